This design comes from an exercise in tuning for small area on the open sky130 flow, not from production work. Where RTL was checked, it was by simulation tests only, not by an equivalence proof against the original. Runs are listed by start time; runs that overlapped did not see each other's results, and the first one shown may already differ from the original design. Some runs may be left out. An edit can pass the tests and still lose a function that they never use. No functional check of the RTL was part of runs 2, 4, 6 to 9, 11 to 14, 16 to 20, 24, 26 to 31 and 35. The clock port is modelled as an ideal driver, which makes a skipped or thinned clock tree look cheaper than it is; a real chip needs a root buffer or a tree. Power and IR drop assume default switching activity.

$ cat flow/design.v
module mul_int4_int8_to_int12 (
    input  wire signed [3:0]  a,    
    input  wire signed [7:0]  b,    
    output wire signed [11:0] y     
);
    assign y = a * b;
endmodule
module add_int12_int20_to_int20 (
    input  wire signed [11:0] in12,  
    input  wire signed [19:0] in20,   
    output wire signed [19:0] out20   
);
    wire signed [19:0] in12_ext;
    assign in12_ext = {{8{in12[11]}}, in12};
    assign out20 = in20 + in12_ext;
endmodule
module cmp_gt_int20 (
    input  wire signed [19:0] a,
    input  wire signed [19:0] b,
    output wire               gt
);
    assign gt = (a > b);
endmodule
module reg_int20_clr_load (
    input  wire               clk,
    input  wire               rst_n,    
    input  wire               clr,      
    input  wire               load,     
    input  wire signed [19:0] d,
    output reg  signed [19:0] q
);
    always @(posedge clk or negedge rst_n) begin
        if (!rst_n)
            q <= '0;
        else if (clr)
            q <= '0;
        else if (load)
            q <= d;
    end
endmodule
module reg_intN_clr_load #(
    parameter N = 3
)(
    input  wire           clk,
    input  wire           rst_n,
    input  wire           clr,
    input  wire           load,
    input  wire [N-1:0]   d,
    output reg  [N-1:0]   q
);
    always @(posedge clk or negedge rst_n) begin
        if (!rst_n) q <= '0;
        else if (clr) q <= '0;
        else if (load) q <= d;
    end
endmodule
`timescale 1ns/1ps
module classifier_mac_argmax_modular #(
    parameter int CLASS_BITS = 3
)(
    input  wire               clk,
    input  wire               rst_n,
    input  wire signed [3:0]  x_int4,
    input  wire signed [7:0]  w_int8,
    input  wire               new_feat,    
    input  wire               new_class,   
    input  wire [CLASS_BITS-1:0] class_id,
    output wire signed [19:0] acc20,
    output wire signed [19:0] max_score,
    output wire [CLASS_BITS-1:0] max_class
);
    wire signed [11:0] prod12;
    wire signed [19:0] acc_fb;
    wire signed [19:0] sum20;
    wire signed [19:0] max_score_q;
    wire               gt;
    wire               update_max;
    mul_int4_int8_to_int12 u_mul (
        .a (x_int4),
        .b (w_int8),
        .y (prod12)
    );
    add_int12_int20_to_int20 u_add (
        .in12 (prod12),
        .in20 (acc_fb),
        .out20(sum20)
    );
    reg_int20_clr_load u_acc (
        .clk  (clk),
        .rst_n(rst_n),
        .clr  (new_class),   
        .load (new_feat & ~new_class),
        .d    (sum20),
        .q    (acc_fb)
    );
    assign acc20 = acc_fb;
    cmp_gt_int20 u_cmp (
        .a  (acc_fb),
        .b  (max_score_q),
        .gt (gt)
    );
    assign update_max = new_class & gt;
    reg_int20_clr_load u_max_score (
        .clk  (clk),
        .rst_n(rst_n),
        .clr  (1'b0),         
        .load (update_max),
        .d    (acc_fb),
        .q    (max_score_q)
    );
    assign max_score = max_score_q;
    reg_intN_clr_load #(
        .N(CLASS_BITS)
    ) u_max_class (
        .clk  (clk),
        .rst_n(rst_n),
        .clr  (1'b0),          
        .load (update_max),
        .d    (class_id),
        .q    (max_class)
    );
endmodule
`timescale 1ns/1ps
module classifier_top (
  input  wire clk,
  input  wire rst_n,
  input  wire signed [3:0]  x_int4,
  input  wire signed [7:0]  w_int8,
  input  wire new_feat,
  input  wire new_class,
  input  wire [2:0] class_id,
  output wire signed [19:0] acc20,
  output wire signed [19:0] max_score,
  output wire [2:0] max_class
);
  classifier_mac_argmax_modular #(.CLASS_BITS(3)) u (
    .clk      (clk),
    .rst_n    (rst_n),
    .x_int4   (x_int4),
    .w_int8   (w_int8),
    .new_feat (new_feat),
    .new_class(new_class),
    .class_id (class_id),
    .acc20    (acc20),
    .max_score(max_score),
    .max_class(max_class)
  );
endmodule
$ cat flow/run.sh
#!/bin/bash
# synth_recipe.tcl (not shown) runs the flow's synth.tcl, then flattens the netlist and writes it again
# the make line also repeats each setting of config.mk as NAME=value (left out here)
make -C /OpenROAD-flow-scripts/flow DESIGN_CONFIG=/design/flow/config.mk WORK_HOME=/design/flow/orfs CLKGATE_MAP_FILE= SYNTH_SCRIPT=/design/flow/synth_recipe.tcl finish
$ cat flow/config.mk
export PLATFORM = sky130hd
export DESIGN_NAME = classifier_top
export DESIGN_NICKNAME = classifier_top
export VERILOG_FILES = /design/flow/design.v
export SDC_FILE = /design/flow/constraint.sdc
export NUM_CORES = 4
export LEC_CHECK = 0
export CAP_MARGIN = 20
export CORE_MARGIN = 2
export CORE_UTILIZATION = 40
export SLEW_MARGIN = 20
$ cat flow/constraint.sdc
create_clock -name core_clock -period 6.5 [get_ports {clk}]
set_input_delay 1.3000 -clock core_clock [delete_from_list [all_inputs] [get_ports {clk}]]
set_output_delay 1.3000 -clock core_clock [all_outputs]
set_load 0.01 [all_outputs]
==> results.yml, run 1 <==
outcome:
  status: "complete, no violations"
timing:
  slew_headroom: 0.2905
  fin_setup_tns_ns: 0
  clock_skew_ns: 0.003056
  period_minus_slack_ns: 5.675
  final_hold_viol_count: 0
  rsz0062_at_grt: "no"
  post-route-period-util: 0.8730
  final-setup-viol-count: 0
  timing.final.max_slew_violations: 0
  worst_pin_slew_ns: 1.064
  max_clock_freq_mhz: 176.2
cells_and_area:
  nFillCells: 1329
  drive_gt1_frac: 0.03482
  areaGrowthSynthToFinish_pct: 15.56
  diodes: 0
  final_cells: 898
  fin_util: 0.4719
  layout.nets: 839
  seq_area_mm2: 0.001076
  multi_input_area_mm2: 0.003998
worst_setup_path:
  crit_chain: "clkdlybuf4s50_1 > mux2_2 > ha_1 > buf_4 > inv_1 > fa_1 > fa_1 > inv_1 > ha_1 > nand2_1 > nor4b_1 > a21boi_1 > o21ba_2 > mux2i_1 > mux2_1"
  r2r.worst_path.cells: 12
  crit_slowest_cell: "clkdlybuf4s50_1"
  criticalPathCategory: "in2reg"
  required_ns: 6.67
  max_stage_delay_ns: 0.56
  reg2reg_to: "u.u_acc.q[16]$_DFFE_PN0P_"
  reg2reg_setup_slack_ns: 2.09
  end_kind: "register"
  cp_top_family: "adder cells"
  start_kind: "input port"
  crit_buf_inv: 4
  crit_arrival_ns: 5.84
  critPathMaxFanout: 9
  critical_path.reg2reg.startpoint: "u.u_acc.q[3]$_DFFE_PN0P_"
global_route:
  antenna_found_initial: 0
  grt_overflow: 0
  grt_max_degree: 70
  grt_usage: 0.2020
  grt_pass1_wl_um: 24540
  grt_pass1_vias: 4908
route:
  wl_per_cell_um: 16.41
  vias: 5015
  vias_per_cell: 5.585
  drt_pass1_iterations: 5
  wirelength_um: 14740
  drtIter0Drc: 522
  final_antenna_net_count: 0
  drc: 0
yosys:
  syn-num-nets: 800
  syn_area_mm2: 0.005647
  yosys.area.top_type: "dfrtp_1"
  yosys_warnings: 2
  ys_ff_latch: 43
  seq_area_frac_synth: 0.1906
  async_flop_share: 1.000
  yosysUniqueCellTypes: 58
  synth-edff-count: 0
  netlist_top_cells_area: "dfrtp_1 (19%), fa_1 (15%), ha_1 (14%)"
  yosysTopAreaCellShare: 0.1906
  synthCells: 678
  synth_area_per_cell_um2: 8.328
  synth_ff_type: "dfrtp_1"
cts:
  cts.sinks: 43
  clk_pin_slew_ns: 0.06
  htree_num_levels: 2
  cts_root_buffer: "clkbuf_16"
  hold_buffers: 0
  cts_resized: 0
  cts_setup_buffers: 0
  cts_buffers: 5
  cts_buffer_depth: 2
  clk_latency_ns: 0.29
  cts_tree: "done"
placed_design:
  place.gp.congestion: 0.8196
  io_buffers: 61
  placedCellCount: 889
  dp_hpwl_um: 10900
die:
  die_x_um: 122.8
  start_util: 0.4084
  io_pins: 62
  num_rows: 43
  dieArea_mm2: 0.01508
  die_y_um: 122.8
  core-area_mm2: 0.01383
hold_path:
  hold_path.class: "reg2reg"
  hold_path_depth: 2
  min_from: "u.u_max_class.q[0]$_DFFE_PN0P_"
  worstHoldEndpoint: "u.u_max_class.q[0]$_DFFE_PN0P_"
flow_run:
  drv_cap: 0
pwr:
  peakVddDrop_v: 0.0002247
  p_per_area_mw_per_mm2: 493.0
  p_leak_uw: 0.003075
routing by layer:
metal | global-route usage | vias to the layer above | routed length (um)
li1 | - | 2438 | -
met1 | 0.2760 | 2424 | 6982
met2 | 0.3494 | 145 | 7083
met3 | 0.01766 | 8 | 582
met4 | 0.03951 | 0 | 93
met5 | 0 | - | 0
worst min-delay path: cells and delay by family, from the launching register on:
family / cells / cell delay, ns
compound gates: 1 / 0.10
flops: 1 / 0.38
simple gates: 1 / 0.05
sequential cells by signal, summed over array words and instances, names as in the netlist:
register         flops
u.u_max_class.q      3
u.u_acc.q           20
u.u_max_score.q     20
layout by cell type (no fill, tap or decap), drive strengths merged, types with 4 or more instances in the layout:
| cell | netlist | final |
|---|---|---|
| inv | 108 | 108 |
| nand2 | 86 | 86 |
| ha | 61 | 61 |
| clkdlybuf4s50 | 0 | 60 |
| dfrtp | 43 | 43 |
| fa | 42 | 42 |
| nor2 | 40 | 40 |
| a311oi | 26 | 26 |
| a31oi | 26 | 26 |
| and2 | 26 | 26 |
| nor4 | 26 | 26 |
| a21oi | 22 | 22 |
| a221oi | 20 | 20 |
| mux2i | 12 | 12 |
| a21o | 10 | 10 |
| xnor2 | 10 | 10 |
| o21ai | 10 | 10 |
| nor2b | 9 | 9 |
| buf | 14 | 9 |
| a211oi | 7 | 7 |
| clkbuf | 23 | 6 |
| nand4 | 5 | 5 |
| nand3 | 4 | 4 |
| nand2b | 4 | 4 |
| o21a | 4 | 4 |
final cells by class:
type                    count  share of cell area
multi-input cells         489              0.6127
clock inverters             2            0.001918
inverters                 109             0.06270
clock buffers               6             0.01975
flip-flops and latches     43              0.1649
repair buffers             69              0.1035
well taps                 180             0.03452
stage by stage:
step | area (um^2) | setup slack, ns | total power, uW | hold WS (ns)
finish | 6525 | 0.8254 | 3217 | 0.5577
global route | 6525 | 0.5538 | 3558 | 0.5940
CTS | 6507 | 0.8279 | 3204 | 0.5612
detailed placement | 6366 | 0.5317 | 2940 | 0.5457
global placement | 6366 | 0.5599 | 2887 | 0.5306
floorplan | 5647 | 1.144 | 2243 | 0.5775
synth_stat cells, types with 5 or more instances:
cell type / number
nor4_1: 25
nand2_1: 86
buf_2: 8
inv_1: 108
xnor2_1: 10
ha_1: 61
a21oi_1: 22
nand4_1: 5
nor2b_1: 9
nor2_1: 40
dfrtp_1: 43
o21ai_0: 8
and2_1: 26
a221oi_1: 19
a21o_1: 10
mux2i_1: 12
a211oi_1: 6
fa_1: 42
a311oi_1: 26
clkbuf_1: 23
a31oi_1: 26
logic make-up after synthesis:
logic type,after synthesis,share of synthesized area
buf+inv,146,0.1035
compound gates,145,0.1937
fa+ha+maj,103,0.2841
simple gates,214,0.1828
xor+xnor,13,0.02016
flops,43,0.1906
mux,14,0.02526
how the worst max path moves through the flow:
stage,from,endpoint,slack (ns),depth (start not counted)
after global routing,x_int4[3],u.u_acc.q[19]$_DFFE_PN0P_,0.55,15
after CTS,x_int4[3],u.u_acc.q[16]$_DFFE_PN0P_,0.83,13
after detailed placement,x_int4[3],u.u_acc.q[16]$_DFFE_PN0P_,0.53,13
final,x_int4[3],u.u_acc.q[19]$_DFFE_PN0P_,0.83,15
after global placement,x_int4[3],u.u_acc.q[16]$_DFFE_PN0P_,0.56,13
after floorplan,w_int8[7],u.u_acc.q[19]$_DFFE_PN0P_,1.14,13
report_power, final:
group,internal [uW],switching (uW),leakage [uW]
combinational,1010,1400,0.00246
sequential,384,180,0.000547
clock,142,105,0.0000669
==> run 2: changes to the inputs <==
==> flow/design.v (replaced) <==
module classifier_top (
  input  wire clk,
  input  wire rst_n,
  input  wire signed [3:0]  x_int4,
  input  wire signed [7:0]  w_int8,
  input  wire new_feat,
  input  wire new_class,
  input  wire [2:0] class_id,
  output reg  signed [19:0] acc20,
  output reg  signed [19:0] max_score,
  output reg  [2:0] max_class
);
  wire en = new_feat & ~new_class;
  wire [3:0] xg = x_int4 & {4{en}};
  wire [19:0] ag = acc20 & {20{~new_class}};
  wire [19:0] sum;
  wire pp1 = (xg[0] & w_int8[0]);
  wire pp2 = (xg[0] & w_int8[1]);
  wire pp3 = (xg[0] & w_int8[2]);
  wire pp4 = (xg[0] & w_int8[3]);
  wire pp5 = (xg[0] & w_int8[4]);
  wire pp6 = (xg[0] & w_int8[5]);
  wire pp7 = (xg[0] & w_int8[6]);
  wire pp8 = ~(xg[0] & w_int8[7]);
  wire pp9 = (xg[1] & w_int8[0]);
  wire pp10 = (xg[1] & w_int8[1]);
  wire pp11 = (xg[1] & w_int8[2]);
  wire pp12 = (xg[1] & w_int8[3]);
  wire pp13 = (xg[1] & w_int8[4]);
  wire pp14 = (xg[1] & w_int8[5]);
  wire pp15 = (xg[1] & w_int8[6]);
  wire pp16 = ~(xg[1] & w_int8[7]);
  wire pp17 = (xg[2] & w_int8[0]);
  wire pp18 = (xg[2] & w_int8[1]);
  wire pp19 = (xg[2] & w_int8[2]);
  wire pp20 = (xg[2] & w_int8[3]);
  wire pp21 = (xg[2] & w_int8[4]);
  wire pp22 = (xg[2] & w_int8[5]);
  wire pp23 = (xg[2] & w_int8[6]);
  wire pp24 = ~(xg[2] & w_int8[7]);
  wire pp25 = ~(xg[3] & w_int8[0]);
  wire pp26 = ~(xg[3] & w_int8[1]);
  wire pp27 = ~(xg[3] & w_int8[2]);
  wire pp28 = ~(xg[3] & w_int8[3]);
  wire pp29 = ~(xg[3] & w_int8[4]);
  wire pp30 = ~(xg[3] & w_int8[5]);
  wire pp31 = ~(xg[3] & w_int8[6]);
  wire pp32 = (xg[3] & w_int8[7]);
  wire s33 = ag[0] ^ pp1;
  wire c34 = ag[0] & pp1;
  wire s35 = ag[1] ^ pp2 ^ pp9;
  wire c36 = (ag[1] & pp2) | (ag[1] & pp9) | (pp2 & pp9);
  wire s37 = c34 ^ s35;
  wire c38 = c34 & s35;
  wire s39 = ag[2] ^ pp3 ^ pp10;
  wire c40 = (ag[2] & pp3) | (ag[2] & pp10) | (pp3 & pp10);
  wire s41 = pp17 ^ c36 ^ s39;
  wire c42 = (pp17 & c36) | (pp17 & s39) | (c36 & s39);
  wire s43 = c38 ^ s41;
  wire c44 = c38 & s41;
  wire s45 = 1'b1 ^ ag[3] ^ pp4;
  wire c46 = (1'b1 & ag[3]) | (1'b1 & pp4) | (ag[3] & pp4);
  wire s47 = pp11 ^ pp18 ^ pp25;
  wire c48 = (pp11 & pp18) | (pp11 & pp25) | (pp18 & pp25);
  wire s49 = c40 ^ s45 ^ s47;
  wire c50 = (c40 & s45) | (c40 & s47) | (s45 & s47);
  wire s51 = c42 ^ s49 ^ c44;
  wire c52 = (c42 & s49) | (c42 & c44) | (s49 & c44);
  wire s53 = ag[4] ^ pp5 ^ pp12;
  wire c54 = (ag[4] & pp5) | (ag[4] & pp12) | (pp5 & pp12);
  wire s55 = pp19 ^ pp26 ^ c46;
  wire c56 = (pp19 & pp26) | (pp19 & c46) | (pp26 & c46);
  wire s57 = c48 ^ s53 ^ c50;
  wire c58 = (c48 & s53) | (c48 & c50) | (s53 & c50);
  wire s59 = s55 ^ s57 ^ c52;
  wire c60 = (s55 & s57) | (s55 & c52) | (s57 & c52);
  wire s61 = ag[5] ^ pp6 ^ pp13;
  wire c62 = (ag[5] & pp6) | (ag[5] & pp13) | (pp6 & pp13);
  wire s63 = pp20 ^ pp27 ^ c54;
  wire c64 = (pp20 & pp27) | (pp20 & c54) | (pp27 & c54);
  wire s65 = s61 ^ c56 ^ s63;
  wire c66 = (s61 & c56) | (s61 & s63) | (c56 & s63);
  wire s67 = c58 ^ s65 ^ c60;
  wire c68 = (c58 & s65) | (c58 & c60) | (s65 & c60);
  wire s69 = ag[6] ^ pp7 ^ pp14;
  wire c70 = (ag[6] & pp7) | (ag[6] & pp14) | (pp7 & pp14);
  wire s71 = pp21 ^ pp28 ^ c62;
  wire c72 = (pp21 & pp28) | (pp21 & c62) | (pp28 & c62);
  wire s73 = s69 ^ c64 ^ s71;
  wire c74 = (s69 & c64) | (s69 & s71) | (c64 & s71);
  wire s75 = c66 ^ s73 ^ c68;
  wire c76 = (c66 & s73) | (c66 & c68) | (s73 & c68);
  wire s77 = 1'b1 ^ ag[7] ^ pp8;
  wire c78 = (1'b1 & ag[7]) | (1'b1 & pp8) | (ag[7] & pp8);
  wire s79 = pp15 ^ pp22 ^ pp29;
  wire c80 = (pp15 & pp22) | (pp15 & pp29) | (pp22 & pp29);
  wire s81 = c70 ^ s77 ^ s79;
  wire c82 = (c70 & s77) | (c70 & s79) | (s77 & s79);
  wire s83 = c72 ^ s81 ^ c74;
  wire c84 = (c72 & s81) | (c72 & c74) | (s81 & c74);
  wire s85 = s83 ^ c76;
  wire c86 = s83 & c76;
  wire s87 = ag[8] ^ pp16 ^ pp23;
  wire c88 = (ag[8] & pp16) | (ag[8] & pp23) | (pp16 & pp23);
  wire s89 = pp30 ^ c78 ^ c80;
  wire c90 = (pp30 & c78) | (pp30 & c80) | (c78 & c80);
  wire s91 = s87 ^ c82 ^ s89;
  wire c92 = (s87 & c82) | (s87 & s89) | (c82 & s89);
  wire s93 = s91 ^ c84 ^ c86;
  wire c94 = (s91 & c84) | (s91 & c86) | (c84 & c86);
  wire s95 = ag[9] ^ pp24 ^ pp31;
  wire c96 = (ag[9] & pp24) | (ag[9] & pp31) | (pp24 & pp31);
  wire s97 = c88 ^ s95 ^ c90;
  wire c98 = (c88 & s95) | (c88 & c90) | (s95 & c90);
  wire s99 = c92 ^ s97 ^ c94;
  wire c100 = (c92 & s97) | (c92 & c94) | (s97 & c94);
  wire s101 = ag[10] ^ pp32 ^ c96;
  wire c102 = (ag[10] & pp32) | (ag[10] & c96) | (pp32 & c96);
  wire s103 = s101 ^ c98 ^ c100;
  wire c104 = (s101 & c98) | (s101 & c100) | (c98 & c100);
  wire inc105 = c102 & c104;
  wire dec106 = ~(c102 | c104);
  wire n107 = ag[11] ^ (inc105 | dec106);
  wire n108 = ag[12] ^ ((inc105 & ag[11]) | (dec106 & ~ag[11]));
  wire all1109 = ag[11] & ag[12];
  wire all0110 = ~ag[11] & ~ag[12];
  wire n111 = ag[13] ^ ((inc105 & all1109) | (dec106 & all0110));
  wire all1112 = all1109 & ag[13];
  wire all0113 = all0110 & ~ag[13];
  wire n114 = ag[14] ^ ((inc105 & all1112) | (dec106 & all0113));
  wire all1115 = all1112 & ag[14];
  wire all0116 = all0113 & ~ag[14];
  wire n117 = ag[15] ^ ((inc105 & all1115) | (dec106 & all0116));
  wire all1118 = all1115 & ag[15];
  wire all0119 = all0116 & ~ag[15];
  wire n120 = ag[16] ^ ((inc105 & all1118) | (dec106 & all0119));
  wire all1121 = all1118 & ag[16];
  wire all0122 = all0119 & ~ag[16];
  wire n123 = ag[17] ^ ((inc105 & all1121) | (dec106 & all0122));
  wire all1124 = all1121 & ag[17];
  wire all0125 = all0122 & ~ag[17];
  wire n126 = ag[18] ^ ((inc105 & all1124) | (dec106 & all0125));
  wire all1127 = all1124 & ag[18];
  wire all0128 = all0125 & ~ag[18];
  wire n129 = ag[19] ^ ((inc105 & all1127) | (dec106 & all0128));
  wire all1130 = all1127 & ag[19];
  wire all0131 = all0128 & ~ag[19];
  assign sum[0] = s33;
  assign sum[1] = s37;
  assign sum[2] = s43;
  assign sum[3] = s51;
  assign sum[4] = s59;
  assign sum[5] = s67;
  assign sum[6] = s75;
  assign sum[7] = s85;
  assign sum[8] = s93;
  assign sum[9] = s99;
  assign sum[10] = s103;
  assign sum[11] = n107;
  assign sum[12] = n108;
  assign sum[13] = n111;
  assign sum[14] = n114;
  assign sum[15] = n117;
  assign sum[16] = n120;
  assign sum[17] = n123;
  assign sum[18] = n126;
  assign sum[19] = n129;
  wire [20:0] g;
  assign g[0] = 1'b0;
  genvar k;
  generate
    for (k = 0; k < 19; k = k + 1) begin : cmp
      assign g[k+1] = (acc20[k] & ~max_score[k]) | ((acc20[k] | ~max_score[k]) & g[k]);
    end
  endgenerate
  assign g[20] = (~acc20[19] & max_score[19]) | ((~acc20[19] | max_score[19]) & g[19]);
  wire upd = new_class & g[20];
  always @(posedge clk or negedge rst_n) begin
    if (!rst_n) begin
      acc20     <= 20'd0;
      max_score <= 20'd0;
      max_class <= 3'd0;
    end else begin
      acc20 <= sum;
      if (upd) begin
        max_score <= acc20;
        max_class <= class_id;
      end
    end
  end
endmodule
--- a/flow/config.mk
+++ b/flow/config.mk
@@ -7,2 +7,3 @@
 export LEC_CHECK = 0
+export ABC_AREA = 1
 export CAP_MARGIN = 20
==> run 2 against run 1 <==
Against the previous run:
- clock power decreased by 33%
- largest power group unchanged
- flip-flop and latch count unchanged
- largest cell class unchanged
- die area decreased by 45%
- highest routed layer unchanged
- via count down 48%
- power decreased by 50%
- core utilization up 8.8 points
- sequential share of layout area increased by 9.7 points
==> results.yml, run 2 <==
worst_setup_path:
  crit_path_frequent_cell: "fa_2"
  end_kind: "register"
  required_ns: 6.72
  critPathMaxFanout: 5
  max_stage_delay_ns: 0.52
  crit_arrival_ns: 6.55
  criticalPathCategory: "in2reg"
  start_kind: "input port"
  crit_slowest_cell: "fa_1"
cts:
  htree_num_levels: 2
  cts_buffers: 5
  cts_tree: "done"
  hold_buffers: 0
  cts_root_buffer: "clkbuf_8"
  cts_buffer_depth: 2
  clk_pin_slew_ns: 0.08
  clk_latency_ns: 0.29
  cts.sinks: 43
placed_design:
  io_buffers: 61
  post-place-ws_ns: -0.6807
  dp_hpwl_um: 5456
  place.gp.congestion: 0.8142
  place_area_mm2: 0.003938
global_route:
  antenna_found_initial: 0
  grt_pass1_wl_um: 11360
  grt_overflow: 0
  grt_pass1_vias: 2411
  grt_usage: 0.1705
  grt_max_degree: 44
cells_and_area:
  final_area_mm2: 0.004101
  seq_area_mm2: 0.001076
  drive_gt1_frac: 0.1598
  multi_input_area_mm2: 0.001724
  layout_common_cells: "nand2_1 (105), inv_1 (66), clkdlybuf4s50_1 (51), dfrtp_1 (43), nor2_1 (35)"
  layout.nets: 519
  nFillCells: 692
  fin_util: 0.5595
  final_common_cell: "nand2_1"
  areaGrowthSynthToFinish_pct: 34.01
  diodes: 0
  largest_registers: "acc20: 20 flops, max_score: 20 flops, max_class: 3 flops"
flow_run:
  drv_cap: 0
outcome:
  status: "complete, no violations"
timing:
  clock_skew_ns: 0.01031
  final_hold_viol_count: 0
  period_minus_slack_ns: 6.333
  hold_ws_ns: 0.5026
  rsz0062_at_grt: "yes"
  timing.final.ws_setup_ns: 0.1675
  worst_pin_slew_ns: 0.9569
  final-setup-viol-count: 0
  timing.final.max_slew_violations: 0
  slew_headroom: 0.3621
  max_clock_freq_mhz: 157.9
  post-route-period-util: 0.9742
yosys:
  synth_common_cells: "nand2_1 (106), inv_1 (75), dfrtp_1 (43), nor2_1 (37), fa_1 (30)"
  netlist_top_cells_area: "dfrtp_1 (35%), fa_1 (20%), nand2_1 (13%)"
  yosysUniqueCellTypes: 24
  async_flop_share: 1.000
  synth_area_per_cell_um2: 8.054
  synth_ff_type: "dfrtp_1"
  yosysTopAreaCellShare: 0.3516
  syn-num-nets: 437
  ys_ff_latch: 43
  synth-edff-count: 0
  yosys.area.top_type: "dfrtp_1"
  yosys_warnings: 1
  seq_area_frac_synth: 0.3516
  syn_area_mm2: 0.003060
  synth_most_common_cell: "nand2_1"
  synthCells: 380
route:
  drc: 0
  drtIter0Drc: 91
  vias_per_cell: 4.628
  wirelength_um: 6959
  wl_per_cell_um: 12.38
  final_antenna_net_count: 0
  drt_pass1_iterations: 5
  vias: 2601
pwr:
  p_switching_uw: 697.8
  p_int_uw: 922.1
  p_per_area_mw_per_mm2: 395.0
  pwr-share-comb: 0.592
  seqPwrFrac: 0.306
  peakVddDrop_v: 0.0001298
  power_uw: 1620
  p_leak_uw: 0.002132
  power_frac_clock: 0.102
  netSwitchingFraction: 0.4308
die:
  die_x_um: 91.47
  num_rows: 31
  die_y_um: 91.47
  start_util: 0.4175
  io_pins: 62
  core-area_mm2: 0.007331
  dieArea_mm2: 0.008367
hold_path:
  hold_path.class: "reg2reg"
## run 2: changes by cell type after synthesis, moves of 26 or more
cell / delta
a311oi_1: -26
a31oi_1: -26
and2_1: -26
ha_1: -53
inv_1: -33
## run 2: power by group through the flow
| stage | combinational [uW] | sequential (uW) | clock (uW) |
|---|---|---|---|
| 4_1_cts | 959 | 497 | 171 |
| 6_report | 959 | 495 | 166 |
| 5_1_grt | 1090 | 515 | 184 |
| 3_3_place_gp | 925 | 499 | 0 |
| 3_5_place_dp | 948 | 502 | 0 |
| 2_1_floorplan | 560 | 526 | 0 |
## run 2: cells by family (layout without fill, tap and decap cells)
kind of cell               after synthesis  count (layout)  share of synthesized area
AOI/OAI and AO/OA                       22              22                    0.04007
xor gates and xnor gates                 9               9                    0.02576
adders and majority gates               38              38                     0.2289
buffers and inverters                   90             173                     0.1161
DFF                                     43              43                     0.3516
and+or+nand+nor                        178             178                     0.2375
## run 2: per-stage QoR
stage / cells / TNS, ns
after floorplan: 380 / -0.03994
after global placement: 548 / -2.674
after detailed placement: 548 / -3.197
after CTS: 558 / 0
after global routing: 562 / -0.08545
final: 562 / 0
## run 2: final timing paths
path / start / end / slack [ns] / depth (start not counted)
max: new_class / acc20[19]$_DFF_PN0_ / 0.17 / 32
min: acc20[0]$_DFF_PN0_ / max_score[0]$_DFFE_PN0P_ / 0.50 / 2
max reg2reg: acc20[2]$_DFF_PN0_ / acc20[19]$_DFF_PN0_ / 1.07 / 28
min reg2reg: acc20[0]$_DFF_PN0_ / max_score[0]$_DFFE_PN0P_ / 0.50 / 2
max in group asynchronous: rst_n / acc20[5]$_DFF_PN0_ / 4.74 / 1
min in group asynchronous: rst_n / acc20[11]$_DFF_PN0_ / 1.14 / 1
## run 2: final cells by class
class                   instances  share of cell area
multi-input cells             247              0.4204
flip-flops and latches         43              0.2624
repair buffers                 83              0.1882
inverters                      82             0.07810
well taps                      99             0.03020
clock buffers                   6             0.01769
clock inverters                 2            0.003051
## run 2: metal layers
| metal | share of wire | vias to the layer above | track usage |
|---|---|---|---|
| li1 | - | 1287 | - |
| met5 | 0 | - | 0 |
| met1 | 0.45 | 1246 | 0.2327 |
| met4 | 0.0092 | 0 | 0.04167 |
| met3 | 0.035 | 7 | 0.01992 |
| met2 | 0.51 | 61 | 0.2892 |
## run 2: worst max-delay path: cells and delay by family
kind,cells,cell delay [ns]
AO/OA/AOI/OAI,1,0.06
XOR/XNOR,1,0.14
adder cells (fa/ha/maj),12,3.65
buffers and inverters,9,0.54
AND/OR/NAND/NOR,9,0.85
## run 2: what timing repair did
item,CTS,global route
setup endpoints to repair,5,4
pin swaps,4,17
buffers inserted,2,4
resized for setup,8,26
==> run 3: changes to the inputs <==
==> flow/design.v (replaced) <==
module classifier_top (
  input  wire clk,
  input  wire rst_n,
  input  wire signed [3:0]  x_int4,
  input  wire signed [7:0]  w_int8,
  input  wire new_feat,
  input  wire new_class,
  input  wire [2:0] class_id,
  output reg  signed [19:0] acc20,
  output reg  signed [19:0] max_score,
  output reg  [2:0] max_class
);
  wire en = new_feat & ~new_class;
  wire [3:0] xg = x_int4 & {4{en}};
  wire [19:0] ag = acc20 & {20{~new_class}};
  wire [19:0] sum;
  wire one1 = xg[0] ^ 1'b0;
  wire two2 = (xg[1] & ~xg[0] & ~1'b0) | (~xg[1] & xg[0] & 1'b0);
  wire pp3 = ((one1 & w_int8[0]) | (two2 & 1'b0)) ^ xg[1];
  wire pp4 = ((one1 & w_int8[1]) | (two2 & w_int8[0])) ^ xg[1];
  wire pp5 = ((one1 & w_int8[2]) | (two2 & w_int8[1])) ^ xg[1];
  wire pp6 = ((one1 & w_int8[3]) | (two2 & w_int8[2])) ^ xg[1];
  wire pp7 = ((one1 & w_int8[4]) | (two2 & w_int8[3])) ^ xg[1];
  wire pp8 = ((one1 & w_int8[5]) | (two2 & w_int8[4])) ^ xg[1];
  wire pp9 = ((one1 & w_int8[6]) | (two2 & w_int8[5])) ^ xg[1];
  wire pp10 = ((one1 & w_int8[7]) | (two2 & w_int8[6])) ^ xg[1];
  wire pp11 = ((one1 & w_int8[7]) | (two2 & w_int8[7])) ^ xg[1];
  wire pp12 = ~pp11;
  wire one13 = xg[2] ^ xg[1];
  wire two14 = (xg[3] & ~xg[2] & ~xg[1]) | (~xg[3] & xg[2] & xg[1]);
  wire pp15 = ((one13 & w_int8[0]) | (two14 & 1'b0)) ^ xg[3];
  wire pp16 = ((one13 & w_int8[1]) | (two14 & w_int8[0])) ^ xg[3];
  wire pp17 = ((one13 & w_int8[2]) | (two14 & w_int8[1])) ^ xg[3];
  wire pp18 = ((one13 & w_int8[3]) | (two14 & w_int8[2])) ^ xg[3];
  wire pp19 = ((one13 & w_int8[4]) | (two14 & w_int8[3])) ^ xg[3];
  wire pp20 = ((one13 & w_int8[5]) | (two14 & w_int8[4])) ^ xg[3];
  wire pp21 = ((one13 & w_int8[6]) | (two14 & w_int8[5])) ^ xg[3];
  wire pp22 = ((one13 & w_int8[7]) | (two14 & w_int8[6])) ^ xg[3];
  wire pp23 = ((one13 & w_int8[7]) | (two14 & w_int8[7])) ^ xg[3];
  wire pp24 = ~pp23;
  wire s25 = ag[0] ^ xg[1] ^ pp3;
  wire c26 = (ag[0] & xg[1]) | (ag[0] & pp3) | (xg[1] & pp3);
  wire s27 = ag[1] ^ pp4 ^ c26;
  wire c28 = (ag[1] & pp4) | (ag[1] & c26) | (pp4 & c26);
  wire s29 = ag[2] ^ xg[3] ^ pp5;
  wire c30 = (ag[2] & xg[3]) | (ag[2] & pp5) | (xg[3] & pp5);
  wire s31 = pp15 ^ s29 ^ c28;
  wire c32 = (pp15 & s29) | (pp15 & c28) | (s29 & c28);
  wire s33 = ag[3] ^ pp6 ^ pp16;
  wire c34 = (ag[3] & pp6) | (ag[3] & pp16) | (pp6 & pp16);
  wire s35 = c30 ^ s33 ^ c32;
  wire c36 = (c30 & s33) | (c30 & c32) | (s33 & c32);
  wire s37 = ag[4] ^ pp7 ^ pp17;
  wire c38 = (ag[4] & pp7) | (ag[4] & pp17) | (pp7 & pp17);
  wire s39 = c34 ^ s37 ^ c36;
  wire c40 = (c34 & s37) | (c34 & c36) | (s37 & c36);
  wire s41 = ag[5] ^ pp8 ^ pp18;
  wire c42 = (ag[5] & pp8) | (ag[5] & pp18) | (pp8 & pp18);
  wire s43 = c38 ^ s41 ^ c40;
  wire c44 = (c38 & s41) | (c38 & c40) | (s41 & c40);
  wire s45 = ag[6] ^ pp9 ^ pp19;
  wire c46 = (ag[6] & pp9) | (ag[6] & pp19) | (pp9 & pp19);
  wire s47 = c42 ^ s45 ^ c44;
  wire c48 = (c42 & s45) | (c42 & c44) | (s45 & c44);
  wire s49 = ag[7] ^ pp10 ^ pp20;
  wire c50 = (ag[7] & pp10) | (ag[7] & pp20) | (pp10 & pp20);
  wire s51 = c46 ^ s49 ^ c48;
  wire c52 = (c46 & s49) | (c46 & c48) | (s49 & c48);
  wire s53 = 1'b1 ^ ag[8] ^ pp12;
  wire c54 = (1'b1 & ag[8]) | (1'b1 & pp12) | (ag[8] & pp12);
  wire s55 = pp21 ^ c50 ^ s53;
  wire c56 = (pp21 & c50) | (pp21 & s53) | (c50 & s53);
  wire s57 = s55 ^ c52;
  wire c58 = s55 & c52;
  wire s59 = 1'b1 ^ ag[9] ^ pp22;
  wire c60 = (1'b1 & ag[9]) | (1'b1 & pp22) | (ag[9] & pp22);
  wire s61 = c54 ^ s59 ^ c56;
  wire c62 = (c54 & s59) | (c54 & c56) | (s59 & c56);
  wire s63 = s61 ^ c58;
  wire c64 = s61 & c58;
  wire s65 = ag[10] ^ pp24 ^ c60;
  wire c66 = (ag[10] & pp24) | (ag[10] & c60) | (pp24 & c60);
  wire s67 = s65 ^ c62 ^ c64;
  wire c68 = (s65 & c62) | (s65 & c64) | (c62 & c64);
  wire s69 = 1'b1 ^ ag[11] ^ c66;
  wire c70 = (1'b1 & ag[11]) | (1'b1 & c66) | (ag[11] & c66);
  wire s71 = s69 ^ c68;
  wire c72 = s69 & c68;
  wire inc73 = c70 & c72;
  wire dec74 = ~(c70 | c72);
  wire n75 = ag[12] ^ (inc73 | dec74);
  wire n76 = ag[13] ^ ((inc73 & ag[12]) | (dec74 & ~ag[12]));
  wire all177 = ag[12] & ag[13];
  wire all078 = ~ag[12] & ~ag[13];
  wire n79 = ag[14] ^ ((inc73 & all177) | (dec74 & all078));
  wire all180 = all177 & ag[14];
  wire all081 = all078 & ~ag[14];
  wire n82 = ag[15] ^ ((inc73 & all180) | (dec74 & all081));
  wire all183 = all180 & ag[15];
  wire all084 = all081 & ~ag[15];
  wire n85 = ag[16] ^ ((inc73 & all183) | (dec74 & all084));
  wire all186 = all183 & ag[16];
  wire all087 = all084 & ~ag[16];
  wire n88 = ag[17] ^ ((inc73 & all186) | (dec74 & all087));
  wire all189 = all186 & ag[17];
  wire all090 = all087 & ~ag[17];
  wire n91 = ag[18] ^ ((inc73 & all189) | (dec74 & all090));
  wire all192 = all189 & ag[18];
  wire all093 = all090 & ~ag[18];
  wire n94 = ag[19] ^ ((inc73 & all192) | (dec74 & all093));
  wire all195 = all192 & ag[19];
  wire all096 = all093 & ~ag[19];
  assign sum[0] = s25;
  assign sum[1] = s27;
  assign sum[2] = s31;
  assign sum[3] = s35;
  assign sum[4] = s39;
  assign sum[5] = s43;
  assign sum[6] = s47;
  assign sum[7] = s51;
  assign sum[8] = s57;
  assign sum[9] = s63;
  assign sum[10] = s67;
  assign sum[11] = s71;
  assign sum[12] = n75;
  assign sum[13] = n76;
  assign sum[14] = n79;
  assign sum[15] = n82;
  assign sum[16] = n85;
  assign sum[17] = n88;
  assign sum[18] = n91;
  assign sum[19] = n94;
  wire [20:0] g;
  assign g[0] = 1'b0;
  genvar k;
  generate
    for (k = 0; k < 19; k = k + 1) begin : cmp
      assign g[k+1] = (acc20[k] & ~max_score[k]) | ((acc20[k] | ~max_score[k]) & g[k]);
    end
  endgenerate
  assign g[20] = (~acc20[19] & max_score[19]) | ((~acc20[19] | max_score[19]) & g[19]);
  wire upd = new_class & g[20];
  always @(posedge clk or negedge rst_n) begin
    if (!rst_n) begin
      acc20     <= 20'd0;
      max_score <= 20'd0;
      max_class <= 3'd0;
    end else begin
      acc20 <= sum;
      if (upd) begin
        max_score <= acc20;
        max_class <= class_id;
      end
    end
  end
endmodule
==> run 3 against run 2 <==
Against the previous run:
- final area decreased by 0.88%
- synthesized cell count shrank 3.7%
- die area down 3.5%
- clock-buffer cell count grew 2
- hold slack improved by 0.00082 ns
- routed wire length is 0.75% lower
- clock skew down 0.0067 ns
- final cell count decreased by 1.4%
- critical path depth down 6
- via count fell by 2.1%
- non-clock buffer count grew 8
- power barely moved
==> results.yml, run 3 <==
outcome:
  status: "complete, no violations"
yosys:
  async_flop_share: 1.000
  synth_area_per_cell_um2: 8.058
  syn-num-nets: 410
  synth_common_cells: "nand2_1 (97), inv_1 (67), dfrtp_1 (43), nand3_1 (24), nor2_1 (22)"
  syn_area_mm2: 0.002949
  synth_most_common_cell: "nand2_1"
  netlist_top_cells_area: "dfrtp_1 (36%), nand2_1 (12%), fa_1 (12%)"
  ys_ff_latch: 43
  yosysTopAreaCellShare: 0.3649
  yosysUniqueCellTypes: 31
  seq_area_frac_synth: 0.3649
  yosys_warnings: 1
  synthCells: 366
  synth_ff_type: "dfrtp_1"
  synth-edff-count: 0
  yosys.area.top_type: "dfrtp_1"
timing:
  worst_pin_slew_ns: 0.5579
  clock_skew_ns: 0.003652
  slew_headroom: 0.6281
  timing.final.max_slew_violations: 0
  post-route-period-util: 0.9755
  final-setup-viol-count: 0
  final_hold_viol_count: 0
  max_clock_freq_mhz: 157.7
  period_minus_slack_ns: 6.341
worst_setup_path:
  crit_slowest_cell: "clkdlybuf4s50_1"
  cp_top_family: "adder cells"
  critPathMaxFanout: 2
  required_ns: 6.68
  crit_path_frequent_cell: "fa_2"
  start_kind: "input port"
  max_stage_delay_ns: 0.49
  criticalPathCategory: "in2reg"
  crit_arrival_ns: 6.52
  reg2reg_setup_slack_ns: 1.46
  crit_buf_inv: 4
  end_kind: "register"
cells_and_area:
  layout.nets: 498
  areaGrowthSynthToFinish_pct: 37.84
  fin_util: 0.5635
  layout_common_cells: "nand2_1 (94), inv_1 (63), clkdlybuf4s50_1 (56), dfrtp_1 (43), buf_4 (30)"
  largest_registers: "acc20: 20 flops, max_score: 20 flops, max_class: 3 flops"
  final_common_cell: "nand2_1"
  seq_area_mm2: 0.001076
  diodes: 0
  nFillCells: 684
  drive_gt1_frac: 0.1560
  multi_input_area_mm2: 0.001657
die:
  dieArea_mm2: 0.008076
  start_util: 0.4088
  io_pins: 62
  core-area_mm2: 0.007214
  die_y_um: 89.87
  die_x_um: 89.87
  num_rows: 31
pwr:
  p_switching_uw: 677.9
  netSwitchingFraction: 0.4183
  power_frac_clock: 0.115
  seqPwrFrac: 0.312
  pwr-share-comb: 0.573
  peakVddDrop_v: 0.0001480
  p_leak_uw: 0.002077
  p_int_uw: 942.8
  power_uw: 1621
  p_per_area_mw_per_mm2: 398.7
cts:
  hold_buffers: 0
  htree_num_levels: 2
  cts_tree: "done"
  clk_pin_slew_ns: 0.08
  cts_buffer_depth: 2
  cts.sinks: 43
  cts_buffers: 5
  cts_root_buffer: "clkbuf_8"
  clk_latency_ns: 0.29
route:
  vias: 2547
  drc: 0
  vias_per_cell: 4.597
  wirelength_um: 6907
  drtIter0Drc: 117
  drt_pass1_iterations: 4
  final_antenna_net_count: 0
  wl_per_cell_um: 12.47
hold_path:
  hold_path.class: "reg2reg"
global_route:
  antenna_found_initial: 0
  grt_usage: 0.1811
  grt_pass1_wl_um: 12000
  grt_overflow: 0
  grt_pass1_vias: 2541
  grt_max_degree: 44
placed_design:
  place.gp.congestion: 0.8506
  io_buffers: 61
  dp_hpwl_um: 5269
flow_run:
  drv_cap: 0
run 3: cell type report:
class | count | area share
Sequential cell | 43 | 0.2647
Tap cell | 99 | 0.03047
Timing Repair Buffer | 91 | 0.2059
Clock buffer | 8 | 0.02462
Inverter | 69 | 0.06679
Multi-Input combinational cell | 244 | 0.4075
run 3: power by group through the flow:
| stage | combinational [uW] | sequential [uW] | clock [uW] |
|---|---|---|---|
| 3_3_place_gp | 921 | 510 | 0 |
| 2_1_floorplan | 519 | 539 | 0 |
| 3_5_place_dp | 939 | 514 | 0 |
| 4_1_cts | 944 | 509 | 192 |
| 5_1_grt | 1060 | 526 | 203 |
| 6_report | 929 | 506 | 186 |
run 3: layer usage:
layer	routed length, um	GRT usage	vias to the layer above
met2	3238	0.2986	34
li1	-	-	1311
met5	0	0	-
met4	66	0.04103	0
met3	199	0.02850	5
met1	3402	0.2540	1197
run 3: path summary, 6_finish.rpt:
path                                           from                   endpoint  cells after the start
worst min-delay path            acc20[18]$_DFF_PN0_  max_score[18]$_DFFE_PN0P_                      2
worst max register to register   acc20[0]$_DFF_PN0_        acc20[19]$_DFF_PN0_                     23
worst min register to register  acc20[18]$_DFF_PN0_  max_score[18]$_DFFE_PN0P_                      2
worst max-delay path                      x_int4[2]        acc20[19]$_DFF_PN0_                     26
max in group asynchronous                     rst_n  max_score[13]$_DFFE_PN0P_                      1
min in group asynchronous                     rst_n         acc20[0]$_DFF_PN0_                      1
run 3: through the flow:
step / std cells / instance area [um^2] / setup slack, ns / hold WS (ns) / TNS, ns
final: 554 / 4065 / 0.1594 / 0.5035 / 0
after CTS: 552 / 4024 / 0.006273 / 0.5069 / 0
after global routing: 554 / 4065 / -0.06126 / 0.5372 / -0.2356
after floorplan: 366 / 3055 / 0.005255 / 0.5227 / 0
after detailed placement: 543 / 3916 / -0.6412 / 0.4910 / -4.498
after global placement: 543 / 3916 / -0.5503 / 0.4865 / -3.804
run 3: timing repair:
action,CTS,global route
buffers inserted,1,2
pin swaps,4,15
setup endpoints to repair,7,7
gates resized for setup,5,11
run 3: tightest hold or removal path: stages, from the launching register on:
cell and delay, ns:
dfrtp_1 0.37, nand2_1 0.06, nand2_1 0.04
run 3: kinds of logic (layout without fill, tap and decap cells):
logic type                 count (synthesis)  in the layout  synth area share
and+or+nand+nor                          153            153            0.2164
buffers and inverters                     79            168            0.1078
DFF                                       43             43            0.3649
AOI/OAI and AO/OA                         40             40           0.08401
adders and majority gates                 25             25            0.1493
xor gates and xnor gates                  25             25           0.07425
muxes                                      1              1          0.003394
==> run 4: changes to the inputs <==
==> flow/design.v (replaced) <==
module classifier_top (
  input  wire clk,
  input  wire rst_n,
  input  wire signed [3:0]  x_int4,
  input  wire signed [7:0]  w_int8,
  input  wire new_feat,
  input  wire new_class,
  input  wire [2:0] class_id,
  output reg  signed [19:0] acc20,
  output reg  signed [19:0] max_score,
  output reg  [2:0] max_class
);
  wire en = new_feat & ~new_class;
  wire [3:0] xg = x_int4 & {4{en}};
  wire [19:0] ag = acc20 & {20{~new_class}};
  wire [19:0] sum;
  wire pp1 = (xg[0] & w_int8[0]);
  wire pp2 = (xg[0] & w_int8[1]);
  wire pp3 = (xg[0] & w_int8[2]);
  wire pp4 = (xg[0] & w_int8[3]);
  wire pp5 = (xg[0] & w_int8[4]);
  wire pp6 = (xg[0] & w_int8[5]);
  wire pp7 = (xg[0] & w_int8[6]);
  wire pp8 = ~(xg[0] & w_int8[7]);
  wire pp9 = (xg[1] & w_int8[0]);
  wire pp10 = (xg[1] & w_int8[1]);
  wire pp11 = (xg[1] & w_int8[2]);
  wire pp12 = (xg[1] & w_int8[3]);
  wire pp13 = (xg[1] & w_int8[4]);
  wire pp14 = (xg[1] & w_int8[5]);
  wire pp15 = (xg[1] & w_int8[6]);
  wire pp16 = ~(xg[1] & w_int8[7]);
  wire pp17 = (xg[2] & w_int8[0]);
  wire pp18 = (xg[2] & w_int8[1]);
  wire pp19 = (xg[2] & w_int8[2]);
  wire pp20 = (xg[2] & w_int8[3]);
  wire pp21 = (xg[2] & w_int8[4]);
  wire pp22 = (xg[2] & w_int8[5]);
  wire pp23 = (xg[2] & w_int8[6]);
  wire pp24 = ~(xg[2] & w_int8[7]);
  wire pp25 = ~(xg[3] & w_int8[0]);
  wire pp26 = ~(xg[3] & w_int8[1]);
  wire pp27 = ~(xg[3] & w_int8[2]);
  wire pp28 = ~(xg[3] & w_int8[3]);
  wire pp29 = ~(xg[3] & w_int8[4]);
  wire pp30 = ~(xg[3] & w_int8[5]);
  wire pp31 = ~(xg[3] & w_int8[6]);
  wire pp32 = (xg[3] & w_int8[7]);
  wire s33 = ag[1] ^ pp2 ^ pp9;
  wire c34 = (ag[1] & pp2) | (ag[1] & pp9) | (pp2 & pp9);
  wire s35 = ag[2] ^ pp3 ^ pp10;
  wire c36 = (ag[2] & pp3) | (ag[2] & pp10) | (pp3 & pp10);
  wire s37 = 1'b1 ^ ag[3] ^ pp4;
  wire c38 = (1'b1 & ag[3]) | (1'b1 & pp4) | (ag[3] & pp4);
  wire s39 = pp11 ^ pp18 ^ pp25;
  wire c40 = (pp11 & pp18) | (pp11 & pp25) | (pp18 & pp25);
  wire s41 = ag[4] ^ pp5 ^ pp12;
  wire c42 = (ag[4] & pp5) | (ag[4] & pp12) | (pp5 & pp12);
  wire s43 = ag[5] ^ pp6 ^ pp13;
  wire c44 = (ag[5] & pp6) | (ag[5] & pp13) | (pp6 & pp13);
  wire s45 = ag[6] ^ pp7 ^ pp14;
  wire c46 = (ag[6] & pp7) | (ag[6] & pp14) | (pp7 & pp14);
  wire s47 = 1'b1 ^ ag[7] ^ pp8;
  wire c48 = (1'b1 & ag[7]) | (1'b1 & pp8) | (ag[7] & pp8);
  wire s49 = pp15 ^ pp22 ^ pp29;
  wire c50 = (pp15 & pp22) | (pp15 & pp29) | (pp22 & pp29);
  wire s51 = ag[8] ^ pp16 ^ pp23;
  wire c52 = (ag[8] & pp16) | (ag[8] & pp23) | (pp16 & pp23);
  wire s53 = ag[9] ^ pp24 ^ pp31;
  wire c54 = (ag[9] & pp24) | (ag[9] & pp31) | (pp24 & pp31);
  wire s55 = pp17 ^ c34 ^ s35;
  wire c56 = (pp17 & c34) | (pp17 & s35) | (c34 & s35);
  wire s57 = c36 ^ s37 ^ s39;
  wire c58 = (c36 & s37) | (c36 & s39) | (s37 & s39);
  wire s59 = pp19 ^ pp26 ^ c38;
  wire c60 = (pp19 & pp26) | (pp19 & c38) | (pp26 & c38);
  wire s61 = pp20 ^ pp27 ^ c42;
  wire c62 = (pp20 & pp27) | (pp20 & c42) | (pp27 & c42);
  wire s63 = pp21 ^ pp28 ^ c44;
  wire c64 = (pp21 & pp28) | (pp21 & c44) | (pp28 & c44);
  wire s65 = c46 ^ s47 ^ s49;
  wire c66 = (c46 & s47) | (c46 & s49) | (s47 & s49);
  wire s67 = pp30 ^ c48 ^ c50;
  wire c68 = (pp30 & c48) | (pp30 & c50) | (c48 & c50);
  wire s69 = ag[10] ^ pp32 ^ c54;
  wire c70 = (ag[10] & pp32) | (ag[10] & c54) | (pp32 & c54);
  wire s71 = c40 ^ s41 ^ c58;
  wire c72 = (c40 & s41) | (c40 & c58) | (s41 & c58);
  wire s73 = s43 ^ c60 ^ s61;
  wire c74 = (s43 & c60) | (s43 & s61) | (c60 & s61);
  wire s75 = s45 ^ c62 ^ s63;
  wire c76 = (s45 & c62) | (s45 & s63) | (c62 & s63);
  wire s77 = s51 ^ c66 ^ s67;
  wire c78 = (s51 & c66) | (s51 & s67) | (c66 & s67);
  wire s79 = c52 ^ s53 ^ c68;
  wire c80 = (c52 & s53) | (c52 & c68) | (s53 & c68);
  wire s81 = c64 ^ s65 ^ c76;
  wire c82 = (c64 & s65) | (c64 & c76) | (s65 & c76);
  wire s83 = ag[0] ^ pp1;
  wire c84 = ag[0] & pp1;
  wire s85 = c84 ^ s33;
  wire c86 = c84 & s33;
  wire s87 = c86 ^ s55;
  wire c88 = c86 & s55;
  wire s89 = c56 ^ s57 ^ c88;
  wire c90 = (c56 & s57) | (c56 & c88) | (s57 & c88);
  wire p91 = s59 ^ s71;
  wire g92 = s59 & s71;
  wire s93 = p91 ^ c90;
  wire cy94 = g92 | (p91 & c90);
  wire p95 = c72 ^ s73;
  wire g96 = c72 & s73;
  wire s97 = p95 ^ cy94;
  wire cy98 = g96 | (p95 & cy94);
  wire p99 = c74 ^ s75;
  wire g100 = c74 & s75;
  wire s101 = p99 ^ cy98;
  wire cy102 = g100 | (p99 & cy98);
  wire s103 = s81 ^ cy102;
  wire cy104 = s81 & cy102;
  wire p105 = s77 ^ c82;
  wire g106 = s77 & c82;
  wire s107 = p105 ^ cy104;
  wire cy108 = g106 | (p105 & cy104);
  wire p109 = c78 ^ s79;
  wire g110 = c78 & s79;
  wire s111 = p109 ^ cy108;
  wire cy112 = g110 | (p109 & cy108);
  wire p113 = s69 ^ c80;
  wire g114 = s69 & c80;
  wire s115 = p113 ^ cy112;
  wire cy116 = g114 | (p113 & cy112);
  wire inc117 = c70 & cy116;
  wire dec118 = ~(c70 | cy116);
  wire n119 = ag[11] ^ (inc117 | dec118);
  wire n120 = ag[12] ^ ((inc117 & ag[11]) | (dec118 & ~ag[11]));
  wire all1121 = ag[11] & ag[12];
  wire all0122 = ~ag[11] & ~ag[12];
  wire n123 = ag[13] ^ ((inc117 & all1121) | (dec118 & all0122));
  wire all1124 = all1121 & ag[13];
  wire all0125 = all0122 & ~ag[13];
  wire n126 = ag[14] ^ ((inc117 & all1124) | (dec118 & all0125));
  wire all1127 = all1124 & ag[14];
  wire all0128 = all0125 & ~ag[14];
  wire n129 = ag[15] ^ ((inc117 & all1127) | (dec118 & all0128));
  wire all1130 = all1127 & ag[15];
  wire all0131 = all0128 & ~ag[15];
  wire n132 = ag[16] ^ ((inc117 & all1130) | (dec118 & all0131));
  wire all1133 = all1130 & ag[16];
  wire all0134 = all0131 & ~ag[16];
  wire n135 = ag[17] ^ ((inc117 & all1133) | (dec118 & all0134));
  wire all1136 = all1133 & ag[17];
  wire all0137 = all0134 & ~ag[17];
  wire n138 = ag[18] ^ ((inc117 & all1136) | (dec118 & all0137));
  wire all1139 = all1136 & ag[18];
  wire all0140 = all0137 & ~ag[18];
  wire n141 = ag[19] ^ ((inc117 & all1139) | (dec118 & all0140));
  wire all1142 = all1139 & ag[19];
  wire all0143 = all0140 & ~ag[19];
  assign sum[0] = s83;
  assign sum[1] = s85;
  assign sum[2] = s87;
  assign sum[3] = s89;
  assign sum[4] = s93;
  assign sum[5] = s97;
  assign sum[6] = s101;
  assign sum[7] = s103;
  assign sum[8] = s107;
  assign sum[9] = s111;
  assign sum[10] = s115;
  assign sum[11] = n119;
  assign sum[12] = n120;
  assign sum[13] = n123;
  assign sum[14] = n126;
  assign sum[15] = n129;
  assign sum[16] = n132;
  assign sum[17] = n135;
  assign sum[18] = n138;
  assign sum[19] = n141;
  wire [20:0] g;
  assign g[0] = 1'b0;
  genvar k;
  generate
    for (k = 0; k < 19; k = k + 1) begin : cmp
      assign g[k+1] = (acc20[k] & ~max_score[k]) | ((acc20[k] | ~max_score[k]) & g[k]);
    end
  endgenerate
  assign g[20] = (~acc20[19] & max_score[19]) | ((~acc20[19] | max_score[19]) & g[19]);
  wire upd = new_class & g[20];
  always @(posedge clk or negedge rst_n) begin
    if (!rst_n) begin
      acc20     <= 20'd0;
      max_score <= 20'd0;
      max_class <= 3'd0;
    end else begin
      acc20 <= sum;
      if (upd) begin
        max_score <= acc20;
        max_class <= class_id;
      end
    end
  end
endmodule
==> flow/flow/run.sh (new file) <==
#!/bin/bash
# Standard ORFS layout (standard.sh, unchanged synthesis), with the port buffers
# that buffer_ports inserts made sky130_fd_sc_hd__buf_1 instead of the default choice.
set -euo pipefail
export BUFFER_PORTS_ARGS="-buffer_cell sky130_fd_sc_hd__buf_1"
bash standard.sh finish > standard_flow.log 2>&1
==> flow/standard.sh (new file) <==
#!/bin/bash
# synth_recipe.tcl (not shown) runs the flow's synth.tcl, then flattens the netlist and writes it again
# the make line also repeats each setting of config.mk as NAME=value (left out here)
make -C /OpenROAD-flow-scripts/flow DESIGN_CONFIG=/design/flow/config.mk WORK_HOME=/design/flow/orfs CLKGATE_MAP_FILE= SYNTH_SCRIPT=/design/flow/synth_recipe.tcl "${@:-finish}"
--- a/flow/config.mk
+++ b/flow/config.mk
@@ -11,2 +11,3 @@
 export CORE_UTILIZATION = 40
+export GPL_TIMING_DRIVEN = 0
 export SLEW_MARGIN = 20
removed: flow/run.sh
==> run 4 against run 3 <==
Against the previous run:
- routed wire length grew 1.8%
- critical endpoint unchanged
- hold slack worse by 0.030 ns
- clock skew up 0.0069 ns
- clock power decreased by 11%
- area after synthesis grew 5.6%
- maximum frequency is 1.1% lower
- combinational power grew 2%
- sequential power is 1% lower
- worst setup slack worse by 0.072 ns
- clock-buffer cell count fell by 2
==> results.yml, run 4 <==
route:
  drc: 0
  drtIter0Drc: 83
  drt_pass1_iterations: 4
  vias: 2565
  final_antenna_net_count: 0
  vias_per_cell: 4.532
  wl_per_cell_um: 12.42
  wirelength_um: 7031
die:
  die_y_um: 92.24
  dieArea_mm2: 0.008507
  io_pins: 62
  num_rows: 32
  core-area_mm2: 0.007647
  start_util: 0.4072
  die_x_um: 92.24
worst_setup_path:
  crit_buf_inv: 10
  crit_end: "acc20[19]$_DFF_PN0_"
  cp_top_family: "adder cells"
  start_kind: "input port"
  r2r.worst_path.cells: 29
  crit_slowest_cell: "fa_1"
  cp-startpoint: "new_class"
  reg2reg_setup_slack_ns: 1.02
  max_stage_delay_ns: 0.55
  path_depth: 31
  crit_arrival_ns: 6.60
  required_ns: 6.68
  critPathMaxFanout: 4
  crit_path_frequent_cell: "fa_2"
  critical_path.reg2reg.startpoint: "acc20[2]$_DFF_PN0_"
  reg2reg_to: "acc20[19]$_DFF_PN0_"
  criticalPathCategory: "in2reg"
  end_kind: "register"
timing:
  final-setup-viol-count: 0
  period_minus_slack_ns: 6.413
  max_clock_freq_mhz: 155.9
  hold_ws_ns: 0.4739
  timing.final.max_slew_violations: 0
  final_hold_viol_count: 0
  slew_headroom: 0.6394
  post-route-period-util: 0.9865
  rsz0062_at_grt: "yes"
  fin_setup_tns_ns: 0
  worst_pin_slew_ns: 0.5408
  clock_skew_ns: 0.01058
outcome:
  status: "complete, no violations"
global_route:
  grt_usage: 0.1765
  grt_pass1_wl_um: 11900
  antenna_found_initial: 0
  grt_max_degree: 24
  grt_overflow: 0
  grt_pass1_vias: 2483
yosys:
  synthCells: 387
  synth_most_common_cell: "nand2_1"
  synth_area_per_cell_um2: 8.047
  synth_ff_type: "dfrtp_1"
  ys_ff_latch: 43
  yosys.area.top_type: "dfrtp_1"
  synth_common_cells: "nand2_1 (100), inv_1 (70), dfrtp_1 (43), nor2_1 (39), fa_1 (30)"
  netlist_top_cells_area: "dfrtp_1 (35%), fa_1 (19%), nand2_1 (12%)"
  syn-num-nets: 444
  seq_area_frac_synth: 0.3455
  yosys_warnings: 1
  syn_area_mm2: 0.003114
  async_flop_share: 1.000
  synth-edff-count: 0
  yosysUniqueCellTypes: 25
  yosysTopAreaCellShare: 0.3455
placed_design:
  io_buffers: 61
  place_area_mm2: 0.003552
  place.gp.congestion: 0.8370
  dp_hpwl_um: 5569
cells_and_area:
  areaGrowthSynthToFinish_pct: 22.54
  drive_gt1_frac: 0.1810
  final_common_cell: "nand2_1"
  diodes: 0
  final_area_mm2: 0.003816
  largest_registers: "acc20: 20 flops, max_score: 20 flops, max_class: 3 flops"
  seq_area_mm2: 0.001076
  multi_input_area_mm2: 0.001774
  nFillCells: 744
  layout_common_cells: "nand2_1 (99), inv_1 (62), buf_1 (58), dfrtp_1 (43), nor2_1 (34)"
  fin_util: 0.4990
  layout.nets: 520
cts:
  cts_root_buffer: "clkbuf_8"
  clk_pin_slew_ns: 0.08
  cts_buffer_depth: 2
  cts.sinks: 43
  htree_num_levels: 2
  cts_tree: "done"
  clk_latency_ns: 0.29
  hold_buffers: 0
  cts_buffers: 5
pwr:
  p_leak_uw: 0.001948
  p_per_area_mw_per_mm2: 422.1
  peakVddDrop_v: 0.0001195
hold_path:
  hold_path.class: "reg2reg"
flow_run:
  drv_cap: 0
==> run 4: layer usage <==
metal	vias up	part of all wire	GRT usage
met1	1219	0.47	0.2513
met2	45	0.48	0.2849
li1	1293	-	-
met3	8	0.033	0.02547
met4	0	0.011	0.04478
met5	-	0	0
==> run 4: what timing repair did <==
item / CTS / global route
hold endpoints to repair: 0 / 0
setup buffers: 6 / 1
gates resized for setup: 13 / 24
setup endpoints to repair: 5 / 4
pin swaps: 6 / 1
==> run 4: where the power goes <==
part           switching [uW]  internal [uW]  leakage [uW]
logic                     572            373       0.00136
clock network            90.4           75.1     0.0000412
registers                 113            387      0.000542
==> run 4: logic make-up after synthesis <==
kind of cell             synth area share
AO/OA/AOI/OAI                     0.03214
XOR/XNOR                          0.02531
adder cells (fa/ha/maj)            0.2250
buffers and inverters              0.1229
flip-flops                         0.3455
AND/OR/NAND/NOR                    0.2491
==> run 4: layout make-up <==
class | count | area share
Buffer | 8 | 0.02066
Clock buffer | 6 | 0.01902
Clock inverter | 2 | 0.003279
Inverter | 87 | 0.08885
Multi-Input combinational cell | 249 | 0.4649
Sequential cell | 43 | 0.2820
Tap cell | 102 | 0.03344
Timing Repair Buffer | 69 | 0.08787
==> run 4: worst min-delay path, stage by stage, from the launching register on <==
cell,delay [ns]
dfrtp_1,0.35
nand2_1,0.05
nand2_1,0.05
==> run 4: how the worst min path moves through the flow <==
| stage | startpoint | end | slack, ns | depth (start not counted) |
|---|---|---|---|---|
| 6_report | max_class[1]$_DFFE_PN0P_ | max_class[1]$_DFFE_PN0P_ | 0.47 | 2 |
| 5_1_grt | max_class[1]$_DFFE_PN0P_ | max_class[1]$_DFFE_PN0P_ | 0.50 | 2 |
| 4_1_cts | max_class[1]$_DFFE_PN0P_ | max_class[1]$_DFFE_PN0P_ | 0.48 | 2 |
| 3_5_place_dp | max_class[1]$_DFFE_PN0P_ | max_class[1]$_DFFE_PN0P_ | 0.46 | 2 |
| 3_3_place_gp | max_class[0]$_DFFE_PN0P_ | max_class[0]$_DFFE_PN0P_ | 0.45 | 2 |
| 2_1_floorplan | max_class[2]$_DFFE_PN0P_ | max_class[2]$_DFFE_PN0P_ | 0.51 | 2 |
==> run 4: stage by stage <==
stage	instances	worst slack, ns	total power (uW)
finish	566	0.08746	1611
global route	566	-0.1714	1794
CTS	565	0.002537	1591
global placement	550	-0.6658	1370
detailed placement	551	-0.7171	1400
floorplan	387	0.005515	1140
==> run 5: changes to the inputs <==
==> flow/design.v: back to that of run 3 <==
==> run 5 against run 4 <==
Against the previous run:
- still clean on timing, DRC and antenna
- synthesized cell count down 5.4%
- clock-buffer cell count unchanged
- final area down 5.6%
- clock power up 29%
- core utilization about the same
- power down 7.0%
- first-iteration DRC count up 13%
- largest cell class unchanged
- highest routed layer unchanged
==> results.yml, run 5 <==
yosys:
  yosys.area.top_type: "dfrtp_1"
  syn_area_mm2: 0.002949
  seq_area_frac_synth: 0.3649
  synth_area_per_cell_um2: 8.058
  async_flop_share: 1.000
  netlist_top_cells_area: "dfrtp_1 (36%), nand2_1 (12%), fa_1 (12%)"
  yosysUniqueCellTypes: 31
  synth_common_cells: "nand2_1 (97), inv_1 (67), dfrtp_1 (43), nand3_1 (24), nor2_1 (22)"
  synthCells: 366
  yosysTopAreaCellShare: 0.3649
  synth_most_common_cell: "nand2_1"
  ys_ff_latch: 43
  synth_ff_type: "dfrtp_1"
  yosys_warnings: 1
  synth-edff-count: 0
  syn-num-nets: 410
route:
  drc: 0
  vias: 2513
  drtIter0Drc: 94
  wirelength_um: 6685
  final_antenna_net_count: 0
  wl_per_cell_um: 12.40
  vias_per_cell: 4.662
  drt_pass1_iterations: 4
timing:
  post-route-period-util: 0.9660
  worst_pin_slew_ns: 0.5448
  fin_setup_tns_ns: 0
  final_hold_viol_count: 0
  max_clock_freq_mhz: 159.3
  slew_headroom: 0.6368
  clock_skew_ns: 0.003924
  rsz0062_at_grt: "no"
  period_minus_slack_ns: 6.279
  timing.final.max_slew_violations: 0
  final-setup-viol-count: 0
die:
  core-area_mm2: 0.007214
  dieArea_mm2: 0.008076
  start_util: 0.4088
  die_x_um: 89.87
  die_y_um: 89.87
  io_pins: 62
  num_rows: 31
pwr:
  p_per_area_mw_per_mm2: 415.7
  netSwitchingFraction: 0.4512
  p_switching_uw: 675.7
  peakVddDrop_v: 0.0001364
  power_frac_clock: 0.143
  seqPwrFrac: 0.336
  p_leak_uw: 0.001843
  pwr-share-comb: 0.520
  power_uw: 1498
  p_int_uw: 822.0
cells_and_area:
  diodes: 0
  layout_common_cells: "nand2_1 (94), inv_1 (64), buf_1 (58), dfrtp_1 (43), nand3_1 (24)"
  layout.nets: 483
  areaGrowthSynthToFinish_pct: 22.19
  fin_util: 0.4995
  final_cells: 539
  largest_registers: "acc20: 20 flops, max_score: 20 flops, max_class: 3 flops"
  nFillCells: 739
  drive_gt1_frac: 0.1205
  final_common_cell: "nand2_1"
worst_setup_path:
  criticalPathCategory: "in2reg"
  start_kind: "input port"
  crit_path_frequent_cell: "fa_2"
  max_stage_delay_ns: 0.54
  crit_slowest_cell: "fa_1"
  crit_arrival_ns: 6.46
  critPathMaxFanout: 7
  end_kind: "register"
  required_ns: 6.68
flow_run:
  drv_cap: 0
cts:
  cts.sinks: 43
  cts_root_buffer: "clkbuf_8"
  cts_buffer_depth: 2
  clk_latency_ns: 0.30
  clk_pin_slew_ns: 0.08
  cts_tree: "done"
  htree_num_levels: 2
  hold_buffers: 0
  cts_buffers: 5
outcome:
  status: "complete, no violations"
placed_design:
  place.gp.congestion: 0.8203
  placedCellCount: 526
  dp_hpwl_um: 5105
  io_buffers: 60
hold_path:
  hold_path.class: "reg2reg"
global_route:
  grt_overflow: 0
  antenna_found_initial: 0
  grt_max_degree: 32
  grt_pass1_wl_um: 11690
  grt_usage: 0.1781
  grt_pass1_vias: 2487
[run 5: area by class of cell]
type                            instances  area (um^2)  share of cell area
Timing Repair Buffer                   66        285.3             0.07917
Clock buffer                            6        82.58             0.02292
Clock inverter                          2        35.03            0.009722
Multi-Input combinational cell        244         1654              0.4590
Buffer                                 10        75.07             0.02083
Sequential cell                        43         1076              0.2986
Tap cell                               99        123.9             0.03438
Inverter                               69        271.5             0.07535
[run 5: kinds of logic after synthesis]
| family | after synthesis | share of synthesized area |
|---|---|---|
| DFF | 43 | 0.3649 |
| xor gates and xnor gates | 25 | 0.07425 |
| muxes | 1 | 0.003394 |
| adders and majority gates | 25 | 0.1493 |
| and+or+nand+nor | 153 | 0.2164 |
| AOI/OAI and AO/OA | 40 | 0.08401 |
| buffers and inverters | 79 | 0.1078 |
[run 5: per-stage QoR]
| step | cell area (um^2) | setup WS, ns | hold WS, ns |
|---|---|---|---|
| after global placement | 3405 | -0.2636 | 0.4850 |
| final | 3603 | 0.2209 | 0.4964 |
| after floorplan | 3055 | 0.005255 | 0.5227 |
| after CTS | 3543 | 0.02263 | 0.5024 |
| after global routing | 3603 | 0.008427 | 0.5361 |
| after detailed placement | 3426 | -0.2909 | 0.4832 |
[run 5: what timing repair did]
action	in CTS	in global routing
setup endpoints to repair	0	8
setup buffers	0	5
gates resized for setup	0	8
[run 5: path summary, 6_finish.rpt]
kind / startpoint / endpoint / slack, ns / cells after the start
worst max-delay path: new_class / acc20[19]$_DFF_PN0_ / 0.22 / 29
worst min-delay path: acc20[17]$_DFF_PN0_ / max_score[17]$_DFFE_PN0P_ / 0.50 / 2
worst max register to register: acc20[0]$_DFF_PN0_ / acc20[19]$_DFF_PN0_ / 1.45 / 23
worst min register to register: acc20[17]$_DFF_PN0_ / max_score[17]$_DFFE_PN0P_ / 0.50 / 2
max in group asynchronous: rst_n / acc20[19]$_DFF_PN0_ / 5.14 / 2
min in group asynchronous: rst_n / acc20[0]$_DFF_PN0_ / 0.89 / 1
[run 5: layer usage]
layer | part of all wire | global-route usage | vias to the layer above | wire, um
li1 | - | - | 1282 | -
met1 | 0.48 | 0.2418 | 1173 | 3239
met2 | 0.47 | 0.2967 | 49 | 3140
met3 | 0.032 | 0.02850 | 9 | 217
met4 | 0.013 | 0.05128 | 0 | 87
met5 | 0 | 0 | - | 0
[run 5: critical path: cells and delay by family]
kind	cells	cell delay [ns]
AOI/OAI and AO/OA	2	0.21
xor gates and xnor gates	2	0.25
adders and majority gates	12	3.56
buffers and inverters	7	0.54
and+or+nand+nor	6	0.58
[run 5: power groups by stage]
stage | registers (uW) | clock network [uW] | logic (uW)
after floorplan | 539 | 0 | 519
after global placement | 507 | 0 | 762
after detailed placement | 509 | 0 | 785
after CTS | 504 | 223 | 786
after global routing | 522 | 234 | 913
final | 504 | 214 | 779
==> run 6: changes to the inputs <==
==> flow/design.v (replaced) <==
module classifier_top (
  input  wire clk,
  input  wire rst_n,
  input  wire signed [3:0]  x_int4,
  input  wire signed [7:0]  w_int8,
  input  wire new_feat,
  input  wire new_class,
  input  wire [2:0] class_id,
  output reg  signed [19:0] acc20,
  output reg  signed [19:0] max_score,
  output reg  [2:0] max_class
);
  wire en = new_feat & ~new_class;
  wire [3:0] xg = x_int4 & {4{en}};
  wire [19:0] ag = acc20 & {20{~new_class}};
  wire [19:0] sum;
  wire pp1 = (xg[0] & w_int8[0]);
  wire pp2 = (xg[0] & w_int8[1]);
  wire pp3 = (xg[0] & w_int8[2]);
  wire pp4 = (xg[0] & w_int8[3]);
  wire pp5 = (xg[0] & w_int8[4]);
  wire pp6 = (xg[0] & w_int8[5]);
  wire pp7 = (xg[0] & w_int8[6]);
  wire pp8 = ~(xg[0] & w_int8[7]);
  wire pp9 = (xg[1] & w_int8[0]);
  wire pp10 = (xg[1] & w_int8[1]);
  wire pp11 = (xg[1] & w_int8[2]);
  wire pp12 = (xg[1] & w_int8[3]);
  wire pp13 = (xg[1] & w_int8[4]);
  wire pp14 = (xg[1] & w_int8[5]);
  wire pp15 = (xg[1] & w_int8[6]);
  wire pp16 = ~(xg[1] & w_int8[7]);
  wire pp17 = (xg[2] & w_int8[0]);
  wire pp18 = (xg[2] & w_int8[1]);
  wire pp19 = (xg[2] & w_int8[2]);
  wire pp20 = (xg[2] & w_int8[3]);
  wire pp21 = (xg[2] & w_int8[4]);
  wire pp22 = (xg[2] & w_int8[5]);
  wire pp23 = (xg[2] & w_int8[6]);
  wire pp24 = ~(xg[2] & w_int8[7]);
  wire pp25 = ~(xg[3] & w_int8[0]);
  wire pp26 = ~(xg[3] & w_int8[1]);
  wire pp27 = ~(xg[3] & w_int8[2]);
  wire pp28 = ~(xg[3] & w_int8[3]);
  wire pp29 = ~(xg[3] & w_int8[4]);
  wire pp30 = ~(xg[3] & w_int8[5]);
  wire pp31 = ~(xg[3] & w_int8[6]);
  wire pp32 = (xg[3] & w_int8[7]);
  wire s33 = ag[1] ^ pp2 ^ pp9;
  wire c34 = (ag[1] & pp2) | (ag[1] & pp9) | (pp2 & pp9);
  wire s35 = ag[2] ^ pp3 ^ pp10;
  wire c36 = (ag[2] & pp3) | (ag[2] & pp10) | (pp3 & pp10);
  wire s37 = 1'b1 ^ ag[3] ^ pp4;
  wire c38 = (1'b1 & ag[3]) | (1'b1 & pp4) | (ag[3] & pp4);
  wire s39 = pp11 ^ pp18 ^ pp25;
  wire c40 = (pp11 & pp18) | (pp11 & pp25) | (pp18 & pp25);
  wire s41 = ag[4] ^ pp5 ^ pp12;
  wire c42 = (ag[4] & pp5) | (ag[4] & pp12) | (pp5 & pp12);
  wire s43 = ag[5] ^ pp6 ^ pp13;
  wire c44 = (ag[5] & pp6) | (ag[5] & pp13) | (pp6 & pp13);
  wire s45 = ag[6] ^ pp7 ^ pp14;
  wire c46 = (ag[6] & pp7) | (ag[6] & pp14) | (pp7 & pp14);
  wire s47 = 1'b1 ^ ag[7] ^ pp8;
  wire c48 = (1'b1 & ag[7]) | (1'b1 & pp8) | (ag[7] & pp8);
  wire s49 = pp15 ^ pp22 ^ pp29;
  wire c50 = (pp15 & pp22) | (pp15 & pp29) | (pp22 & pp29);
  wire s51 = ag[8] ^ pp16 ^ pp23;
  wire c52 = (ag[8] & pp16) | (ag[8] & pp23) | (pp16 & pp23);
  wire s53 = ag[9] ^ pp24 ^ pp31;
  wire c54 = (ag[9] & pp24) | (ag[9] & pp31) | (pp24 & pp31);
  wire s55 = pp17 ^ c34 ^ s35;
  wire c56 = (pp17 & c34) | (pp17 & s35) | (c34 & s35);
  wire s57 = c36 ^ s37 ^ s39;
  wire c58 = (c36 & s37) | (c36 & s39) | (s37 & s39);
  wire s59 = pp19 ^ pp26 ^ c38;
  wire c60 = (pp19 & pp26) | (pp19 & c38) | (pp26 & c38);
  wire s61 = pp20 ^ pp27 ^ c42;
  wire c62 = (pp20 & pp27) | (pp20 & c42) | (pp27 & c42);
  wire s63 = pp21 ^ pp28 ^ c44;
  wire c64 = (pp21 & pp28) | (pp21 & c44) | (pp28 & c44);
  wire s65 = c46 ^ s47 ^ s49;
  wire c66 = (c46 & s47) | (c46 & s49) | (s47 & s49);
  wire s67 = pp30 ^ c48 ^ c50;
  wire c68 = (pp30 & c48) | (pp30 & c50) | (c48 & c50);
  wire s69 = ag[10] ^ pp32 ^ c54;
  wire c70 = (ag[10] & pp32) | (ag[10] & c54) | (pp32 & c54);
  wire s71 = c40 ^ s41 ^ c58;
  wire c72 = (c40 & s41) | (c40 & c58) | (s41 & c58);
  wire s73 = s43 ^ c60 ^ s61;
  wire c74 = (s43 & c60) | (s43 & s61) | (c60 & s61);
  wire s75 = s45 ^ c62 ^ s63;
  wire c76 = (s45 & c62) | (s45 & s63) | (c62 & s63);
  wire s77 = s51 ^ c66 ^ s67;
  wire c78 = (s51 & c66) | (s51 & s67) | (c66 & s67);
  wire s79 = c52 ^ s53 ^ c68;
  wire c80 = (c52 & s53) | (c52 & c68) | (s53 & c68);
  wire s81 = c64 ^ s65 ^ c76;
  wire c82 = (c64 & s65) | (c64 & c76) | (s65 & c76);
  wire s83 = ag[0] ^ pp1;
  wire c84 = ag[0] & pp1;
  wire s85 = c84 ^ s33;
  wire c86 = c84 & s33;
  wire s87 = c86 ^ s55;
  wire c88 = c86 & s55;
  wire s89 = c56 ^ s57 ^ c88;
  wire c90 = (c56 & s57) | (c56 & c88) | (s57 & c88);
  wire p91, g92, cy93;
  mac_gp u_p91 (.a(s59), .b(s71), .p(p91), .g(g92));
  mac_cy u_cy93 (.g(g92), .p(p91), .c(c90), .co(cy93));
  wire s94 = p91 ^ c90;
  wire p95, g96, cy97;
  mac_gp u_p95 (.a(c72), .b(s73), .p(p95), .g(g96));
  mac_cy u_cy97 (.g(g96), .p(p95), .c(cy93), .co(cy97));
  wire s98 = p95 ^ cy93;
  wire p99, g100, cy101;
  mac_gp u_p99 (.a(c74), .b(s75), .p(p99), .g(g100));
  mac_cy u_cy101 (.g(g100), .p(p99), .c(cy97), .co(cy101));
  wire s102 = p99 ^ cy97;
  wire s103 = s81 ^ cy101;
  wire cy104 = s81 & cy101;
  wire p105, g106, cy107;
  mac_gp u_p105 (.a(s77), .b(c82), .p(p105), .g(g106));
  mac_cy u_cy107 (.g(g106), .p(p105), .c(cy104), .co(cy107));
  wire s108 = p105 ^ cy104;
  wire p109, g110, cy111;
  mac_gp u_p109 (.a(c78), .b(s79), .p(p109), .g(g110));
  mac_cy u_cy111 (.g(g110), .p(p109), .c(cy107), .co(cy111));
  wire s112 = p109 ^ cy107;
  wire p113, g114, cy115;
  mac_gp u_p113 (.a(s69), .b(c80), .p(p113), .g(g114));
  mac_cy u_cy115 (.g(g114), .p(p113), .c(cy111), .co(cy115));
  wire s116 = p113 ^ cy111;
  wire inc117 = c70 & cy115;
  wire dec118 = ~(c70 | cy115);
  wire n119 = ag[11] ^ (inc117 | dec118);
  wire n120 = ag[12] ^ ((inc117 & ag[11]) | (dec118 & ~ag[11]));
  wire all1121 = ag[11] & ag[12];
  wire all0122 = ~ag[11] & ~ag[12];
  wire n123 = ag[13] ^ ((inc117 & all1121) | (dec118 & all0122));
  wire all1124 = all1121 & ag[13];
  wire all0125 = all0122 & ~ag[13];
  wire n126 = ag[14] ^ ((inc117 & all1124) | (dec118 & all0125));
  wire all1127 = all1124 & ag[14];
  wire all0128 = all0125 & ~ag[14];
  wire n129 = ag[15] ^ ((inc117 & all1127) | (dec118 & all0128));
  wire all1130 = all1127 & ag[15];
  wire all0131 = all0128 & ~ag[15];
  wire n132 = ag[16] ^ ((inc117 & all1130) | (dec118 & all0131));
  wire all1133 = all1130 & ag[16];
  wire all0134 = all0131 & ~ag[16];
  wire n135 = ag[17] ^ ((inc117 & all1133) | (dec118 & all0134));
  wire all1136 = all1133 & ag[17];
  wire all0137 = all0134 & ~ag[17];
  wire n138 = ag[18] ^ ((inc117 & all1136) | (dec118 & all0137));
  wire all1139 = all1136 & ag[18];
  wire all0140 = all0137 & ~ag[18];
  wire n141 = ag[19] ^ ((inc117 & all1139) | (dec118 & all0140));
  wire all1142 = all1139 & ag[19];
  wire all0143 = all0140 & ~ag[19];
  assign sum[0] = s83;
  assign sum[1] = s85;
  assign sum[2] = s87;
  assign sum[3] = s89;
  assign sum[4] = s94;
  assign sum[5] = s98;
  assign sum[6] = s102;
  assign sum[7] = s103;
  assign sum[8] = s108;
  assign sum[9] = s112;
  assign sum[10] = s116;
  assign sum[11] = n119;
  assign sum[12] = n120;
  assign sum[13] = n123;
  assign sum[14] = n126;
  assign sum[15] = n129;
  assign sum[16] = n132;
  assign sum[17] = n135;
  assign sum[18] = n138;
  assign sum[19] = n141;
  wire [20:0] g;
  assign g[0] = 1'b0;
  genvar k;
  generate
    for (k = 0; k < 19; k = k + 1) begin : cmp
      assign g[k+1] = (acc20[k] & ~max_score[k]) | ((acc20[k] | ~max_score[k]) & g[k]);
    end
  endgenerate
  assign g[20] = (~acc20[19] & max_score[19]) | ((~acc20[19] | max_score[19]) & g[19]);
  wire upd = new_class & g[20];
  always @(posedge clk or negedge rst_n) begin
    if (!rst_n) begin
      acc20     <= 20'd0;
      max_score <= 20'd0;
      max_class <= 3'd0;
    end else begin
      acc20 <= sum;
      if (upd) begin
        max_score <= acc20;
        max_class <= class_id;
      end
    end
  end
endmodule
module mac_gp (input wire a, input wire b, output wire p, output wire g);
  assign p = a ^ b;
  assign g = a & b;
endmodule
module mac_cy (input wire g, input wire p, input wire c, output wire co);
  assign co = g | (p & c);
endmodule
--- a/flow/config.mk
+++ b/flow/config.mk
@@ -13 +13,3 @@
 export SLEW_MARGIN = 20
+export SYNTH_HIERARCHICAL = 1
+export SYNTH_MINIMUM_KEEP_SIZE = 0
==> run 6 against run 5 <==
Against the previous run:
- clock-buffer cell count did not move
- sequential share of layout area decreased by 0.85 points
- flip-flop and latch count unchanged
- area after synthesis up 7.8%
- first-iteration DRC count grew 69%
- via count increased by 7.3%
- power grew 5.6%
==> results.yml, run 6 <==
outcome:
  status: "complete, no violations"
cells_and_area:
  areaGrowthSynthToFinish_pct: 16.60
  largest_registers: "acc20: 20 flops, max_score: 20 flops, max_class: 3 flops"
  drive_gt1_frac: 0.1023
  layout_common_cells: "nand2_1 (96), inv_1 (78), buf_1 (60), dfrtp_1 (43), nor2_1 (40)"
  layout.nets: 525
  final_area_mm2: 0.003709
  diodes: 0
  final_common_cell: "nand2_1"
yosys:
  synthAdderAreaFrac: 0.2061
  synth_top_family_by_area: "simple AND/OR/NAND/NOR gates"
  synth_area_per_cell_um2: 8.032
  synth_compound_gate_area_share: 0.03659
  syn_area_mm2: 0.003181
  synth-xor-area-share: 0.04131
  async_flop_share: 1.000
  synthCells: 396
  ys_ff_latch: 43
  synth_most_common_cell: "nand2_1"
  yosysUniqueCellTypes: 28
  syn-num-nets: 453
  yosys.area.top_type: "dfrtp_1"
  synth_common_cells: "nand2_1 (96), inv_1 (79), dfrtp_1 (43), nor2_1 (40), nand3_1 (30)"
  seq_area_frac_synth: 0.3383
  yosys.area_share.simple: 0.2596
  yosys_warnings: 7
  synth_ff_type: "dfrtp_1"
  yosysTopAreaCellShare: 0.3383
  netlist_top_cells_area: "dfrtp_1 (34%), fa_1 (15%), nand2_1 (11%)"
  muxShareOfSynthArea: 0
  synth-edff-count: 0
worst_setup_path:
  crit_arrival_ns: 6.18
  crit_end: "acc20[18]$_DFF_PN0_"
  reg2reg_setup_slack_ns: 1.79
  max_stage_delay_ns: 0.53
  reg2reg_to: "acc20[18]$_DFF_PN0_"
  end_kind: "register"
  critPathMaxFanout: 10
  required_ns: 6.73
  critical_path.reg2reg.startpoint: "acc20[4]$_DFF_PN0_"
  crit_slowest_cell: "fa_1"
  crit_path_frequent_cell: "nand2_1"
  start_kind: "input port"
  cp-startpoint: "new_class"
  criticalPathCategory: "in2reg"
  r2r.worst_path.cells: 30
cts:
  clk_latency_ns: 0.30
  cts_root_buffer: "clkbuf_8"
  cts_tree: "done"
  htree_num_levels: 2
  hold_buffers: 0
  clk_pin_slew_ns: 0.09
  cts.sinks: 43
  cts_buffers: 5
  cts_buffer_depth: 2
timing:
  timing.final.max_slew_violations: 0
  slew_headroom: 0.6622
  timing.final.ws_setup_ns: 0.5490
  rsz0062_at_grt: "no"
  clock_skew_ns: 0.009203
  final-setup-viol-count: 0
  period_minus_slack_ns: 5.951
  final_hold_viol_count: 0
  post-route-period-util: 0.9155
  fin_setup_tns_ns: 0
  max_clock_freq_mhz: 168.0
  worst_pin_slew_ns: 0.5066
die:
  core-area_mm2: 0.007727
  die_x_um: 93.17
  start_util: 0.4116
  io_pins: 62
  die_y_um: 93.17
  num_rows: 32
  dieArea_mm2: 0.008681
global_route:
  grt_pass1_wl_um: 11620
  antenna_found_initial: 0
  grt_usage: 0.1694
  grt_max_degree: 24
  grt_overflow: 0
  grt_pass1_vias: 2486
pwr:
  peakVddDrop_v: 0.0002421
  p_per_area_mw_per_mm2: 426.4
  p_int_uw: 827.3
  pwr-share-comb: 0.567
  seqPwrFrac: 0.325
  p_leak_uw: 0.001954
  power_frac_clock: 0.108
  netSwitchingFraction: 0.4768
  p_switching_uw: 753.9
route:
  drt_pass1_iterations: 4
  drtIter0Drc: 159
  vias: 2697
  wirelength_um: 7065
  vias_per_cell: 4.723
  final_antenna_net_count: 0
  wl_per_cell_um: 12.37
  drc: 0
placed_design:
  io_buffers: 60
  place.gp.congestion: 0.7868
  place_area_mm2: 0.003555
  post-place-ws_ns: -0.1615
  dp_hpwl_um: 5556
flow_run:
  drv_cap: 0
hold_path:
  hold_path.class: "reg2reg"
## run 6: worst min-delay path by stage
stage,start,to,slack (ns),cells past startpoint
after floorplan,acc20[0]$_DFF_PN0_,max_score[0]$_DFFE_PN0P_,0.52,2
after global placement,acc20[14]$_DFF_PN0_,max_score[14]$_DFFE_PN0P_,0.48,2
after detailed placement,acc20[14]$_DFF_PN0_,max_score[14]$_DFFE_PN0P_,0.49,2
after CTS,acc20[14]$_DFF_PN0_,max_score[14]$_DFFE_PN0P_,0.50,2
after global routing,acc20[14]$_DFF_PN0_,max_score[14]$_DFFE_PN0P_,0.51,2
final,acc20[14]$_DFF_PN0_,max_score[14]$_DFFE_PN0P_,0.50,2
## run 6: per-stage QoR
stage | power (uW) | util | cells | hold WS, ns
CTS | 1598 | 0.4710 | 567 | 0.4970
finish | 1581 | 0.4799 | 571 | 0.4963
floorplan | 1165 | - | 396 | 0.5227
global placement | 1394 | 0.4573 | 558 | 0.4787
global route | 1754 | 0.4799 | 571 | 0.5129
detailed placement | 1418 | 0.4600 | 559 | 0.4866
## run 6: area by class of cell
cell class	instances	area, um^2
clock buffers	6	72.57
clock inverters	2	12.51
inverters	81	307.8
flip-flops and latches	43	1076
plain buffers	8	73.82
well taps	102	127.6
multi-input cells	264	1762
fillers	783	4019
repair buffers	65	276.5
## run 6: metal layers
| layer | up-vias | global-route usage | routed length, um |
|---|---|---|---|
| met3 | 7 | 0.03223 | 345 |
| met4 | 0 | 0.04779 | 66 |
| li1 | 1329 | - | - |
| met5 | - | 0 | 0 |
| met1 | 1291 | 0.2393 | 3300 |
| met2 | 70 | 0.2669 | 3353 |
## run 6: critical path: cells and delay by family
kind | cells | cell delay (ns)
AOI/OAI and AO/OA | 1 | 0.22
xor gates and xnor gates | 1 | 0.18
buffers and inverters | 9 | 0.87
and+or+nand+nor | 19 | 1.61
adders and majority gates | 6 | 1.97
## run 6: Yosys stat by module (local to each module, per instance)
module,area (um^2),cells inside,copies in the design,flops+latches
classifier_top,3038,372,1,43
mac_cy,11.26,3,6,0
mac_gp,12.51,1,6,0
## run 6: what timing repair did
action,4_1_cts,5_1_grt
endpoints found under the setup margin,0,4
buffers inserted,0,4
gates resized for setup,0,9
endpoints found under the hold margin,0,0
## run 6: cell families (layout without fill, tap and decap cells)
group	count (synthesis)	in the layout
flops	43	43
compound gates	20	20
fa+ha+maj	38	38
simple gates	191	191
buf+inv	89	162
xor+xnor	15	15
## run 6: power by group through the flow
stage	Combinational, uW	Clock, uW	Sequential, uW
floorplan	623	0	542
global placement	878	0	516
detailed placement	899	0	519
CTS	908	176	515
global route	1040	185	532
finish	897	170	514
==> run 7: changes to the inputs <==
--- a/flow/design.v
+++ b/flow/design.v
@@ -48,88 +48,94 @@
   wire pp32 = (xg[3] & w_int8[7]);
-  wire s33 = ag[1] ^ pp2 ^ pp9;
-  wire c34 = (ag[1] & pp2) | (ag[1] & pp9) | (pp2 & pp9);
+  wire s33 = ag[1] ^ pp2;
+  wire c34 = ag[1] & pp2;
   wire s35 = ag[2] ^ pp3 ^ pp10;
   wire c36 = (ag[2] & pp3) | (ag[2] & pp10) | (pp3 & pp10);
-  wire s37 = 1'b1 ^ ag[3] ^ pp4;
-  wire c38 = (1'b1 & ag[3]) | (1'b1 & pp4) | (ag[3] & pp4);
-  wire s39 = pp11 ^ pp18 ^ pp25;
-  wire c40 = (pp11 & pp18) | (pp11 & pp25) | (pp18 & pp25);
-  wire s41 = ag[4] ^ pp5 ^ pp12;
-  wire c42 = (ag[4] & pp5) | (ag[4] & pp12) | (pp5 & pp12);
-  wire s43 = ag[5] ^ pp6 ^ pp13;
-  wire c44 = (ag[5] & pp6) | (ag[5] & pp13) | (pp6 & pp13);
-  wire s45 = ag[6] ^ pp7 ^ pp14;
-  wire c46 = (ag[6] & pp7) | (ag[6] & pp14) | (pp7 & pp14);
-  wire s47 = 1'b1 ^ ag[7] ^ pp8;
-  wire c48 = (1'b1 & ag[7]) | (1'b1 & pp8) | (ag[7] & pp8);
-  wire s49 = pp15 ^ pp22 ^ pp29;
-  wire c50 = (pp15 & pp22) | (pp15 & pp29) | (pp22 & pp29);
-  wire s51 = ag[8] ^ pp16 ^ pp23;
-  wire c52 = (ag[8] & pp16) | (ag[8] & pp23) | (pp16 & pp23);
-  wire s53 = ag[9] ^ pp24 ^ pp31;
-  wire c54 = (ag[9] & pp24) | (ag[9] & pp31) | (pp24 & pp31);
-  wire s55 = pp17 ^ c34 ^ s35;
-  wire c56 = (pp17 & c34) | (pp17 & s35) | (c34 & s35);
-  wire s57 = c36 ^ s37 ^ s39;
-  wire c58 = (c36 & s37) | (c36 & s39) | (s37 & s39);
-  wire s59 = pp19 ^ pp26 ^ c38;
-  wire c60 = (pp19 & pp26) | (pp19 & c38) | (pp26 & c38);
-  wire s61 = pp20 ^ pp27 ^ c42;
-  wire c62 = (pp20 & pp27) | (pp20 & c42) | (pp27 & c42);
-  wire s63 = pp21 ^ pp28 ^ c44;
-  wire c64 = (pp21 & pp28) | (pp21 & c44) | (pp28 & c44);
-  wire s65 = c46 ^ s47 ^ s49;
-  wire c66 = (c46 & s47) | (c46 & s49) | (s47 & s49);
-  wire s67 = pp30 ^ c48 ^ c50;
-  wire c68 = (pp30 & c48) | (pp30 & c50) | (c48 & c50);
-  wire s69 = ag[10] ^ pp32 ^ c54;
-  wire c70 = (ag[10] & pp32) | (ag[10] & c54) | (pp32 & c54);
-  wire s71 = c40 ^ s41 ^ c58;
-  wire c72 = (c40 & s41) | (c40 & c58) | (s41 & c58);
-  wire s73 = s43 ^ c60 ^ s61;
-  wire c74 = (s43 & c60) | (s43 & s61) | (c60 & s61);
-  wire s75 = s45 ^ c62 ^ s63;
-  wire c76 = (s45 & c62) | (s45 & s63) | (c62 & s63);
-  wire s77 = s51 ^ c66 ^ s67;
-  wire c78 = (s51 & c66) | (s51 & s67) | (c66 & s67);
-  wire s79 = c52 ^ s53 ^ c68;
-  wire c80 = (c52 & s53) | (c52 & c68) | (s53 & c68);
-  wire s81 = c64 ^ s65 ^ c76;
-  wire c82 = (c64 & s65) | (c64 & c76) | (s65 & c76);
+  wire s37 = pp17 ^ c34;
+  wire c38 = pp17 & c34;
+  wire s39 = 1'b1 ^ ag[3] ^ pp4;
+  wire c40 = (1'b1 & ag[3]) | (1'b1 & pp4) | (ag[3] & pp4);
+  wire s41 = pp11 ^ pp18 ^ pp25;
+  wire c42 = (pp11 & pp18) | (pp11 & pp25) | (pp18 & pp25);
+  wire s43 = c36 ^ c38 ^ s39;
+  wire c44 = (c36 & c38) | (c36 & s39) | (c38 & s39);
+  wire s45 = ag[4] ^ pp5 ^ pp12;
+  wire c46 = (ag[4] & pp5) | (ag[4] & pp12) | (pp5 & pp12);
+  wire s47 = pp19 ^ pp26 ^ c40;
+  wire c48 = (pp19 & pp26) | (pp19 & c40) | (pp26 & c40);
+  wire s49 = c42 ^ s45 ^ c44;
+  wire c50 = (c42 & s45) | (c42 & c44) | (s45 & c44);
+  wire s51 = ag[5] ^ pp6 ^ pp13;
+  wire c52 = (ag[5] & pp6) | (ag[5] & pp13) | (pp6 & pp13);
+  wire s53 = pp20 ^ pp27 ^ c46;
+  wire c54 = (pp20 & pp27) | (pp20 & c46) | (pp27 & c46);
+  wire s55 = s51 ^ c48 ^ s53;
+  wire c56 = (s51 & c48) | (s51 & s53) | (c48 & s53);
+  wire s57 = ag[6] ^ pp7 ^ pp14;
+  wire c58 = (ag[6] & pp7) | (ag[6] & pp14) | (pp7 & pp14);
+  wire s59 = pp21 ^ pp28 ^ c52;
+  wire c60 = (pp21 & pp28) | (pp21 & c52) | (pp28 & c52);
+  wire s61 = s57 ^ c54 ^ s59;
+  wire c62 = (s57 & c54) | (s57 & s59) | (c54 & s59);
+  wire s63 = 1'b1 ^ ag[7] ^ pp8;
+  wire c64 = (1'b1 & ag[7]) | (1'b1 & pp8) | (ag[7] & pp8);
+  wire s65 = pp15 ^ pp22 ^ pp29;
+  wire c66 = (pp15 & pp22) | (pp15 & pp29) | (pp22 & pp29);
+  wire s67 = c58 ^ s63 ^ s65;
+  wire c68 = (c58 & s63) | (c58 & s65) | (s63 & s65);
+  wire s69 = c60 ^ s67 ^ c62;
+  wire c70 = (c60 & s67) | (c60 & c62) | (s67 & c62);
+  wire s71 = ag[8] ^ pp16 ^ pp23;
+  wire c72 = (ag[8] & pp16) | (ag[8] & pp23) | (pp16 & pp23);
+  wire s73 = pp30 ^ c64 ^ c66;
+  wire c74 = (pp30 & c64) | (pp30 & c66) | (c64 & c66);
+  wire s75 = s71 ^ c68 ^ s73;
+  wire c76 = (s71 & c68) | (s71 & s73) | (c68 & s73);
+  wire s77 = ag[9] ^ pp24 ^ pp31;
+  wire c78 = (ag[9] & pp24) | (ag[9] & pp31) | (pp24 & pp31);
+  wire s79 = c72 ^ s77 ^ c74;
+  wire c80 = (c72 & s77) | (c72 & c74) | (s77 & c74);
+  wire s81 = ag[10] ^ pp32 ^ c78;
+  wire c82 = (ag[10] & pp32) | (ag[10] & c78) | (pp32 & c78);
   wire s83 = ag[0] ^ pp1;
   wire c84 = ag[0] & pp1;
-  wire s85 = c84 ^ s33;
-  wire c86 = c84 & s33;
-  wire s87 = c86 ^ s55;
-  wire c88 = c86 & s55;
-  wire s89 = c56 ^ s57 ^ c88;
-  wire c90 = (c56 & s57) | (c56 & c88) | (s57 & c88);
-  wire p91, g92, cy93;
-  mac_gp u_p91 (.a(s59), .b(s71), .p(p91), .g(g92));
+  wire s85 = pp9 ^ s33 ^ c84;
+  wire c86 = (pp9 & s33) | (pp9 & c84) | (s33 & c84);
+  wire s87 = s35 ^ s37 ^ c86;
+  wire c88 = (s35 & s37) | (s35 & c86) | (s37 & c86);
+  wire s89 = s41 ^ s43 ^ c88;
+  wire c90 = (s41 & s43) | (s41 & c88) | (s43 & c88);
+  wire p91 = s47 ^ s49;
+  wire g92 = s47 & s49;
+  wire cy93;
   mac_cy u_cy93 (.g(g92), .p(p91), .c(c90), .co(cy93));
   wire s94 = p91 ^ c90;
-  wire p95, g96, cy97;
-  mac_gp u_p95 (.a(c72), .b(s73), .p(p95), .g(g96));
+  wire p95 = c50 ^ s55;
+  wire g96 = c50 & s55;
+  wire cy97;
   mac_cy u_cy97 (.g(g96), .p(p95), .c(cy93), .co(cy97));
   wire s98 = p95 ^ cy93;
-  wire p99, g100, cy101;
-  mac_gp u_p99 (.a(c74), .b(s75), .p(p99), .g(g100));
+  wire p99 = c56 ^ s61;
+  wire g100 = c56 & s61;
+  wire cy101;
   mac_cy u_cy101 (.g(g100), .p(p99), .c(cy97), .co(cy101));
   wire s102 = p99 ^ cy97;
-  wire s103 = s81 ^ cy101;
-  wire cy104 = s81 & cy101;
-  wire p105, g106, cy107;
-  mac_gp u_p105 (.a(s77), .b(c82), .p(p105), .g(g106));
-  mac_cy u_cy107 (.g(g106), .p(p105), .c(cy104), .co(cy107));
-  wire s108 = p105 ^ cy104;
-  wire p109, g110, cy111;
-  mac_gp u_p109 (.a(c78), .b(s79), .p(p109), .g(g110));
+  wire s103 = s69 ^ cy101;
+  wire c104 = s69 & cy101;
+  wire p105 = s75 ^ c70;
+  wire g106 = s75 & c70;
+  wire cy107;
+  mac_cy u_cy107 (.g(g106), .p(p105), .c(c104), .co(cy107));
+  wire s108 = p105 ^ c104;
+  wire p109 = c76 ^ s79;
+  wire g110 = c76 & s79;
+  wire cy111;
   mac_cy u_cy111 (.g(g110), .p(p109), .c(cy107), .co(cy111));
   wire s112 = p109 ^ cy107;
-  wire p113, g114, cy115;
-  mac_gp u_p113 (.a(s69), .b(c80), .p(p113), .g(g114));
+  wire p113 = s81 ^ c80;
+  wire g114 = s81 & c80;
+  wire cy115;
   mac_cy u_cy115 (.g(g114), .p(p113), .c(cy111), .co(cy115));
   wire s116 = p113 ^ cy111;
-  wire inc117 = c70 & cy115;
-  wire dec118 = ~(c70 | cy115);
+  wire inc117 = c82 & cy115;
+  wire dec118 = ~(c82 | cy115);
   wire n119 = ag[11] ^ (inc117 | dec118);
@@ -203,7 +209,8 @@
 endmodule
-module mac_gp (input wire a, input wire b, output wire p, output wire g);
-  assign p = a ^ b;
-  assign g = a & b;
-endmodule
-module mac_cy (input wire g, input wire p, input wire c, output wire co);
+module mac_cy (
+  input  wire g,
+  input  wire p,
+  input  wire c,
+  output wire co
+);
   assign co = g | (p & c);
==> run 7 against run 6 <==
Against the previous run:
- clock-buffer cell count is the same
- maximum frequency grew 0.25%
- global-route usage shrank 0.11 points
- clock skew shrank 0.0060 ns
- routed wire length shrank 3.2%
- critical path type unchanged
- largest power group unchanged
==> results.yml, run 7 <==
outcome:
  status: "complete, no violations"
cells_and_area:
  fin_util: 0.4707
  diodes: 0
  drive_gt1_frac: 0.03758
  largest_registers: "acc20: 20 flops, max_score: 20 flops, max_class: 3 flops"
  areaGrowthSynthToFinish_pct: 14.90
  nFillCells: 798
  layout.nets: 537
  layout_common_cells: "nand2_1 (128), inv_1 (90), buf_1 (59), dfrtp_1 (43), nor2_1 (37)"
  final_common_cell: "nand2_1"
die:
  io_pins: 62
  dieArea_mm2: 0.008599
  core-area_mm2: 0.007687
  num_rows: 32
  die_x_um: 92.73
  start_util: 0.4097
  die_y_um: 92.73
yosys:
  seq_area_frac_synth: 0.3417
  synth_area_per_cell_um2: 7.644
  syn-num-nets: 469
  yosys.area.top_type: "dfrtp_1"
  syn_area_mm2: 0.003149
  yosysTopAreaCellShare: 0.3417
  synth_most_common_cell: "nand2_1"
  synth-edff-count: 0
  async_flop_share: 1.000
  synth_common_cells: "nand2_1 (128), inv_1 (91), dfrtp_1 (43), nor2_1 (37), nand3_1 (29)"
  yosys_warnings: 7
  netlist_top_cells_area: "dfrtp_1 (34%), fa_1 (15%), nand2_1 (15%)"
  yosysUniqueCellTypes: 17
  synth_ff_type: "dfrtp_1"
  ys_ff_latch: 43
  synthCells: 412
global_route:
  grt_pass1_wl_um: 11600
  grt_max_degree: 24
  grt_usage: 0.1683
  grt_overflow: 0
  grt_pass1_vias: 2593
  antenna_found_initial: 0
timing:
  fin_setup_tns_ns: 0
  worst_pin_slew_ns: 0.5839
  max_clock_freq_mhz: 168.5
  slew_headroom: 0.6107
  final-setup-viol-count: 0
  rsz0062_at_grt: "no"
  period_minus_slack_ns: 5.936
  final_hold_viol_count: 0
  post-route-period-util: 0.9133
  clock_skew_ns: 0.003170
  timing.final.max_slew_violations: 0
route:
  vias: 2619
  vias_per_cell: 4.508
  drt_pass1_iterations: 4
  wl_per_cell_um: 11.77
  final_antenna_net_count: 0
  wirelength_um: 6841
  drc: 0
  drtIter0Drc: 85
placed_design:
  dp_hpwl_um: 5618
  io_buffers: 60
  place.gp.congestion: 0.8467
worst_setup_path:
  criticalPathCategory: "in2reg"
  end_kind: "register"
  required_ns: 6.72
  crit_arrival_ns: 6.15
  start_kind: "input port"
  cp_top_family: "adder cells"
  max_stage_delay_ns: 0.49
  critPathMaxFanout: 8
  crit_slowest_cell: "fa_1"
  crit_path_frequent_cell: "nand2_1"
  crit_buf_inv: 7
cts:
  cts.sinks: 43
  clk_pin_slew_ns: 0.08
  cts_root_buffer: "clkbuf_8"
  cts_tree: "done"
  htree_num_levels: 2
  hold_buffers: 0
  cts_buffers: 5
  cts_buffer_depth: 2
  clk_latency_ns: 0.29
flow_run:
  drv_cap: 0
hold_path:
  hold_path.class: "reg2reg"
pwr:
  peakVddDrop_v: 0.0001203
  p_per_area_mw_per_mm2: 406.1
  p_leak_uw: 0.002002
## run 7: changes by cell type in the layout (fill, tap and decap cells not counted), moves of 3 or more
cell / delta
nor2_1: -3
buf_12: -3
nand2_2: -19
nand2_1: +32
buf_4: -5
inv_1: +12
## run 7: modules after synthesis (local to each module, per instance)
module,cell area (um^2),flip-flops and latches,copies in the design
classifier_top,3082,43,1
mac_cy,11.26,0,6
## run 7: logic make-up after synthesis
logic type / Yosys count / share of synthesized area
and+or+nand+nor: 197 / 0.2515
buffers and inverters: 100 / 0.1248
DFF: 43 / 0.3417
adders and majority gates: 38 / 0.2082
AOI/OAI and AO/OA: 19 / 0.03218
xor gates and xnor gates: 15 / 0.04172
## run 7: worst register-to-register path, delay by kind of cell, from the launching register on
kind	cells	cell delay [ns]
xor+xnor	1	0.18
fa+ha+maj	6	2.10
buf+inv	6	0.41
simple gates	18	1.44
compound gates	1	0.09
flops	1	0.41
## run 7: final timing paths
path,start,slack [ns],cells after the start,end
worst min-delay path,acc20[13]$_DFF_PN0_,0.50,2,max_score[13]$_DFFE_PN0P_
worst max-delay path,new_class,0.56,36,acc20[19]$_DFF_PN0_
worst min register to register,acc20[13]$_DFF_PN0_,0.50,2,max_score[13]$_DFFE_PN0P_
min in group asynchronous,rst_n,1.00,1,max_class[1]$_DFFE_PN0P_
max in group asynchronous,rst_n,4.99,2,acc20[12]$_DFF_PN0_
worst max register to register,acc20[4]$_DFF_PN0_,1.80,32,acc20[19]$_DFF_PN0_
## run 7: repair_timing
action                     CTS  global route
setup endpoints to repair    2             4
gates resized for setup      0             6
cloned                       0             0
setup buffers                0             1
## run 7: layer usage
metal | routed length [um] | GRT usage | part of all wire | vias to the layer above
li1 | - | - | - | 1354
met1 | 3168 | 0.2116 | 0.46 | 1200
met2 | 3320 | 0.3005 | 0.49 | 54
met3 | 250 | 0.02604 | 0.037 | 11
met4 | 100 | 0.04657 | 0.015 | 0
met5 | 0 | 0 | 0 | -
## run 7: cell type report
class                   count  area (um^2)  share of cell area
inverters                  91        345.3             0.09544
clock buffers               6        72.57             0.02006
well taps                 102        127.6             0.03527
repair buffers             62        261.5             0.07227
flip-flops and latches     43         1076              0.2974
plain buffers               8        50.05             0.01383
multi-input cells         269         1685              0.4658
## run 7: per-stage QoR
| step | total power [uW] | instance area, um^2 | hold slack (ns) | setup slack [ns] | std cells |
|---|---|---|---|---|---|
| finish | 1470 | 3618 | 0.4973 | 0.5636 | 581 |
| global route | 1646 | 3618 | 0.5468 | 0.02065 | 581 |
| CTS | 1491 | 3600 | 0.5067 | 0.1518 | 580 |
| detailed placement | 1329 | 3531 | 0.4876 | -0.3940 | 575 |
| global placement | 1298 | 3502 | 0.4831 | -0.2686 | 574 |
| floorplan | 1090 | 3149 | 0.5223 | 0.5907 | 412 |
## run 7: power by group
| part | leakage (uW) | internal (uW) | switching, uW |
|---|---|---|---|
| registers | 0.000540 | 387 | 112 |
| logic | 0.00142 | 319 | 493 |
| clock network | 0.0000371 | 71.7 | 86.1 |
==> run 8: changes to the inputs <==
==> flow/design.v (replaced) <==
module classifier_top (
  input  wire clk,
  input  wire rst_n,
  input  wire signed [3:0]  x_int4,
  input  wire signed [7:0]  w_int8,
  input  wire new_feat,
  input  wire new_class,
  input  wire [2:0] class_id,
  output reg  signed [19:0] acc20,
  output reg  signed [19:0] max_score,
  output reg  [2:0] max_class
);
  wire en = new_feat & ~new_class;
  wire [3:0] xg = x_int4 & {4{en}};
  wire [19:0] ag = acc20 & {20{~new_class}};
  wire [19:0] sum;
  wire two1 = xg[1] & ~xg[0];
  wire pp2 = ((xg[0] & w_int8[0]) | (two1 & 1'b0)) ^ xg[1];
  wire pp3 = ((xg[0] & w_int8[1]) | (two1 & w_int8[0])) ^ xg[1];
  wire pp4 = ((xg[0] & w_int8[2]) | (two1 & w_int8[1])) ^ xg[1];
  wire pp5 = ((xg[0] & w_int8[3]) | (two1 & w_int8[2])) ^ xg[1];
  wire pp6 = ((xg[0] & w_int8[4]) | (two1 & w_int8[3])) ^ xg[1];
  wire pp7 = ((xg[0] & w_int8[5]) | (two1 & w_int8[4])) ^ xg[1];
  wire pp8 = ((xg[0] & w_int8[6]) | (two1 & w_int8[5])) ^ xg[1];
  wire pp9 = ((xg[0] & w_int8[7]) | (two1 & w_int8[6])) ^ xg[1];
  wire pp10 = ~(((xg[0] & w_int8[7]) | (two1 & w_int8[7])) ^ xg[1]);
  wire one11 = xg[2] ^ xg[1];
  wire two12 = (xg[3] & ~xg[2] & ~xg[1]) | (~xg[3] & xg[2] & xg[1]);
  wire pp13 = ((one11 & w_int8[0]) | (two12 & 1'b0)) ^ xg[3];
  wire pp14 = ((one11 & w_int8[1]) | (two12 & w_int8[0])) ^ xg[3];
  wire pp15 = ((one11 & w_int8[2]) | (two12 & w_int8[1])) ^ xg[3];
  wire pp16 = ((one11 & w_int8[3]) | (two12 & w_int8[2])) ^ xg[3];
  wire pp17 = ((one11 & w_int8[4]) | (two12 & w_int8[3])) ^ xg[3];
  wire pp18 = ((one11 & w_int8[5]) | (two12 & w_int8[4])) ^ xg[3];
  wire pp19 = ((one11 & w_int8[6]) | (two12 & w_int8[5])) ^ xg[3];
  wire pp20 = ((one11 & w_int8[7]) | (two12 & w_int8[6])) ^ xg[3];
  wire pp21 = ~(((one11 & w_int8[7]) | (two12 & w_int8[7])) ^ xg[3]);
  wire s22 = ag[0] ^ xg[1] ^ pp2;
  wire c23 = (ag[0] & xg[1]) | (ag[0] & pp2) | (xg[1] & pp2);
  wire s24 = ag[1] ^ pp3 ^ c23;
  wire c25 = (ag[1] & pp3) | (ag[1] & c23) | (pp3 & c23);
  wire s26 = ag[2] ^ xg[3] ^ pp4;
  wire c27 = (ag[2] & xg[3]) | (ag[2] & pp4) | (xg[3] & pp4);
  wire s28 = pp13 ^ s26;
  wire c29 = pp13 & s26;
  wire s30 = ag[3] ^ pp5 ^ pp14;
  wire c31 = (ag[3] & pp5) | (ag[3] & pp14) | (pp5 & pp14);
  wire s32 = c27 ^ s30;
  wire c33 = c27 & s30;
  wire s34 = ag[4] ^ pp6 ^ pp15;
  wire c35 = (ag[4] & pp6) | (ag[4] & pp15) | (pp6 & pp15);
  wire s36 = c31 ^ s34;
  wire c37 = c31 & s34;
  wire s38 = ag[5] ^ pp7 ^ pp16;
  wire c39 = (ag[5] & pp7) | (ag[5] & pp16) | (pp7 & pp16);
  wire s40 = c35 ^ s38;
  wire c41 = c35 & s38;
  wire s42 = ag[6] ^ pp8 ^ pp17;
  wire c43 = (ag[6] & pp8) | (ag[6] & pp17) | (pp8 & pp17);
  wire s44 = c39 ^ s42 ^ c41;
  wire c45 = (c39 & s42) | (c39 & c41) | (s42 & c41);
  wire s46 = ag[7] ^ pp9 ^ pp18;
  wire c47 = (ag[7] & pp9) | (ag[7] & pp18) | (pp9 & pp18);
  wire s48 = c43 ^ s46 ^ c45;
  wire c49 = (c43 & s46) | (c43 & c45) | (s46 & c45);
  wire s50 = 1'b1 ^ ag[8] ^ pp10;
  wire c51 = (1'b1 & ag[8]) | (1'b1 & pp10) | (ag[8] & pp10);
  wire s52 = pp19 ^ c47 ^ s50;
  wire c53 = (pp19 & c47) | (pp19 & s50) | (c47 & s50);
  wire s54 = 1'b1 ^ ag[9] ^ pp20;
  wire c55 = (1'b1 & ag[9]) | (1'b1 & pp20) | (ag[9] & pp20);
  wire s56 = c51 ^ s54 ^ c53;
  wire c57 = (c51 & s54) | (c51 & c53) | (s54 & c53);
  wire s58 = ag[10] ^ pp21 ^ c55;
  wire c59 = (ag[10] & pp21) | (ag[10] & c55) | (pp21 & c55);
  wire s60 = s28 ^ c25;
  wire c61 = s28 & c25;
  wire p62 = c29 ^ s32;
  wire g63 = c29 & s32;
  wire cy64;
  mac_cy u_cy64 (.g(g63), .p(p62), .c(c61), .co(cy64));
  wire s65 = p62 ^ c61;
  wire p66 = c33 ^ s36;
  wire g67 = c33 & s36;
  wire cy68;
  mac_cy u_cy68 (.g(g67), .p(p66), .c(cy64), .co(cy68));
  wire s69 = p66 ^ cy64;
  wire p70 = c37 ^ s40;
  wire g71 = c37 & s40;
  wire cy72;
  mac_cy u_cy72 (.g(g71), .p(p70), .c(cy68), .co(cy72));
  wire s73 = p70 ^ cy68;
  wire s74 = s44 ^ cy72;
  wire c75 = s44 & cy72;
  wire s76 = s48 ^ c75;
  wire c77 = s48 & c75;
  wire p78 = s52 ^ c49;
  wire g79 = s52 & c49;
  wire cy80;
  mac_cy u_cy80 (.g(g79), .p(p78), .c(c77), .co(cy80));
  wire s81 = p78 ^ c77;
  wire s82 = s56 ^ cy80;
  wire c83 = s56 & cy80;
  wire p84 = s58 ^ c57;
  wire g85 = s58 & c57;
  wire cy86;
  mac_cy u_cy86 (.g(g85), .p(p84), .c(c83), .co(cy86));
  wire s87 = p84 ^ c83;
  wire inc88 = c59 & cy86;
  wire dec89 = ~(c59 | cy86);
  wire n90 = ag[11] ^ (inc88 | dec89);
  wire n91 = ag[12] ^ ((inc88 & ag[11]) | (dec89 & ~ag[11]));
  wire all192 = ag[11] & ag[12];
  wire all093 = ~ag[11] & ~ag[12];
  wire n94 = ag[13] ^ ((inc88 & all192) | (dec89 & all093));
  wire all195 = all192 & ag[13];
  wire all096 = all093 & ~ag[13];
  wire n97 = ag[14] ^ ((inc88 & all195) | (dec89 & all096));
  wire all198 = all195 & ag[14];
  wire all099 = all096 & ~ag[14];
  wire n100 = ag[15] ^ ((inc88 & all198) | (dec89 & all099));
  wire all1101 = all198 & ag[15];
  wire all0102 = all099 & ~ag[15];
  wire n103 = ag[16] ^ ((inc88 & all1101) | (dec89 & all0102));
  wire all1104 = all1101 & ag[16];
  wire all0105 = all0102 & ~ag[16];
  wire n106 = ag[17] ^ ((inc88 & all1104) | (dec89 & all0105));
  wire all1107 = all1104 & ag[17];
  wire all0108 = all0105 & ~ag[17];
  wire n109 = ag[18] ^ ((inc88 & all1107) | (dec89 & all0108));
  wire all1110 = all1107 & ag[18];
  wire all0111 = all0108 & ~ag[18];
  wire n112 = ag[19] ^ ((inc88 & all1110) | (dec89 & all0111));
  wire all1113 = all1110 & ag[19];
  wire all0114 = all0111 & ~ag[19];
  assign sum[0] = s22;
  assign sum[1] = s24;
  assign sum[2] = s60;
  assign sum[3] = s65;
  assign sum[4] = s69;
  assign sum[5] = s73;
  assign sum[6] = s74;
  assign sum[7] = s76;
  assign sum[8] = s81;
  assign sum[9] = s82;
  assign sum[10] = s87;
  assign sum[11] = n90;
  assign sum[12] = n91;
  assign sum[13] = n94;
  assign sum[14] = n97;
  assign sum[15] = n100;
  assign sum[16] = n103;
  assign sum[17] = n106;
  assign sum[18] = n109;
  assign sum[19] = n112;
  wire [20:0] g;
  assign g[0] = 1'b0;
  genvar k;
  generate
    for (k = 0; k < 19; k = k + 1) begin : cmp
      assign g[k+1] = (acc20[k] & ~max_score[k]) | ((acc20[k] | ~max_score[k]) & g[k]);
    end
  endgenerate
  assign g[20] = (~acc20[19] & max_score[19]) | ((~acc20[19] | max_score[19]) & g[19]);
  wire upd = new_class & g[20];
  always @(posedge clk or negedge rst_n) begin
    if (!rst_n) begin
      acc20     <= 20'd0;
      max_score <= 20'd0;
      max_class <= 3'd0;
    end else begin
      acc20 <= sum;
      if (upd) begin
        max_score <= acc20;
        max_class <= class_id;
      end
    end
  end
endmodule
module mac_cy (
  input  wire g,
  input  wire p,
  input  wire c,
  output wire co
);
  assign co = g | (p & c);
endmodule
==> run 8 against run 7 <==
Against the previous run:
- still clean
- combinational power shrank 1%
- core utilization grew 1.2 points
- global-route usage grew 1.1 points
- power grew 3.9%
- die area shrank 1.9%
- worst setup slack lost 0.072 ns
- clock power grew 39%
==> results.yml, run 8 <==
yosys:
  yosysTopAreaCellShare: 0.3486
  ys_ff_latch: 43
  yosys.area.top_type: "dfrtp_1"
  synth-edff-count: 0
  synth_ff_type: "dfrtp_1"
  synth_common_cells: "nand2_1 (102), inv_1 (68), dfrtp_1 (43), xor2_1 (27), nand3_1 (25)"
  synthCells: 396
  synth_most_common_cell: "nand2_1"
  yosys_warnings: 7
  async_flop_share: 1.000
  yosysUniqueCellTypes: 26
  syn_area_mm2: 0.003087
  syn-num-nets: 444
  netlist_top_cells_area: "dfrtp_1 (35%), nand2_1 (12%), inv_1 (8.3%)"
  seq_area_frac_synth: 0.3486
  synth_area_per_cell_um2: 7.795
die:
  die_x_um: 91.85
  io_pins: 62
  start_util: 0.4058
  num_rows: 32
  core-area_mm2: 0.007607
  die_y_um: 91.85
  dieArea_mm2: 0.008436
cells_and_area:
  drive_gt1_frac: 0.1109
  multi_input_area_mm2: 0.001717
  largest_registers: "acc20: 20 flops, max_score: 20 flops, max_class: 3 flops"
  layout.nets: 516
  seq_area_mm2: 0.001076
  final_common_cell: "nand2_1"
  diodes: 0
  nFillCells: 783
  layout_common_cells: "nand2_1 (98), inv_1 (68), buf_1 (59), dfrtp_1 (43), xor2_1 (27)"
  areaGrowthSynthToFinish_pct: 18.89
placed_design:
  place.gp.congestion: 0.8341
  post-place-ws_ns: -0.4770
  dp_hpwl_um: 5553
  io_buffers: 60
cts:
  hold_buffers: 0
  htree_num_levels: 2
  cts_tree: "done"
  clk_pin_slew_ns: 0.09
  cts_buffer_depth: 2
  cts_buffers: 5
  clk_latency_ns: 0.30
  cts_root_buffer: "clkbuf_8"
  cts.sinks: 43
timing:
  post-route-period-util: 0.9243
  clock_skew_ns: 0.01113
  max_clock_freq_mhz: 166.4
  timing.final.ws_setup_ns: 0.4918
  final_hold_viol_count: 0
  worst_pin_slew_ns: 0.5946
  period_minus_slack_ns: 6.008
  slew_headroom: 0.6036
  fin_setup_tns_ns: 0
  timing.final.max_slew_violations: 0
  final-setup-viol-count: 0
worst_setup_path:
  criticalPathCategory: "in2reg"
  start_kind: "input port"
  critical_path.reg2reg.startpoint: "acc20[3]$_DFF_PN0_"
  cp-startpoint: "new_class"
  crit_slowest_cell: "fa_1"
  max_stage_delay_ns: 0.49
  critPathMaxFanout: 9
  crit_arrival_ns: 6.25
  required_ns: 6.74
  crit_path_frequent_cell: "nand2_1"
  reg2reg_setup_slack_ns: 2.08
  end_kind: "register"
flow_run:
  drv_cap: 0
route:
  drt_pass1_iterations: 5
  wl_per_cell_um: 12.38
  drc: 0
  drtIter0Drc: 117
  vias: 2732
  final_antenna_net_count: 0
  wirelength_um: 7068
  vias_per_cell: 4.785
outcome:
  status: "complete, no violations"
hold_path:
  hold_path.class: "reg2reg"
  min_from: "acc20[7]$_DFF_PN0_"
global_route:
  grt_pass1_wl_um: 12120
  grt_usage: 0.1791
  grt_max_degree: 24
  antenna_found_initial: 0
  grt_overflow: 0
  grt_pass1_vias: 2654
pwr:
  power_uw: 1528
  p_leak_uw: 0.001964
  peakVddDrop_v: 0.0001220
  p_per_area_mw_per_mm2: 416.2
## run 8: cell types whose count changed in the layout (fill, tap and decap cells not counted), moves of 12 or more
cell     delta
xor2_1     +14
nand2_1    -30
nand2_2    +14
fa_1       -12
o22ai_1    +13
inv_1      -22
nor2_1     -20
## run 8: metrics by stage
step | instance area (um^2) | hold slack, ns | instances | utilization
4_1_cts | 3595 | 0.5085 | 567 | 0.4725
6_report | 3670 | 0.5014 | 571 | 0.4824
3_5_place_dp | 3468 | 0.4888 | 559 | 0.4559
2_1_floorplan | 3087 | 0.5227 | 396 | -
5_1_grt | 3670 | 0.5194 | 571 | 0.4824
3_3_place_gp | 3440 | 0.4862 | 558 | 0.4521
## run 8: power breakdown
part	switching, uW	internal (uW)	leakage, uW
Sequential	118	387	0.000540
Combinational	492	311	0.00136
Clock	95.3	124	0.0000612
Total	706	822	0.00196
## run 8: routing by layer
layer | part of all wire | vias to the layer above | global-route usage
met2 | 0.51 | 54 | 0.3180
met5 | 0 | - | 0
met1 | 0.44 | 1299 | 0.2234
met4 | 0.015 | 0 | 0.06219
li1 | - | 1371 | -
met3 | 0.036 | 8 | 0.02383
## run 8: logic make-up (layout without fill, tap and decap cells)
group           after synthesis  after routing  share of synthesized area
xor+xnor                     30             30                    0.08513
fa+ha+maj                    29             29                     0.1467
simple gates                163            163                     0.2238
flops                        43             43                     0.3486
compound gates               45             45                    0.08391
buf+inv                      86            159                     0.1119
## run 8: area by class of cell
cell class | instances | share of cell area
Clock buffer | 6 | 0.02250
Inverter | 78 | 0.08046
Multi-Input combinational cell | 267 | 0.4678
Clock inverter | 2 | 0.009547
Buffer | 8 | 0.01432
Tap cell | 102 | 0.03478
Timing Repair Buffer | 65 | 0.07740
Sequential cell | 43 | 0.2932
## run 8: worst paths after layout
path | to | cells after the start
setup / recovery | acc20[19]$_DFF_PN0_ | 36
hold / removal | max_score[7]$_DFFE_PN0P_ | 2
setup reg to reg | acc20[19]$_DFF_PN0_ | 28
hold reg to reg | max_score[7]$_DFFE_PN0P_ | 2
max in group asynchronous | acc20[10]$_DFF_PN0_ | 2
min in group asynchronous | max_class[2]$_DFFE_PN0P_ | 1
## run 8: critical path: cells and delay by family
kind            cells  cell delay (ns)
fa+ha+maj           7             1.84
buf+inv             5             0.48
simple gates       18             1.72
xor+xnor            2             0.32
compound gates      4             0.61
## run 8: timing repair
action / CTS / global route
buffers inserted: 0 / 4
endpoints found under the setup margin: 2 / 4
endpoints found under the hold margin: 0 / 0
resized for setup: 2 / 12
pin swaps: 0 / 1
## run 8: modules after synthesis, one instance, submodules excluded
module	area, um^2	cells	times used
classifier_top	3030	381	1
mac_cy	11.26	3	5
==> run 9: changes to the inputs <==
==> flow/design.v: back to that of run 7 <==
==> flow/flow/run.sh (replaced) <==
#!/bin/bash
# Standard ORFS layout (standard.sh, unchanged synthesis), with the port buffers
# that buffer_ports inserts made sky130_fd_sc_hd__buf_1 instead of the default choice, and
# ORFS's power recovery (downsizing gates off the critical paths) after global routing.
set -euo pipefail
export BUFFER_PORTS_ARGS="-buffer_cell sky130_fd_sc_hd__buf_1"
export RECOVER_POWER=100
bash standard.sh finish > standard_flow.log 2>&1
==> run 9 against run 8 <==
Against the previous run:
- area after synthesis is 2.0% higher
- global-route usage is 1.1 points lower
- routed wire length is 3.4% lower
- maximum frequency is 1.1% higher
- still clean on timing, DRC and antenna
- die area is 1.9% higher
- clock-buffer cell count stayed put
- non-clock buffer count is 3 lower
- largest cell class unchanged
- critical path depth stayed put
==> results.yml, run 9 <==
placed_design:
  placedCellCount: 575
  io_buffers: 60
  dp_hpwl_um: 5618
  place.gp.congestion: 0.8467
  place_area_mm2: 0.003531
  post-place-ws_ns: -0.3940
timing:
  period_minus_slack_ns: 5.941
  post-route-period-util: 0.9140
  max_clock_freq_mhz: 168.3
  final_hold_viol_count: 0
  worst_pin_slew_ns: 1.242
  timing.final.max_slew_violations: 0
  slew_headroom: 0.1719
  timing.final.ws_setup_ns: 0.5593
  clock_skew_ns: 0.002831
  final-setup-viol-count: 0
  rsz0062_at_grt: "no"
  fin_setup_tns_ns: 0
cells_and_area:
  diodes: 0
  final_cells: 581
  areaGrowthSynthToFinish_pct: 13.15
  drive_gt1_frac: 0.02505
  layout_common_cells: "nand2_1 (130), inv_1 (90), buf_1 (59), dfrtp_1 (43), nor2_1 (37)"
  fin_util: 0.4635
  layout.nets: 537
  final_area_mm2: 0.003563
  final_common_cell: "nand2_1"
  largest_registers: "acc20: 20 flops, max_score: 20 flops, max_class: 3 flops"
  nFillCells: 805
worst_setup_path:
  r2r.worst_path.cells: 32
  crit_end: "acc20[19]$_DFF_PN0_"
  path_depth: 36
  crit_path_frequent_cell: "nand2_1"
  reg2reg_to: "acc20[19]$_DFF_PN0_"
  criticalPathCategory: "in2reg"
  crit_slowest_cell: "fa_1"
  cp-startpoint: "new_class"
  reg2reg_setup_slack_ns: 1.80
  critical_path.reg2reg.startpoint: "acc20[4]$_DFF_PN0_"
  crit_buf_inv: 7
  max_stage_delay_ns: 0.49
  crit_arrival_ns: 6.15
  start_kind: "input port"
  required_ns: 6.71
  critPathMaxFanout: 8
  cp_top_family: "adder cells"
  end_kind: "register"
cts:
  htree_num_levels: 2
  cts_buffers: 5
  hold_buffers: 0
  clk_latency_ns: 0.29
  cts_tree: "done"
  clk_pin_slew_ns: 0.07
  cts_root_buffer: "clkbuf_8"
  cts.sinks: 43
  cts_buffer_depth: 2
yosys:
  synth_top_family_by_area: "simple AND/OR/NAND/NOR gates"
  synth_common_cells: "nand2_1 (128), inv_1 (91), dfrtp_1 (43), nor2_1 (37), nand3_1 (29)"
  yosys.area_share.simple: 0.2515
  syn-num-nets: 469
  synth_ff_type: "dfrtp_1"
  netlist_top_cells_area: "dfrtp_1 (34%), fa_1 (15%), nand2_1 (15%)"
  synth-edff-count: 0
  yosysTopAreaCellShare: 0.3417
  yosysUniqueCellTypes: 17
  async_flop_share: 1.000
  synthCells: 412
  ys_ff_latch: 43
  yosys.area.top_type: "dfrtp_1"
  synthAdderAreaFrac: 0.2082
  synth_most_common_cell: "nand2_1"
  synth-xor-area-share: 0.04172
  synth_compound_gate_area_share: 0.03218
  synth_area_per_cell_um2: 7.644
  muxShareOfSynthArea: 0
  yosys_warnings: 7
  seq_area_frac_synth: 0.3417
  syn_area_mm2: 0.003149
die:
  die_y_um: 92.73
  num_rows: 32
  dieArea_mm2: 0.008599
  die_x_um: 92.73
  start_util: 0.4097
  io_pins: 62
  core-area_mm2: 0.007687
pwr:
  p_int_uw: 762.3
  power_frac_clock: 0.108
  netSwitchingFraction: 0.4728
  p_leak_uw: 0.001972
  p_switching_uw: 683.5
  pwr-share-comb: 0.546
  peakVddDrop_v: 0.0001203
  seqPwrFrac: 0.346
  p_per_area_mw_per_mm2: 405.7
global_route:
  antenna_found_initial: 0
  grt_usage: 0.1683
  grt_pass1_wl_um: 11600
  grt_pass1_vias: 2593
  grt_max_degree: 24
  grt_overflow: 0
route:
  final_antenna_net_count: 0
  wl_per_cell_um: 11.75
  vias_per_cell: 4.525
  wirelength_um: 6827
  vias: 2629
  drt_pass1_iterations: 4
  drtIter0Drc: 96
  drc: 0
outcome:
  status: "complete, no violations"
hold_path:
  hold_path.class: "reg2reg"
  hold_path_depth: 2
flow_run:
  drv_cap: 0
[run 9: modules after synthesis, one instance, submodules excluded]
module	cells inside	cell area (um^2)	times used	flip-flops and latches
classifier_top	394	3082	1	43
mac_cy	3	11.26	6	0
[run 9: kinds of logic (layout without fill, tap and decap cells)]
group / count (synthesis) / in the layout
xor+xnor: 15 / 15
buf+inv: 100 / 167
simple gates: 197 / 197
fa+ha+maj: 38 / 38
compound gates: 19 / 19
flops: 43 / 43
[run 9: metrics by stage]
| stage | hold WS [ns] | total power, uW |
|---|---|---|
| global placement | 0.4831 | 1298 |
| detailed placement | 0.4876 | 1329 |
| global route | 0.5468 | 1622 |
| finish | 0.4986 | 1446 |
| CTS | 0.5067 | 1491 |
| floorplan | 0.5223 | 1090 |
[run 9: cell type report]
type | instances | area, um^2 | area share
Multi-Input combinational cell | 269 | 1670 | 0.4687
Sequential cell | 43 | 1076 | 0.3020
Inverter | 91 | 345.3 | 0.09691
Buffer | 8 | 35.03 | 0.009831
Timing Repair Buffer | 62 | 236.5 | 0.06636
Tap cell | 102 | 127.6 | 0.03581
Clock buffer | 6 | 72.57 | 0.02037
[run 9: power groups by stage]
stage / combinational [uW] / sequential [uW] / clock [uW]
final: 789 / 500 / 157
after global routing: 934 / 517 / 171
after CTS: 828 / 500 / 163
after detailed placement: 823 / 506 / 0
after global placement: 796 / 502 / 0
after floorplan: 559 / 530 / 0
[run 9: worst min-delay path: stages (launching register included)]
cell and delay [ns]:
dfrtp_1 0.37, nand2_1 0.06, nand2_1 0.05
[run 9: worst min-delay path by stage]
| stage | slack (ns) | from | end |
|---|---|---|---|
| floorplan | 0.52 | acc20[2]$_DFF_PN0_ | max_score[2]$_DFFE_PN0P_ |
| global placement | 0.48 | acc20[13]$_DFF_PN0_ | max_score[13]$_DFFE_PN0P_ |
| detailed placement | 0.49 | acc20[13]$_DFF_PN0_ | max_score[13]$_DFFE_PN0P_ |
| CTS | 0.51 | acc20[13]$_DFF_PN0_ | max_score[13]$_DFFE_PN0P_ |
| global route | 0.55 | acc20[4]$_DFF_PN0_ | max_score[4]$_DFFE_PN0P_ |
| finish | 0.50 | acc20[13]$_DFF_PN0_ | max_score[13]$_DFFE_PN0P_ |
[run 9: timing repair]
action	CTS	global route
buffers inserted	0	1
resized for setup	0	6
setup endpoints to repair	2	4
[run 9: routing by layer]
metal | GRT usage | vias up | wire length [um]
met5 | 0 | - | 0
li1 | - | 1350 | -
met3 | 0.02604 | 9 | 280
met1 | 0.2116 | 1208 | 3148
met4 | 0.04657 | 0 | 93
met2 | 0.3005 | 62 | 3304
==> run 10: changes to the inputs <==
==> flow/design.v: back to that of run 3 <==
--- a/flow/config.mk
+++ b/flow/config.mk
@@ -13,3 +13 @@
 export SLEW_MARGIN = 20
-export SYNTH_HIERARCHICAL = 1
-export SYNTH_MINIMUM_KEEP_SIZE = 0
==> run 10 against run 9 <==
Against the previous run:
- the layout now fails its checks (capacitance limit, slew limit)
- first-iteration DRC count fell by 6.3%
- area after synthesis fell by 6.4%
- maximum frequency fell by 5.1%
- clock power rose by 37%
- die area fell by 6.1%
- sequential share of layout area rose by 0.053 points
- worst setup slack got worse by 0.32 ns
- critical path type unchanged
- largest cell class unchanged
- highest routed layer unchanged
==> results.yml, run 10 <==
yosys:
  synth_common_cells: "nand2_1 (97), inv_1 (67), dfrtp_1 (43), nand3_1 (24), nor2_1 (22)"
  yosys.area.top_type: "dfrtp_1"
  netlist_top_cells_area: "dfrtp_1 (36%), nand2_1 (12%), fa_1 (12%)"
  syn_area_mm2: 0.002949
  synth-edff-count: 0
  yosysTopAreaCellShare: 0.3649
  yosys_warnings: 1
  ys_ff_latch: 43
  seq_area_frac_synth: 0.3649
  synthCells: 366
  async_flop_share: 1.000
  syn-num-nets: 410
  synth_area_per_cell_um2: 8.058
  synth_most_common_cell: "nand2_1"
  yosysUniqueCellTypes: 31
  synth_ff_type: "dfrtp_1"
timing:
  timing.final.ws_setup_ns: 0.2419
  fin_setup_tns_ns: 0
  rsz0062_at_grt: "no"
  post-route-period-util: 0.9628
  period_minus_slack_ns: 6.258
  timing.final.max_slew_violations: 32
  max_clock_freq_mhz: 159.8
  worst_pin_slew_ns: 1.674
  slew_headroom: -0.1158
  clock_skew_ns: 0.002633
  final_hold_viol_count: 0
  final-setup-viol-count: 0
route:
  drtIter0Drc: 90
  drc: 0
  final_antenna_net_count: 0
  vias_per_cell: 4.620
  vias: 2490
  wl_per_cell_um: 12.36
  drt_pass1_iterations: 4
  wirelength_um: 6664
hold_path:
  hold_path.class: "reg2reg"
  hold_path_depth: 2
cells_and_area:
  layout.nets: 483
  areaGrowthSynthToFinish_pct: 20.62
  fin_util: 0.4931
  seq_area_mm2: 0.001076
  drive_gt1_frac: 0.1023
  layout_common_cells: "nand2_1 (96), inv_1 (64), buf_1 (58), dfrtp_1 (43), nand3_1 (24)"
  largest_registers: "acc20: 20 flops, max_score: 20 flops, max_class: 3 flops"
  final_area_mm2: 0.003557
  nFillCells: 747
  multi_input_area_mm2: 0.001634
  diodes: 0
  final_common_cell: "nand2_1"
cts:
  cts_buffer_depth: 2
  cts_tree: "done"
  cts_buffers: 5
  htree_num_levels: 2
  cts.sinks: 43
  clk_latency_ns: 0.30
  clk_pin_slew_ns: 0.08
  cts_root_buffer: "clkbuf_8"
placed_design:
  post-place-ws_ns: -0.2909
  dp_hpwl_um: 5105
  io_buffers: 60
  place.gp.congestion: 0.8203
  place_area_mm2: 0.003426
worst_setup_path:
  r2r.worst_path.cells: 22
  start_kind: "input port"
  criticalPathCategory: "in2reg"
  end_kind: "register"
  required_ns: 6.68
  critPathMaxFanout: 7
  reg2reg_setup_slack_ns: 1.47
  crit_arrival_ns: 6.44
die:
  die_y_um: 89.87
  start_util: 0.4088
  dieArea_mm2: 0.008076
  io_pins: 62
  die_x_um: 89.87
  core-area_mm2: 0.007214
  num_rows: 31
global_route:
  grt_max_degree: 32
  antenna_found_initial: 0
  grt_pass1_vias: 2487
  grt_pass1_wl_um: 11690
  grt_overflow: 0
  grt_usage: 0.1781
pwr:
  p_leak_uw: 0.001821
  p_per_area_mw_per_mm2: 415.2
  peakVddDrop_v: 0.0001374
  power_uw: 1477
outcome:
  status: "finished with violations"
  violations: "capacitance limit, slew limit"
flow_run:
  drv_cap: 1
-- run 10: metrics by stage --
stage,hold slack (ns),std cells
detailed placement,0.4832,526
global placement,0.4850,525
floorplan,0.5227,366
global route,0.5361,539
CTS,0.5024,534
finish,0.4964,539
-- run 10: where the power goes --
group | total, uW | internal (uW) | switching, uW
clock | 215 | 124 | 91.0
sequential | 504 | 390 | 114
combinational | 758 | 295 | 463
-- run 10: per-layer routing --
metal,part of all wire,global-route usage
met5,0,0
met3,0.031,0.02850
met4,0.013,0.05128
met2,0.47,0.2967
met1,0.49,0.2418
-- run 10: final cells by class --
class | instances | area share
Tap cell | 99 | 0.03482
Multi-Input combinational cell | 244 | 0.4594
Inverter | 69 | 0.07633
Clock buffer | 6 | 0.02321
Timing Repair Buffer | 66 | 0.07527
Buffer | 10 | 0.01864
Sequential cell | 43 | 0.3025
Clock inverter | 2 | 0.009849
-- run 10: kinds of logic after synthesis --
group,after synthesis,share of synthesized area
xor gates and xnor gates,25,0.07425
and+or+nand+nor,153,0.2164
muxes,1,0.003394
DFF,43,0.3649
adders and majority gates,25,0.1493
buffers and inverters,79,0.1078
AOI/OAI and AO/OA,40,0.08401
-- run 10: timing repair --
item	4_1_cts	5_1_grt
hold buffers	0	0
setup buffers	0	5
resized for setup	0	8
setup endpoints to repair	0	8
-- run 10: worst max-delay path, stage by stage --
cell and delay [ns]:
buf_6 0.13, clkinv_8 0.06, nand2_4 0.05, nor2_4 0.14, buf_8 0.13, nand2_4 0.07, o22ai_2 0.13, xor2_1 0.11
fa_1 0.54, inv_1 0.05, fa_2 0.34, fa_2 0.39, fa_2 0.34, fa_2 0.35, fa_2 0.36, fa_2 0.36
ha_4 0.16, ha_2 0.18, inv_2 0.05, fa_1 0.16, inv_1 0.04, ha_2 0.18, ha_1 0.18, inv_1 0.07
nor3_1 0.07, nor3b_2 0.17, o21bai_1 0.16, xor2_1 0.14
-- run 10: final timing paths --
path,from,end
min reg2reg,acc20[17]$_DFF_PN0_,max_score[17]$_DFFE_PN0P_
max in group asynchronous,rst_n,acc20[13]$_DFF_PN0_
min in group asynchronous,rst_n,acc20[0]$_DFF_PN0_
min,acc20[17]$_DFF_PN0_,max_score[17]$_DFFE_PN0P_
max reg2reg,acc20[0]$_DFF_PN0_,acc20[17]$_DFF_PN0_
max,new_class,acc20[17]$_DFF_PN0_
==> run 11: changes to the inputs <==
==> flow/design.v (replaced) <==
module classifier_top (
  input  wire clk,
  input  wire rst_n,
  input  wire signed [3:0]  x_int4,
  input  wire signed [7:0]  w_int8,
  input  wire new_feat,
  input  wire new_class,
  input  wire [2:0] class_id,
  output reg  signed [19:0] acc20,
  output reg  signed [19:0] max_score,
  output reg  [2:0] max_class
);
  wire en1;
  c_nor2b u_en1 (new_class, new_feat, en1);
  wire nxg2;
  c_nand2 u_nxg2 (x_int4[0], en1, nxg2);
  wire nxg3;
  c_nand2 u_nxg3 (x_int4[1], en1, nxg3);
  wire nxg4;
  c_nand2 u_nxg4 (x_int4[2], en1, nxg4);
  wire nxg5;
  c_nand2 u_nxg5 (x_int4[3], en1, nxg5);
  wire xg6;
  c_inv u_xg6 (nxg5, xg6);
  wire nw7;
  c_inv u_nw7 (w_int8[0], nw7);
  wire nw8;
  c_inv u_nw8 (w_int8[1], nw8);
  wire nw9;
  c_inv u_nw9 (w_int8[2], nw9);
  wire nw10;
  c_inv u_nw10 (w_int8[3], nw10);
  wire nw11;
  c_inv u_nw11 (w_int8[4], nw11);
  wire nw12;
  c_inv u_nw12 (w_int8[5], nw12);
  wire nw13;
  c_inv u_nw13 (w_int8[6], nw13);
  wire pp14;
  c_nor2 u_pp14 (nxg2, nw7, pp14);
  wire pp15;
  c_nor2 u_pp15 (nxg2, nw8, pp15);
  wire pp16;
  c_nor2 u_pp16 (nxg2, nw9, pp16);
  wire pp17;
  c_nor2 u_pp17 (nxg2, nw10, pp17);
  wire pp18;
  c_nor2 u_pp18 (nxg2, nw11, pp18);
  wire pp19;
  c_nor2 u_pp19 (nxg2, nw12, pp19);
  wire pp20;
  c_nor2 u_pp20 (nxg2, nw13, pp20);
  wire pp21;
  c_nand2b u_pp21 (nxg2, w_int8[7], pp21);
  wire pp22;
  c_nor2 u_pp22 (nxg3, nw7, pp22);
  wire pp23;
  c_nor2 u_pp23 (nxg3, nw8, pp23);
  wire pp24;
  c_nor2 u_pp24 (nxg3, nw9, pp24);
  wire pp25;
  c_nor2 u_pp25 (nxg3, nw10, pp25);
  wire pp26;
  c_nor2 u_pp26 (nxg3, nw11, pp26);
  wire pp27;
  c_nor2 u_pp27 (nxg3, nw12, pp27);
  wire pp28;
  c_nor2 u_pp28 (nxg3, nw13, pp28);
  wire pp29;
  c_nand2b u_pp29 (nxg3, w_int8[7], pp29);
  wire pp30;
  c_nor2 u_pp30 (nxg4, nw7, pp30);
  wire pp31;
  c_nor2 u_pp31 (nxg4, nw8, pp31);
  wire pp32;
  c_nor2 u_pp32 (nxg4, nw9, pp32);
  wire pp33;
  c_nor2 u_pp33 (nxg4, nw10, pp33);
  wire pp34;
  c_nor2 u_pp34 (nxg4, nw11, pp34);
  wire pp35;
  c_nor2 u_pp35 (nxg4, nw12, pp35);
  wire pp36;
  c_nor2 u_pp36 (nxg4, nw13, pp36);
  wire pp37;
  c_nand2b u_pp37 (nxg4, w_int8[7], pp37);
  wire pp38;
  c_nand2 u_pp38 (xg6, w_int8[0], pp38);
  wire pp39;
  c_nand2 u_pp39 (xg6, w_int8[1], pp39);
  wire pp40;
  c_nand2 u_pp40 (xg6, w_int8[2], pp40);
  wire pp41;
  c_nand2 u_pp41 (xg6, w_int8[3], pp41);
  wire pp42;
  c_nand2 u_pp42 (xg6, w_int8[4], pp42);
  wire pp43;
  c_nand2 u_pp43 (xg6, w_int8[5], pp43);
  wire pp44;
  c_nand2 u_pp44 (xg6, w_int8[6], pp44);
  wire pp45;
  c_nor2b u_pp45 (nxg5, w_int8[7], pp45);
  wire ag46;
  c_nor2b u_ag46 (new_class, acc20[1], ag46);
  wire f47, f48;
  c_fa u_f47 (ag46, pp15, pp22, f47, f48);
  wire ag49;
  c_nor2b u_ag49 (new_class, acc20[2], ag49);
  wire f50, f51;
  c_fa u_f50 (ag49, pp16, pp23, f50, f51);
  wire f52, f53;
  c_fa u_f52 (pp30, f48, f50, f52, f53);
  wire ag54;
  c_nor2b u_ag54 (new_class, acc20[3], ag54);
  wire s55;
  c_xnor2 u_s55 (ag54, pp17, s55);
  wire co56;
  c_or2 u_co56 (ag54, pp17, co56);
  wire f57, f58;
  c_fa u_f57 (pp24, pp31, pp38, f57, f58);
  wire f59, f60;
  c_fa u_f59 (s55, f51, f57, f59, f60);
  wire ag61;
  c_nor2b u_ag61 (new_class, acc20[4], ag61);
  wire f62, f63;
  c_fa u_f62 (ag61, pp18, pp25, f62, f63);
  wire f64, f65;
  c_fa u_f64 (pp32, pp39, co56, f64, f65);
  wire f66, f67;
  c_fa u_f66 (f58, f62, f64, f66, f67);
  wire ag68;
  c_nor2b u_ag68 (new_class, acc20[5], ag68);
  wire f69, f70;
  c_fa u_f69 (ag68, pp19, pp26, f69, f70);
  wire f71, f72;
  c_fa u_f71 (pp33, pp40, f63, f71, f72);
  wire f73, f74;
  c_fa u_f73 (f69, f65, f71, f73, f74);
  wire ag75;
  c_nor2b u_ag75 (new_class, acc20[6], ag75);
  wire f76, f77;
  c_fa u_f76 (ag75, pp20, pp27, f76, f77);
  wire f78, f79;
  c_fa u_f78 (pp34, pp41, f70, f78, f79);
  wire f80, f81;
  c_fa u_f80 (f76, f72, f78, f80, f81);
  wire ag82;
  c_nor2b u_ag82 (new_class, acc20[7], ag82);
  wire s83;
  c_xnor2 u_s83 (ag82, pp21, s83);
  wire co84;
  c_or2 u_co84 (ag82, pp21, co84);
  wire f85, f86;
  c_fa u_f85 (pp28, pp35, pp42, f85, f86);
  wire f87, f88;
  c_fa u_f87 (s83, f77, f85, f87, f88);
  wire f89, f90;
  c_fa u_f89 (f79, f87, f81, f89, f90);
  wire ag91;
  c_nor2b u_ag91 (new_class, acc20[8], ag91);
  wire f92, f93;
  c_fa u_f92 (ag91, pp29, pp36, f92, f93);
  wire f94, f95;
  c_fa u_f94 (pp43, co84, f86, f94, f95);
  wire f96, f97;
  c_fa u_f96 (f92, f88, f94, f96, f97);
  wire ag98;
  c_nor2b u_ag98 (new_class, acc20[9], ag98);
  wire f99, f100;
  c_fa u_f99 (ag98, pp37, pp44, f99, f100);
  wire f101, f102;
  c_fa u_f101 (f93, f99, f95, f101, f102);
  wire ag103;
  c_nor2b u_ag103 (new_class, acc20[10], ag103);
  wire f104, f105;
  c_fa u_f104 (ag103, pp45, f100, f104, f105);
  wire ag106;
  c_nor2b u_ag106 (new_class, acc20[11], ag106);
  wire s107;
  c_xnor2 u_s107 (ag106, f105, s107);
  wire co108;
  c_or2 u_co108 (ag106, f105, co108);
  wire ag109;
  c_nor2b u_ag109 (new_class, acc20[12], ag109);
  wire s110;
  c_xnor2 u_s110 (ag109, co108, s110);
  wire co111;
  c_or2 u_co111 (ag109, co108, co111);
  wire ag112;
  c_nor2b u_ag112 (new_class, acc20[13], ag112);
  wire s113;
  c_xnor2 u_s113 (ag112, co111, s113);
  wire co114;
  c_or2 u_co114 (ag112, co111, co114);
  wire ag115;
  c_nor2b u_ag115 (new_class, acc20[14], ag115);
  wire s116;
  c_xnor2 u_s116 (ag115, co114, s116);
  wire co117;
  c_or2 u_co117 (ag115, co114, co117);
  wire ag118;
  c_nor2b u_ag118 (new_class, acc20[15], ag118);
  wire s119;
  c_xnor2 u_s119 (ag118, co117, s119);
  wire co120;
  c_or2 u_co120 (ag118, co117, co120);
  wire ag121;
  c_nor2b u_ag121 (new_class, acc20[16], ag121);
  wire s122;
  c_xnor2 u_s122 (ag121, co120, s122);
  wire co123;
  c_or2 u_co123 (ag121, co120, co123);
  wire ag124;
  c_nor2b u_ag124 (new_class, acc20[17], ag124);
  wire s125;
  c_xnor2 u_s125 (ag124, co123, s125);
  wire co126;
  c_or2 u_co126 (ag124, co123, co126);
  wire ag127;
  c_nor2b u_ag127 (new_class, acc20[18], ag127);
  wire s128;
  c_xnor2 u_s128 (ag127, co126, s128);
  wire co129;
  c_or2 u_co129 (ag127, co126, co129);
  wire ag130;
  c_nor2b u_ag130 (new_class, acc20[19], ag130);
  wire s131;
  c_xnor2 u_s131 (ag130, co129, s131);
  wire co132;
  c_or2 u_co132 (ag130, co129, co132);
  wire ag133;
  c_nor2b u_ag133 (new_class, acc20[0], ag133);
  wire h134, h135;
  c_ha u_h134 (ag133, pp14, h134, h135);
  wire s136;
  c_xor2 u_s136 (f47, h135, s136);
  wire cy137;
  c_nand2 u_cy137 (f47, h135, cy137);
  wire s138;
  c_xnor2 u_s138 (f52, cy137, s138);
  wire cy139;
  c_nand2b u_cy139 (cy137, f52, cy139);
  wire ci140;
  c_inv u_ci140 (cy139, ci140);
  wire f141, f142;
  c_fa u_f141 (f53, f59, ci140, f141, f142);
  wire gp143, gp144;
  c_ha u_gp143 (f60, f66, gp143, gp144);
  wire s145;
  c_xor2 u_s145 (gp143, f142, s145);
  wire cy146;
  c_a21oi u_cy146 (gp143, f142, gp144, cy146);
  wire pn147;
  c_xnor2 u_pn147 (f67, f73, pn147);
  wire gn148;
  c_nand2 u_gn148 (f67, f73, gn148);
  wire s149;
  c_xor2 u_s149 (pn147, cy146, s149);
  wire cy150;
  c_o21ai u_cy150 (pn147, cy146, gn148, cy150);
  wire gp151, gp152;
  c_ha u_gp151 (f74, f80, gp151, gp152);
  wire s153;
  c_xor2 u_s153 (gp151, cy150, s153);
  wire cy154;
  c_a21oi u_cy154 (gp151, cy150, gp152, cy154);
  wire s155;
  c_xnor2 u_s155 (f89, cy154, s155);
  wire cy156;
  c_nand2b u_cy156 (cy154, f89, cy156);
  wire pn157;
  c_xnor2 u_pn157 (f96, f90, pn157);
  wire gn158;
  c_nand2 u_gn158 (f96, f90, gn158);
  wire s159;
  c_xor2 u_s159 (pn157, cy156, s159);
  wire cy160;
  c_o21ai u_cy160 (pn157, cy156, gn158, cy160);
  wire gp161, gp162;
  c_ha u_gp161 (f97, f101, gp161, gp162);
  wire s163;
  c_xor2 u_s163 (gp161, cy160, s163);
  wire cy164;
  c_a21oi u_cy164 (gp161, cy160, gp162, cy164);
  wire pn165;
  c_xnor2 u_pn165 (f104, f102, pn165);
  wire gn166;
  c_nand2 u_gn166 (f104, f102, gn166);
  wire s167;
  c_xor2 u_s167 (pn165, cy164, s167);
  wire cy168;
  c_o21ai u_cy168 (pn165, cy164, gn166, cy168);
  wire s169;
  c_xor2 u_s169 (s107, cy168, s169);
  wire cy170;
  c_nand2 u_cy170 (s107, cy168, cy170);
  wire s171;
  c_xnor2 u_s171 (s110, cy170, s171);
  wire cy172;
  c_nand2b u_cy172 (cy170, s110, cy172);
  wire s173;
  c_xnor2 u_s173 (s113, cy172, s173);
  wire cy174;
  c_nand2b u_cy174 (cy172, s113, cy174);
  wire s175;
  c_xnor2 u_s175 (s116, cy174, s175);
  wire cy176;
  c_nand2b u_cy176 (cy174, s116, cy176);
  wire s177;
  c_xnor2 u_s177 (s119, cy176, s177);
  wire cy178;
  c_nand2b u_cy178 (cy176, s119, cy178);
  wire s179;
  c_xnor2 u_s179 (s122, cy178, s179);
  wire cy180;
  c_nand2b u_cy180 (cy178, s122, cy180);
  wire s181;
  c_xnor2 u_s181 (s125, cy180, s181);
  wire cy182;
  c_nand2b u_cy182 (cy180, s125, cy182);
  wire s183;
  c_xnor2 u_s183 (s128, cy182, s183);
  wire cy184;
  c_nand2b u_cy184 (cy182, s128, cy184);
  wire s185;
  c_xnor2 u_s185 (s131, cy184, s185);
  wire gt186;
  c_nor2b u_gt186 (max_score[0], acc20[0], gt186);
  wire cx187;
  c_nor2b u_cx187 (max_score[1], acc20[1], cx187);
  wire cy188;
  c_nand2b u_cy188 (acc20[1], max_score[1], cy188);
  wire gt189;
  c_a21oi u_gt189 (cy188, gt186, cx187, gt189);
  wire cx190;
  c_nand2b u_cx190 (max_score[2], acc20[2], cx190);
  wire cy191;
  c_nor2b u_cy191 (acc20[2], max_score[2], cy191);
  wire gt192;
  c_o21ai u_gt192 (cy191, gt189, cx190, gt192);
  wire cx193;
  c_nor2b u_cx193 (max_score[3], acc20[3], cx193);
  wire cy194;
  c_nand2b u_cy194 (acc20[3], max_score[3], cy194);
  wire gt195;
  c_a21oi u_gt195 (cy194, gt192, cx193, gt195);
  wire cx196;
  c_nand2b u_cx196 (max_score[4], acc20[4], cx196);
  wire cy197;
  c_nor2b u_cy197 (acc20[4], max_score[4], cy197);
  wire gt198;
  c_o21ai u_gt198 (cy197, gt195, cx196, gt198);
  wire cx199;
  c_nor2b u_cx199 (max_score[5], acc20[5], cx199);
  wire cy200;
  c_nand2b u_cy200 (acc20[5], max_score[5], cy200);
  wire gt201;
  c_a21oi u_gt201 (cy200, gt198, cx199, gt201);
  wire cx202;
  c_nand2b u_cx202 (max_score[6], acc20[6], cx202);
  wire cy203;
  c_nor2b u_cy203 (acc20[6], max_score[6], cy203);
  wire gt204;
  c_o21ai u_gt204 (cy203, gt201, cx202, gt204);
  wire cx205;
  c_nor2b u_cx205 (max_score[7], acc20[7], cx205);
  wire cy206;
  c_nand2b u_cy206 (acc20[7], max_score[7], cy206);
  wire gt207;
  c_a21oi u_gt207 (cy206, gt204, cx205, gt207);
  wire cx208;
  c_nand2b u_cx208 (max_score[8], acc20[8], cx208);
  wire cy209;
  c_nor2b u_cy209 (acc20[8], max_score[8], cy209);
  wire gt210;
  c_o21ai u_gt210 (cy209, gt207, cx208, gt210);
  wire cx211;
  c_nor2b u_cx211 (max_score[9], acc20[9], cx211);
  wire cy212;
  c_nand2b u_cy212 (acc20[9], max_score[9], cy212);
  wire gt213;
  c_a21oi u_gt213 (cy212, gt210, cx211, gt213);
  wire cx214;
  c_nand2b u_cx214 (max_score[10], acc20[10], cx214);
  wire cy215;
  c_nor2b u_cy215 (acc20[10], max_score[10], cy215);
  wire gt216;
  c_o21ai u_gt216 (cy215, gt213, cx214, gt216);
  wire cx217;
  c_nor2b u_cx217 (max_score[11], acc20[11], cx217);
  wire cy218;
  c_nand2b u_cy218 (acc20[11], max_score[11], cy218);
  wire gt219;
  c_a21oi u_gt219 (cy218, gt216, cx217, gt219);
  wire cx220;
  c_nand2b u_cx220 (max_score[12], acc20[12], cx220);
  wire cy221;
  c_nor2b u_cy221 (acc20[12], max_score[12], cy221);
  wire gt222;
  c_o21ai u_gt222 (cy221, gt219, cx220, gt222);
  wire cx223;
  c_nor2b u_cx223 (max_score[13], acc20[13], cx223);
  wire cy224;
  c_nand2b u_cy224 (acc20[13], max_score[13], cy224);
  wire gt225;
  c_a21oi u_gt225 (cy224, gt222, cx223, gt225);
  wire cx226;
  c_nand2b u_cx226 (max_score[14], acc20[14], cx226);
  wire cy227;
  c_nor2b u_cy227 (acc20[14], max_score[14], cy227);
  wire gt228;
  c_o21ai u_gt228 (cy227, gt225, cx226, gt228);
  wire cx229;
  c_nor2b u_cx229 (max_score[15], acc20[15], cx229);
  wire cy230;
  c_nand2b u_cy230 (acc20[15], max_score[15], cy230);
  wire gt231;
  c_a21oi u_gt231 (cy230, gt228, cx229, gt231);
  wire cx232;
  c_nand2b u_cx232 (max_score[16], acc20[16], cx232);
  wire cy233;
  c_nor2b u_cy233 (acc20[16], max_score[16], cy233);
  wire gt234;
  c_o21ai u_gt234 (cy233, gt231, cx232, gt234);
  wire cx235;
  c_nor2b u_cx235 (max_score[17], acc20[17], cx235);
  wire cy236;
  c_nand2b u_cy236 (acc20[17], max_score[17], cy236);
  wire gt237;
  c_a21oi u_gt237 (cy236, gt234, cx235, gt237);
  wire cx238;
  c_nand2b u_cx238 (max_score[18], acc20[18], cx238);
  wire cy239;
  c_nor2b u_cy239 (acc20[18], max_score[18], cy239);
  wire gt240;
  c_o21ai u_gt240 (cy239, gt237, cx238, gt240);
  wire cx241;
  c_nor2b u_cx241 (acc20[19], max_score[19], cx241);
  wire cy242;
  c_nand2b u_cy242 (max_score[19], acc20[19], cy242);
  wire gt243;
  c_a21oi u_gt243 (cy242, gt240, cx241, gt243);
  wire upd244;
  c_nor2b u_upd244 (gt243, new_class, upd244);
  wire updn245;
  c_nand2b u_updn245 (gt243, new_class, updn245);
  wire md246;
  c_a22o u_md246 (upd244, acc20[0], updn245, max_score[0], md246);
  wire md247;
  c_a22o u_md247 (upd244, acc20[1], updn245, max_score[1], md247);
  wire md248;
  c_a22o u_md248 (upd244, acc20[2], updn245, max_score[2], md248);
  wire md249;
  c_a22o u_md249 (upd244, acc20[3], updn245, max_score[3], md249);
  wire md250;
  c_a22o u_md250 (upd244, acc20[4], updn245, max_score[4], md250);
  wire md251;
  c_a22o u_md251 (upd244, acc20[5], updn245, max_score[5], md251);
  wire md252;
  c_a22o u_md252 (upd244, acc20[6], updn245, max_score[6], md252);
  wire md253;
  c_a22o u_md253 (upd244, acc20[7], updn245, max_score[7], md253);
  wire md254;
  c_a22o u_md254 (upd244, acc20[8], updn245, max_score[8], md254);
  wire md255;
  c_a22o u_md255 (upd244, acc20[9], updn245, max_score[9], md255);
  wire md256;
  c_a22o u_md256 (upd244, acc20[10], updn245, max_score[10], md256);
  wire md257;
  c_a22o u_md257 (upd244, acc20[11], updn245, max_score[11], md257);
  wire md258;
  c_a22o u_md258 (upd244, acc20[12], updn245, max_score[12], md258);
  wire md259;
  c_a22o u_md259 (upd244, acc20[13], updn245, max_score[13], md259);
  wire md260;
  c_a22o u_md260 (upd244, acc20[14], updn245, max_score[14], md260);
  wire md261;
  c_a22o u_md261 (upd244, acc20[15], updn245, max_score[15], md261);
  wire md262;
  c_a22o u_md262 (upd244, acc20[16], updn245, max_score[16], md262);
  wire md263;
  c_a22o u_md263 (upd244, acc20[17], updn245, max_score[17], md263);
  wire md264;
  c_a22o u_md264 (upd244, acc20[18], updn245, max_score[18], md264);
  wire md265;
  c_a22o u_md265 (upd244, acc20[19], updn245, max_score[19], md265);
  wire cd266;
  c_a22o u_cd266 (upd244, class_id[0], updn245, max_class[0], cd266);
  wire cd267;
  c_a22o u_cd267 (upd244, class_id[1], updn245, max_class[1], cd267);
  wire cd268;
  c_a22o u_cd268 (upd244, class_id[2], updn245, max_class[2], cd268);
  wire [19:0] acc_d = {s185, s183, s181, s179, s177, s175, s173, s171, s169, s167, s163, s159, s155, s153, s149, s145, f141, s138, s136, h134};
  wire [19:0] max_d = {md265, md264, md263, md262, md261, md260, md259, md258, md257, md256, md255, md254, md253, md252, md251, md250, md249, md248, md247, md246};
  wire [2:0] cls_d = {cd268, cd267, cd266};
  always @(posedge clk or negedge rst_n) begin
    if (!rst_n) begin
      acc20     <= 20'd0;
      max_score <= 20'd0;
      max_class <= 3'd0;
    end else begin
      acc20     <= acc_d;
      max_score <= max_d;
      max_class <= cls_d;
    end
  end
endmodule
module c_a21oi (input a1, input a2, input b1, output y);
  assign y = ~((a1 & a2) | b1);
endmodule
module c_a22o (input a1, input a2, input b1, input b2, output y);
  assign y = (a1 & a2) | (b1 & b2);
endmodule
module c_fa (input a, input b, input c, output s, output co);
  assign s = a ^ b ^ c;
  assign co = (a & b) | (a & c) | (b & c);
endmodule
module c_ha (input a, input b, output s, output co);
  assign s = a ^ b;
  assign co = a & b;
endmodule
module c_inv (input a, output y);
  assign y = ~a;
endmodule
module c_nand2 (input a, input b, output y);
  assign y = ~(a & b);
endmodule
module c_nand2b (input an, input b, output y);
  assign y = an | ~b;
endmodule
module c_nor2 (input a, input b, output y);
  assign y = ~(a | b);
endmodule
module c_nor2b (input a, input bn, output y);
  assign y = ~a & bn;
endmodule
module c_o21ai (input a1, input a2, input b1, output y);
  assign y = ~((a1 | a2) & b1);
endmodule
module c_or2 (input a, input b, output y);
  assign y = a | b;
endmodule
module c_xnor2 (input a, input b, output y);
  assign y = ~(a ^ b);
endmodule
module c_xor2 (input a, input b, output y);
  assign y = a ^ b;
endmodule
==> flow/flow/run.sh (replaced) <==
#!/bin/bash
# The standard layout (standard.sh) with two changes to how the layout is made:
#  - the port buffers that buffer_ports inserts are sky130_fd_sc_hd__buf_1;
#  - after the standard synthesis (run unchanged), combinational cells that synthesis
#    upsized are set back to their smallest drive strength (downsize.tcl); the floorplan's
#    timing repair and the later repair steps upsize again wherever timing needs it.
# Each tool's output goes to its own log file here.
set -euo pipefail
export BUFFER_PORTS_ARGS="-buffer_cell sky130_fd_sc_hd__buf_1"
bash standard.sh synth > synth.log 2>&1
export RESULTS=orfs/results/sky130hd/classifier_top/base
openroad -no_init -exit flow/downsize.tcl > downsize.log 2>&1
bash standard.sh finish > standard_flow.log 2>&1
==> flow/flow/downsize.tcl (new file) <==
# Set every combinational cell of the synthesized netlist to its smallest-area variant of
# the same function (e.g. nor2b_4 -> nor2b_1). Registers, buffers and tie cells are kept.
set results $::env(RESULTS)
read_db $results/1_synth.odb
read_liberty $::env(FLOW_HOME)/platforms/sky130hd/lib/sky130_fd_sc_hd__tt_025C_1v80.lib
set db [ord::get_db]
set block [[$db getChip] getBlock]
set n 0
foreach inst [$block getInsts] {
  set m [[$inst getMaster] getName]
  if {![regexp {^sky130_fd_sc_hd__([a-z0-9]+)_([0-9]+)$} $m -> base size]} { continue }
  if {[regexp {^(df|edf|sdf|dl|buf|clkbuf|clkdly|dlygate|dlymetal|conb|tap|fill|decap|diode|lpflow|probe)} $base]} { continue }
  set best $m
  set best_area [[$inst getMaster] getWidth]
  foreach s {0 1 2} {
    set cand "sky130_fd_sc_hd__${base}_$s"
    set cm [$db findMaster $cand]
    if {$cm == "NULL" || $cand == $m} { continue }
    if {[get_lib_cells -quiet $cand] == ""} { continue }
    if {[$cm getWidth] < $best_area} {
      set best $cand
      set best_area [$cm getWidth]
    }
  }
  if {$best != $m} {
    puts "[$inst getName]: $m -> $best"
    replace_cell [$inst getName] $best
    incr n
  }
}
puts "downsized $n cells"
write_db $results/1_synth.odb
--- a/flow/config.mk
+++ b/flow/config.mk
@@ -7,3 +7,2 @@
 export LEC_CHECK = 0
-export ABC_AREA = 1
 export CAP_MARGIN = 20
@@ -13 +12,3 @@
 export SLEW_MARGIN = 20
+export SYNTH_HIERARCHICAL = 1
+export SYNTH_MINIMUM_KEEP_SIZE = 0
==> run 11 against run 10 <==
Against the previous run:
- now clean on timing, DRC and antenna
- synthesized cell count is 23% lower
- hold slack better by 0.0060 ns
- worst setup slack better by 0.29 ns
- largest cell class unchanged
==> results.yml, run 11 <==
die:
  num_rows: 31
  core-area_mm2: 0.007176
  die_x_um: 89.41
  start_util: 0.4066
  die_y_um: 89.41
  io_pins: 62
  dieArea_mm2: 0.007993
pwr:
  power_uw: 1539
  peakVddDrop_v: 0.0002367
  power_frac_clock: 0.108
  p_switching_uw: 656.8
  p_per_area_mw_per_mm2: 451.4
  seqPwrFrac: 0.337
  netSwitchingFraction: 0.4267
  p_int_uw: 882.6
  p_leak_uw: 0.001433
  pwr-share-comb: 0.555
cts:
  cts_buffers: 5
  cts_buffer_depth: 2
  cts_root_buffer: "clkbuf_8"
  htree_num_levels: 2
  cts_tree: "done"
  hold_buffers: 0
  cts.sinks: 43
  clk_pin_slew_ns: 0.08
  clk_latency_ns: 0.29
  cts_setup_buffers: 0
placed_design:
  io_buffers: 61
  place.gp.congestion: 0.7366
  placedCellCount: 444
  dp_hpwl_um: 4463
  place_area_mm2: 0.003317
worst_setup_path:
  end_kind: "register"
  critPathMaxFanout: 23
  required_ns: 6.69
  crit_arrival_ns: 6.16
  reg2reg_setup_slack_ns: 1.65
  criticalPathCategory: "in2reg"
  start_kind: "input port"
route:
  vias: 2170
  drt_pass1_iterations: 4
  wirelength_um: 5762
  final_antenna_net_count: 0
  wl_per_cell_um: 12.75
  vias_per_cell: 4.801
  drtIter0Drc: 83
  drc: 0
outcome:
  status: "complete, no violations"
global_route:
  antenna_found_initial: 0
  grt_pass1_vias: 2133
  grt_overflow: 0
  grt_max_degree: 24
  grt_usage: 0.1597
  grt_pass1_wl_um: 9887
yosys:
  synthCells: 282
  syn-num-nets: 329
  synth_area_per_cell_um2: 10.35
  yosys_warnings: 7
  syn_area_mm2: 0.002918
cells_and_area:
  areaGrowthSynthToFinish_pct: 16.90
  final_area_mm2: 0.003411
  nFillCells: 718
  largest_registers: "acc20: 20 flops, max_score: 20 flops, max_class: 3 flops"
  final_cells: 452
  layout.nets: 399
  final_common_cell: "buf_1"
  drive_gt1_frac: 0.03966
  layout_common_cells: "buf_1 (59), dfrtp_1 (43), nor2b_1 (41), nand2b_1 (32)"
  diodes: 0
timing:
  final-setup-viol-count: 0
  period_minus_slack_ns: 5.972
  max_clock_freq_mhz: 167.4
  post-route-period-util: 0.9188
  slew_headroom: 0.3579
  hold_ws_ns: 0.5024
  worst_pin_slew_ns: 0.9631
  final_hold_viol_count: 0
  rsz0062_at_grt: "no"
  timing.final.max_slew_violations: 0
  clock_skew_ns: 0.005267
  fin_setup_tns_ns: 0
flow_run:
  drv_cap: 0
hold_path:
  hold_path.class: "reg2reg"
## run 11: per-stage QoR
step | util | setup slack, ns
3_3_place_gp | 0.4558 | -0.5511
5_1_grt | 0.4753 | 0.01528
6_report | 0.4753 | 0.5276
3_5_place_dp | 0.4622 | -0.5953
2_1_floorplan | - | 0.8515
4_1_cts | 0.4752 | 0.09808
## run 11: layout make-up
| type | instances | area, um^2 | share of cell area |
|---|---|---|---|
| clock inverter | 2 | 12.51 | 0.003668 |
| tap | 99 | 123.9 | 0.03632 |
| inverter | 9 | 33.78 | 0.009905 |
| sequential | 43 | 1076 | 0.3155 |
| clock buffer | 6 | 72.57 | 0.02128 |
| timing repair buffer | 63 | 276.5 | 0.08107 |
| multi-input combinational | 230 | 1815 | 0.5323 |
## run 11: worst paths after layout
path / endpoint / from / depth (start not counted)
max in group asynchronous: max_score[9]$_DFF_PN0_ / rst_n / 2
min in group asynchronous: max_score[1]$_DFF_PN0_ / rst_n / 1
worst min register to register: max_class[1]$_DFF_PN0_ / max_class[1]$_DFF_PN0_ / 1
worst max register to register: acc20[19]$_DFF_PN0_ / acc20[4]$_DFF_PN0_ / 20
worst max-delay path: acc20[19]$_DFF_PN0_ / new_class / 25
worst min-delay path: max_class[1]$_DFF_PN0_ / max_class[1]$_DFF_PN0_ / 1
## run 11: power by group through the flow
stage	sequential [uW]	clock, uW	combinational, uW
after detailed placement	525	0	864
after global placement	518	0	838
final	519	167	854
after CTS	521	176	871
after global routing	545	184	975
after floorplan	551	0	589
## run 11: timing repair
| item | 4_1_cts | 5_1_grt |
|---|---|---|
| cloned | 0 | 0 |
| setup endpoints to repair | 2 | 3 |
| resized for setup | 2 | 5 |
## run 11: critical path, stage by stage
cell and delay (ns):
clkbuf_4 0.24, nor2b_2 0.23, nand2_1 0.22, nor2_1 0.18, fa_1 0.44, fa_1 0.53, nand2b_1 0.06, inv_1 0.06
fa_1 0.20, a21oi_1 0.10, o21ai_1 0.21, a21oi_1 0.12, nand2b_1 0.19, o21ai_1 0.22, a21oi_1 0.13, o21ai_1 0.23
nand2_1 0.12, nand2b_1 0.18, nand2b_1 0.18, nand2b_1 0.17, nand2b_1 0.18, nand2b_1 0.17, nand2b_1 0.17, nand2b_1 0.16
xnor2_1 0.13
## run 11: layer usage
metal	track usage	part of all wire	vias up
li1	-	-	1059
met1	0.2303	0.48	1052
met2	0.2451	0.45	54
met3	0.03509	0.056	5
met4	0.04071	0.0073	0
met5	0	0	-
==> run 12: too many edits to list; what changed since run 11 <==
flow/design.v: 548 -> 565 lines; modules unchanged: 12
  classifier_top: edited, 507 -> 527 lines, not shown
  removed: c_or2
--- a/flow/flow/run.sh
+++ b/flow/flow/run.sh
@@ -9,2 +9,3 @@
 export BUFFER_PORTS_ARGS="-buffer_cell sky130_fd_sc_hd__buf_1"
+export CTS_ARGS="-sink_clustering_enable -repair_clock_nets -dont_use_dummy_load -buf_list sky130_fd_sc_hd__clkbuf_8 -root_buf sky130_fd_sc_hd__clkbuf_8 -sink_clustering_size 25"
 bash standard.sh synth > synth.log 2>&1
==> run 12 against run 11 <==
Against the previous run:
- first-iteration DRC count decreased by 22%
- final cell count rose by 1.3%
- still clean
- register-to-register slack gained 0.14 ns
- die area up 0.49%
- maximum frequency about the same
- critical path depth is the same
- non-clock buffer count shrank 1
- clock-buffer cell count shrank 1
- hold slack got worse by 0.0031 ns
- largest power group unchanged
- critical path type unchanged
- sequential share of layout area is 0.29 points higher
- sequential power grew 0.8%
- routed wire length rose by 10%
==> results.yml, run 12 <==
outcome:
  status: "complete, no violations"
route:
  vias: 2214
  drt_pass1_iterations: 6
  final_antenna_net_count: 0
  vias_per_cell: 4.834
  drtIter0Drc: 65
  wirelength_um: 6353
  wl_per_cell_um: 13.87
  drc: 0
cts:
  cts_buffers: 5
  cts_root_buffer: "clkbuf_8"
  cts_tree: "done"
  cts_buffer_depth: 2
  cts_setup_buffers: 0
  cts.sinks: 43
  clk_pin_slew_ns: 0.08
  htree_num_levels: 2
  clk_latency_ns: 0.29
placed_design:
  post-place-ws_ns: 0.1270
  io_buffers: 61
  place.gp.congestion: 0.7490
  dp_hpwl_um: 4851
  place_area_mm2: 0.003308
cells_and_area:
  layout_common_cells: "buf_1 (59), nor2b_1 (45), dfrtp_1 (43), nand2b_1 (31), nor2_1 (31)"
  areaGrowthSynthToFinish_pct: 15.23
  layout.nets: 408
  nFillCells: 694
  seq_area_mm2: 0.001076
  diodes: 0
  drive_gt1_frac: 0.02228
  multi_input_area_mm2: 0.001815
  final_area_mm2: 0.003379
  final_common_cell: "buf_1"
  largest_registers: "acc20: 20 flops, max_score: 20 flops, max_class: 3 flops"
timing:
  final-setup-viol-count: 0
  rsz0062_at_grt: "no"
  slew_headroom: 0.4488
  timing.final.ws_setup_ns: 0.5243
  period_minus_slack_ns: 5.976
  worst_pin_slew_ns: 0.8251
  clock_skew_ns: 0.003394
  timing.final.max_slew_violations: 0
  final_hold_viol_count: 0
  post-route-period-util: 0.9193
  max_clock_freq_mhz: 167.3
die:
  start_util: 0.4087
  die_y_um: 89.63
  core-area_mm2: 0.007176
  dieArea_mm2: 0.008033
  num_rows: 31
  die_x_um: 89.63
  io_pins: 62
pwr:
  peakVddDrop_v: 0.0001707
  power_uw: 1529
  p_per_area_mw_per_mm2: 452.5
  p_leak_uw: 0.001455
global_route:
  antenna_found_initial: 0
  grt_usage: 0.1738
  grt_pass1_wl_um: 10580
  grt_max_degree: 32
  grt_overflow: 0
  grt_pass1_vias: 2172
worst_setup_path:
  end_kind: "register"
  critPathMaxFanout: 31
  required_ns: 6.72
  crit_arrival_ns: 6.20
  criticalPathCategory: "in2reg"
  crit_slowest_cell: "fa_1"
  crit_path_frequent_cell: "nor2_1"
  max_stage_delay_ns: 0.45
  start_kind: "input port"
flow_run:
  drv_cap: 0
yosys:
  syn-num-nets: 339
  syn_area_mm2: 0.002933
  synthCells: 292
  yosys_warnings: 7
  synth_area_per_cell_um2: 10.04
hold_path:
  hold_path.class: "reg2reg"
[run 12: final timing paths]
kind / startpoint / to / slack (ns) / cells after the start
min reg2reg: max_class[2]$_DFF_PN0_ / max_class[2]$_DFF_PN0_ / 0.50 / 1
max in group asynchronous: rst_n / acc20[6]$_DFF_PN0_ / 5.12 / 2
min: max_class[2]$_DFF_PN0_ / max_class[2]$_DFF_PN0_ / 0.50 / 1
min in group asynchronous: rst_n / max_score[17]$_DFF_PN0_ / 0.90 / 1
max reg2reg: acc20[4]$_DFF_PN0_ / acc20[19]$_DFF_PN0_ / 1.79 / 20
max: new_class / acc20[19]$_DFF_PN0_ / 0.52 / 25
[run 12: what timing repair did]
action | in CTS | in global routing
resized for setup | 0 | 1
setup endpoints to repair | 0 | 1
hold buffers | 0 | 0
[run 12: power by group]
group / leakage (uW) / switching, uW / total [uW] / internal [uW]
Clock: 0.0000359 / 84.0 / 153 / 69.3
Combinational: 0.000884 / 462 / 853 / 390
Sequential: 0.000535 / 127 / 523 / 396
[run 12: layout make-up]
| class | instances | share of cell area |
|---|---|---|
| Timing Repair Buffer | 62 | 0.07516 |
| Multi-Input combinational cell | 238 | 0.5372 |
| Sequential cell | 43 | 0.3184 |
| Inverter | 11 | 0.01222 |
| Tap cell | 99 | 0.03665 |
| Clock buffer | 5 | 0.02036 |
[run 12: through the flow]
| stage | hold slack [ns] | utilization | std cells | TNS [ns] |
|---|---|---|---|---|
| final | 0.4992 | 0.4710 | 458 | 0 |
| after detailed placement | 0.4784 | 0.4610 | 453 | 0 |
| after floorplan | 0.5325 | - | 292 | 0 |
| after global routing | 0.5192 | 0.4710 | 458 | 0 |
| after global placement | 0.4774 | 0.4579 | 452 | -0.9784 |
| after CTS | 0.5029 | 0.4706 | 458 | 0 |
[run 12: worst max-delay path, delay by kind of cell]
family	cells	cell delay (ns)
compound gates	6	1.05
xor+xnor	1	0.14
fa+ha+maj	3	1.19
buf+inv	2	0.32
simple gates	13	2.16
[run 12: routing by layer]
metal | global-route usage | vias up | routed length, um
met5 | 0 | - | 0
met4 | 0.04478 | 0 | 78
met3 | 0.02651 | 7 | 189
met2 | 0.2921 | 37 | 3091
met1 | 0.2361 | 1089 | 2994
li1 | - | 1081 | -
==> run 13: changes to the inputs <==
--- a/flow/flow/run.sh
+++ b/flow/flow/run.sh
@@ -9,3 +9,3 @@
 export BUFFER_PORTS_ARGS="-buffer_cell sky130_fd_sc_hd__buf_1"
-export CTS_ARGS="-sink_clustering_enable -repair_clock_nets -dont_use_dummy_load -buf_list sky130_fd_sc_hd__clkbuf_8 -root_buf sky130_fd_sc_hd__clkbuf_8 -sink_clustering_size 25"
+export CTS_ARGS="-sink_clustering_enable -repair_clock_nets -dont_use_dummy_load -buf_list sky130_fd_sc_hd__clkbuf_16 -root_buf sky130_fd_sc_hd__clkbuf_16 -sink_clustering_size 50 -sink_clustering_max_diameter 500"
 bash standard.sh synth > synth.log 2>&1
==> run 13 against run 12 <==
Against the previous run:
- first-iteration DRC count up 32%
- area after synthesis unchanged
- combinational power hardly changed
- clock-buffer cell count unchanged
- flip-flop and latch count unchanged
- routed wire length hardly changed
- clock power rose by 48%
- sequential power about the same
- clock skew about the same
- critical endpoint unchanged
==> results.yml, run 13 <==
worst_setup_path:
  criticalPathCategory: "in2reg"
  path_depth: 25
  crit_buf_inv: 2
  critical_path.reg2reg.startpoint: "acc20[4]$_DFF_PN0_"
  r2r.worst_path.cells: 20
  critPathMaxFanout: 31
  crit_slowest_cell: "fa_1"
  required_ns: 6.71
  reg2reg_to: "acc20[19]$_DFF_PN0_"
  cp_top_family: "simple AND/OR/NAND/NOR gates"
  end_kind: "register"
  max_stage_delay_ns: 0.54
  start_kind: "input port"
  reg2reg_setup_slack_ns: 1.79
  crit_arrival_ns: 6.10
die:
  dieArea_mm2: 0.008033
  start_util: 0.4087
  die_y_um: 89.63
  die_x_um: 89.63
  io_pins: 62
  core-area_mm2: 0.007176
  num_rows: 31
timing:
  max_clock_freq_mhz: 169.5
  post-route-period-util: 0.9076
  slew_headroom: 0.4139
  fin_setup_tns_ns: 0
  period_minus_slack_ns: 5.899
  final_hold_viol_count: 0
  final-setup-viol-count: 0
  rsz0062_at_grt: "no"
  worst_pin_slew_ns: 0.8774
  timing.final.max_slew_violations: 0
  hold_ws_ns: 0.4943
  clock_skew_ns: 0.003237
global_route:
  grt_max_degree: 32
  antenna_found_initial: 0
  grt_usage: 0.1757
  grt_overflow: 0
  grt_pass1_wl_um: 10610
  grt_pass1_vias: 2174
cts:
  cts_root_buffer: "clkbuf_16"
  cts_buffers: 5
  cts_buffer_depth: 2
  clk_latency_ns: 0.28
  cts.sinks: 43
  cts_tree: "done"
  clk_pin_slew_ns: 0.05
  cts_setup_buffers: 0
  htree_num_levels: 2
  hold_buffers: 0
route:
  vias_per_cell: 4.810
  final_antenna_net_count: 0
  drtIter0Drc: 86
  drc: 0
  wirelength_um: 6347
  wl_per_cell_um: 13.86
  vias: 2203
  drt_pass1_iterations: 4
placed_design:
  place.gp.congestion: 0.7490
  io_buffers: 61
  placedCellCount: 453
  dp_hpwl_um: 4851
pwr:
  p_leak_uw: 0.001482
  p_per_area_mw_per_mm2: 466.1
  peakVddDrop_v: 0.0001591
yosys:
  syn-num-nets: 339
  syn_area_mm2: 0.002933
  synthCells: 292
  yosys_warnings: 7
  synth_area_per_cell_um2: 10.04
flow_run:
  drv_cap: 0
hold_path:
  worstHoldEndpoint: "max_class[2]$_DFF_PN0_"
  min_from: "max_class[2]$_DFF_PN0_"
  hold_path_depth: 1
  hold_path.class: "reg2reg"
cells_and_area:
  areaGrowthSynthToFinish_pct: 17.24
  largest_registers: "acc20: 20 flops, max_score: 20 flops, max_class: 3 flops"
  final_common_cell: "buf_1"
  layout_common_cells: "buf_1 (59), nor2b_1 (44), dfrtp_1 (43), nand2b_1 (31), nor2_1 (31)"
  diodes: 0
  final_cells: 458
  fin_util: 0.4792
  layout.nets: 408
  drive_gt1_frac: 0.02507
outcome:
  status: "complete, no violations"
-- run 13: metal layers --
metal | GRT usage | part of all wire | vias up
li1 | - | - | 1081
met1 | 0.2411 | 0.48 | 1077
met2 | 0.2868 | 0.48 | 38
met3 | 0.02925 | 0.029 | 7
met4 | 0.05292 | 0.013 | 0
met5 | 0 | 0 | -
-- run 13: cell type report --
cell class                      count  area, um^2
Fill cell                         694        3737
Multi-Input combinational cell    238        1818
Timing Repair Buffer               62       254.0
Clock buffer                        5       125.1
Tap cell                           99       123.9
Inverter                           11       41.29
Sequential cell                    43        1076
-- run 13: power breakdown --
group	switching [uW]	internal, uW	total, uW
Sequential	127	396	523
Clock	90.1	136	226
Combinational	463	391	854
-- run 13: what timing repair did --
| item | 4_1_cts | 5_1_grt |
|---|---|---|
| endpoints found under the hold margin | 0 | 0 |
| endpoints found under the setup margin | 0 | 1 |
| resized for setup | 0 | 2 |
-- run 13: how the worst max path moves through the flow --
stage | end | slack, ns | start
4_1_cts | acc20[19]$_DFF_PN0_ | 0.40 | new_class
2_1_floorplan | acc20[19]$_DFF_PN0_ | 1.15 | new_feat
5_1_grt | acc20[19]$_DFF_PN0_ | 0.08 | new_class
6_report | acc20[19]$_DFF_PN0_ | 0.60 | new_class
3_3_place_gp | acc20[19]$_DFF_PN0_ | -0.41 | new_class
3_5_place_dp | acc20[19]$_DFF_PN0_ | 0.13 | new_class
-- run 13: stage by stage --
step	setup slack (ns)	power, uW	instance area (um^2)
after floorplan	1.155	1139	2933
after global placement	-0.4112	1370	3286
after detailed placement	0.1270	1392	3308
after CTS	0.3968	1629	3433
after global routing	0.07966	1762	3438
final	0.6005	1603	3438
-- run 13: worst reg2reg max path, stage by stage, from the launching register on --
cell and delay [ns]:
dfrtp_1 0.43, nor2b_1 0.18, fa_1 0.45, fa_1 0.50, fa_1 0.44, xnor2_1 0.17
o21ai_1 0.21, a21oi_1 0.13, nand2b_1 0.20, o21ai_1 0.23, a21oi_1 0.13, o21ai_1 0.24
nand2_1 0.12, nor2_1 0.18, nand2_1 0.11, nor2_1 0.19, nand2_1 0.11, nor2_1 0.19
nand2_1 0.11, nor2_1 0.15, xor2_1 0.14
## Run 14: large edit since run 13, in outline
flow/design.v: 565 -> 539 lines; modules unchanged: 12
  classifier_top: edited, 527 -> 501 lines, not shown
--- a/flow/flow/run.sh
+++ b/flow/flow/run.sh
@@ -3,2 +3,3 @@
 #  - the port buffers that buffer_ports inserts are sky130_fd_sc_hd__buf_1;
+#  - clock tree synthesis inserts no dummy loads;
 #  - after the standard synthesis (run unchanged), combinational cells that synthesis
@@ -9,3 +10,3 @@
 export BUFFER_PORTS_ARGS="-buffer_cell sky130_fd_sc_hd__buf_1"
-export CTS_ARGS="-sink_clustering_enable -repair_clock_nets -dont_use_dummy_load -buf_list sky130_fd_sc_hd__clkbuf_16 -root_buf sky130_fd_sc_hd__clkbuf_16 -sink_clustering_size 50 -sink_clustering_max_diameter 500"
+export CTS_ARGS="-sink_clustering_enable -repair_clock_nets -dont_use_dummy_load"
 bash standard.sh synth > synth.log 2>&1
==> run 14 against run 13 <==
Against the previous run:
- final cell count shrank 3.1%
- area after synthesis shrank 3.4%
- power grew 1.9%
- first-iteration DRC count grew 35%
- via count shrank 1.7%
==> results.yml, run 14 <==
cts:
  cts_tree: "done"
  clk_latency_ns: 0.29
  cts_root_buffer: "clkbuf_8"
  htree_num_levels: 2
  cts.sinks: 43
  cts_buffer_depth: 2
  cts_buffers: 5
  clk_pin_slew_ns: 0.08
route:
  drc: 0
  wl_per_cell_um: 13.98
  drtIter0Drc: 116
  vias_per_cell: 4.876
  vias: 2165
  final_antenna_net_count: 0
  drt_pass1_iterations: 4
  wirelength_um: 6205
timing:
  rsz0062_at_grt: "no"
  final_hold_viol_count: 0
  worst_pin_slew_ns: 0.8062
  period_minus_slack_ns: 5.923
  clock_skew_ns: 0.009959
  max_clock_freq_mhz: 168.8
  timing.final.max_slew_violations: 0
  slew_headroom: 0.4614
  hold_ws_ns: 0.4985
  final-setup-viol-count: 0
  post-route-period-util: 0.9112
yosys:
  yosys_warnings: 7
  synth_area_per_cell_um2: 10.12
  syn-num-nets: 327
  synthCells: 280
  syn_area_mm2: 0.002833
cells_and_area:
  largest_registers: "acc20: 20 flops, max_score: 20 flops, max_class: 3 flops"
  final_cells: 444
  fin_util: 0.4844
  layout_common_cells: "buf_1 (59), nor2_1 (45), dfrtp_1 (43), nand2b_1 (27), nor2b_1 (26)"
  layout.nets: 397
  final_common_cell: "buf_1"
  diodes: 0
  areaGrowthSynthToFinish_pct: 16.83
  drive_gt1_frac: 0.04598
  nFillCells: 679
pwr:
  p_switching_uw: 742.5
  power_frac_clock: 0.094
  netSwitchingFraction: 0.4545
  p_leak_uw: 0.001447
  pwr-share-comb: 0.611
  peakVddDrop_v: 0.0002117
  power_uw: 1634
  p_int_uw: 891.3
  seqPwrFrac: 0.295
  p_per_area_mw_per_mm2: 493.7
worst_setup_path:
  crit_buf_inv: 2
  cp_top_family: "simple AND/OR/NAND/NOR gates"
  critPathMaxFanout: 27
  crit_slowest_cell: "fa_1"
  end_kind: "register"
  crit_path_frequent_cell: "nor2_1"
  crit_arrival_ns: 6.09
  start_kind: "input port"
  max_stage_delay_ns: 0.48
  required_ns: 6.67
  criticalPathCategory: "in2reg"
die:
  core-area_mm2: 0.006832
  die_y_um: 88.16
  die_x_um: 88.16
  io_pins: 62
  start_util: 0.4147
  dieArea_mm2: 0.007771
  num_rows: 30
global_route:
  grt_pass1_wl_um: 10290
  grt_overflow: 0
  use_met3: 0.03676
  busiest_layer: "met2"
  grtUsageMet1: 0.2428
  grt_max_degree: 28
  grt_pass1_vias: 2135
  antenna_found_initial: 0
  grt_usage: 0.1728
  grt_util_met2: 0.2782
placed_design:
  place.gp.congestion: 0.7352
  dp_hpwl_um: 4806
  io_buffers: 61
  placedCellCount: 438
flow_run:
  drv_cap: 0
outcome:
  status: "complete, no violations"
hold_path:
  hold_path.class: "reg2reg"
## run 14: what timing repair did
| action | in CTS | in global routing |
|---|---|---|
| gates resized for setup | 0 | 10 |
| hold buffers | 0 | 0 |
| buffers inserted | 0 | 1 |
| endpoints found under the setup margin | 0 | 5 |
## run 14: final timing paths
path,from,to,slack (ns),cells after the start
worst max-delay path,new_class,acc20[19]$_DFF_PN0_,0.58,27
worst min-delay path,max_class[2]$_DFF_PN0_,max_class[2]$_DFF_PN0_,0.50,1
worst max register to register,acc20[2]$_DFF_PN0_,acc20[19]$_DFF_PN0_,1.75,23
worst min register to register,max_class[2]$_DFF_PN0_,max_class[2]$_DFF_PN0_,0.50,1
max in group asynchronous,rst_n,max_score[6]$_DFF_PN0_,5.06,2
min in group asynchronous,rst_n,max_score[1]$_DFF_PN0_,0.95,1
## run 14: through the flow
step	setup TNS (ns)	worst slack (ns)	instance area, um^2
after CTS	0	0.006555	3273
after global routing	0	0.01822	3309
final	0	0.5773	3309
after detailed placement	-0.4735	-0.2846	3204
after floorplan	0	0.7667	2833
after global placement	-2.448	-0.7149	3182
## run 14: power groups by stage
| stage | logic (uW) | clock network [uW] | registers (uW) |
|---|---|---|---|
| 2_1_floorplan | 697 | 0 | 507 |
| 3_3_place_gp | 958 | 0 | 486 |
| 3_5_place_dp | 977 | 0 | 490 |
| 4_1_cts | 981 | 156 | 485 |
| 5_1_grt | 1140 | 166 | 504 |
| 6_report | 999 | 153 | 482 |
## run 14: layer usage
metal / part of all wire / vias up
li1: - / 1049
met5: 0 / -
met2: 0.49 / 40
met1: 0.46 / 1074
met3: 0.043 / 2
met4: 0.0045 / 0
## run 14: cell type report
class / count / area (um^2) / area share
clock buffers: 5 / 68.82 / 0.02079
inverters: 11 / 41.29 / 0.01248
multi-input cells: 226 / 1742 / 0.5263
flip-flops and latches: 43 / 1076 / 0.3251
well taps: 96 / 120.1 / 0.03629
repair buffers: 63 / 261.5 / 0.07902
--- run 15: outline of the changes from run 14 ---
flow/design.v: 539 -> 527 lines; modules unchanged: 12
  classifier_top: edited, 501 -> 483 lines, not shown
  c_a22oi: new, 3 lines
  c_and2: new, 3 lines
==> module c_a22oi as of run 15 <==
module c_a22oi (input a1, input a2, input b1, input b2, output y);
  assign y = ~((a1 & a2) | (b1 & b2));
endmodule
==> module c_and2 as of run 15 <==
module c_and2 (input a, input b, output y);
  assign y = a & b;
endmodule
==> run 15 against run 14 <==
Against the previous run:
- still clean on timing, DRC and antenna
- sequential share of layout area up 0.49 points
- global-route usage down 1.5 points
- clock power about the same
- final area is 1.5% lower
- power is 7.3% lower
- highest routed layer unchanged
==> results.yml, run 15 <==
placed_design:
  dp_hpwl_um: 4397
  place_area_mm2: 0.003142
  place.gp.congestion: 0.7636
  io_buffers: 61
timing:
  max_clock_freq_mhz: 164.2
  final-setup-viol-count: 0
  final_hold_viol_count: 0
  timing.final.max_slew_violations: 0
  slew_headroom: 0.4314
  fin_setup_tns_ns: 0
  clock_skew_ns: 0.01776
  post-route-period-util: 0.9370
  rsz0062_at_grt: "no"
  worst_pin_slew_ns: 0.8511
  period_minus_slack_ns: 6.091
worst_setup_path:
  max_stage_delay_ns: 0.51
  crit_path_frequent_cell: "nand2_1"
  crit_slowest_cell: "fa_1"
  start_kind: "input port"
  critPathMaxFanout: 27
  criticalPathCategory: "in2reg"
  end_kind: "register"
  crit_arrival_ns: 6.28
  required_ns: 6.69
cts:
  cts.sinks: 43
  clk_pin_slew_ns: 0.09
  hold_buffers: 0
  cts_tree: "done"
  cts_root_buffer: "clkbuf_8"
  clk_latency_ns: 0.30
  cts_buffer_depth: 2
  cts_buffers: 5
  htree_num_levels: 2
pwr:
  netSwitchingFraction: 0.4547
  peakVddDrop_v: 0.0001331
  p_switching_uw: 689.0
  p_leak_uw: 0.001379
  p_per_area_mw_per_mm2: 464.7
  power_frac_clock: 0.100
  pwr-share-comb: 0.595
  seqPwrFrac: 0.305
  p_int_uw: 826.2
route:
  wl_met2_um: 2794
  vias: 2157
  wirelength_um: 5702
  wl_per_cell_um: 13.61
  final_antenna_net_count: 0
  top_layer: "met4"
  wl_met1_um: 2654
  vias_per_cell: 5.148
  drt_pass1_iterations: 4
  drc: 0
  drtIter0Drc: 75
  wl_met3_um: 223
die:
  die_y_um: 87.54
  io_pins: 62
  start_util: 0.4131
  num_rows: 30
  core-area_mm2: 0.006756
  dieArea_mm2: 0.007662
  die_x_um: 87.54
cells_and_area:
  drive_gt1_frac: 0.05310
  largest_registers: "acc20: 20 flops, max_score: 20 flops, max_class: 3 flops"
  layout.nets: 379
  diodes: 0
  areaGrowthSynthToFinish_pct: 16.81
  nFillCells: 651
  final_area_mm2: 0.003261
  final_common_cell: "buf_1"
  layout_common_cells: "buf_1 (59), dfrtp_1 (43), xnor2_1 (36), nor2b_1 (27), a22o_1 (23)"
yosys:
  syn-num-nets: 309
  synth_area_per_cell_um2: 10.30
  yosys_warnings: 7
  synthCells: 271
  syn_area_mm2: 0.002791
global_route:
  grt_overflow: 0
  grt_pass1_wl_um: 9404
  grt_usage: 0.1576
  antenna_found_initial: 0
  grt_pass1_vias: 1977
  grt_max_degree: 31
outcome:
  status: "complete, no violations"
hold_path:
  hold_path.class: "reg2reg"
flow_run:
  drv_cap: 0
[run 15: final timing paths]
path	cells past startpoint	slack [ns]	endpoint	startpoint
max in group asynchronous	2	5.12	max_score[11]$_DFF_PN0_	rst_n
setup reg to reg	22	2.11	acc20[19]$_DFF_PN0_	acc20[0]$_DFF_PN0_
hold reg to reg	1	0.50	max_class[1]$_DFF_PN0_	max_class[1]$_DFF_PN0_
setup / recovery	28	0.41	acc20[19]$_DFF_PN0_	new_class
min in group asynchronous	1	0.89	max_class[1]$_DFF_PN0_	rst_n
hold / removal	1	0.50	max_class[1]$_DFF_PN0_	max_class[1]$_DFF_PN0_
[run 15: final cells by class]
| cell class | count | area [um^2] | area share |
|---|---|---|---|
| multi-input cells | 224 | 1739 | 0.5334 |
| flip-flops and latches | 43 | 1076 | 0.3300 |
| repair buffers | 63 | 261.5 | 0.08020 |
| well taps | 80 | 100.1 | 0.03070 |
| clock buffers | 5 | 68.82 | 0.02111 |
| inverters | 4 | 15.01 | 0.004605 |
[run 15: routing by layer]
metal | vias to the layer above | GRT usage
met4 | 0 | 0.04196
met3 | 3 | 0.02922
li1 | 1060 | -
met2 | 49 | 0.2679
met1 | 1045 | 0.2076
met5 | - | 0
[run 15: power by group through the flow]
stage	clock (uW)	sequential [uW]	combinational [uW]
3_5_place_dp	0	469	883
5_1_grt	164	482	1010
2_1_floorplan	0	489	612
3_3_place_gp	0	466	870
4_1_cts	159	464	889
6_report	151	462	902
[run 15: what timing repair did]
item,4_1_cts,5_1_grt
resized for setup,7,9
endpoints found under the setup margin,6,4
setup buffers,0,1
cloned,0,0
pin swaps,0,1
[run 15: worst max-delay path: cells and delay by family]
| family | cells | cell delay, ns |
|---|---|---|
| xor gates and xnor gates | 4 | 0.73 |
| adders and majority gates | 3 | 1.15 |
| and+or+nand+nor | 14 | 1.88 |
| buffers and inverters | 1 | 0.20 |
| AOI/OAI and AO/OA | 6 | 1.00 |
[run 15: metrics by stage]
step	hold WS, ns	total power, uW	worst slack, ns	std cells	util
after global routing	0.5247	1658	0.03398	419	0.4826
after CTS	0.5064	1512	0.02854	418	0.4772
after detailed placement	0.4853	1352	-1.068	413	0.4650
after global placement	0.4762	1336	-0.9026	412	0.4619
after floorplan	0.5325	1101	0.5322	271	-
final	0.4968	1515	0.4095	419	0.4826
==> run 16: changes to the inputs <==
--- a/flow/design.v
+++ b/flow/design.v
@@ -296,177 +296,163 @@
   c_nor2b u_gt161 (max_score[0], acc20[0], gt161);
-  wire cpx162;
-  c_nor2b u_cpx162 (max_score[1], acc20[1], cpx162);
-  wire cpy163;
-  c_nand2b u_cpy163 (acc20[1], max_score[1], cpy163);
-  wire gt164;
-  c_a21oi u_gt164 (cpy163, gt161, cpx162, gt164);
-  wire cpx165;
-  c_nand2b u_cpx165 (max_score[2], acc20[2], cpx165);
-  wire cpy166;
-  c_nor2b u_cpy166 (acc20[2], max_score[2], cpy166);
+  wire mn162;
+  c_inv u_mn162 (max_score[1], mn162);
+  wire gt163;
+  c_maj3 u_gt163 (acc20[1], mn162, gt161, gt163);
+  wire mn164;
+  c_inv u_mn164 (max_score[2], mn164);
+  wire gt165;
+  c_maj3 u_gt165 (acc20[2], mn164, gt163, gt165);
+  wire mn166;
+  c_inv u_mn166 (max_score[3], mn166);
   wire gt167;
-  c_o21ai u_gt167 (cpy166, gt164, cpx165, gt167);
-  wire cpx168;
-  c_nor2b u_cpx168 (max_score[3], acc20[3], cpx168);
-  wire cpy169;
-  c_nand2b u_cpy169 (acc20[3], max_score[3], cpy169);
-  wire gt170;
-  c_a21oi u_gt170 (cpy169, gt167, cpx168, gt170);
-  wire cpx171;
-  c_nand2b u_cpx171 (max_score[4], acc20[4], cpx171);
-  wire cpy172;
-  c_nor2b u_cpy172 (acc20[4], max_score[4], cpy172);
+  c_maj3 u_gt167 (acc20[3], mn166, gt165, gt167);
+  wire mn168;
+  c_inv u_mn168 (max_score[4], mn168);
+  wire gt169;
+  c_maj3 u_gt169 (acc20[4], mn168, gt167, gt169);
+  wire mn170;
+  c_inv u_mn170 (max_score[5], mn170);
+  wire gt171;
+  c_maj3 u_gt171 (acc20[5], mn170, gt169, gt171);
+  wire mn172;
+  c_inv u_mn172 (max_score[6], mn172);
   wire gt173;
-  c_o21ai u_gt173 (cpy172, gt170, cpx171, gt173);
-  wire cpx174;
-  c_nor2b u_cpx174 (max_score[5], acc20[5], cpx174);
-  wire cpy175;
-  c_nand2b u_cpy175 (acc20[5], max_score[5], cpy175);
-  wire gt176;
-  c_a21oi u_gt176 (cpy175, gt173, cpx174, gt176);
-  wire cpx177;
-  c_nand2b u_cpx177 (max_score[6], acc20[6], cpx177);
-  wire cpy178;
-  c_nor2b u_cpy178 (acc20[6], max_score[6], cpy178);
-  wire gt179;
-  c_o21ai u_gt179 (cpy178, gt176, cpx177, gt179);
-  wire cpx180;
-  c_nor2b u_cpx180 (max_score[7], acc20[7], cpx180);
-  wire cpy181;
-  c_nand2b u_cpy181 (acc20[7], max_score[7], cpy181);
-  wire gt182;
-  c_a21oi u_gt182 (cpy181, gt179, cpx180, gt182);
-  wire cpx183;
-  c_nand2b u_cpx183 (max_score[8], acc20[8], cpx183);
-  wire cpy184;
-  c_nor2b u_cpy184 (acc20[8], max_score[8], cpy184);
-  wire gt185;
-  c_o21ai u_gt185 (cpy184, gt182, cpx183, gt185);
-  wire cpx186;
-  c_nor2b u_cpx186 (max_score[9], acc20[9], cpx186);
-  wire cpy187;
-  c_nand2b u_cpy187 (acc20[9], max_score[9], cpy187);
-  wire gt188;
-  c_a21oi u_gt188 (cpy187, gt185, cpx186, gt188);
-  wire cpx189;
-  c_nand2b u_cpx189 (max_score[10], acc20[10], cpx189);
-  wire cpy190;
-  c_nor2b u_cpy190 (acc20[10], max_score[10], cpy190);
-  wire gt191;
-  c_o21ai u_gt191 (cpy190, gt188, cpx189, gt191);
-  wire cpx192;
-  c_nor2b u_cpx192 (max_score[11], acc20[11], cpx192);
-  wire cpy193;
-  c_nand2b u_cpy193 (acc20[11], max_score[11], cpy193);
-  wire gt194;
-  c_a21oi u_gt194 (cpy193, gt191, cpx192, gt194);
-  wire cpx195;
-  c_nand2b u_cpx195 (max_score[12], acc20[12], cpx195);
-  wire cpy196;
-  c_nor2b u_cpy196 (acc20[12], max_score[12], cpy196);
-  wire gt197;
-  c_o21ai u_gt197 (cpy196, gt194, cpx195, gt197);
-  wire cpx198;
-  c_nor2b u_cpx198 (max_score[13], acc20[13], cpx198);
-  wire cpy199;
-  c_nand2b u_cpy199 (acc20[13], max_score[13], cpy199);
-  wire gt200;
-  c_a21oi u_gt200 (cpy199, gt197, cpx198, gt200);
-  wire cpx201;
-  c_nand2b u_cpx201 (max_score[14], acc20[14], cpx201);
-  wire cpy202;
-  c_nor2b u_cpy202 (acc20[14], max_score[14], cpy202);
-  wire gt203;
-  c_o21ai u_gt203 (cpy202, gt200, cpx201, gt203);
-  wire cpx204;
-  c_nor2b u_cpx204 (max_score[15], acc20[15], cpx204);
-  wire cpy205;
-  c_nand2b u_cpy205 (acc20[15], max_score[15], cpy205);
-  wire gt206;
-  c_a21oi u_gt206 (cpy205, gt203, cpx204, gt206);
-  wire cpx207;
-  c_nand2b u_cpx207 (max_score[16], acc20[16], cpx207);
-  wire cpy208;
-  c_nor2b u_cpy208 (acc20[16], max_score[16], cpy208);
-  wire gt209;
-  c_o21ai u_gt209 (cpy208, gt206, cpx207, gt209);
-  wire cpx210;
-  c_nor2b u_cpx210 (max_score[17], acc20[17], cpx210);
-  wire cpy211;
-  c_nand2b u_cpy211 (acc20[17], max_score[17], cpy211);
-  wire gt212;
-  c_a21oi u_gt212 (cpy211, gt209, cpx210, gt212);
-  wire cpx213;
-  c_nand2b u_cpx213 (max_score[18], acc20[18], cpx213);
-  wire cpy214;
-  c_nor2b u_cpy214 (acc20[18], max_score[18], cpy214);
-  wire gt215;
-  c_o21ai u_gt215 (cpy214, gt212, cpx213, gt215);
-  wire cpx216;
-  c_nor2b u_cpx216 (acc20[19], max_score[19], cpx216);
-  wire cpy217;
-  c_nand2b u_cpy217 (max_score[19], acc20[19], cpy217);
-  wire gt218;
-  c_a21oi u_gt218 (cpy217, gt215, cpx216, gt218);
-  wire upd219;
-  c_nor2b u_upd219 (gt218, new_class, upd219);
-  wire updn220;
-  c_nand2b u_updn220 (gt218, new_class, updn220);
+  c_maj3 u_gt173 (acc20[6], mn172, gt171, gt173);
+  wire mn174;
+  c_inv u_mn174 (max_score[7], mn174);
+  wire gt175;
+  c_maj3 u_gt175 (acc20[7], mn174, gt173, gt175);
+  wire cpx176;
+  c_nor2b u_cpx176 (max_score[8], acc20[8], cpx176);
+  wire cpy177;
+  c_nand2b u_cpy177 (acc20[8], max_score[8], cpy177);
+  wire gt178;
+  c_a21oi u_gt178 (cpy177, gt175, cpx176, gt178);
+  wire cpx179;
+  c_nand2b u_cpx179 (max_score[9], acc20[9], cpx179);
+  wire cpy180;
+  c_nor2b u_cpy180 (acc20[9], max_score[9], cpy180);
+  wire gt181;
+  c_o21ai u_gt181 (cpy180, gt178, cpx179, gt181);
+  wire cpx182;
+  c_nor2b u_cpx182 (max_score[10], acc20[10], cpx182);
+  wire cpy183;
+  c_nand2b u_cpy183 (acc20[10], max_score[10], cpy183);
+  wire gt184;
+  c_a21oi u_gt184 (cpy183, gt181, cpx182, gt184);
+  wire cpx185;
+  c_nand2b u_cpx185 (max_score[11], acc20[11], cpx185);
+  wire cpy186;
+  c_nor2b u_cpy186 (acc20[11], max_score[11], cpy186);
+  wire gt187;
+  c_o21ai u_gt187 (cpy186, gt184, cpx185, gt187);
+  wire cpx188;
+  c_nor2b u_cpx188 (max_score[12], acc20[12], cpx188);
+  wire cpy189;
+  c_nand2b u_cpy189 (acc20[12], max_score[12], cpy189);
+  wire gt190;
+  c_a21oi u_gt190 (cpy189, gt187, cpx188, gt190);
+  wire cpx191;
+  c_nand2b u_cpx191 (max_score[13], acc20[13], cpx191);
+  wire cpy192;
+  c_nor2b u_cpy192 (acc20[13], max_score[13], cpy192);
+  wire gt193;
+  c_o21ai u_gt193 (cpy192, gt190, cpx191, gt193);
+  wire cpx194;
+  c_nor2b u_cpx194 (max_score[14], acc20[14], cpx194);
+  wire cpy195;
+  c_nand2b u_cpy195 (acc20[14], max_score[14], cpy195);
+  wire gt196;
+  c_a21oi u_gt196 (cpy195, gt193, cpx194, gt196);
+  wire cpx197;
+  c_nand2b u_cpx197 (max_score[15], acc20[15], cpx197);
+  wire cpy198;
+  c_nor2b u_cpy198 (acc20[15], max_score[15], cpy198);
+  wire gt199;
+  c_o21ai u_gt199 (cpy198, gt196, cpx197, gt199);
+  wire cpx200;
+  c_nor2b u_cpx200 (max_score[16], acc20[16], cpx200);
+  wire cpy201;
+  c_nand2b u_cpy201 (acc20[16], max_score[16], cpy201);
+  wire gt202;
+  c_a21oi u_gt202 (cpy201, gt199, cpx200, gt202);
+  wire cpx203;
+  c_nand2b u_cpx203 (max_score[17], acc20[17], cpx203);
+  wire cpy204;
+  c_nor2b u_cpy204 (acc20[17], max_score[17], cpy204);
+  wire gt205;
+  c_o21ai u_gt205 (cpy204, gt202, cpx203, gt205);
+  wire cpx206;
+  c_nor2b u_cpx206 (max_score[18], acc20[18], cpx206);
+  wire cpy207;
+  c_nand2b u_cpy207 (acc20[18], max_score[18], cpy207);
+  wire gt208;
+  c_a21oi u_gt208 (cpy207, gt205, cpx206, gt208);
+  wire cpx209;
+  c_nand2b u_cpx209 (acc20[19], max_score[19], cpx209);
+  wire cpy210;
+  c_nor2b u_cpy210 (max_score[19], acc20[19], cpy210);
+  wire gt211;
+  c_o21ai u_gt211 (cpy210, gt208, cpx209, gt211);
+  wire updn212;
+  c_nand2 u_updn212 (new_class, gt211, updn212);
+  wire upd213;
+  c_inv u_upd213 (updn212, upd213);
+  wire md214;
+  c_a22o u_md214 (upd213, acc20[0], updn212, max_score[0], md214);
+  wire md215;
+  c_a22o u_md215 (upd213, acc20[3], updn212, max_score[3], md215);
+  wire md216;
+  c_a22o u_md216 (upd213, acc20[6], updn212, max_score[6], md216);
+  wire md217;
+  c_a22o u_md217 (upd213, acc20[9], updn212, max_score[9], md217);
+  wire md218;
+  c_a22o u_md218 (upd213, acc20[12], updn212, max_score[12], md218);
+  wire md219;
+  c_a22o u_md219 (upd213, acc20[15], updn212, max_score[15], md219);
+  wire md220;
+  c_a22o u_md220 (upd213, acc20[18], updn212, max_score[18], md220);
   wire md221;
-  c_a22o u_md221 (upd219, acc20[0], updn220, max_score[0], md221);
-  wire md222;
-  c_a22o u_md222 (upd219, acc20[3], updn220, max_score[3], md222);
-  wire md223;
-  c_a22o u_md223 (upd219, acc20[6], updn220, max_score[6], md223);
+  c_a22o u_md221 (upd213, class_id[1], updn212, max_class[1], md221);
+  wire updn222;
+  c_nand2 u_updn222 (new_class, gt211, updn222);
+  wire upd223;
+  c_inv u_upd223 (updn222, upd223);
   wire md224;
-  c_a22o u_md224 (upd219, acc20[9], updn220, max_score[9], md224);
+  c_a22o u_md224 (upd223, acc20[1], updn222, max_score[1], md224);
   wire md225;
-  c_a22o u_md225 (upd219, acc20[12], updn220, max_score[12], md225);
+  c_a22o u_md225 (upd223, acc20[4], updn222, max_score[4], md225);
   wire md226;
-  c_a22o u_md226 (upd219, acc20[15], updn220, max_score[15], md226);
+  c_a22o u_md226 (upd223, acc20[7], updn222, max_score[7], md226);
   wire md227;
-  c_a22o u_md227 (upd219, acc20[18], updn220, max_score[18], md227);
+  c_a22o u_md227 (upd223, acc20[10], updn222, max_score[10], md227);
   wire md228;
-  c_a22o u_md228 (upd219, class_id[1], updn220, max_class[1], md228);
-  wire upd229;
-  c_nor2b u_upd229 (gt218, new_class, upd229);
-  wire updn230;
-  c_nand2b u_updn230 (gt218, new_class, updn230);
+  c_a22o u_md228 (upd223, acc20[13], updn222, max_score[13], md228);
+  wire md229;
+  c_a22o u_md229 (upd223, acc20[16], updn222, max_score[16], md229);
+  wire md230;
+  c_a22o u_md230 (upd223, acc20[19], updn222, max_score[19], md230);
   wire md231;
-  c_a22o u_md231 (upd229, acc20[1], updn230, max_score[1], md231);
-  wire md232;
-  c_a22o u_md232 (upd229, acc20[4], updn230, max_score[4], md232);
-  wire md233;
-  c_a22o u_md233 (upd229, acc20[7], updn230, max_score[7], md233);
+  c_a22o u_md231 (upd223, class_id[2], updn222, max_class[2], md231);
+  wire updn232;
+  c_nand2 u_updn232 (new_class, gt211, updn232);
+  wire upd233;
+  c_inv u_upd233 (updn232, upd233);
   wire md234;
-  c_a22o u_md234 (upd229, acc20[10], updn230, max_score[10], md234);
+  c_a22o u_md234 (upd233, acc20[2], updn232, max_score[2], md234);
   wire md235;
-  c_a22o u_md235 (upd229, acc20[13], updn230, max_score[13], md235);
+  c_a22o u_md235 (upd233, acc20[5], updn232, max_score[5], md235);
   wire md236;
-  c_a22o u_md236 (upd229, acc20[16], updn230, max_score[16], md236);
+  c_a22o u_md236 (upd233, acc20[8], updn232, max_score[8], md236);
   wire md237;
-  c_a22o u_md237 (upd229, acc20[19], updn230, max_score[19], md237);
+  c_a22o u_md237 (upd233, acc20[11], updn232, max_score[11], md237);
   wire md238;
-  c_a22o u_md238 (upd229, class_id[2], updn230, max_class[2], md238);
-  wire upd239;
-  c_nor2b u_upd239 (gt218, new_class, upd239);
-  wire updn240;
-  c_nand2b u_updn240 (gt218, new_class, updn240);
-  wire md241;
-  c_a22o u_md241 (upd239, acc20[2], updn240, max_score[2], md241);
-  wire md242;
-  c_a22o u_md242 (upd239, acc20[5], updn240, max_score[5], md242);
-  wire md243;
-  c_a22o u_md243 (upd239, acc20[8], updn240, max_score[8], md243);
-  wire md244;
-  c_a22o u_md244 (upd239, acc20[11], updn240, max_score[11], md244);
-  wire md245;
-  c_a22o u_md245 (upd239, acc20[14], updn240, max_score[14], md245);
-  wire md246;
-  c_a22o u_md246 (upd239, acc20[17], updn240, max_score[17], md246);
-  wire md247;
-  c_a22o u_md247 (upd239, class_id[0], updn240, max_class[0], md247);
+  c_a22o u_md238 (upd233, acc20[14], updn232, max_score[14], md238);
+  wire md239;
+  c_a22o u_md239 (upd233, acc20[17], updn232, max_score[17], md239);
+  wire md240;
+  c_a22o u_md240 (upd233, class_id[0], updn232, max_class[0], md240);
   wire [19:0] acc_d = {z160, z159, z158, z157, z156, z155, z154, z153, z152, z151, z150, z149, z148, z147, z146, z145, z144, z143, z142, z141};
-  wire [19:0] max_d = {md237, md227, md246, md236, md226, md245, md235, md225, md244, md234, md224, md243, md233, md223, md242, md232, md222, md241, md231, md221};
-  wire [2:0] cls_d = {md238, md228, md247};
+  wire [19:0] max_d = {md230, md220, md239, md229, md219, md238, md228, md218, md237, md227, md217, md236, md226, md216, md235, md225, md215, md234, md224, md214};
+  wire [2:0] cls_d = {md231, md221, md240};
   always @(posedge clk or negedge rst_n) begin
@@ -506,2 +492,5 @@
 endmodule
+module c_maj3 (input a, input b, input c, output y);
+  assign y = (a & b) | (a & c) | (b & c);
+endmodule
 module c_nand2 (input a, input b, output y);
==> run 16 against run 15 <==
Against the previous run:
- die area down 1.4%
- clock skew down 0.0022 ns
- non-clock buffer count unchanged
- largest cell class unchanged
- final cell count down 1.7%
- synthesized cell count down 2.6%
- highest routed layer unchanged
- core utilization up 0.12 points
- power down 0.85%
- sequential power about the same
- final area down 0.31%
==> results.yml, run 16 <==
timing:
  slew_headroom: 0.6361
  clock_skew_ns: 0.01560
  period_minus_slack_ns: 6.039
  post-route-period-util: 0.9291
  worst_pin_slew_ns: 0.5443
  final-setup-viol-count: 0
  fin_setup_tns_ns: 0
  max_clock_freq_mhz: 165.6
  final_hold_viol_count: 0
  timing.final.max_slew_violations: 0
global_route:
  use_met3: 0.03318
  busiest_layer: "met2"
  grt_util_met2: 0.2727
  antenna_found_initial: 0
  grt_usage: 0.1615
  grtUsageMet1: 0.2066
  grt_overflow: 0
  grt_max_degree: 25
  grt_pass1_wl_um: 9342
  grt_pass1_vias: 1948
worst_setup_path:
  crit_arrival_ns: 6.20
  max_stage_delay_ns: 0.51
  crit_path_frequent_cell: "nand2_1"
  crit_buf_inv: 1
  start_kind: "input port"
  required_ns: 6.66
  critPathMaxFanout: 24
  criticalPathCategory: "in2reg"
  cp_top_family: "simple AND/OR/NAND/NOR gates"
  end_kind: "register"
  crit_slowest_cell: "fa_1"
cts:
  clk_latency_ns: 0.29
  clk_pin_slew_ns: 0.07
  htree_num_levels: 2
  cts_buffer_depth: 2
  hold_buffers: 0
  cts.sinks: 43
  cts_tree: "done"
  cts_buffers: 5
  cts_root_buffer: "clkbuf_8"
cells_and_area:
  layout_common_cells: "buf_1 (59), dfrtp_1 (43), xnor2_1 (36), a22o_1 (23), nor2_1 (21)"
  largest_registers: "acc20: 20 flops, max_score: 20 flops, max_class: 3 flops"
  areaGrowthSynthToFinish_pct: 18.20
  final_common_cell: "buf_1"
  fin_util: 0.4838
  multi_input_area_mm2: 0.001684
  seq_area_mm2: 0.001076
  layout.nets: 372
  diodes: 0
  drive_gt1_frac: 0.06627
  nFillCells: 649
die:
  io_pins: 62
  die_y_um: 86.92
  dieArea_mm2: 0.007554
  num_rows: 30
  start_util: 0.4093
  core-area_mm2: 0.006719
  die_x_um: 86.92
route:
  vias_per_cell: 5.070
  wl_per_cell_um: 14.17
  vias: 2089
  drt_pass1_iterations: 4
  wirelength_um: 5838
  final_antenna_net_count: 0
  drc: 0
  drtIter0Drc: 82
outcome:
  status: "complete, no violations"
yosys:
  synthCells: 264
  syn_area_mm2: 0.002750
  yosys_warnings: 7
  syn-num-nets: 302
  synth_area_per_cell_um2: 10.42
hold_path:
  hold_path.class: "reg2reg"
pwr:
  peakVddDrop_v: 0.0001482
  p_per_area_mw_per_mm2: 462.2
  p_leak_uw: 0.001390
placed_design:
  place.gp.congestion: 0.7500
  io_buffers: 61
  dp_hpwl_um: 4475
flow_run:
  drv_cap: 0
==> run 16: repair_timing <==
item / CTS / global route
setup endpoints to repair: 6 / 4
buffers inserted: 0 / 1
pin swaps: 0 / 1
gates resized for setup: 7 / 13
==> run 16: path summary, 6_finish.rpt <==
check | start | endpoint | slack, ns | cells past startpoint
worst min-delay path | max_class[1]$_DFF_PN0_ | max_class[1]$_DFF_PN0_ | 0.50 | 1
worst max-delay path | new_class | acc20[19]$_DFF_PN0_ | 0.46 | 28
worst min register to register | max_class[1]$_DFF_PN0_ | max_class[1]$_DFF_PN0_ | 0.50 | 1
worst max register to register | acc20[0]$_DFF_PN0_ | max_score[9]$_DFF_PN0_ | 0.86 | 23
min in group asynchronous | rst_n | max_score[2]$_DFF_PN0_ | 0.98 | 1
max in group asynchronous | rst_n | acc20[19]$_DFF_PN0_ | 5.02 | 2
==> run 16: layout make-up <==
type / count / area share
well taps: 80 / 0.03079
repair buffers: 63 / 0.08276
clock buffers: 5 / 0.02117
inverters: 14 / 0.01617
multi-input cells: 207 / 0.5181
flip-flops and latches: 43 / 0.3310
==> run 16: where the power goes <==
part           internal (uW)  leakage, uW  switching [uW]
registers                358     0.000571             105
logic                    386     0.000783             502
clock network           69.3    0.0000359            80.6
total                    814      0.00139             688
==> run 16: worst register-to-register path: stages, from the launching register on <==
cell     delay (ns)
dfrtp_1        0.44
nor2b_1        0.16
maj3_1         0.35
maj3_1         0.36
maj3_1         0.38
maj3_1         0.37
maj3_1         0.37
maj3_1         0.38
maj3_1         0.37
a21oi_1        0.13
o21ai_1        0.08
a21oi_1        0.12
o21ai_1        0.09
a21oi_1        0.16
o21ai_1        0.12
a21oi_1        0.15
o21ai_1        0.08
a21oi_1        0.13
o21ai_1        0.09
a21oi_1        0.15
o21ai_1        0.13
nand2_1        0.33
inv_1          0.29
a22o_1         0.30
==> run 16: metal layers <==
layer | share of wire | wire length [um] | vias up
met2 | 0.50 | 2891 | 48
met3 | 0.042 | 244 | 7
met5 | 0 | 0 | -
met4 | 0.015 | 87 | 0
li1 | - | - | 1030
met1 | 0.45 | 2615 | 1004
==> run 16: stage by stage <==
step / cells / power, uW / hold slack [ns] / area, um^2 / setup slack [ns]
2_1_floorplan: 264 / 1080 / 0.5322 / 2750 / 0.5322
3_3_place_gp: 405 / 1314 / 0.4798 / 3079 / -0.8777
3_5_place_dp: 406 / 1333 / 0.4829 / 3108 / -1.002
4_1_cts: 411 / 1491 / 0.5070 / 3191 / 0.04416
5_1_grt: 412 / 1644 / 0.5426 / 3251 / -0.05399
6_report: 412 / 1502 / 0.5028 / 3251 / 0.4607
==> run 17: changes to the inputs <==
--- a/flow/design.v
+++ b/flow/design.v
@@ -324,18 +324,18 @@
   c_maj3 u_gt175 (acc20[7], mn174, gt173, gt175);
-  wire cpx176;
-  c_nor2b u_cpx176 (max_score[8], acc20[8], cpx176);
-  wire cpy177;
-  c_nand2b u_cpy177 (acc20[8], max_score[8], cpy177);
-  wire gt178;
-  c_a21oi u_gt178 (cpy177, gt175, cpx176, gt178);
-  wire cpx179;
-  c_nand2b u_cpx179 (max_score[9], acc20[9], cpx179);
-  wire cpy180;
-  c_nor2b u_cpy180 (acc20[9], max_score[9], cpy180);
+  wire mn176;
+  c_inv u_mn176 (max_score[8], mn176);
+  wire gt177;
+  c_maj3 u_gt177 (acc20[8], mn176, gt175, gt177);
+  wire mn178;
+  c_inv u_mn178 (max_score[9], mn178);
+  wire gt179;
+  c_maj3 u_gt179 (acc20[9], mn178, gt177, gt179);
+  wire mn180;
+  c_inv u_mn180 (max_score[10], mn180);
   wire gt181;
-  c_o21ai u_gt181 (cpy180, gt178, cpx179, gt181);
+  c_maj3 u_gt181 (acc20[10], mn180, gt179, gt181);
   wire cpx182;
-  c_nor2b u_cpx182 (max_score[10], acc20[10], cpx182);
+  c_nor2b u_cpx182 (max_score[11], acc20[11], cpx182);
   wire cpy183;
-  c_nand2b u_cpy183 (acc20[10], max_score[10], cpy183);
+  c_nand2b u_cpy183 (acc20[11], max_score[11], cpy183);
   wire gt184;
@@ -343,5 +343,5 @@
   wire cpx185;
-  c_nand2b u_cpx185 (max_score[11], acc20[11], cpx185);
+  c_nand2b u_cpx185 (max_score[12], acc20[12], cpx185);
   wire cpy186;
-  c_nor2b u_cpy186 (acc20[11], max_score[11], cpy186);
+  c_nor2b u_cpy186 (acc20[12], max_score[12], cpy186);
   wire gt187;
@@ -349,5 +349,5 @@
   wire cpx188;
-  c_nor2b u_cpx188 (max_score[12], acc20[12], cpx188);
+  c_nor2b u_cpx188 (max_score[13], acc20[13], cpx188);
   wire cpy189;
-  c_nand2b u_cpy189 (acc20[12], max_score[12], cpy189);
+  c_nand2b u_cpy189 (acc20[13], max_score[13], cpy189);
   wire gt190;
@@ -355,5 +355,5 @@
   wire cpx191;
-  c_nand2b u_cpx191 (max_score[13], acc20[13], cpx191);
+  c_nand2b u_cpx191 (max_score[14], acc20[14], cpx191);
   wire cpy192;
-  c_nor2b u_cpy192 (acc20[13], max_score[13], cpy192);
+  c_nor2b u_cpy192 (acc20[14], max_score[14], cpy192);
   wire gt193;
@@ -361,5 +361,5 @@
   wire cpx194;
-  c_nor2b u_cpx194 (max_score[14], acc20[14], cpx194);
+  c_nor2b u_cpx194 (max_score[15], acc20[15], cpx194);
   wire cpy195;
-  c_nand2b u_cpy195 (acc20[14], max_score[14], cpy195);
+  c_nand2b u_cpy195 (acc20[15], max_score[15], cpy195);
   wire gt196;
@@ -367,5 +367,5 @@
   wire cpx197;
-  c_nand2b u_cpx197 (max_score[15], acc20[15], cpx197);
+  c_nand2b u_cpx197 (max_score[16], acc20[16], cpx197);
   wire cpy198;
-  c_nor2b u_cpy198 (acc20[15], max_score[15], cpy198);
+  c_nor2b u_cpy198 (acc20[16], max_score[16], cpy198);
   wire gt199;
@@ -373,5 +373,5 @@
   wire cpx200;
-  c_nor2b u_cpx200 (max_score[16], acc20[16], cpx200);
+  c_nor2b u_cpx200 (max_score[17], acc20[17], cpx200);
   wire cpy201;
-  c_nand2b u_cpy201 (acc20[16], max_score[16], cpy201);
+  c_nand2b u_cpy201 (acc20[17], max_score[17], cpy201);
   wire gt202;
@@ -379,5 +379,5 @@
   wire cpx203;
-  c_nand2b u_cpx203 (max_score[17], acc20[17], cpx203);
+  c_nand2b u_cpx203 (max_score[18], acc20[18], cpx203);
   wire cpy204;
-  c_nor2b u_cpy204 (acc20[17], max_score[17], cpy204);
+  c_nor2b u_cpy204 (acc20[18], max_score[18], cpy204);
   wire gt205;
@@ -385,74 +385,68 @@
   wire cpx206;
-  c_nor2b u_cpx206 (max_score[18], acc20[18], cpx206);
+  c_nor2b u_cpx206 (acc20[19], max_score[19], cpx206);
   wire cpy207;
-  c_nand2b u_cpy207 (acc20[18], max_score[18], cpy207);
+  c_nand2b u_cpy207 (max_score[19], acc20[19], cpy207);
   wire gt208;
   c_a21oi u_gt208 (cpy207, gt205, cpx206, gt208);
-  wire cpx209;
-  c_nand2b u_cpx209 (acc20[19], max_score[19], cpx209);
-  wire cpy210;
-  c_nor2b u_cpy210 (max_score[19], acc20[19], cpy210);
-  wire gt211;
-  c_o21ai u_gt211 (cpy210, gt208, cpx209, gt211);
-  wire updn212;
-  c_nand2 u_updn212 (new_class, gt211, updn212);
-  wire upd213;
-  c_inv u_upd213 (updn212, upd213);
+  wire upd209;
+  c_nor2b u_upd209 (gt208, new_class, upd209);
+  wire updn210;
+  c_nand2b u_updn210 (gt208, new_class, updn210);
+  wire md211;
+  c_a22o u_md211 (upd209, acc20[0], updn210, max_score[0], md211);
+  wire md212;
+  c_a22o u_md212 (upd209, acc20[3], updn210, max_score[3], md212);
+  wire md213;
+  c_a22o u_md213 (upd209, acc20[6], updn210, max_score[6], md213);
   wire md214;
-  c_a22o u_md214 (upd213, acc20[0], updn212, max_score[0], md214);
+  c_a22o u_md214 (upd209, acc20[9], updn210, max_score[9], md214);
   wire md215;
-  c_a22o u_md215 (upd213, acc20[3], updn212, max_score[3], md215);
+  c_a22o u_md215 (upd209, acc20[12], updn210, max_score[12], md215);
   wire md216;
-  c_a22o u_md216 (upd213, acc20[6], updn212, max_score[6], md216);
+  c_a22o u_md216 (upd209, acc20[15], updn210, max_score[15], md216);
   wire md217;
-  c_a22o u_md217 (upd213, acc20[9], updn212, max_score[9], md217);
+  c_a22o u_md217 (upd209, acc20[18], updn210, max_score[18], md217);
   wire md218;
-  c_a22o u_md218 (upd213, acc20[12], updn212, max_score[12], md218);
-  wire md219;
-  c_a22o u_md219 (upd213, acc20[15], updn212, max_score[15], md219);
-  wire md220;
-  c_a22o u_md220 (upd213, acc20[18], updn212, max_score[18], md220);
+  c_a22o u_md218 (upd209, class_id[1], updn210, max_class[1], md218);
+  wire upd219;
+  c_nor2b u_upd219 (gt208, new_class, upd219);
+  wire updn220;
+  c_nand2b u_updn220 (gt208, new_class, updn220);
   wire md221;
-  c_a22o u_md221 (upd213, class_id[1], updn212, max_class[1], md221);
-  wire updn222;
-  c_nand2 u_updn222 (new_class, gt211, updn222);
-  wire upd223;
-  c_inv u_upd223 (updn222, upd223);
+  c_a22o u_md221 (upd219, acc20[1], updn220, max_score[1], md221);
+  wire md222;
+  c_a22o u_md222 (upd219, acc20[4], updn220, max_score[4], md222);
+  wire md223;
+  c_a22o u_md223 (upd219, acc20[7], updn220, max_score[7], md223);
   wire md224;
-  c_a22o u_md224 (upd223, acc20[1], updn222, max_score[1], md224);
+  c_a22o u_md224 (upd219, acc20[10], updn220, max_score[10], md224);
   wire md225;
-  c_a22o u_md225 (upd223, acc20[4], updn222, max_score[4], md225);
+  c_a22o u_md225 (upd219, acc20[13], updn220, max_score[13], md225);
   wire md226;
-  c_a22o u_md226 (upd223, acc20[7], updn222, max_score[7], md226);
+  c_a22o u_md226 (upd219, acc20[16], updn220, max_score[16], md226);
   wire md227;
-  c_a22o u_md227 (upd223, acc20[10], updn222, max_score[10], md227);
+  c_a22o u_md227 (upd219, acc20[19], updn220, max_score[19], md227);
   wire md228;
-  c_a22o u_md228 (upd223, acc20[13], updn222, max_score[13], md228);
-  wire md229;
-  c_a22o u_md229 (upd223, acc20[16], updn222, max_score[16], md229);
-  wire md230;
-  c_a22o u_md230 (upd223, acc20[19], updn222, max_score[19], md230);
+  c_a22o u_md228 (upd219, class_id[2], updn220, max_class[2], md228);
+  wire upd229;
+  c_nor2b u_upd229 (gt208, new_class, upd229);
+  wire updn230;
+  c_nand2b u_updn230 (gt208, new_class, updn230);
   wire md231;
-  c_a22o u_md231 (upd223, class_id[2], updn222, max_class[2], md231);
-  wire updn232;
-  c_nand2 u_updn232 (new_class, gt211, updn232);
-  wire upd233;
-  c_inv u_upd233 (updn232, upd233);
+  c_a22o u_md231 (upd229, acc20[2], updn230, max_score[2], md231);
+  wire md232;
+  c_a22o u_md232 (upd229, acc20[5], updn230, max_score[5], md232);
+  wire md233;
+  c_a22o u_md233 (upd229, acc20[8], updn230, max_score[8], md233);
   wire md234;
-  c_a22o u_md234 (upd233, acc20[2], updn232, max_score[2], md234);
+  c_a22o u_md234 (upd229, acc20[11], updn230, max_score[11], md234);
   wire md235;
-  c_a22o u_md235 (upd233, acc20[5], updn232, max_score[5], md235);
+  c_a22o u_md235 (upd229, acc20[14], updn230, max_score[14], md235);
   wire md236;
-  c_a22o u_md236 (upd233, acc20[8], updn232, max_score[8], md236);
+  c_a22o u_md236 (upd229, acc20[17], updn230, max_score[17], md236);
   wire md237;
-  c_a22o u_md237 (upd233, acc20[11], updn232, max_score[11], md237);
-  wire md238;
-  c_a22o u_md238 (upd233, acc20[14], updn232, max_score[14], md238);
-  wire md239;
-  c_a22o u_md239 (upd233, acc20[17], updn232, max_score[17], md239);
-  wire md240;
-  c_a22o u_md240 (upd233, class_id[0], updn232, max_class[0], md240);
+  c_a22o u_md237 (upd229, class_id[0], updn230, max_class[0], md237);
   wire [19:0] acc_d = {z160, z159, z158, z157, z156, z155, z154, z153, z152, z151, z150, z149, z148, z147, z146, z145, z144, z143, z142, z141};
-  wire [19:0] max_d = {md230, md220, md239, md229, md219, md238, md228, md218, md237, md227, md217, md236, md226, md216, md235, md225, md215, md234, md224, md214};
-  wire [2:0] cls_d = {md231, md221, md240};
+  wire [19:0] max_d = {md227, md217, md236, md226, md216, md235, md225, md215, md234, md224, md214, md233, md223, md213, md232, md222, md212, md231, md221, md211};
+  wire [2:0] cls_d = {md228, md218, md237};
   always @(posedge clk or negedge rst_n) begin
==> run 17 against run 16 <==
Against the previous run:
- register-to-register slack got worse by 0.51 ns
- critical path depth fell by 6
- critical endpoint is now max_score[17]$_DFF_PN0_
- area after synthesis rose by 0.14%
- combinational power rose by 5.3%
- clock skew rose by 0.0021 ns
- non-clock buffer count did not move
- final area rose by 0.19%
- largest power group unchanged
==> results.yml, run 17 <==
timing:
  rsz0062_at_grt: "yes"
  max_clock_freq_mhz: 162.5
  period_minus_slack_ns: 6.152
  final-setup-viol-count: 0
  final_hold_viol_count: 0
  worst_pin_slew_ns: 0.6650
  timing.final.max_slew_violations: 0
  post-route-period-util: 0.9465
  clock_skew_ns: 0.01770
  timing.final.ws_setup_ns: 0.3476
  slew_headroom: 0.5558
cts:
  clk_latency_ns: 0.29
  cts_buffer_depth: 2
  htree_num_levels: 2
  cts_buffers: 5
  cts.sinks: 43
  cts_tree: "done"
  cts_root_buffer: "clkbuf_8"
  clk_pin_slew_ns: 0.07
worst_setup_path:
  criticalPathCategory: "reg2reg"
  crit_slowest_cell: "dfrtp_1"
  crit_path_frequent_cell: "maj3_1"
  start_kind: "register"
  crit_arrival_ns: 6.32
  critPathMaxFanout: 7
  crit_chain: "nor2b_1 > maj3_1 > maj3_1 > maj3_1 > maj3_1 > maj3_1 > maj3_1 > maj3_1 > maj3_1 > maj3_1 > maj3_1 > a21oi_1 > o21ai_1 > a21oi_1 > o21ai_1 > a21oi_1 > o21ai_1 > a21oi_1 > o21ai_1 > a21oi_2 > nor2b_1 > a22o_1"
  end_kind: "register"
  crit_buf_inv: 0
  max_stage_delay_ns: 0.43
  required_ns: 6.67
  cp_top_family: "adder cells"
route:
  drtIter0Drc: 86
  drc: 0
  wirelength_um: 5935
  vias: 2057
  final_antenna_net_count: 0
  wl_per_cell_um: 14.51
  drt_pass1_iterations: 4
  vias_per_cell: 5.029
die:
  dieArea_mm2: 0.007565
  die_y_um: 86.98
  num_rows: 30
  io_pins: 62
  core-area_mm2: 0.006719
  die_x_um: 86.98
  start_util: 0.4099
global_route:
  grt_max_degree: 28
  grt_usage: 0.1702
  grt_overflow: 0
  antenna_found_initial: 0
  grt_pass1_wl_um: 10010
  grt_pass1_vias: 2061
yosys:
  syn-num-nets: 299
  syn_area_mm2: 0.002754
  synthCells: 261
  yosys_warnings: 7
  synth_area_per_cell_um2: 10.55
cells_and_area:
  largest_registers: "acc20: 20 flops, max_score: 20 flops, max_class: 3 flops"
  diodes: 0
  final_cells: 409
  final_common_cell: "buf_1"
  areaGrowthSynthToFinish_pct: 18.26
  layout_common_cells: "buf_1 (59), dfrtp_1 (43), xnor2_1 (36), a22o_1 (23), nor2_1 (21)"
  final_area_mm2: 0.003257
  layout.nets: 369
  nFillCells: 666
  drive_gt1_frac: 0.08207
pwr:
  p_leak_uw: 0.001371
  p_per_area_mw_per_mm2: 475.2
  power_uw: 1548
  peakVddDrop_v: 0.0001549
placed_design:
  dp_hpwl_um: 4408
  post-place-ws_ns: -1.072
  io_buffers: 61
  place.gp.congestion: 0.7704
  place_area_mm2: 0.003112
  placedCellCount: 403
outcome:
  status: "complete, no violations"
hold_path:
  hold_path.class: "reg2reg"
flow_run:
  drv_cap: 0
## run 17: what timing repair did
item	4_1_cts	5_1_grt
setup endpoints to repair	6	27
gates cloned	0	0
setup buffers	0	1
gates resized for setup	8	16
hold buffers	0	0
pin swaps	0	1
## run 17: path summary, 6_finish.rpt
path,start,endpoint,cells after the start,slack [ns]
max,acc20[0]$_DFF_PN0_,max_score[17]$_DFF_PN0_,22,0.35
max reg2reg,acc20[0]$_DFF_PN0_,max_score[17]$_DFF_PN0_,22,0.35
max in group asynchronous,rst_n,max_score[19]$_DFF_PN0_,2,5.00
min in group asynchronous,rst_n,max_score[12]$_DFF_PN0_,1,0.98
min,max_class[2]$_DFF_PN0_,max_class[2]$_DFF_PN0_,1,0.50
min reg2reg,max_class[2]$_DFF_PN0_,max_class[2]$_DFF_PN0_,1,0.50
## run 17: cell type report
| cell class | count | area [um^2] | share of cell area |
|---|---|---|---|
| timing repair buffer | 63 | 269.0 | 0.08260 |
| clock buffer | 5 | 68.82 | 0.02113 |
| tap | 80 | 100.1 | 0.03073 |
| inverter | 14 | 52.55 | 0.01614 |
| multi-input combinational | 204 | 1690 | 0.5190 |
| sequential | 43 | 1076 | 0.3304 |
## run 17: per-stage QoR
| step | TNS [ns] | util | hold slack (ns) |
|---|---|---|---|
| after detailed placement | -4.929 | 0.4631 | 0.4842 |
| final | 0 | 0.4847 | 0.4962 |
| after CTS | 0 | 0.4758 | 0.5045 |
| after floorplan | 0 | - | 0.5325 |
| after global routing | -0.2332 | 0.4847 | 0.5231 |
| after global placement | -4.293 | 0.4588 | 0.4791 |
## run 17: worst register-to-register path, stage by stage (launching register included)
cell,delay (ns)
dfrtp_1,0.43
nor2b_1,0.15
maj3_1,0.35
maj3_1,0.36
maj3_1,0.38
maj3_1,0.36
maj3_1,0.36
maj3_1,0.36
maj3_1,0.36
maj3_1,0.37
maj3_1,0.36
maj3_1,0.40
a21oi_1,0.21
o21ai_1,0.10
a21oi_1,0.15
o21ai_1,0.09
a21oi_1,0.14
o21ai_1,0.08
a21oi_1,0.13
o21ai_1,0.12
a21oi_2,0.26
nor2b_1,0.22
a22o_1,0.28
## run 17: routing by layer
| metal | wire, um | GRT usage | up-vias | part of all wire |
|---|---|---|---|---|
| met5 | 0 | 0 | - | 0 |
| met4 | 73 | 0.05256 | 0 | 0.012 |
| met3 | 240 | 0.03318 | 6 | 0.040 |
| met2 | 2859 | 0.2901 | 45 | 0.48 |
| met1 | 2762 | 0.2179 | 984 | 0.47 |
| li1 | - | - | 1022 | - |
## run 17: where the power goes
part,switching (uW),internal (uW)
Sequential,103,358
Combinational,519,418
Clock,81.2,69.3
Total,702,845
==> run 18: changes to the inputs <==
==> flow/design.v: back to that of run 16 <==
--- a/flow/flow/run.sh
+++ b/flow/flow/run.sh
@@ -1,5 +1,7 @@
 #!/bin/bash
-# The standard layout (standard.sh) with two changes to how the layout is made:
+# The standard layout (standard.sh) with these changes to how the layout is made:
 #  - the port buffers that buffer_ports inserts are sky130_fd_sc_hd__buf_1;
-#  - clock tree synthesis inserts no dummy loads;
+#  - clock tree synthesis inserts no dummy loads, and its tree (a root buffer and leaf
+#    buffers) is then reduced to 3 leaf buffers (collapse.tcl), each register still clocked
+#    through the root and one leaf;
 #  - after the standard synthesis (run unchanged), combinational cells that synthesis
@@ -11,2 +13,4 @@
 export CTS_ARGS="-sink_clustering_enable -repair_clock_nets -dont_use_dummy_load"
+export POST_CTS_TCL=$PWD/flow/collapse.tcl CLK_KEEP=3
+export CLK_LEAF_CELL=sky130_fd_sc_hd__clkbuf_8 CLK_ROOT_CELL=sky130_fd_sc_hd__clkbuf_2
 bash standard.sh synth > synth.log 2>&1
==> flow/flow/collapse.tcl (new file) <==
# Reduce the clock tree that clock_tree_synthesis built (a root buffer feeding leaf buffers)
# to $::env(CLK_KEEP) leaf buffers: the sinks of every other leaf move to the nearest kept
# leaf. Kept leaves become $::env(CLK_LEAF_CELL), the root $::env(CLK_ROOT_CELL). The clock
# still reaches every register through buffers, all at the same depth.
set block [ord::get_db_block]
set clk_net [$block findNet clk]
set roots {}
foreach it [$clk_net getITerms] {
  if {[$it isInputSignal]} { lappend roots [$it getInst] }
}
proc inst_xy {inst} {
  set b [$inst getBBox]
  return [list [expr {([$b xMin] + [$b xMax]) / 2}] [expr {([$b yMin] + [$b yMax]) / 2}]]
}
if {[llength $roots] != 1} {
  puts "collapse: clock port feeds [llength $roots] cells; left as is"
} else {
  set root [lindex $roots 0]
  set n0 [[$root findITerm X] getNet]
  set leaves {}
  foreach it [$n0 getITerms] {
    if {[$it isInputSignal] && [string match *clkbuf* [[[$it getInst] getMaster] getName]]} {
      lappend leaves [$it getInst]
    }
  }
  set keep [expr {min($::env(CLK_KEEP), [llength $leaves])}]
  # keep the leaves farthest apart: greedy, starting from the first
  set kept [list [lindex $leaves 0]]
  while {[llength $kept] < $keep} {
    set bestl ""; set bestd -1
    foreach l $leaves {
      if {[lsearch -exact $kept $l] >= 0} { continue }
      lassign [inst_xy $l] x y
      set dmin 1e30
      foreach k $kept { lassign [inst_xy $k] kx ky; set d [expr {abs($x-$kx)+abs($y-$ky)}]; if {$d < $dmin} { set dmin $d } }
      if {$dmin > $bestd} { set bestd $dmin; set bestl $l }
    }
    lappend kept $bestl
  }
  set moved 0
  foreach l $leaves {
    if {[lsearch -exact $kept $l] >= 0} { continue }
    set n1 [[$l findITerm X] getNet]
    foreach s [$n1 getITerms] {
      if {![$s isInputSignal]} { continue }
      lassign [inst_xy [$s getInst]] x y
      set best ""; set bd 1e30
      foreach k $kept { lassign [inst_xy $k] kx ky; set d [expr {abs($x-$kx)+abs($y-$ky)}]; if {$d < $bd} { set bd $d; set best $k } }
      $s disconnect
      $s connect [[$best findITerm X] getNet]
      incr moved
    }
    [$l findITerm A] disconnect
    [$l findITerm X] disconnect
    odb::dbInst_destroy $l
    odb::dbNet_destroy $n1
  }
  foreach k $kept { replace_cell [$k getName] $::env(CLK_LEAF_CELL) }
  replace_cell [$root getName] $::env(CLK_ROOT_CELL)
  puts "collapse: kept [llength $kept] of [llength $leaves] leaves, moved $moved sinks"
}
==> run 18 against run 17 <==
Against the previous run:
- die area fell by 0.14%
- clock power fell by 18%
- power fell by 5.5%
- clock-buffer cell count fell by 1
- register-to-register slack improved by 0.47 ns
- critical path depth rose by 6
- highest routed layer unchanged
==> results.yml, run 18 <==
timing:
  clock_skew_ns: 0.03923
  timing.final.max_slew_violations: 0
  worst_pin_slew_ns: 0.5473
  max_clock_freq_mhz: 167.1
  fin_setup_tns_ns: 0
  post-route-period-util: 0.9209
  final-setup-viol-count: 0
  slew_headroom: 0.6341
  final_hold_viol_count: 0
  period_minus_slack_ns: 5.986
worst_setup_path:
  reg2reg_setup_slack_ns: 0.82
  crit_slowest_cell: "fa_1"
  crit_arrival_ns: 6.21
  r2r.worst_path.cells: 23
  end_kind: "register"
  crit_path_frequent_cell: "nand2_1"
  critPathMaxFanout: 24
  critical_path.reg2reg.startpoint: "acc20[0]$_DFF_PN0_"
  max_stage_delay_ns: 0.51
  required_ns: 6.73
  reg2reg_to: "max_score[9]$_DFF_PN0_"
  start_kind: "input port"
  criticalPathCategory: "in2reg"
die:
  start_util: 0.4093
  dieArea_mm2: 0.007554
  num_rows: 30
  die_y_um: 86.92
  die_x_um: 86.92
  io_pins: 62
  core-area_mm2: 0.006719
cts:
  clk_pin_slew_ns: 0.12
  cts.sinks: 43
  clk_latency_ns: 0.37
route:
  vias_per_cell: 5.044
  wirelength_um: 5804
  wl_per_cell_um: 14.12
  drt_pass1_iterations: 4
  vias: 2073
  drtIter0Drc: 76
  drc: 0
  final_antenna_net_count: 0
pwr:
  p_per_area_mw_per_mm2: 454.4
  peakVddDrop_v: 0.0001531
  p_leak_uw: 0.001376
  power_uw: 1462
placed_design:
  dp_hpwl_um: 4475
  io_buffers: 61
  place.gp.congestion: 0.7500
  place_area_mm2: 0.003108
cells_and_area:
  final_area_mm2: 0.003218
  diodes: 0
  layout_common_cells: "buf_1 (59), dfrtp_1 (43), xnor2_1 (37), a22o_1 (23), nor2_1 (22)"
  drive_gt1_frac: 0.05740
  fin_util: 0.4790
  final_common_cell: "buf_1"
  areaGrowthSynthToFinish_pct: 17.02
  largest_registers: "acc20: 20 flops, max_score: 20 flops, max_class: 3 flops"
  layout.nets: 371
outcome:
  status: "complete, no violations"
yosys:
  syn-num-nets: 302
  synth_area_per_cell_um2: 10.42
  syn_area_mm2: 0.002750
  yosys_warnings: 7
  synthCells: 264
global_route:
  grt_pass1_wl_um: 9335
  grt_pass1_vias: 1949
  grt_usage: 0.1613
  grt_max_degree: 25
  grt_overflow: 0
  antenna_found_initial: 0
flow_run:
  drv_cap: 0
hold_path:
  hold_path.class: "reg2reg"
  hold_path_depth: 1
  worstHoldEndpoint: "max_class[1]$_DFF_PN0_"
  min_from: "max_class[1]$_DFF_PN0_"
## run 18: worst max-delay path, delay by kind of cell
kind | cells | cell delay (ns)
compound gates | 6 | 0.96
xor+xnor | 4 | 0.67
fa+ha+maj | 3 | 1.15
buf+inv | 1 | 0.24
simple gates | 14 | 1.87
## run 18: how the worst max path moves through the flow
stage	start	end	slack, ns
5_1_grt	new_class	acc20[19]$_DFF_PN0_	-0.02
3_3_place_gp	new_class	acc20[19]$_DFF_PN0_	-0.88
2_1_floorplan	new_feat	acc20[19]$_DFF_PN0_	0.53
3_5_place_dp	new_class	acc20[19]$_DFF_PN0_	-1.00
6_report	new_class	acc20[19]$_DFF_PN0_	0.51
## run 18: layout make-up
cell class	instances	area, um^2
Clock buffer	4	46.29
Fill cell	654	3501
Inverter	14	52.55
Multi-Input combinational cell	207	1674
Sequential cell	43	1076
Tap cell	80	100.1
Timing Repair Buffer	63	269.0
## run 18: stage by stage
stage	std cells	hold slack [ns]	setup slack (ns)
global placement	405	0.4798	-0.8777
detailed placement	406	0.4829	-1.002
floorplan	264	0.5322	0.5322
global route	411	0.5554	-0.02077
finish	411	0.5132	0.5145
## run 18: routing by layer
metal / global-route usage / routed length (um) / vias to the layer above
li1: - / - / 1026
met1: 0.2097 / 2624 / 985
met2: 0.2706 / 2836 / 51
met3: 0.03033 / 246 / 11
met4: 0.05398 / 96 / 0
met5: 0 / 0 / -
## run 18: report_power, final
| group | leakage [uW] | total (uW) | switching, uW | internal (uW) |
|---|---|---|---|---|
| clock | 0.0000257 | 123 | 77.1 | 45.7 |
| combinational | 0.000779 | 876 | 495 | 381 |
| sequential | 0.000571 | 463 | 106 | 358 |
| total | 0.00138 | 1460 | 677 | 785 |
==> run 19: changes to the inputs <==
--- a/flow/config.mk
+++ b/flow/config.mk
@@ -7,3 +7,3 @@
 export LEC_CHECK = 0
-export CAP_MARGIN = 20
+export CAP_MARGIN = 0
 export CORE_MARGIN = 2
@@ -11,3 +11,3 @@
 export GPL_TIMING_DRIVEN = 0
-export SLEW_MARGIN = 20
+export SLEW_MARGIN = 0
 export SYNTH_HIERARCHICAL = 1
==> run 19 against run 18 <==
Against the previous run:
- via count unchanged
- core utilization is the same
- synthesized cell count unchanged
- flip-flop and latch count unchanged
- sequential share of layout area did not move
- critical path type unchanged
- final area unchanged
- die area unchanged
- still clean on timing, DRC and antenna
==> results.yml, run 19 <==
outcome:
  status: "complete, no violations"
cts:
  cts.sinks: 43
  clk_pin_slew_ns: 0.12
  clk_latency_ns: 0.37
die:
  start_util: 0.4093
  num_rows: 30
  die_x_um: 86.92
  core-area_mm2: 0.006719
  dieArea_mm2: 0.007554
  die_y_um: 86.92
  io_pins: 62
timing:
  clock_skew_ns: 0.03923
  slew_headroom: 0.6341
  final_hold_viol_count: 0
  final-setup-viol-count: 0
  max_clock_freq_mhz: 167.1
  period_minus_slack_ns: 5.986
  worst_pin_slew_ns: 0.5473
  post-route-period-util: 0.9209
  timing.final.max_slew_violations: 0
placed_design:
  dp_hpwl_um: 4475
  io_buffers: 61
  placedCellCount: 406
  place_area_mm2: 0.003108
  place.gp.congestion: 0.7500
global_route:
  antenna_found_initial: 0
  grt_overflow: 0
  grt_max_degree: 25
  grt_pass1_wl_um: 9335
  grt_pass1_vias: 1949
  grt_usage: 0.1613
flow_run:
  drv_cap: 0
yosys:
  syn-num-nets: 302
  synthCells: 264
  syn_area_mm2: 0.002750
  synth_area_per_cell_um2: 10.42
  yosys_warnings: 7
cells_and_area:
  layout.nets: 371
  drive_gt1_frac: 0.05740
  final_cells: 411
  nFillCells: 654
  diodes: 0
  final_area_mm2: 0.003218
  final_common_cell: "buf_1"
  areaGrowthSynthToFinish_pct: 17.02
  largest_registers: "acc20: 20 flops, max_score: 20 flops, max_class: 3 flops"
  layout_common_cells: "buf_1 (59), dfrtp_1 (43), xnor2_1 (37), a22o_1 (23), nor2_1 (22)"
route:
  wl_per_cell_um: 14.12
  drtIter0Drc: 76
  drt_pass1_iterations: 4
  wirelength_um: 5804
  final_antenna_net_count: 0
  drc: 0
  vias: 2073
  vias_per_cell: 5.044
pwr:
  peakVddDrop_v: 0.0001531
  p_leak_uw: 0.001376
  p_per_area_mw_per_mm2: 454.4
worst_setup_path:
  required_ns: 6.73
  end_kind: "register"
  reg2reg_to: "max_score[9]$_DFF_PN0_"
  critPathMaxFanout: 24
  criticalPathCategory: "in2reg"
  r2r.worst_path.cells: 23
  reg2reg_setup_slack_ns: 0.82
  critical_path.reg2reg.startpoint: "acc20[0]$_DFF_PN0_"
  start_kind: "input port"
  crit_arrival_ns: 6.21
hold_path:
  hold_path.class: "reg2reg"
  worstHoldEndpoint: "max_class[1]$_DFF_PN0_"
  hold_path_depth: 1
  min_from: "max_class[1]$_DFF_PN0_"
## run 19: critical path: stages
cell      delay [ns]
clkbuf_4        0.24
nor2b_4         0.21
nand2_2         0.14
xor2_1          0.18
and2_2          0.22
a22oi_1         0.20
xnor2_1         0.16
fa_1            0.44
ha_1            0.20
fa_1            0.51
nand2_1         0.10
o21ai_2         0.19
nand2_1         0.11
o21ai_2         0.20
a21oi_2         0.10
o21ai_2         0.16
a21oi_1         0.11
xor2_1          0.20
nand2_1         0.10
nor2_1          0.17
nand2_1         0.12
nor2_1          0.16
nand2_1         0.12
nor2_2          0.13
nand2_1         0.10
nor2_1          0.13
xnor2_1         0.13
nor2_1          0.06
## run 19: routing by layer
metal,wire [um],up-vias,global-route usage
li1,-,1026,-
met2,2836,51,0.2706
met1,2624,985,0.2097
met4,96,0,0.05398
met5,0,-,0
met3,246,11,0.03033
## run 19: layout make-up
| cell class | instances | area [um^2] | share of cell area |
|---|---|---|---|
| multi-input cells | 207 | 1674 | 0.5202 |
| flip-flops and latches | 43 | 1076 | 0.3344 |
| repair buffers | 63 | 269.0 | 0.08359 |
| well taps | 80 | 100.1 | 0.03110 |
| inverters | 14 | 52.55 | 0.01633 |
| clock buffers | 4 | 46.29 | 0.01439 |
## run 19: worst max-delay path by stage
stage | startpoint | to | slack [ns] | cells after the start
2_1_floorplan | new_feat | acc20[19]$_DFF_PN0_ | 0.53 | 26
3_3_place_gp | new_class | acc20[19]$_DFF_PN0_ | -0.88 | 27
3_5_place_dp | new_class | acc20[19]$_DFF_PN0_ | -1.00 | 27
5_1_grt | new_class | acc20[19]$_DFF_PN0_ | -0.02 | 28
6_report | new_class | acc20[19]$_DFF_PN0_ | 0.51 | 28
## run 19: power breakdown
part / leakage [uW] / switching [uW] / internal (uW) / total, uW
Clock: 0.0000257 / 77.1 / 45.7 / 123
Sequential: 0.000571 / 106 / 358 / 463
Combinational: 0.000779 / 495 / 381 / 876
## run 19: through the flow
stage               TNS (ns)  worst slack (ns)  total power [uW]  hold WS, ns    util
floorplan                  0            0.5322              1080       0.5322       -
global placement      -3.455           -0.8777              1314       0.4798  0.4583
detailed placement    -4.323            -1.002              1333       0.4829  0.4626
global route        -0.02077          -0.02077              1607       0.5554  0.4790
finish                     0            0.5145              1462       0.5132  0.4790
## Run 20: large edit since run 19, in outline
flow/design.v: 516 -> 519 lines; modules unchanged: 15
  classifier_top: edited, 469 -> 463 lines, not shown
  c_and3: new, 3 lines
  c_and3b: new, 3 lines
  c_nand3: new, 3 lines
==> module c_and3 as of run 20 <==
module c_and3 (input a, input b, input c, output y);
  assign y = a & b & c;
endmodule
==> module c_and3b as of run 20 <==
module c_and3b (input an, input b, input c, output y);
  assign y = ~an & b & c;
endmodule
==> module c_nand3 as of run 20 <==
module c_nand3 (input a, input b, input c, output y);
  assign y = ~(a & b & c);
endmodule
--- a/flow/flow/run.sh
+++ b/flow/flow/run.sh
@@ -14,3 +14,3 @@
 export POST_CTS_TCL=$PWD/flow/collapse.tcl CLK_KEEP=3
-export CLK_LEAF_CELL=sky130_fd_sc_hd__clkbuf_8 CLK_ROOT_CELL=sky130_fd_sc_hd__clkbuf_2
+export CLK_LEAF_CELL=sky130_fd_sc_hd__clkbuf_8 CLK_ROOT_CELL=sky130_fd_sc_hd__clkbuf_4
 bash standard.sh synth > synth.log 2>&1
--- a/flow/config.mk
+++ b/flow/config.mk
@@ -7,3 +7,3 @@
 export LEC_CHECK = 0
-export CAP_MARGIN = 0
+export CAP_MARGIN = 20
 export CORE_MARGIN = 2
@@ -11,3 +11,3 @@
 export GPL_TIMING_DRIVEN = 0
-export SLEW_MARGIN = 0
+export SLEW_MARGIN = 20
 export SYNTH_HIERARCHICAL = 1
==> run 20 against run 19 <==
Against the previous run:
- sequential power up 4%
- final area fell by 0.97%
- flip-flop and latch count did not move
- global-route usage down 0.49 points
- combinational power rose by 4.7%
- non-clock buffer count shrank 1
- synthesized cell count shrank 1.1%
- power is 4.1% higher
- largest power group unchanged
==> results.yml, run 20 <==
pwr:
  power_uw: 1522
  p_leak_uw: 0.001331
  p_per_area_mw_per_mm2: 477.5
  peakVddDrop_v: 0.0001562
cells_and_area:
  final_common_cell: "buf_1"
  layout_common_cells: "buf_1 (59), dfrtp_1 (43), xnor2_1 (42), a22o_1 (23), nor2_1 (20)"
  fin_util: 0.4717
  areaGrowthSynthToFinish_pct: 14.83
  layout.nets: 366
  diodes: 0
  multi_input_area_mm2: 0.001658
  nFillCells: 655
  drive_gt1_frac: 0.02752
  largest_registers: "acc20: 20 flops, max_score: 20 flops, max_class: 3 flops"
  seq_area_mm2: 0.001076
worst_setup_path:
  criticalPathCategory: "in2reg"
  reg2reg_setup_slack_ns: 0.82
  required_ns: 6.71
  crit_arrival_ns: 6.15
  start_kind: "input port"
  critical_path.reg2reg.startpoint: "acc20[0]$_DFF_PN0_"
  cp-startpoint: "new_class"
  crit_end: "acc20[19]$_DFF_PN0_"
  r2r.worst_path.cells: 23
  critPathMaxFanout: 24
  end_kind: "register"
  reg2reg_to: "max_score[9]$_DFF_PN0_"
timing:
  post-route-period-util: 0.9145
  max_clock_freq_mhz: 168.2
  fin_setup_tns_ns: 0
  slew_headroom: 0.5740
  final-setup-viol-count: 0
  period_minus_slack_ns: 5.944
  timing.final.max_slew_violations: 0
  hold_ws_ns: 0.5020
  clock_skew_ns: 0.02811
  final_hold_viol_count: 0
  worst_pin_slew_ns: 0.6372
  rsz0062_at_grt: "no"
outcome:
  status: "complete, no violations"
route:
  vias: 2032
  drc: 0
  drt_pass1_iterations: 4
  final_antenna_net_count: 0
  wirelength_um: 5657
  vias_per_cell: 4.993
  drtIter0Drc: 68
  wl_per_cell_um: 13.90
die:
  start_util: 0.4107
  core-area_mm2: 0.006756
  die_x_um: 87.30
  num_rows: 30
  dieArea_mm2: 0.007620
  die_y_um: 87.30
  io_pins: 62
global_route:
  grt_max_degree: 25
  grt_usage: 0.1564
  grt_overflow: 0
  antenna_found_initial: 0
  grt_pass1_wl_um: 9315
  grt_pass1_vias: 1919
yosys:
  synth_area_per_cell_um2: 10.63
  synthCells: 261
  syn_area_mm2: 0.002775
  yosys_warnings: 7
  syn-num-nets: 298
cts:
  clk_latency_ns: 0.33
  clk_pin_slew_ns: 0.10
  cts.sinks: 43
placed_design:
  io_buffers: 61
  place.gp.congestion: 0.7198
  dp_hpwl_um: 4354
flow_run:
  drv_cap: 0
hold_path:
  hold_path.class: "reg2reg"
## run 20: cell count changes in the layout (fill, tap and decap cells not counted), moves of 3 or more
cell,before,now
and2_1,0,3
and3b_1,0,3
ha_1,6,3
nand2_1,16,13
o21ai_1,6,9
o21ai_2,3,0
xnor2_1,37,42
xor2_1,14,11
## run 20: cell type report
cell class | instances | share of cell area
multi-input combinational | 206 | 0.5202
sequential | 43 | 0.3377
timing repair buffer | 62 | 0.08127
tap | 80 | 0.03141
clock buffer | 4 | 0.01531
inverter | 12 | 0.01413
## run 20: how the worst min path moves through the flow
stage / start / end / slack (ns) / cells after the start
after floorplan: max_class[0]$_DFF_PN0_ / max_class[0]$_DFF_PN0_ / 0.53 / 1
final: max_class[0]$_DFF_PN0_ / max_class[0]$_DFF_PN0_ / 0.50 / 1
after detailed placement: max_class[0]$_DFF_PN0_ / max_class[0]$_DFF_PN0_ / 0.49 / 1
after global routing: max_class[1]$_DFF_PN0_ / max_class[1]$_DFF_PN0_ / 0.54 / 1
after global placement: max_class[0]$_DFF_PN0_ / max_class[0]$_DFF_PN0_ / 0.48 / 1
## run 20: worst max-delay path, stage by stage
cell      delay, ns
clkbuf_2       0.31
nor2b_2        0.27
and2_1         0.34
a22oi_1        0.16
xnor2_1        0.22
fa_1           0.45
ha_1           0.20
fa_1           0.51
nand2_1        0.09
o21ai_1        0.20
nand2_1        0.11
nand2b_1       0.18
o21ai_1        0.23
nand2_1        0.12
o21ai_1        0.18
xnor2_1        0.20
nand3_1        0.19
and3b_1        0.31
nand3_1        0.15
and3b_1        0.26
xnor2_1        0.12
nor2_1         0.06
## run 20: per-stage QoR
| step | area, um^2 | cells | setup slack [ns] |
|---|---|---|---|
| final | 3187 | 407 | 0.5560 |
| after global routing | 3187 | 407 | 0.08749 |
| after detailed placement | 3133 | 403 | -0.3000 |
| after global placement | 3104 | 402 | -0.2372 |
| after floorplan | 2775 | 261 | 0.9670 |
## run 20: routing by layer
layer / GRT usage / vias to the layer above / share of wire
li1: - / 1023 / -
met1: 0.2143 / 957 / 0.49
met2: 0.2603 / 48 / 0.46
met3: 0.02275 / 4 / 0.042
met4: 0.03916 / 0 / 0.0081
met5: 0 / - / 0
## run 20: where the power goes
part	switching [uW]	internal [uW]
Combinational	514	403
Clock	75.6	49.2
Sequential	116	364
==> run 21: too many edits to list; what changed since run 20 <==
flow/design.v: 519 -> 516 lines; modules unchanged: 17
  classifier_top: edited, 463 -> 463 lines, not shown
  removed: c_nand3
==> run 21 against run 20 <==
Against the previous run:
- critical endpoint unchanged
- global-route usage is 0.86 points higher
- still clean
- clock skew fell by 0.0030 ns
- first-iteration DRC count up 60%
- power rose by 0.63%
- via count grew 2.4%
==> results.yml, run 21 <==
flow_run:
  drv_cap: 0
cells_and_area:
  final_area_mm2: 0.003181
  layout_common_cells: "buf_1 (59), dfrtp_1 (43), xnor2_1 (37), nor2_1 (23), a22o_1 (23)"
  areaGrowthSynthToFinish_pct: 15.60
  drive_gt1_frac: 0.04587
  layout.nets: 367
  nFillCells: 651
  final_common_cell: "buf_1"
  largest_registers: "acc20: 20 flops, max_score: 20 flops, max_class: 3 flops"
  diodes: 0
worst_setup_path:
  required_ns: 6.73
  path_depth: 27
  crit_buf_inv: 1
  r2r.worst_path.cells: 23
  crit_slowest_cell: "fa_1"
  cp_top_family: "simple AND/OR/NAND/NOR gates"
  reg2reg_to: "max_score[4]$_DFF_PN0_"
  max_stage_delay_ns: 0.41
  crit_path_frequent_cell: "nand2_1"
  reg2reg_setup_slack_ns: 0.77
  criticalPathCategory: "in2reg"
  critical_path.reg2reg.startpoint: "acc20[0]$_DFF_PN0_"
  critPathMaxFanout: 24
  crit_end: "acc20[19]$_DFF_PN0_"
  start_kind: "input port"
  end_kind: "register"
  crit_arrival_ns: 6.11
  cp-startpoint: "new_class"
route:
  wirelength_um: 6008
  vias_per_cell: 5.113
  drt_pass1_iterations: 4
  vias: 2081
  drtIter0Drc: 109
  wl_per_cell_um: 14.76
  drc: 0
  final_antenna_net_count: 0
die:
  die_y_um: 86.94
  die_x_um: 86.94
  io_pins: 62
  num_rows: 30
  start_util: 0.4095
  core-area_mm2: 0.006719
  dieArea_mm2: 0.007558
timing:
  rsz0062_at_grt: "no"
  slew_headroom: 0.6211
  clock_skew_ns: 0.02510
  hold_ws_ns: 0.5028
  max_clock_freq_mhz: 170.0
  post-route-period-util: 0.9052
  timing.final.max_slew_violations: 0
  period_minus_slack_ns: 5.884
  worst_pin_slew_ns: 0.5683
  final-setup-viol-count: 0
  final_hold_viol_count: 0
pwr:
  p_per_area_mw_per_mm2: 481.4
  p_leak_uw: 0.001352
  peakVddDrop_v: 0.0001989
global_route:
  antenna_found_initial: 0
  grt_usage: 0.1650
  grtUsageMet1: 0.2163
  grt_pass1_vias: 1969
  grt_max_degree: 25
  grt_util_met2: 0.2790
  grt_pass1_wl_um: 9625
  busiest_layer: "met2"
  use_met3: 0.02559
  grt_overflow: 0
yosys:
  synth_area_per_cell_um2: 10.54
  yosys_warnings: 7
  synthCells: 261
  syn_area_mm2: 0.002751
  syn-num-nets: 299
placed_design:
  place.gp.congestion: 0.7275
  io_buffers: 61
  dp_hpwl_um: 4538
  place_area_mm2: 0.003109
cts:
  clk_pin_slew_ns: 0.11
  clk_latency_ns: 0.33
  cts.sinks: 43
hold_path:
  hold_path.class: "reg2reg"
outcome:
  status: "complete, no violations"
## run 21: cell count changes in the layout (fill, tap and decap cells not counted), moves of 3 or more
| cell | previous run | this run |
|---|---|---|
| xnor2_1 | 42 | 37 |
| xor2_1 | 11 | 15 |
| and2_1 | 3 | 0 |
| and2_2 | 1 | 4 |
| and3b_1 | 3 | 0 |
| ha_1 | 3 | 6 |
| nor2_1 | 20 | 23 |
## run 21: through the flow
step | worst slack (ns) | utilization | total power, uW | cells | setup TNS, ns
final | 0.6162 | 0.4734 | 1531 | 407 | 0
after global routing | 0.05739 | 0.4734 | 1676 | 407 | 0
after floorplan | 0.7931 | - | 1132 | 261 | 0
after detailed placement | -0.6236 | 0.4628 | 1410 | 403 | -1.848
after global placement | -0.5158 | 0.4585 | 1386 | 402 | -1.332
## run 21: cell type report
cell class	instances	area (um^2)	share of cell area
multi-input combinational	207	1653	0.5197
sequential	43	1076	0.3383
timing repair buffer	62	261.5	0.08222
tap	80	100.1	0.03147
clock buffer	4	48.80	0.01534
inverter	11	41.29	0.01298
## run 21: per-layer routing
metal | vias up | share of wire
li1 | 1028 | -
met1 | 1000 | 0.47
met2 | 51 | 0.49
met3 | 2 | 0.038
met4 | 0 | 0.0052
met5 | - | 0
## run 21: worst min path at each step
stage                                 startpoint                      to  slack [ns]  cells after the start
final                     max_class[1]$_DFF_PN0_  max_class[1]$_DFF_PN0_        0.50                      1
after global placement    max_class[2]$_DFF_PN0_  max_class[2]$_DFF_PN0_        0.48                      1
after detailed placement  max_class[2]$_DFF_PN0_  max_class[2]$_DFF_PN0_        0.49                      1
after global routing      max_class[1]$_DFF_PN0_  max_class[1]$_DFF_PN0_        0.53                      1
after floorplan           max_class[0]$_DFF_PN0_  max_class[0]$_DFF_PN0_        0.53                      1
## run 21: power breakdown
group | leakage (uW) | internal, uW | switching (uW)
registers | 0.000572 | 364 | 117
clock network | 0.0000262 | 49.3 | 80.6
logic | 0.000753 | 391 | 529
total | 0.00135 | 804 | 727
==> run 22: changes to the inputs <==
--- a/flow/flow/run.sh
+++ b/flow/flow/run.sh
@@ -6,2 +6,4 @@
 #    through the root and one leaf;
+#  - the reset port's buffer is made sky130_fd_sc_hd__buf_4 before repair_design (rst.tcl),
+#    since it drives every register's reset;
 #  - after the standard synthesis (run unchanged), combinational cells that synthesis
@@ -14,2 +16,3 @@
 export POST_CTS_TCL=$PWD/flow/collapse.tcl CLK_KEEP=3
+export PRE_RESIZE_TCL=$PWD/flow/rst.tcl RST_BUF_CELL=sky130_fd_sc_hd__buf_4
 export CLK_LEAF_CELL=sky130_fd_sc_hd__clkbuf_8 CLK_ROOT_CELL=sky130_fd_sc_hd__clkbuf_4
==> flow/flow/rst.tcl (new file) <==
# Size the reset input's port buffer for its load (all register resets) up front
set block [ord::get_db_block]
set bt [$block findBTerm rst_n]
set net [$bt getNet]
foreach it [$net getITerms] {
  if {[$it isInputSignal]} {
    set inst [$it getInst]
    puts "rst buffer [$inst getName] [[$inst getMaster] getName] -> $::env(RST_BUF_CELL)"
    replace_cell [$inst getName] $::env(RST_BUF_CELL)
  }
}
--- a/flow/config.mk
+++ b/flow/config.mk
@@ -11,2 +11,3 @@
 export GPL_TIMING_DRIVEN = 0
+export SETUP_SLACK_MARGIN = -0.45
 export SLEW_MARGIN = 20
==> run 22 against run 21 <==
Against the previous run:
- still clean
- sequential share of layout area up 0.44 points
- maximum frequency down 5.8%
- first-iteration DRC count down 59%
- hold slack better by 0.0050 ns
- clock power about the same
- final area down 1.3%
- global-route usage up 0.16 points
- largest power group unchanged
- highest routed layer unchanged
==> results.yml, run 22 <==
cells_and_area:
  largest_registers: "acc20: 20 flops, max_score: 20 flops, max_class: 3 flops"
  diodes: 0
  drive_gt1_frac: 0.02761
  final_area_mm2: 0.003139
  final_common_cell: "buf_1"
  areaGrowthSynthToFinish_pct: 14.10
  layout_common_cells: "buf_1 (59), dfrtp_1 (43), xnor2_1 (37), nor2_1 (23), a22o_1 (23)"
  layout.nets: 366
timing:
  timing.final.max_slew_violations: 0
  final_hold_viol_count: 0
  slew_headroom: 0.6292
  max_clock_freq_mhz: 160.1
  final-setup-viol-count: 0
  post-route-period-util: 0.9609
  fin_setup_tns_ns: 0
  clock_skew_ns: 0.02700
  worst_pin_slew_ns: 0.5562
  period_minus_slack_ns: 6.246
cts:
  cts.sinks: 43
  clk_pin_slew_ns: 0.11
  clk_latency_ns: 0.34
pwr:
  power_frac_clock: 0.085
  p_leak_uw: 0.001332
  peakVddDrop_v: 0.0001969
  p_switching_uw: 715.5
  pwr-share-comb: 0.598
  p_int_uw: 801.4
  seqPwrFrac: 0.317
  p_per_area_mw_per_mm2: 483.2
  netSwitchingFraction: 0.4717
route:
  wirelength_um: 5957
  final_antenna_net_count: 0
  drc: 0
  drt_pass1_iterations: 4
  vias: 2095
  wl_per_cell_um: 14.67
  vias_per_cell: 5.160
  drtIter0Drc: 45
global_route:
  grt_max_degree: 44
  grt_pass1_vias: 2000
  grt_usage: 0.1666
  grt_overflow: 0
  grt_pass1_wl_um: 9715
  antenna_found_initial: 0
die:
  num_rows: 30
  dieArea_mm2: 0.007558
  io_pins: 62
  die_x_um: 86.94
  start_util: 0.4095
  core-area_mm2: 0.006719
  die_y_um: 86.94
yosys:
  yosys_warnings: 7
  syn_area_mm2: 0.002751
  syn-num-nets: 299
  synth_area_per_cell_um2: 10.54
  synthCells: 261
worst_setup_path:
  reg2reg_setup_slack_ns: 0.81
  criticalPathCategory: "in2reg"
  end_kind: "register"
  r2r.worst_path.cells: 23
  reg2reg_to: "max_score[15]$_DFF_PN0_"
  required_ns: 6.72
  start_kind: "input port"
  critPathMaxFanout: 24
  critical_path.reg2reg.startpoint: "acc20[0]$_DFF_PN0_"
  crit_arrival_ns: 6.46
outcome:
  status: "complete, no violations"
hold_path:
  hold_path_depth: 1
  hold_path.class: "reg2reg"
  worstHoldEndpoint: "max_class[1]$_DFF_PN0_"
  min_from: "max_class[1]$_DFF_PN0_"
placed_design:
  dp_hpwl_um: 4477
  place_area_mm2: 0.003084
  place.gp.congestion: 0.7275
  io_buffers: 61
flow_run:
  drv_cap: 0
-- run 22: metal layers --
layer,wire (um),global-route usage,up-vias
li1,-,-,1025
met1,2788,0.2175,1014
met2,2891,0.2845,51
met5,0,0,-
met3,227,0.02654,5
met4,50,0.04972,0
-- run 22: power by group through the flow --
stage | logic, uW | registers, uW | clock network [uW]
after floorplan | 629 | 503 | 0
after global placement | 901 | 484 | 0
after detailed placement | 916 | 488 | 0
after global routing | 1030 | 500 | 144
final | 906 | 481 | 130
-- run 22: worst max-delay path, cell delays in order --
cell	delay (ns)
clkbuf_2	0.31
nor2b_2	0.29
and2_1	0.34
a22oi_1	0.16
xnor2_1	0.22
fa_1	0.46
ha_1	0.21
fa_1	0.51
nand2_1	0.09
o21ai_1	0.22
nand2_1	0.12
o21ai_1	0.21
a21oi_1	0.12
o21ai_1	0.23
a21oi_1	0.13
xor2_1	0.25
nand2_1	0.12
nor2_1	0.17
nand2_1	0.12
nor2_1	0.17
nand2_1	0.11
nor2_1	0.17
nand2_1	0.11
nor2_1	0.13
xnor2_1	0.13
nor2_1	0.06
-- run 22: how the worst max path moves through the flow --
stage,startpoint,end,slack [ns],cells past startpoint
final,new_class,acc20[19]$_DFF_PN0_,0.25,26
after global routing,new_class,acc20[19]$_DFF_PN0_,-0.44,26
after detailed placement,new_class,acc20[19]$_DFF_PN0_,-0.65,26
after global placement,new_class,acc20[19]$_DFF_PN0_,-0.52,26
after floorplan,new_feat,acc20[19]$_DFF_PN0_,0.79,25
-- run 22: stage by stage --
step	hold slack, ns	cells	total power, uW	util	worst slack (ns)
floorplan	0.5322	261	1132	-	0.7931
global placement	0.4800	402	1386	0.4585	-0.5158
detailed placement	0.4855	402	1404	0.4590	-0.6473
global route	0.5283	406	1674	0.4672	-0.4403
finish	0.5078	406	1517	0.4672	0.2539
-- run 22: layout make-up --
type / count / area (um^2)
Clock buffer: 4 / 48.80
Fill cell: 661 / 3580
Multi-Input combinational cell: 207 / 1639
Tap cell: 80 / 100.1
Timing Repair Buffer: 61 / 234.0
Inverter: 11 / 41.29
Sequential cell: 43 / 1076
==> run 23: changes to the inputs <==
--- a/flow/config.mk
+++ b/flow/config.mk
@@ -11,3 +11,3 @@
 export GPL_TIMING_DRIVEN = 0
-export SETUP_SLACK_MARGIN = -0.45
+export SETUP_SLACK_MARGIN = -0.3
 export SLEW_MARGIN = 20
==> run 23 against run 22 <==
Against the previous run:
- highest routed layer unchanged
- sequential power hardly changed
- maximum frequency is 2.1% higher
- area after synthesis stayed put
- synthesized cell count stayed put
==> results.yml, run 23 <==
outcome:
  status: "complete, no violations"
route:
  final_antenna_net_count: 0
  vias: 2089
  drt_pass1_iterations: 4
  vias_per_cell: 5.145
  wirelength_um: 5956
  drc: 0
  wl_per_cell_um: 14.67
  drtIter0Drc: 44
die:
  start_util: 0.4095
  dieArea_mm2: 0.007558
  core-area_mm2: 0.006719
  num_rows: 30
  die_x_um: 86.94
  die_y_um: 86.94
  io_pins: 62
placed_design:
  placedCellCount: 402
  io_buffers: 61
  place.gp.congestion: 0.7275
  dp_hpwl_um: 4477
worst_setup_path:
  cp-startpoint: "new_class"
  start_kind: "input port"
  critical_path.reg2reg.startpoint: "acc20[0]$_DFF_PN0_"
  critPathMaxFanout: 24
  criticalPathCategory: "in2reg"
  required_ns: 6.72
  end_kind: "register"
  crit_arrival_ns: 6.34
yosys:
  syn_area_mm2: 0.002751
  yosys_warnings: 7
  synth_area_per_cell_um2: 10.54
  synthCells: 261
  syn-num-nets: 299
timing:
  final_hold_viol_count: 0
  final-setup-viol-count: 0
  timing.final.max_slew_violations: 0
  post-route-period-util: 0.9414
  fin_setup_tns_ns: 0
  worst_pin_slew_ns: 0.5500
  period_minus_slack_ns: 6.119
  max_clock_freq_mhz: 163.4
  clock_skew_ns: 0.02645
  slew_headroom: 0.6334
cts:
  cts.sinks: 43
  clk_pin_slew_ns: 0.11
  clk_latency_ns: 0.34
cells_and_area:
  final_cells: 406
  final_common_cell: "buf_1"
  layout_common_cells: "buf_1 (59), dfrtp_1 (43), xnor2_1 (37), nor2_1 (23), a22o_1 (23)"
  largest_registers: "acc20: 20 flops, max_score: 20 flops, max_class: 3 flops"
  layout.nets: 366
  areaGrowthSynthToFinish_pct: 14.23
  diodes: 0
  drive_gt1_frac: 0.03681
hold_path:
  min_from: "max_class[1]$_DFF_PN0_"
  hold_path.class: "reg2reg"
global_route:
  grt_usage: 0.1666
  grt_pass1_wl_um: 9715
  grt_overflow: 0
  grt_max_degree: 44
  antenna_found_initial: 0
  grt_pass1_vias: 2000
flow_run:
  drv_cap: 0
pwr:
  p_per_area_mw_per_mm2: 482.5
  p_leak_uw: 0.001334
  peakVddDrop_v: 0.0001965
run 23: routing by layer:
layer	track usage	routed length [um]	share of wire
met1	0.2175	2789	0.47
met2	0.2845	2894	0.49
met3	0.02654	221	0.037
met4	0.04972	50	0.0084
met5	0	0	0
run 23: metrics by stage:
step	utilization	cell area, um^2	hold slack (ns)	setup slack, ns	total power [uW]
after detailed placement	0.4590	3084	0.4855	-0.6473	1404
final	0.4678	3143	0.5078	0.3811	1517
after floorplan	-	2751	0.5322	0.7931	1132
after global routing	0.4678	3143	0.5283	-0.2619	1675
after global placement	0.4585	3080	0.4800	-0.5158	1386
run 23: path summary, 6_finish.rpt:
path / end / slack [ns] / cells after the start
worst max-delay path: acc20[19]$_DFF_PN0_ / 0.38 / 26
worst max register to register: max_score[15]$_DFF_PN0_ / 0.81 / 23
min in group asynchronous: acc20[8]$_DFF_PN0_ / 0.95 / 1
max in group asynchronous: acc20[17]$_DFF_PN0_ / 5.15 / 1
worst min register to register: max_class[1]$_DFF_PN0_ / 0.51 / 1
worst min-delay path: max_class[1]$_DFF_PN0_ / 0.51 / 1
run 23: area by class of cell:
cell class                      instances  area [um^2]
Clock buffer                            4        48.80
Fill cell                             660         3576
Inverter                               11        41.29
Multi-Input combinational cell        207         1643
Sequential cell                        43         1076
Tap cell                               80        100.1
Timing Repair Buffer                   61        234.0
run 23: worst max-delay path, stage by stage:
cell and delay, ns:
buf_2 0.38, nor2b_2 0.13, and3b_2 0.30, a22oi_1 0.21
xnor2_1 0.18, fa_1 0.46, ha_1 0.21, fa_1 0.51
nand2_1 0.09, o21ai_1 0.22, nand2_1 0.12, o21ai_1 0.21
a21oi_1 0.12, o21ai_1 0.23, a21oi_1 0.13, xor2_1 0.25
nand2_1 0.12, nor2_1 0.17, nand2_1 0.12, nor2_1 0.17
nand2_1 0.11, nor2_1 0.17, nand2_1 0.11, nor2_1 0.13
xnor2_1 0.13, nor2_1 0.06
run 23: power breakdown:
part           internal [uW]  switching [uW]  total (uW)  leakage (uW)
logic                    388             518         907      0.000736
clock network           49.3            80.2         129     0.0000262
registers                364             117         481      0.000572
## Run 24: large edit since run 23, in outline
flow/design.v: 516 -> 500 lines; modules unchanged: 17
  classifier_top: edited, 463 -> 447 lines, shown in part
==> module classifier_top, changes in run 24, first 43 of 802 lines <==
@@ -9,153 +9,151 @@
   output reg  signed [19:0] acc20,
-  output reg  signed [19:0] max_score,
+  output wire signed [19:0] max_score,
   output reg  [2:0] max_class
 );
-  wire en1;
-  c_nor2b u_en1 (new_class, new_feat, en1);
-  wire one2;
-  c_and2 u_one2 (x_int4[0], en1, one2);
-  wire two3;
-  c_and3b u_two3 (x_int4[0], x_int4[1], en1, two3);
-  wire neg4;
-  c_and2 u_neg4 (x_int4[1], en1, neg4);
+  wire one1;
+  c_and2 u_one1 (x_int4[0], new_feat, one1);
+  wire two2;
+  c_and3b u_two2 (x_int4[0], x_int4[1], new_feat, two2);
+  wire neg3;
+  c_and2 u_neg3 (x_int4[1], new_feat, neg3);
+  wire one4;
+  c_xor2 u_one4 (x_int4[1], x_int4[2], one4);
   wire one5;
-  c_xor2 u_one5 (x_int4[1], x_int4[2], one5);
-  wire one6;
-  c_and2 u_one6 (one5, en1, one6);
+  c_and2 u_one5 (one4, new_feat, one5);
+  wire two6;
+  c_xnor2 u_two6 (x_int4[2], x_int4[1], two6);
   wire two7;
-  c_xnor2 u_two7 (x_int4[2], x_int4[1], two7);
+  c_xor2 u_two7 (x_int4[3], x_int4[2], two7);
   wire two8;
-  c_xor2 u_two8 (x_int4[3], x_int4[2], two8);
-  wire two9;
-  c_and3 u_two9 (two7, two8, en1, two9);
-  wire neg10;
-  c_and2 u_neg10 (x_int4[3], en1, neg10);
-  wire sel11;
-  c_nand2 u_sel11 (one2, w_int8[0], sel11);
-  wire pp12;
-  c_xnor2 u_pp12 (sel11, neg4, pp12);
-  wire sel13;
==> run 24 against run 23 <==
Against the previous run:
- still clean
- register-to-register slack got worse by 0.71 ns
- final area fell by 2.3%
- critical path type is now reg2reg
- highest routed layer unchanged
- power decreased by 2.5%
- global-route usage down 0.70 points
==> results.yml, run 24 <==
outcome:
  status: "complete, no violations"
global_route:
  grt_overflow: 0
  grt_usage: 0.1595
  antenna_found_initial: 0
  grt_max_degree: 43
  grt_pass1_wl_um: 9418
  grt_pass1_vias: 1912
die:
  die_y_um: 86.07
  num_rows: 29
  start_util: 0.4194
  io_pins: 62
  core-area_mm2: 0.006422
  die_x_um: 86.07
  dieArea_mm2: 0.007407
timing:
  period_minus_slack_ns: 6.397
  post-route-period-util: 0.9842
  final_hold_viol_count: 0
  fin_setup_tns_ns: 0
  worst_pin_slew_ns: 1.025
  slew_headroom: 0.3169
  timing.final.max_slew_violations: 0
  max_clock_freq_mhz: 156.3
  final-setup-viol-count: 0
  clock_skew_ns: 0.04187
yosys:
  syn-num-nets: 290
  yosys_warnings: 7
  synth_area_per_cell_um2: 10.65
  synthCells: 253
  syn_area_mm2: 0.002694
cts:
  clk_latency_ns: 0.34
  clk_pin_slew_ns: 0.12
  cts.sinks: 42
cells_and_area:
  drive_gt1_frac: 0.02208
  largest_register_ff_count: 20
  diodes: 0
  layout.nets: 356
  final_area_mm2: 0.003070
  layout_common_cells: "buf_1 (59), dfrtp_1 (42), xnor2_1 (38), nor2_1 (22), a22o_1 (22)"
  top_register: "acc20"
  final_common_cell: "buf_1"
  areaGrowthSynthToFinish_pct: 13.98
  largest_registers: "acc20: 20 flops, max_q: 19 flops, max_class: 3 flops"
pwr:
  p_leak_uw: 0.001279
  seqPwrFrac: 0.312
  netSwitchingFraction: 0.4562
  p_switching_uw: 674.5
  power_frac_clock: 0.086
  power_uw: 1479
  peakVddDrop_v: 0.0001296
  p_int_uw: 804.1
  pwr-share-comb: 0.602
  p_per_area_mw_per_mm2: 481.5
route:
  drc: 0
  final_antenna_net_count: 0
  wirelength_um: 5641
  vias_per_cell: 5.033
  drt_pass1_iterations: 4
  wl_per_cell_um: 14.32
  vias: 1983
  drtIter0Drc: 64
worst_setup_path:
  critPathMaxFanout: 8
  crit_arrival_ns: 6.59
  required_ns: 6.69
  criticalPathCategory: "reg2reg"
  start_kind: "register"
  end_kind: "register"
placed_design:
  dp_hpwl_um: 4268
  place_area_mm2: 0.003019
  place.gp.congestion: 0.8019
  io_buffers: 60
flow_run:
  drv_cap: 0
hold_path:
  hold_path.class: "reg2reg"
-- run 24: worst paths after layout --
check / startpoint / end / slack, ns / depth (start not counted)
max: acc20[0]$_DFF_PN0_ / max_q[8]$_DFF_PN0_ / 0.10 / 23
min: max_class[1]$_DFF_PN0_ / max_class[1]$_DFF_PN0_ / 0.51 / 1
max reg2reg: acc20[0]$_DFF_PN0_ / max_q[8]$_DFF_PN0_ / 0.10 / 23
min reg2reg: max_class[1]$_DFF_PN0_ / max_class[1]$_DFF_PN0_ / 0.51 / 1
max in group asynchronous: rst_n / max_q[9]$_DFF_PN0_ / 5.16 / 1
min in group asynchronous: rst_n / max_class[1]$_DFF_PN0_ / 0.91 / 1
-- run 24: final cells by class --
class	instances	area, um^2
buffer	1	7.507
clock buffer	4	48.80
fill	624	3352
inverter	15	56.30
multi-input combinational	195	1582
sequential	42	1051
tap	77	96.34
timing repair buffer	60	229.0
-- run 24: power by group through the flow --
stage          Combinational (uW)  Clock [uW]  Sequential (uW)
3_3_place_gp                  879           0              464
3_5_place_dp                  902           0              467
5_1_grt                      1020         139              479
6_report                      890         127              461
2_1_floorplan                 639           0              481
-- run 24: worst max-delay path, stage by stage (launching register included) --
cell     delay [ns]
dfrtp_1        0.45
nor2b_1        0.16
maj3_1         0.36
maj3_1         0.37
maj3_1         0.37
maj3_1         0.37
maj3_1         0.37
maj3_1         0.36
maj3_1         0.37
maj3_1         0.38
maj3_1         0.36
maj3_1         0.36
a21oi_1        0.15
o21ai_1        0.11
a21oi_1        0.15
o21ai_1        0.09
a21oi_1        0.15
o21ai_1        0.09
a21oi_1        0.15
o21ai_1        0.09
nor2b_1        0.16
nand2_1        0.27
inv_1          0.26
a22o_1         0.29
-- run 24: stage by stage --
step	utilization	setup WS [ns]	hold WS [ns]	cells
5_1_grt	0.4781	-0.2636	0.5468	394
3_5_place_dp	0.4701	0.01982	0.4854	390
3_3_place_gp	0.4695	0.07434	0.4760	390
2_1_floorplan	-	0.8346	0.5322	253
6_report	0.4781	0.1028	0.5078	394
-- run 24: layer usage --
layer / part of all wire / global-route usage / vias up / routed length [um]
met5: 0 / 0 / - / 0
met4: 0.0067 / 0.03030 / 0 / 38
met3: 0.041 / 0.02695 / 4 / 234
met2: 0.47 / 0.2692 / 48 / 2670
met1: 0.48 / 0.2176 / 943 / 2697
li1: - / - / 988 / -
## Run 25: large edit since run 24, in outline
flow/design.v: 500 -> 510 lines; modules unchanged: 17
  classifier_top: edited, 447 -> 457 lines, not shown
==> run 25 against run 24 <==
Against the previous run:
- synthesized cell count grew 2.0%
- clock power is essentially flat
- largest power group unchanged
- via count grew 1.2%
- critical endpoint is now acc20[19]$_DFF_PN0_
- hold slack lost 0.0077 ns
- power grew 1.4%
- first-iteration DRC count shrank 28%
- critical path type is now in2reg
- worst setup slack gained 0.47 ns
- still clean
==> results.yml, run 25 <==
timing:
  slew_headroom: 0.3335
  timing.final.ws_setup_ns: 0.5748
  rsz0062_at_grt: "no"
  fin_setup_tns_ns: 0
  timing.final.max_slew_violations: 0
  clock_skew_ns: 0.02956
  max_clock_freq_mhz: 168.8
  final_hold_viol_count: 0
  final-setup-viol-count: 0
  worst_pin_slew_ns: 0.9998
  post-route-period-util: 0.9116
  period_minus_slack_ns: 5.925
worst_setup_path:
  critPathMaxFanout: 9
  crit_path_frequent_cell: "nand2_1"
  reg2reg_setup_slack_ns: 0.96
  crit_slowest_cell: "fa_1"
  max_stage_delay_ns: 0.51
  end_kind: "register"
  required_ns: 6.66
  start_kind: "input port"
  reg2reg_to: "max_q[0]$_DFF_PN0_"
  r2r.worst_path.cells: 23
  cp_top_family: "simple AND/OR/NAND/NOR gates"
  crit_arrival_ns: 6.09
  criticalPathCategory: "in2reg"
  crit_buf_inv: 1
  critical_path.reg2reg.startpoint: "acc20[0]$_DFF_PN0_"
route:
  top_layer: "met4"
  wirelength_um: 5477
  drtIter0Drc: 46
  wl_met1_um: 2753
  final_antenna_net_count: 0
  vias: 2006
  wl_met2_um: 2499
  wl_met3_um: 194
  wl_per_cell_um: 13.73
  drc: 0
  vias_per_cell: 5.028
  drt_pass1_iterations: 6
die:
  io_pins: 62
  start_util: 0.4194
  die_x_um: 86.29
  die_y_um: 86.29
  dieArea_mm2: 0.007446
  core-area_mm2: 0.006459
  num_rows: 29
yosys:
  synth_area_per_cell_um2: 10.50
  synthCells: 258
  syn-num-nets: 296
  yosys_warnings: 7
  syn_area_mm2: 0.002709
global_route:
  grt_max_degree: 43
  grt_pass1_wl_um: 9066
  grt_pass1_vias: 1879
  grt_overflow: 0
  grt_usage: 0.1553
  antenna_found_initial: 0
pwr:
  p_leak_uw: 0.001300
  seqPwrFrac: 0.309
  peakVddDrop_v: 0.0001358
  p_int_uw: 809.0
  p_per_area_mw_per_mm2: 486.4
  power_uw: 1500
  netSwitchingFraction: 0.4605
  p_switching_uw: 690.6
  power_frac_clock: 0.084
  pwr-share-comb: 0.606
cts:
  clk_latency_ns: 0.34
  clk_pin_slew_ns: 0.08
  cts.sinks: 42
placed_design:
  post-place-ws_ns: 0.2500
  dp_hpwl_um: 4183
  place.gp.congestion: 0.7396
  placedCellCount: 395
  io_buffers: 60
hold_path:
  min_from: "max_class[1]$_DFF_PN0_"
  hold_path_depth: 1
  worstHoldEndpoint: "max_class[1]$_DFF_PN0_"
  hold_path.class: "reg2reg"
cells_and_area:
  areaGrowthSynthToFinish_pct: 13.81
  largest_register_ff_count: 20
  nFillCells: 624
  layout_common_cells: "buf_1 (59), dfrtp_1 (42), xnor2_1 (37), nor2_1 (24), a22o_1 (22)"
  largest_registers: "acc20: 20 flops, max_q: 19 flops, max_class: 3 flops"
  final_cells: 399
  drive_gt1_frac: 0.01863
  final_common_cell: "buf_1"
  diodes: 0
  fin_util: 0.4773
  top_register: "acc20"
  layout.nets: 362
outcome:
  status: "complete, no violations"
flow_run:
  drv_cap: 0
## run 25: final cells by class
class | instances | area, um^2 | area share
Buffer | 1 | 7.507 | 0.002435
Inverter | 11 | 41.29 | 0.01339
Timing Repair Buffer | 60 | 229.0 | 0.07427
Multi-Input combinational cell | 204 | 1609 | 0.5219
Tap cell | 77 | 96.34 | 0.03125
Clock buffer | 4 | 48.80 | 0.01583
Sequential cell | 42 | 1051 | 0.3409
## run 25: stage by stage
stage | cell area, um^2 | hold WS (ns)
floorplan | 2709 | 0.5322
global placement | 3030 | 0.4800
detailed placement | 3034 | 0.4829
global route | 3083 | 0.5190
finish | 3083 | 0.5001
## run 25: routing by layer
metal / up-vias / global-route usage
met5: - / 0
met4: 0 / 0.04261
met3: 4 / 0.02667
met2: 47 / 0.2530
met1: 948 / 0.2155
li1: 1007 / -
## run 25: power groups by stage
stage                     Combinational, uW  Clock, uW  Sequential (uW)
after floorplan                         653          0              488
after global placement                  904          0              468
after detailed placement                921          0              471
after global routing                   1030        140              482
final                                   909        127              464
## run 25: how the worst max path moves through the flow
stage	startpoint	end	slack (ns)	cells after the start
after detailed placement	x_int4[2]	acc20[19]$_DFF_PN0_	0.25	26
final	x_int4[2]	acc20[19]$_DFF_PN0_	0.57	26
after global routing	x_int4[1]	acc20[19]$_DFF_PN0_	0.06	26
after global placement	x_int4[1]	acc20[19]$_DFF_PN0_	0.36	25
after floorplan	x_int4[2]	acc20[19]$_DFF_PN0_	0.94	25
==> run 26: too many edits to list; what changed since run 25 <==
flow/design.v: 510 -> 506 lines; modules unchanged: 17
  classifier_top: edited, 457 -> 453 lines, not shown
==> run 26 against run 25 <==
Against the previous run:
- via count is 0.90% lower
- clock power hardly changed
- area after synthesis is 0.46% lower
- synthesized cell count is 0.78% lower
- register-to-register slack worse by 0.04 ns
- combinational power is 8.9% higher
- routed wire length is 1.3% lower
- core utilization is 0.11 points higher
- sequential power is 1% higher
- sequential share of layout area is 0.11 points higher
- flip-flop and latch count stayed put
- largest cell class unchanged
- still clean on timing, DRC and antenna
==> results.yml, run 26 <==
cells_and_area:
  areaGrowthSynthToFinish_pct: 13.97
  diodes: 0
  layout_common_cells: "buf_1 (57), dfrtp_1 (42), xnor2_1 (37), nor2_1 (24), a22o_1 (22)"
  largest_registers: "acc20: 20 flops, max_q: 19 flops, max_class: 3 flops"
  layout.nets: 360
  final_area_mm2: 0.003073
  nFillCells: 637
  fin_util: 0.4785
  final_cells: 397
  top_register: "acc20"
  final_common_cell: "buf_1"
  drive_gt1_frac: 0.02500
  largest_register_ff_count: 20
die:
  dieArea_mm2: 0.007413
  io_pins: 62
  start_util: 0.4198
  die_y_um: 86.10
  die_x_um: 86.10
  num_rows: 29
  core-area_mm2: 0.006422
cts:
  cts.sinks: 42
  clk_latency_ns: 0.34
  clk_pin_slew_ns: 0.11
timing:
  worst_pin_slew_ns: 1.029
  timing.final.max_slew_violations: 0
  max_clock_freq_mhz: 165.8
  post-route-period-util: 0.9278
  slew_headroom: 0.3137
  final-setup-viol-count: 0
  period_minus_slack_ns: 6.030
  clock_skew_ns: 0.02717
  hold_ws_ns: 0.5028
  final_hold_viol_count: 0
route:
  drc: 0
  drt_pass1_iterations: 4
  vias_per_cell: 5.008
  wl_per_cell_um: 13.62
  drtIter0Drc: 108
  final_antenna_net_count: 0
  vias: 1988
  wirelength_um: 5407
flow_run:
  drv_cap: 0
hold_path:
  hold_path_depth: 1
  hold_path.class: "reg2reg"
  worstHoldEndpoint: "max_class[2]$_DFF_PN0_"
  min_from: "max_class[2]$_DFF_PN0_"
placed_design:
  place_area_mm2: 0.003022
  placedCellCount: 393
  io_buffers: 60
  place.gp.congestion: 0.7100
  dp_hpwl_um: 4093
pwr:
  p_leak_uw: 0.001290
  p_per_area_mw_per_mm2: 515.6
  peakVddDrop_v: 0.0001526
  power_uw: 1584
worst_setup_path:
  crit_arrival_ns: 6.23
  r2r.worst_path.cells: 23
  end_kind: "register"
  reg2reg_to: "max_q[12]$_DFF_PN0_"
  reg2reg_setup_slack_ns: 0.92
  required_ns: 6.70
  start_kind: "input port"
  critical_path.reg2reg.startpoint: "acc20[0]$_DFF_PN0_"
  critPathMaxFanout: 13
  criticalPathCategory: "in2reg"
global_route:
  grt_usage: 0.1609
  grt_max_degree: 43
  grt_pass1_vias: 1935
  grt_overflow: 0
  antenna_found_initial: 0
  grt_pass1_wl_um: 9328
yosys:
  yosys_warnings: 7
  syn-num-nets: 294
  synthCells: 256
  syn_area_mm2: 0.002696
  synth_area_per_cell_um2: 10.53
outcome:
  status: "complete, no violations"
[run 26: layout make-up]
type / count / area, um^2 / share of cell area
Tap cell: 77 / 96.34 / 0.03135
Inverter: 11 / 41.29 / 0.01344
Timing Repair Buffer: 60 / 231.5 / 0.07533
Clock buffer: 4 / 48.80 / 0.01588
Multi-Input combinational cell: 202 / 1597 / 0.5195
Sequential cell: 42 / 1051 / 0.3420
Buffer: 1 / 7.507 / 0.002443
[run 26: how the worst max path moves through the flow]
stage,startpoint,endpoint,slack (ns),cells past startpoint
after detailed placement,x_int4[1],acc20[19]$_DFF_PN0_,-0.26,26
after floorplan,x_int4[2],acc20[19]$_DFF_PN0_,0.95,25
final,x_int4[1],acc20[19]$_DFF_PN0_,0.47,26
after global routing,x_int4[1],acc20[19]$_DFF_PN0_,-0.15,26
after global placement,x_int4[1],acc20[19]$_DFF_PN0_,-0.17,26
[run 26: critical path: stages]
cell and delay (ns):
clkbuf_2 0.32, xor2_1 0.17, and2_1 0.32, a22oi_1 0.16, xnor2_1 0.19, fa_1 0.44
ha_1 0.20, fa_1 0.51, nand2_1 0.09, o21ai_1 0.20, nand2_1 0.11, o21ai_1 0.23
a21oi_1 0.14, o21ai_1 0.21, a21oi_1 0.11, xor2_1 0.26, nand2_1 0.12, nor2_1 0.17
nand2_1 0.10, nor2_1 0.17, nand2_1 0.11, nor2_1 0.16, nand2_1 0.11, nor2_1 0.12
xnor2_1 0.14, nor2_1 0.06
[run 26: power by group]
| group | internal [uW] | switching, uW | total [uW] |
|---|---|---|---|
| combinational | 445 | 546 | 990 |
| sequential | 361 | 109 | 470 |
| clock | 49.1 | 75.5 | 125 |
| total | 854 | 730 | 1580 |
[run 26: metal layers]
layer  global-route usage  part of all wire
met1               0.2217              0.49
met5                    0                 0
met2               0.2622              0.45
met4              0.04762             0.012
met3              0.02502             0.039
[run 26: metrics by stage]
| stage | TNS (ns) | worst slack (ns) |
|---|---|---|
| after floorplan | 0 | 0.9455 |
| after detailed placement | -0.4459 | -0.2611 |
| after global placement | -0.2656 | -0.1745 |
| after global routing | -0.1778 | -0.1461 |
| final | 0 | 0.4696 |
--- run 27: outline of the changes from run 26 ---
flow/design.v: 506 -> 492 lines; modules unchanged: 17
  classifier_top: edited, 453 -> 439 lines, not shown
==> run 27 against run 26 <==
Against the previous run:
- critical endpoint is now max_q[16]$_DFF_PN0_
- sequential share of layout area is 0.30 points higher
- final cell count is 1.8% lower
- worst setup slack worse by 0.29 ns
- flip-flop and latch count stayed put
==> results.yml, run 27 <==
placed_design:
  placedCellCount: 386
  io_buffers: 60
  dp_hpwl_um: 4161
  place.gp.congestion: 0.7591
cts:
  clk_latency_ns: 0.32
  cts.sinks: 42
  clk_pin_slew_ns: 0.10
timing:
  final_hold_viol_count: 0
  final-setup-viol-count: 0
  worst_pin_slew_ns: 1.029
  timing.final.max_slew_violations: 0
  post-route-period-util: 0.9719
  fin_setup_tns_ns: 0
  hold_ws_ns: 0.5039
  clock_skew_ns: 0.01360
  period_minus_slack_ns: 6.317
  max_clock_freq_mhz: 158.3
  slew_headroom: 0.3142
worst_setup_path:
  crit_arrival_ns: 6.52
  reg2reg_setup_slack_ns: 0.18
  critPathMaxFanout: 8
  required_ns: 6.70
  criticalPathCategory: "reg2reg"
  reg2reg_to: "max_q[16]$_DFF_PN0_"
  r2r.worst_path.cells: 23
  end_kind: "register"
  start_kind: "register"
  critical_path.reg2reg.startpoint: "acc20[0]$_DFF_PN0_"
cells_and_area:
  largest_registers: "acc20: 20 flops, max_q: 19 flops, max_class: 3 flops"
  largest_register_ff_count: 20
  layout.nets: 352
  layout_common_cells: "buf_1 (58), dfrtp_1 (42), xnor2_1 (38), a22o_1 (22), nor2_1 (21)"
  final_cells: 390
  final_common_cell: "buf_1"
  top_register: "acc20"
  diodes: 0
  areaGrowthSynthToFinish_pct: 14.16
  drive_gt1_frac: 0.02556
hold_path:
  min_from: "max_class[1]$_DFF_PN0_"
  hold_path_depth: 1
  worstHoldEndpoint: "max_class[1]$_DFF_PN0_"
  hold_path.class: "reg2reg"
route:
  final_antenna_net_count: 0
  drc: 0
  drt_pass1_iterations: 6
  vias_per_cell: 4.946
  vias: 1929
  wirelength_um: 5361
  drtIter0Drc: 85
  wl_per_cell_um: 13.75
die:
  start_util: 0.4179
  die_y_um: 85.68
  die_x_um: 85.68
  io_pins: 62
  num_rows: 29
  dieArea_mm2: 0.007341
  core-area_mm2: 0.006386
pwr:
  p_leak_uw: 0.001263
  p_per_area_mw_per_mm2: 511.1
  peakVddDrop_v: 0.0003797
yosys:
  syn-num-nets: 286
  yosys_warnings: 7
  syn_area_mm2: 0.002669
  synthCells: 249
  synth_area_per_cell_um2: 10.72
global_route:
  grt_overflow: 0
  grt_pass1_wl_um: 9328
  antenna_found_initial: 0
  grt_max_degree: 43
  grt_usage: 0.1615
  grt_pass1_vias: 2031
outcome:
  status: "complete, no violations"
flow_run:
  drv_cap: 0
run 27: how the worst max path moves through the flow:
stage                                        end                from  slack, ns  depth (start not counted)
after detailed placement     acc20[19]$_DFF_PN0_           x_int4[1]      -0.10                         25
after global routing      max_class[0]$_DFF_PN0_  acc20[0]$_DFF_PN0_      -0.22                         23
after global placement       acc20[19]$_DFF_PN0_           x_int4[1]      -0.05                         25
final                        max_q[16]$_DFF_PN0_  acc20[0]$_DFF_PN0_       0.18                         23
after floorplan           max_class[2]$_DFF_PN0_  acc20[0]$_DFF_PN0_       0.83                         23
run 27: per-stage QoR:
step	util	setup slack, ns	cell area (um^2)	power [uW]
final	0.4771	0.1827	3047	1557
after detailed placement	0.4688	-0.1032	2994	1451
after floorplan	-	0.8346	2669	1193
after global routing	0.4771	-0.2172	3047	1742
after global placement	0.4683	-0.04730	2990	1434
run 27: final cells by class:
class / instances / area (um^2)
well taps: 77 / 96.34
repair buffers: 60 / 230.2
inverters: 15 / 56.30
flip-flops and latches: 42 / 1051
plain buffers: 1 / 7.507
clock buffers: 4 / 48.80
multi-input cells: 191 / 1556
fillers: 621 / 3339
run 27: power breakdown:
part           internal (uW)  switching (uW)  leakage, uW
registers                360             108     0.000555
clock network           49.1            72.7    0.0000262
logic                    438             529     0.000682
run 27: per-layer routing:
| metal | track usage | wire [um] |
|---|---|---|
| met1 | 0.2019 | 2450 |
| met4 | 0.04906 | 53 |
| met5 | 0 | 0 |
| met3 | 0.02887 | 267 |
| met2 | 0.2848 | 2589 |
run 27: worst max-delay path, stage by stage, from the launching register on:
cell and delay, ns:
dfrtp_1 0.44, nor2b_1 0.16, maj3_1 0.35, maj3_1 0.36, maj3_1 0.36, maj3_1 0.36, maj3_1 0.36, maj3_1 0.37
maj3_1 0.37, maj3_1 0.36, maj3_1 0.36, maj3_1 0.36, a21oi_1 0.15, o21ai_1 0.10, a21oi_1 0.18, o21ai_1 0.09
a21oi_1 0.14, o21ai_1 0.09, a21oi_1 0.15, o21ai_1 0.09, nor2b_1 0.16, nand2_1 0.29, inv_1 0.26, a22o_1 0.28
## Run 28: large edit since run 27, in outline
flow/design.v: 492 -> 502 lines; modules unchanged: 17
  classifier_top: edited, 439 -> 449 lines, shown in part
==> module classifier_top, changes in run 28, first 46 of 598 lines <==
@@ -108,20 +108,20 @@
   c_fa u_f52 (acc20[3], pp15, pp29, f52, f53);
-  wire f54, f55;
-  c_fa u_f54 (f49, f52, f51, f54, f55);
+  wire h54, h55;
+  c_ha u_h54 (f49, f52, h54, h55);
   wire f56, f57;
   c_fa u_f56 (acc20[4], pp17, pp31, f56, f57);
-  wire h58, h59;
-  c_ha u_h58 (f53, f56, h58, h59);
+  wire f58, f59;
+  c_fa u_f58 (f53, f56, h55, f58, f59);
   wire f60, f61;
   c_fa u_f60 (acc20[5], pp19, pp33, f60, f61);
-  wire f62, f63;
-  c_fa u_f62 (f57, f60, h59, f62, f63);
+  wire h62, h63;
+  c_ha u_h62 (f57, f60, h62, h63);
   wire f64, f65;
   c_fa u_f64 (acc20[6], pp21, pp35, f64, f65);
-  wire h66, h67;
-  c_ha u_h66 (f61, f64, h66, h67);
+  wire f66, f67;
+  c_fa u_f66 (f61, f64, h63, f66, f67);
   wire f68, f69;
   c_fa u_f68 (acc20[7], pp23, pp37, f68, f69);
-  wire f70, f71;
-  c_fa u_f70 (f65, f68, h67, f70, f71);
+  wire h70, h71;
+  c_ha u_h70 (f65, f68, h70, h71);
   wire co72;
@@ -134,293 +134,303 @@
   c_nor2 u_co76 (acc20[9], pp41, co76);
-  wire i77;
-  c_inv u_i77 (co72, i77);
+  wire s77;
+  c_xor2 u_s77 (acc20[9], pp41, s77);
   wire s78;
-  c_xnor2 u_s78 (acc20[9], pp41, s78);
-  wire f79, f80;
-  c_fa u_f79 (i77, s78, f75, f79, f80);
-  wire i81;
-  c_inv u_i81 (co76, i81);
-  wire f82, f83;
-  c_fa u_f82 (acc20[10], pp43, i81, f82, f83);
-  wire h84, h85;
==> run 28 against run 27 <==
Against the previous run:
- critical path type is now in2reg
- hold slack got worse by 0.0049 ns
- final area increased by 0.62%
- maximum frequency increased by 5.9%
- final cell count increased by 1.3%
- largest power group unchanged
- global-route usage decreased by 0.46 points
- core utilization about the same
- critical endpoint is now acc20[19]$_DFF_PN0_
- non-clock buffer count unchanged
- still clean
==> results.yml, run 28 <==
worst_setup_path:
  required_ns: 6.67
  crit_path_frequent_cell: "nand2_1"
  end_kind: "register"
  critPathMaxFanout: 13
  start_kind: "input port"
  crit_arrival_ns: 6.13
  crit_slowest_cell: "fa_1"
  max_stage_delay_ns: 0.51
  criticalPathCategory: "in2reg"
die:
  io_pins: 62
  dieArea_mm2: 0.007394
  die_x_um: 85.99
  die_y_um: 85.99
  core-area_mm2: 0.006422
  num_rows: 29
  start_util: 0.4187
route:
  drt_pass1_iterations: 4
  top_layer: "met4"
  drc: 0
  wl_met1_um: 2571
  vias: 1996
  vias_per_cell: 5.053
  wl_per_cell_um: 13.45
  wl_met3_um: 272
  wirelength_um: 5312
  final_antenna_net_count: 0
  wl_met2_um: 2453
  drtIter0Drc: 61
pwr:
  peakVddDrop_v: 0.0001587
  power_frac_clock: 0.079
  p_per_area_mw_per_mm2: 511.8
  p_leak_uw: 0.001280
  p_int_uw: 852.0
  seqPwrFrac: 0.299
  pwr-share-comb: 0.621
  netSwitchingFraction: 0.4570
  p_switching_uw: 717.0
outcome:
  status: "complete, no violations"
global_route:
  grt_pass1_wl_um: 9225
  grt_overflow: 0
  grt_max_degree: 43
  grt_usage: 0.1569
  grt_pass1_vias: 1938
  antenna_found_initial: 0
cells_and_area:
  largest_register_ff_count: 20
  areaGrowthSynthToFinish_pct: 14.01
  layout_common_cells: "buf_1 (57), dfrtp_1 (42), xnor2_1 (37), nor2_1 (24), a22o_1 (22)"
  fin_util: 0.4773
  largest_registers: "acc20: 20 flops, max_q: 19 flops, max_class: 3 flops"
  layout.nets: 358
  final_common_cell: "buf_1"
  top_register: "acc20"
  final_cells: 395
  drive_gt1_frac: 0.02516
  diodes: 0
timing:
  clock_skew_ns: 0.03197
  hold_ws_ns: 0.4990
  max_clock_freq_mhz: 167.6
  slew_headroom: 0.3394
  worst_pin_slew_ns: 0.9909
  timing.final.ws_setup_ns: 0.5318
  final_hold_viol_count: 0
  post-route-period-util: 0.9182
  final-setup-viol-count: 0
  timing.final.max_slew_violations: 0
  period_minus_slack_ns: 5.968
hold_path:
  hold_path.class: "reg2reg"
placed_design:
  post-place-ws_ns: -0.1821
  io_buffers: 60
  dp_hpwl_um: 3964
  placedCellCount: 391
  place.gp.congestion: 0.7237
yosys:
  synth_area_per_cell_um2: 10.59
  yosys_warnings: 7
  synthCells: 254
  syn-num-nets: 292
  syn_area_mm2: 0.002689
cts:
  clk_pin_slew_ns: 0.08
  clk_latency_ns: 0.34
  cts.sinks: 42
flow_run:
  drv_cap: 0
## run 28: per-layer routing
| metal | GRT usage | up-vias |
|---|---|---|
| li1 | - | 997 |
| met1 | 0.2131 | 941 |
| met2 | 0.2565 | 56 |
| met3 | 0.02599 | 2 |
| met4 | 0.04906 | 0 |
| met5 | 0 | - |
## run 28: worst max-delay path: cells and delay by family
family	cells	cell delay, ns
buf+inv	1	0.32
fa+ha+maj	3	1.15
xor+xnor	4	0.69
simple gates	12	1.64
compound gates	6	1.03
## run 28: final timing paths
path | from | end | slack [ns] | depth (start not counted)
setup / recovery | x_int4[1] | acc20[19]$_DFF_PN0_ | 0.53 | 26
hold reg to reg | max_class[2]$_DFF_PN0_ | max_class[2]$_DFF_PN0_ | 0.50 | 1
hold / removal | max_class[2]$_DFF_PN0_ | max_class[2]$_DFF_PN0_ | 0.50 | 1
max in group asynchronous | rst_n | acc20[1]$_DFF_PN0_ | 5.18 | 1
setup reg to reg | acc20[0]$_DFF_PN0_ | max_q[0]$_DFF_PN0_ | 0.86 | 23
min in group asynchronous | rst_n | max_q[16]$_DFF_PN0_ | 0.92 | 1
## run 28: cell type report
cell class                      instances  area, um^2
Fill cell                             623        3357
Clock buffer                            4       48.80
Multi-Input combinational cell        201        1593
Buffer                                  1       7.507
Timing Repair Buffer                   60       231.5
Sequential cell                        42        1051
Inverter                               10       37.54
Tap cell                               77       96.34
## run 28: power by group through the flow
stage	Combinational (uW)	Clock [uW]	Sequential, uW
finish	975	125	469
global route	1120	141	489
detailed placement	985	0	476
global placement	971	0	472
floorplan	713	0	497
## run 28: through the flow
step	cell area (um^2)	TNS [ns]	total power, uW
after floorplan	2689	0	1210
after global placement	3010	-0.1944	1443
after detailed placement	3014	-0.2790	1461
after global routing	3065	-0.03586	1748
final	3065	0	1569
## Run 29: large edit since run 28, in outline
flow/design.v: 502 -> 490 lines; modules unchanged: 17
  classifier_top: edited, 449 -> 437 lines, not shown
==> run 29 against run 28 <==
Against the previous run:
- still clean
- final cell count shrank 1.5%
- die area decreased by 0.94%
- hold slack better by 0.014 ns
- core utilization is 0.18 points lower
- synthesized cell count fell by 2.4%
- non-clock buffer count stayed put
- sequential power down 1%
- flip-flop and latch count did not move
- via count is 2.1% lower
- maximum frequency fell by 5.0%
- critical endpoint is now max_q[9]$_DFF_PN0_
==> results.yml, run 29 <==
die:
  io_pins: 62
  die_x_um: 85.59
  num_rows: 29
  dieArea_mm2: 0.007325
  start_util: 0.4169
  die_y_um: 85.59
  core-area_mm2: 0.006386
cells_and_area:
  final_cells: 389
  final_common_cell: "buf_1"
  layout.nets: 351
  nFillCells: 619
  largest_register_ff_count: 20
  largest_registers: "acc20: 20 flops, max_q: 19 flops, max_class: 3 flops"
  areaGrowthSynthToFinish_pct: 14.05
  drive_gt1_frac: 0.01923
  diodes: 0
  layout_common_cells: "buf_1 (59), dfrtp_1 (42), xnor2_1 (38), nor2_1 (22), a22o_1 (22)"
  top_register: "acc20"
worst_setup_path:
  crit_arrival_ns: 6.49
  crit_path_frequent_cell: "maj3_1"
  crit_slowest_cell: "dfrtp_1"
  start_kind: "register"
  end_kind: "register"
  crit_chain: "nor2b_1 > maj3_1 > maj3_1 > maj3_1 > maj3_1 > maj3_1 > maj3_1 > maj3_1 > maj3_1 > maj3_1 > a21oi_1 > o21ai_1 > a21oi_1 > o21ai_1 > a21oi_1 > o21ai_1 > a21oi_1 > o21ai_1 > a21oi_1 > nor2_1 > nand2_1 > inv_1 > a22o_1"
  crit_buf_inv: 1
  cp_top_family: "adder cells"
  max_stage_delay_ns: 0.45
  criticalPathCategory: "reg2reg"
  critPathMaxFanout: 12
  required_ns: 6.71
route:
  vias: 1955
  drc: 0
  final_antenna_net_count: 0
  drtIter0Drc: 53
  vias_per_cell: 5.026
  wirelength_um: 5301
  wl_per_cell_um: 13.63
  drt_pass1_iterations: 6
timing:
  hold_ws_ns: 0.5130
  final-setup-viol-count: 0
  timing.final.max_slew_violations: 0
  post-route-period-util: 0.9666
  clock_skew_ns: 0.04528
  period_minus_slack_ns: 6.283
  worst_pin_slew_ns: 0.9617
  fin_setup_tns_ns: 0
  max_clock_freq_mhz: 159.2
  slew_headroom: 0.3588
  final_hold_viol_count: 0
  timing.final.ws_setup_ns: 0.2174
hold_path:
  hold_path.class: "reg2reg"
yosys:
  syn-num-nets: 285
  synth_area_per_cell_um2: 10.74
  yosys_warnings: 7
  syn_area_mm2: 0.002663
  synthCells: 248
pwr:
  peakVddDrop_v: 0.0003431
  p_per_area_mw_per_mm2: 498.1
  p_leak_uw: 0.001251
global_route:
  grt_overflow: 0
  grt_pass1_wl_um: 9328
  grt_max_degree: 43
  grt_pass1_vias: 1913
  grt_usage: 0.1600
  antenna_found_initial: 0
placed_design:
  dp_hpwl_um: 4058
  post-place-ws_ns: -0.06850
  io_buffers: 60
  placedCellCount: 385
  place.gp.congestion: 0.7234
flow_run:
  drv_cap: 0
cts:
  clk_latency_ns: 0.36
  cts.sinks: 42
  clk_pin_slew_ns: 0.12
outcome:
  status: "complete, no violations"
[run 29: report_power, final]
group | internal (uW) | switching [uW] | total (uW) | leakage [uW]
registers | 357 | 106 | 463 | 0.000555
clock network | 49.1 | 78.2 | 127 | 0.0000262
logic | 423 | 499 | 922 | 0.000670
total | 829 | 684 | 1510 | 0.00125
[run 29: cell type report]
cell class / count / area, um^2 / area share
Buffer: 1 / 7.507 / 0.002472
Clock buffer: 4 / 48.80 / 0.01607
Inverter: 13 / 48.80 / 0.01607
Multi-Input combinational cell: 192 / 1555 / 0.5122
Sequential cell: 42 / 1051 / 0.3461
Tap cell: 77 / 96.34 / 0.03173
Timing Repair Buffer: 60 / 229.0 / 0.07540
[run 29: stage by stage]
| stage | cell area, um^2 | power, uW | utilization |
|---|---|---|---|
| global route | 3037 | 1686 | 0.4755 |
| detailed placement | 2988 | 1404 | 0.4679 |
| global placement | 2984 | 1388 | 0.4673 |
| finish | 3037 | 1512 | 0.4755 |
| floorplan | 2663 | 1161 | - |
[run 29: final timing paths]
kind | startpoint | endpoint | slack, ns | depth (start not counted)
min in group asynchronous | rst_n | max_class[1]$_DFF_PN0_ | 0.89 | 1
max in group asynchronous | rst_n | acc20[19]$_DFF_PN0_ | 5.18 | 1
worst min-delay path | max_class[1]$_DFF_PN0_ | max_class[1]$_DFF_PN0_ | 0.51 | 1
worst min register to register | max_class[1]$_DFF_PN0_ | max_class[1]$_DFF_PN0_ | 0.51 | 1
worst max-delay path | acc20[0]$_DFF_PN0_ | max_q[9]$_DFF_PN0_ | 0.22 | 23
worst max register to register | acc20[0]$_DFF_PN0_ | max_q[9]$_DFF_PN0_ | 0.22 | 23
[run 29: worst reg2reg max path, stage by stage (launching register included)]
cell and delay, ns:
dfrtp_1 0.45, nor2b_1 0.16, maj3_1 0.35, maj3_1 0.37
maj3_1 0.37, maj3_1 0.36, maj3_1 0.36, maj3_1 0.37
maj3_1 0.36, maj3_1 0.37, maj3_1 0.36, a21oi_1 0.14
o21ai_1 0.09, a21oi_1 0.18, o21ai_1 0.11, a21oi_1 0.13
o21ai_1 0.09, a21oi_1 0.13, o21ai_1 0.09, a21oi_1 0.12
nor2_1 0.07, nand2_1 0.40, inv_1 0.37, a22o_1 0.33
[run 29: per-layer routing]
layer / up-vias / part of all wire / track usage
met5: - / 0 / 0
met4: 0 / 0.015 / 0.05051
met3: 9 / 0.055 / 0.03465
met2: 56 / 0.47 / 0.2642
met1: 917 / 0.46 / 0.2110
li1: 973 / - / -
==> run 30: changes to the inputs <==
--- a/flow/design.v
+++ b/flow/design.v
@@ -308,117 +308,119 @@
   c_maj3 u_gt166 (acc20[8], mn165, gt164, gt166);
-  wire mn167;
-  c_inv u_mn167 (max_q[9], mn167);
-  wire gt168;
-  c_maj3 u_gt168 (acc20[9], mn167, gt166, gt168);
-  wire cpx169;
-  c_nor2b u_cpx169 (max_q[10], acc20[10], cpx169);
-  wire cpy170;
-  c_nand2b u_cpy170 (acc20[10], max_q[10], cpy170);
-  wire gt171;
-  c_a21oi u_gt171 (cpy170, gt168, cpx169, gt171);
-  wire cpx172;
-  c_nand2b u_cpx172 (max_q[11], acc20[11], cpx172);
-  wire cpy173;
-  c_nor2b u_cpy173 (acc20[11], max_q[11], cpy173);
-  wire gt174;
-  c_o21ai u_gt174 (cpy173, gt171, cpx172, gt174);
-  wire cpx175;
-  c_nor2b u_cpx175 (max_q[12], acc20[12], cpx175);
-  wire cpy176;
-  c_nand2b u_cpy176 (acc20[12], max_q[12], cpy176);
-  wire gt177;
-  c_a21oi u_gt177 (cpy176, gt174, cpx175, gt177);
-  wire cpx178;
-  c_nand2b u_cpx178 (max_q[13], acc20[13], cpx178);
-  wire cpy179;
-  c_nor2b u_cpy179 (acc20[13], max_q[13], cpy179);
-  wire gt180;
-  c_o21ai u_gt180 (cpy179, gt177, cpx178, gt180);
-  wire cpx181;
-  c_nor2b u_cpx181 (max_q[14], acc20[14], cpx181);
-  wire cpy182;
-  c_nand2b u_cpy182 (acc20[14], max_q[14], cpy182);
-  wire gt183;
-  c_a21oi u_gt183 (cpy182, gt180, cpx181, gt183);
-  wire cpx184;
-  c_nand2b u_cpx184 (max_q[15], acc20[15], cpx184);
-  wire cpy185;
-  c_nor2b u_cpy185 (acc20[15], max_q[15], cpy185);
-  wire gt186;
-  c_o21ai u_gt186 (cpy185, gt183, cpx184, gt186);
-  wire cpx187;
-  c_nor2b u_cpx187 (max_q[16], acc20[16], cpx187);
-  wire cpy188;
-  c_nand2b u_cpy188 (acc20[16], max_q[16], cpy188);
-  wire gt189;
-  c_a21oi u_gt189 (cpy188, gt186, cpx187, gt189);
-  wire cpx190;
-  c_nand2b u_cpx190 (max_q[17], acc20[17], cpx190);
-  wire cpy191;
-  c_nor2b u_cpy191 (acc20[17], max_q[17], cpy191);
-  wire gt192;
-  c_o21ai u_gt192 (cpy191, gt189, cpx190, gt192);
-  wire cpx193;
-  c_nor2b u_cpx193 (max_q[18], acc20[18], cpx193);
-  wire cpy194;
-  c_nand2b u_cpy194 (acc20[18], max_q[18], cpy194);
-  wire gt195;
-  c_a21oi u_gt195 (cpy194, gt192, cpx193, gt195);
+  wire cpx167;
+  c_nor2b u_cpx167 (max_q[9], acc20[9], cpx167);
+  wire cpy168;
+  c_nand2b u_cpy168 (acc20[9], max_q[9], cpy168);
+  wire gt169;
+  c_a21oi u_gt169 (cpy168, gt166, cpx167, gt169);
+  wire cpx170;
+  c_nand2b u_cpx170 (max_q[10], acc20[10], cpx170);
+  wire cpy171;
+  c_nor2b u_cpy171 (acc20[10], max_q[10], cpy171);
+  wire gt172;
+  c_o21ai u_gt172 (cpy171, gt169, cpx170, gt172);
+  wire cpx173;
+  c_nor2b u_cpx173 (max_q[11], acc20[11], cpx173);
+  wire cpy174;
+  c_nand2b u_cpy174 (acc20[11], max_q[11], cpy174);
+  wire gt175;
+  c_a21oi u_gt175 (cpy174, gt172, cpx173, gt175);
+  wire cpx176;
+  c_nand2b u_cpx176 (max_q[12], acc20[12], cpx176);
+  wire cpy177;
+  c_nor2b u_cpy177 (acc20[12], max_q[12], cpy177);
+  wire gt178;
+  c_o21ai u_gt178 (cpy177, gt175, cpx176, gt178);
+  wire cpx179;
+  c_nor2b u_cpx179 (max_q[13], acc20[13], cpx179);
+  wire cpy180;
+  c_nand2b u_cpy180 (acc20[13], max_q[13], cpy180);
+  wire gt181;
+  c_a21oi u_gt181 (cpy180, gt178, cpx179, gt181);
+  wire cpx182;
+  c_nand2b u_cpx182 (max_q[14], acc20[14], cpx182);
+  wire cpy183;
+  c_nor2b u_cpy183 (acc20[14], max_q[14], cpy183);
+  wire gt184;
+  c_o21ai u_gt184 (cpy183, gt181, cpx182, gt184);
+  wire cpx185;
+  c_nor2b u_cpx185 (max_q[15], acc20[15], cpx185);
+  wire cpy186;
+  c_nand2b u_cpy186 (acc20[15], max_q[15], cpy186);
+  wire gt187;
+  c_a21oi u_gt187 (cpy186, gt184, cpx185, gt187);
+  wire cpx188;
+  c_nand2b u_cpx188 (max_q[16], acc20[16], cpx188);
+  wire cpy189;
+  c_nor2b u_cpy189 (acc20[16], max_q[16], cpy189);
+  wire gt190;
+  c_o21ai u_gt190 (cpy189, gt187, cpx188, gt190);
+  wire cpx191;
+  c_nor2b u_cpx191 (max_q[17], acc20[17], cpx191);
+  wire cpy192;
+  c_nand2b u_cpy192 (acc20[17], max_q[17], cpy192);
+  wire gt193;
+  c_a21oi u_gt193 (cpy192, gt190, cpx191, gt193);
+  wire cpx194;
+  c_nand2b u_cpx194 (max_q[18], acc20[18], cpx194);
+  wire cpy195;
+  c_nor2b u_cpy195 (acc20[18], max_q[18], cpy195);
   wire gt196;
-  c_nor2 u_gt196 (acc20[19], gt195, gt196);
-  wire updn197;
-  c_nand2 u_updn197 (new_class, gt196, updn197);
-  wire upd198;
-  c_inv u_upd198 (updn197, upd198);
-  wire md199;
-  c_a22o u_md199 (upd198, acc20[0], updn197, max_q[0], md199);
+  c_o21ai u_gt196 (cpy195, gt193, cpx194, gt196);
+  wire gt197;
+  c_nor2b u_gt197 (acc20[19], gt196, gt197);
+  wire updn198;
+  c_nand2 u_updn198 (new_class, gt197, updn198);
+  wire upd199;
+  c_inv u_upd199 (updn198, upd199);
   wire md200;
-  c_a22o u_md200 (upd198, acc20[2], updn197, max_q[2], md200);
+  c_a22o u_md200 (upd199, acc20[0], updn198, max_q[0], md200);
   wire md201;
-  c_a22o u_md201 (upd198, acc20[4], updn197, max_q[4], md201);
+  c_a22o u_md201 (upd199, acc20[2], updn198, max_q[2], md201);
   wire md202;
-  c_a22o u_md202 (upd198, acc20[6], updn197, max_q[6], md202);
+  c_a22o u_md202 (upd199, acc20[4], updn198, max_q[4], md202);
   wire md203;
-  c_a22o u_md203 (upd198, acc20[8], updn197, max_q[8], md203);
+  c_a22o u_md203 (upd199, acc20[6], updn198, max_q[6], md203);
   wire md204;
-  c_a22o u_md204 (upd198, acc20[10], updn197, max_q[10], md204);
+  c_a22o u_md204 (upd199, acc20[8], updn198, max_q[8], md204);
   wire md205;
-  c_a22o u_md205 (upd198, acc20[12], updn197, max_q[12], md205);
+  c_a22o u_md205 (upd199, acc20[10], updn198, max_q[10], md205);
   wire md206;
-  c_a22o u_md206 (upd198, acc20[14], updn197, max_q[14], md206);
+  c_a22o u_md206 (upd199, acc20[12], updn198, max_q[12], md206);
   wire md207;
-  c_a22o u_md207 (upd198, acc20[16], updn197, max_q[16], md207);
+  c_a22o u_md207 (upd199, acc20[14], updn198, max_q[14], md207);
   wire md208;
-  c_a22o u_md208 (upd198, acc20[18], updn197, max_q[18], md208);
+  c_a22o u_md208 (upd199, acc20[16], updn198, max_q[16], md208);
   wire md209;
-  c_a22o u_md209 (upd198, class_id[1], updn197, max_class[1], md209);
-  wire updn210;
-  c_nand2 u_updn210 (new_class, gt196, updn210);
-  wire upd211;
-  c_inv u_upd211 (updn210, upd211);
-  wire md212;
-  c_a22o u_md212 (upd211, acc20[1], updn210, max_q[1], md212);
+  c_a22o u_md209 (upd199, acc20[18], updn198, max_q[18], md209);
+  wire md210;
+  c_a22o u_md210 (upd199, class_id[1], updn198, max_class[1], md210);
+  wire updn211;
+  c_nand2 u_updn211 (new_class, gt197, updn211);
+  wire upd212;
+  c_inv u_upd212 (updn211, upd212);
   wire md213;
-  c_a22o u_md213 (upd211, acc20[3], updn210, max_q[3], md213);
+  c_a22o u_md213 (upd212, acc20[1], updn211, max_q[1], md213);
   wire md214;
-  c_a22o u_md214 (upd211, acc20[5], updn210, max_q[5], md214);
+  c_a22o u_md214 (upd212, acc20[3], updn211, max_q[3], md214);
   wire md215;
-  c_a22o u_md215 (upd211, acc20[7], updn210, max_q[7], md215);
+  c_a22o u_md215 (upd212, acc20[5], updn211, max_q[5], md215);
   wire md216;
-  c_a22o u_md216 (upd211, acc20[9], updn210, max_q[9], md216);
+  c_a22o u_md216 (upd212, acc20[7], updn211, max_q[7], md216);
   wire md217;
-  c_a22o u_md217 (upd211, acc20[11], updn210, max_q[11], md217);
+  c_a22o u_md217 (upd212, acc20[9], updn211, max_q[9], md217);
   wire md218;
-  c_a22o u_md218 (upd211, acc20[13], updn210, max_q[13], md218);
+  c_a22o u_md218 (upd212, acc20[11], updn211, max_q[11], md218);
   wire md219;
-  c_a22o u_md219 (upd211, acc20[15], updn210, max_q[15], md219);
+  c_a22o u_md219 (upd212, acc20[13], updn211, max_q[13], md219);
   wire md220;
-  c_a22o u_md220 (upd211, acc20[17], updn210, max_q[17], md220);
+  c_a22o u_md220 (upd212, acc20[15], updn211, max_q[15], md220);
   wire md221;
-  c_a22o u_md221 (upd211, class_id[0], updn210, max_class[0], md221);
+  c_a22o u_md221 (upd212, acc20[17], updn211, max_q[17], md221);
   wire md222;
-  c_a22o u_md222 (upd211, class_id[2], updn210, max_class[2], md222);
+  c_a22o u_md222 (upd212, class_id[0], updn211, max_class[0], md222);
+  wire md223;
+  c_a22o u_md223 (upd212, class_id[2], updn211, max_class[2], md223);
   wire [19:0] acc_d = {z149, z148, z147, z146, z145, z144, z143, z142, z141, z140, z139, z138, z137, z136, z135, z134, z133, z132, z131, z130};
-  wire [18:0] max_d = {md208, md220, md207, md219, md206, md218, md205, md217, md204, md216, md203, md215, md202, md214, md201, md213, md200, md212, md199};
-  wire [2:0] cls_d = {md222, md209, md221};
+  wire [18:0] max_d = {md209, md221, md208, md220, md207, md219, md206, md218, md205, md217, md204, md216, md203, md215, md202, md214, md201, md213, md200};
+  wire [2:0] cls_d = {md223, md210, md222};
   reg [18:0] max_q;
==> run 30 against run 29 <==
Against the previous run:
- critical path depth up 2
- final area up 0.21%
- flip-flop and latch count unchanged
- area after synthesis up 0.23%
- die area up 0.22%
- core utilization up 0.098 points
- critical path type is now in2reg
- largest cell class unchanged
- highest routed layer unchanged
==> results.yml, run 30 <==
flow_run:
  drv_cap: 0
cells_and_area:
  final_common_cell: "buf_1"
  layout.nets: 352
  drive_gt1_frac: 0.01917
  largest_registers: "acc20: 20 flops, max_q: 19 flops, max_class: 3 flops"
  multi_input_area_mm2: 0.001565
  final_cells: 390
  areaGrowthSynthToFinish_pct: 14.02
  layout_common_cells: "buf_1 (59), dfrtp_1 (42), xnor2_1 (38), a22o_1 (22), nor2_1 (21)"
  nFillCells: 607
  seq_area_mm2: 0.001051
  largest_register_ff_count: 20
  top_register: "acc20"
  diodes: 0
worst_setup_path:
  criticalPathCategory: "in2reg"
  critPathMaxFanout: 13
  required_ns: 6.67
  crit_slowest_cell: "buf_1"
  start_kind: "input port"
  max_stage_delay_ns: 0.62
  end_kind: "register"
  crit_path_frequent_cell: "nand2_1"
  crit_buf_inv: 1
  cp_top_family: "simple AND/OR/NAND/NOR gates"
  crit_arrival_ns: 6.38
yosys:
  synthCells: 249
  synth_area_per_cell_um2: 10.72
  syn_area_mm2: 0.002669
  yosys_warnings: 7
  syn-num-nets: 286
timing:
  final_hold_viol_count: 0
  max_clock_freq_mhz: 160.9
  clock_skew_ns: 0.01407
  worst_pin_slew_ns: 0.9721
  period_minus_slack_ns: 6.213
  post-route-period-util: 0.9559
  timing.final.max_slew_violations: 0
  fin_setup_tns_ns: 0
  final-setup-viol-count: 0
  slew_headroom: 0.3519
route:
  drtIter0Drc: 43
  drt_pass1_iterations: 4
  wl_per_cell_um: 13.42
  vias: 1947
  final_antenna_net_count: 0
  vias_per_cell: 4.992
  wirelength_um: 5235
  drc: 0
die:
  die_x_um: 85.68
  dieArea_mm2: 0.007341
  num_rows: 29
  io_pins: 62
  core-area_mm2: 0.006386
  die_y_um: 85.68
  start_util: 0.4179
placed_design:
  placedCellCount: 386
  io_buffers: 60
  dp_hpwl_um: 3949
  place.gp.congestion: 0.7090
global_route:
  grt_pass1_vias: 1881
  antenna_found_initial: 0
  grt_max_degree: 43
  grt_usage: 0.1549
  grt_pass1_wl_um: 9011
  grt_overflow: 0
pwr:
  seqPwrFrac: 0.306
  power_frac_clock: 0.080
  power_uw: 1510
  p_per_area_mw_per_mm2: 496.4
  p_leak_uw: 0.001253
  p_int_uw: 832.4
  peakVddDrop_v: 0.0002517
  pwr-share-comb: 0.614
  netSwitchingFraction: 0.4489
  p_switching_uw: 678.1
cts:
  cts.sinks: 42
  clk_latency_ns: 0.32
  clk_pin_slew_ns: 0.09
outcome:
  status: "complete, no violations"
hold_path:
  hold_path.class: "reg2reg"
## run 30: final timing paths
kind                                   startpoint                endpoint  slack [ns]  cells after the start
max                                     x_int4[1]     acc20[19]$_DFF_PN0_        0.29                     25
min                        max_class[0]$_DFF_PN0_  max_class[0]$_DFF_PN0_        0.50                      1
max reg2reg                    acc20[0]$_DFF_PN0_      max_q[8]$_DFF_PN0_        0.49                     23
min reg2reg                max_class[0]$_DFF_PN0_  max_class[0]$_DFF_PN0_        0.50                      1
max in group asynchronous                   rst_n      acc20[5]$_DFF_PN0_        5.18                      1
min in group asynchronous                   rst_n  max_class[0]$_DFF_PN0_        0.94                      1
## run 30: cell type report
class                           count  area share
Multi-Input combinational cell    194      0.5144
Sequential cell                    42      0.3454
Timing Repair Buffer               60     0.07525
Tap cell                           77     0.03166
Clock buffer                        4     0.01604
Inverter                           12     0.01480
Buffer                              1    0.002467
## run 30: per-stage QoR
stage | worst slack, ns | hold WS [ns] | utilization | instance area (um^2)
final | 0.2868 | 0.5009 | 0.4765 | 3043
after global routing | -0.2524 | 0.5401 | 0.4765 | 3043
after global placement | 0.007975 | 0.4775 | 0.4683 | 2990
after floorplan | 1.042 | 0.5324 | - | 2669
after detailed placement | -0.06840 | 0.4779 | 0.4688 | 2994
## run 30: metal layers
layer / up-vias / routed length, um / track usage
met3: 5 / 206 / 0.02214
met2: 44 / 2460 / 0.2543
li1: 975 / - / -
met5: - / 0 / 0
met4: 0 / 49 / 0.03896
met1: 923 / 2518 / 0.2173
## run 30: power groups by stage
stage,sequential (uW),clock [uW],combinational (uW)
finish,462,121,927
detailed placement,468,0,940
global placement,467,0,920
global route,483,138,1060
floorplan,489,0,675
--- run 31: outline of the changes from run 30 ---
flow/design.v: 492 -> 487 lines; modules unchanged: 16
  classifier_top: edited, 439 -> 437 lines, shown in part
  removed: c_and3
==> module classifier_top as of run 31, first 33 of 437 lines <==
module classifier_top (
  input  wire clk,
  input  wire rst_n,
  input  wire signed [3:0]  x_int4,
  input  wire signed [7:0]  w_int8,
  input  wire new_feat,
  input  wire new_class,
  input  wire [2:0] class_id,
  output reg  signed [19:0] acc20,
  output wire signed [19:0] max_score,
  output reg  [2:0] max_class
);
  wire one1;
  c_and2 u_one1 (x_int4[0], new_feat, one1);
  wire two2;
  c_and3b u_two2 (x_int4[0], x_int4[1], new_feat, two2);
  wire one3;
  c_xor2 u_one3 (x_int4[1], x_int4[2], one3);
  wire one4;
  c_and2 u_one4 (one3, new_feat, one4);
  wire two5;
  c_xor2 u_two5 (x_int4[3], x_int4[2], two5);
  wire two6;
  c_and3b u_two6 (one3, two5, new_feat, two6);
  wire sel7;
  c_nand2 u_sel7 (one1, w_int8[0], sel7);
  wire pp8;
  c_xnor2 u_pp8 (sel7, x_int4[1], pp8);
  wire sel9;
  c_a22oi u_sel9 (one1, w_int8[1], two2, w_int8[0], sel9);
  wire pp10;
  c_xnor2 u_pp10 (sel9, x_int4[1], pp10);
  wire sel11;
changed, not shown: flow/flow/collapse.tcl
--- a/flow/flow/run.sh
+++ b/flow/flow/run.sh
@@ -4,4 +4,5 @@
 #  - clock tree synthesis inserts no dummy loads, and its tree (a root buffer and leaf
-#    buffers) is then reduced to 3 leaf buffers (collapse.tcl), each register still clocked
-#    through the root and one leaf;
+#    buffers) is then reduced to 3 leaf buffers, each driving a balanced group of registers
+#    from the group's centre (collapse.tcl); every register is still clocked through the
+#    root and one leaf;
 #  - the reset port's buffer is made sky130_fd_sc_hd__buf_4 before repair_design (rst.tcl),
==> run 31 against run 30 <==
Against the previous run:
- sequential power about the same
- maximum frequency up 0.36%
- largest power group unchanged
- power up 0.59%
- clock power up 6%
- critical path depth unchanged
- core utilization down 0.098 points
- still clean
- synthesized cell count down 0.40%
- sequential share of layout area up 0.071 points
- worst setup slack better by 0.022 ns
==> results.yml, run 31 <==
yosys:
  syn-num-nets: 285
  yosys_warnings: 7
  syn_area_mm2: 0.002663
  synthCells: 248
  synth_area_per_cell_um2: 10.74
timing:
  worst_pin_slew_ns: 0.9576
  slew_headroom: 0.3616
  post-route-period-util: 0.9525
  clock_skew_ns: 0.006518
  timing.final.max_slew_violations: 0
  period_minus_slack_ns: 6.191
  timing.final.ws_setup_ns: 0.3088
  final_hold_viol_count: 0
  max_clock_freq_mhz: 161.5
  hold_ws_ns: 0.5086
  final-setup-viol-count: 0
cells_and_area:
  layout_common_cells: "buf_1 (59), dfrtp_1 (42), xnor2_1 (37), a22o_1 (22), nor2_1 (21)"
  largest_registers: "acc20: 20 flops, max_q: 19 flops, max_class: 3 flops"
  final_common_cell: "buf_1"
  drive_gt1_frac: 0.01923
  largest_register_ff_count: 20
  layout.nets: 351
  diodes: 0
  areaGrowthSynthToFinish_pct: 14.05
  top_register: "acc20"
worst_setup_path:
  start_kind: "input port"
  cp-startpoint: "x_int4[1]"
  critical_path.reg2reg.startpoint: "acc20[0]$_DFF_PN0_"
  critPathMaxFanout: 12
  crit_arrival_ns: 6.37
  end_kind: "register"
  criticalPathCategory: "in2reg"
  required_ns: 6.68
die:
  start_util: 0.4169
  core-area_mm2: 0.006386
  num_rows: 29
  die_x_um: 85.59
  io_pins: 62
  die_y_um: 85.59
  dieArea_mm2: 0.007325
pwr:
  power_uw: 1519
  p_leak_uw: 0.001253
  seqPwrFrac: 0.305
  power_frac_clock: 0.084
  p_switching_uw: 686.9
  pwr-share-comb: 0.611
  netSwitchingFraction: 0.4521
  p_per_area_mw_per_mm2: 500.3
  peakVddDrop_v: 0.0003334
  p_int_uw: 832.5
global_route:
  grt_max_degree: 43
  grt_overflow: 0
  grt_pass1_wl_um: 8990
  grt_usage: 0.1541
  antenna_found_initial: 0
  grt_pass1_vias: 1833
route:
  vias: 1919
  vias_per_cell: 4.933
  drc: 0
  final_antenna_net_count: 0
  wirelength_um: 5387
  drtIter0Drc: 78
  drt_pass1_iterations: 4
  wl_per_cell_um: 13.85
outcome:
  status: "complete, no violations"
placed_design:
  dp_hpwl_um: 4023
  post-place-ws_ns: -0.1059
  io_buffers: 60
  place.gp.congestion: 0.7361
flow_run:
  drv_cap: 0
cts:
  cts.sinks: 42
  clk_pin_slew_ns: 0.09
  clk_latency_ns: 0.32
hold_path:
  hold_path.class: "reg2reg"
  min_from: "max_class[0]$_DFF_PN0_"
-- run 31: power by group through the flow --
stage | Combinational, uW | Clock (uW) | Sequential (uW)
after floorplan | 675 | 0 | 489
after global placement | 927 | 0 | 465
after detailed placement | 942 | 0 | 470
after global routing | 1060 | 138 | 481
final | 929 | 128 | 463
-- run 31: per-layer routing --
metal,GRT usage,wire length (um),vias up
met3,0.02021,268,3
met1,0.2176,2594,900
met5,0,0,-
li1,-,-,970
met4,0.04329,41,0
met2,0.2500,2483,46
-- run 31: through the flow --
stage / std cells / setup TNS, ns / instance area (um^2) / utilization
detailed placement: 385 / -0.1090 / 2988 / 0.4679
floorplan: 248 / 0 / 2663 / -
global route: 389 / -0.3262 / 3037 / 0.4755
finish: 389 / 0 / 3037 / 0.4755
global placement: 385 / 0 / 2984 / 0.4673
-- run 31: final timing paths --
| kind | to | slack (ns) | cells past startpoint |
|---|---|---|---|
| max | acc20[19]$_DFF_PN0_ | 0.31 | 25 |
| min | max_class[0]$_DFF_PN0_ | 0.51 | 1 |
| max reg2reg | max_q[0]$_DFF_PN0_ | 0.47 | 23 |
| min reg2reg | max_class[0]$_DFF_PN0_ | 0.51 | 1 |
| max in group asynchronous | max_q[18]$_DFF_PN0_ | 5.18 | 1 |
| min in group asynchronous | max_q[4]$_DFF_PN0_ | 0.96 | 1 |
-- run 31: cell type report --
type / instances / area (um^2)
inverter: 12 / 45.04
fill: 652 / 3349
buffer: 1 / 7.507
clock buffer: 4 / 48.80
timing repair buffer: 60 / 229.0
sequential: 42 / 1051
tap: 77 / 96.34
multi-input combinational: 193 / 1559
-- run 31: critical path: stages --
cell and delay, ns:
buf_1 0.59, xor2_1 0.16, and3b_1 0.42, a22oi_1 0.13
xnor2_1 0.18, fa_1 0.44, ha_1 0.20, fa_1 0.51
nand2_1 0.09, o21ai_1 0.21, nand2_1 0.11, o21ai_1 0.22
nand2_1 0.12, o21ai_1 0.18, xnor2_1 0.18, nand2_1 0.13
nor2_1 0.18, nand2_1 0.12, nor2_1 0.17, nand2_1 0.11
nor2_1 0.18, nand2_1 0.12, nor2_1 0.13, xnor2_1 0.13
nor2_1 0.06
==> run 32: changes to the inputs <==
--- a/flow/design.v
+++ b/flow/design.v
@@ -306,119 +306,117 @@
   c_maj3 u_gt165 (acc20[8], mn164, gt163, gt165);
-  wire cpx166;
-  c_nor2b u_cpx166 (max_q[9], acc20[9], cpx166);
-  wire cpy167;
-  c_nand2b u_cpy167 (acc20[9], max_q[9], cpy167);
-  wire gt168;
-  c_a21oi u_gt168 (cpy167, gt165, cpx166, gt168);
-  wire cpx169;
-  c_nand2b u_cpx169 (max_q[10], acc20[10], cpx169);
-  wire cpy170;
-  c_nor2b u_cpy170 (acc20[10], max_q[10], cpy170);
-  wire gt171;
-  c_o21ai u_gt171 (cpy170, gt168, cpx169, gt171);
-  wire cpx172;
-  c_nor2b u_cpx172 (max_q[11], acc20[11], cpx172);
-  wire cpy173;
-  c_nand2b u_cpy173 (acc20[11], max_q[11], cpy173);
-  wire gt174;
-  c_a21oi u_gt174 (cpy173, gt171, cpx172, gt174);
-  wire cpx175;
-  c_nand2b u_cpx175 (max_q[12], acc20[12], cpx175);
-  wire cpy176;
-  c_nor2b u_cpy176 (acc20[12], max_q[12], cpy176);
-  wire gt177;
-  c_o21ai u_gt177 (cpy176, gt174, cpx175, gt177);
-  wire cpx178;
-  c_nor2b u_cpx178 (max_q[13], acc20[13], cpx178);
-  wire cpy179;
-  c_nand2b u_cpy179 (acc20[13], max_q[13], cpy179);
-  wire gt180;
-  c_a21oi u_gt180 (cpy179, gt177, cpx178, gt180);
-  wire cpx181;
-  c_nand2b u_cpx181 (max_q[14], acc20[14], cpx181);
-  wire cpy182;
-  c_nor2b u_cpy182 (acc20[14], max_q[14], cpy182);
-  wire gt183;
-  c_o21ai u_gt183 (cpy182, gt180, cpx181, gt183);
-  wire cpx184;
-  c_nor2b u_cpx184 (max_q[15], acc20[15], cpx184);
-  wire cpy185;
-  c_nand2b u_cpy185 (acc20[15], max_q[15], cpy185);
-  wire gt186;
-  c_a21oi u_gt186 (cpy185, gt183, cpx184, gt186);
-  wire cpx187;
-  c_nand2b u_cpx187 (max_q[16], acc20[16], cpx187);
-  wire cpy188;
-  c_nor2b u_cpy188 (acc20[16], max_q[16], cpy188);
-  wire gt189;
-  c_o21ai u_gt189 (cpy188, gt186, cpx187, gt189);
-  wire cpx190;
-  c_nor2b u_cpx190 (max_q[17], acc20[17], cpx190);
-  wire cpy191;
-  c_nand2b u_cpy191 (acc20[17], max_q[17], cpy191);
-  wire gt192;
-  c_a21oi u_gt192 (cpy191, gt189, cpx190, gt192);
-  wire cpx193;
-  c_nand2b u_cpx193 (max_q[18], acc20[18], cpx193);
-  wire cpy194;
-  c_nor2b u_cpy194 (acc20[18], max_q[18], cpy194);
+  wire mn166;
+  c_inv u_mn166 (max_q[9], mn166);
+  wire gt167;
+  c_maj3 u_gt167 (acc20[9], mn166, gt165, gt167);
+  wire cpx168;
+  c_nor2b u_cpx168 (max_q[10], acc20[10], cpx168);
+  wire cpy169;
+  c_nand2b u_cpy169 (acc20[10], max_q[10], cpy169);
+  wire gt170;
+  c_a21oi u_gt170 (cpy169, gt167, cpx168, gt170);
+  wire cpx171;
+  c_nand2b u_cpx171 (max_q[11], acc20[11], cpx171);
+  wire cpy172;
+  c_nor2b u_cpy172 (acc20[11], max_q[11], cpy172);
+  wire gt173;
+  c_o21ai u_gt173 (cpy172, gt170, cpx171, gt173);
+  wire cpx174;
+  c_nor2b u_cpx174 (max_q[12], acc20[12], cpx174);
+  wire cpy175;
+  c_nand2b u_cpy175 (acc20[12], max_q[12], cpy175);
+  wire gt176;
+  c_a21oi u_gt176 (cpy175, gt173, cpx174, gt176);
+  wire cpx177;
+  c_nand2b u_cpx177 (max_q[13], acc20[13], cpx177);
+  wire cpy178;
+  c_nor2b u_cpy178 (acc20[13], max_q[13], cpy178);
+  wire gt179;
+  c_o21ai u_gt179 (cpy178, gt176, cpx177, gt179);
+  wire cpx180;
+  c_nor2b u_cpx180 (max_q[14], acc20[14], cpx180);
+  wire cpy181;
+  c_nand2b u_cpy181 (acc20[14], max_q[14], cpy181);
+  wire gt182;
+  c_a21oi u_gt182 (cpy181, gt179, cpx180, gt182);
+  wire cpx183;
+  c_nand2b u_cpx183 (max_q[15], acc20[15], cpx183);
+  wire cpy184;
+  c_nor2b u_cpy184 (acc20[15], max_q[15], cpy184);
+  wire gt185;
+  c_o21ai u_gt185 (cpy184, gt182, cpx183, gt185);
+  wire cpx186;
+  c_nor2b u_cpx186 (max_q[16], acc20[16], cpx186);
+  wire cpy187;
+  c_nand2b u_cpy187 (acc20[16], max_q[16], cpy187);
+  wire gt188;
+  c_a21oi u_gt188 (cpy187, gt185, cpx186, gt188);
+  wire cpx189;
+  c_nand2b u_cpx189 (max_q[17], acc20[17], cpx189);
+  wire cpy190;
+  c_nor2b u_cpy190 (acc20[17], max_q[17], cpy190);
+  wire gt191;
+  c_o21ai u_gt191 (cpy190, gt188, cpx189, gt191);
+  wire cpx192;
+  c_nor2b u_cpx192 (max_q[18], acc20[18], cpx192);
+  wire cpy193;
+  c_nand2b u_cpy193 (acc20[18], max_q[18], cpy193);
+  wire gt194;
+  c_a21oi u_gt194 (cpy193, gt191, cpx192, gt194);
   wire gt195;
-  c_o21ai u_gt195 (cpy194, gt192, cpx193, gt195);
-  wire gt196;
-  c_nor2b u_gt196 (acc20[19], gt195, gt196);
-  wire updn197;
-  c_nand2 u_updn197 (new_class, gt196, updn197);
-  wire upd198;
-  c_inv u_upd198 (updn197, upd198);
+  c_nor2 u_gt195 (acc20[19], gt194, gt195);
+  wire updn196;
+  c_nand2 u_updn196 (new_class, gt195, updn196);
+  wire upd197;
+  c_inv u_upd197 (updn196, upd197);
+  wire md198;
+  c_a22o u_md198 (upd197, acc20[0], updn196, max_q[0], md198);
   wire md199;
-  c_a22o u_md199 (upd198, acc20[0], updn197, max_q[0], md199);
+  c_a22o u_md199 (upd197, acc20[2], updn196, max_q[2], md199);
   wire md200;
-  c_a22o u_md200 (upd198, acc20[2], updn197, max_q[2], md200);
+  c_a22o u_md200 (upd197, acc20[4], updn196, max_q[4], md200);
   wire md201;
-  c_a22o u_md201 (upd198, acc20[4], updn197, max_q[4], md201);
+  c_a22o u_md201 (upd197, acc20[6], updn196, max_q[6], md201);
   wire md202;
-  c_a22o u_md202 (upd198, acc20[6], updn197, max_q[6], md202);
+  c_a22o u_md202 (upd197, acc20[8], updn196, max_q[8], md202);
   wire md203;
-  c_a22o u_md203 (upd198, acc20[8], updn197, max_q[8], md203);
+  c_a22o u_md203 (upd197, acc20[10], updn196, max_q[10], md203);
   wire md204;
-  c_a22o u_md204 (upd198, acc20[10], updn197, max_q[10], md204);
+  c_a22o u_md204 (upd197, acc20[12], updn196, max_q[12], md204);
   wire md205;
-  c_a22o u_md205 (upd198, acc20[12], updn197, max_q[12], md205);
+  c_a22o u_md205 (upd197, acc20[14], updn196, max_q[14], md205);
   wire md206;
-  c_a22o u_md206 (upd198, acc20[14], updn197, max_q[14], md206);
+  c_a22o u_md206 (upd197, acc20[16], updn196, max_q[16], md206);
   wire md207;
-  c_a22o u_md207 (upd198, acc20[16], updn197, max_q[16], md207);
+  c_a22o u_md207 (upd197, acc20[18], updn196, max_q[18], md207);
   wire md208;
-  c_a22o u_md208 (upd198, acc20[18], updn197, max_q[18], md208);
-  wire md209;
-  c_a22o u_md209 (upd198, class_id[1], updn197, max_class[1], md209);
-  wire updn210;
-  c_nand2 u_updn210 (new_class, gt196, updn210);
-  wire upd211;
-  c_inv u_upd211 (updn210, upd211);
+  c_a22o u_md208 (upd197, class_id[1], updn196, max_class[1], md208);
+  wire updn209;
+  c_nand2 u_updn209 (new_class, gt195, updn209);
+  wire upd210;
+  c_inv u_upd210 (updn209, upd210);
+  wire md211;
+  c_a22o u_md211 (upd210, acc20[1], updn209, max_q[1], md211);
   wire md212;
-  c_a22o u_md212 (upd211, acc20[1], updn210, max_q[1], md212);
+  c_a22o u_md212 (upd210, acc20[3], updn209, max_q[3], md212);
   wire md213;
-  c_a22o u_md213 (upd211, acc20[3], updn210, max_q[3], md213);
+  c_a22o u_md213 (upd210, acc20[5], updn209, max_q[5], md213);
   wire md214;
-  c_a22o u_md214 (upd211, acc20[5], updn210, max_q[5], md214);
+  c_a22o u_md214 (upd210, acc20[7], updn209, max_q[7], md214);
   wire md215;
-  c_a22o u_md215 (upd211, acc20[7], updn210, max_q[7], md215);
+  c_a22o u_md215 (upd210, acc20[9], updn209, max_q[9], md215);
   wire md216;
-  c_a22o u_md216 (upd211, acc20[9], updn210, max_q[9], md216);
+  c_a22o u_md216 (upd210, acc20[11], updn209, max_q[11], md216);
   wire md217;
-  c_a22o u_md217 (upd211, acc20[11], updn210, max_q[11], md217);
+  c_a22o u_md217 (upd210, acc20[13], updn209, max_q[13], md217);
   wire md218;
-  c_a22o u_md218 (upd211, acc20[13], updn210, max_q[13], md218);
+  c_a22o u_md218 (upd210, acc20[15], updn209, max_q[15], md218);
   wire md219;
-  c_a22o u_md219 (upd211, acc20[15], updn210, max_q[15], md219);
+  c_a22o u_md219 (upd210, acc20[17], updn209, max_q[17], md219);
   wire md220;
-  c_a22o u_md220 (upd211, acc20[17], updn210, max_q[17], md220);
+  c_a22o u_md220 (upd210, class_id[0], updn209, max_class[0], md220);
   wire md221;
-  c_a22o u_md221 (upd211, class_id[0], updn210, max_class[0], md221);
-  wire md222;
-  c_a22o u_md222 (upd211, class_id[2], updn210, max_class[2], md222);
+  c_a22o u_md221 (upd210, class_id[2], updn209, max_class[2], md221);
   wire [19:0] acc_d = {z148, z147, z146, z145, z144, z143, z142, z141, z140, z139, z138, z137, z136, z135, z134, z133, z132, z131, z130, z129};
-  wire [18:0] max_d = {md208, md220, md207, md219, md206, md218, md205, md217, md204, md216, md203, md215, md202, md214, md201, md213, md200, md212, md199};
-  wire [2:0] cls_d = {md222, md209, md221};
+  wire [18:0] max_d = {md207, md219, md206, md218, md205, md217, md204, md216, md203, md215, md202, md214, md201, md213, md200, md212, md199, md211, md198};
+  wire [2:0] cls_d = {md221, md208, md220};
   reg [18:0] max_q;
==> run 32 against run 31 <==
Against the previous run:
- still clean
- clock power barely moved
- critical path depth fell by 2
- die area fell by 0.22%
- clock-buffer cell count did not move
- final area fell by 0.21%
- via count rose by 2.1%
- sequential power barely moved
- routed wire length fell by 1.5%
- area after synthesis fell by 0.23%
- power fell by 0.58%
- largest power group unchanged
- highest routed layer unchanged
==> results.yml, run 32 <==
outcome:
  status: "complete, no violations"
die:
  num_rows: 29
  die_x_um: 85.49
  die_y_um: 85.49
  dieArea_mm2: 0.007309
  start_util: 0.4159
  core-area_mm2: 0.006386
  io_pins: 62
worst_setup_path:
  critical_path.reg2reg.startpoint: "acc20[0]$_DFF_PN0_"
  crit_buf_inv: 1
  required_ns: 6.71
  cp-startpoint: "acc20[0]$_DFF_PN0_"
  crit_arrival_ns: 6.51
  max_stage_delay_ns: 0.43
  crit_chain: "nor2b_1 > maj3_1 > maj3_1 > maj3_1 > maj3_1 > maj3_1 > maj3_1 > maj3_1 > maj3_1 > maj3_1 > a21oi_1 > o21ai_1 > a21oi_1 > o21ai_1 > a21oi_1 > o21ai_1 > a21oi_1 > o21ai_1 > a21oi_1 > nor2_1 > nand2_1 > inv_1 > a22o_1"
  critPathMaxFanout: 12
  crit_slowest_cell: "dfrtp_1"
  criticalPathCategory: "reg2reg"
  cp_top_family: "adder cells"
  crit_path_frequent_cell: "maj3_1"
  end_kind: "register"
  start_kind: "register"
cells_and_area:
  final_area_mm2: 0.003030
  final_common_cell: "buf_1"
  drive_gt1_frac: 0.01929
  nFillCells: 635
  layout.nets: 350
  layout_common_cells: "buf_1 (59), dfrtp_1 (42), xnor2_1 (37), nor2_1 (22), a22o_1 (22)"
  areaGrowthSynthToFinish_pct: 14.08
  largest_register_ff_count: 20
  largest_registers: "acc20: 20 flops, max_q: 19 flops, max_class: 3 flops"
  top_register: "acc20"
  diodes: 0
pwr:
  peakVddDrop_v: 0.0002666
  power_uw: 1511
  p_leak_uw: 0.001250
  p_per_area_mw_per_mm2: 498.5
route:
  drtIter0Drc: 72
  vias: 1960
  wirelength_um: 5306
  vias_per_cell: 5.052
  drt_pass1_iterations: 4
  drc: 0
  final_antenna_net_count: 0
  wl_per_cell_um: 13.68
cts:
  clk_latency_ns: 0.32
  clk_pin_slew_ns: 0.09
  cts.sinks: 42
timing:
  final_hold_viol_count: 0
  period_minus_slack_ns: 6.298
  slew_headroom: 0.3901
  timing.final.ws_setup_ns: 0.2020
  final-setup-viol-count: 0
  fin_setup_tns_ns: 0
  max_clock_freq_mhz: 158.8
  hold_ws_ns: 0.4989
  post-route-period-util: 0.9689
  timing.final.max_slew_violations: 0
  clock_skew_ns: 0.007167
  worst_pin_slew_ns: 0.9149
placed_design:
  place.gp.congestion: 0.7119
  place_area_mm2: 0.002982
  post-place-ws_ns: -0.08616
  dp_hpwl_um: 3990
  io_buffers: 60
yosys:
  syn_area_mm2: 0.002656
  syn-num-nets: 284
  yosys_warnings: 7
  synthCells: 247
  synth_area_per_cell_um2: 10.75
flow_run:
  drv_cap: 0
global_route:
  grt_pass1_wl_um: 8997
  antenna_found_initial: 0
  grt_pass1_vias: 1907
  grt_max_degree: 43
  grt_overflow: 0
  grt_usage: 0.1550
hold_path:
  min_from: "max_class[0]$_DFF_PN0_"
  hold_path.class: "reg2reg"
[run 32: power by group]
part	switching (uW)	internal (uW)	total, uW
sequential	103	357	460
combinational	503	422	925
clock	75.9	49.1	125
total	682	828	1510
[run 32: layout make-up]
type / instances / area [um^2] / area share
Sequential cell: 42 / 1051 / 0.3468
Buffer: 1 / 7.507 / 0.002477
Timing Repair Buffer: 60 / 229.0 / 0.07556
Multi-Input combinational cell: 191 / 1549 / 0.5111
Tap cell: 77 / 96.34 / 0.03179
Inverter: 13 / 48.80 / 0.01610
Clock buffer: 4 / 48.80 / 0.01610
[run 32: worst paths after layout]
kind	slack, ns	end	cells after the start
max in group asynchronous	5.18	max_q[16]$_DFF_PN0_	1
setup reg to reg	0.20	max_q[4]$_DFF_PN0_	23
setup / recovery	0.20	max_q[4]$_DFF_PN0_	23
hold reg to reg	0.50	max_class[0]$_DFF_PN0_	1
hold / removal	0.50	max_class[0]$_DFF_PN0_	1
min in group asynchronous	0.95	max_q[15]$_DFF_PN0_	1
[run 32: per-stage QoR]
stage,instances,util
3_3_place_gp,384,0.4663
5_1_grt,388,0.4745
2_1_floorplan,247,-
6_report,388,0.4745
3_5_place_dp,384,0.4669
[run 32: routing by layer]
layer	vias to the layer above	wire length, um	GRT usage
met1	934	2456	0.1928
met3	7	275	0.02695
met5	-	0	0
met2	53	2479	0.2720
met4	0	95	0.05339
li1	966	-	-
==> run 33: changes to the inputs <==
--- a/flow/flow/run.sh
+++ b/flow/flow/run.sh
@@ -4,5 +4,5 @@
 #  - clock tree synthesis inserts no dummy loads, and its tree (a root buffer and leaf
-#    buffers) is then reduced to 3 leaf buffers, each driving a balanced group of registers
-#    from the group's centre (collapse.tcl); every register is still clocked through the
-#    root and one leaf;
+#    buffers) is then reduced to 3 leaf buffers driven by the clock port, each driving a
+#    balanced group of registers from the group's centre (collapse.tcl); every register is
+#    still clocked through exactly one buffer;
 #  - the reset port's buffer is made sky130_fd_sc_hd__buf_4 before repair_design (rst.tcl),
@@ -18,3 +18,3 @@
 export PRE_RESIZE_TCL=$PWD/flow/rst.tcl RST_BUF_CELL=sky130_fd_sc_hd__buf_4
-export CLK_LEAF_CELL=sky130_fd_sc_hd__clkbuf_8 CLK_ROOT_CELL=sky130_fd_sc_hd__clkbuf_4
+export CLK_LEAF_CELL=sky130_fd_sc_hd__clkbuf_8 CLK_ROOT_CELL=none
 bash standard.sh synth > synth.log 2>&1
--- a/flow/flow/collapse.tcl
+++ b/flow/flow/collapse.tcl
@@ -2,3 +2,3 @@
 # to $::env(CLK_KEEP) leaf buffers of $::env(CLK_LEAF_CELL) under a root of
-# $::env(CLK_ROOT_CELL): the clock sinks are split into that many balanced groups by
+# $::env(CLK_ROOT_CELL) (none: no root, the clock port drives the leaves): the clock sinks are split into that many balanced groups by
 # position, each kept leaf drives one group and moves to its centre, and the placement is
@@ -73,3 +73,14 @@
 }
-replace_cell [$root getName] $::env(CLK_ROOT_CELL)
+if {$::env(CLK_ROOT_CELL) == "none"} {
+  foreach l $kept {
+    [$l findITerm A] disconnect
+    [$l findITerm A] connect $clk_net
+  }
+  [$root findITerm A] disconnect
+  [$root findITerm X] disconnect
+  odb::dbInst_destroy $root
+  odb::dbNet_destroy $n0
+} else {
+  replace_cell [$root getName] $::env(CLK_ROOT_CELL)
+}
 detailed_placement
==> run 33 against run 32 <==
Against the previous run:
- final area is 0.17% lower
- sequential share of layout area rose by 0.057 points
- combinational power hardly changed
- register-to-register slack about the same
- routed wire length shrank 0.17%
- largest power group unchanged
- still clean
- via count shrank 0.66%
- area after synthesis stayed put
- critical endpoint unchanged
- critical path depth stayed put
- global-route usage down 0.18 points
- flip-flop and latch count stayed put
- highest routed layer unchanged
- synthesized cell count is the same
==> results.yml, run 33 <==
worst_setup_path:
  criticalPathCategory: "reg2reg"
  critPathMaxFanout: 12
  reg2reg_setup_slack_ns: 0.21
  reg2reg_to: "max_q[4]$_DFF_PN0_"
  required_ns: 6.54
  start_kind: "register"
  r2r.worst_path.cells: 23
  cp-startpoint: "acc20[0]$_DFF_PN0_"
  crit_arrival_ns: 6.33
  end_kind: "register"
  critical_path.reg2reg.startpoint: "acc20[0]$_DFF_PN0_"
pwr:
  p_switching_uw: 671.4
  netSwitchingFraction: 0.4496
  p_leak_uw: 0.001251
  pwr-share-comb: 0.620
  power_frac_clock: 0.072
  seqPwrFrac: 0.308
  p_int_uw: 822.1
  p_per_area_mw_per_mm2: 493.6
  peakVddDrop_v: 0.0002650
placed_design:
  post-place-ws_ns: -0.08616
  placedCellCount: 384
  place.gp.congestion: 0.7119
  place_area_mm2: 0.002982
  io_buffers: 60
  dp_hpwl_um: 3990
cts:
  cts.sinks: 42
  clk_pin_slew_ns: 0.09
  clk_latency_ns: 0.15
timing:
  slew_headroom: 0.3767
  timing.final.ws_setup_ns: 0.2093
  period_minus_slack_ns: 6.291
  max_clock_freq_mhz: 159.0
  timing.final.max_slew_violations: 0
  worst_pin_slew_ns: 0.9350
  fin_setup_tns_ns: 0
  final-setup-viol-count: 0
  post-route-period-util: 0.9678
  final_hold_viol_count: 0
  clock_skew_ns: 0.007646
yosys:
  syn_area_mm2: 0.002656
  yosys_warnings: 7
  syn-num-nets: 284
  synthCells: 247
  synth_area_per_cell_um2: 10.75
route:
  wirelength_um: 5297
  vias_per_cell: 5.031
  wl_per_cell_um: 13.69
  drtIter0Drc: 77
  final_antenna_net_count: 0
  drc: 0
  vias: 1947
  drt_pass1_iterations: 4
global_route:
  grt_pass1_vias: 1890
  antenna_found_initial: 0
  grt_max_degree: 43
  grt_overflow: 0
  grt_usage: 0.1531
  grt_pass1_wl_um: 8956
hold_path:
  hold_path_depth: 1
  min_from: "max_class[0]$_DFF_PN0_"
  hold_path.class: "reg2reg"
  worstHoldEndpoint: "max_class[0]$_DFF_PN0_"
die:
  io_pins: 62
  die_x_um: 85.49
  core-area_mm2: 0.006386
  die_y_um: 85.49
  dieArea_mm2: 0.007309
  num_rows: 29
  start_util: 0.4159
outcome:
  status: "complete, no violations"
cells_and_area:
  areaGrowthSynthToFinish_pct: 13.90
  drive_gt1_frac: 0.02258
  multi_input_area_mm2: 0.001549
  fin_util: 0.4737
  largest_register_ff_count: 20
  final_cells: 387
  final_area_mm2: 0.003025
  layout_common_cells: "buf_1 (57), dfrtp_1 (42), xnor2_1 (37), nor2_1 (22), a22o_1 (22)"
  nFillCells: 634
  layout.nets: 349
  top_register: "acc20"
  final_common_cell: "buf_1"
  largest_registers: "acc20: 20 flops, max_q: 19 flops, max_class: 3 flops"
  seq_area_mm2: 0.001051
  diodes: 0
flow_run:
  drv_cap: 0
run 33: layout make-up:
type	instances	area share
buffer	1	0.002481
clock buffer	3	0.01365
inverter	13	0.01613
multi-input combinational	191	0.5120
sequential	42	0.3474
tap	77	0.03184
timing repair buffer	60	0.07651
run 33: worst max-delay path, stage by stage (launching register included):
cell and delay (ns):
dfrtp_1 0.43, nor2b_1 0.15, maj3_1 0.36, maj3_1 0.37
maj3_1 0.36, maj3_1 0.36, maj3_1 0.37, maj3_1 0.37
maj3_1 0.36, maj3_1 0.37, maj3_1 0.36, a21oi_1 0.15
o21ai_1 0.10, a21oi_1 0.17, o21ai_1 0.11, a21oi_1 0.14
o21ai_1 0.09, a21oi_1 0.14, o21ai_1 0.09, a21oi_1 0.12
nor2_1 0.07, nand2_1 0.41, inv_1 0.38, a22o_1 0.33
run 33: power by group through the flow:
stage          Combinational (uW)  Clock (uW)  Sequential (uW)
6_report                      925         108              460
5_1_grt                      1060         120              481
3_3_place_gp                  922           0              465
2_1_floorplan                 673           0              489
3_5_place_dp                  938           0              467
run 33: per-stage QoR:
step | power [uW] | hold slack, ns
floorplan | 1161 | 0.5324
global placement | 1387 | 0.4787
detailed placement | 1406 | 0.4805
global route | 1664 | 0.5317
finish | 1493 | 0.4989
run 33: how the worst max path moves through the flow:
stage          cells past startpoint  slack, ns                     end
2_1_floorplan                     23       1.04  max_class[0]$_DFF_PN0_
3_3_place_gp                      25       0.02     acc20[19]$_DFF_PN0_
5_1_grt                           23      -0.25      max_q[2]$_DFF_PN0_
6_report                          23       0.21      max_q[4]$_DFF_PN0_
3_5_place_dp                      25      -0.09     acc20[19]$_DFF_PN0_
run 33: routing by layer:
layer  part of all wire  global-route usage  wire [um]
met1               0.47              0.1928       2466
met2               0.47              0.2720       2480
met3              0.053             0.02695        280
met4              0.013             0.04040         70
met5                  0                   0          0
## Run 34: large edit since run 33, in outline
flow/design.v: 485 -> 477 lines; modules unchanged: 16
  classifier_top: edited, 435 -> 427 lines, not shown
==> run 34 against run 33 <==
Against the previous run:
- still clean
- combinational power shrank 4.0%
- flip-flop and latch count is the same
- routed wire length shrank 2.5%
- area after synthesis shrank 0.52%
- final area shrank 0.50%
- clock skew shrank 0.0048 ns
- maximum frequency grew 0.50%
- via count shrank 3.5%
- non-clock buffer count is the same
- critical path type is now in2reg
==> results.yml, run 34 <==
global_route:
  grt_usage: 0.1531
  antenna_found_initial: 0
  grt_pass1_wl_um: 8928
  grt_pass1_vias: 1800
  grt_overflow: 0
  grt_max_degree: 43
timing:
  period_minus_slack_ns: 6.259
  final-setup-viol-count: 0
  timing.final.max_slew_violations: 0
  timing.final.ws_setup_ns: 0.2409
  worst_pin_slew_ns: 1.019
  slew_headroom: 0.3207
  fin_setup_tns_ns: 0
  max_clock_freq_mhz: 159.8
  post-route-period-util: 0.9629
  final_hold_viol_count: 0
  clock_skew_ns: 0.002826
route:
  drc: 0
  wl_per_cell_um: 13.48
  drt_pass1_iterations: 4
  vias: 1878
  vias_per_cell: 4.903
  drtIter0Drc: 85
  final_antenna_net_count: 0
  wirelength_um: 5162
worst_setup_path:
  cp-startpoint: "x_int4[3]"
  required_ns: 6.50
  crit_arrival_ns: 6.26
  start_kind: "input port"
  criticalPathCategory: "in2reg"
  critPathMaxFanout: 11
  critical_path.reg2reg.startpoint: "acc20[0]$_DFF_PN0_"
  end_kind: "register"
yosys:
  synthCells: 243
  synth_area_per_cell_um2: 10.87
  syn-num-nets: 280
  syn_area_mm2: 0.002643
  yosys_warnings: 7
hold_path:
  hold_path.class: "reg2reg"
  min_from: "max_class[0]$_DFF_PN0_"
cells_and_area:
  nFillCells: 643
  fin_util: 0.4714
  diodes: 0
  layout.nets: 345
  areaGrowthSynthToFinish_pct: 13.92
  largest_registers: "acc20: 20 flops, max_q: 19 flops, max_class: 3 flops"
  final_common_cell: "buf_1"
  final_area_mm2: 0.003010
  seq_area_mm2: 0.001051
  drive_gt1_frac: 0.01961
  layout_common_cells: "buf_1 (58), dfrtp_1 (42), xnor2_1 (34), a22o_1 (22), nor2_1 (21)"
  top_register: "acc20"
  largest_register_ff_count: 20
  multi_input_area_mm2: 0.001535
pwr:
  peakVddDrop_v: 0.0002946
  p_leak_uw: 0.001242
  power_uw: 1457
  p_per_area_mw_per_mm2: 484.1
outcome:
  status: "complete, no violations"
cts:
  clk_latency_ns: 0.15
  cts.sinks: 42
  clk_pin_slew_ns: 0.09
die:
  dieArea_mm2: 0.007273
  io_pins: 62
  num_rows: 29
  die_y_um: 85.28
  start_util: 0.4138
  core-area_mm2: 0.006386
  die_x_um: 85.28
placed_design:
  place_area_mm2: 0.002968
  post-place-ws_ns: -0.2535
  io_buffers: 60
  place.gp.congestion: 0.7278
  dp_hpwl_um: 3874
flow_run:
  drv_cap: 0
-- run 34: where the power goes --
part | switching (uW) | internal, uW | total [uW]
Clock | 63.9 | 42.5 | 106
Combinational | 480 | 408 | 888
Sequential | 106 | 357 | 462
Total | 649 | 808 | 1460
-- run 34: path summary, 6_finish.rpt --
check | to | slack (ns) | cells after the start
max in group asynchronous | acc20[13]$_DFF_PN0_ | 5.01 | 1
min in group asynchronous | max_class[1]$_DFF_PN0_ | 1.12 | 1
worst max register to register | max_q[6]$_DFF_PN0_ | 0.30 | 23
worst min register to register | max_class[0]$_DFF_PN0_ | 0.50 | 1
worst min-delay path | max_class[0]$_DFF_PN0_ | 0.50 | 1
worst max-delay path | acc20[19]$_DFF_PN0_ | 0.24 | 24
-- run 34: routing by layer --
layer  vias up  GRT usage  part of all wire
li1        952          -                 -
met1       876     0.2180              0.47
met2        47     0.2536              0.48
met3         3    0.01556             0.038
met4         0    0.03463            0.0093
met5         -          0                 0
-- run 34: through the flow --
| step | hold WS [ns] | instances |
|---|---|---|
| after global placement | 0.4781 | 380 |
| after global routing | 0.5333 | 383 |
| after floorplan | 0.5324 | 243 |
| final | 0.4998 | 383 |
| after detailed placement | 0.4798 | 380 |
-- run 34: layout make-up --
cell class	count	share of cell area
Multi-Input combinational cell	187	0.5100
Timing Repair Buffer	60	0.07648
Clock buffer	3	0.01372
Sequential cell	42	0.3491
Tap cell	77	0.03200
Buffer	1	0.002494
Inverter	13	0.01621
-- run 34: worst max-delay path, stage by stage --
cell      delay [ns]
buf_1           0.55
xor2_1          0.19
and3b_1         0.34
a22oi_1         0.14
xnor2_1         0.18
fa_1            0.44
ha_1            0.20
fa_1            0.38
fa_1            0.53
nand2b_1        0.09
o21ai_1         0.20
nand2_1         0.11
o21ai_1         0.17
xnor2_1         0.17
nand2_1         0.12
nor2_1          0.17
nand2_1         0.11
nor2_1          0.17
nand2_1         0.11
nor2_1          0.16
nand2_1         0.11
nor2_1          0.12
xnor2_1         0.12
nor2_1          0.06
==> run 35: changes to the inputs <==
==> flow/design.v (replaced) <==
module classifier_top (
  input  wire clk,
  input  wire rst_n,
  input  wire signed [3:0]  x_int4,
  input  wire signed [7:0]  w_int8,
  input  wire new_feat,
  input  wire new_class,
  input  wire [2:0] class_id,
  output reg  signed [19:0] acc20,
  output wire signed [19:0] max_score,
  output reg  [2:0] max_class
);
  wire one1;
  c_and2 u_one1 (x_int4[0], new_feat, one1);
  wire two2;
  c_and3b u_two2 (x_int4[0], x_int4[1], new_feat, two2);
  wire one3;
  c_xor2 u_one3 (x_int4[1], x_int4[2], one3);
  wire one4;
  c_and2 u_one4 (one3, new_feat, one4);
  wire two5;
  c_xor2 u_two5 (x_int4[3], x_int4[2], two5);
  wire two6;
  c_and3b u_two6 (one3, two5, new_feat, two6);
  wire sel7;
  c_nand2 u_sel7 (one1, w_int8[0], sel7);
  wire pp8;
  c_xnor2 u_pp8 (sel7, x_int4[1], pp8);
  wire sel9;
  c_a22oi u_sel9 (one1, w_int8[1], two2, w_int8[0], sel9);
  wire pp10;
  c_xnor2 u_pp10 (sel9, x_int4[1], pp10);
  wire sel11;
  c_a22oi u_sel11 (one1, w_int8[2], two2, w_int8[1], sel11);
  wire pp12;
  c_xnor2 u_pp12 (sel11, x_int4[1], pp12);
  wire sel13;
  c_a22oi u_sel13 (one1, w_int8[3], two2, w_int8[2], sel13);
  wire pp14;
  c_xnor2 u_pp14 (sel13, x_int4[1], pp14);
  wire sel15;
  c_a22oi u_sel15 (one1, w_int8[4], two2, w_int8[3], sel15);
  wire pp16;
  c_xnor2 u_pp16 (sel15, x_int4[1], pp16);
  wire sel17;
  c_a22oi u_sel17 (one1, w_int8[5], two2, w_int8[4], sel17);
  wire pp18;
  c_xnor2 u_pp18 (sel17, x_int4[1], pp18);
  wire sel19;
  c_a22oi u_sel19 (one1, w_int8[6], two2, w_int8[5], sel19);
  wire pp20;
  c_xnor2 u_pp20 (sel19, x_int4[1], pp20);
  wire sel21;
  c_a22oi u_sel21 (one1, w_int8[7], two2, w_int8[6], sel21);
  wire pp22;
  c_xnor2 u_pp22 (sel21, x_int4[1], pp22);
  wire sel23;
  c_a22oi u_sel23 (one1, w_int8[7], two2, w_int8[7], sel23);
  wire pp24;
  c_xor2 u_pp24 (sel23, x_int4[1], pp24);
  wire sel25;
  c_nand2 u_sel25 (one4, w_int8[0], sel25);
  wire pp26;
  c_xnor2 u_pp26 (sel25, x_int4[3], pp26);
  wire sel27;
  c_a22oi u_sel27 (one4, w_int8[1], two6, w_int8[0], sel27);
  wire pp28;
  c_xnor2 u_pp28 (sel27, x_int4[3], pp28);
  wire sel29;
  c_a22oi u_sel29 (one4, w_int8[2], two6, w_int8[1], sel29);
  wire pp30;
  c_xnor2 u_pp30 (sel29, x_int4[3], pp30);
  wire sel31;
  c_a22oi u_sel31 (one4, w_int8[3], two6, w_int8[2], sel31);
  wire pp32;
  c_xnor2 u_pp32 (sel31, x_int4[3], pp32);
  wire sel33;
  c_a22oi u_sel33 (one4, w_int8[4], two6, w_int8[3], sel33);
  wire pp34;
  c_xnor2 u_pp34 (sel33, x_int4[3], pp34);
  wire sel35;
  c_a22oi u_sel35 (one4, w_int8[5], two6, w_int8[4], sel35);
  wire pp36;
  c_xnor2 u_pp36 (sel35, x_int4[3], pp36);
  wire sel37;
  c_a22oi u_sel37 (one4, w_int8[6], two6, w_int8[5], sel37);
  wire pp38;
  c_xnor2 u_pp38 (sel37, x_int4[3], pp38);
  wire sel39;
  c_a22oi u_sel39 (one4, w_int8[7], two6, w_int8[6], sel39);
  wire pp40;
  c_xnor2 u_pp40 (sel39, x_int4[3], pp40);
  wire sel41;
  c_a22oi u_sel41 (one4, w_int8[7], two6, w_int8[7], sel41);
  wire pp42;
  c_xor2 u_pp42 (sel41, x_int4[3], pp42);
  wire f43, f44;
  c_fa u_f43 (acc20[0], x_int4[1], pp8, f43, f44);
  wire f45, f46;
  c_fa u_f45 (acc20[1], pp10, f44, f45, f46);
  wire f47, f48;
  c_fa u_f47 (acc20[2], x_int4[3], pp12, f47, f48);
  wire f49, f50;
  c_fa u_f49 (pp26, f47, f46, f49, f50);
  wire f51, f52;
  c_fa u_f51 (acc20[3], pp14, pp28, f51, f52);
  wire f53, f54;
  c_fa u_f53 (f48, f51, f50, f53, f54);
  wire f55, f56;
  c_fa u_f55 (acc20[4], pp16, pp30, f55, f56);
  wire f57, f58;
  c_fa u_f57 (f52, f55, f54, f57, f58);
  wire f59, f60;
  c_fa u_f59 (acc20[5], pp18, pp32, f59, f60);
  wire f61, f62;
  c_fa u_f61 (f56, f59, f58, f61, f62);
  wire f63, f64;
  c_fa u_f63 (acc20[6], pp20, pp34, f63, f64);
  wire h65, h66;
  c_ha u_h65 (f60, f63, h65, h66);
  wire f67, f68;
  c_fa u_f67 (acc20[7], pp22, pp36, f67, f68);
  wire f69, f70;
  c_fa u_f69 (f64, f67, h66, f69, f70);
  wire co71;
  c_nor2 u_co71 (acc20[8], pp24, co71);
  wire s72;
  c_xnor2 u_s72 (acc20[8], pp24, s72);
  wire f73, f74;
  c_fa u_f73 (pp38, s72, f68, f73, f74);
  wire co75;
  c_nor2 u_co75 (acc20[9], pp40, co75);
  wire i76;
  c_inv u_i76 (co71, i76);
  wire s77;
  c_xnor2 u_s77 (acc20[9], pp40, s77);
  wire f78, f79;
  c_fa u_f78 (i76, s77, f74, f78, f79);
  wire i80;
  c_inv u_i80 (co75, i80);
  wire f81, f82;
  c_fa u_f81 (acc20[10], pp42, i80, f81, f82);
  wire h83, h84;
  c_ha u_h83 (h65, f62, h83, h84);
  wire s85;
  c_xnor2 u_s85 (f69, h84, s85);
  wire cy86;
  c_nand2 u_cy86 (f69, h84, cy86);
  wire pn87;
  c_xnor2 u_pn87 (f73, f70, pn87);
  wire gn88;
  c_nand2 u_gn88 (f73, f70, gn88);
  wire s89;
  c_xnor2 u_s89 (pn87, cy86, s89);
  wire cy90;
  c_o21ai u_cy90 (pn87, cy86, gn88, cy90);
  wire s91;
  c_xnor2 u_s91 (f78, cy90, s91);
  wire cy92;
  c_nand2 u_cy92 (f78, cy90, cy92);
  wire pn93;
  c_xnor2 u_pn93 (f81, f79, pn93);
  wire gn94;
  c_nand2 u_gn94 (f81, f79, gn94);
  wire s95;
  c_xnor2 u_s95 (pn93, cy92, s95);
  wire cy96;
  c_o21ai u_cy96 (pn93, cy92, gn94, cy96);
  wire t97;
  c_xnor2 u_t97 (f82, cy96, t97);
  wire s98;
  c_xnor2 u_s98 (acc20[11], t97, s98);
  wire fk99;
  c_xnor2 u_fk99 (acc20[11], f82, fk99);
  wire tc100;
  c_nand2 u_tc100 (t97, fk99, tc100);
  wire s101;
  c_xor2 u_s101 (acc20[12], tc100, s101);
  wire fk102;
  c_xor2 u_fk102 (acc20[12], f82, fk102);
  wire tc103;
  c_nor2 u_tc103 (tc100, fk102, tc103);
  wire s104;
  c_xnor2 u_s104 (acc20[13], tc103, s104);
  wire fk105;
  c_xnor2 u_fk105 (acc20[13], f82, fk105);
  wire tc106;
  c_nand2 u_tc106 (tc103, fk105, tc106);
  wire s107;
  c_xor2 u_s107 (acc20[14], tc106, s107);
  wire fk108;
  c_xor2 u_fk108 (acc20[14], f82, fk108);
  wire tc109;
  c_nor2 u_tc109 (tc106, fk108, tc109);
  wire s110;
  c_xnor2 u_s110 (acc20[15], tc109, s110);
  wire fk111;
  c_xnor2 u_fk111 (acc20[15], f82, fk111);
  wire tc112;
  c_nand2 u_tc112 (tc109, fk111, tc112);
  wire s113;
  c_xor2 u_s113 (acc20[16], tc112, s113);
  wire fk114;
  c_xor2 u_fk114 (acc20[16], f82, fk114);
  wire tc115;
  c_nor2 u_tc115 (tc112, fk114, tc115);
  wire s116;
  c_xnor2 u_s116 (acc20[17], tc115, s116);
  wire fk117;
  c_xnor2 u_fk117 (acc20[17], f82, fk117);
  wire tc118;
  c_nand2 u_tc118 (tc115, fk117, tc118);
  wire s119;
  c_xor2 u_s119 (acc20[18], tc118, s119);
  wire fk120;
  c_xor2 u_fk120 (acc20[18], f82, fk120);
  wire tc121;
  c_nor2 u_tc121 (tc118, fk120, tc121);
  wire s122;
  c_xnor2 u_s122 (acc20[19], tc121, s122);
  wire z123;
  c_nor2b u_z123 (new_class, f43, z123);
  wire z124;
  c_nor2b u_z124 (new_class, f45, z124);
  wire z125;
  c_nor2b u_z125 (new_class, f49, z125);
  wire z126;
  c_nor2b u_z126 (new_class, f53, z126);
  wire z127;
  c_nor2b u_z127 (new_class, f57, z127);
  wire z128;
  c_nor2b u_z128 (new_class, f61, z128);
  wire z129;
  c_nor2b u_z129 (new_class, h83, z129);
  wire z130;
  c_nor2 u_z130 (new_class, s85, z130);
  wire z131;
  c_nor2 u_z131 (new_class, s89, z131);
  wire z132;
  c_nor2 u_z132 (new_class, s91, z132);
  wire z133;
  c_nor2 u_z133 (new_class, s95, z133);
  wire z134;
  c_nor2 u_z134 (new_class, s98, z134);
  wire z135;
  c_nor2 u_z135 (new_class, s101, z135);
  wire z136;
  c_nor2 u_z136 (new_class, s104, z136);
  wire z137;
  c_nor2 u_z137 (new_class, s107, z137);
  wire z138;
  c_nor2 u_z138 (new_class, s110, z138);
  wire z139;
  c_nor2 u_z139 (new_class, s113, z139);
  wire z140;
  c_nor2 u_z140 (new_class, s116, z140);
  wire z141;
  c_nor2 u_z141 (new_class, s119, z141);
  wire z142;
  c_nor2 u_z142 (new_class, s122, z142);
  wire gt143;
  c_nor2b u_gt143 (max_q[0], acc20[0], gt143);
  wire mn144;
  c_inv u_mn144 (max_q[1], mn144);
  wire gt145;
  c_maj3 u_gt145 (acc20[1], mn144, gt143, gt145);
  wire mn146;
  c_inv u_mn146 (max_q[2], mn146);
  wire gt147;
  c_maj3 u_gt147 (acc20[2], mn146, gt145, gt147);
  wire mn148;
  c_inv u_mn148 (max_q[3], mn148);
  wire gt149;
  c_maj3 u_gt149 (acc20[3], mn148, gt147, gt149);
  wire mn150;
  c_inv u_mn150 (max_q[4], mn150);
  wire gt151;
  c_maj3 u_gt151 (acc20[4], mn150, gt149, gt151);
  wire mn152;
  c_inv u_mn152 (max_q[5], mn152);
  wire gt153;
  c_maj3 u_gt153 (acc20[5], mn152, gt151, gt153);
  wire mn154;
  c_inv u_mn154 (max_q[6], mn154);
  wire gt155;
  c_maj3 u_gt155 (acc20[6], mn154, gt153, gt155);
  wire mn156;
  c_inv u_mn156 (max_q[7], mn156);
  wire gt157;
  c_maj3 u_gt157 (acc20[7], mn156, gt155, gt157);
  wire mn158;
  c_inv u_mn158 (max_q[8], mn158);
  wire gt159;
  c_maj3 u_gt159 (acc20[8], mn158, gt157, gt159);
  wire mn160;
  c_inv u_mn160 (max_q[9], mn160);
  wire gt161;
  c_maj3 u_gt161 (acc20[9], mn160, gt159, gt161);
  wire cpx162;
  c_nor2b u_cpx162 (max_q[10], acc20[10], cpx162);
  wire cpy163;
  c_nand2b u_cpy163 (acc20[10], max_q[10], cpy163);
  wire gt164;
  c_a21oi u_gt164 (cpy163, gt161, cpx162, gt164);
  wire cpx165;
  c_nand2b u_cpx165 (max_q[11], acc20[11], cpx165);
  wire cpy166;
  c_nor2b u_cpy166 (acc20[11], max_q[11], cpy166);
  wire gt167;
  c_o21ai u_gt167 (cpy166, gt164, cpx165, gt167);
  wire cpx168;
  c_nor2b u_cpx168 (max_q[12], acc20[12], cpx168);
  wire cpy169;
  c_nand2b u_cpy169 (acc20[12], max_q[12], cpy169);
  wire gt170;
  c_a21oi u_gt170 (cpy169, gt167, cpx168, gt170);
  wire cpx171;
  c_nand2b u_cpx171 (max_q[13], acc20[13], cpx171);
  wire cpy172;
  c_nor2b u_cpy172 (acc20[13], max_q[13], cpy172);
  wire gt173;
  c_o21ai u_gt173 (cpy172, gt170, cpx171, gt173);
  wire cpx174;
  c_nor2b u_cpx174 (max_q[14], acc20[14], cpx174);
  wire cpy175;
  c_nand2b u_cpy175 (acc20[14], max_q[14], cpy175);
  wire gt176;
  c_a21oi u_gt176 (cpy175, gt173, cpx174, gt176);
  wire cpx177;
  c_nand2b u_cpx177 (max_q[15], acc20[15], cpx177);
  wire cpy178;
  c_nor2b u_cpy178 (acc20[15], max_q[15], cpy178);
  wire gt179;
  c_o21ai u_gt179 (cpy178, gt176, cpx177, gt179);
  wire cpx180;
  c_nor2b u_cpx180 (max_q[16], acc20[16], cpx180);
  wire cpy181;
  c_nand2b u_cpy181 (acc20[16], max_q[16], cpy181);
  wire gt182;
  c_a21oi u_gt182 (cpy181, gt179, cpx180, gt182);
  wire cpx183;
  c_nand2b u_cpx183 (max_q[17], acc20[17], cpx183);
  wire cpy184;
  c_nor2b u_cpy184 (acc20[17], max_q[17], cpy184);
  wire gt185;
  c_o21ai u_gt185 (cpy184, gt182, cpx183, gt185);
  wire cpx186;
  c_nor2b u_cpx186 (max_q[18], acc20[18], cpx186);
  wire cpy187;
  c_nand2b u_cpy187 (acc20[18], max_q[18], cpy187);
  wire gt188;
  c_a21oi u_gt188 (cpy187, gt185, cpx186, gt188);
  wire gt189;
  c_nor2 u_gt189 (acc20[19], gt188, gt189);
  wire updn190;
  c_nand2 u_updn190 (new_class, gt189, updn190);
  wire upd191;
  c_inv u_upd191 (updn190, upd191);
  wire md192;
  c_a22o u_md192 (upd191, acc20[0], updn190, max_q[0], md192);
  wire md193;
  c_a22o u_md193 (upd191, acc20[2], updn190, max_q[2], md193);
  wire md194;
  c_a22o u_md194 (upd191, acc20[4], updn190, max_q[4], md194);
  wire md195;
  c_a22o u_md195 (upd191, acc20[6], updn190, max_q[6], md195);
  wire md196;
  c_a22o u_md196 (upd191, acc20[8], updn190, max_q[8], md196);
  wire md197;
  c_a22o u_md197 (upd191, acc20[10], updn190, max_q[10], md197);
  wire md198;
  c_a22o u_md198 (upd191, acc20[12], updn190, max_q[12], md198);
  wire md199;
  c_a22o u_md199 (upd191, acc20[14], updn190, max_q[14], md199);
  wire md200;
  c_a22o u_md200 (upd191, acc20[16], updn190, max_q[16], md200);
  wire md201;
  c_a22o u_md201 (upd191, acc20[18], updn190, max_q[18], md201);
  wire md202;
  c_a22o u_md202 (upd191, class_id[1], updn190, max_class[1], md202);
  wire updn203;
  c_nand2 u_updn203 (new_class, gt189, updn203);
  wire upd204;
  c_inv u_upd204 (updn203, upd204);
  wire md205;
  c_a22o u_md205 (upd204, acc20[1], updn203, max_q[1], md205);
  wire md206;
  c_a22o u_md206 (upd204, acc20[3], updn203, max_q[3], md206);
  wire md207;
  c_a22o u_md207 (upd204, acc20[5], updn203, max_q[5], md207);
  wire md208;
  c_a22o u_md208 (upd204, acc20[7], updn203, max_q[7], md208);
  wire md209;
  c_a22o u_md209 (upd204, acc20[9], updn203, max_q[9], md209);
  wire md210;
  c_a22o u_md210 (upd204, acc20[11], updn203, max_q[11], md210);
  wire md211;
  c_a22o u_md211 (upd204, acc20[13], updn203, max_q[13], md211);
  wire md212;
  c_a22o u_md212 (upd204, acc20[15], updn203, max_q[15], md212);
  wire md213;
  c_a22o u_md213 (upd204, acc20[17], updn203, max_q[17], md213);
  wire md214;
  c_a22o u_md214 (upd204, class_id[0], updn203, max_class[0], md214);
  wire md215;
  c_a22o u_md215 (upd204, class_id[2], updn203, max_class[2], md215);
  wire [19:0] acc_d = {z142, z141, z140, z139, z138, z137, z136, z135, z134, z133, z132, z131, z130, z129, z128, z127, z126, z125, z124, z123};
  wire [18:0] max_d = {md201, md213, md200, md212, md199, md211, md198, md210, md197, md209, md196, md208, md195, md207, md194, md206, md193, md205, md192};
  wire [2:0] cls_d = {md215, md202, md214};
  reg [18:0] max_q;
  assign max_score = {1'b0, max_q};
  always @(posedge clk or negedge rst_n) begin
    if (!rst_n) begin
      acc20     <= 20'd0;
      max_q     <= 19'd0;
      max_class <= 3'd0;
    end else begin
      acc20     <= acc_d;
      max_q     <= max_d;
      max_class <= cls_d;
    end
  end
endmodule
module c_a21oi (input a1, input a2, input b1, output y);
  assign y = ~((a1 & a2) | b1);
endmodule
module c_a22o (input a1, input a2, input b1, input b2, output y);
  assign y = (a1 & a2) | (b1 & b2);
endmodule
module c_a22oi (input a1, input a2, input b1, input b2, output y);
  assign y = ~((a1 & a2) | (b1 & b2));
endmodule
module c_and2 (input a, input b, output y);
  assign y = a & b;
endmodule
module c_and3b (input an, input b, input c, output y);
  assign y = ~an & b & c;
endmodule
module c_fa (input a, input b, input c, output s, output co);
  assign s = a ^ b ^ c;
  assign co = (a & b) | (a & c) | (b & c);
endmodule
module c_ha (input a, input b, output s, output co);
  assign s = a ^ b;
  assign co = a & b;
endmodule
module c_inv (input a, output y);
  assign y = ~a;
endmodule
module c_maj3 (input a, input b, input c, output y);
  assign y = (a & b) | (a & c) | (b & c);
endmodule
module c_nand2 (input a, input b, output y);
  assign y = ~(a & b);
endmodule
module c_nand2b (input an, input b, output y);
  assign y = an | ~b;
endmodule
module c_nor2 (input a, input b, output y);
  assign y = ~(a | b);
endmodule
module c_nor2b (input a, input bn, output y);
  assign y = ~a & bn;
endmodule
module c_o21ai (input a1, input a2, input b1, output y);
  assign y = ~((a1 | a2) & b1);
endmodule
module c_xnor2 (input a, input b, output y);
  assign y = ~(a ^ b);
endmodule
module c_xor2 (input a, input b, output y);
  assign y = a ^ b;
endmodule
==> run 35 against run 34 <==
Against the previous run:
- combinational power increased by 2%
- synthesized cell count shrank 0.82%
- power grew 1.2%
- critical path type unchanged
- register-to-register slack worse by 0.10 ns
- first-iteration DRC count rose by 38%
- clock skew grew 0.0026 ns
- clock power hardly changed
- final cell count stayed put
- worst setup slack got worse by 0.043 ns
- sequential share of layout area decreased by 0.072 points
- hold slack lost 0.0017 ns
- still clean on timing, DRC and antenna
==> results.yml, run 35 <==
cells_and_area:
  areaGrowthSynthToFinish_pct: 14.70
  layout_common_cells: "buf_1 (57), dfrtp_1 (42), xnor2_1 (34), a22o_1 (22), nor2_1 (20)"
  layout.nets: 345
  diodes: 0
  drive_gt1_frac: 0.03595
  top_register: "acc20"
  largest_register_ff_count: 20
  final_common_cell: "buf_1"
  final_cells: 383
  largest_registers: "acc20: 20 flops, max_q: 19 flops, max_class: 3 flops"
timing:
  final_hold_viol_count: 0
  period_minus_slack_ns: 6.302
  post-route-period-util: 0.9695
  hold_ws_ns: 0.4982
  clock_skew_ns: 0.005444
  timing.final.max_slew_violations: 0
  slew_headroom: 0.3473
  final-setup-viol-count: 0
  max_clock_freq_mhz: 158.7
  worst_pin_slew_ns: 0.9790
  fin_setup_tns_ns: 0
flow_run:
  drv_cap: 0
worst_setup_path:
  crit_end: "acc20[19]$_DFF_PN0_"
  max_stage_delay_ns: 0.40
  cp-startpoint: "new_feat"
  critical_path.reg2reg.startpoint: "acc20[0]$_DFF_PN0_"
  start_kind: "input port"
  cp_top_family: "adder cells"
  crit_arrival_ns: 6.31
  critPathMaxFanout: 9
  crit_buf_inv: 1
  reg2reg_setup_slack_ns: 0.20
  crit_slowest_cell: "fa_1"
  end_kind: "register"
  path_depth: 26
  reg2reg_to: "max_q[8]$_DFF_PN0_"
  criticalPathCategory: "in2reg"
  r2r.worst_path.cells: 23
  required_ns: 6.51
  crit_path_frequent_cell: "nand2_1"
pwr:
  p_int_uw: 813.3
  seqPwrFrac: 0.315
  pwr-share-comb: 0.612
  peakVddDrop_v: 0.0003183
  p_switching_uw: 661.2
  netSwitchingFraction: 0.4484
  power_frac_clock: 0.073
  p_per_area_mw_per_mm2: 488.8
  p_leak_uw: 0.001251
placed_design:
  placedCellCount: 378
  dp_hpwl_um: 4021
  io_buffers: 60
  place.gp.congestion: 0.7441
global_route:
  grt_usage: 0.1607
  grt_max_degree: 43
  antenna_found_initial: 0
  grt_overflow: 0
  grt_pass1_vias: 1933
  grt_pass1_wl_um: 9335
yosys:
  synth_area_per_cell_um2: 10.91
  syn_area_mm2: 0.002630
  synthCells: 241
  syn-num-nets: 278
  yosys_warnings: 7
route:
  wl_per_cell_um: 14.29
  drt_pass1_iterations: 4
  vias_per_cell: 5.029
  vias: 1926
  drtIter0Drc: 117
  wirelength_um: 5473
  drc: 0
  final_antenna_net_count: 0
hold_path:
  hold_path.class: "reg2reg"
cts:
  cts.sinks: 42
  clk_pin_slew_ns: 0.09
  clk_latency_ns: 0.15
die:
  start_util: 0.4142
  die_x_um: 85.09
  io_pins: 62
  core-area_mm2: 0.006350
  dieArea_mm2: 0.007239
  die_y_um: 85.09
  num_rows: 29
outcome:
  status: "complete, no violations"
## run 35: how the worst min path moves through the flow
stage	slack [ns]	cells after the start	endpoint	from
floorplan	0.53	1	max_class[0]$_DFF_PN0_	max_class[0]$_DFF_PN0_
global placement	0.48	1	max_class[2]$_DFF_PN0_	max_class[2]$_DFF_PN0_
detailed placement	0.49	1	max_class[2]$_DFF_PN0_	max_class[2]$_DFF_PN0_
global route	0.52	1	max_class[2]$_DFF_PN0_	max_class[2]$_DFF_PN0_
finish	0.50	1	max_class[1]$_DFF_PN0_	max_class[1]$_DFF_PN0_
## run 35: power by group through the flow
stage	Combinational (uW)	Clock (uW)	Sequential [uW]
floorplan	631	0	488
global placement	879	0	466
detailed placement	902	0	471
global route	1030	121	484
finish	902	107	465
## run 35: per-stage QoR
| stage | instance area, um^2 | total power [uW] | util | setup slack (ns) |
|---|---|---|---|---|
| 3_3_place_gp | 2952 | 1345 | 0.4648 | -0.4894 |
| 3_5_place_dp | 2955 | 1373 | 0.4654 | -0.5604 |
| 6_report | 3017 | 1475 | 0.4751 | 0.1980 |
| 5_1_grt | 3017 | 1637 | 0.4751 | -0.2929 |
| 2_1_floorplan | 2630 | 1119 | - | 0.4723 |
## run 35: worst reg2reg max path, delay by kind of cell, from the launching register on
| kind | cells | cell delay (ns) |
|---|---|---|
| AO/OA/AOI/OAI | 10 | 1.45 |
| adder cells (fa/ha/maj) | 9 | 3.30 |
| flip-flops | 1 | 0.44 |
| buffers and inverters | 1 | 0.39 |
| AND/OR/NAND/NOR | 3 | 0.63 |
## run 35: cell type report
class	instances	area, um^2
clock buffer	3	41.29
fill	613	3333
timing repair buffer	62	246.5
inverter	13	48.80
multi-input combinational	185	1525
tap	77	96.34
sequential	42	1051
buffer	1	7.507
## run 35: layer usage
| layer | track usage | share of wire | wire length [um] | vias to the layer above |
|---|---|---|---|---|
| met5 | 0 | 0 | 0 | - |
| met4 | 0.04185 | 0.011 | 59 | 0 |
| li1 | - | - | - | 951 |
| met3 | 0.01946 | 0.041 | 222 | 5 |
| met2 | 0.2642 | 0.47 | 2597 | 49 |
| met1 | 0.2266 | 0.47 | 2593 | 921 |
==> run 36: changes to the inputs <==
==> flow/design.v: back to that of run 34 <==
--- a/flow/flow/run.sh
+++ b/flow/flow/run.sh
@@ -4,3 +4,3 @@
 #  - clock tree synthesis inserts no dummy loads, and its tree (a root buffer and leaf
-#    buffers) is then reduced to 3 leaf buffers driven by the clock port, each driving a
+#    buffers) is then reduced to 4 leaf buffers driven by the clock port, each driving a
 #    balanced group of registers from the group's centre (collapse.tcl); every register is
@@ -16,5 +16,5 @@
 export CTS_ARGS="-sink_clustering_enable -repair_clock_nets -dont_use_dummy_load"
-export POST_CTS_TCL=$PWD/flow/collapse.tcl CLK_KEEP=3
+export POST_CTS_TCL=$PWD/flow/collapse.tcl CLK_KEEP=4
 export PRE_RESIZE_TCL=$PWD/flow/rst.tcl RST_BUF_CELL=sky130_fd_sc_hd__buf_4
-export CLK_LEAF_CELL=sky130_fd_sc_hd__clkbuf_8 CLK_ROOT_CELL=none
+export CLK_LEAF_CELL=sky130_fd_sc_hd__clkbuf_4 CLK_ROOT_CELL=none
 bash standard.sh synth > synth.log 2>&1
==> run 36 against run 35 <==
Against the previous run:
- still clean
- clock skew is 0.0057 ns higher
- final cell count increased by 0.26%
- register-to-register slack gained 0.12 ns
- via count fell by 1.9%
- sequential power barely moved
- routed wire length decreased by 5.8%
- core utilization fell by 0.54 points
- final area fell by 0.58%
- first-iteration DRC count fell by 29%
- hold slack gained 0.0043 ns
- critical path type unchanged
- largest cell class unchanged
- largest power group unchanged
==> results.yml, run 36 <==
timing:
  final-setup-viol-count: 0
  timing.final.max_slew_violations: 0
  max_clock_freq_mhz: 160.5
  final_hold_viol_count: 0
  post-route-period-util: 0.9584
  hold_ws_ns: 0.5025
  worst_pin_slew_ns: 1.007
  slew_headroom: 0.3289
  period_minus_slack_ns: 6.230
  clock_skew_ns: 0.01112
worst_setup_path:
  critical_path.reg2reg.startpoint: "acc20[0]$_DFF_PN0_"
  cp_top_family: "simple AND/OR/NAND/NOR gates"
  crit_arrival_ns: 6.26
  path_depth: 24
  start_kind: "input port"
  max_stage_delay_ns: 0.55
  reg2reg_to: "max_q[8]$_DFF_PN0_"
  cp-startpoint: "x_int4[3]"
  required_ns: 6.53
  critPathMaxFanout: 11
  reg2reg_setup_slack_ns: 0.32
  end_kind: "register"
  r2r.worst_path.cells: 23
  crit_chain: "buf_1 > xor2_1 > and3b_1 > a22oi_1 > xnor2_1 > fa_1 > ha_1 > fa_1 > fa_1 > nand2b_1 > o21ai_1 > nand2_1 > o21ai_1 > xnor2_1 > nand2_1 > nor2_1 > nand2_1 > nor2_1 > nand2_1 > nor2_1 > nand2_1 > nor2_1 > xnor2_1 > nor2_1"
  criticalPathCategory: "in2reg"
  crit_end: "acc20[19]$_DFF_PN0_"
  crit_buf_inv: 1
  crit_slowest_cell: "buf_1"
route:
  wirelength_um: 5158
  vias: 1890
  drc: 0
  wl_per_cell_um: 13.43
  drt_pass1_iterations: 4
  vias_per_cell: 4.922
  final_antenna_net_count: 0
  drtIter0Drc: 83
pwr:
  p_leak_uw: 0.001239
  peakVddDrop_v: 0.0002893
  p_per_area_mw_per_mm2: 480.8
  power_uw: 1442
placed_design:
  place.gp.congestion: 0.7278
  dp_hpwl_um: 3874
  io_buffers: 60
  place_area_mm2: 0.002968
die:
  start_util: 0.4138
  die_y_um: 85.28
  dieArea_mm2: 0.007273
  io_pins: 62
  core-area_mm2: 0.006386
  die_x_um: 85.28
  num_rows: 29
flow_run:
  drv_cap: 0
yosys:
  syn-num-nets: 280
  yosys_warnings: 7
  syn_area_mm2: 0.002643
  synthCells: 243
  synth_area_per_cell_um2: 10.87
cells_and_area:
  diodes: 0
  largest_registers: "acc20: 20 flops, max_q: 19 flops, max_class: 3 flops"
  layout_common_cells: "buf_1 (58), dfrtp_1 (42), xnor2_1 (34), a22o_1 (22), nor2_1 (21)"
  final_common_cell: "buf_1"
  nFillCells: 644
  drive_gt1_frac: 0.02280
  fin_util: 0.4696
  layout.nets: 346
  largest_register_ff_count: 20
  final_area_mm2: 0.002999
  top_register: "acc20"
  areaGrowthSynthToFinish_pct: 13.49
global_route:
  grt_overflow: 0
  grt_max_degree: 43
  antenna_found_initial: 0
  grt_pass1_vias: 1806
  grt_usage: 0.1525
  grt_pass1_wl_um: 8859
cts:
  cts.sinks: 42
  clk_latency_ns: 0.17
  clk_pin_slew_ns: 0.11
outcome:
  status: "complete, no violations"
hold_path:
  hold_path.class: "reg2reg"
[run 36: area by class of cell]
cell class | count | area, um^2 | area share
Multi-Input combinational cell | 187 | 1535 | 0.5119
Inverter | 13 | 48.80 | 0.01627
Sequential cell | 42 | 1051 | 0.3504
Timing Repair Buffer | 60 | 230.2 | 0.07676
Buffer | 1 | 7.507 | 0.002503
Tap cell | 77 | 96.34 | 0.03212
Clock buffer | 4 | 30.03 | 0.01001
[run 36: worst min path at each step]
| stage | from | endpoint | slack [ns] | cells past startpoint |
|---|---|---|---|---|
| final | max_class[1]$_DFF_PN0_ | max_class[1]$_DFF_PN0_ | 0.50 | 1 |
| after global routing | max_class[1]$_DFF_PN0_ | max_class[1]$_DFF_PN0_ | 0.54 | 1 |
| after detailed placement | max_class[0]$_DFF_PN0_ | max_class[0]$_DFF_PN0_ | 0.48 | 1 |
| after global placement | max_class[0]$_DFF_PN0_ | max_class[0]$_DFF_PN0_ | 0.48 | 1 |
| after floorplan | max_class[0]$_DFF_PN0_ | max_class[0]$_DFF_PN0_ | 0.53 | 1 |
[run 36: per-layer routing]
| layer | up-vias | global-route usage | share of wire |
|---|---|---|---|
| li1 | 957 | - | - |
| met1 | 881 | 0.2199 | 0.48 |
| met2 | 48 | 0.2472 | 0.46 |
| met3 | 4 | 0.01848 | 0.044 |
| met4 | 0 | 0.03463 | 0.0095 |
| met5 | - | 0 | 0 |
[run 36: power breakdown]
group | internal [uW] | leakage [uW] | switching (uW)
Combinational | 408 | 0.000666 | 478
Sequential | 357 | 0.000555 | 106
Clock | 29.6 | 0.0000184 | 63.6
Total | 795 | 0.00124 | 647
[run 36: through the flow]
stage	cells	setup WS (ns)	setup TNS, ns
2_1_floorplan	243	0.7241	0
5_1_grt	384	-0.2406	-2.732
6_report	384	0.2701	0
3_5_place_dp	380	-0.2535	-0.4305
3_3_place_gp	380	-0.2295	-0.3577
==> run 37: changes to the inputs <==
--- a/flow/config.mk
+++ b/flow/config.mk
@@ -9,3 +9,3 @@
 export CORE_MARGIN = 2
-export CORE_UTILIZATION = 40
+export CORE_UTILIZATION = 60
 export GPL_TIMING_DRIVEN = 0
==> run 37 against run 36 <==
Against the previous run:
- sequential power about the same
- core utilization increased by 22 points
- clock-buffer cell count unchanged
- critical path depth up 1
- register-to-register slack got worse by 0.05 ns
- area after synthesis unchanged
- global-route usage grew 6.9 points
- critical path type unchanged
- critical endpoint unchanged
- largest cell class unchanged
==> results.yml, run 37 <==
pwr:
  peakVddDrop_v: 0.0002972
  p_int_uw: 796.2
  p_leak_uw: 0.001242
  p_switching_uw: 657.6
  pwr-share-comb: 0.617
  power_frac_clock: 0.067
  netSwitchingFraction: 0.4523
  p_per_area_mw_per_mm2: 489.2
  seqPwrFrac: 0.316
cells_and_area:
  top_register: "acc20"
  layout.nets: 346
  fin_util: 0.6920
  nFillCells: 356
  final_area_mm2: 0.002972
  layout_common_cells: "buf_1 (57), dfrtp_1 (42), xnor2_1 (34), a22o_1 (22), nor2_1 (21)"
  drive_gt1_frac: 0.03257
  largest_register_ff_count: 20
  final_common_cell: "buf_1"
  diodes: 0
  areaGrowthSynthToFinish_pct: 12.45
  largest_registers: "acc20: 20 flops, max_q: 19 flops, max_class: 3 flops"
timing:
  timing.final.max_slew_violations: 0
  period_minus_slack_ns: 6.234
  final-setup-viol-count: 0
  hold_ws_ns: 0.5136
  clock_skew_ns: 0.002484
  final_hold_viol_count: 0
  max_clock_freq_mhz: 160.4
  worst_pin_slew_ns: 1.028
  post-route-period-util: 0.9590
  slew_headroom: 0.3146
die:
  die_x_um: 70.37
  start_util: 0.6154
  num_rows: 24
  die_y_um: 70.37
  core-area_mm2: 0.004294
  io_pins: 62
  dieArea_mm2: 0.004951
global_route:
  grt_util_met2: 0.3396
  grt_max_degree: 43
  grt_pass1_vias: 1865
  grt_overflow: 0
  grtUsageMet1: 0.3391
  busiest_layer: "met2"
  grt_pass1_wl_um: 8790
  use_met3: 0.03175
  grt_usage: 0.2210
  antenna_found_initial: 0
placed_design:
  place.gp.congestion: 0.7710
  dp_hpwl_um: 3790
  place_area_mm2: 0.002937
  io_buffers: 60
hold_path:
  hold_path.class: "reg2reg"
yosys:
  syn_area_mm2: 0.002643
  synthCells: 243
  synth_area_per_cell_um2: 10.87
  syn-num-nets: 280
  yosys_warnings: 7
worst_setup_path:
  crit_arrival_ns: 6.26
  start_kind: "input port"
  end_kind: "register"
  required_ns: 6.52
  critPathMaxFanout: 12
  criticalPathCategory: "in2reg"
route:
  final_antenna_net_count: 0
  drc: 0
  drt_pass1_iterations: 5
  wl_per_cell_um: 14.16
  vias: 1959
  vias_per_cell: 5.457
  wirelength_um: 5084
  drtIter0Drc: 106
cts:
  clk_latency_ns: 0.17
  cts.sinks: 42
  clk_pin_slew_ns: 0.11
flow_run:
  drv_cap: 0
outcome:
  status: "complete, no violations"
==> run 37: final cells by class <==
cell class,instances,area (um^2),share of cell area
multi-input cells,187,1538,0.5175
flip-flops and latches,42,1051,0.3537
repair buffers,60,231.5,0.07789
well taps,52,65.06,0.02189
inverters,13,48.80,0.01642
clock buffers,4,30.03,0.01011
plain buffers,1,7.507,0.002526
==> run 37: worst paths after layout <==
path / from / end / slack, ns / depth (start not counted)
max reg2reg: acc20[0]$_DFF_PN0_ / max_q[12]$_DFF_PN0_ / 0.27 / 23
min reg2reg: max_class[2]$_DFF_PN0_ / max_class[2]$_DFF_PN0_ / 0.51 / 1
max in group asynchronous: rst_n / max_q[15]$_DFF_PN0_ / 5.06 / 1
min in group asynchronous: rst_n / acc20[1]$_DFF_PN0_ / 1.09 / 1
min: max_class[2]$_DFF_PN0_ / max_class[2]$_DFF_PN0_ / 0.51 / 1
max: x_int4[1] / acc20[19]$_DFF_PN0_ / 0.27 / 25
==> run 37: power groups by stage <==
stage	registers (uW)	clock network [uW]	logic [uW]
3_5_place_dp	466	0	900
2_1_floorplan	488	0	646
3_3_place_gp	465	0	881
5_1_grt	475	110	1020
6_report	459	97.0	897
==> run 37: critical path, cell delays in order <==
cell and delay, ns:
clkbuf_2 0.25, and3b_2 0.34, a22oi_1 0.20, xnor2_1 0.17, fa_1 0.46, fa_1 0.42, fa_1 0.40, fa_1 0.37
ha_1 0.21, nand2_1 0.09, nand2b_1 0.17, o21ai_1 0.12, nand2_1 0.12, o21ai_1 0.10, xnor2_1 0.24, nand2_1 0.13
nor2_1 0.19, nand2_1 0.11, nor2_1 0.16, nand2_1 0.11, nor2_1 0.16, nand2_1 0.11, nor2_1 0.12, xnor2_1 0.12
nor2_1 0.07
==> run 37: layer usage <==
| layer | wire length, um | share of wire |
|---|---|---|
| met1 | 2568 | 0.51 |
| met2 | 2232 | 0.44 |
| met3 | 247 | 0.049 |
| met4 | 36 | 0.0071 |
| met5 | 0 | 0 |
==> run 37: stage by stage <==
| step | setup WS, ns | cells | TNS [ns] | power [uW] |
|---|---|---|---|---|
| after floorplan | 0.7241 | 243 | 0 | 1134 |
| after global placement | -0.2340 | 355 | -0.3953 | 1345 |
| after detailed placement | -0.3174 | 355 | -0.6168 | 1366 |
| after global routing | -0.2633 | 359 | -2.975 | 1603 |
| final | 0.2665 | 359 | 0 | 1454 |

==> afterwards: timing with drivers on the ports <==
In the flow no input, the clock included, has a driving cell. The finished layouts below were timed again as built, in two steps.
Step 1 assumes that a clkbuf_16 drives the clock port and a buf_2 every other input.
Step 2 adds t to the input delays and takes it off the output delays; t is the mean of the earliest and latest rising clock arrival at the registers after step 1. Input paths then give back, and output paths get back, about the clock's delay inside the block.
Slacks: ideal / step 1 / step 2; pairs: ideal / step 1.
| run | t (ns) | setup slack, ns | latest minus earliest clock arrival (ns) | slew at the worst register clock pin (ns) | pins driven straight from the clock port |
|---|---|---|---|---|---|
| run 1 | 0.322 | 0.825 / 0.841 / 0.519 | 0.003 / 0.003 | 0.06 / 0.06 | 1 |
| run 2 | 0.316 | 0.167 / 0.163 / -0.153 | 0.011 / 0.010 | 0.09 / 0.09 | 1 |
| run 3 | 0.317 | 0.159 / 0.164 / -0.153 | 0.003 / 0.004 | 0.08 / 0.08 | 1 |
| run 4 | 0.319 | 0.087 / 0.076 / -0.243 | 0.011 / 0.010 | 0.08 / 0.08 | 1 |
| run 5 | 0.324 | 0.221 / 0.211 / -0.112 | 0.004 / 0.003 | 0.08 / 0.08 | 1 |
| run 6 | 0.326 | 0.549 / 0.557 / 0.231 | 0.009 / 0.009 | 0.09 / 0.09 | 1 |
| run 7 | 0.320 | 0.564 / 0.560 / 0.240 | 0.003 / 0.004 | 0.08 / 0.08 | 1 |
| run 8 | 0.330 | 0.492 / 0.497 / 0.168 | 0.011 / 0.011 | 0.09 / 0.09 | 1 |
| run 9 | 0.319 | 0.559 / 0.555 / 0.236 | 0.003 / 0.003 | 0.08 / 0.08 | 1 |
| run 10 | 0.324 | 0.242 / 0.232 / -0.092 | 0.003 / 0.002 | 0.08 / 0.08 | 1 |
| run 11 | 0.321 | 0.528 / 0.532 / 0.211 | 0.005 / 0.005 | 0.08 / 0.08 | 1 |
| run 12 | 0.318 | 0.524 / 0.525 / 0.207 | 0.003 / 0.004 | 0.08 / 0.08 | 1 |
| run 13 | 0.307 | 0.601 / 0.604 / 0.297 | 0.003 / 0.003 | 0.05 / 0.05 | 1 |
| run 14 | 0.318 | 0.577 / 0.582 / 0.264 | 0.010 / 0.010 | 0.08 / 0.08 | 1 |
| run 15 | 0.315 | 0.409 / 0.408 / 0.093 | 0.018 / 0.018 | 0.09 / 0.09 | 1 |
| run 16 | 0.315 | 0.461 / 0.462 / 0.147 | 0.015 / 0.016 | 0.08 / 0.08 | 1 |
| run 17 | 0.316 | 0.348 / 0.348 / 0.148 | 0.017 / 0.017 | 0.08 / 0.08 | 1 |
| run 18 | 0.380 | 0.514 / 0.514 / 0.134 | 0.039 / 0.040 | 0.12 / 0.12 | 1 |
| run 19 | 0.380 | 0.514 / 0.514 / 0.134 | 0.039 / 0.040 | 0.12 / 0.12 | 1 |
| run 20 | 0.339 | 0.556 / 0.556 / 0.217 | 0.028 / 0.028 | 0.10 / 0.10 | 1 |
| run 21 | 0.349 | 0.616 / 0.616 / 0.268 | 0.025 / 0.025 | 0.11 / 0.11 | 1 |
| run 22 | 0.351 | 0.254 / 0.256 / -0.095 | 0.027 / 0.027 | 0.11 / 0.11 | 1 |
| run 23 | 0.351 | 0.381 / 0.382 / 0.032 | 0.026 / 0.027 | 0.11 / 0.11 | 1 |
| run 24 | 0.348 | 0.103 / 0.103 / 0.103 | 0.042 / 0.042 | 0.12 / 0.12 | 1 |
| run 25 | 0.349 | 0.575 / 0.577 / 0.228 | 0.030 / 0.030 | 0.11 / 0.11 | 1 |
| run 26 | 0.351 | 0.470 / 0.474 / 0.123 | 0.027 / 0.027 | 0.11 / 0.11 | 1 |
| run 27 | 0.337 | 0.183 / 0.183 / 0.101 | 0.014 / 0.014 | 0.10 / 0.10 | 1 |
| run 28 | 0.352 | 0.532 / 0.533 / 0.181 | 0.032 / 0.032 | 0.11 / 0.11 | 1 |
| run 29 | 0.360 | 0.217 / 0.217 / -0.008 | 0.045 / 0.045 | 0.12 / 0.12 | 1 |
| run 30 | 0.336 | 0.287 / 0.289 / -0.046 | 0.015 / 0.015 | 0.09 / 0.09 | 1 |
| run 31 | 0.337 | 0.309 / 0.308 / -0.029 | 0.007 / 0.006 | 0.09 / 0.09 | 1 |
| run 32 | 0.342 | 0.202 / 0.202 / -0.001 | 0.007 / 0.007 | 0.09 / 0.09 | 1 |
| run 33 | 0.190 | 0.209 / 0.209 / 0.209 | 0.008 / 0.007 | 0.09 / 0.09 | 3 |
| run 34 | 0.189 | 0.241 / 0.261 / 0.073 | 0.002 / 0.003 | 0.09 / 0.09 | 3 |
| run 35 | 0.190 | 0.198 / 0.203 / 0.031 | 0.005 / 0.006 | 0.09 / 0.09 | 3 |
| run 36 | 0.205 | 0.270 / 0.287 / 0.083 | 0.011 / 0.011 | 0.11 / 0.11 | 4 |
| run 37 | 0.207 | 0.266 / 0.273 / 0.078 | 0.003 / 0.002 | 0.11 / 0.11 | 4 |
